Source: an optimization exercise on an open RTL-to-GDS flow (aim: small area). Production flows keep margins and buffers that such runs may drop. RTL that was checked went through simulation tests only; none was proved equivalent to the original. Runs are listed by start time; runs that overlapped did not see each other's results, and the first one shown may already differ from the original design. Some runs may be left out. An edit can pass the tests and still lose a function that they never use. Function not checked in runs 1, 2, 13, 17, 19 and 20: the RTL went through the layout flow alone. Power and IR drop assume default switching activity.

File: flow/config.mk
export PLATFORM = sky130hd
export DESIGN_NAME = DSP
export DESIGN_NICKNAME = DSP
export VERILOG_FILES = /design/flow/design.v
export SDC_FILE = /design/flow/constraint.sdc
export NUM_CORES = 4
export LEC_CHECK = 0
export CAP_MARGIN = 20
export CORE_MARGIN = 2
export CORE_UTILIZATION = 40
export PLACE_DENSITY = 0.6
export SLEW_MARGIN = 20
File: flow/constraint.sdc
create_clock -name core_clock -period 7.0 [get_ports {clk}]
set_input_delay 1.4000 -clock core_clock [delete_from_list [all_inputs] [get_ports {clk}]]
set_output_delay 1.4000 -clock core_clock [all_outputs]
set_load 0.01 [all_outputs]
File: flow/design.v
module DSP(A, B, C, D, clk, rst_n, P);
input  [17:0] A, B, D;
input  [47:0] C;
input clk, rst_n;
output reg  [47:0] P;
reg  [17:0] A_reg_stg1, A_reg_stg2, B_reg, D_reg;
reg  [18:0] adder_out_stg1, adder_out_stg2;
reg  [47:0] C_reg;
reg  [36:0] mult_out;
always @(posedge clk or negedge rst_n) begin
	if (!rst_n) begin
		 A_reg_stg1 <= 0;
		 A_reg_stg2 <= 0;
		 B_reg <= 0;
                 C_reg <= 0; 
		 D_reg <= 0;
		 adder_out_stg1 <= 0; 
                 adder_out_stg2 <= 0;
		 mult_out <= 0;
		 P <= 0;
	end
	else begin
		A_reg_stg1 <= A;
		A_reg_stg2 <= A_reg_stg1;
		B_reg <= B;
		C_reg <= C;
		D_reg <= D; 
                adder_out_stg1 <= D_reg + B_reg;
		adder_out_stg2 <= adder_out_stg1; 
                mult_out <= A_reg_stg2 * adder_out_stg2;
		P <= mult_out + C_reg;
		end
end
endmodule
File: flow/run.sh
#!/bin/bash
# synth_recipe.tcl (not shown) runs the flow's synth.tcl, then flattens the netlist and writes it again
# the make line also repeats each setting of config.mk as NAME=value (left out here)
make -C /OpenROAD-flow-scripts/flow DESIGN_CONFIG=/design/flow/config.mk WORK_HOME=/design/flow/orfs CLKGATE_MAP_FILE= SYNTH_SCRIPT=/design/flow/synth_recipe.tcl finish
==> qor.csv, run 1 <==
metric,value,unit
outcome,"complete, no violations",
grt_max_degree,125,
finalSetupTns,0,ns
path_clk_slew,0.06,ns
grt_pass1_wl,74.2,mm
worst_setup_path_end_kind,flip-flop,
synthAdderAreaFrac,38.1,%
hp-class,reg2reg,
r2r_end,mult_out[36],
area_delta_synth_final,16.9,%
wirelength,45.5,mm
finClkSkew,0.0113,ns
syn_area_per_cell,10.4,um^2
cts_buffer_depth,3,
pin_count,152,
post_drt_wl_per_cell,16.6,um
slew_violations,0,
htreeDepth,1,
dieArea,51400,um^2
synth-main-ff-cell,dfrtp_1,
place.gp.congestion,0.874,
hold_depth,0,
insertion_delay,0.56,ns
synth-edff-count,0,
drv_cap,0,
num-nets-final,2604,
cts_tree,done,
worstPathArrival,7.14,ns
setup_viol,0,
maxSlewHeadroom,36.3,%
synth-compound-area-share,7.86,%
final_antenna_net_count,0,
r2r_cells,23,
row_count,81,
start_util,40.6,%
cp_cell_sequence,and2_1 > fa_1 > inv_1 > fa_1 > fa_1 > fa_1 > inv_1 > fa_1 > inv_1 > fa_1 > inv_1 > ha_1 > and3_1 > and3_1 > a21o_1 > a2111oi_2 > o21bai_1 > a21oi_2 > o21ai_1 > buf_4 > a221oi_1 > a211oi_1 > xnor2_1,
die_w,227,um
postLayoutCellArea,23200,um^2
port_buffers,151,
hpwl,36.3,mm
fmax,149,MHz
synth_cells,1908,
critPathKind,reg2reg,
grt_usage,18.4,%
cts_sinks,243,
crit_fanout,19,
die_h,227,um
grt_pass1_vias,14100,
ys_seq_area_share,30.6,%
netlist_area,19900,um^2
gr-total-overflow,0,
drive_above_1_share,4.28,%
yosys_register_bits,243,
max_stage_delay,0.56,ns
synthSimpleGateAreaFrac,12.0,%
multi_input_area,12300,um^2
postCtsSetupRepairBufs,0,
period_share,95.7,%
n_antenna_cell,0,
core-area,49000,um^2
period_needed,6.70,ns
synth_cell_types,49,
antenna_found_initial,0,
critPathRequiredTime,7.44,ns
start_kind,flip-flop,
cp_slowest_cell,fa_1,
hold_end,A_reg_stg2[2],
synth.area.mux_share,0,%
worst_pin_slew,0.955,ns
nFillCells,4523,
vias,13200,
register_area,6090,um^2
async_flop_share,100,%
vias_per_cell,4.80,
critPathMostFrequentCell,fa_1,
yosysWarnings,1,
hp-start,A_reg_stg1[2],
drt_iter0_markers,680,
synthesis.nets,2452,
rsz0062_at_grt,false,
drc,0,
hold_viol,0,
cts_root_buffer,clkbuf_16,
mostFrequentLayoutCells,"inv_1, fa_1, nand2_1",
dr.pass1.iters,5,
r2r_start,A_reg_stg2[6],
placed_area,22200,um^2
r2r_slack,0.30,ns
final_common_cell,inv_1,
cts_buffers,29,
synth_xor_area_share,3.84,%
synth_top_family_by_area,adder cells,
area by class of cell:
cell class                 count  share of cell area, %
inverter                     342                   5.53
multi-input combinational   1263                   52.9
clock inverter                13                  0.787
tap                          664                   3.58
sequential                   243                   26.2
timing repair buffer         181                   7.56
clock buffer                  39                   3.42
cells in the mapped netlist, drive strengths merged, types with 4 or more instances:
cell type / number / area, um^2
nor2b: 7 / 43.8
nand3: 15 / 75.1
a31oi: 7 / 43.8
ha: 166 / 2080
nand2: 246 / 923
nand2b: 7 / 43.8
o211ai: 6 / 45.0
a21oi: 71 / 355
xnor2: 66 / 578
and2: 149 / 932
o21a: 9 / 67.6
o31a: 5 / 43.8
o21ai: 40 / 204
nand4: 11 / 68.8
a2111oi: 4 / 47.6
a21o: 49 / 368
fa: 274 / 5490
a211oi: 6 / 45.0
xor2: 21 / 184
o31ai: 4 / 30.0
a21boi: 6 / 48.8
clkbuf: 59 / 221
dfrtp: 243 / 6080
and3: 14 / 87.6
nor2: 39 / 146
a221oi: 4 / 35.0
inv: 342 / 1280
nor3: 4 / 20.0
o21bai: 12 / 90.1
per-stage QoR:
stage	util, %	cells	hold WS (ns)	setup WS, ns
floorplan	-	1908	0.331	0.458
global placement	45.4	2693	0.332	0.223
detailed placement	45.4	2693	0.335	0.140
CTS	47.4	2745	0.348	0.123
global route	47.4	2745	0.354	0.0123
finish	47.4	2745	0.347	0.301
worst max-delay path, delay by kind of cell (launching register included):
family,cells,cell delay (ns)
buffers and inverters,5,0.38
adder cells (fa/ha/maj),7,3.39
AND/OR/NAND/NOR,3,0.65
XOR/XNOR,1,0.13
flip-flops,1,0.51
AO/OA/AOI/OAI,7,1.53
how the worst max path moves through the flow:
stage,startpoint,slack [ns],depth (start not counted),endpoint
final,A_reg_stg2[6],0.30,23,mult_out[36]
after global placement,A_reg_stg2[6],0.22,22,mult_out[32]
after CTS,A_reg_stg2[6],0.12,23,mult_out[36]
after global routing,A_reg_stg2[6],0.01,23,mult_out[36]
after detailed placement,A_reg_stg2[6],0.14,23,mult_out[36]
after floorplan,A_reg_stg2[3],0.46,23,mult_out[32]
what timing repair did:
| action | 4_1_cts | 5_1_grt |
|---|---|---|
| hold buffers | 0 | 0 |
| resized for setup | 0 | 7 |
| hold endpoints to repair | 0 | 0 |
| setup endpoints to repair | 0 | 8 |
cells by family (layout without fill, tap and decap cells):
logic type	after synthesis	after routing
DFF	243	243
adders and majority gates	440	440
xor gates and xnor gates	87	87
buffers and inverters	402	575
AOI/OAI and AO/OA	238	238
and+or+nand+nor	498	498
per-layer routing:
| layer | GRT usage (%) | wire (um) |
|---|---|---|
| met1 | 25.7 | 20800 |
| met2 | 30.2 | 21300 |
| met3 | 2.97 | 2660 |
| met4 | 4.01 | 834 |
| met5 | 0 | 0 |
Power of run 1 is not shown: default switching activity piles up to over one toggle a cycle in this logic, so the estimate is an artifact.
==> run 2, diff against run 1 <==
==> flow/design.v (replaced) <==
module DSP(A, B, C, D, clk, rst_n, P);
input  [17:0] A, B, D;
input  [47:0] C;
input clk, rst_n;
output reg [47:0] P;
reg [18:0] Sr, S1, S2;
reg [17:0] A0, A1;
reg [2:0] v;
reg [47:0] Q;
always @(posedge clk) begin
  Sr <= B + D;
  S1 <= Sr;
  S2 <= S1;
  A0 <= A;
  A1 <= A0;
end
always @(posedge clk or negedge rst_n)
  if (!rst_n) v <= 3'b000;
  else        v <= {v[1:0], 1'b1};
wire [17:0] Am = A1 & {18{v[2]}};
wire [18:0] pp [0:17];
genvar gi;
generate for (gi = 0; gi < 18; gi = gi + 1) begin : g_pp
  assign pp[gi] = S2 & {19{Am[gi]}};
end endgenerate
  wire s1, c2;
  assign s1 = pp[0][12] ^ pp[10][2];
  assign c2 = pp[0][12] & pp[10][2];
  wire s3, c4;
  assign s3 = pp[0][13] ^ pp[10][3] ^ pp[11][2];
  assign c4 = (pp[0][13] & pp[10][3]) | (pp[0][13] & pp[11][2]) | (pp[10][3] & pp[11][2]);
  wire s5, c6;
  assign s5 = pp[12][1] ^ pp[13][0];
  assign c6 = pp[12][1] & pp[13][0];
  wire s7, c8;
  assign s7 = pp[0][14] ^ pp[10][4] ^ pp[11][3];
  assign c8 = (pp[0][14] & pp[10][4]) | (pp[0][14] & pp[11][3]) | (pp[10][4] & pp[11][3]);
  wire s9, c10;
  assign s9 = pp[12][2] ^ pp[13][1] ^ pp[14][0];
  assign c10 = (pp[12][2] & pp[13][1]) | (pp[12][2] & pp[14][0]) | (pp[13][1] & pp[14][0]);
  wire s11, c12;
  assign s11 = pp[1][13] ^ pp[2][12];
  assign c12 = pp[1][13] & pp[2][12];
  wire s13, c14;
  assign s13 = pp[0][15] ^ pp[10][5] ^ pp[11][4];
  assign c14 = (pp[0][15] & pp[10][5]) | (pp[0][15] & pp[11][4]) | (pp[10][5] & pp[11][4]);
  wire s15, c16;
  assign s15 = pp[12][3] ^ pp[13][2] ^ pp[14][1];
  assign c16 = (pp[12][3] & pp[13][2]) | (pp[12][3] & pp[14][1]) | (pp[13][2] & pp[14][1]);
  wire s17, c18;
  assign s17 = pp[15][0] ^ pp[1][14] ^ pp[2][13];
  assign c18 = (pp[15][0] & pp[1][14]) | (pp[15][0] & pp[2][13]) | (pp[1][14] & pp[2][13]);
  wire s19, c20;
  assign s19 = pp[3][12] ^ pp[4][11];
  assign c20 = pp[3][12] & pp[4][11];
  wire s21, c22;
  assign s21 = pp[0][16] ^ pp[10][6] ^ pp[11][5];
  assign c22 = (pp[0][16] & pp[10][6]) | (pp[0][16] & pp[11][5]) | (pp[10][6] & pp[11][5]);
  wire s23, c24;
  assign s23 = pp[12][4] ^ pp[13][3] ^ pp[14][2];
  assign c24 = (pp[12][4] & pp[13][3]) | (pp[12][4] & pp[14][2]) | (pp[13][3] & pp[14][2]);
  wire s25, c26;
  assign s25 = pp[15][1] ^ pp[16][0] ^ pp[1][15];
  assign c26 = (pp[15][1] & pp[16][0]) | (pp[15][1] & pp[1][15]) | (pp[16][0] & pp[1][15]);
  wire s27, c28;
  assign s27 = pp[2][14] ^ pp[3][13] ^ pp[4][12];
  assign c28 = (pp[2][14] & pp[3][13]) | (pp[2][14] & pp[4][12]) | (pp[3][13] & pp[4][12]);
  wire s29, c30;
  assign s29 = pp[5][11] ^ pp[6][10];
  assign c30 = pp[5][11] & pp[6][10];
  wire s31, c32;
  assign s31 = pp[0][17] ^ pp[10][7] ^ pp[11][6];
  assign c32 = (pp[0][17] & pp[10][7]) | (pp[0][17] & pp[11][6]) | (pp[10][7] & pp[11][6]);
  wire s33, c34;
  assign s33 = pp[12][5] ^ pp[13][4] ^ pp[14][3];
  assign c34 = (pp[12][5] & pp[13][4]) | (pp[12][5] & pp[14][3]) | (pp[13][4] & pp[14][3]);
  wire s35, c36;
  assign s35 = pp[15][2] ^ pp[16][1] ^ pp[17][0];
  assign c36 = (pp[15][2] & pp[16][1]) | (pp[15][2] & pp[17][0]) | (pp[16][1] & pp[17][0]);
  wire s37, c38;
  assign s37 = pp[1][16] ^ pp[2][15] ^ pp[3][14];
  assign c38 = (pp[1][16] & pp[2][15]) | (pp[1][16] & pp[3][14]) | (pp[2][15] & pp[3][14]);
  wire s39, c40;
  assign s39 = pp[4][13] ^ pp[5][12] ^ pp[6][11];
  assign c40 = (pp[4][13] & pp[5][12]) | (pp[4][13] & pp[6][11]) | (pp[5][12] & pp[6][11]);
  wire s41, c42;
  assign s41 = pp[7][10] ^ pp[8][9];
  assign c42 = pp[7][10] & pp[8][9];
  wire s43, c44;
  assign s43 = pp[0][18] ^ pp[10][8] ^ pp[11][7];
  assign c44 = (pp[0][18] & pp[10][8]) | (pp[0][18] & pp[11][7]) | (pp[10][8] & pp[11][7]);
  wire s45, c46;
  assign s45 = pp[12][6] ^ pp[13][5] ^ pp[14][4];
  assign c46 = (pp[12][6] & pp[13][5]) | (pp[12][6] & pp[14][4]) | (pp[13][5] & pp[14][4]);
  wire s47, c48;
  assign s47 = pp[15][3] ^ pp[16][2] ^ pp[17][1];
  assign c48 = (pp[15][3] & pp[16][2]) | (pp[15][3] & pp[17][1]) | (pp[16][2] & pp[17][1]);
  wire s49, c50;
  assign s49 = pp[1][17] ^ pp[2][16] ^ pp[3][15];
  assign c50 = (pp[1][17] & pp[2][16]) | (pp[1][17] & pp[3][15]) | (pp[2][16] & pp[3][15]);
  wire s51, c52;
  assign s51 = pp[4][14] ^ pp[5][13] ^ pp[6][12];
  assign c52 = (pp[4][14] & pp[5][13]) | (pp[4][14] & pp[6][12]) | (pp[5][13] & pp[6][12]);
  wire s53, c54;
  assign s53 = pp[7][11] ^ pp[8][10] ^ pp[9][9];
  assign c54 = (pp[7][11] & pp[8][10]) | (pp[7][11] & pp[9][9]) | (pp[8][10] & pp[9][9]);
  wire s55, c56;
  assign s55 = pp[10][9] ^ pp[11][8] ^ pp[12][7];
  assign c56 = (pp[10][9] & pp[11][8]) | (pp[10][9] & pp[12][7]) | (pp[11][8] & pp[12][7]);
  wire s57, c58;
  assign s57 = pp[13][6] ^ pp[14][5] ^ pp[15][4];
  assign c58 = (pp[13][6] & pp[14][5]) | (pp[13][6] & pp[15][4]) | (pp[14][5] & pp[15][4]);
  wire s59, c60;
  assign s59 = pp[16][3] ^ pp[17][2] ^ pp[1][18];
  assign c60 = (pp[16][3] & pp[17][2]) | (pp[16][3] & pp[1][18]) | (pp[17][2] & pp[1][18]);
  wire s61, c62;
  assign s61 = pp[2][17] ^ pp[3][16] ^ pp[4][15];
  assign c62 = (pp[2][17] & pp[3][16]) | (pp[2][17] & pp[4][15]) | (pp[3][16] & pp[4][15]);
  wire s63, c64;
  assign s63 = pp[5][14] ^ pp[6][13] ^ pp[7][12];
  assign c64 = (pp[5][14] & pp[6][13]) | (pp[5][14] & pp[7][12]) | (pp[6][13] & pp[7][12]);
  wire s65, c66;
  assign s65 = pp[8][11] ^ pp[9][10];
  assign c66 = pp[8][11] & pp[9][10];
  wire s67, c68;
  assign s67 = pp[10][10] ^ pp[11][9] ^ pp[12][8];
  assign c68 = (pp[10][10] & pp[11][9]) | (pp[10][10] & pp[12][8]) | (pp[11][9] & pp[12][8]);
  wire s69, c70;
  assign s69 = pp[13][7] ^ pp[14][6] ^ pp[15][5];
  assign c70 = (pp[13][7] & pp[14][6]) | (pp[13][7] & pp[15][5]) | (pp[14][6] & pp[15][5]);
  wire s71, c72;
  assign s71 = pp[16][4] ^ pp[17][3] ^ pp[2][18];
  assign c72 = (pp[16][4] & pp[17][3]) | (pp[16][4] & pp[2][18]) | (pp[17][3] & pp[2][18]);
  wire s73, c74;
  assign s73 = pp[3][17] ^ pp[4][16] ^ pp[5][15];
  assign c74 = (pp[3][17] & pp[4][16]) | (pp[3][17] & pp[5][15]) | (pp[4][16] & pp[5][15]);
  wire s75, c76;
  assign s75 = pp[6][14] ^ pp[7][13] ^ pp[8][12];
  assign c76 = (pp[6][14] & pp[7][13]) | (pp[6][14] & pp[8][12]) | (pp[7][13] & pp[8][12]);
  wire s77, c78;
  assign s77 = pp[10][11] ^ pp[11][10] ^ pp[12][9];
  assign c78 = (pp[10][11] & pp[11][10]) | (pp[10][11] & pp[12][9]) | (pp[11][10] & pp[12][9]);
  wire s79, c80;
  assign s79 = pp[13][8] ^ pp[14][7] ^ pp[15][6];
  assign c80 = (pp[13][8] & pp[14][7]) | (pp[13][8] & pp[15][6]) | (pp[14][7] & pp[15][6]);
  wire s81, c82;
  assign s81 = pp[16][5] ^ pp[17][4] ^ pp[3][18];
  assign c82 = (pp[16][5] & pp[17][4]) | (pp[16][5] & pp[3][18]) | (pp[17][4] & pp[3][18]);
  wire s83, c84;
  assign s83 = pp[4][17] ^ pp[5][16] ^ pp[6][15];
  assign c84 = (pp[4][17] & pp[5][16]) | (pp[4][17] & pp[6][15]) | (pp[5][16] & pp[6][15]);
  wire s85, c86;
  assign s85 = pp[10][12] ^ pp[11][11] ^ pp[12][10];
  assign c86 = (pp[10][12] & pp[11][11]) | (pp[10][12] & pp[12][10]) | (pp[11][11] & pp[12][10]);
  wire s87, c88;
  assign s87 = pp[13][9] ^ pp[14][8] ^ pp[15][7];
  assign c88 = (pp[13][9] & pp[14][8]) | (pp[13][9] & pp[15][7]) | (pp[14][8] & pp[15][7]);
  wire s89, c90;
  assign s89 = pp[16][6] ^ pp[17][5] ^ pp[4][18];
  assign c90 = (pp[16][6] & pp[17][5]) | (pp[16][6] & pp[4][18]) | (pp[17][5] & pp[4][18]);
  wire s91, c92;
  assign s91 = pp[10][13] ^ pp[11][12] ^ pp[12][11];
  assign c92 = (pp[10][13] & pp[11][12]) | (pp[10][13] & pp[12][11]) | (pp[11][12] & pp[12][11]);
  wire s93, c94;
  assign s93 = pp[13][10] ^ pp[14][9] ^ pp[15][8];
  assign c94 = (pp[13][10] & pp[14][9]) | (pp[13][10] & pp[15][8]) | (pp[14][9] & pp[15][8]);
  wire s95, c96;
  assign s95 = pp[10][14] ^ pp[11][13] ^ pp[12][12];
  assign c96 = (pp[10][14] & pp[11][13]) | (pp[10][14] & pp[12][12]) | (pp[11][13] & pp[12][12]);
  wire s97, c98;
  assign s97 = pp[0][8] ^ pp[1][7];
  assign c98 = pp[0][8] & pp[1][7];
  wire s99, c100;
  assign s99 = pp[0][9] ^ pp[1][8] ^ pp[2][7];
  assign c100 = (pp[0][9] & pp[1][8]) | (pp[0][9] & pp[2][7]) | (pp[1][8] & pp[2][7]);
  wire s101, c102;
  assign s101 = pp[3][6] ^ pp[4][5];
  assign c102 = pp[3][6] & pp[4][5];
  wire s103, c104;
  assign s103 = pp[0][10] ^ pp[10][0] ^ pp[1][9];
  assign c104 = (pp[0][10] & pp[10][0]) | (pp[0][10] & pp[1][9]) | (pp[10][0] & pp[1][9]);
  wire s105, c106;
  assign s105 = pp[2][8] ^ pp[3][7] ^ pp[4][6];
  assign c106 = (pp[2][8] & pp[3][7]) | (pp[2][8] & pp[4][6]) | (pp[3][7] & pp[4][6]);
  wire s107, c108;
  assign s107 = pp[5][5] ^ pp[6][4];
  assign c108 = pp[5][5] & pp[6][4];
  wire s109, c110;
  assign s109 = pp[0][11] ^ pp[10][1] ^ pp[11][0];
  assign c110 = (pp[0][11] & pp[10][1]) | (pp[0][11] & pp[11][0]) | (pp[10][1] & pp[11][0]);
  wire s111, c112;
  assign s111 = pp[1][10] ^ pp[2][9] ^ pp[3][8];
  assign c112 = (pp[1][10] & pp[2][9]) | (pp[1][10] & pp[3][8]) | (pp[2][9] & pp[3][8]);
  wire s113, c114;
  assign s113 = pp[4][7] ^ pp[5][6] ^ pp[6][5];
  assign c114 = (pp[4][7] & pp[5][6]) | (pp[4][7] & pp[6][5]) | (pp[5][6] & pp[6][5]);
  wire s115, c116;
  assign s115 = pp[7][4] ^ pp[8][3];
  assign c116 = pp[7][4] & pp[8][3];
  wire s117, c118;
  assign s117 = pp[11][1] ^ pp[12][0] ^ pp[1][11];
  assign c118 = (pp[11][1] & pp[12][0]) | (pp[11][1] & pp[1][11]) | (pp[12][0] & pp[1][11]);
  wire s119, c120;
  assign s119 = pp[2][10] ^ pp[3][9] ^ pp[4][8];
  assign c120 = (pp[2][10] & pp[3][9]) | (pp[2][10] & pp[4][8]) | (pp[3][9] & pp[4][8]);
  wire s121, c122;
  assign s121 = pp[5][7] ^ pp[6][6] ^ pp[7][5];
  assign c122 = (pp[5][7] & pp[6][6]) | (pp[5][7] & pp[7][5]) | (pp[6][6] & pp[7][5]);
  wire s123, c124;
  assign s123 = pp[8][4] ^ pp[9][3] ^ s1;
  assign c124 = (pp[8][4] & pp[9][3]) | (pp[8][4] & s1) | (pp[9][3] & s1);
  wire s125, c126;
  assign s125 = pp[1][12] ^ pp[2][11] ^ pp[3][10];
  assign c126 = (pp[1][12] & pp[2][11]) | (pp[1][12] & pp[3][10]) | (pp[2][11] & pp[3][10]);
  wire s127, c128;
  assign s127 = pp[4][9] ^ pp[5][8] ^ pp[6][7];
  assign c128 = (pp[4][9] & pp[5][8]) | (pp[4][9] & pp[6][7]) | (pp[5][8] & pp[6][7]);
  wire s129, c130;
  assign s129 = pp[7][6] ^ pp[8][5] ^ pp[9][4];
  assign c130 = (pp[7][6] & pp[8][5]) | (pp[7][6] & pp[9][4]) | (pp[8][5] & pp[9][4]);
  wire s131, c132;
  assign s131 = c2 ^ s5 ^ s3;
  assign c132 = (c2 & s5) | (c2 & s3) | (s5 & s3);
  wire s133, c134;
  assign s133 = pp[3][11] ^ pp[4][10] ^ pp[5][9];
  assign c134 = (pp[3][11] & pp[4][10]) | (pp[3][11] & pp[5][9]) | (pp[4][10] & pp[5][9]);
  wire s135, c136;
  assign s135 = pp[6][8] ^ pp[7][7] ^ pp[8][6];
  assign c136 = (pp[6][8] & pp[7][7]) | (pp[6][8] & pp[8][6]) | (pp[7][7] & pp[8][6]);
  wire s137, c138;
  assign s137 = pp[9][5] ^ c6 ^ s11;
  assign c138 = (pp[9][5] & c6) | (pp[9][5] & s11) | (c6 & s11);
  wire s139, c140;
  assign s139 = c4 ^ s7 ^ s9;
  assign c140 = (c4 & s7) | (c4 & s9) | (s7 & s9);
  wire s141, c142;
  assign s141 = pp[5][10] ^ pp[6][9] ^ pp[7][8];
  assign c142 = (pp[5][10] & pp[6][9]) | (pp[5][10] & pp[7][8]) | (pp[6][9] & pp[7][8]);
  wire s143, c144;
  assign s143 = pp[8][7] ^ pp[9][6] ^ c12;
  assign c144 = (pp[8][7] & pp[9][6]) | (pp[8][7] & c12) | (pp[9][6] & c12);
  wire s145, c146;
  assign s145 = s19 ^ c10 ^ c8;
  assign c146 = (s19 & c10) | (s19 & c8) | (c10 & c8);
  wire s147, c148;
  assign s147 = s13 ^ s15 ^ s17;
  assign c148 = (s13 & s15) | (s13 & s17) | (s15 & s17);
  wire s149, c150;
  assign s149 = pp[7][9] ^ pp[8][8] ^ pp[9][7];
  assign c150 = (pp[7][9] & pp[8][8]) | (pp[7][9] & pp[9][7]) | (pp[8][8] & pp[9][7]);
  wire s151, c152;
  assign s151 = c20 ^ s29 ^ c14;
  assign c152 = (c20 & s29) | (c20 & c14) | (s29 & c14);
  wire s153, c154;
  assign s153 = c16 ^ c18 ^ s21;
  assign c154 = (c16 & c18) | (c16 & s21) | (c18 & s21);
  wire s155, c156;
  assign s155 = s23 ^ s25 ^ s27;
  assign c156 = (s23 & s25) | (s23 & s27) | (s25 & s27);
  wire s157, c158;
  assign s157 = pp[9][8] ^ c30 ^ s41;
  assign c158 = (pp[9][8] & c30) | (pp[9][8] & s41) | (c30 & s41);
  wire s159, c160;
  assign s159 = c22 ^ c24 ^ c26;
  assign c160 = (c22 & c24) | (c22 & c26) | (c24 & c26);
  wire s161, c162;
  assign s161 = c28 ^ s31 ^ s33;
  assign c162 = (c28 & s31) | (c28 & s33) | (s31 & s33);
  wire s163, c164;
  assign s163 = s35 ^ s37 ^ s39;
  assign c164 = (s35 & s37) | (s35 & s39) | (s37 & s39);
  wire s165, c166;
  assign s165 = c42 ^ c32 ^ c34;
  assign c166 = (c42 & c32) | (c42 & c34) | (c32 & c34);
  wire s167, c168;
  assign s167 = c36 ^ c38 ^ c40;
  assign c168 = (c36 & c38) | (c36 & c40) | (c38 & c40);
  wire s169, c170;
  assign s169 = s43 ^ s45 ^ s47;
  assign c170 = (s43 & s45) | (s43 & s47) | (s45 & s47);
  wire s171, c172;
  assign s171 = s49 ^ s51 ^ s53;
  assign c172 = (s49 & s51) | (s49 & s53) | (s51 & s53);
  wire s173, c174;
  assign s173 = s65 ^ c44 ^ c46;
  assign c174 = (s65 & c44) | (s65 & c46) | (c44 & c46);
  wire s175, c176;
  assign s175 = c48 ^ c50 ^ c52;
  assign c176 = (c48 & c50) | (c48 & c52) | (c50 & c52);
  wire s177, c178;
  assign s177 = c54 ^ s55 ^ s57;
  assign c178 = (c54 & s55) | (c54 & s57) | (s55 & s57);
  wire s179, c180;
  assign s179 = s59 ^ s61 ^ s63;
  assign c180 = (s59 & s61) | (s59 & s63) | (s61 & s63);
  wire s181, c182;
  assign s181 = pp[9][11] ^ c66 ^ c56;
  assign c182 = (pp[9][11] & c66) | (pp[9][11] & c56) | (c66 & c56);
  wire s183, c184;
  assign s183 = c58 ^ c60 ^ c62;
  assign c184 = (c58 & c60) | (c58 & c62) | (c60 & c62);
  wire s185, c186;
  assign s185 = c64 ^ s67 ^ s69;
  assign c186 = (c64 & s67) | (c64 & s69) | (s67 & s69);
  wire s187, c188;
  assign s187 = s71 ^ s73 ^ s75;
  assign c188 = (s71 & s73) | (s71 & s75) | (s73 & s75);
  wire s189, c190;
  assign s189 = pp[7][14] ^ pp[8][13] ^ pp[9][12];
  assign c190 = (pp[7][14] & pp[8][13]) | (pp[7][14] & pp[9][12]) | (pp[8][13] & pp[9][12]);
  wire s191, c192;
  assign s191 = c68 ^ c70 ^ c72;
  assign c192 = (c68 & c70) | (c68 & c72) | (c70 & c72);
  wire s193, c194;
  assign s193 = c74 ^ c76 ^ s77;
  assign c194 = (c74 & c76) | (c74 & s77) | (c76 & s77);
  wire s195, c196;
  assign s195 = s79 ^ s81 ^ s83;
  assign c196 = (s79 & s81) | (s79 & s83) | (s81 & s83);
  wire s197, c198;
  assign s197 = pp[5][17] ^ pp[6][16] ^ pp[7][15];
  assign c198 = (pp[5][17] & pp[6][16]) | (pp[5][17] & pp[7][15]) | (pp[6][16] & pp[7][15]);
  wire s199, c200;
  assign s199 = pp[8][14] ^ pp[9][13] ^ c78;
  assign c200 = (pp[8][14] & pp[9][13]) | (pp[8][14] & c78) | (pp[9][13] & c78);
  wire s201, c202;
  assign s201 = c80 ^ c82 ^ c84;
  assign c202 = (c80 & c82) | (c80 & c84) | (c82 & c84);
  wire s203, c204;
  assign s203 = s85 ^ s87 ^ s89;
  assign c204 = (s85 & s87) | (s85 & s89) | (s87 & s89);
  wire s205, c206;
  assign s205 = pp[16][7] ^ pp[17][6] ^ pp[5][18];
  assign c206 = (pp[16][7] & pp[17][6]) | (pp[16][7] & pp[5][18]) | (pp[17][6] & pp[5][18]);
  wire s207, c208;
  assign s207 = pp[6][17] ^ pp[7][16] ^ pp[8][15];
  assign c208 = (pp[6][17] & pp[7][16]) | (pp[6][17] & pp[8][15]) | (pp[7][16] & pp[8][15]);
  wire s209, c210;
  assign s209 = pp[9][14] ^ c86 ^ c88;
  assign c210 = (pp[9][14] & c86) | (pp[9][14] & c88) | (c86 & c88);
  wire s211, c212;
  assign s211 = c90 ^ s91 ^ s93;
  assign c212 = (c90 & s91) | (c90 & s93) | (s91 & s93);
  wire s213, c214;
  assign s213 = pp[13][11] ^ pp[14][10] ^ pp[15][9];
  assign c214 = (pp[13][11] & pp[14][10]) | (pp[13][11] & pp[15][9]) | (pp[14][10] & pp[15][9]);
  wire s215, c216;
  assign s215 = pp[16][8] ^ pp[17][7] ^ pp[6][18];
  assign c216 = (pp[16][8] & pp[17][7]) | (pp[16][8] & pp[6][18]) | (pp[17][7] & pp[6][18]);
  wire s217, c218;
  assign s217 = pp[7][17] ^ pp[8][16] ^ pp[9][15];
  assign c218 = (pp[7][17] & pp[8][16]) | (pp[7][17] & pp[9][15]) | (pp[8][16] & pp[9][15]);
  wire s219, c220;
  assign s219 = c92 ^ c94 ^ s95;
  assign c220 = (c92 & c94) | (c92 & s95) | (c94 & s95);
  wire s221, c222;
  assign s221 = pp[10][15] ^ pp[11][14] ^ pp[12][13];
  assign c222 = (pp[10][15] & pp[11][14]) | (pp[10][15] & pp[12][13]) | (pp[11][14] & pp[12][13]);
  wire s223, c224;
  assign s223 = pp[13][12] ^ pp[14][11] ^ pp[15][10];
  assign c224 = (pp[13][12] & pp[14][11]) | (pp[13][12] & pp[15][10]) | (pp[14][11] & pp[15][10]);
  wire s225, c226;
  assign s225 = pp[16][9] ^ pp[17][8] ^ pp[7][18];
  assign c226 = (pp[16][9] & pp[17][8]) | (pp[16][9] & pp[7][18]) | (pp[17][8] & pp[7][18]);
  wire s227, c228;
  assign s227 = pp[8][17] ^ pp[9][16] ^ c96;
  assign c228 = (pp[8][17] & pp[9][16]) | (pp[8][17] & c96) | (pp[9][16] & c96);
  wire s229, c230;
  assign s229 = pp[10][16] ^ pp[11][15] ^ pp[12][14];
  assign c230 = (pp[10][16] & pp[11][15]) | (pp[10][16] & pp[12][14]) | (pp[11][15] & pp[12][14]);
  wire s231, c232;
  assign s231 = pp[13][13] ^ pp[14][12] ^ pp[15][11];
  assign c232 = (pp[13][13] & pp[14][12]) | (pp[13][13] & pp[15][11]) | (pp[14][12] & pp[15][11]);
  wire s233, c234;
  assign s233 = pp[16][10] ^ pp[17][9] ^ pp[8][18];
  assign c234 = (pp[16][10] & pp[17][9]) | (pp[16][10] & pp[8][18]) | (pp[17][9] & pp[8][18]);
  wire s235, c236;
  assign s235 = pp[10][17] ^ pp[11][16] ^ pp[12][15];
  assign c236 = (pp[10][17] & pp[11][16]) | (pp[10][17] & pp[12][15]) | (pp[11][16] & pp[12][15]);
  wire s237, c238;
  assign s237 = pp[13][14] ^ pp[14][13] ^ pp[15][12];
  assign c238 = (pp[13][14] & pp[14][13]) | (pp[13][14] & pp[15][12]) | (pp[14][13] & pp[15][12]);
  wire s239, c240;
  assign s239 = pp[10][18] ^ pp[11][17] ^ pp[12][16];
  assign c240 = (pp[10][18] & pp[11][17]) | (pp[10][18] & pp[12][16]) | (pp[11][17] & pp[12][16]);
  wire s241, c242;
  assign s241 = pp[0][5] ^ pp[1][4];
  assign c242 = pp[0][5] & pp[1][4];
  wire s243, c244;
  assign s243 = pp[0][6] ^ pp[1][5] ^ pp[2][4];
  assign c244 = (pp[0][6] & pp[1][5]) | (pp[0][6] & pp[2][4]) | (pp[1][5] & pp[2][4]);
  wire s245, c246;
  assign s245 = pp[3][3] ^ pp[4][2];
  assign c246 = pp[3][3] & pp[4][2];
  wire s247, c248;
  assign s247 = pp[0][7] ^ pp[1][6] ^ pp[2][5];
  assign c248 = (pp[0][7] & pp[1][6]) | (pp[0][7] & pp[2][5]) | (pp[1][6] & pp[2][5]);
  wire s249, c250;
  assign s249 = pp[3][4] ^ pp[4][3] ^ pp[5][2];
  assign c250 = (pp[3][4] & pp[4][3]) | (pp[3][4] & pp[5][2]) | (pp[4][3] & pp[5][2]);
  wire s251, c252;
  assign s251 = pp[6][1] ^ pp[7][0];
  assign c252 = pp[6][1] & pp[7][0];
  wire s253, c254;
  assign s253 = pp[2][6] ^ pp[3][5] ^ pp[4][4];
  assign c254 = (pp[2][6] & pp[3][5]) | (pp[2][6] & pp[4][4]) | (pp[3][5] & pp[4][4]);
  wire s255, c256;
  assign s255 = pp[5][3] ^ pp[6][2] ^ pp[7][1];
  assign c256 = (pp[5][3] & pp[6][2]) | (pp[5][3] & pp[7][1]) | (pp[6][2] & pp[7][1]);
  wire s257, c258;
  assign s257 = pp[8][0] ^ s97 ^ C[8];
  assign c258 = (pp[8][0] & s97) | (pp[8][0] & C[8]) | (s97 & C[8]);
  wire s259, c260;
  assign s259 = pp[5][4] ^ pp[6][3] ^ pp[7][2];
  assign c260 = (pp[5][4] & pp[6][3]) | (pp[5][4] & pp[7][2]) | (pp[6][3] & pp[7][2]);
  wire s261, c262;
  assign s261 = pp[8][1] ^ pp[9][0] ^ c98;
  assign c262 = (pp[8][1] & pp[9][0]) | (pp[8][1] & c98) | (pp[9][0] & c98);
  wire s263, c264;
  assign s263 = s101 ^ s99 ^ C[9];
  assign c264 = (s101 & s99) | (s101 & C[9]) | (s99 & C[9]);
  wire s265, c266;
  assign s265 = pp[7][3] ^ pp[8][2] ^ pp[9][1];
  assign c266 = (pp[7][3] & pp[8][2]) | (pp[7][3] & pp[9][1]) | (pp[8][2] & pp[9][1]);
  wire s267, c268;
  assign s267 = c102 ^ s107 ^ c100;
  assign c268 = (c102 & s107) | (c102 & c100) | (s107 & c100);
  wire s269, c270;
  assign s269 = s103 ^ s105 ^ C[10];
  assign c270 = (s103 & s105) | (s103 & C[10]) | (s105 & C[10]);
  wire s271, c272;
  assign s271 = pp[9][2] ^ c108 ^ s115;
  assign c272 = (pp[9][2] & c108) | (pp[9][2] & s115) | (c108 & s115);
  wire s273, c274;
  assign s273 = c104 ^ c106 ^ s109;
  assign c274 = (c104 & c106) | (c104 & s109) | (c106 & s109);
  wire s275, c276;
  assign s275 = s111 ^ s113 ^ C[11];
  assign c276 = (s111 & s113) | (s111 & C[11]) | (s113 & C[11]);
  wire s277, c278;
  assign s277 = c116 ^ c110 ^ c112;
  assign c278 = (c116 & c110) | (c116 & c112) | (c110 & c112);
  wire s279, c280;
  assign s279 = c114 ^ s117 ^ s119;
  assign c280 = (c114 & s117) | (c114 & s119) | (s117 & s119);
  wire s281, c282;
  assign s281 = s121 ^ s123 ^ C[12];
  assign c282 = (s121 & s123) | (s121 & C[12]) | (s123 & C[12]);
  wire s283, c284;
  assign s283 = c118 ^ c120 ^ c122;
  assign c284 = (c118 & c120) | (c118 & c122) | (c120 & c122);
  wire s285, c286;
  assign s285 = s125 ^ s127 ^ s129;
  assign c286 = (s125 & s127) | (s125 & s129) | (s127 & s129);
  wire s287, c288;
  assign s287 = c124 ^ s131 ^ C[13];
  assign c288 = (c124 & s131) | (c124 & C[13]) | (s131 & C[13]);
  wire s289, c290;
  assign s289 = c126 ^ c128 ^ c130;
  assign c290 = (c126 & c128) | (c126 & c130) | (c128 & c130);
  wire s291, c292;
  assign s291 = s133 ^ s135 ^ s137;
  assign c292 = (s133 & s135) | (s133 & s137) | (s135 & s137);
  wire s293, c294;
  assign s293 = c132 ^ s139 ^ C[14];
  assign c294 = (c132 & s139) | (c132 & C[14]) | (s139 & C[14]);
  wire s295, c296;
  assign s295 = c134 ^ c136 ^ s141;
  assign c296 = (c134 & c136) | (c134 & s141) | (c136 & s141);
  wire s297, c298;
  assign s297 = c138 ^ s143 ^ c140;
  assign c298 = (c138 & s143) | (c138 & c140) | (s143 & c140);
  wire s299, c300;
  assign s299 = s145 ^ s147 ^ C[15];
  assign c300 = (s145 & s147) | (s145 & C[15]) | (s147 & C[15]);
  wire s301, c302;
  assign s301 = c142 ^ s149 ^ c144;
  assign c302 = (c142 & s149) | (c142 & c144) | (s149 & c144);
  wire s303, c304;
  assign s303 = c146 ^ c148 ^ s151;
  assign c304 = (c146 & c148) | (c146 & s151) | (c148 & s151);
  wire s305, c306;
  assign s305 = s153 ^ s155 ^ C[16];
  assign c306 = (s153 & s155) | (s153 & C[16]) | (s155 & C[16]);
  wire s307, c308;
  assign s307 = c150 ^ s157 ^ c152;
  assign c308 = (c150 & s157) | (c150 & c152) | (s157 & c152);
  wire s309, c310;
  assign s309 = c154 ^ c156 ^ s159;
  assign c310 = (c154 & c156) | (c154 & s159) | (c156 & s159);
  wire s311, c312;
  assign s311 = s161 ^ s163 ^ C[17];
  assign c312 = (s161 & s163) | (s161 & C[17]) | (s163 & C[17]);
  wire s313, c314;
  assign s313 = c158 ^ c160 ^ c162;
  assign c314 = (c158 & c160) | (c158 & c162) | (c160 & c162);
  wire s315, c316;
  assign s315 = c164 ^ s165 ^ s167;
  assign c316 = (c164 & s165) | (c164 & s167) | (s165 & s167);
  wire s317, c318;
  assign s317 = s169 ^ s171 ^ C[18];
  assign c318 = (s169 & s171) | (s169 & C[18]) | (s171 & C[18]);
  wire s319, c320;
  assign s319 = c166 ^ c168 ^ c170;
  assign c320 = (c166 & c168) | (c166 & c170) | (c168 & c170);
  wire s321, c322;
  assign s321 = c172 ^ s173 ^ s175;
  assign c322 = (c172 & s173) | (c172 & s175) | (s173 & s175);
  wire s323, c324;
  assign s323 = s177 ^ s179 ^ C[19];
  assign c324 = (s177 & s179) | (s177 & C[19]) | (s179 & C[19]);
  wire s325, c326;
  assign s325 = c174 ^ c176 ^ c178;
  assign c326 = (c174 & c176) | (c174 & c178) | (c176 & c178);
  wire s327, c328;
  assign s327 = c180 ^ s181 ^ s183;
  assign c328 = (c180 & s181) | (c180 & s183) | (s181 & s183);
  wire s329, c330;
  assign s329 = s185 ^ s187 ^ C[20];
  assign c330 = (s185 & s187) | (s185 & C[20]) | (s187 & C[20]);
  wire s331, c332;
  assign s331 = s189 ^ c182 ^ c184;
  assign c332 = (s189 & c182) | (s189 & c184) | (c182 & c184);
  wire s333, c334;
  assign s333 = c186 ^ c188 ^ s191;
  assign c334 = (c186 & c188) | (c186 & s191) | (c188 & s191);
  wire s335, c336;
  assign s335 = s193 ^ s195 ^ C[21];
  assign c336 = (s193 & s195) | (s193 & C[21]) | (s195 & C[21]);
  wire s337, c338;
  assign s337 = c190 ^ s197 ^ c192;
  assign c338 = (c190 & s197) | (c190 & c192) | (s197 & c192);
  wire s339, c340;
  assign s339 = c194 ^ c196 ^ s199;
  assign c340 = (c194 & c196) | (c194 & s199) | (c196 & s199);
  wire s341, c342;
  assign s341 = s201 ^ s203 ^ C[22];
  assign c342 = (s201 & s203) | (s201 & C[22]) | (s203 & C[22]);
  wire s343, c344;
  assign s343 = c198 ^ s205 ^ s207;
  assign c344 = (c198 & s205) | (c198 & s207) | (s205 & s207);
  wire s345, c346;
  assign s345 = c200 ^ c202 ^ c204;
  assign c346 = (c200 & c202) | (c200 & c204) | (c202 & c204);
  wire s347, c348;
  assign s347 = s209 ^ s211 ^ C[23];
  assign c348 = (s209 & s211) | (s209 & C[23]) | (s211 & C[23]);
  wire s349, c350;
  assign s349 = c206 ^ c208 ^ s213;
  assign c350 = (c206 & c208) | (c206 & s213) | (c208 & s213);
  wire s351, c352;
  assign s351 = s215 ^ s217 ^ c210;
  assign c352 = (s215 & s217) | (s215 & c210) | (s217 & c210);
  wire s353, c354;
  assign s353 = c212 ^ s219 ^ C[24];
  assign c354 = (c212 & s219) | (c212 & C[24]) | (s219 & C[24]);
  wire s355, c356;
  assign s355 = c214 ^ c216 ^ c218;
  assign c356 = (c214 & c216) | (c214 & c218) | (c216 & c218);
  wire s357, c358;
  assign s357 = s221 ^ s223 ^ s225;
  assign c358 = (s221 & s223) | (s221 & s225) | (s223 & s225);
  wire s359, c360;
  assign s359 = c220 ^ s227 ^ C[25];
  assign c360 = (c220 & s227) | (c220 & C[25]) | (s227 & C[25]);
  wire s361, c362;
  assign s361 = pp[9][17] ^ c222 ^ c224;
  assign c362 = (pp[9][17] & c222) | (pp[9][17] & c224) | (c222 & c224);
  wire s363, c364;
  assign s363 = c226 ^ s229 ^ s231;
  assign c364 = (c226 & s229) | (c226 & s231) | (s229 & s231);
  wire s365, c366;
  assign s365 = s233 ^ c228 ^ C[26];
  assign c366 = (s233 & c228) | (s233 & C[26]) | (c228 & C[26]);
  wire s367, c368;
  assign s367 = pp[16][11] ^ pp[17][10] ^ pp[9][18];
  assign c368 = (pp[16][11] & pp[17][10]) | (pp[16][11] & pp[9][18]) | (pp[17][10] & pp[9][18]);
  wire s369, c370;
  assign s369 = c230 ^ c232 ^ c234;
  assign c370 = (c230 & c232) | (c230 & c234) | (c232 & c234);
  wire s371, c372;
  assign s371 = s235 ^ s237 ^ C[27];
  assign c372 = (s235 & s237) | (s235 & C[27]) | (s237 & C[27]);
  wire s373, c374;
  assign s373 = pp[13][15] ^ pp[14][14] ^ pp[15][13];
  assign c374 = (pp[13][15] & pp[14][14]) | (pp[13][15] & pp[15][13]) | (pp[14][14] & pp[15][13]);
  wire s375, c376;
  assign s375 = pp[16][12] ^ pp[17][11] ^ c236;
  assign c376 = (pp[16][12] & pp[17][11]) | (pp[16][12] & c236) | (pp[17][11] & c236);
  wire s377, c378;
  assign s377 = c238 ^ s239 ^ C[28];
  assign c378 = (c238 & s239) | (c238 & C[28]) | (s239 & C[28]);
  wire s379, c380;
  assign s379 = pp[11][18] ^ pp[12][17] ^ pp[13][16];
  assign c380 = (pp[11][18] & pp[12][17]) | (pp[11][18] & pp[13][16]) | (pp[12][17] & pp[13][16]);
  wire s381, c382;
  assign s381 = pp[14][15] ^ pp[15][14] ^ pp[16][13];
  assign c382 = (pp[14][15] & pp[15][14]) | (pp[14][15] & pp[16][13]) | (pp[15][14] & pp[16][13]);
  wire s383, c384;
  assign s383 = pp[17][12] ^ c240 ^ C[29];
  assign c384 = (pp[17][12] & c240) | (pp[17][12] & C[29]) | (c240 & C[29]);
  wire s385, c386;
  assign s385 = pp[12][18] ^ pp[13][17] ^ pp[14][16];
  assign c386 = (pp[12][18] & pp[13][17]) | (pp[12][18] & pp[14][16]) | (pp[13][17] & pp[14][16]);
  wire s387, c388;
  assign s387 = pp[15][15] ^ pp[16][14] ^ pp[17][13];
  assign c388 = (pp[15][15] & pp[16][14]) | (pp[15][15] & pp[17][13]) | (pp[16][14] & pp[17][13]);
  wire s389, c390;
  assign s389 = pp[13][18] ^ pp[14][17] ^ pp[15][16];
  assign c390 = (pp[13][18] & pp[14][17]) | (pp[13][18] & pp[15][16]) | (pp[14][17] & pp[15][16]);
  wire s391, c392;
  assign s391 = pp[0][3] ^ pp[1][2];
  assign c392 = pp[0][3] & pp[1][2];
  wire s393, c394;
  assign s393 = pp[0][4] ^ pp[1][3] ^ pp[2][2];
  assign c394 = (pp[0][4] & pp[1][3]) | (pp[0][4] & pp[2][2]) | (pp[1][3] & pp[2][2]);
  wire s395, c396;
  assign s395 = pp[3][1] ^ pp[4][0];
  assign c396 = pp[3][1] & pp[4][0];
  wire s397, c398;
  assign s397 = pp[2][3] ^ pp[3][2] ^ pp[4][1];
  assign c398 = (pp[2][3] & pp[3][2]) | (pp[2][3] & pp[4][1]) | (pp[3][2] & pp[4][1]);
  wire s399, c400;
  assign s399 = pp[5][0] ^ s241 ^ C[5];
  assign c400 = (pp[5][0] & s241) | (pp[5][0] & C[5]) | (s241 & C[5]);
  wire s401, c402;
  assign s401 = pp[5][1] ^ pp[6][0] ^ c242;
  assign c402 = (pp[5][1] & pp[6][0]) | (pp[5][1] & c242) | (pp[6][0] & c242);
  wire s403, c404;
  assign s403 = s245 ^ s243 ^ C[6];
  assign c404 = (s245 & s243) | (s245 & C[6]) | (s243 & C[6]);
  wire s405, c406;
  assign s405 = c246 ^ s251 ^ c244;
  assign c406 = (c246 & s251) | (c246 & c244) | (s251 & c244);
  wire s407, c408;
  assign s407 = s247 ^ s249 ^ C[7];
  assign c408 = (s247 & s249) | (s247 & C[7]) | (s249 & C[7]);
  wire s409, c410;
  assign s409 = c252 ^ c248 ^ c250;
  assign c410 = (c252 & c248) | (c252 & c250) | (c248 & c250);
  wire s411, c412;
  assign s411 = s253 ^ s255 ^ s257;
  assign c412 = (s253 & s255) | (s253 & s257) | (s255 & s257);
  wire s413, c414;
  assign s413 = c254 ^ c256 ^ s259;
  assign c414 = (c254 & c256) | (c254 & s259) | (c256 & s259);
  wire s415, c416;
  assign s415 = s261 ^ c258 ^ s263;
  assign c416 = (s261 & c258) | (s261 & s263) | (c258 & s263);
  wire s417, c418;
  assign s417 = c260 ^ s265 ^ c262;
  assign c418 = (c260 & s265) | (c260 & c262) | (s265 & c262);
  wire s419, c420;
  assign s419 = s267 ^ c264 ^ s269;
  assign c420 = (s267 & c264) | (s267 & s269) | (c264 & s269);
  wire s421, c422;
  assign s421 = c266 ^ s271 ^ c268;
  assign c422 = (c266 & s271) | (c266 & c268) | (s271 & c268);
  wire s423, c424;
  assign s423 = s273 ^ c270 ^ s275;
  assign c424 = (s273 & c270) | (s273 & s275) | (c270 & s275);
  wire s425, c426;
  assign s425 = c272 ^ c274 ^ s277;
  assign c426 = (c272 & c274) | (c272 & s277) | (c274 & s277);
  wire s427, c428;
  assign s427 = s279 ^ c276 ^ s281;
  assign c428 = (s279 & c276) | (s279 & s281) | (c276 & s281);
  wire s429, c430;
  assign s429 = c278 ^ c280 ^ s283;
  assign c430 = (c278 & c280) | (c278 & s283) | (c280 & s283);
  wire s431, c432;
  assign s431 = s285 ^ c282 ^ s287;
  assign c432 = (s285 & c282) | (s285 & s287) | (c282 & s287);
  wire s433, c434;
  assign s433 = c284 ^ c286 ^ s289;
  assign c434 = (c284 & c286) | (c284 & s289) | (c286 & s289);
  wire s435, c436;
  assign s435 = s291 ^ c288 ^ s293;
  assign c436 = (s291 & c288) | (s291 & s293) | (c288 & s293);
  wire s437, c438;
  assign s437 = c290 ^ s295 ^ c292;
  assign c438 = (c290 & s295) | (c290 & c292) | (s295 & c292);
  wire s439, c440;
  assign s439 = s297 ^ c294 ^ s299;
  assign c440 = (s297 & c294) | (s297 & s299) | (c294 & s299);
  wire s441, c442;
  assign s441 = c296 ^ s301 ^ c298;
  assign c442 = (c296 & s301) | (c296 & c298) | (s301 & c298);
  wire s443, c444;
  assign s443 = s303 ^ c300 ^ s305;
  assign c444 = (s303 & c300) | (s303 & s305) | (c300 & s305);
  wire s445, c446;
  assign s445 = c302 ^ c304 ^ s307;
  assign c446 = (c302 & c304) | (c302 & s307) | (c304 & s307);
  wire s447, c448;
  assign s447 = s309 ^ c306 ^ s311;
  assign c448 = (s309 & c306) | (s309 & s311) | (c306 & s311);
  wire s449, c450;
  assign s449 = c308 ^ c310 ^ s313;
  assign c450 = (c308 & c310) | (c308 & s313) | (c310 & s313);
  wire s451, c452;
  assign s451 = s315 ^ c312 ^ s317;
  assign c452 = (s315 & c312) | (s315 & s317) | (c312 & s317);
  wire s453, c454;
  assign s453 = c314 ^ c316 ^ s319;
  assign c454 = (c314 & c316) | (c314 & s319) | (c316 & s319);
  wire s455, c456;
  assign s455 = s321 ^ c318 ^ s323;
  assign c456 = (s321 & c318) | (s321 & s323) | (c318 & s323);
  wire s457, c458;
  assign s457 = c320 ^ c322 ^ s325;
  assign c458 = (c320 & c322) | (c320 & s325) | (c322 & s325);
  wire s459, c460;
  assign s459 = s327 ^ c324 ^ s329;
  assign c460 = (s327 & c324) | (s327 & s329) | (c324 & s329);
  wire s461, c462;
  assign s461 = c326 ^ c328 ^ s331;
  assign c462 = (c326 & c328) | (c326 & s331) | (c328 & s331);
  wire s463, c464;
  assign s463 = s333 ^ c330 ^ s335;
  assign c464 = (s333 & c330) | (s333 & s335) | (c330 & s335);
  wire s465, c466;
  assign s465 = c332 ^ c334 ^ s337;
  assign c466 = (c332 & c334) | (c332 & s337) | (c334 & s337);
  wire s467, c468;
  assign s467 = s339 ^ c336 ^ s341;
  assign c468 = (s339 & c336) | (s339 & s341) | (c336 & s341);
  wire s469, c470;
  assign s469 = s343 ^ c338 ^ c340;
  assign c470 = (s343 & c338) | (s343 & c340) | (c338 & c340);
  wire s471, c472;
  assign s471 = s345 ^ c342 ^ s347;
  assign c472 = (s345 & c342) | (s345 & s347) | (c342 & s347);
  wire s473, c474;
  assign s473 = c344 ^ s349 ^ c346;
  assign c474 = (c344 & s349) | (c344 & c346) | (s349 & c346);
  wire s475, c476;
  assign s475 = s351 ^ c348 ^ s353;
  assign c476 = (s351 & c348) | (s351 & s353) | (c348 & s353);
  wire s477, c478;
  assign s477 = c350 ^ s355 ^ s357;
  assign c478 = (c350 & s355) | (c350 & s357) | (s355 & s357);
  wire s479, c480;
  assign s479 = c352 ^ c354 ^ s359;
  assign c480 = (c352 & c354) | (c352 & s359) | (c354 & s359);
  wire s481, c482;
  assign s481 = c356 ^ c358 ^ s361;
  assign c482 = (c356 & c358) | (c356 & s361) | (c358 & s361);
  wire s483, c484;
  assign s483 = s363 ^ c360 ^ s365;
  assign c484 = (s363 & c360) | (s363 & s365) | (c360 & s365);
  wire s485, c486;
  assign s485 = s367 ^ c362 ^ c364;
  assign c486 = (s367 & c362) | (s367 & c364) | (c362 & c364);
  wire s487, c488;
  assign s487 = s369 ^ c366 ^ s371;
  assign c488 = (s369 & c366) | (s369 & s371) | (c366 & s371);
  wire s489, c490;
  assign s489 = c368 ^ s373 ^ c370;
  assign c490 = (c368 & s373) | (c368 & c370) | (s373 & c370);
  wire s491, c492;
  assign s491 = s375 ^ c372 ^ s377;
  assign c492 = (s375 & c372) | (s375 & s377) | (c372 & s377);
  wire s493, c494;
  assign s493 = c374 ^ s379 ^ s381;
  assign c494 = (c374 & s379) | (c374 & s381) | (s379 & s381);
  wire s495, c496;
  assign s495 = c376 ^ c378 ^ s383;
  assign c496 = (c376 & c378) | (c376 & s383) | (c378 & s383);
  wire s497, c498;
  assign s497 = c380 ^ c382 ^ s385;
  assign c498 = (c380 & c382) | (c380 & s385) | (c382 & s385);
  wire s499, c500;
  assign s499 = s387 ^ C[30] ^ c384;
  assign c500 = (s387 & C[30]) | (s387 & c384) | (C[30] & c384);
  wire s501, c502;
  assign s501 = pp[16][15] ^ pp[17][14] ^ c386;
  assign c502 = (pp[16][15] & pp[17][14]) | (pp[16][15] & c386) | (pp[17][14] & c386);
  wire s503, c504;
  assign s503 = c388 ^ s389 ^ C[31];
  assign c504 = (c388 & s389) | (c388 & C[31]) | (s389 & C[31]);
  wire s505, c506;
  assign s505 = pp[14][18] ^ pp[15][17] ^ pp[16][16];
  assign c506 = (pp[14][18] & pp[15][17]) | (pp[14][18] & pp[16][16]) | (pp[15][17] & pp[16][16]);
  wire s507, c508;
  assign s507 = pp[17][15] ^ c390 ^ C[32];
  assign c508 = (pp[17][15] & c390) | (pp[17][15] & C[32]) | (c390 & C[32]);
  wire s509, c510;
  assign s509 = pp[15][18] ^ pp[16][17] ^ pp[17][16];
  assign c510 = (pp[15][18] & pp[16][17]) | (pp[15][18] & pp[17][16]) | (pp[16][17] & pp[17][16]);
  wire s511, c512;
  assign s511 = pp[0][2] ^ pp[1][1];
  assign c512 = pp[0][2] & pp[1][1];
  wire s513, c514;
  assign s513 = pp[2][1] ^ pp[3][0] ^ s391;
  assign c514 = (pp[2][1] & pp[3][0]) | (pp[2][1] & s391) | (pp[3][0] & s391);
  wire s515, c516;
  assign s515 = c392 ^ s395 ^ s393;
  assign c516 = (c392 & s395) | (c392 & s393) | (s395 & s393);
  wire s517, c518;
  assign s517 = c396 ^ c394 ^ s397;
  assign c518 = (c396 & c394) | (c396 & s397) | (c394 & s397);
  wire s519, c520;
  assign s519 = c398 ^ s401 ^ c400;
  assign c520 = (c398 & s401) | (c398 & c400) | (s401 & c400);
  wire s521, c522;
  assign s521 = c402 ^ s405 ^ c404;
  assign c522 = (c402 & s405) | (c402 & c404) | (s405 & c404);
  wire s523, c524;
  assign s523 = c406 ^ s409 ^ c408;
  assign c524 = (c406 & s409) | (c406 & c408) | (s409 & c408);
  wire s525, c526;
  assign s525 = c410 ^ s413 ^ c412;
  assign c526 = (c410 & s413) | (c410 & c412) | (s413 & c412);
  wire s527, c528;
  assign s527 = c414 ^ s417 ^ c416;
  assign c528 = (c414 & s417) | (c414 & c416) | (s417 & c416);
  wire s529, c530;
  assign s529 = c418 ^ s421 ^ c420;
  assign c530 = (c418 & s421) | (c418 & c420) | (s421 & c420);
  wire s531, c532;
  assign s531 = c422 ^ s425 ^ c424;
  assign c532 = (c422 & s425) | (c422 & c424) | (s425 & c424);
  wire s533, c534;
  assign s533 = c426 ^ s429 ^ c428;
  assign c534 = (c426 & s429) | (c426 & c428) | (s429 & c428);
  wire s535, c536;
  assign s535 = c430 ^ s433 ^ c432;
  assign c536 = (c430 & s433) | (c430 & c432) | (s433 & c432);
  wire s537, c538;
  assign s537 = c434 ^ s437 ^ c436;
  assign c538 = (c434 & s437) | (c434 & c436) | (s437 & c436);
  wire s539, c540;
  assign s539 = c438 ^ s441 ^ c440;
  assign c540 = (c438 & s441) | (c438 & c440) | (s441 & c440);
  wire s541, c542;
  assign s541 = c442 ^ s445 ^ c444;
  assign c542 = (c442 & s445) | (c442 & c444) | (s445 & c444);
  wire s543, c544;
  assign s543 = c446 ^ s449 ^ c448;
  assign c544 = (c446 & s449) | (c446 & c448) | (s449 & c448);
  wire s545, c546;
  assign s545 = c450 ^ s453 ^ c452;
  assign c546 = (c450 & s453) | (c450 & c452) | (s453 & c452);
  wire s547, c548;
  assign s547 = c454 ^ s457 ^ c456;
  assign c548 = (c454 & s457) | (c454 & c456) | (s457 & c456);
  wire s549, c550;
  assign s549 = s461 ^ c458 ^ c460;
  assign c550 = (s461 & c458) | (s461 & c460) | (c458 & c460);
  wire s551, c552;
  assign s551 = c462 ^ s465 ^ c464;
  assign c552 = (c462 & s465) | (c462 & c464) | (s465 & c464);
  wire s553, c554;
  assign s553 = c466 ^ s469 ^ c468;
  assign c554 = (c466 & s469) | (c466 & c468) | (s469 & c468);
  wire s555, c556;
  assign s555 = c470 ^ s473 ^ c472;
  assign c556 = (c470 & s473) | (c470 & c472) | (s473 & c472);
  wire s557, c558;
  assign s557 = s477 ^ c474 ^ c476;
  assign c558 = (s477 & c474) | (s477 & c476) | (c474 & c476);
  wire s559, c560;
  assign s559 = c478 ^ s481 ^ c480;
  assign c560 = (c478 & s481) | (c478 & c480) | (s481 & c480);
  wire s561, c562;
  assign s561 = c482 ^ s485 ^ c484;
  assign c562 = (c482 & s485) | (c482 & c484) | (s485 & c484);
  wire s563, c564;
  assign s563 = c486 ^ s489 ^ c488;
  assign c564 = (c486 & s489) | (c486 & c488) | (s489 & c488);
  wire s565, c566;
  assign s565 = s493 ^ c490 ^ c492;
  assign c566 = (s493 & c490) | (s493 & c492) | (c490 & c492);
  wire s567, c568;
  assign s567 = c494 ^ s497 ^ s499;
  assign c568 = (c494 & s497) | (c494 & s499) | (s497 & s499);
  wire s569, c570;
  assign s569 = c498 ^ s501 ^ s503;
  assign c570 = (c498 & s501) | (c498 & s503) | (s501 & s503);
  wire s571, c572;
  assign s571 = s505 ^ c502 ^ c504;
  assign c572 = (s505 & c502) | (s505 & c504) | (c502 & c504);
  wire s573, c574;
  assign s573 = c506 ^ s509 ^ C[33];
  assign c574 = (c506 & s509) | (c506 & C[33]) | (s509 & C[33]);
  wire s575, c576;
  assign s575 = pp[16][18] ^ pp[17][17] ^ c510;
  assign c576 = (pp[16][18] & pp[17][17]) | (pp[16][18] & c510) | (pp[17][17] & c510);
  wire s577, c578;
  assign s577 = pp[0][1] ^ pp[1][0];
  assign c578 = pp[0][1] & pp[1][0];
  wire s579, c580;
  assign s579 = pp[2][0] ^ s511 ^ C[2];
  assign c580 = (pp[2][0] & s511) | (pp[2][0] & C[2]) | (s511 & C[2]);
  wire s581, c582;
  assign s581 = c512 ^ s513 ^ C[3];
  assign c582 = (c512 & s513) | (c512 & C[3]) | (s513 & C[3]);
  wire s583, c584;
  assign s583 = c514 ^ s515 ^ C[4];
  assign c584 = (c514 & s515) | (c514 & C[4]) | (s515 & C[4]);
  wire s585, c586;
  assign s585 = c516 ^ s517 ^ s399;
  assign c586 = (c516 & s517) | (c516 & s399) | (s517 & s399);
  wire s587, c588;
  assign s587 = c518 ^ s403 ^ s519;
  assign c588 = (c518 & s403) | (c518 & s519) | (s403 & s519);
  wire s589, c590;
  assign s589 = s407 ^ c520 ^ s521;
  assign c590 = (s407 & c520) | (s407 & s521) | (c520 & s521);
  wire s591, c592;
  assign s591 = c522 ^ s523 ^ s411;
  assign c592 = (c522 & s523) | (c522 & s411) | (s523 & s411);
  wire s593, c594;
  assign s593 = c524 ^ s415 ^ s525;
  assign c594 = (c524 & s415) | (c524 & s525) | (s415 & s525);
  wire s595, c596;
  assign s595 = s419 ^ c526 ^ s527;
  assign c596 = (s419 & c526) | (s419 & s527) | (c526 & s527);
  wire s597, c598;
  assign s597 = s423 ^ c528 ^ s529;
  assign c598 = (s423 & c528) | (s423 & s529) | (c528 & s529);
  wire s599, c600;
  assign s599 = s427 ^ c530 ^ s531;
  assign c600 = (s427 & c530) | (s427 & s531) | (c530 & s531);
  wire s601, c602;
  assign s601 = s431 ^ c532 ^ s533;
  assign c602 = (s431 & c532) | (s431 & s533) | (c532 & s533);
  wire s603, c604;
  assign s603 = s435 ^ c534 ^ s535;
  assign c604 = (s435 & c534) | (s435 & s535) | (c534 & s535);
  wire s605, c606;
  assign s605 = s439 ^ c536 ^ s537;
  assign c606 = (s439 & c536) | (s439 & s537) | (c536 & s537);
  wire s607, c608;
  assign s607 = s443 ^ c538 ^ s539;
  assign c608 = (s443 & c538) | (s443 & s539) | (c538 & s539);
  wire s609, c610;
  assign s609 = s447 ^ c540 ^ s541;
  assign c610 = (s447 & c540) | (s447 & s541) | (c540 & s541);
  wire s611, c612;
  assign s611 = s451 ^ c542 ^ s543;
  assign c612 = (s451 & c542) | (s451 & s543) | (c542 & s543);
  wire s613, c614;
  assign s613 = s455 ^ c544 ^ s545;
  assign c614 = (s455 & c544) | (s455 & s545) | (c544 & s545);
  wire s615, c616;
  assign s615 = s459 ^ c546 ^ s547;
  assign c616 = (s459 & c546) | (s459 & s547) | (c546 & s547);
  wire s617, c618;
  assign s617 = s463 ^ c548 ^ s549;
  assign c618 = (s463 & c548) | (s463 & s549) | (c548 & s549);
  wire s619, c620;
  assign s619 = s467 ^ c550 ^ s551;
  assign c620 = (s467 & c550) | (s467 & s551) | (c550 & s551);
  wire s621, c622;
  assign s621 = s471 ^ c552 ^ s553;
  assign c622 = (s471 & c552) | (s471 & s553) | (c552 & s553);
  wire s623, c624;
  assign s623 = s475 ^ c554 ^ s555;
  assign c624 = (s475 & c554) | (s475 & s555) | (c554 & s555);
  wire s625, c626;
  assign s625 = s479 ^ c556 ^ s557;
  assign c626 = (s479 & c556) | (s479 & s557) | (c556 & s557);
  wire s627, c628;
  assign s627 = s483 ^ c558 ^ s559;
  assign c628 = (s483 & c558) | (s483 & s559) | (c558 & s559);
  wire s629, c630;
  assign s629 = s487 ^ c560 ^ s561;
  assign c630 = (s487 & c560) | (s487 & s561) | (c560 & s561);
  wire s631, c632;
  assign s631 = s491 ^ c562 ^ s563;
  assign c632 = (s491 & c562) | (s491 & s563) | (c562 & s563);
  wire s633, c634;
  assign s633 = s495 ^ c564 ^ s565;
  assign c634 = (s495 & c564) | (s495 & s565) | (c564 & s565);
  wire s635, c636;
  assign s635 = c496 ^ c566 ^ s567;
  assign c636 = (c496 & c566) | (c496 & s567) | (c566 & s567);
  wire s637, c638;
  assign s637 = c500 ^ s569 ^ c568;
  assign c638 = (c500 & s569) | (c500 & c568) | (s569 & c568);
  wire s639, c640;
  assign s639 = s507 ^ s571 ^ c570;
  assign c640 = (s507 & s571) | (s507 & c570) | (s571 & c570);
  wire s641, c642;
  assign s641 = c508 ^ s573 ^ c572;
  assign c642 = (c508 & s573) | (c508 & c572) | (s573 & c572);
  wire s643, c644;
  assign s643 = s575 ^ C[34] ^ c574;
  assign c644 = (s575 & C[34]) | (s575 & c574) | (C[34] & c574);
  wire s645, c646;
  assign s645 = pp[17][18] ^ c576 ^ C[35];
  assign c646 = (pp[17][18] & c576) | (pp[17][18] & C[35]) | (c576 & C[35]);
  wire [47:0] X = {C[47], C[46], C[45], C[44], C[43], C[42], C[41], C[40], C[39], C[38], C[37], C[36], s645, s643, c640, s639, c636, c634, c632, c630, c628, c626, c624, c622, c620, c618, c616, c614, c612, c610, c608, c606, c604, c602, c600, c598, c596, c594, c592, c590, c588, c586, c584, c582, c580, c578, s577, pp[0][0]};
  wire [47:0] Y = {1'b0, 1'b0, 1'b0, 1'b0, 1'b0, 1'b0, 1'b0, 1'b0, 1'b0, 1'b0, 1'b0, c646, c644, c642, s641, c638, s637, s635, s633, s631, s629, s627, s625, s623, s621, s619, s617, s615, s613, s611, s609, s607, s605, s603, s601, s599, s597, s595, s593, s591, s589, s587, s585, s583, s581, s579, C[1], C[0]};
  wire [47:0] SUM = X + Y;
always @(posedge clk or negedge rst_n)
  if (!rst_n) begin
    Q <= 48'd0;
    P <= 48'd0;
  end else begin
    Q <= SUM;
    P <= Q;
  end
endmodule
--- a/flow/config.mk
+++ b/flow/config.mk
@@ -6,4 +6,5 @@
 export NUM_CORES = 4
 export LEC_CHECK = 0
+export ABC_AREA = 1
 export CAP_MARGIN = 20
 export CORE_MARGIN = 2
==> run 2 against run 1 <==
  * Via count increased by 7.7%
  * Critical path depth shrank 1
  * Utilization down 0.46 points
  * Synthesized cell count rose by 17%
  * Synthesized area is 7.9% lower
  * First-iteration DRC count grew 46%
  * Sequential cell count decreased by 51
  * Register-to-register slack gained 0.43 ns
  * Still clean
  * Critical endpoint is now Q[36]
==> qor.csv, run 2 <==
metric,value,unit
outcome,"complete, no violations",
cts_buffer_depth,2,
hold_viol,0,
ys_top_cells_by_area,"fa_1, dfrtp_1, inv_1, nand2_1, dfxtp_1",
critPathRequiredTime,7.36,ns
r2r_slack,0.73,ns
crit_fanout,18,
post_drt_wl_per_cell,17.7,um
num-nets-final,2883,
grt-busiest-layer,met2,
synth-edff-count,0,
grtUsageMet1,29.6,%
drc,0,
setup_viol,0,
synthTopCellsByCount,"inv_1, nand2_1, nor2_1, fa_1, dfrtp_1",
synth-main-ff-cell,dfrtp_1,
cts_root_buffer,clkbuf_16,
vias_per_cell,4.71,
n_antenna_cell,0,
finalSetupTns,0,ns
postCtsSetupRepairBufs,0,
die_w,218,um
period_needed,6.27,ns
area_delta_synth_final,16.2,%
synth_cells,2236,
yosys_register_bits,192,
slew_violations,0,
hpwl,44.3,mm
pin_count,152,
worst_setup_path_end_kind,flip-flop,
drv_cap,0,
met2_usage,40.6,%
grt_usage,23.7,%
start_util,40.4,%
yosysMostFrequentCell,inv_1,
worst_pin_slew,0.917,ns
gr-total-overflow,0,
port_buffers,151,
rsz0062_at_grt,false,
synth_cell_types,37,
path_clk_slew,0.08,ns
htreeDepth,4,
async_flop_share,51.6,%
worstPathArrival,6.63,ns
cts_tree,done,
syn_area_per_cell,8.18,um^2
ys_seq_area_share,23.7,%
nFillCells,4486,
dieArea,47500,um^2
synth_top_cell_area_share,33.3,%
critPathKind,reg2reg,
antenna_found_initial,0,
insertion_delay,0.48,ns
yosysWarnings,1,
maxSlewHeadroom,38.9,%
die_h,218,um
mostFrequentLayoutCells,"inv_1, nand2_1, nor2_1",
row_count,78,
final_antenna_net_count,0,
post_cts_resize_count,0,
synth_top_area_cell,fa_1,
netlist_area,18300,um^2
drt_iter0_markers,995,
vias,14200,
cts_sinks,192,
grt_pass1_wl,83.6,mm
grt_max_degree,76,
grt_pass1_vias,15200,
start_kind,flip-flop,
core-area,45300,um^2
final_common_cell,inv_1,
cts_buffers,17,
synthesis.nets,2720,
period_share,89.6,%
cts_hold_buffers,0,
place.gp.congestion,0.930,
hp-class,reg2reg,
wirelength,53.2,mm
drive_above_1_share,5.85,%
met3_usage,3.86,%
dr.pass1.iters,4,
fmax,160,MHz
finClkSkew,0.0219,ns
## run 2: logic make-up (layout without fill, tap and decap cells)
| family | after synthesis | count (layout) | synth area share, % |
|---|---|---|---|
| other | 1 | 1 | 0.0205 |
| flip-flops | 192 | 192 | 23.7 |
| adder cells (fa/ha/maj) | 380 | 380 | 38.5 |
| AO/OA/AOI/OAI | 67 | 67 | 2.07 |
| XOR/XNOR | 39 | 39 | 1.87 |
| buffers and inverters | 597 | 773 | 12.3 |
| AND/OR/NAND/NOR | 960 | 960 | 21.6 |
## run 2: stage by stage
step / worst slack, ns / utilization, % / instance area (um^2) / hold slack [ns] / instances
floorplan: 1.57 / - / 18300 / 0.310 / 2236
global placement: 0.736 / 45.6 / 20600 / 0.310 / 2980
detailed placement: 0.736 / 45.6 / 20600 / 0.312 / 2980
CTS: 0.719 / 47.0 / 21300 / 0.317 / 3012
global route: 0.431 / 47.0 / 21300 / 0.329 / 3012
finish: 0.731 / 47.0 / 21300 / 0.313 / 3012
## run 2: path summary, 6_finish.rpt
| path | depth (start not counted) | to | from |
|---|---|---|---|
| setup / recovery | 22 | Q[36] | v[2] |
| hold / removal | 0 | S2[13] | S1[13] |
| setup reg to reg | 22 | Q[36] | v[2] |
| hold reg to reg | 0 | S2[13] | S1[13] |
| min in group asynchronous | 1 | Q[7] | rst_n |
| max in group asynchronous | 2 | P[36] | rst_n |
## run 2: cell type report
| type | count | area (um^2) | area share, % |
|---|---|---|---|
| multi-input cells | 1447 | 11700 | 55.1 |
| repair buffers | 183 | 1750 | 8.22 |
| well taps | 600 | 751 | 3.53 |
| clock inverters | 11 | 131 | 0.618 |
| flip-flops and latches | 192 | 4340 | 20.4 |
| inverters | 558 | 2090 | 9.85 |
| clock buffers | 21 | 493 | 2.32 |
## run 2: routing by layer
| metal | vias up | wire, um |
|---|---|---|
| met2 | 494 | 25700 |
| met5 | - | 0 |
| met4 | 0 | 1990 |
| met1 | 6873 | 22200 |
| met3 | 99 | 3330 |
| li1 | 6732 | - |
## run 2: worst max-delay path: stages, from the launching register on
cell and delay (ns):
dfrtp_1 0.72, nand2_1 0.39, inv_1 0.31, nand2_1 0.12
fa_1 0.56, inv_1 0.09, fa_1 0.53, inv_1 0.05
fa_1 0.48, fa_1 0.44, inv_1 0.09, fa_1 0.41
fa_1 0.47, ha_1 0.40, nand2_2 0.11, nor2_2 0.19
inv_2 0.07, nor2_4 0.21, nand3b_1 0.13, nand3_2 0.16
nand2_1 0.09, nand3_1 0.08, nand2_1 0.05
Power of run 2 is not shown: the default activity estimate is doubtful for this run.
==> run 3, diff against run 2 <==
==> flow/design.v (replaced) <==
module DSP(A, B, C, D, clk, rst_n, P);
input  [17:0] A, B, D;
input  [47:0] C;
input clk, rst_n;
output reg [47:0] P;
reg [18:0] Sr, S1, S2;
reg [17:0] A0, A1;
reg [2:0] v;
reg [47:0] Q;
  wire [18:0] Ssum = {u53, u52, u51, u50, u49, u48, u47, u46, u45, s19, s17, s15, s13, s11, s9, s7, s5, s3, s1};
always @(posedge clk) begin
  Sr <= Ssum;
  S1 <= Sr;
  S2 <= S1;
  A0 <= A;
  A1 <= A0;
end
always @(posedge clk or negedge rst_n)
  if (!rst_n) v <= 3'b000;
  else        v <= {v[1:0], 1'b1};
wire [17:0] Am = A1 & {18{v[2]}};
  wire [18:0] pp0 = S2 & {19{Am[0]}};
  wire [18:0] pp1 = S2 & {19{Am[1]}};
  wire [18:0] pp2 = S2 & {19{Am[2]}};
  wire [18:0] pp3 = S2 & {19{Am[3]}};
  wire [18:0] pp4 = S2 & {19{Am[4]}};
  wire [18:0] pp5 = S2 & {19{Am[5]}};
  wire [18:0] pp6 = S2 & {19{Am[6]}};
  wire [18:0] pp7 = S2 & {19{Am[7]}};
  wire [18:0] pp8 = S2 & {19{Am[8]}};
  wire [18:0] pp9 = S2 & {19{Am[9]}};
  wire [18:0] pp10 = S2 & {19{Am[10]}};
  wire [18:0] pp11 = S2 & {19{Am[11]}};
  wire [18:0] pp12 = S2 & {19{Am[12]}};
  wire [18:0] pp13 = S2 & {19{Am[13]}};
  wire [18:0] pp14 = S2 & {19{Am[14]}};
  wire [18:0] pp15 = S2 & {19{Am[15]}};
  wire [18:0] pp16 = S2 & {19{Am[16]}};
  wire [18:0] pp17 = S2 & {19{Am[17]}};
  wire s1, c2;
  ha u_s1 (B[0], D[0], s1, c2);
  wire s3, c4;
  fa u_s3 (B[1], D[1], c2, s3, c4);
  wire s5, c6;
  fa u_s5 (B[2], D[2], c4, s5, c6);
  wire s7, c8;
  fa u_s7 (B[3], D[3], c6, s7, c8);
  wire s9, c10;
  fa u_s9 (B[4], D[4], c8, s9, c10);
  wire s11, c12;
  fa u_s11 (B[5], D[5], c10, s11, c12);
  wire s13, c14;
  fa u_s13 (B[6], D[6], c12, s13, c14);
  wire s15, c16;
  fa u_s15 (B[7], D[7], c14, s15, c16);
  wire s17, c18;
  fa u_s17 (B[8], D[8], c16, s17, c18);
  wire s19, c20;
  fa u_s19 (B[9], D[9], c18, s19, c20);
  wire s21, c22;
  ha u_s21 (B[10], D[10], s21, c22);
  wire s23, c24;
  fa u_s23 (B[11], D[11], c22, s23, c24);
  wire s25, c26;
  fa u_s25 (B[12], D[12], c24, s25, c26);
  wire s27, c28;
  fa u_s27 (B[13], D[13], c26, s27, c28);
  wire s29, c30;
  fa u_s29 (B[14], D[14], c28, s29, c30);
  wire s31, c32;
  fa u_s31 (B[15], D[15], c30, s31, c32);
  wire s33, c34;
  fa u_s33 (B[16], D[16], c32, s33, c34);
  wire s35, c36;
  fa u_s35 (B[17], D[17], c34, s35, c36);
  wire t37 = s21;
  wire t38 = t37 & s23;
  wire t39 = t38 & s25;
  wire t40 = t39 & s27;
  wire t41 = t40 & s29;
  wire t42 = t41 & s31;
  wire t43 = t42 & s33;
  wire t44 = t43 & s35;
  wire u45 = s21 ^ (c20 & 1'b1);
  wire u46 = s23 ^ (c20 & t37);
  wire u47 = s25 ^ (c20 & t38);
  wire u48 = s27 ^ (c20 & t39);
  wire u49 = s29 ^ (c20 & t40);
  wire u50 = s31 ^ (c20 & t41);
  wire u51 = s33 ^ (c20 & t42);
  wire u52 = s35 ^ (c20 & t43);
  wire u53 = c36 | (c20 & t44);
  wire s54, c55;
  ha u_s54 (pp0[12], pp10[2], s54, c55);
  wire s56, c57;
  fa u_s56 (pp0[13], pp10[3], pp11[2], s56, c57);
  wire s58, c59;
  ha u_s58 (pp12[1], pp13[0], s58, c59);
  wire s60, c61;
  fa u_s60 (pp0[14], pp10[4], pp11[3], s60, c61);
  wire s62, c63;
  fa u_s62 (pp12[2], pp13[1], pp14[0], s62, c63);
  wire s64, c65;
  ha u_s64 (pp1[13], pp2[12], s64, c65);
  wire s66, c67;
  fa u_s66 (pp0[15], pp10[5], pp11[4], s66, c67);
  wire s68, c69;
  fa u_s68 (pp12[3], pp13[2], pp14[1], s68, c69);
  wire s70, c71;
  fa u_s70 (pp15[0], pp1[14], pp2[13], s70, c71);
  wire s72, c73;
  ha u_s72 (pp3[12], pp4[11], s72, c73);
  wire s74, c75;
  fa u_s74 (pp0[16], pp10[6], pp11[5], s74, c75);
  wire s76, c77;
  fa u_s76 (pp12[4], pp13[3], pp14[2], s76, c77);
  wire s78, c79;
  fa u_s78 (pp15[1], pp16[0], pp1[15], s78, c79);
  wire s80, c81;
  fa u_s80 (pp2[14], pp3[13], pp4[12], s80, c81);
  wire s82, c83;
  ha u_s82 (pp5[11], pp6[10], s82, c83);
  wire s84, c85;
  fa u_s84 (pp0[17], pp10[7], pp11[6], s84, c85);
  wire s86, c87;
  fa u_s86 (pp12[5], pp13[4], pp14[3], s86, c87);
  wire s88, c89;
  fa u_s88 (pp15[2], pp16[1], pp17[0], s88, c89);
  wire s90, c91;
  fa u_s90 (pp1[16], pp2[15], pp3[14], s90, c91);
  wire s92, c93;
  fa u_s92 (pp4[13], pp5[12], pp6[11], s92, c93);
  wire s94, c95;
  ha u_s94 (pp7[10], pp8[9], s94, c95);
  wire s96, c97;
  fa u_s96 (pp0[18], pp10[8], pp11[7], s96, c97);
  wire s98, c99;
  fa u_s98 (pp12[6], pp13[5], pp14[4], s98, c99);
  wire s100, c101;
  fa u_s100 (pp15[3], pp16[2], pp17[1], s100, c101);
  wire s102, c103;
  fa u_s102 (pp1[17], pp2[16], pp3[15], s102, c103);
  wire s104, c105;
  fa u_s104 (pp4[14], pp5[13], pp6[12], s104, c105);
  wire s106, c107;
  fa u_s106 (pp7[11], pp8[10], pp9[9], s106, c107);
  wire s108, c109;
  fa u_s108 (pp10[9], pp11[8], pp12[7], s108, c109);
  wire s110, c111;
  fa u_s110 (pp13[6], pp14[5], pp15[4], s110, c111);
  wire s112, c113;
  fa u_s112 (pp16[3], pp17[2], pp1[18], s112, c113);
  wire s114, c115;
  fa u_s114 (pp2[17], pp3[16], pp4[15], s114, c115);
  wire s116, c117;
  fa u_s116 (pp5[14], pp6[13], pp7[12], s116, c117);
  wire s118, c119;
  ha u_s118 (pp8[11], pp9[10], s118, c119);
  wire s120, c121;
  fa u_s120 (pp10[10], pp11[9], pp12[8], s120, c121);
  wire s122, c123;
  fa u_s122 (pp13[7], pp14[6], pp15[5], s122, c123);
  wire s124, c125;
  fa u_s124 (pp16[4], pp17[3], pp2[18], s124, c125);
  wire s126, c127;
  fa u_s126 (pp3[17], pp4[16], pp5[15], s126, c127);
  wire s128, c129;
  fa u_s128 (pp6[14], pp7[13], pp8[12], s128, c129);
  wire s130, c131;
  fa u_s130 (pp10[11], pp11[10], pp12[9], s130, c131);
  wire s132, c133;
  fa u_s132 (pp13[8], pp14[7], pp15[6], s132, c133);
  wire s134, c135;
  fa u_s134 (pp16[5], pp17[4], pp3[18], s134, c135);
  wire s136, c137;
  fa u_s136 (pp4[17], pp5[16], pp6[15], s136, c137);
  wire s138, c139;
  fa u_s138 (pp10[12], pp11[11], pp12[10], s138, c139);
  wire s140, c141;
  fa u_s140 (pp13[9], pp14[8], pp15[7], s140, c141);
  wire s142, c143;
  fa u_s142 (pp16[6], pp17[5], pp4[18], s142, c143);
  wire s144, c145;
  fa u_s144 (pp10[13], pp11[12], pp12[11], s144, c145);
  wire s146, c147;
  fa u_s146 (pp13[10], pp14[9], pp15[8], s146, c147);
  wire s148, c149;
  fa u_s148 (pp10[14], pp11[13], pp12[12], s148, c149);
  wire s150, c151;
  ha u_s150 (pp0[8], pp1[7], s150, c151);
  wire s152, c153;
  fa u_s152 (pp0[9], pp1[8], pp2[7], s152, c153);
  wire s154, c155;
  ha u_s154 (pp3[6], pp4[5], s154, c155);
  wire s156, c157;
  fa u_s156 (pp0[10], pp10[0], pp1[9], s156, c157);
  wire s158, c159;
  fa u_s158 (pp2[8], pp3[7], pp4[6], s158, c159);
  wire s160, c161;
  ha u_s160 (pp5[5], pp6[4], s160, c161);
  wire s162, c163;
  fa u_s162 (pp0[11], pp10[1], pp11[0], s162, c163);
  wire s164, c165;
  fa u_s164 (pp1[10], pp2[9], pp3[8], s164, c165);
  wire s166, c167;
  fa u_s166 (pp4[7], pp5[6], pp6[5], s166, c167);
  wire s168, c169;
  ha u_s168 (pp7[4], pp8[3], s168, c169);
  wire s170, c171;
  fa u_s170 (pp11[1], pp12[0], pp1[11], s170, c171);
  wire s172, c173;
  fa u_s172 (pp2[10], pp3[9], pp4[8], s172, c173);
  wire s174, c175;
  fa u_s174 (pp5[7], pp6[6], pp7[5], s174, c175);
  wire s176, c177;
  fa u_s176 (pp8[4], pp9[3], s54, s176, c177);
  wire s178, c179;
  fa u_s178 (pp1[12], pp2[11], pp3[10], s178, c179);
  wire s180, c181;
  fa u_s180 (pp4[9], pp5[8], pp6[7], s180, c181);
  wire s182, c183;
  fa u_s182 (pp7[6], pp8[5], pp9[4], s182, c183);
  wire s184, c185;
  fa u_s184 (c55, s58, s56, s184, c185);
  wire s186, c187;
  fa u_s186 (pp3[11], pp4[10], pp5[9], s186, c187);
  wire s188, c189;
  fa u_s188 (pp6[8], pp7[7], pp8[6], s188, c189);
  wire s190, c191;
  fa u_s190 (pp9[5], c59, s64, s190, c191);
  wire s192, c193;
  fa u_s192 (c57, s60, s62, s192, c193);
  wire s194, c195;
  fa u_s194 (pp5[10], pp6[9], pp7[8], s194, c195);
  wire s196, c197;
  fa u_s196 (pp8[7], pp9[6], c65, s196, c197);
  wire s198, c199;
  fa u_s198 (s72, c61, c63, s198, c199);
  wire s200, c201;
  fa u_s200 (s66, s68, s70, s200, c201);
  wire s202, c203;
  fa u_s202 (pp7[9], pp8[8], pp9[7], s202, c203);
  wire s204, c205;
  fa u_s204 (c73, s82, c67, s204, c205);
  wire s206, c207;
  fa u_s206 (c69, c71, s74, s206, c207);
  wire s208, c209;
  fa u_s208 (s76, s78, s80, s208, c209);
  wire s210, c211;
  fa u_s210 (pp9[8], c83, s94, s210, c211);
  wire s212, c213;
  fa u_s212 (c75, c77, c79, s212, c213);
  wire s214, c215;
  fa u_s214 (c81, s84, s86, s214, c215);
  wire s216, c217;
  fa u_s216 (s88, s90, s92, s216, c217);
  wire s218, c219;
  fa u_s218 (c95, c85, c87, s218, c219);
  wire s220, c221;
  fa u_s220 (c89, c91, c93, s220, c221);
  wire s222, c223;
  fa u_s222 (s100, s102, s104, s222, c223);
  wire s224, c225;
  fa u_s224 (s106, s96, s98, s224, c225);
  wire s226, c227;
  fa u_s226 (s118, c101, c103, s226, c227);
  wire s228, c229;
  fa u_s228 (c105, c107, c97, s228, c229);
  wire s230, c231;
  fa u_s230 (c99, s108, s110, s230, c231);
  wire s232, c233;
  fa u_s232 (s112, s114, s116, s232, c233);
  wire s234, c235;
  fa u_s234 (pp9[11], c119, c109, s234, c235);
  wire s236, c237;
  fa u_s236 (c111, c113, c115, s236, c237);
  wire s238, c239;
  fa u_s238 (c117, s120, s122, s238, c239);
  wire s240, c241;
  fa u_s240 (s124, s126, s128, s240, c241);
  wire s242, c243;
  fa u_s242 (pp7[14], pp8[13], pp9[12], s242, c243);
  wire s244, c245;
  fa u_s244 (c121, c123, c125, s244, c245);
  wire s246, c247;
  fa u_s246 (c127, c129, s130, s246, c247);
  wire s248, c249;
  fa u_s248 (s132, s134, s136, s248, c249);
  wire s250, c251;
  fa u_s250 (pp5[17], pp6[16], pp7[15], s250, c251);
  wire s252, c253;
  fa u_s252 (pp8[14], pp9[13], c131, s252, c253);
  wire s254, c255;
  fa u_s254 (c133, c135, c137, s254, c255);
  wire s256, c257;
  fa u_s256 (s138, s140, s142, s256, c257);
  wire s258, c259;
  fa u_s258 (pp16[7], pp17[6], pp5[18], s258, c259);
  wire s260, c261;
  fa u_s260 (pp6[17], pp7[16], pp8[15], s260, c261);
  wire s262, c263;
  fa u_s262 (pp9[14], c139, c141, s262, c263);
  wire s264, c265;
  fa u_s264 (c143, s144, s146, s264, c265);
  wire s266, c267;
  fa u_s266 (pp13[11], pp14[10], pp15[9], s266, c267);
  wire s268, c269;
  fa u_s268 (pp16[8], pp17[7], pp6[18], s268, c269);
  wire s270, c271;
  fa u_s270 (pp7[17], pp8[16], pp9[15], s270, c271);
  wire s272, c273;
  fa u_s272 (c145, c147, s148, s272, c273);
  wire s274, c275;
  fa u_s274 (pp10[15], pp11[14], pp12[13], s274, c275);
  wire s276, c277;
  fa u_s276 (pp13[12], pp14[11], pp15[10], s276, c277);
  wire s278, c279;
  fa u_s278 (pp16[9], pp17[8], pp7[18], s278, c279);
  wire s280, c281;
  fa u_s280 (pp8[17], pp9[16], c149, s280, c281);
  wire s282, c283;
  fa u_s282 (pp10[16], pp11[15], pp12[14], s282, c283);
  wire s284, c285;
  fa u_s284 (pp13[13], pp14[12], pp15[11], s284, c285);
  wire s286, c287;
  fa u_s286 (pp16[10], pp17[9], pp8[18], s286, c287);
  wire s288, c289;
  fa u_s288 (pp10[17], pp11[16], pp12[15], s288, c289);
  wire s290, c291;
  fa u_s290 (pp13[14], pp14[13], pp15[12], s290, c291);
  wire s292, c293;
  fa u_s292 (pp10[18], pp11[17], pp12[16], s292, c293);
  wire s294, c295;
  ha u_s294 (pp0[5], pp1[4], s294, c295);
  wire s296, c297;
  fa u_s296 (pp0[6], pp1[5], pp2[4], s296, c297);
  wire s298, c299;
  ha u_s298 (pp3[3], pp4[2], s298, c299);
  wire s300, c301;
  fa u_s300 (pp0[7], pp1[6], pp2[5], s300, c301);
  wire s302, c303;
  fa u_s302 (pp3[4], pp4[3], pp5[2], s302, c303);
  wire s304, c305;
  ha u_s304 (pp6[1], pp7[0], s304, c305);
  wire s306, c307;
  fa u_s306 (pp2[6], pp3[5], pp4[4], s306, c307);
  wire s308, c309;
  fa u_s308 (pp5[3], pp6[2], pp7[1], s308, c309);
  wire s310, c311;
  fa u_s310 (pp8[0], s150, C[8], s310, c311);
  wire s312, c313;
  fa u_s312 (pp5[4], pp6[3], pp7[2], s312, c313);
  wire s314, c315;
  fa u_s314 (pp8[1], pp9[0], c151, s314, c315);
  wire s316, c317;
  fa u_s316 (s154, s152, C[9], s316, c317);
  wire s318, c319;
  fa u_s318 (pp7[3], pp8[2], pp9[1], s318, c319);
  wire s320, c321;
  fa u_s320 (c155, s160, c153, s320, c321);
  wire s322, c323;
  fa u_s322 (s156, s158, C[10], s322, c323);
  wire s324, c325;
  fa u_s324 (pp9[2], c161, s168, s324, c325);
  wire s326, c327;
  fa u_s326 (c157, c159, s162, s326, c327);
  wire s328, c329;
  fa u_s328 (s164, s166, C[11], s328, c329);
  wire s330, c331;
  fa u_s330 (c169, c163, c165, s330, c331);
  wire s332, c333;
  fa u_s332 (c167, s170, s172, s332, c333);
  wire s334, c335;
  fa u_s334 (s174, s176, C[12], s334, c335);
  wire s336, c337;
  fa u_s336 (c171, c173, c175, s336, c337);
  wire s338, c339;
  fa u_s338 (s178, s180, s182, s338, c339);
  wire s340, c341;
  fa u_s340 (c177, s184, C[13], s340, c341);
  wire s342, c343;
  fa u_s342 (c179, c181, c183, s342, c343);
  wire s344, c345;
  fa u_s344 (s186, s188, s190, s344, c345);
  wire s346, c347;
  fa u_s346 (c185, s192, C[14], s346, c347);
  wire s348, c349;
  fa u_s348 (c187, c189, s194, s348, c349);
  wire s350, c351;
  fa u_s350 (c191, s196, c193, s350, c351);
  wire s352, c353;
  fa u_s352 (s198, s200, C[15], s352, c353);
  wire s354, c355;
  fa u_s354 (c195, s202, c197, s354, c355);
  wire s356, c357;
  fa u_s356 (c199, c201, s204, s356, c357);
  wire s358, c359;
  fa u_s358 (s206, s208, C[16], s358, c359);
  wire s360, c361;
  fa u_s360 (c203, s210, c205, s360, c361);
  wire s362, c363;
  fa u_s362 (c207, c209, s212, s362, c363);
  wire s364, c365;
  fa u_s364 (s214, s216, C[17], s364, c365);
  wire s366, c367;
  fa u_s366 (c211, c213, c215, s366, c367);
  wire s368, c369;
  fa u_s368 (c217, s218, s220, s368, c369);
  wire s370, c371;
  fa u_s370 (s222, s224, C[18], s370, c371);
  wire s372, c373;
  fa u_s372 (c219, c221, c223, s372, c373);
  wire s374, c375;
  fa u_s374 (c225, s226, s228, s374, c375);
  wire s376, c377;
  fa u_s376 (s230, s232, C[19], s376, c377);
  wire s378, c379;
  fa u_s378 (c227, c229, c231, s378, c379);
  wire s380, c381;
  fa u_s380 (c233, s234, s236, s380, c381);
  wire s382, c383;
  fa u_s382 (s238, s240, C[20], s382, c383);
  wire s384, c385;
  fa u_s384 (s242, c235, c237, s384, c385);
  wire s386, c387;
  fa u_s386 (c239, c241, s244, s386, c387);
  wire s388, c389;
  fa u_s388 (s246, s248, C[21], s388, c389);
  wire s390, c391;
  fa u_s390 (c243, s250, c245, s390, c391);
  wire s392, c393;
  fa u_s392 (c247, c249, s252, s392, c393);
  wire s394, c395;
  fa u_s394 (s254, s256, C[22], s394, c395);
  wire s396, c397;
  fa u_s396 (c251, s258, s260, s396, c397);
  wire s398, c399;
  fa u_s398 (c253, c255, c257, s398, c399);
  wire s400, c401;
  fa u_s400 (s262, s264, C[23], s400, c401);
  wire s402, c403;
  fa u_s402 (c259, c261, s266, s402, c403);
  wire s404, c405;
  fa u_s404 (s268, s270, c263, s404, c405);
  wire s406, c407;
  fa u_s406 (c265, s272, C[24], s406, c407);
  wire s408, c409;
  fa u_s408 (c267, c269, c271, s408, c409);
  wire s410, c411;
  fa u_s410 (s274, s276, s278, s410, c411);
  wire s412, c413;
  fa u_s412 (c273, s280, C[25], s412, c413);
  wire s414, c415;
  fa u_s414 (pp9[17], c275, c277, s414, c415);
  wire s416, c417;
  fa u_s416 (c279, s282, s284, s416, c417);
  wire s418, c419;
  fa u_s418 (s286, c281, C[26], s418, c419);
  wire s420, c421;
  fa u_s420 (pp16[11], pp17[10], pp9[18], s420, c421);
  wire s422, c423;
  fa u_s422 (c283, c285, c287, s422, c423);
  wire s424, c425;
  fa u_s424 (s288, s290, C[27], s424, c425);
  wire s426, c427;
  fa u_s426 (pp13[15], pp14[14], pp15[13], s426, c427);
  wire s428, c429;
  fa u_s428 (pp16[12], pp17[11], c289, s428, c429);
  wire s430, c431;
  fa u_s430 (c291, s292, C[28], s430, c431);
  wire s432, c433;
  fa u_s432 (pp11[18], pp12[17], pp13[16], s432, c433);
  wire s434, c435;
  fa u_s434 (pp14[15], pp15[14], pp16[13], s434, c435);
  wire s436, c437;
  fa u_s436 (pp17[12], c293, C[29], s436, c437);
  wire s438, c439;
  fa u_s438 (pp12[18], pp13[17], pp14[16], s438, c439);
  wire s440, c441;
  fa u_s440 (pp15[15], pp16[14], pp17[13], s440, c441);
  wire s442, c443;
  fa u_s442 (pp13[18], pp14[17], pp15[16], s442, c443);
  wire s444, c445;
  ha u_s444 (pp0[3], pp1[2], s444, c445);
  wire s446, c447;
  fa u_s446 (pp0[4], pp1[3], pp2[2], s446, c447);
  wire s448, c449;
  ha u_s448 (pp3[1], pp4[0], s448, c449);
  wire s450, c451;
  fa u_s450 (pp2[3], pp3[2], pp4[1], s450, c451);
  wire s452, c453;
  fa u_s452 (pp5[0], s294, C[5], s452, c453);
  wire s454, c455;
  fa u_s454 (pp5[1], pp6[0], c295, s454, c455);
  wire s456, c457;
  fa u_s456 (s298, s296, C[6], s456, c457);
  wire s458, c459;
  fa u_s458 (c299, s304, c297, s458, c459);
  wire s460, c461;
  fa u_s460 (s300, s302, C[7], s460, c461);
  wire s462, c463;
  fa u_s462 (c305, c301, c303, s462, c463);
  wire s464, c465;
  fa u_s464 (s306, s308, s310, s464, c465);
  wire s466, c467;
  fa u_s466 (c307, c309, s312, s466, c467);
  wire s468, c469;
  fa u_s468 (s314, c311, s316, s468, c469);
  wire s470, c471;
  fa u_s470 (c313, s318, c315, s470, c471);
  wire s472, c473;
  fa u_s472 (s320, c317, s322, s472, c473);
  wire s474, c475;
  fa u_s474 (c319, s324, c321, s474, c475);
  wire s476, c477;
  fa u_s476 (s326, c323, s328, s476, c477);
  wire s478, c479;
  fa u_s478 (c325, c327, s330, s478, c479);
  wire s480, c481;
  fa u_s480 (s332, c329, s334, s480, c481);
  wire s482, c483;
  fa u_s482 (c331, c333, s336, s482, c483);
  wire s484, c485;
  fa u_s484 (s338, c335, s340, s484, c485);
  wire s486, c487;
  fa u_s486 (c337, c339, s342, s486, c487);
  wire s488, c489;
  fa u_s488 (s344, c341, s346, s488, c489);
  wire s490, c491;
  fa u_s490 (c343, s348, c345, s490, c491);
  wire s492, c493;
  fa u_s492 (s350, c347, s352, s492, c493);
  wire s494, c495;
  fa u_s494 (c349, s354, c351, s494, c495);
  wire s496, c497;
  fa u_s496 (s356, c353, s358, s496, c497);
  wire s498, c499;
  fa u_s498 (c355, c357, s360, s498, c499);
  wire s500, c501;
  fa u_s500 (s362, c359, s364, s500, c501);
  wire s502, c503;
  fa u_s502 (c361, c363, s366, s502, c503);
  wire s504, c505;
  fa u_s504 (s368, c365, s370, s504, c505);
  wire s506, c507;
  fa u_s506 (c367, c369, s372, s506, c507);
  wire s508, c509;
  fa u_s508 (s374, c371, s376, s508, c509);
  wire s510, c511;
  fa u_s510 (c373, c375, s378, s510, c511);
  wire s512, c513;
  fa u_s512 (s380, c377, s382, s512, c513);
  wire s514, c515;
  fa u_s514 (c379, c381, s384, s514, c515);
  wire s516, c517;
  fa u_s516 (s386, c383, s388, s516, c517);
  wire s518, c519;
  fa u_s518 (c385, c387, s390, s518, c519);
  wire s520, c521;
  fa u_s520 (s392, c389, s394, s520, c521);
  wire s522, c523;
  fa u_s522 (s396, c391, c393, s522, c523);
  wire s524, c525;
  fa u_s524 (s398, c395, s400, s524, c525);
  wire s526, c527;
  fa u_s526 (c397, s402, c399, s526, c527);
  wire s528, c529;
  fa u_s528 (s404, c401, s406, s528, c529);
  wire s530, c531;
  fa u_s530 (c403, s408, s410, s530, c531);
  wire s532, c533;
  fa u_s532 (c405, c407, s412, s532, c533);
  wire s534, c535;
  fa u_s534 (c409, c411, s414, s534, c535);
  wire s536, c537;
  fa u_s536 (s416, c413, s418, s536, c537);
  wire s538, c539;
  fa u_s538 (s420, c415, c417, s538, c539);
  wire s540, c541;
  fa u_s540 (s422, c419, s424, s540, c541);
  wire s542, c543;
  fa u_s542 (c421, s426, c423, s542, c543);
  wire s544, c545;
  fa u_s544 (s428, c425, s430, s544, c545);
  wire s546, c547;
  fa u_s546 (c427, s432, s434, s546, c547);
  wire s548, c549;
  fa u_s548 (c429, c431, s436, s548, c549);
  wire s550, c551;
  fa u_s550 (c433, c435, s438, s550, c551);
  wire s552, c553;
  fa u_s552 (s440, C[30], c437, s552, c553);
  wire s554, c555;
  fa u_s554 (pp16[15], pp17[14], c439, s554, c555);
  wire s556, c557;
  fa u_s556 (c441, s442, C[31], s556, c557);
  wire s558, c559;
  fa u_s558 (pp14[18], pp15[17], pp16[16], s558, c559);
  wire s560, c561;
  fa u_s560 (pp17[15], c443, C[32], s560, c561);
  wire s562, c563;
  fa u_s562 (pp15[18], pp16[17], pp17[16], s562, c563);
  wire s564, c565;
  ha u_s564 (pp0[2], pp1[1], s564, c565);
  wire s566, c567;
  fa u_s566 (pp2[1], pp3[0], s444, s566, c567);
  wire s568, c569;
  fa u_s568 (c445, s448, s446, s568, c569);
  wire s570, c571;
  fa u_s570 (c449, c447, s450, s570, c571);
  wire s572, c573;
  fa u_s572 (c451, s454, c453, s572, c573);
  wire s574, c575;
  fa u_s574 (c455, s458, c457, s574, c575);
  wire s576, c577;
  fa u_s576 (c459, s462, c461, s576, c577);
  wire s578, c579;
  fa u_s578 (c463, s466, c465, s578, c579);
  wire s580, c581;
  fa u_s580 (c467, s470, c469, s580, c581);
  wire s582, c583;
  fa u_s582 (c471, s474, c473, s582, c583);
  wire s584, c585;
  fa u_s584 (c475, s478, c477, s584, c585);
  wire s586, c587;
  fa u_s586 (c479, s482, c481, s586, c587);
  wire s588, c589;
  fa u_s588 (c483, s486, c485, s588, c589);
  wire s590, c591;
  fa u_s590 (c487, s490, c489, s590, c591);
  wire s592, c593;
  fa u_s592 (c491, s494, c493, s592, c593);
  wire s594, c595;
  fa u_s594 (c495, s498, c497, s594, c595);
  wire s596, c597;
  fa u_s596 (c499, s502, c501, s596, c597);
  wire s598, c599;
  fa u_s598 (c503, s506, c505, s598, c599);
  wire s600, c601;
  fa u_s600 (c507, s510, c509, s600, c601);
  wire s602, c603;
  fa u_s602 (s514, c511, c513, s602, c603);
  wire s604, c605;
  fa u_s604 (c515, s518, c517, s604, c605);
  wire s606, c607;
  fa u_s606 (c519, s522, c521, s606, c607);
  wire s608, c609;
  fa u_s608 (c523, s526, c525, s608, c609);
  wire s610, c611;
  fa u_s610 (s530, c527, c529, s610, c611);
  wire s612, c613;
  fa u_s612 (c531, s534, c533, s612, c613);
  wire s614, c615;
  fa u_s614 (c535, s538, c537, s614, c615);
  wire s616, c617;
  fa u_s616 (c539, s542, c541, s616, c617);
  wire s618, c619;
  fa u_s618 (s546, c543, c545, s618, c619);
  wire s620, c621;
  fa u_s620 (c547, s550, s552, s620, c621);
  wire s622, c623;
  fa u_s622 (c551, s554, s556, s622, c623);
  wire s624, c625;
  fa u_s624 (s558, c555, c557, s624, c625);
  wire s626, c627;
  fa u_s626 (c559, s562, C[33], s626, c627);
  wire s628, c629;
  fa u_s628 (pp16[18], pp17[17], c563, s628, c629);
  wire s630, c631;
  ha u_s630 (pp0[1], pp1[0], s630, c631);
  wire s632, c633;
  fa u_s632 (pp2[0], s564, C[2], s632, c633);
  wire s634, c635;
  fa u_s634 (c565, s566, C[3], s634, c635);
  wire s636, c637;
  fa u_s636 (c567, s568, C[4], s636, c637);
  wire s638, c639;
  fa u_s638 (c569, s570, s452, s638, c639);
  wire s640, c641;
  fa u_s640 (c571, s456, s572, s640, c641);
  wire s642, c643;
  fa u_s642 (s460, c573, s574, s642, c643);
  wire s644, c645;
  fa u_s644 (c575, s576, s464, s644, c645);
  wire s646, c647;
  fa u_s646 (c577, s468, s578, s646, c647);
  wire s648, c649;
  fa u_s648 (s472, c579, s580, s648, c649);
  wire s650, c651;
  fa u_s650 (s476, c581, s582, s650, c651);
  wire s652, c653;
  fa u_s652 (s480, c583, s584, s652, c653);
  wire s654, c655;
  fa u_s654 (s484, c585, s586, s654, c655);
  wire s656, c657;
  fa u_s656 (s488, c587, s588, s656, c657);
  wire s658, c659;
  fa u_s658 (s492, c589, s590, s658, c659);
  wire s660, c661;
  fa u_s660 (s496, c591, s592, s660, c661);
  wire s662, c663;
  fa u_s662 (s500, c593, s594, s662, c663);
  wire s664, c665;
  fa u_s664 (s504, c595, s596, s664, c665);
  wire s666, c667;
  fa u_s666 (s508, c597, s598, s666, c667);
  wire s668, c669;
  fa u_s668 (s512, c599, s600, s668, c669);
  wire s670, c671;
  fa u_s670 (s516, c601, s602, s670, c671);
  wire s672, c673;
  fa u_s672 (s520, c603, s604, s672, c673);
  wire s674, c675;
  fa u_s674 (s524, c605, s606, s674, c675);
  wire s676, c677;
  fa u_s676 (s528, c607, s608, s676, c677);
  wire s678, c679;
  fa u_s678 (s532, c609, s610, s678, c679);
  wire s680, c681;
  fa u_s680 (s536, c611, s612, s680, c681);
  wire s682, c683;
  fa u_s682 (s540, c613, s614, s682, c683);
  wire s684, c685;
  fa u_s684 (s544, c615, s616, s684, c685);
  wire s686, c687;
  fa u_s686 (s548, c617, s618, s686, c687);
  wire s688, c689;
  fa u_s688 (c549, c619, s620, s688, c689);
  wire s690, c691;
  fa u_s690 (c553, s622, c621, s690, c691);
  wire s692, c693;
  fa u_s692 (s560, s624, c623, s692, c693);
  wire s694, c695;
  fa u_s694 (c561, s626, c625, s694, c695);
  wire s696, c697;
  fa u_s696 (s628, C[34], c627, s696, c697);
  wire s698, c699;
  fa u_s698 (pp17[18], c629, C[35], s698, c699);
  wire s700, c701;
  ha u_s700 (pp0[0], C[0], s700, c701);
  wire s702, c703;
  fa u_s702 (s630, C[1], c701, s702, c703);
  wire s704, c705;
  fa u_s704 (c631, s632, c703, s704, c705);
  wire s706, c707;
  fa u_s706 (c633, s634, c705, s706, c707);
  wire s708, c709;
  fa u_s708 (c635, s636, c707, s708, c709);
  wire s710, c711;
  fa u_s710 (c637, s638, c709, s710, c711);
  wire s712, c713;
  fa u_s712 (c639, s640, c711, s712, c713);
  wire s714, c715;
  fa u_s714 (c641, s642, c713, s714, c715);
  wire s716, c717;
  ha u_s716 (c643, s644, s716, c717);
  wire s718, c719;
  ha u_s718 (c645, s646, s718, c719);
  wire s720, c721;
  ha u_s720 (c647, s648, s720, c721);
  wire s722, c723;
  ha u_s722 (c649, s650, s722, c723);
  wire s724, c725;
  ha u_s724 (c651, s652, s724, c725);
  wire s726, c727;
  ha u_s726 (c653, s654, s726, c727);
  wire s728, c729;
  ha u_s728 (c655, s656, s728, c729);
  wire s730, c731;
  ha u_s730 (c657, s658, s730, c731);
  wire s732, c733;
  ha u_s732 (c659, s660, s732, c733);
  wire s734, c735;
  ha u_s734 (c661, s662, s734, c735);
  wire s736, c737;
  ha u_s736 (c663, s664, s736, c737);
  wire s738, c739;
  ha u_s738 (c665, s666, s738, c739);
  wire s740, c741;
  ha u_s740 (c667, s668, s740, c741);
  wire s742, c743;
  ha u_s742 (c669, s670, s742, c743);
  wire s744, c745;
  ha u_s744 (c671, s672, s744, c745);
  wire s746, c747;
  ha u_s746 (c673, s674, s746, c747);
  wire s748, c749;
  ha u_s748 (c675, s676, s748, c749);
  wire s750, c751;
  ha u_s750 (c677, s678, s750, c751);
  wire s752, c753;
  ha u_s752 (c679, s680, s752, c753);
  wire s754, c755;
  ha u_s754 (c681, s682, s754, c755);
  wire s756, c757;
  ha u_s756 (c683, s684, s756, c757);
  wire s758, c759;
  ha u_s758 (c685, s686, s758, c759);
  wire s760, c761;
  ha u_s760 (c687, s688, s760, c761);
  wire s762, c763;
  ha u_s762 (c689, s690, s762, c763);
  wire s764, c765;
  ha u_s764 (s692, c691, s764, c765);
  wire s766, c767;
  ha u_s766 (c693, s694, s766, c767);
  wire s768, c769;
  ha u_s768 (s696, c695, s768, c769);
  wire s770, c771;
  ha u_s770 (s698, c697, s770, c771);
  wire s772, c773;
  ha u_s772 (C[36], c699, s772, c773);
  wire g774 = c717 | (s716 & c715);
  wire g775 = c719 | (s718 & g774);
  wire p776 = s718 & s716;
  wire g777 = c723 | (s722 & c721);
  wire p778 = s722 & s720;
  wire g779 = c727 | (s726 & c725);
  wire p780 = s726 & s724;
  wire g781 = c731 | (s730 & c729);
  wire p782 = s730 & s728;
  wire g783 = c735 | (s734 & c733);
  wire p784 = s734 & s732;
  wire g785 = c739 | (s738 & c737);
  wire p786 = s738 & s736;
  wire g787 = c743 | (s742 & c741);
  wire p788 = s742 & s740;
  wire g789 = c747 | (s746 & c745);
  wire p790 = s746 & s744;
  wire g791 = c751 | (s750 & c749);
  wire p792 = s750 & s748;
  wire g793 = c755 | (s754 & c753);
  wire p794 = s754 & s752;
  wire g795 = c759 | (s758 & c757);
  wire p796 = s758 & s756;
  wire g797 = c763 | (s762 & c761);
  wire p798 = s762 & s760;
  wire g799 = c767 | (s766 & c765);
  wire p800 = s766 & s764;
  wire g801 = c771 | (s770 & c769);
  wire p802 = s770 & s768;
  wire g803 = g777 | (p778 & g775);
  wire p804 = p778 & p776;
  wire g805 = g781 | (p782 & g779);
  wire p806 = p782 & p780;
  wire g807 = g785 | (p786 & g783);
  wire p808 = p786 & p784;
  wire g809 = g789 | (p790 & g787);
  wire p810 = p790 & p788;
  wire g811 = g793 | (p794 & g791);
  wire p812 = p794 & p792;
  wire g813 = g797 | (p798 & g795);
  wire p814 = p798 & p796;
  wire g815 = g801 | (p802 & g799);
  wire p816 = p802 & p800;
  wire g817 = g805 | (p806 & g803);
  wire p818 = p806 & p804;
  wire g819 = g809 | (p810 & g807);
  wire p820 = p810 & p808;
  wire g821 = g813 | (p814 & g811);
  wire p822 = p814 & p812;
  wire g823 = g819 | (p820 & g817);
  wire p824 = p820 & p818;
  wire g825 = g821 | (p822 & g823);
  wire p826 = p822 & p824;
  wire g827 = g807 | (p808 & g817);
  wire p828 = p808 & p818;
  wire g829 = g811 | (p812 & g823);
  wire p830 = p812 & p824;
  wire g831 = g815 | (p816 & g825);
  wire p832 = p816 & p826;
  wire g833 = g779 | (p780 & g803);
  wire p834 = p780 & p804;
  wire g835 = g783 | (p784 & g817);
  wire p836 = p784 & p818;
  wire g837 = g787 | (p788 & g827);
  wire p838 = p788 & p828;
  wire g839 = g791 | (p792 & g823);
  wire p840 = p792 & p824;
  wire g841 = g795 | (p796 & g829);
  wire p842 = p796 & p830;
  wire g843 = g799 | (p800 & g825);
  wire p844 = p800 & p826;
  wire g845 = c721 | (s720 & g775);
  wire p846 = s720 & p776;
  wire g847 = c725 | (s724 & g803);
  wire p848 = s724 & p804;
  wire g849 = c729 | (s728 & g833);
  wire p850 = s728 & p834;
  wire g851 = c733 | (s732 & g817);
  wire p852 = s732 & p818;
  wire g853 = c737 | (s736 & g835);
  wire p854 = s736 & p836;
  wire g855 = c741 | (s740 & g827);
  wire p856 = s740 & p828;
  wire g857 = c745 | (s744 & g837);
  wire p858 = s744 & p838;
  wire g859 = c749 | (s748 & g823);
  wire p860 = s748 & p824;
  wire g861 = c753 | (s752 & g839);
  wire p862 = s752 & p840;
  wire g863 = c757 | (s756 & g829);
  wire p864 = s756 & p830;
  wire g865 = c761 | (s760 & g841);
  wire p866 = s760 & p842;
  wire g867 = c765 | (s764 & g825);
  wire p868 = s764 & p826;
  wire g869 = c769 | (s768 & g843);
  wire p870 = s768 & p844;
  wire g871 = c773 | (s772 & g831);
  wire p872 = s772 & p832;
  wire r873 = s716 ^ c715;
  wire r874 = s718 ^ g774;
  wire r875 = s720 ^ g775;
  wire r876 = s722 ^ g845;
  wire r877 = s724 ^ g803;
  wire r878 = s726 ^ g847;
  wire r879 = s728 ^ g833;
  wire r880 = s730 ^ g849;
  wire r881 = s732 ^ g817;
  wire r882 = s734 ^ g851;
  wire r883 = s736 ^ g835;
  wire r884 = s738 ^ g853;
  wire r885 = s740 ^ g827;
  wire r886 = s742 ^ g855;
  wire r887 = s744 ^ g837;
  wire r888 = s746 ^ g857;
  wire r889 = s748 ^ g823;
  wire r890 = s750 ^ g859;
  wire r891 = s752 ^ g839;
  wire r892 = s754 ^ g861;
  wire r893 = s756 ^ g829;
  wire r894 = s758 ^ g863;
  wire r895 = s760 ^ g841;
  wire r896 = s762 ^ g865;
  wire r897 = s764 ^ g825;
  wire r898 = s766 ^ g867;
  wire r899 = s768 ^ g843;
  wire r900 = s770 ^ g869;
  wire r901 = s772 ^ g831;
  wire i902 = ~C[37];
  wire s903, c904;
  ha u_s903 (C[38], C[37], s903, c904);
  wire s905, c906;
  ha u_s905 (C[39], c904, s905, c906);
  wire s907, c908;
  ha u_s907 (C[40], c906, s907, c908);
  wire s909, c910;
  ha u_s909 (C[41], c908, s909, c910);
  wire s911, c912;
  ha u_s911 (C[42], c910, s911, c912);
  wire s913, c914;
  ha u_s913 (C[43], c912, s913, c914);
  wire s915, c916;
  ha u_s915 (C[44], c914, s915, c916);
  wire s917, c918;
  ha u_s917 (C[45], c916, s917, c918);
  wire s919, c920;
  ha u_s919 (C[46], c918, s919, c920);
  wire s921, c922;
  ha u_s921 (C[47], c920, s921, c922);
  wire r923 = g871 ? i902 : C[37];
  wire r924 = g871 ? s903 : C[38];
  wire r925 = g871 ? s905 : C[39];
  wire r926 = g871 ? s907 : C[40];
  wire r927 = g871 ? s909 : C[41];
  wire r928 = g871 ? s911 : C[42];
  wire r929 = g871 ? s913 : C[43];
  wire r930 = g871 ? s915 : C[44];
  wire r931 = g871 ? s917 : C[45];
  wire r932 = g871 ? s919 : C[46];
  wire r933 = g871 ? s921 : C[47];
  wire [47:0] SUM = {r933, r932, r931, r930, r929, r928, r927, r926, r925, r924, r923, r901, r900, r899, r898, r897, r896, r895, r894, r893, r892, r891, r890, r889, r888, r887, r886, r885, r884, r883, r882, r881, r880, r879, r878, r877, r876, r875, r874, r873, s714, s712, s710, s708, s706, s704, s702, s700};
always @(posedge clk or negedge rst_n)
  if (!rst_n) begin
    Q <= 48'd0;
    P <= 48'd0;
  end else begin
    Q <= SUM;
    P <= Q;
  end
endmodule
module fa(input a, input b, input c, output s, output co);
  assign s = a ^ b ^ c;
  assign co = (a & b) | (a & c) | (b & c);
endmodule
module ha(input a, input b, output s, output co);
  assign s = a ^ b;
  assign co = a & b;
endmodule
--- a/flow/config.mk
+++ b/flow/config.mk
@@ -12,2 +12,4 @@
 export PLACE_DENSITY = 0.6
 export SLEW_MARGIN = 20
+export SYNTH_HIERARCHICAL = 1
+export SYNTH_MINIMUM_KEEP_SIZE = 0
==> run 3 against run 2 <==
  * Final cell count is 40% lower
  * Die area decreased by 21%
  * Sequential share of layout area up 4.8 points
  * First-iteration DRC count shrank 45%
  * Sequential cell count is the same
  * Utilization is 1.6 points higher
  * Cell area is 19% lower
  * Non-clock buffer count increased by 13
  * Critical path depth increased by 6
  * Worst hold slack better by 0.0070 ns
  * Global-route usage is 4.5 points lower
  * Wire length fell by 37%
==> qor.csv, run 3 <==
metric,value,unit
placed_area,16600,um^2
cts_sinks,192,
grt_usage,19.1,%
worst_setup_path_end_kind,flip-flop,
crit_fanout,5,
cp_slowest_cell,clkdlybuf4s50_1,
final_antenna_net_count,0,
synthTopCellsByCount,"nor2_1, fa_1, dfrtp_1, dfxtp_1, ha_1",
grt_pass1_wl,54.9,mm
postCtsSetupRepairBufs,0,
insertion_delay,0.46,ns
ys_top_cells_by_area,"fa_1, dfrtp_1, dfxtp_1, nor2_1, ha_1",
grt_max_degree,52,
yosysWarnings,7,
crit_buf_inv,3,
core-area,35500,um^2
netlist_area,14300,um^2
slew_violations,0,
synth_top_cell_area_share,45.8,%
worstPathArrival,7.09,ns
post_drt_wl_per_cell,18.5,um
wirelength,33.5,mm
drive_above_1_share,8.73,%
drv_cap,0,
seq_power_share,19.2,%
cts_hold_buffers,0,
hold_slack,0.320,ns
period_needed,6.73,ns
synth_top_area_cell,fa_1,
place.gp.congestion,0.873,
crit_family,adder cells,
port_buffers,151,
setup_viol,0,
gr-total-overflow,0,
hold_viol,0,
critPathRequiredTime,7.36,ns
rsz0062_at_grt,false,
combPwrFrac,68.4,%
critPathMostFrequentCell,fa_1,
power_frac_clock,12.4,%
mostFrequentLayoutCells,"nor2_1, fa_1, clkdlybuf4s50_1",
maxSlewHeadroom,53.3,%
period_share,96.1,%
synth_cell_types,31,
cts_buffer_depth,2,
cts_root_buffer,clkbuf_16,
worst_pin_slew,0.700,ns
p_int,4750,uW
htreeDepth,4,
place_ws,-0.246,ns
path_clk_slew,0.09,ns
hpwl,26.1,mm
vias,8900,
critPathKind,in2reg,
fmax,149,MHz
synthesis.nets,1673,
outcome,"complete, no violations",
dr.pass1.iters,5,
switching_share,43.9,%
postLayoutCellArea,17200,um^2
cts_tree,done,
start_util,40.4,%
max_stage_delay,0.40,ns
synth-main-ff-cell,dfrtp_1,
finClkSkew,0.0118,ns
die_w,193,um
p_leak,0.00821,uW
dieArea,37400,um^2
area_delta_synth_final,20.2,%
pin_count,152,
final_common_cell,nor2_1,
drc,0,
peakVddDrop,0.552,mV
power_density,491,nW/um^2
num-nets-final,1848,
start_kind,input port,
hp-class,reg2reg,
p_switching,3720,uW
ys_seq_area_share,30.2,%
row_count,69,
grt_pass1_vias,10300,
yosysMostFrequentCell,nor2_1,
drt_iter0_markers,547,
antenna_found_initial,1,
synth_cells,1164,
die_h,193,um
synth-edff-count,0,
vias_per_cell,4.91,
async_flop_share,51.6,%
yosys_register_bits,192,
cts_buffers,17,
syn_area_per_cell,12.3,um^2
timing.final.ws_setup,0.271,ns
-- run 3: changes by cell type in the layout (fill, tap and decap cells not counted), sizes merged, moves of 27 or more --
cell	before	now
inv	563	34
nand2	535	61
nand3	66	5
nor2	334	367
xor2	35	6
a21oi	40	13
-- run 3: cell families after synthesis --
logic type      synth area share (%)
other cells                   0.0261
flops                           30.2
fa+ha+maj                       52.5
compound gates                 0.811
simple gates                    12.1
buf+inv                         2.34
xor+xnor                        1.21
mux                            0.785
-- run 3: metrics by stage --
stage	power, uW	cells	setup TNS, ns	util (%)
after CTS	8650	1812	0	48.6
after floorplan	5850	1164	0	-
after detailed placement	7540	1780	-2.46	46.7
after global routing	9530	1813	0	48.6
final	8470	1814	0	48.6
after global placement	7390	1780	-2.63	46.7
-- run 3: per-layer routing --
| layer | up-vias | global-route usage, % | wire [um] |
|---|---|---|---|
| met2 | 310 | 33.1 | 17300 |
| met1 | 4630 | 23.5 | 13300 |
| li1 | 3905 | - | - |
| met5 | - | 0 | 0 |
| met3 | 55 | 4.57 | 2110 |
| met4 | 0 | 6.53 | 827 |
-- run 3: area by class of cell --
type | count | area, um^2
diodes | 1 | 2.50
clock buffers | 17 | 425
clock inverters | 15 | 221
fillers | 3184 | 18200
inverters | 41 | 154
multi-input cells | 891 | 9680
flip-flops and latches | 192 | 4340
well taps | 461 | 577
repair buffers | 196 | 1850
-- run 3: power groups by stage --
| stage | Sequential, uW | Combinational [uW] | Clock [uW] |
|---|---|---|---|
| finish | 1620 | 5800 | 1050 |
| global route | 1660 | 6740 | 1130 |
| CTS | 1630 | 5920 | 1100 |
| detailed placement | 1650 | 5890 | 0 |
| global placement | 1660 | 5740 | 0 |
| floorplan | 1700 | 4160 | 0 |
-- run 3: worst register-to-register path: cells and delay by family (launching register included) --
kind	cells	cell delay, ns
adder cells (fa/ha/maj)	11	3.86
AND/OR/NAND/NOR	15	1.59
flip-flops	1	0.41
multiplexers	1	0.33
buffers and inverters	2	0.20
-- run 3: final timing paths --
path	cells after the start	slack (ns)	start	to
worst min-delay path	0	0.32	Sr[17]	S1[17]
max in group asynchronous	2	4.89	rst_n	P[17]
worst max register to register	29	0.49	v[2]	Q[43]
worst max-delay path	28	0.27	C[0]	Q[43]
worst min register to register	0	0.32	Sr[17]	S1[17]
min in group asynchronous	1	0.94	rst_n	Q[39]
-- run 3: what timing repair did --
item | 4_1_cts | 5_1_grt
endpoints found under the setup margin | 0 | 10
hold endpoints to repair | 0 | 0
resized for setup | 0 | 5
-- run 3: Yosys stat by module, one instance, submodules excluded --
| module | cells inside | flip-flops and latches | cell area, um^2 |
|---|---|---|---|
| fa | 1 | 0 | 20.0 |
| ha | 1 | 0 | 12.5 |
| DSP | 776 | 192 | 7030 |
==> run 4, diff against run 3 <==
==> flow/flow/run.sh (new file) <==
#!/bin/bash
# The standard layout (standard.sh, unchanged synthesis), with each
# port buffered by the smallest buffer cell instead of a delay cell.
set -euo pipefail
export BUFFER_PORTS_ARGS="-buffer_cell sky130_fd_sc_hd__buf_1"
bash standard.sh > standard.log 2>&1
==> flow/standard.sh (new file) <==
#!/bin/bash
# synth_recipe.tcl (not shown) runs the flow's synth.tcl, then flattens the netlist and writes it again
# the make line also repeats each setting of config.mk as NAME=value (left out here)
make -C /OpenROAD-flow-scripts/flow DESIGN_CONFIG=/design/flow/config.mk WORK_HOME=/design/flow/orfs CLKGATE_MAP_FILE= SYNTH_SCRIPT=/design/flow/synth_recipe.tcl "${@:-finish}"
removed: flow/run.sh
==> run 4 against run 3 <==
  * Still clean
  * Global-route usage up 0.22 points
  * Clock power shrank 5%
  * Maximum frequency increased by 2.9%
  * Sequential cell count is the same
  * Worst setup slack improved by 0.19 ns
  * Final cell count shrank 0.33%
  * Sequential share of layout area grew 1.6 points
  * First-iteration DRC count grew 9.5%
  * Synthesized area is the same
  * Sequential power barely moved
  * Clock-buffer cell count grew 1
  * Non-clock buffer count shrank 7
  * Largest power group unchanged
==> qor.csv, run 4 <==
metric,value,unit
maxSlewHeadroom,49.1,%
critPathRequiredTime,7.34,ns
period_needed,6.54,ns
ys_top_cells_by_area,"fa_1, dfrtp_1, dfxtp_1, nor2_1, ha_1",
setup_viol,0,
multi_input_area,9670,um^2
die_h,193,um
hpwl,25.8,mm
p_leak,0.00775,uW
htreeDepth,4,
critPathMostFrequentCell,fa_1,
yosys_register_bits,192,
hold_depth,0,
async_flop_share,51.6,%
cts_buffer_depth,2,
mostFrequentLayoutCells,"nor2_1, fa_1, buf_1",
r2r_cells,29,
row_count,69,
placed_area,15600,um^2
core-area,35500,um^2
worst_pin_slew,0.763,ns
synth-edff-count,0,
worstPathArrival,6.88,ns
synth_cells,1164,
cp_slowest_cell,fa_1,
start_util,40.4,%
finClkSkew,0.0109,ns
drv_cap,0,
period_share,93.4,%
ys_seq_area_share,30.2,%
area_delta_synth_final,13.1,%
postCtsSetupRepairBufs,0,
synth-main-ff-cell,dfrtp_1,
path_clk_slew,0.08,ns
synth_top_area_cell,fa_1,
hold_slack,0.322,ns
yosysWarnings,7,
place.gp.congestion,0.853,
worst_setup_path_end_kind,flip-flop,
slew_violations,0,
rsz0062_at_grt,false,
grt_pass1_wl,55.7,mm
netlist_area,14300,um^2
synthesis.nets,1673,
cts_tree,done,
max_stage_delay,0.53,ns
port_buffers,151,
hp-class,reg2reg,
drive_above_1_share,8.18,%
drc,0,
critPathKind,reg2reg,
post_cts_resize_count,0,
grt_max_degree,58,
postLayoutCellArea,16200,um^2
dieArea,37400,um^2
cts_hold_buffers,0,
vias_per_cell,4.91,
vias,8880,
outcome,"complete, no violations",
cts_sinks,192,
fmax,153,MHz
num-nets-final,1841,
hold_viol,0,
gr-total-overflow,0,
final_antenna_net_count,0,
grt_usage,19.4,%
pin_count,152,
synth_cell_types,31,
final_common_cell,nor2_1,
synth_top_cell_area_share,45.8,%
yosysMostFrequentCell,nor2_1,
syn_area_per_cell,12.3,um^2
nFillCells,3280,
insertion_delay,0.46,ns
power_density,505,nW/um^2
register_area,4340,um^2
peakVddDrop,0.460,mV
wirelength,33.5,mm
dr.pass1.iters,5,
drt_iter0_markers,599,
start_kind,flip-flop,
crit_fanout,16,
antenna_found_initial,2,
synthTopCellsByCount,"nor2_1, fa_1, dfrtp_1, dfxtp_1, ha_1",
grt_pass1_vias,10500,
die_w,193,um
cts_buffers,17,
cts_root_buffer,clkbuf_16,
post_drt_wl_per_cell,18.5,um
-- run 4: changes by cell type in the layout (fill, tap and decap cells not counted), moves of 2 or more --
cell	change
buf_1	+150
clkdlybuf4s50_1	-150
buf_4	-7
inv_12	-4
clkinv_8	+2
inv_16	-2
inv_8	+2
-- run 4: worst max-delay path: cells and delay by family (launching register included) --
kind                     cells  cell delay (ns)
adder cells (fa/ha/maj)     10             3.58
AND/OR/NAND/NOR             15             1.62
multiplexers                 1             0.35
flip-flops                   1             0.37
buffers and inverters        3             0.52
-- run 4: final timing paths --
| path | from | to | slack [ns] |
|---|---|---|---|
| setup / recovery | v[2] | Q[38] | 0.46 |
| hold / removal | S1[1] | S2[1] | 0.32 |
| setup reg to reg | v[2] | Q[38] | 0.46 |
| hold reg to reg | S1[1] | S2[1] | 0.32 |
| max in group asynchronous | rst_n | v[2] | 4.81 |
| min in group asynchronous | rst_n | Q[41] | 0.97 |
-- run 4: layout make-up --
type,instances,area share (%)
Multi-Input combinational cell,891,59.6
Sequential cell,192,26.7
Timing Repair Buffer,189,5.28
Tap cell,461,3.56
Clock buffer,18,2.71
Clock inverter,14,1.11
Inverter,41,0.949
Antenna cell,2,0.0309
-- run 4: layer usage --
layer	up-vias	global-route usage [%]	share of wire, %
met5	-	0	0
met4	0	7.89	3.1
met3	68	4.86	7.2
met2	369	33.0	51
met1	4557	23.6	39
li1	3886	-	-
-- run 4: Yosys stat by module, one instance, submodules excluded --
module | area [um^2] | cells inside
DSP | 7030 | 776
fa | 20.0 | 1
ha | 12.5 | 1
-- run 4: through the flow --
stage	instances	TNS [ns]	power, uW	util [%]	setup slack (ns)
after floorplan	1164	0	5850	-	0.500
after global placement	1774	0	7160	44.0	0.0364
after detailed placement	1774	-0.110	7280	44.0	-0.0139
after CTS	1806	0	8340	45.7	0.410
after global routing	1806	0	9240	45.7	0.103
final	1808	0	8180	45.7	0.461
-- run 4: report_power, final --
part | internal [uW] | switching [uW]
clock network | 499 | 502
registers | 1540 | 75.9
logic | 2430 | 3130
total | 4470 | 3710
-- run 4: logic make-up after synthesis --
family / count (synthesis) / share of synthesized area (%)
flip-flops: 192 / 30.2
other: 1 / 0.0261
buffers and inverters: 81 / 2.34
AND/OR/NAND/NOR: 437 / 12.1
multiplexers: 10 / 0.785
XOR/XNOR: 19 / 1.21
adder cells (fa/ha/maj): 405 / 52.5
AO/OA/AOI/OAI: 19 / 0.811
==> run 5, diff against run 4 <==
==> flow/flow/run.sh (replaced) <==
#!/bin/bash
set -euo pipefail
export BUFFER_PORTS_ARGS="-buffer_cell sky130_fd_sc_hd__buf_1"
export CTS_ARGS="-sink_clustering_enable -repair_clock_nets -dont_use_dummy_load -buf_list sky130_fd_sc_hd__clkbuf_8"
bash standard.sh > standard.log 2>&1
==> run 5 against run 4 <==
  * Still clean on timing, DRC and antenna
  * Synthesized area did not move
  * Wire length shrank 1.1%
  * Register-to-register slack got worse by 0.02 ns
  * Sequential cell count is the same
  * Cell area is 2.4% lower
  * Global-route usage fell by 0.17 points
  * Combinational power is essentially flat
  * Final cell count decreased by 0.83%
  * Via count down 0.24%
==> qor.csv, run 5 <==
metric,value,unit
outcome,"complete, no violations",
hold_depth,0,
fmax,153,MHz
critPathKind,reg2reg,
r2r_cells,29,
cts_hold_buffers,0,
cts_buffers,17,
pin_count,152,
synthTopCellsByCount,"nor2_1, fa_1, dfrtp_1, dfxtp_1, ha_1",
syn_area_per_cell,12.3,um^2
setup_viol,0,
post_cts_resize_count,0,
htreeDepth,4,
num-nets-final,1841,
power_density,488,nW/um^2
drt_iter0_markers,555,
hp-start,S1[12],
cts_tree,done,
mostFrequentLayoutCells,"nor2_1, fa_1, buf_1",
drive_above_1_share,7.14,%
ys_top_cells_by_area,"fa_1, dfrtp_1, dfxtp_1, nor2_1, ha_1",
netlist_area,14300,um^2
max_stage_delay,0.53,ns
async_flop_share,51.6,%
vias_per_cell,4.94,
synth_cell_types,31,
placedCellCount,1774,
cts_sinks,192,
vias,8859,
row_count,69,
start_util,40.4,%
nFillCells,3320,
final_antenna_net_count,0,
antenna_found_initial,2,
rsz0062_at_grt,false,
maxSlewHeadroom,49.3,%
finClkSkew,0.0412,ns
ys_seq_area_share,30.2,%
postCtsSetupRepairBufs,0,
finalNonFillerCells,1793,
dr.pass1.iters,5,
synth_cells,1164,
synth-main-ff-cell,dfrtp_1,
synth-edff-count,0,
postLayoutCellArea,15800,um^2
cts_root_buffer,clkbuf_8,
peakVddDrop,0.459,mV
placed_area,15600,um^2
synth_top_area_cell,fa_1,
hp-class,reg2reg,
yosysWarnings,7,
p_leak,0.00757,uW
post_drt_wl_per_cell,18.5,um
r2r_start,v[2],
worst_pin_slew,0.760,ns
drv_cap,0,
cp_slowest_cell,fa_1,
path_clk_slew,0.11,ns
grt_pass1_vias,10400,
area_delta_synth_final,10.4,%
period_share,93.6,%
slew_violations,0,
yosysMostFrequentCell,nor2_1,
cts_buffer_depth,2,
multi_input_area,9670,um^2
gr-total-overflow,0,
final_common_cell,nor2_1,
hpwl,25.8,mm
register_area,4340,um^2
die_h,193,um
critPathRequiredTime,7.35,ns
r2r_slack,0.45,ns
wirelength,33.1,mm
crit_fanout,16,
core-area,35500,um^2
hold_viol,0,
worstPathArrival,6.90,ns
dieArea,37400,um^2
critPathMostFrequentCell,fa_1,
synth_top_cell_area_share,45.8,%
drc,0,
port_buffers,151,
insertion_delay,0.49,ns
grt_max_degree,58,
r2r_end,Q[38],
place.gp.congestion,0.853,
grt_usage,19.2,%
hold_slack,0.301,ns
die_w,193,um
grt_pass1_wl,55.2,mm
synthesis.nets,1673,
worst_setup_path_end_kind,flip-flop,
start_kind,flip-flop,
period_needed,6.55,ns
yosys_register_bits,192,
hold_end,S2[12],
## run 5: changes by cell type in the layout (fill, tap and decap cells not counted), sizes merged
cell | before | now
inv | 31 | 22
clkinv | 24 | 19
clkbuf | 19 | 18
## run 5: kinds of logic after synthesis
group / after synthesis / share of synthesized area [%]
AOI/OAI and AO/OA: 19 / 0.811
buffers and inverters: 81 / 2.34
adders and majority gates: 405 / 52.5
muxes: 10 / 0.785
DFF: 192 / 30.2
and+or+nand+nor: 437 / 12.1
other: 1 / 0.0261
xor gates and xnor gates: 19 / 1.21
## run 5: cell type report
type	count	share of cell area, %
Inverter	41	0.972
Antenna cell	2	0.0316
Tap cell	461	3.64
Sequential cell	192	27.4
Timing Repair Buffer	189	5.40
Clock buffer	17	1.48
Multi-Input combinational cell	891	61.1
## run 5: worst max path at each step
stage | from | endpoint | slack (ns) | depth (start not counted)
4_1_cts | v[2] | Q[38] | 0.41 | 29
6_report | v[2] | Q[38] | 0.45 | 29
3_3_place_gp | C[0] | Q[39] | 0.04 | 28
3_5_place_dp | C[0] | Q[40] | -0.01 | 28
2_1_floorplan | C[0] | Q[38] | 0.50 | 27
5_1_grt | v[2] | Q[38] | 0.1 | 29
## run 5: stage by stage
stage | utilization [%] | worst slack (ns) | total power [uW] | TNS (ns)
after floorplan | - | 0.500 | 5850 | 0
after detailed placement | 44.0 | -0.0139 | 7280 | -0.110
final | 44.6 | 0.445 | 7720 | 0
after CTS | 44.6 | 0.413 | 7880 | 0
after global routing | 44.6 | 0.0993 | 8770 | 0
after global placement | 44.0 | 0.0364 | 7160 | 0
## run 5: metal layers
metal / up-vias / GRT usage [%] / share of wire [%]
li1: 3867 / - / -
met5: - / 0 / 0
met1: 4561 / 23.5 / 39
met3: 68 / 4.60 / 7.3
met4: 0 / 8.09 / 3.4
met2: 363 / 32.6 / 50
## run 5: Yosys stat by module, one instance, submodules excluded
module / times used / flops+latches
DSP: 1 / 192
fa: 328 / 0
ha: 60 / 0
## run 5: critical path, delay by kind of cell (launching register included)
family / cells / cell delay, ns
adders and majority gates: 10 / 3.59
buffers and inverters: 3 / 0.52
DFF: 1 / 0.37
muxes: 1 / 0.35
and+or+nand+nor: 15 / 1.63
## run 5: power by group
group | leakage, uW | internal (uW) | switching [uW]
Sequential | 0.00194 | 1540 | 75.9
Combinational | 0.00551 | 2430 | 3120
Clock | 0.000122 | 215 | 338
==> run 6, diff against run 5 <==
--- a/flow/config.mk
+++ b/flow/config.mk
@@ -7,9 +7,9 @@
 export LEC_CHECK = 0
 export ABC_AREA = 1
-export CAP_MARGIN = 20
+export CAP_MARGIN = 0
 export CORE_MARGIN = 2
 export CORE_UTILIZATION = 40
 export PLACE_DENSITY = 0.6
-export SLEW_MARGIN = 20
+export SLEW_MARGIN = 0
 export SYNTH_HIERARCHICAL = 1
 export SYNTH_MINIMUM_KEEP_SIZE = 0
==> run 6 against run 5 <==
  * Synthesized cell count is the same
  * Final cell count is the same
  * Register-to-register slack is essentially flat
  * Synthesized area unchanged
  * Largest cell class unchanged
  * Sequential power barely moved
  * Largest power group unchanged
  * Total power did not move
  * Critical path depth unchanged
  * Worst setup slack stayed put
==> qor.csv, run 6 <==
metric,value,unit
final_common_cell,nor2_1,
cts_buffers,17,
synth_top_cell_area_share,45.8,%
drive_above_1_share,7.14,%
htreeDepth,4,
r2r_cells,29,
fmax,153,MHz
area_delta_synth_final,10.4,%
power_density,488,nW/um^2
critPathRequiredTime,7.35,ns
cp_slowest_cell,fa_1,
antenna_found_initial,2,
nFillCells,3320,
hold_viol,0,
register_area,4340,um^2
maxSlewHeadroom,49.3,%
synth-edff-count,0,
worstPathArrival,6.90,ns
rsz0062_at_grt,false,
grt_pass1_vias,10400,
crit_family,adder cells,
post_cts_resize_count,0,
drc,0,
synth_cell_types,31,
fin_util,44.6,%
yosysWarnings,7,
hp-class,reg2reg,
placedCellCount,1774,
start_kind,flip-flop,
hpwl,25.8,mm
p_leak,0.00757,uW
gr-total-overflow,0,
grt_max_degree,58,
die_h,193,um
critPathKind,reg2reg,
place_ws,-0.0139,ns
async_flop_share,51.6,%
cts_hold_buffers,0,
wirelength,33.1,mm
cts_root_buffer,clkbuf_8,
insertion_delay,0.49,ns
period_share,93.6,%
finClkSkew,0.0412,ns
yosysMostFrequentCell,nor2_1,
drt_iter0_markers,555,
netlist_area,14300,um^2
max_stage_delay,0.53,ns
hold_depth,0,
synth-main-ff-cell,dfrtp_1,
outcome,"complete, no violations",
ys_top_cells_by_area,"fa_1, dfrtp_1, dfxtp_1, nor2_1, ha_1",
grt_pass1_wl,55.2,mm
row_count,69,
cts_sinks,192,
synthesis.nets,1673,
num-nets-final,1841,
drv_cap,0,
worst_pin_slew,0.760,ns
port_buffers,151,
ys_seq_area_share,30.2,%
place.gp.congestion,0.853,
dieArea,37400,um^2
yosys_register_bits,192,
peakVddDrop,0.459,mV
cts_buffer_depth,2,
setup_viol,0,
crit_buf_inv,3,
critPathMostFrequentCell,fa_1,
mostFrequentLayoutCells,"nor2_1, fa_1, buf_1",
pin_count,152,
crit_fanout,16,
period_needed,6.55,ns
vias_per_cell,4.94,
dr.pass1.iters,5,
finalNonFillerCells,1793,
cts_tree,done,
final_antenna_net_count,0,
slew_violations,0,
die_w,193,um
synthTopCellsByCount,"nor2_1, fa_1, dfrtp_1, dfxtp_1, ha_1",
vias,8859,
grt_usage,19.2,%
path_clk_slew,0.11,ns
postCtsSetupRepairBufs,0,
worst_setup_path_end_kind,flip-flop,
synth_top_area_cell,fa_1,
start_util,40.4,%
core-area,35500,um^2
syn_area_per_cell,12.3,um^2
path_depth,29,
timing.final.ws_setup,0.445,ns
synth_cells,1164,
post_drt_wl_per_cell,18.5,um
multi_input_area,9670,um^2
run 6: cells by family (layout without fill, tap and decap cells):
family,after synthesis,in the layout,share of synthesized area [%]
mux,10,10,0.785
xor+xnor,19,19,1.21
flops,192,192,30.2
other cells,1,3,0.0261
simple gates,437,437,12.1
buf+inv,81,247,2.34
compound gates,19,19,0.811
fa+ha+maj,405,405,52.5
run 6: metal layers:
metal	vias to the layer above	part of all wire, %	GRT usage [%]
met4	0	3.4	8.09
li1	3867	-	-
met2	363	50	32.6
met3	68	7.3	4.60
met5	-	0	0
met1	4561	39	23.5
run 6: report_power, final:
| part | total [uW] | internal (uW) | switching (uW) |
|---|---|---|---|
| combinational | 5550 | 2430 | 3120 |
| sequential | 1620 | 1540 | 75.9 |
| clock | 553 | 215 | 338 |
run 6: worst register-to-register path, delay by kind of cell, from the launching register on:
kind | cells | cell delay, ns
adders and majority gates | 10 | 3.59
and+or+nand+nor | 15 | 1.64
buffers and inverters | 3 | 0.52
DFF | 1 | 0.37
muxes | 1 | 0.35
run 6: final cells by class:
type                            instances  area share [%]
Antenna cell                            2          0.0316
Clock buffer                           17            1.48
Inverter                               41           0.972
Multi-Input combinational cell        891            61.1
Sequential cell                       192            27.4
Tap cell                              461            3.64
Timing Repair Buffer                  189            5.40
run 6: metrics by stage:
step	hold WS [ns]	total power [uW]	setup TNS, ns	instance area [um^2]
finish	0.301	7720	0	15800
global route	0.304	8770	0	15800
CTS	0.307	7880	0	15800
detailed placement	0.312	7280	-0.110	15600
global placement	0.310	7160	0	15600
floorplan	0.310	5850	0	14300
run 6: path summary, 6_finish.rpt:
check	end	startpoint	slack [ns]
worst max-delay path	Q[38]	v[2]	0.45
worst min register to register	S2[12]	S1[12]	0.30
max in group asynchronous	v[2]	rst_n	4.83
worst max register to register	Q[38]	v[2]	0.45
worst min-delay path	S2[12]	S1[12]	0.30
min in group asynchronous	Q[41]	rst_n	0.94
run 6: Yosys stat by module, one instance, submodules excluded:
module,area (um^2),times used
DSP,7030,1
fa,20.0,328
ha,12.5,60
==> run 7, diff against run 6 <==
--- a/flow/config.mk
+++ b/flow/config.mk
@@ -7,9 +7,10 @@
 export LEC_CHECK = 0
 export ABC_AREA = 1
-export CAP_MARGIN = 0
+export CAP_MARGIN = 20
 export CORE_MARGIN = 2
 export CORE_UTILIZATION = 40
+export GPL_TIMING_DRIVEN = 0
 export PLACE_DENSITY = 0.6
-export SLEW_MARGIN = 0
+export SLEW_MARGIN = 20
 export SYNTH_HIERARCHICAL = 1
 export SYNTH_MINIMUM_KEEP_SIZE = 0
==> run 7 against run 6 <==
  * Synthesized area unchanged
  * Clock skew down 0.0074 ns
  * Utilization down 0.081 points
  * Combinational power down 1%
  * Global-route usage down 0.42 points
  * Synthesized cell count unchanged
  * Worst setup slack worse by 0.12 ns
  * Critical path type unchanged
  * Largest cell class unchanged
  * Largest power group unchanged
==> qor.csv, run 7 <==
metric,value,unit
outcome,"complete, no violations",
grt_max_degree,33,
row_count,69,
critPathKind,reg2reg,
hold_slack,0.313,ns
area_delta_synth_final,10.2,%
r2r_cells,30,
place.gp.congestion,0.888,
max_stage_delay,0.50,ns
finClkSkew,0.0339,ns
synth-main-ff-cell,dfrtp_1,
wirelength,32.8,mm
grt_pass1_vias,10000,
cts_tree,done,
vias,8892,
finalSetupTns,0,ns
port_buffers,151,
final_common_cell,nor2_1,
setup_viol,0,
postCtsSetupRepairBufs,0,
peakVddDrop,0.409,mV
cts_sinks,192,
hold_depth,0,
synthAdderAreaFrac,52.5,%
synth_top_area_cell,fa_1,
synth_cell_types,31,
syn_area_per_cell,12.3,um^2
gr-total-overflow,0,
synth.area.mux_share,0.785,%
p_leak,0.00752,uW
synth_top_cell_area_share,45.8,%
cts_root_buffer,clkbuf_8,
r2r_start,v[2],
r2r_end,Q[42],
critPathMostFrequentCell,fa_1,
synthSimpleGateAreaFrac,12.1,%
grt_pass1_wl,53.8,mm
post_drt_wl_per_cell,18.3,um
drt_iter0_markers,622,
vias_per_cell,4.95,
drive_above_1_share,6.37,%
synth_xor_area_share,1.21,%
worstPathArrival,7.04,ns
htreeDepth,4,
power_density,486,nW/um^2
final_antenna_net_count,0,
worst_setup_path_end_kind,flip-flop,
maxSlewHeadroom,54.6,%
netlist_area,14300,um^2
period_needed,6.68,ns
power_frac_clock,7.4,%
yosysWarnings,7,
start_util,40.4,%
rsz0062_at_grt,false,
nFillCells,3388,
grt_usage,18.8,%
start_kind,flip-flop,
cp_slowest_cell,fa_1,
cts_buffers,17,
core-area,35500,um^2
yosysMostFrequentCell,nor2_1,
insertion_delay,0.50,ns
crit_fanout,10,
async_flop_share,51.6,%
antenna_found_initial,0,
p_int,4150,uW
combPwrFrac,71.5,%
ys_seq_area_share,30.2,%
r2r_slack,0.32,ns
synth_top_family_by_area,adder cells,
pin_count,152,
power,7680,uW
hp-start,S1[4],
fin_util,44.6,%
drc,0,
hold_end,S2[4],
fmax,150,MHz
slew_violations,0,
seq_power_share,21.1,%
synth-edff-count,0,
dr.pass1.iters,5,
hold_viol,0,
num-nets-final,1846,
die_h,193,um
die_w,193,um
drv_cap,0,
hpwl,25.7,mm
n_antenna_cell,0,
synth-compound-area-share,0.811,%
register_area,4340,um^2
switching_share,45.9,%
synth_cells,1164,
synthesis.nets,1673,
path_clk_slew,0.11,ns
cts_buffer_depth,2,
hp-class,reg2reg,
multi_input_area,9690,um^2
yosys_register_bits,192,
startpoint,v[2],
synthTopCellsByCount,"nor2_1, fa_1, dfrtp_1, dfxtp_1, ha_1",
dieArea,37400,um^2
period_share,95.4,%
critPathRequiredTime,7.36,ns
ys_top_cells_by_area,"fa_1, dfrtp_1, dfxtp_1, nor2_1, ha_1",
p_switching,3520,uW
worst_pin_slew,0.681,ns
mostFrequentLayoutCells,"nor2_1, fa_1, buf_1",
## run 7: cell types whose count changed in the layout (fill, tap and decap cells not counted), sizes merged
cell    before  now
diode        2    0
clkbuf      18   37
buf        188  174
## run 7: modules after synthesis (local to each module, per instance)
module  cells  times used  flip-flops and latches
DSP       776           1                     192
fa          1         328                       0
ha          1          60                       0
## run 7: metrics by stage
stage               setup WS, ns  instance area [um^2]  cells
floorplan                  0.500                 14300   1164
global placement          -0.102                 15500   1776
detailed placement        -0.183                 15600   1779
CTS                      0.00244                 15800   1796
global route              0.0247                 15800   1796
finish                     0.325                 15800   1796
## run 7: cell type report
class	count	share of cell area, %
buffer	40	1.16
clock buffer	17	1.48
inverter	41	0.974
multi-input combinational	891	61.3
sequential	192	27.4
tap	461	3.65
timing repair buffer	154	3.97
## run 7: kinds of logic (layout without fill, tap and decap cells)
family          count (synthesis)  in the layout
other cells                     1              1
simple gates                  437            437
buf+inv                        81            252
flops                         192            192
mux                            10             10
fa+ha+maj                     405            405
xor+xnor                       19             19
compound gates                 19             19
## run 7: worst max-delay path by stage
stage               slack (ns)    end  depth (start not counted)
global placement         -0.10  Q[38]                         28
detailed placement       -0.18  Q[42]                         28
finish                    0.32  Q[42]                         30
global route              0.02  Q[39]                         30
CTS                      0.002  Q[42]                         30
floorplan                 0.50  Q[38]                         27
## run 7: per-layer routing
layer / track usage (%) / part of all wire [%] / vias up
li1: - / - / 3876
met1: 24.2 / 41 / 4593
met2: 30.8 / 49 / 361
met3: 4.76 / 7.3 / 62
met4: 6.98 / 3.3 / 0
met5: 0 / 0 / -
## run 7: worst max-delay path, delay by kind of cell, from the launching register on
kind          cells  cell delay [ns]
flops             1             0.37
simple gates     15             1.54
fa+ha+maj        11             3.81
buf+inv           3             0.48
mux               1             0.36
## run 7: power by group through the flow
stage	Sequential (uW)	Combinational (uW)	Clock [uW]
floorplan	1700	4160	0
global placement	1650	5490	0
detailed placement	1650	5560	0
CTS	1630	5610	598
global route	1660	6450	635
finish	1620	5490	565
## run 7: timing repair
item | CTS | global route
hold endpoints to repair | 0 | 0
endpoints found under the setup margin | 0 | 10
gates resized for setup | 0 | 7
hold buffers | 0 | 0
==> run 8, diff against run 7 <==
==> flow/flow/run.sh (replaced) <==
#!/bin/bash
set -euo pipefail
export BUFFER_PORTS_ARGS="-buffer_cell sky130_fd_sc_hd__buf_1"
export CTS_ARGS="-sink_clustering_enable -repair_clock_nets -dont_use_dummy_load -buf_list sky130_fd_sc_hd__clkbuf_8 -sink_clustering_size 30 -sink_clustering_max_diameter 80"
bash standard.sh > standard.log 2>&1
==> run 8 against run 7 <==
  * Sequential share of layout area did not move
  * Clock-buffer cell count did not move
  * First-iteration DRC count did not move
  * Wire length did not move
  * Cell area did not move
  * Sequential power barely moved
  * Clock power barely moved
  * Synthesized area did not move
  * Utilization did not move
  * Via count did not move
  * Maximum frequency did not move
  * Total power did not move
==> qor.csv, run 8 <==
metric,value,unit
nFillCells,3388,
dr.pass1.iters,5,
final_antenna_net_count,0,
insertion_delay,0.50,ns
cts_buffer_depth,2,
port_buffers,151,
power_density,486,nW/um^2
cts_sinks,192,
peakVddDrop,0.409,mV
p_leak,0.00752,uW
gr-total-overflow,0,
period_share,95.4,%
worstPathArrival,7.04,ns
outcome,"complete, no violations",
finalSetupTns,0,ns
r2r_start,v[2],
drt_iter0_markers,622,
yosys_register_bits,192,
grt_usage,18.8,%
finalNonFillerCells,1796,
critPathRequiredTime,7.36,ns
register_area,4340,um^2
finClkSkew,0.0339,ns
yosysMostFrequentCell,nor2_1,
post_drt_wl_per_cell,18.3,um
synth_top_cell_area_share,45.8,%
path_clk_slew,0.11,ns
mostFrequentLayoutCells,"nor2_1, fa_1, buf_1",
wirelength,32.8,mm
r2r_slack,0.32,ns
synth_cell_types,31,
die_w,193,um
hp-start,S1[4],
synthesis.nets,1673,
fmax,150,MHz
hp-class,reg2reg,
row_count,69,
rsz0062_at_grt,false,
hpwl,25.7,mm
pin_count,152,
critPathKind,reg2reg,
max_stage_delay,0.50,ns
hold_viol,0,
dieArea,37400,um^2
num-nets-final,1846,
start_kind,flip-flop,
drv_cap,0,
syn_area_per_cell,12.3,um^2
cts_buffers,17,
synthTopCellsByCount,"nor2_1, fa_1, dfrtp_1, dfxtp_1, ha_1",
final_common_cell,nor2_1,
drive_above_1_share,6.37,%
maxSlewHeadroom,54.6,%
place.gp.congestion,0.888,
drc,0,
period_needed,6.68,ns
core-area,35500,um^2
synth_top_area_cell,fa_1,
n_antenna_cell,0,
multi_input_area,9690,um^2
cts_root_buffer,clkbuf_8,
placedCellCount,1779,
synth-edff-count,0,
crit_fanout,10,
area_delta_synth_final,10.2,%
grt_pass1_wl,53.8,mm
worst_pin_slew,0.681,ns
vias,8892,
ys_top_cells_by_area,"fa_1, dfrtp_1, dfxtp_1, nor2_1, ha_1",
start_util,40.4,%
grt_max_degree,33,
ys_seq_area_share,30.2,%
cp_slowest_cell,fa_1,
grt_pass1_vias,10000,
slew_violations,0,
htreeDepth,4,
async_flop_share,51.6,%
synth-main-ff-cell,dfrtp_1,
die_h,193,um
startpoint,v[2],
cts_tree,done,
setup_viol,0,
critPathMostFrequentCell,fa_1,
worst_setup_path_end_kind,flip-flop,
netlist_area,14300,um^2
antenna_found_initial,0,
yosysWarnings,7,
vias_per_cell,4.95,
synth_cells,1164,
## run 8: cell counts after synthesis
No cell type changed its count.
## run 8: stage by stage
step | setup WS [ns] | power [uW] | util (%) | hold slack, ns | instance area, um^2
after global routing | 0.0247 | 8740 | 44.6 | 0.309 | 15800
final | 0.325 | 7680 | 44.6 | 0.313 | 15800
after detailed placement | -0.183 | 7210 | 43.8 | 0.312 | 15600
after floorplan | 0.500 | 5850 | - | 0.310 | 14300
after global placement | -0.102 | 7140 | 43.7 | 0.312 | 15500
after CTS | 0.00244 | 7840 | 44.5 | 0.310 | 15800
## run 8: path summary, 6_finish.rpt
check / endpoint / cells after the start
setup / recovery: Q[42] / 30
hold / removal: S2[4] / 0
setup reg to reg: Q[42] / 30
hold reg to reg: S2[4] / 0
max in group asynchronous: Q[17] / 3
min in group asynchronous: P[38] / 1
## run 8: cells by family (layout without fill, tap and decap cells)
logic type / count (synthesis) / in the layout / share of synthesized area [%]
AND/OR/NAND/NOR: 437 / 437 / 12.1
adder cells (fa/ha/maj): 405 / 405 / 52.5
flip-flops: 192 / 192 / 30.2
buffers and inverters: 81 / 252 / 2.34
AO/OA/AOI/OAI: 19 / 19 / 0.811
XOR/XNOR: 19 / 19 / 1.21
multiplexers: 10 / 10 / 0.785
other: 1 / 1 / 0.0261
## run 8: repair_timing
| item | 4_1_cts | 5_1_grt |
|---|---|---|
| endpoints found under the hold margin | 0 | 0 |
| hold buffers | 0 | 0 |
| resized for setup | 0 | 7 |
| setup endpoints to repair | 0 | 10 |
| setup buffers | 0 | 0 |
## run 8: layout make-up
type	count	share of cell area, %
Clock buffer	17	1.48
Multi-Input combinational cell	891	61.3
Buffer	40	1.16
Tap cell	461	3.65
Inverter	41	0.974
Sequential cell	192	27.4
Timing Repair Buffer	154	3.97
## run 8: power breakdown
| part | switching, uW | internal [uW] | total, uW |
|---|---|---|---|
| Clock | 350 | 215 | 565 |
| Sequential | 78.1 | 1540 | 1620 |
| Combinational | 3100 | 2400 | 5490 |
## run 8: metal layers
layer / GRT usage [%] / wire [um] / up-vias
met2: 30.8 / 16000 / 361
met5: 0 / 0 / -
met3: 4.76 / 2390 / 62
li1: - / - / 3876
met4: 6.98 / 1080 / 0
met1: 24.2 / 13300 / 4593
## run 8: critical path, delay by kind of cell, from the launching register on
family | cells | cell delay (ns)
fa+ha+maj | 11 | 3.81
buf+inv | 3 | 0.48
flops | 1 | 0.37
mux | 1 | 0.36
simple gates | 15 | 1.54
## run 8: Yosys stat by module (local to each module, per instance)
module	cells	copies in the design	area, um^2	flops+latches
ha	1	60	12.5	0
fa	1	328	20.0	0
DSP	776	1	7030	192
==> run 9, diff against run 8 <==
==> flow/flow/run.sh (replaced) <==
#!/bin/bash
set -euo pipefail
export BUFFER_PORTS_ARGS="-buffer_cell sky130_fd_sc_hd__buf_1"
export CTS_ARGS="-sink_clustering_enable -repair_clock_nets -dont_use_dummy_load -buf_list sky130_fd_sc_hd__clkbuf_8 -sink_buffer_max_cap_derate 0.03"
bash standard.sh > standard.log 2>&1
==> run 9 against run 8 <==
  * Sequential cell count unchanged
  * Sequential share of layout area unchanged
  * Critical path depth unchanged
  * Register-to-register slack about the same
  * Largest cell class unchanged
  * Wire length unchanged
  * Final cell count unchanged
  * Maximum frequency unchanged
  * Non-clock buffer count unchanged
  * Clock skew unchanged
==> qor.csv, run 9 <==
metric,value,unit
die_h,193,um
period_needed,6.68,ns
wirelength,32.8,mm
pin_count,152,
synth_top_area_cell,fa_1,
power_density,486,nW/um^2
critPathKind,reg2reg,
dieArea,37400,um^2
synthesis.nets,1673,
synth-edff-count,0,
fmax,150,MHz
synthTopCellsByCount,"nor2_1, fa_1, dfrtp_1, dfxtp_1, ha_1",
timing.final.ws_setup,0.325,ns
place.gp.congestion,0.888,
n_antenna_cell,0,
place_ws,-0.183,ns
grt_pass1_vias,10000,
hp-class,reg2reg,
post_drt_wl_per_cell,18.3,um
cts_sinks,192,
postCtsSetupRepairBufs,0,
yosysWarnings,7,
start_util,40.4,%
power_frac_clock,7.4,%
worst_setup_path_end_kind,flip-flop,
p_leak,0.00752,uW
rsz0062_at_grt,false,
row_count,69,
area_delta_synth_final,10.2,%
worstPathArrival,7.04,ns
drc,0,
vias,8892,
switching_share,45.9,%
p_switching,3520,uW
path_clk_slew,0.11,ns
critPathRequiredTime,7.36,ns
port_buffers,151,
cts_tree,done,
hpwl,25.7,mm
grt_usage,18.8,%
combPwrFrac,71.5,%
synth_cell_types,31,
hold_viol,0,
finClkSkew,0.0339,ns
grt_max_degree,33,
start_kind,flip-flop,
yosysMostFrequentCell,nor2_1,
drt_iter0_markers,622,
cp_slowest_cell,fa_1,
syn_area_per_cell,12.3,um^2
power,7680,uW
setup_viol,0,
crit_fanout,10,
met2_usage,30.8,%
htreeDepth,4,
cts_hold_buffers,0,
drive_above_1_share,6.37,%
synth-main-ff-cell,dfrtp_1,
grtUsageMet1,24.2,%
worst_pin_slew,0.681,ns
netlist_area,14300,um^2
drv_cap,0,
num-nets-final,1846,
outcome,"complete, no violations",
met3_usage,4.76,%
slew_violations,0,
nFillCells,3388,
synth_top_cell_area_share,45.8,%
peakVddDrop,0.409,mV
post_cts_resize_count,0,
cts_buffer_depth,2,
final_common_cell,nor2_1,
grt_pass1_wl,53.8,mm
seq_power_share,21.1,%
synth_cells,1164,
p_int,4150,uW
die_w,193,um
maxSlewHeadroom,54.6,%
mostFrequentLayoutCells,"nor2_1, fa_1, buf_1",
cts_root_buffer,clkbuf_8,
hold_slack,0.313,ns
gr-total-overflow,0,
vias_per_cell,4.95,
antenna_found_initial,0,
r2r_slack,0.32,ns
fin_util,44.6,%
period_share,95.4,%
final_antenna_net_count,0,
grt-busiest-layer,met2,
finalSetupTns,0,ns
async_flop_share,51.6,%
ys_seq_area_share,30.2,%
insertion_delay,0.50,ns
yosys_register_bits,192,
ys_top_cells_by_area,"fa_1, dfrtp_1, dfxtp_1, nor2_1, ha_1",
critPathMostFrequentCell,fa_1,
cts_buffers,17,
max_stage_delay,0.50,ns
core-area,35500,um^2
dr.pass1.iters,5,
run 9: cell counts in the layout (fill, tap and decap cells not counted):
Identical to the previous run, type by type.
run 9: cells by family (layout without fill, tap and decap cells):
group                      Yosys count  after routing  synth area share [%]
AOI/OAI and AO/OA                   19             19                 0.811
adders and majority gates          405            405                  52.5
xor gates and xnor gates            19             19                  1.21
muxes                               10             10                 0.785
and+or+nand+nor                    437            437                  12.1
buffers and inverters               81            252                  2.34
DFF                                192            192                  30.2
other                                1              1                0.0261
run 9: path summary, 6_finish.rpt:
kind,from,end,depth (start not counted)
setup / recovery,v[2],Q[42],30
hold / removal,S1[4],S2[4],0
setup reg to reg,v[2],Q[42],30
hold reg to reg,S1[4],S2[4],0
max in group asynchronous,rst_n,Q[17],3
min in group asynchronous,rst_n,P[38],1
run 9: worst max-delay path, delay by kind of cell, from the launching register on:
family | cells | cell delay [ns]
simple gates | 15 | 1.54
buf+inv | 3 | 0.48
fa+ha+maj | 11 | 3.81
flops | 1 | 0.37
mux | 1 | 0.36
run 9: metal layers:
metal	share of wire (%)	routed length, um
met5	0	0
met4	3.3	1080
met3	7.3	2390
met2	49	16000
met1	41	13300
run 9: cell type report:
class / instances / area (um^2) / share of cell area, %
well taps: 461 / 577 / 3.65
inverters: 41 / 154 / 0.974
clock buffers: 17 / 234 / 1.48
flip-flops and latches: 192 / 4340 / 27.4
multi-input cells: 891 / 9690 / 61.3
repair buffers: 154 / 628 / 3.97
plain buffers: 40 / 184 / 1.16
run 9: power groups by stage:
stage	Clock, uW	Combinational [uW]	Sequential [uW]
final	565	5490	1620
after detailed placement	0	5560	1650
after CTS	598	5610	1630
after global placement	0	5490	1650
after floorplan	0	4160	1700
after global routing	635	6450	1660
run 9: per-module statistics from Yosys (local to each module, per instance):
module,area [um^2],flops+latches
DSP,7030,192
fa,20.0,0
ha,12.5,0
run 9: per-stage QoR:
| stage | std cells | instance area [um^2] |
|---|---|---|
| after floorplan | 1164 | 14300 |
| after global placement | 1776 | 15500 |
| after detailed placement | 1779 | 15600 |
| after CTS | 1796 | 15800 |
| after global routing | 1796 | 15800 |
| final | 1796 | 15800 |
==> run 10, diff against run 9 <==
==> flow/flow/run.sh (replaced) <==
#!/bin/bash
set -euo pipefail
export BUFFER_PORTS_ARGS="-buffer_cell sky130_fd_sc_hd__buf_1"
export CTS_ARGS="-sink_clustering_enable -repair_clock_nets -dont_use_dummy_load -buf_list sky130_fd_sc_hd__clkbuf_16"
bash standard.sh > standard.log 2>&1
==> run 10 against run 9 <==
  * Utilization increased by 0.54 points
  * Cell area increased by 1.2%
  * Clock skew decreased by 0.011 ns
  * Maximum frequency increased by 0.17%
  * Die area unchanged
  * Total power grew 3.1%
  * Clock power up 42%
  * Register-to-register slack hardly changed
  * Critical endpoint unchanged
  * Largest power group unchanged
  * Highest routed layer unchanged
==> qor.csv, run 10 <==
metric,value,unit
peakVddDrop,0.409,mV
fin_util,45.1,%
cts_buffers,17,
grt_pass1_vias,10100,
finClkSkew,0.0229,ns
critPathRequiredTime,7.32,ns
placed_area,15600,um^2
r2r_cells,30,
mostFrequentLayoutCells,"nor2_1, fa_1, buf_1",
crit_fanout,10,
setup_viol,0,
start_kind,flip-flop,
start_util,40.4,%
cts_sinks,192,
synth_cell_types,31,
final_antenna_net_count,0,
port_buffers,151,
pin_count,152,
p_leak,0.00761,uW
synth-edff-count,0,
rsz0062_at_grt,false,
core-area,35500,um^2
hpwl,25.7,mm
antenna_found_initial,0,
power,7920,uW
power_density,495,nW/um^2
post_cts_resize_count,0,
area_delta_synth_final,11.5,%
synth_top_area_cell,fa_1,
synthTopCellsByCount,"nor2_1, fa_1, dfrtp_1, dfxtp_1, ha_1",
crit_family,adder cells,
grt_pass1_wl,54.2,mm
die_h,193,um
synth_top_cell_area_share,45.8,%
crit_buf_inv,3,
startpoint,v[2],
drive_above_1_share,6.37,%
path_depth,30,
num-nets-final,1846,
syn_area_per_cell,12.3,um^2
yosys_register_bits,192,
async_flop_share,51.6,%
post_drt_wl_per_cell,18.4,um
drt_iter0_markers,548,
place.gp.congestion,0.888,
period_needed,6.66,ns
postLayoutCellArea,16000,um^2
period_share,95.2,%
ys_seq_area_share,30.2,%
maxSlewHeadroom,54.6,%
path_clk_slew,0.07,ns
vias,8932,
htreeDepth,4,
worst_pin_slew,0.681,ns
synth_cells,1164,
die_w,193,um
netlist_area,14300,um^2
final_common_cell,nor2_1,
r2r_start,v[2],
hp-class,reg2reg,
yosysWarnings,7,
drc,0,
critPathMostFrequentCell,fa_1,
drv_cap,0,
outcome,"complete, no violations",
wirelength,33.0,mm
row_count,69,
cts_tree,done,
vias_per_cell,4.97,
dieArea,37400,um^2
synth-main-ff-cell,dfrtp_1,
critPathKind,reg2reg,
worst_setup_path_end_kind,flip-flop,
n_antenna_cell,0,
gr-total-overflow,0,
hold_depth,0,
yosysMostFrequentCell,nor2_1,
cp_slowest_cell,fa_1,
cts_buffer_depth,2,
hold_slack,0.315,ns
cts_root_buffer,clkbuf_16,
ys_top_cells_by_area,"fa_1, dfrtp_1, dfxtp_1, nor2_1, ha_1",
postCtsSetupRepairBufs,0,
worstPathArrival,6.98,ns
max_stage_delay,0.50,ns
fmax,150,MHz
hold_viol,0,
hp-start,A0[14],
synthesis.nets,1673,
insertion_delay,0.45,ns
cts_hold_buffers,0,
grt_max_degree,33,
grt_usage,18.9,%
slew_violations,0,
dr.pass1.iters,5,
## run 10: kinds of logic after synthesis
logic type / count (synthesis) / share of synthesized area, %
buffers and inverters: 81 / 2.34
and+or+nand+nor: 437 / 12.1
other: 1 / 0.0261
AOI/OAI and AO/OA: 19 / 0.811
muxes: 10 / 0.785
DFF: 192 / 30.2
xor gates and xnor gates: 19 / 1.21
adders and majority gates: 405 / 52.5
## run 10: area by class of cell
cell class,count,area (um^2)
fill,3356,19500
multi-input combinational,891,9690
sequential,192,4340
timing repair buffer,154,628
tap,461,577
clock buffer,17,425
buffer,40,184
inverter,41,154
## run 10: final timing paths
check                         end  slack, ns
max                         Q[42]       0.34
min                        A1[14]       0.31
max reg2reg                 Q[42]       0.34
min reg2reg                A1[14]       0.31
max in group asynchronous   Q[17]       5.48
min in group asynchronous   P[38]       0.82
## run 10: metal layers
layer	track usage (%)	part of all wire (%)	wire length (um)	vias up
met5	0	0	0	-
met4	6.73	3.1	1030	0
met3	4.92	7.6	2510	63
met2	31.3	49	16100	360
met1	24.2	40	13300	4630
li1	-	-	-	3879
## run 10: worst reg2reg max path, delay by kind of cell, from the launching register on
family | cells | cell delay [ns]
adders and majority gates | 11 | 3.81
muxes | 1 | 0.36
and+or+nand+nor | 15 | 1.55
buffers and inverters | 3 | 0.48
DFF | 1 | 0.36
## run 10: power breakdown
group | internal, uW | switching [uW] | total (uW) | leakage (uW)
Clock | 422 | 379 | 801 | 0.000209
Combinational | 2400 | 3100 | 5490 | 0.00546
Sequential | 1550 | 78.5 | 1630 | 0.00194
## run 10: through the flow
step                      TNS, ns  worst slack (ns)  std cells
after floorplan                 0             0.500       1164
after global placement     -0.832            -0.102       1776
after detailed placement    -1.55            -0.183       1779
after CTS                       0           0.00432       1796
after global routing            0            0.0371       1796
final                           0             0.336       1796
## run 10: modules after synthesis, one instance, submodules excluded
module	cells inside	area (um^2)	flops+latches
fa	1	20.0	0
DSP	776	7030	192
ha	1	12.5	0
==> run 11, diff against run 10 <==
==> flow/flow/run.sh (replaced) <==
#!/bin/bash
# The standard layout (standard.sh, unchanged synthesis) with:
#  - each port buffered by the smallest buffer cell instead of a delay cell,
#  - clock tree built from clkbuf_8 cells, without dummy loads.
set -euo pipefail
export BUFFER_PORTS_ARGS="-buffer_cell sky130_fd_sc_hd__buf_1"
export CTS_ARGS="-sink_clustering_enable -repair_clock_nets -dont_use_dummy_load -buf_list sky130_fd_sc_hd__clkbuf_8"
bash standard.sh > standard.log 2>&1
==> run 11 against run 10 <==
  * Register-to-register slack barely moved
  * Sequential cell count did not move
  * Sequential power barely moved
  * Largest cell class unchanged
  * Synthesized area did not move
  * First-iteration DRC count rose by 14%
  * Utilization fell by 0.54 points
  * Clock skew rose by 0.011 ns
  * Worst hold slack got worse by 0.0022 ns
  * Synthesized cell count did not move
==> qor.csv, run 11 <==
metric,value,unit
die_w,193,um
critPathMostFrequentCell,fa_1,
placed_area,15600,um^2
vias,8892,
gr-total-overflow,0,
ys_seq_area_share,30.2,%
crit_buf_inv,3,
area_delta_synth_final,10.2,%
synth-main-ff-cell,dfrtp_1,
syn_area_per_cell,12.3,um^2
post_cts_resize_count,0,
hold_slack,0.313,ns
grt_pass1_wl,53.8,mm
final_common_cell,nor2_1,
yosysWarnings,7,
synth-edff-count,0,
worst_setup_path_end_kind,flip-flop,
cts_hold_buffers,0,
start_util,40.4,%
synth_cells,1164,
hpwl,25.7,mm
postCtsSetupRepairBufs,0,
worst_pin_slew,0.681,ns
row_count,69,
ys_top_cells_by_area,"fa_1, dfrtp_1, dfxtp_1, nor2_1, ha_1",
period_needed,6.68,ns
nFillCells,3388,
timing.final.ws_setup,0.325,ns
max_stage_delay,0.50,ns
num-nets-final,1846,
grt_pass1_vias,10000,
place.gp.congestion,0.888,
peakVddDrop,0.409,mV
setup_viol,0,
n_antenna_cell,0,
period_share,95.4,%
cts_sinks,192,
cts_tree,done,
die_h,193,um
outcome,"complete, no violations",
drt_iter0_markers,622,
final_antenna_net_count,0,
crit_family,adder cells,
rsz0062_at_grt,false,
place_ws,-0.183,ns
yosysMostFrequentCell,nor2_1,
critPathKind,reg2reg,
synthTopCellsByCount,"nor2_1, fa_1, dfrtp_1, dfxtp_1, ha_1",
netlist_area,14300,um^2
port_buffers,151,
synth_top_area_cell,fa_1,
hp-class,reg2reg,
maxSlewHeadroom,54.6,%
synth_top_cell_area_share,45.8,%
worstPathArrival,7.04,ns
drc,0,
dieArea,37400,um^2
insertion_delay,0.50,ns
wirelength,32.8,mm
p_leak,0.00752,uW
mostFrequentLayoutCells,"nor2_1, fa_1, buf_1",
cts_root_buffer,clkbuf_8,
post_drt_wl_per_cell,18.3,um
crit_fanout,10,
grt_max_degree,33,
finClkSkew,0.0339,ns
synth_cell_types,31,
core-area,35500,um^2
async_flop_share,51.6,%
cp_slowest_cell,fa_1,
antenna_found_initial,0,
dr.pass1.iters,5,
start_kind,flip-flop,
hold_viol,0,
cts_buffer_depth,2,
grt_usage,18.8,%
yosys_register_bits,192,
critPathRequiredTime,7.36,ns
drive_above_1_share,6.37,%
power_density,486,nW/um^2
htreeDepth,4,
synthesis.nets,1673,
vias_per_cell,4.95,
fin_util,44.6,%
finalSetupTns,0,ns
cts_buffers,17,
postLayoutCellArea,15800,um^2
pin_count,152,
slew_violations,0,
drv_cap,0,
fmax,150,MHz
path_clk_slew,0.11,ns
-- run 11: cell counts after synthesis --
No cell type changed its count.
-- run 11: stage by stage --
step                power (uW)  instances
floorplan                 5850       1164
finish                    7680       1796
detailed placement        7210       1779
CTS                       7840       1796
global route              8740       1796
global placement          7140       1776
-- run 11: cells by family (layout without fill, tap and decap cells) --
group | count (synthesis) | in the layout | synth area share [%]
AOI/OAI and AO/OA | 19 | 19 | 0.811
xor gates and xnor gates | 19 | 19 | 1.21
adders and majority gates | 405 | 405 | 52.5
buffers and inverters | 81 | 252 | 2.34
DFF | 192 | 192 | 30.2
muxes | 10 | 10 | 0.785
other | 1 | 1 | 0.0261
and+or+nand+nor | 437 | 437 | 12.1
-- run 11: path summary, 6_finish.rpt --
path / startpoint / end / slack (ns) / cells past startpoint
worst min register to register: S1[4] / S2[4] / 0.31 / 0
worst max-delay path: v[2] / Q[42] / 0.32 / 30
min in group asynchronous: rst_n / P[38] / 0.78 / 1
worst min-delay path: S1[4] / S2[4] / 0.31 / 0
worst max register to register: v[2] / Q[42] / 0.32 / 30
max in group asynchronous: rst_n / Q[17] / 5.53 / 3
-- run 11: where the power goes --
| part | internal (uW) | switching, uW | total [uW] |
|---|---|---|---|
| registers | 1540 | 78.1 | 1620 |
| logic | 2400 | 3100 | 5490 |
| clock network | 215 | 350 | 565 |
| total | 4150 | 3520 | 7680 |
-- run 11: per-module statistics from Yosys, one instance, submodules excluded --
module	cells inside	flip-flops and latches	copies in the design
fa	1	0	328
ha	1	0	60
DSP	776	192	1
-- run 11: area by class of cell --
class	count	area, um^2	share of cell area, %
clock buffer	17	234	1.48
inverter	41	154	0.974
tap	461	577	3.65
buffer	40	184	1.16
multi-input combinational	891	9690	61.3
timing repair buffer	154	628	3.97
sequential	192	4340	27.4
-- run 11: routing by layer --
metal / vias to the layer above / part of all wire [%] / track usage, %
met5: - / 0 / 0
met4: 0 / 3.3 / 6.98
met3: 62 / 7.3 / 4.76
met2: 361 / 49 / 30.8
met1: 4593 / 41 / 24.2
li1: 3876 / - / -
==> run 12, diff against run 11 <==
==> flow/design.v (replaced) <==
module DSP(A, B, C, D, clk, rst_n, P);
input  [17:0] A, B, D;
input  [47:0] C;
input clk, rst_n;
output reg [47:0] P;
reg [18:0] Sr, S1, S2;
reg [17:0] A0, A1;
reg [2:0] v;     
reg [47:0] Q;
reg [20:0] T2;
  wire [18:0] Ssum = {u52, u50, u48, u46, u44, u42, u40, u38, u37, s19, s17, s15, s13, s11, s9, s7, s5, s3, s1};
  wire [20:0] T3 = {u104, u102, u100, u98, u96, u94, u92, u91, s75, s73, s71, s69, s67, s65, s63, s61, s59, s57, s55, s53, S1[0]};
always @(posedge clk) begin
  Sr <= Ssum;
  S1 <= Sr;
  S2 <= S1;
  T2 <= T3;
  A0 <= A;
  A1 <= A0;
end
always @(posedge clk or negedge rst_n)
  if (!rst_n) v <= 3'b000;
  else        v <= {v[1:0], 1'b1};
  wire [20:0] s1x = {2'b00, S2};
  wire [20:0] s2x = {1'b0, S2, 1'b0};
  wire e1_0 = v[2] & ~A1[1] & A1[0];
  wire e2_0 = v[2] & A1[1] & ~A1[0];
  wire e3_0 = v[2] & A1[1] & A1[0];
  wire [20:0] pp0 = (({21{e1_0}} & s1x) | ({21{e2_0}} & s2x) | ({21{e3_0}} & T2));
  wire e1_1 = v[2] & ~A1[3] & A1[2];
  wire e2_1 = v[2] & A1[3] & ~A1[2];
  wire e3_1 = v[2] & A1[3] & A1[2];
  wire [20:0] pp1 = (({21{e1_1}} & s1x) | ({21{e2_1}} & s2x) | ({21{e3_1}} & T2));
  wire e1_2 = v[2] & ~A1[5] & A1[4];
  wire e2_2 = v[2] & A1[5] & ~A1[4];
  wire e3_2 = v[2] & A1[5] & A1[4];
  wire [20:0] pp2 = (({21{e1_2}} & s1x) | ({21{e2_2}} & s2x) | ({21{e3_2}} & T2));
  wire e1_3 = v[2] & ~A1[7] & A1[6];
  wire e2_3 = v[2] & A1[7] & ~A1[6];
  wire e3_3 = v[2] & A1[7] & A1[6];
  wire [20:0] pp3 = (({21{e1_3}} & s1x) | ({21{e2_3}} & s2x) | ({21{e3_3}} & T2));
  wire e1_4 = v[2] & ~A1[9] & A1[8];
  wire e2_4 = v[2] & A1[9] & ~A1[8];
  wire e3_4 = v[2] & A1[9] & A1[8];
  wire [20:0] pp4 = (({21{e1_4}} & s1x) | ({21{e2_4}} & s2x) | ({21{e3_4}} & T2));
  wire e1_5 = v[2] & ~A1[11] & A1[10];
  wire e2_5 = v[2] & A1[11] & ~A1[10];
  wire e3_5 = v[2] & A1[11] & A1[10];
  wire [20:0] pp5 = (({21{e1_5}} & s1x) | ({21{e2_5}} & s2x) | ({21{e3_5}} & T2));
  wire e1_6 = v[2] & ~A1[13] & A1[12];
  wire e2_6 = v[2] & A1[13] & ~A1[12];
  wire e3_6 = v[2] & A1[13] & A1[12];
  wire [20:0] pp6 = (({21{e1_6}} & s1x) | ({21{e2_6}} & s2x) | ({21{e3_6}} & T2));
  wire e1_7 = v[2] & ~A1[15] & A1[14];
  wire e2_7 = v[2] & A1[15] & ~A1[14];
  wire e3_7 = v[2] & A1[15] & A1[14];
  wire [20:0] pp7 = (({21{e1_7}} & s1x) | ({21{e2_7}} & s2x) | ({21{e3_7}} & T2));
  wire e1_8 = v[2] & ~A1[17] & A1[16];
  wire e2_8 = v[2] & A1[17] & ~A1[16];
  wire e3_8 = v[2] & A1[17] & A1[16];
  wire [20:0] pp8 = (({21{e1_8}} & s1x) | ({21{e2_8}} & s2x) | ({21{e3_8}} & T2));
  wire s1, c2;
  ha u_s1 (B[0], D[0], s1, c2);
  wire s3, c4;
  fa u_s3 (B[1], D[1], c2, s3, c4);
  wire s5, c6;
  fa u_s5 (B[2], D[2], c4, s5, c6);
  wire s7, c8;
  fa u_s7 (B[3], D[3], c6, s7, c8);
  wire s9, c10;
  fa u_s9 (B[4], D[4], c8, s9, c10);
  wire s11, c12;
  fa u_s11 (B[5], D[5], c10, s11, c12);
  wire s13, c14;
  fa u_s13 (B[6], D[6], c12, s13, c14);
  wire s15, c16;
  fa u_s15 (B[7], D[7], c14, s15, c16);
  wire s17, c18;
  fa u_s17 (B[8], D[8], c16, s17, c18);
  wire s19, c20;
  fa u_s19 (B[9], D[9], c18, s19, c20);
  wire s21, c22;
  ha u_s21 (B[10], D[10], s21, c22);
  wire s23, c24;
  fa u_s23 (B[11], D[11], c22, s23, c24);
  wire s25, c26;
  fa u_s25 (B[12], D[12], c24, s25, c26);
  wire s27, c28;
  fa u_s27 (B[13], D[13], c26, s27, c28);
  wire s29, c30;
  fa u_s29 (B[14], D[14], c28, s29, c30);
  wire s31, c32;
  fa u_s31 (B[15], D[15], c30, s31, c32);
  wire s33, c34;
  fa u_s33 (B[16], D[16], c32, s33, c34);
  wire s35, c36;
  fa u_s35 (B[17], D[17], c34, s35, c36);
  wire u37 = s21 ^ c20;
  wire u38 = s23 ^ (c20 & s21);
  wire t39 = s21 & s23;
  wire u40 = s25 ^ (c20 & t39);
  wire t41 = t39 & s25;
  wire u42 = s27 ^ (c20 & t41);
  wire t43 = t41 & s27;
  wire u44 = s29 ^ (c20 & t43);
  wire t45 = t43 & s29;
  wire u46 = s31 ^ (c20 & t45);
  wire t47 = t45 & s31;
  wire u48 = s33 ^ (c20 & t47);
  wire t49 = t47 & s33;
  wire u50 = s35 ^ (c20 & t49);
  wire t51 = t49 & s35;
  wire u52 = c36 | (c20 & t51);
  wire s53, c54;
  ha u_s53 (S1[0], S1[1], s53, c54);
  wire s55, c56;
  fa u_s55 (S1[1], S1[2], c54, s55, c56);
  wire s57, c58;
  fa u_s57 (S1[2], S1[3], c56, s57, c58);
  wire s59, c60;
  fa u_s59 (S1[3], S1[4], c58, s59, c60);
  wire s61, c62;
  fa u_s61 (S1[4], S1[5], c60, s61, c62);
  wire s63, c64;
  fa u_s63 (S1[5], S1[6], c62, s63, c64);
  wire s65, c66;
  fa u_s65 (S1[6], S1[7], c64, s65, c66);
  wire s67, c68;
  fa u_s67 (S1[7], S1[8], c66, s67, c68);
  wire s69, c70;
  fa u_s69 (S1[8], S1[9], c68, s69, c70);
  wire s71, c72;
  fa u_s71 (S1[9], S1[10], c70, s71, c72);
  wire s73, c74;
  fa u_s73 (S1[10], S1[11], c72, s73, c74);
  wire s75, c76;
  fa u_s75 (S1[11], S1[12], c74, s75, c76);
  wire s77, c78;
  ha u_s77 (S1[12], S1[13], s77, c78);
  wire s79, c80;
  fa u_s79 (S1[13], S1[14], c78, s79, c80);
  wire s81, c82;
  fa u_s81 (S1[14], S1[15], c80, s81, c82);
  wire s83, c84;
  fa u_s83 (S1[15], S1[16], c82, s83, c84);
  wire s85, c86;
  fa u_s85 (S1[16], S1[17], c84, s85, c86);
  wire s87, c88;
  fa u_s87 (S1[17], S1[18], c86, s87, c88);
  wire s89, c90;
  ha u_s89 (S1[18], c88, s89, c90);
  wire u91 = s77 ^ c76;
  wire u92 = s79 ^ (c76 & s77);
  wire t93 = s77 & s79;
  wire u94 = s81 ^ (c76 & t93);
  wire t95 = t93 & s81;
  wire u96 = s83 ^ (c76 & t95);
  wire t97 = t95 & s83;
  wire u98 = s85 ^ (c76 & t97);
  wire t99 = t97 & s85;
  wire u100 = s87 ^ (c76 & t99);
  wire t101 = t99 & s87;
  wire u102 = s89 ^ (c76 & t101);
  wire t103 = t101 & s89;
  wire u104 = c90 | (c76 & t103);
  wire s105, c106;
  ha u_s105 (pp0[16], pp1[14], s105, c106);
  wire s107, c108;
  fa u_s107 (pp0[17], pp1[15], pp2[13], s107, c108);
  wire s109, c110;
  fa u_s109 (pp0[18], pp1[16], pp2[14], s109, c110);
  wire s111, c112;
  fa u_s111 (pp0[19], pp1[17], pp2[15], s111, c112);
  wire s113, c114;
  fa u_s113 (pp0[20], pp1[18], pp2[16], s113, c114);
  wire s115, c116;
  ha u_s115 (pp1[19], pp2[17], s115, c116);
  wire s117, c118;
  ha u_s117 (pp1[20], pp2[18], s117, c118);
  wire s119, c120;
  ha u_s119 (pp0[10], pp1[8], s119, c120);
  wire s121, c122;
  fa u_s121 (pp0[11], pp1[9], pp2[7], s121, c122);
  wire s123, c124;
  fa u_s123 (pp0[12], pp1[10], pp2[8], s123, c124);
  wire s125, c126;
  ha u_s125 (pp3[6], pp4[4], s125, c126);
  wire s127, c128;
  fa u_s127 (pp0[13], pp1[11], pp2[9], s127, c128);
  wire s129, c130;
  fa u_s129 (pp3[7], pp4[5], pp5[3], s129, c130);
  wire s131, c132;
  fa u_s131 (pp0[14], pp1[12], pp2[10], s131, c132);
  wire s133, c134;
  fa u_s133 (pp3[8], pp4[6], pp5[4], s133, c134);
  wire s135, c136;
  ha u_s135 (pp6[2], pp7[0], s135, c136);
  wire s137, c138;
  fa u_s137 (pp0[15], pp1[13], pp2[11], s137, c138);
  wire s139, c140;
  fa u_s139 (pp3[9], pp4[7], pp5[5], s139, c140);
  wire s141, c142;
  fa u_s141 (pp6[3], pp7[1], C[15], s141, c142);
  wire s143, c144;
  fa u_s143 (pp2[12], pp3[10], pp4[8], s143, c144);
  wire s145, c146;
  fa u_s145 (pp5[6], pp6[4], pp7[2], s145, c146);
  wire s147, c148;
  fa u_s147 (pp8[0], s105, C[16], s147, c148);
  wire s149, c150;
  fa u_s149 (pp3[11], pp4[9], pp5[7], s149, c150);
  wire s151, c152;
  fa u_s151 (pp6[5], pp7[3], pp8[1], s151, c152);
  wire s153, c154;
  fa u_s153 (c106, s107, C[17], s153, c154);
  wire s155, c156;
  fa u_s155 (pp3[12], pp4[10], pp5[8], s155, c156);
  wire s157, c158;
  fa u_s157 (pp6[6], pp7[4], pp8[2], s157, c158);
  wire s159, c160;
  fa u_s159 (c108, s109, C[18], s159, c160);
  wire s161, c162;
  fa u_s161 (pp3[13], pp4[11], pp5[9], s161, c162);
  wire s163, c164;
  fa u_s163 (pp6[7], pp7[5], pp8[3], s163, c164);
  wire s165, c166;
  fa u_s165 (c110, s111, C[19], s165, c166);
  wire s167, c168;
  fa u_s167 (pp3[14], pp4[12], pp5[10], s167, c168);
  wire s169, c170;
  fa u_s169 (pp6[8], pp7[6], pp8[4], s169, c170);
  wire s171, c172;
  fa u_s171 (c112, s113, C[20], s171, c172);
  wire s173, c174;
  fa u_s173 (pp3[15], pp4[13], pp5[11], s173, c174);
  wire s175, c176;
  fa u_s175 (pp6[9], pp7[7], pp8[5], s175, c176);
  wire s177, c178;
  fa u_s177 (s115, c114, C[21], s177, c178);
  wire s179, c180;
  fa u_s179 (pp3[16], pp4[14], pp5[12], s179, c180);
  wire s181, c182;
  fa u_s181 (pp6[10], pp7[8], pp8[6], s181, c182);
  wire s183, c184;
  fa u_s183 (c116, s117, C[22], s183, c184);
  wire s185, c186;
  fa u_s185 (pp2[19], pp3[17], pp4[15], s185, c186);
  wire s187, c188;
  fa u_s187 (pp5[13], pp6[11], pp7[9], s187, c188);
  wire s189, c190;
  fa u_s189 (pp8[7], c118, C[23], s189, c190);
  wire s191, c192;
  fa u_s191 (pp2[20], pp3[18], pp4[16], s191, c192);
  wire s193, c194;
  fa u_s193 (pp5[14], pp6[12], pp7[10], s193, c194);
  wire s195, c196;
  ha u_s195 (pp8[8], C[24], s195, c196);
  wire s197, c198;
  fa u_s197 (pp3[19], pp4[17], pp5[15], s197, c198);
  wire s199, c200;
  fa u_s199 (pp6[13], pp7[11], pp8[9], s199, c200);
  wire s201, c202;
  fa u_s201 (pp3[20], pp4[18], pp5[16], s201, c202);
  wire s203, c204;
  ha u_s203 (pp6[14], pp7[12], s203, c204);
  wire s205, c206;
  fa u_s205 (pp4[19], pp5[17], pp6[15], s205, c206);
  wire s207, c208;
  ha u_s207 (pp4[20], pp5[18], s207, c208);
  wire s209, c210;
  ha u_s209 (pp0[6], pp1[4], s209, c210);
  wire s211, c212;
  fa u_s211 (pp0[7], pp1[5], pp2[3], s211, c212);
  wire s213, c214;
  fa u_s213 (pp0[8], pp1[6], pp2[4], s213, c214);
  wire s215, c216;
  ha u_s215 (pp3[2], pp4[0], s215, c216);
  wire s217, c218;
  fa u_s217 (pp0[9], pp1[7], pp2[5], s217, c218);
  wire s219, c220;
  fa u_s219 (pp3[3], pp4[1], C[9], s219, c220);
  wire s221, c222;
  fa u_s221 (pp2[6], pp3[4], pp4[2], s221, c222);
  wire s223, c224;
  fa u_s223 (pp5[0], s119, C[10], s223, c224);
  wire s225, c226;
  fa u_s225 (pp3[5], pp4[3], pp5[1], s225, c226);
  wire s227, c228;
  fa u_s227 (c120, s121, C[11], s227, c228);
  wire s229, c230;
  fa u_s229 (pp5[2], pp6[0], s125, s229, c230);
  wire s231, c232;
  fa u_s231 (c122, s123, C[12], s231, c232);
  wire s233, c234;
  fa u_s233 (pp6[1], c126, c124, s233, c234);
  wire s235, c236;
  fa u_s235 (s127, s129, C[13], s235, c236);
  wire s237, c238;
  fa u_s237 (s135, c128, c130, s237, c238);
  wire s239, c240;
  fa u_s239 (s131, s133, C[14], s239, c240);
  wire s241, c242;
  fa u_s241 (c136, c132, c134, s241, c242);
  wire s243, c244;
  fa u_s243 (s137, s139, s141, s243, c244);
  wire s245, c246;
  fa u_s245 (c138, c140, s143, s245, c246);
  wire s247, c248;
  fa u_s247 (s145, c142, s147, s247, c248);
  wire s249, c250;
  fa u_s249 (c144, c146, s149, s249, c250);
  wire s251, c252;
  fa u_s251 (s151, c148, s153, s251, c252);
  wire s253, c254;
  fa u_s253 (c150, c152, s155, s253, c254);
  wire s255, c256;
  fa u_s255 (s157, c154, s159, s255, c256);
  wire s257, c258;
  fa u_s257 (c156, c158, s161, s257, c258);
  wire s259, c260;
  fa u_s259 (s163, c160, s165, s259, c260);
  wire s261, c262;
  fa u_s261 (c162, c164, s167, s261, c262);
  wire s263, c264;
  fa u_s263 (s169, c166, s171, s263, c264);
  wire s265, c266;
  fa u_s265 (c168, c170, s173, s265, c266);
  wire s267, c268;
  fa u_s267 (s175, c172, s177, s267, c268);
  wire s269, c270;
  fa u_s269 (c174, c176, s179, s269, c270);
  wire s271, c272;
  fa u_s271 (s181, c178, s183, s271, c272);
  wire s273, c274;
  fa u_s273 (c180, c182, s185, s273, c274);
  wire s275, c276;
  fa u_s275 (s187, c184, s189, s275, c276);
  wire s277, c278;
  fa u_s277 (c186, c188, s191, s277, c278);
  wire s279, c280;
  fa u_s279 (s193, s195, c190, s279, c280);
  wire s281, c282;
  fa u_s281 (c192, c194, s197, s281, c282);
  wire s283, c284;
  fa u_s283 (s199, C[25], c196, s283, c284);
  wire s285, c286;
  fa u_s285 (pp8[10], s203, c198, s285, c286);
  wire s287, c288;
  fa u_s287 (c200, s201, C[26], s287, c288);
  wire s289, c290;
  fa u_s289 (pp7[13], pp8[11], c204, s289, c290);
  wire s291, c292;
  fa u_s291 (c202, s205, C[27], s291, c292);
  wire s293, c294;
  fa u_s293 (pp6[16], pp7[14], pp8[12], s293, c294);
  wire s295, c296;
  fa u_s295 (s207, c206, C[28], s295, c296);
  wire s297, c298;
  fa u_s297 (pp5[19], pp6[17], pp7[15], s297, c298);
  wire s299, c300;
  fa u_s299 (pp8[13], c208, C[29], s299, c300);
  wire s301, c302;
  fa u_s301 (pp5[20], pp6[18], pp7[16], s301, c302);
  wire s303, c304;
  ha u_s303 (pp8[14], C[30], s303, c304);
  wire s305, c306;
  fa u_s305 (pp6[19], pp7[17], pp8[15], s305, c306);
  wire s307, c308;
  ha u_s307 (pp6[20], pp7[18], s307, c308);
  wire s309, c310;
  ha u_s309 (pp0[4], pp1[2], s309, c310);
  wire s311, c312;
  fa u_s311 (pp0[5], pp1[3], pp2[1], s311, c312);
  wire s313, c314;
  fa u_s313 (pp2[2], pp3[0], s209, s313, c314);
  wire s315, c316;
  fa u_s315 (pp3[1], c210, s211, s315, c316);
  wire s317, c318;
  fa u_s317 (s215, c212, s213, s317, c318);
  wire s319, c320;
  fa u_s319 (c216, c214, s217, s319, c320);
  wire s321, c322;
  fa u_s321 (c218, s221, c220, s321, c322);
  wire s323, c324;
  fa u_s323 (c222, s225, c224, s323, c324);
  wire s325, c326;
  fa u_s325 (c226, s229, c228, s325, c326);
  wire s327, c328;
  fa u_s327 (c230, s233, c232, s327, c328);
  wire s329, c330;
  fa u_s329 (c234, s237, c236, s329, c330);
  wire s331, c332;
  fa u_s331 (c238, s241, c240, s331, c332);
  wire s333, c334;
  fa u_s333 (c242, s245, c244, s333, c334);
  wire s335, c336;
  fa u_s335 (c246, s249, c248, s335, c336);
  wire s337, c338;
  fa u_s337 (c250, s253, c252, s337, c338);
  wire s339, c340;
  fa u_s339 (c254, s257, c256, s339, c340);
  wire s341, c342;
  fa u_s341 (c258, s261, c260, s341, c342);
  wire s343, c344;
  fa u_s343 (c262, s265, c264, s343, c344);
  wire s345, c346;
  fa u_s345 (c266, s269, c268, s345, c346);
  wire s347, c348;
  fa u_s347 (c270, s273, c272, s347, c348);
  wire s349, c350;
  fa u_s349 (c274, s277, s279, s349, c350);
  wire s351, c352;
  fa u_s351 (c278, s281, s283, s351, c352);
  wire s353, c354;
  fa u_s353 (c282, s285, s287, s353, c354);
  wire s355, c356;
  fa u_s355 (s289, c286, c288, s355, c356);
  wire s357, c358;
  fa u_s357 (s293, c290, c292, s357, c358);
  wire s359, c360;
  fa u_s359 (c294, s297, c296, s359, c360);
  wire s361, c362;
  fa u_s361 (c298, s301, s303, s361, c362);
  wire s363, c364;
  fa u_s363 (c302, s305, C[31], s363, c364);
  wire s365, c366;
  fa u_s365 (pp8[16], s307, c306, s365, c366);
  wire s367, c368;
  fa u_s367 (pp7[19], pp8[17], c308, s367, c368);
  wire s369, c370;
  ha u_s369 (pp7[20], pp8[18], s369, c370);
  wire s371, c372;
  ha u_s371 (pp0[2], pp1[0], s371, c372);
  wire s373, c374;
  fa u_s373 (pp0[3], pp1[1], C[3], s373, c374);
  wire s375, c376;
  fa u_s375 (pp2[0], s309, C[4], s375, c376);
  wire s377, c378;
  fa u_s377 (c310, s311, C[5], s377, c378);
  wire s379, c380;
  fa u_s379 (c312, s313, C[6], s379, c380);
  wire s381, c382;
  fa u_s381 (c314, s315, C[7], s381, c382);
  wire s383, c384;
  fa u_s383 (c316, s317, C[8], s383, c384);
  wire s385, c386;
  fa u_s385 (c318, s319, s219, s385, c386);
  wire s387, c388;
  fa u_s387 (c320, s223, s321, s387, c388);
  wire s389, c390;
  fa u_s389 (s227, c322, s323, s389, c390);
  wire s391, c392;
  fa u_s391 (s231, c324, s325, s391, c392);
  wire s393, c394;
  fa u_s393 (s235, c326, s327, s393, c394);
  wire s395, c396;
  fa u_s395 (s239, c328, s329, s395, c396);
  wire s397, c398;
  fa u_s397 (c330, s331, s243, s397, c398);
  wire s399, c400;
  fa u_s399 (c332, s247, s333, s399, c400);
  wire s401, c402;
  fa u_s401 (s251, c334, s335, s401, c402);
  wire s403, c404;
  fa u_s403 (s255, c336, s337, s403, c404);
  wire s405, c406;
  fa u_s405 (s259, c338, s339, s405, c406);
  wire s407, c408;
  fa u_s407 (s263, c340, s341, s407, c408);
  wire s409, c410;
  fa u_s409 (s267, c342, s343, s409, c410);
  wire s411, c412;
  fa u_s411 (s271, c344, s345, s411, c412);
  wire s413, c414;
  fa u_s413 (s275, c346, s347, s413, c414);
  wire s415, c416;
  fa u_s415 (c276, c348, s349, s415, c416);
  wire s417, c418;
  fa u_s417 (c280, s351, c350, s417, c418);
  wire s419, c420;
  fa u_s419 (c284, s353, c352, s419, c420);
  wire s421, c422;
  fa u_s421 (s291, s355, c354, s421, c422);
  wire s423, c424;
  fa u_s423 (s295, c356, s357, s423, c424);
  wire s425, c426;
  fa u_s425 (s299, c358, s359, s425, c426);
  wire s427, c428;
  fa u_s427 (c300, s361, c360, s427, c428);
  wire s429, c430;
  fa u_s429 (c304, s363, c362, s429, c430);
  wire s431, c432;
  fa u_s431 (s365, C[32], c364, s431, c432);
  wire s433, c434;
  fa u_s433 (s367, c366, C[33], s433, c434);
  wire s435, c436;
  fa u_s435 (s369, c368, C[34], s435, c436);
  wire s437, c438;
  fa u_s437 (pp8[19], c370, C[35], s437, c438);
  wire s439, c440;
  ha u_s439 (pp8[20], C[36], s439, c440);
  wire s441, c442;
  ha u_s441 (pp0[0], C[0], s441, c442);
  wire s443, c444;
  fa u_s443 (pp0[1], C[1], c442, s443, c444);
  wire s445, c446;
  fa u_s445 (s371, C[2], c444, s445, c446);
  wire s447, c448;
  fa u_s447 (c372, s373, c446, s447, c448);
  wire s449, c450;
  fa u_s449 (c374, s375, c448, s449, c450);
  wire s451, c452;
  fa u_s451 (c376, s377, c450, s451, c452);
  wire s453, c454;
  fa u_s453 (c378, s379, c452, s453, c454);
  wire s455, c456;
  fa u_s455 (c380, s381, c454, s455, c456);
  wire s457, c458;
  ha u_s457 (c382, s383, s457, c458);
  wire s459, c460;
  ha u_s459 (c384, s385, s459, c460);
  wire s461, c462;
  ha u_s461 (c386, s387, s461, c462);
  wire s463, c464;
  ha u_s463 (c388, s389, s463, c464);
  wire s465, c466;
  ha u_s465 (c390, s391, s465, c466);
  wire s467, c468;
  ha u_s467 (c392, s393, s467, c468);
  wire s469, c470;
  ha u_s469 (c394, s395, s469, c470);
  wire s471, c472;
  ha u_s471 (c396, s397, s471, c472);
  wire s473, c474;
  ha u_s473 (c398, s399, s473, c474);
  wire s475, c476;
  ha u_s475 (c400, s401, s475, c476);
  wire s477, c478;
  ha u_s477 (c402, s403, s477, c478);
  wire s479, c480;
  ha u_s479 (c404, s405, s479, c480);
  wire s481, c482;
  ha u_s481 (c406, s407, s481, c482);
  wire s483, c484;
  ha u_s483 (c408, s409, s483, c484);
  wire s485, c486;
  ha u_s485 (c410, s411, s485, c486);
  wire s487, c488;
  ha u_s487 (c412, s413, s487, c488);
  wire s489, c490;
  ha u_s489 (c414, s415, s489, c490);
  wire s491, c492;
  ha u_s491 (c416, s417, s491, c492);
  wire s493, c494;
  ha u_s493 (s419, c418, s493, c494);
  wire s495, c496;
  ha u_s495 (s421, c420, s495, c496);
  wire s497, c498;
  ha u_s497 (c422, s423, s497, c498);
  wire s499, c500;
  ha u_s499 (c424, s425, s499, c500);
  wire s501, c502;
  ha u_s501 (c426, s427, s501, c502);
  wire s503, c504;
  ha u_s503 (s429, c428, s503, c504);
  wire s505, c506;
  ha u_s505 (s431, c430, s505, c506);
  wire s507, c508;
  ha u_s507 (s433, c432, s507, c508);
  wire s509, c510;
  ha u_s509 (c434, s435, s509, c510);
  wire s511, c512;
  ha u_s511 (c436, s437, s511, c512);
  wire s513, c514;
  ha u_s513 (s439, c438, s513, c514);
  wire g515 = c458 | (s457 & c456);
  wire g516 = c460 | (s459 & g515);
  wire p517 = s459 & s457;
  wire g518 = c464 | (s463 & c462);
  wire p519 = s463 & s461;
  wire g520 = c468 | (s467 & c466);
  wire p521 = s467 & s465;
  wire g522 = c472 | (s471 & c470);
  wire p523 = s471 & s469;
  wire g524 = c476 | (s475 & c474);
  wire p525 = s475 & s473;
  wire g526 = c480 | (s479 & c478);
  wire p527 = s479 & s477;
  wire g528 = c484 | (s483 & c482);
  wire p529 = s483 & s481;
  wire g530 = c488 | (s487 & c486);
  wire p531 = s487 & s485;
  wire g532 = c492 | (s491 & c490);
  wire p533 = s491 & s489;
  wire g534 = c496 | (s495 & c494);
  wire p535 = s495 & s493;
  wire g536 = c500 | (s499 & c498);
  wire p537 = s499 & s497;
  wire g538 = c504 | (s503 & c502);
  wire p539 = s503 & s501;
  wire g540 = c508 | (s507 & c506);
  wire p541 = s507 & s505;
  wire g542 = c512 | (s511 & c510);
  wire p543 = s511 & s509;
  wire g544 = g518 | (p519 & g516);
  wire p545 = p519 & p517;
  wire g546 = g522 | (p523 & g520);
  wire p547 = p523 & p521;
  wire g548 = g526 | (p527 & g524);
  wire p549 = p527 & p525;
  wire g550 = g530 | (p531 & g528);
  wire p551 = p531 & p529;
  wire g552 = g534 | (p535 & g532);
  wire p553 = p535 & p533;
  wire g554 = g538 | (p539 & g536);
  wire p555 = p539 & p537;
  wire g556 = g542 | (p543 & g540);
  wire p557 = p543 & p541;
  wire g558 = g546 | (p547 & g544);
  wire p559 = p547 & p545;
  wire g560 = g550 | (p551 & g548);
  wire p561 = p551 & p549;
  wire g562 = g554 | (p555 & g552);
  wire p563 = p555 & p553;
  wire g564 = g560 | (p561 & g558);
  wire p565 = p561 & p559;
  wire g566 = g562 | (p563 & g564);
  wire p567 = p563 & p565;
  wire g568 = g548 | (p549 & g558);
  wire p569 = p549 & p559;
  wire g570 = g552 | (p553 & g564);
  wire p571 = p553 & p565;
  wire g572 = g556 | (p557 & g566);
  wire p573 = p557 & p567;
  wire g574 = g520 | (p521 & g544);
  wire p575 = p521 & p545;
  wire g576 = g524 | (p525 & g558);
  wire p577 = p525 & p559;
  wire g578 = g528 | (p529 & g568);
  wire p579 = p529 & p569;
  wire g580 = g532 | (p533 & g564);
  wire p581 = p533 & p565;
  wire g582 = g536 | (p537 & g570);
  wire p583 = p537 & p571;
  wire g584 = g540 | (p541 & g566);
  wire p585 = p541 & p567;
  wire g586 = c462 | (s461 & g516);
  wire p587 = s461 & p517;
  wire g588 = c466 | (s465 & g544);
  wire p589 = s465 & p545;
  wire g590 = c470 | (s469 & g574);
  wire p591 = s469 & p575;
  wire g592 = c474 | (s473 & g558);
  wire p593 = s473 & p559;
  wire g594 = c478 | (s477 & g576);
  wire p595 = s477 & p577;
  wire g596 = c482 | (s481 & g568);
  wire p597 = s481 & p569;
  wire g598 = c486 | (s485 & g578);
  wire p599 = s485 & p579;
  wire g600 = c490 | (s489 & g564);
  wire p601 = s489 & p565;
  wire g602 = c494 | (s493 & g580);
  wire p603 = s493 & p581;
  wire g604 = c498 | (s497 & g570);
  wire p605 = s497 & p571;
  wire g606 = c502 | (s501 & g582);
  wire p607 = s501 & p583;
  wire g608 = c506 | (s505 & g566);
  wire p609 = s505 & p567;
  wire g610 = c510 | (s509 & g584);
  wire p611 = s509 & p585;
  wire g612 = c514 | (s513 & g572);
  wire p613 = s513 & p573;
  wire r614 = s457 ^ c456;
  wire r615 = s459 ^ g515;
  wire r616 = s461 ^ g516;
  wire r617 = s463 ^ g586;
  wire r618 = s465 ^ g544;
  wire r619 = s467 ^ g588;
  wire r620 = s469 ^ g574;
  wire r621 = s471 ^ g590;
  wire r622 = s473 ^ g558;
  wire r623 = s475 ^ g592;
  wire r624 = s477 ^ g576;
  wire r625 = s479 ^ g594;
  wire r626 = s481 ^ g568;
  wire r627 = s483 ^ g596;
  wire r628 = s485 ^ g578;
  wire r629 = s487 ^ g598;
  wire r630 = s489 ^ g564;
  wire r631 = s491 ^ g600;
  wire r632 = s493 ^ g580;
  wire r633 = s495 ^ g602;
  wire r634 = s497 ^ g570;
  wire r635 = s499 ^ g604;
  wire r636 = s501 ^ g582;
  wire r637 = s503 ^ g606;
  wire r638 = s505 ^ g566;
  wire r639 = s507 ^ g608;
  wire r640 = s509 ^ g584;
  wire r641 = s511 ^ g610;
  wire r642 = s513 ^ g572;
  wire k643 = g612 ^ c440;
  wire r644 = C[37] ^ k643;
  wire r645 = C[38] ^ (k643 & C[37]);
  wire t646 = C[37] & C[38];
  wire r647 = C[39] ^ (k643 & t646);
  wire t648 = t646 & C[39];
  wire r649 = C[40] ^ (k643 & t648);
  wire t650 = t648 & C[40];
  wire r651 = C[41] ^ (k643 & t650);
  wire t652 = t650 & C[41];
  wire r653 = C[42] ^ (k643 & t652);
  wire t654 = t652 & C[42];
  wire r655 = C[43] ^ (k643 & t654);
  wire t656 = t654 & C[43];
  wire r657 = C[44] ^ (k643 & t656);
  wire t658 = t656 & C[44];
  wire r659 = C[45] ^ (k643 & t658);
  wire t660 = t658 & C[45];
  wire r661 = C[46] ^ (k643 & t660);
  wire t662 = t660 & C[46];
  wire r663 = C[47] ^ (k643 & t662);
  wire t664 = t662 & C[47];
  wire [47:0] SUM = {r663, r661, r659, r657, r655, r653, r651, r649, r647, r645, r644, r642, r641, r640, r639, r638, r637, r636, r635, r634, r633, r632, r631, r630, r629, r628, r627, r626, r625, r624, r623, r622, r621, r620, r619, r618, r617, r616, r615, r614, s455, s453, s451, s449, s447, s445, s443, s441};
always @(posedge clk or negedge rst_n)
  if (!rst_n) begin
    Q <= 48'd0;
    P <= 48'd0;
  end else begin
    Q <= SUM;
    P <= Q;
  end
endmodule
module fa(input a, input b, input c, output s, output co);
  assign s = a ^ b ^ c;
  assign co = (a & b) | (a & c) | (b & c);
endmodule
module ha(input a, input b, output s, output co);
  assign s = a ^ b;
  assign co = a & b;
endmodule
==> run 12 against run 11 <==
  * Sequential share of layout area up 3.9 points
  * Synthesized cell count down 1.1%
  * Critical path depth up 5
  * Sequential cell count up 20
  * Total power down 8.1%
  * Synthesized area down 6.9%
  * Critical endpoint is now Q[38]
==> qor.csv, run 12 <==
metric,value,unit
outcome,"complete, no violations",
critPathMostFrequentCell,nand2_1,
vias_per_cell,5.36,
crit_fanout,10,
path_clk_slew,0.05,ns
worst_pin_slew,0.663,ns
cts_buffer_depth,3,
core-area,32700,um^2
grt_usage,20.8,%
synth-main-ff-cell,dfxtp_1,
setup_viol,0,
cts_sinks,212,
die_w,187,um
r2r_end,Q[38],
yosys_register_bits,212,
yosysWarnings,7,
finClkSkew,0.0525,ns
synth-edff-count,0,
critPathRequiredTime,7.37,ns
synth_cell_types,37,
post_drt_wl_per_cell,19.8,um
row_count,66,
port_buffers,151,
ys_seq_area_share,35.5,%
r2r_start,v[2],
fin_util,46.2,%
pin_count,152,
hold_viol,0,
wirelength,35.3,mm
synthAdderAreaFrac,35.1,%
ys_top_cells_by_area,"fa_1, dfrtp_1, dfxtp_1, o221ai_1, ha_1",
syn_area_per_cell,11.6,um^2
gr-total-overflow,0,
worst_setup_path_end_kind,flip-flop,
finalSetupTns,0,ns
start_util,40.8,%
final_common_cell,nand2_1,
r2r_cells,35,
grt_max_degree,34,
synth_top_family_by_area,adder cells,
die_h,187,um
r2r_slack,0.39,ns
netlist_area,13400,um^2
drt_iter0_markers,687,
rsz0062_at_grt,false,
mostFrequentLayoutCells,"nand2_1, fa_1, o221ai_1",
drc,0,
cts_tree,done,
synth_xor_area_share,1.77,%
cts_root_buffer,clkbuf_8,
synth.area.mux_share,0,%
hpwl,27.8,mm
synth_top_area_cell,fa_1,
fmax,151,MHz
maxSlewHeadroom,55.8,%
cp_slowest_cell,fa_2,
vias,9558,
synthesis.nets,1516,
num-nets-final,1708,
insertion_delay,0.53,ns
cts_buffers,35,
period_share,94.5,%
period_needed,6.61,ns
worstPathArrival,6.98,ns
dr.pass1.iters,5,
dieArea,34900,um^2
final_antenna_net_count,0,
p_leak,0.00649,uW
synthSimpleGateAreaFrac,11.4,%
nFillCells,3094,
critPathKind,reg2reg,
drv_cap,0,
antenna_found_initial,0,
start_kind,flip-flop,
max_stage_delay,0.41,ns
area_delta_synth_final,13.1,%
grt_pass1_wl,56.6,mm
async_flop_share,46.7,%
power_density,467,nW/um^2
grt_pass1_vias,10300,
place.gp.congestion,0.893,
htreeDepth,2,
yosysMostFrequentCell,nand2_1,
synth_top_cell_area_share,28.5,%
startpoint,v[2],
slew_violations,0,
synth_cells,1151,
drive_above_1_share,9.84,%
endpoint,Q[38],
synthTopCellsByCount,"nand2_1, fa_1, o221ai_1, dfxtp_1, dfrtp_1",
synth-compound-area-share,12.0,%
hp-class,reg2reg,
peakVddDrop,0.259,mV
n_antenna_cell,0,
## run 12: area by class of cell
type	count	area, um^2	area share (%)
multi-input combinational	811	8110	53.7
sequential	212	4740	31.4
timing repair buffer	156	648	4.29
tap	442	553	3.66
clock buffer	35	482	3.19
buffer	57	303	2.00
inverter	70	265	1.76
## run 12: per-stage QoR
step                total power [uW]  area (um^2)  hold slack, ns  std cells  worst slack [ns]
floorplan                       5060        13400           0.310       1151             0.348
global placement                6130        14500           0.312       1744            -0.505
detailed placement              6250        14500           0.312       1747            -0.544
CTS                             7140        15000           0.318       1781           0.00336
global route                    7910        15100           0.322       1783            0.0418
finish                          7050        15100           0.316       1783             0.388
## run 12: layer usage
layer	track usage (%)	wire, um	vias up
li1	-	-	4364
met1	26.8	14700	4733
met2	34.0	16600	403
met3	5.91	3070	58
met4	6.38	898	0
met5	0	0	-
## run 12: worst min-delay path by stage
| stage | from | to | slack (ns) | cells past startpoint |
|---|---|---|---|---|
| after floorplan | A0[0] | A1[0] | 0.31 | 0 |
| after global placement | Sr[1] | S1[1] | 0.31 | 0 |
| after detailed placement | A0[6] | A1[6] | 0.31 | 0 |
| after CTS | A0[13] | A1[13] | 0.32 | 0 |
| after global routing | A0[17] | A1[17] | 0.32 | 0 |
| final | A0[13] | A1[13] | 0.32 | 0 |
## run 12: kinds of logic (layout without fill, tap and decap cells)
family,Yosys count,after routing
DFF,212,212
buffers and inverters,128,318
adders and majority gates,261,261
other,1,1
AOI/OAI and AO/OA,192,192
and+or+nand+nor,330,330
xor gates and xnor gates,27,27
## run 12: where the power goes
| part | internal, uW | switching, uW | leakage [uW] |
|---|---|---|---|
| Sequential | 1670 | 114 | 0.00211 |
| Clock | 441 | 410 | 0.000252 |
| Combinational | 1840 | 2570 | 0.00413 |
## run 12: critical path, delay by kind of cell (launching register included)
family                   cells  cell delay [ns]
adder cells (fa/ha/maj)     11             3.37
AND/OR/NAND/NOR             16             1.47
buffers and inverters        5             0.67
XOR/XNOR                     2             0.46
flip-flops                   1             0.35
AO/OA/AOI/OAI                1             0.11
## run 12: what timing repair did
item / in CTS / in global routing
pin swaps: 1 / 2
hold buffers: 0 / 0
endpoints found under the setup margin: 11 / 11
gates resized for setup: 4 / 16
setup buffers: 0 / 2
## run 12: per-module statistics from Yosys (local to each module, per instance)
module	cells inside	area (um^2)	copies in the design
DSP	909	8900	1
fa	1	20.0	190
ha	1	12.5	52
==> run 13, diff against run 12 <==
--- a/flow/design.v
+++ b/flow/design.v
@@ -513,7 +513,7 @@
   fa u_s451 (c376, s377, c450, s451, c452);
   wire s453, c454;
-  fa u_s453 (c378, s379, c452, s453, c454);
+  ha u_s453 (c378, s379, s453, c454);
   wire s455, c456;
-  fa u_s455 (c380, s381, c454, s455, c456);
+  ha u_s455 (c380, s381, s455, c456);
   wire s457, c458;
   ha u_s457 (c382, s383, s457, c458);
@@ -574,155 +574,163 @@
   wire s513, c514;
   ha u_s513 (s439, c438, s513, c514);
-  wire g515 = c458 | (s457 & c456);
-  wire g516 = c460 | (s459 & g515);
-  wire p517 = s459 & s457;
-  wire g518 = c464 | (s463 & c462);
-  wire p519 = s463 & s461;
-  wire g520 = c468 | (s467 & c466);
-  wire p521 = s467 & s465;
-  wire g522 = c472 | (s471 & c470);
-  wire p523 = s471 & s469;
-  wire g524 = c476 | (s475 & c474);
-  wire p525 = s475 & s473;
-  wire g526 = c480 | (s479 & c478);
-  wire p527 = s479 & s477;
-  wire g528 = c484 | (s483 & c482);
-  wire p529 = s483 & s481;
-  wire g530 = c488 | (s487 & c486);
-  wire p531 = s487 & s485;
-  wire g532 = c492 | (s491 & c490);
-  wire p533 = s491 & s489;
-  wire g534 = c496 | (s495 & c494);
-  wire p535 = s495 & s493;
-  wire g536 = c500 | (s499 & c498);
-  wire p537 = s499 & s497;
-  wire g538 = c504 | (s503 & c502);
-  wire p539 = s503 & s501;
-  wire g540 = c508 | (s507 & c506);
-  wire p541 = s507 & s505;
-  wire g542 = c512 | (s511 & c510);
-  wire p543 = s511 & s509;
-  wire g544 = g518 | (p519 & g516);
-  wire p545 = p519 & p517;
-  wire g546 = g522 | (p523 & g520);
-  wire p547 = p523 & p521;
-  wire g548 = g526 | (p527 & g524);
-  wire p549 = p527 & p525;
-  wire g550 = g530 | (p531 & g528);
-  wire p551 = p531 & p529;
-  wire g552 = g534 | (p535 & g532);
-  wire p553 = p535 & p533;
-  wire g554 = g538 | (p539 & g536);
-  wire p555 = p539 & p537;
-  wire g556 = g542 | (p543 & g540);
-  wire p557 = p543 & p541;
-  wire g558 = g546 | (p547 & g544);
-  wire p559 = p547 & p545;
-  wire g560 = g550 | (p551 & g548);
-  wire p561 = p551 & p549;
-  wire g562 = g554 | (p555 & g552);
-  wire p563 = p555 & p553;
-  wire g564 = g560 | (p561 & g558);
-  wire p565 = p561 & p559;
-  wire g566 = g562 | (p563 & g564);
-  wire p567 = p563 & p565;
-  wire g568 = g548 | (p549 & g558);
-  wire p569 = p549 & p559;
-  wire g570 = g552 | (p553 & g564);
-  wire p571 = p553 & p565;
-  wire g572 = g556 | (p557 & g566);
-  wire p573 = p557 & p567;
-  wire g574 = g520 | (p521 & g544);
-  wire p575 = p521 & p545;
-  wire g576 = g524 | (p525 & g558);
-  wire p577 = p525 & p559;
-  wire g578 = g528 | (p529 & g568);
-  wire p579 = p529 & p569;
-  wire g580 = g532 | (p533 & g564);
-  wire p581 = p533 & p565;
-  wire g582 = g536 | (p537 & g570);
-  wire p583 = p537 & p571;
-  wire g584 = g540 | (p541 & g566);
-  wire p585 = p541 & p567;
-  wire g586 = c462 | (s461 & g516);
-  wire p587 = s461 & p517;
-  wire g588 = c466 | (s465 & g544);
-  wire p589 = s465 & p545;
-  wire g590 = c470 | (s469 & g574);
-  wire p591 = s469 & p575;
-  wire g592 = c474 | (s473 & g558);
-  wire p593 = s473 & p559;
-  wire g594 = c478 | (s477 & g576);
-  wire p595 = s477 & p577;
-  wire g596 = c482 | (s481 & g568);
-  wire p597 = s481 & p569;
-  wire g598 = c486 | (s485 & g578);
-  wire p599 = s485 & p579;
-  wire g600 = c490 | (s489 & g564);
-  wire p601 = s489 & p565;
-  wire g602 = c494 | (s493 & g580);
-  wire p603 = s493 & p581;
-  wire g604 = c498 | (s497 & g570);
-  wire p605 = s497 & p571;
-  wire g606 = c502 | (s501 & g582);
-  wire p607 = s501 & p583;
-  wire g608 = c506 | (s505 & g566);
-  wire p609 = s505 & p567;
-  wire g610 = c510 | (s509 & g584);
-  wire p611 = s509 & p585;
-  wire g612 = c514 | (s513 & g572);
-  wire p613 = s513 & p573;
-  wire r614 = s457 ^ c456;
-  wire r615 = s459 ^ g515;
-  wire r616 = s461 ^ g516;
-  wire r617 = s463 ^ g586;
-  wire r618 = s465 ^ g544;
-  wire r619 = s467 ^ g588;
-  wire r620 = s469 ^ g574;
-  wire r621 = s471 ^ g590;
-  wire r622 = s473 ^ g558;
-  wire r623 = s475 ^ g592;
-  wire r624 = s477 ^ g576;
-  wire r625 = s479 ^ g594;
-  wire r626 = s481 ^ g568;
-  wire r627 = s483 ^ g596;
-  wire r628 = s485 ^ g578;
-  wire r629 = s487 ^ g598;
-  wire r630 = s489 ^ g564;
-  wire r631 = s491 ^ g600;
-  wire r632 = s493 ^ g580;
-  wire r633 = s495 ^ g602;
-  wire r634 = s497 ^ g570;
-  wire r635 = s499 ^ g604;
-  wire r636 = s501 ^ g582;
-  wire r637 = s503 ^ g606;
-  wire r638 = s505 ^ g566;
-  wire r639 = s507 ^ g608;
-  wire r640 = s509 ^ g584;
-  wire r641 = s511 ^ g610;
-  wire r642 = s513 ^ g572;
-  wire k643 = g612 ^ c440;
-  wire r644 = C[37] ^ k643;
-  wire r645 = C[38] ^ (k643 & C[37]);
-  wire t646 = C[37] & C[38];
-  wire r647 = C[39] ^ (k643 & t646);
-  wire t648 = t646 & C[39];
-  wire r649 = C[40] ^ (k643 & t648);
-  wire t650 = t648 & C[40];
-  wire r651 = C[41] ^ (k643 & t650);
-  wire t652 = t650 & C[41];
-  wire r653 = C[42] ^ (k643 & t652);
-  wire t654 = t652 & C[42];
-  wire r655 = C[43] ^ (k643 & t654);
-  wire t656 = t654 & C[43];
-  wire r657 = C[44] ^ (k643 & t656);
-  wire t658 = t656 & C[44];
-  wire r659 = C[45] ^ (k643 & t658);
-  wire t660 = t658 & C[45];
-  wire r661 = C[46] ^ (k643 & t660);
-  wire t662 = t660 & C[46];
-  wire r663 = C[47] ^ (k643 & t662);
-  wire t664 = t662 & C[47];
-  wire [47:0] SUM = {r663, r661, r659, r657, r655, r653, r651, r649, r647, r645, r644, r642, r641, r640, r639, r638, r637, r636, r635, r634, r633, r632, r631, r630, r629, r628, r627, r626, r625, r624, r623, r622, r621, r620, r619, r618, r617, r616, r615, r614, s455, s453, s451, s449, s447, s445, s443, s441};
+  wire g515 = c454 | (s453 & c452);
+  wire g516 = c456 | (s455 & g515);
+  wire p517 = s455 & s453;
+  wire g518 = c460 | (s459 & c458);
+  wire p519 = s459 & s457;
+  wire g520 = c464 | (s463 & c462);
+  wire p521 = s463 & s461;
+  wire g522 = c468 | (s467 & c466);
+  wire p523 = s467 & s465;
+  wire g524 = c472 | (s471 & c470);
+  wire p525 = s471 & s469;
+  wire g526 = c476 | (s475 & c474);
+  wire p527 = s475 & s473;
+  wire g528 = c480 | (s479 & c478);
+  wire p529 = s479 & s477;
+  wire g530 = c484 | (s483 & c482);
+  wire p531 = s483 & s481;
+  wire g532 = c488 | (s487 & c486);
+  wire p533 = s487 & s485;
+  wire g534 = c492 | (s491 & c490);
+  wire p535 = s491 & s489;
+  wire g536 = c496 | (s495 & c494);
+  wire p537 = s495 & s493;
+  wire g538 = c500 | (s499 & c498);
+  wire p539 = s499 & s497;
+  wire g540 = c504 | (s503 & c502);
+  wire p541 = s503 & s501;
+  wire g542 = c508 | (s507 & c506);
+  wire p543 = s507 & s505;
+  wire g544 = c512 | (s511 & c510);
+  wire p545 = s511 & s509;
+  wire g546 = g518 | (p519 & g516);
+  wire p547 = p519 & p517;
+  wire g548 = g522 | (p523 & g520);
+  wire p549 = p523 & p521;
+  wire g550 = g526 | (p527 & g524);
+  wire p551 = p527 & p525;
+  wire g552 = g530 | (p531 & g528);
+  wire p553 = p531 & p529;
+  wire g554 = g534 | (p535 & g532);
+  wire p555 = p535 & p533;
+  wire g556 = g538 | (p539 & g536);
+  wire p557 = p539 & p537;
+  wire g558 = g542 | (p543 & g540);
+  wire p559 = p543 & p541;
+  wire g560 = g548 | (p549 & g546);
+  wire p561 = p549 & p547;
+  wire g562 = g552 | (p553 & g550);
+  wire p563 = p553 & p551;
+  wire g564 = g556 | (p557 & g554);
+  wire p565 = p557 & p555;
+  wire g566 = g562 | (p563 & g560);
+  wire p567 = p563 & p561;
+  wire g568 = g564 | (p565 & g566);
+  wire p569 = p565 & p567;
+  wire g570 = g550 | (p551 & g560);
+  wire p571 = p551 & p561;
+  wire g572 = g554 | (p555 & g566);
+  wire p573 = p555 & p567;
+  wire g574 = g558 | (p559 & g568);
+  wire p575 = p559 & p569;
+  wire g576 = g520 | (p521 & g546);
+  wire p577 = p521 & p547;
+  wire g578 = g524 | (p525 & g560);
+  wire p579 = p525 & p561;
+  wire g580 = g528 | (p529 & g570);
+  wire p581 = p529 & p571;
+  wire g582 = g532 | (p533 & g566);
+  wire p583 = p533 & p567;
+  wire g584 = g536 | (p537 & g572);
+  wire p585 = p537 & p573;
+  wire g586 = g540 | (p541 & g568);
+  wire p587 = p541 & p569;
+  wire g588 = g544 | (p545 & g574);
+  wire p589 = p545 & p575;
+  wire g590 = c458 | (s457 & g516);
+  wire p591 = s457 & p517;
+  wire g592 = c462 | (s461 & g546);
+  wire p593 = s461 & p547;
+  wire g594 = c466 | (s465 & g576);
+  wire p595 = s465 & p577;
+  wire g596 = c470 | (s469 & g560);
+  wire p597 = s469 & p561;
+  wire g598 = c474 | (s473 & g578);
+  wire p599 = s473 & p579;
+  wire g600 = c478 | (s477 & g570);
+  wire p601 = s477 & p571;
+  wire g602 = c482 | (s481 & g580);
+  wire p603 = s481 & p581;
+  wire g604 = c486 | (s485 & g566);
+  wire p605 = s485 & p567;
+  wire g606 = c490 | (s489 & g582);
+  wire p607 = s489 & p583;
+  wire g608 = c494 | (s493 & g572);
+  wire p609 = s493 & p573;
+  wire g610 = c498 | (s497 & g584);
+  wire p611 = s497 & p585;
+  wire g612 = c502 | (s501 & g568);
+  wire p613 = s501 & p569;
+  wire g614 = c506 | (s505 & g586);
+  wire p615 = s505 & p587;
+  wire g616 = c510 | (s509 & g574);
+  wire p617 = s509 & p575;
+  wire g618 = c514 | (s513 & g588);
+  wire p619 = s513 & p589;
+  wire r620 = s453 ^ c452;
+  wire r621 = s455 ^ g515;
+  wire r622 = s457 ^ g516;
+  wire r623 = s459 ^ g590;
+  wire r624 = s461 ^ g546;
+  wire r625 = s463 ^ g592;
+  wire r626 = s465 ^ g576;
+  wire r627 = s467 ^ g594;
+  wire r628 = s469 ^ g560;
+  wire r629 = s471 ^ g596;
+  wire r630 = s473 ^ g578;
+  wire r631 = s475 ^ g598;
+  wire r632 = s477 ^ g570;
+  wire r633 = s479 ^ g600;
+  wire r634 = s481 ^ g580;
+  wire r635 = s483 ^ g602;
+  wire r636 = s485 ^ g566;
+  wire r637 = s487 ^ g604;
+  wire r638 = s489 ^ g582;
+  wire r639 = s491 ^ g606;
+  wire r640 = s493 ^ g572;
+  wire r641 = s495 ^ g608;
+  wire r642 = s497 ^ g584;
+  wire r643 = s499 ^ g610;
+  wire r644 = s501 ^ g568;
+  wire r645 = s503 ^ g612;
+  wire r646 = s505 ^ g586;
+  wire r647 = s507 ^ g614;
+  wire r648 = s509 ^ g574;
+  wire r649 = s511 ^ g616;
+  wire r650 = s513 ^ g588;
+  wire k651 = g618 ^ c440;
+  wire r652 = C[37] ^ k651;
+  wire r653 = C[38] ^ (k651 & C[37]);
+  wire t654 = C[37] & C[38];
+  wire r655 = C[39] ^ (k651 & t654);
+  wire t656 = t654 & C[39];
+  wire r657 = C[40] ^ (k651 & t656);
+  wire t658 = t656 & C[40];
+  wire r659 = C[41] ^ (k651 & t658);
+  wire t660 = t658 & C[41];
+  wire r661 = C[42] ^ (k651 & t660);
+  wire t662 = t660 & C[42];
+  wire r663 = C[43] ^ (k651 & t662);
+  wire t664 = t662 & C[43];
+  wire r665 = C[44] ^ (k651 & t664);
+  wire t666 = t664 & C[44];
+  wire r667 = C[45] ^ (k651 & t666);
+  wire t668 = t666 & C[45];
+  wire r669 = C[46] ^ (k651 & t668);
+  wire t670 = t668 & C[46];
+  wire r671 = C[47] ^ (k651 & t670);
+  wire t672 = t670 & C[47];
+  wire [47:0] SUM = {r671, r669, r667, r665, r663, r661, r659, r657, r655, r653, r652, r650, r649, r648, r647, r646, r645, r644, r643, r642, r641, r640, r639, r638, r637, r636, r635, r634, r633, r632, r631, r630, r629, r628, r627, r626, r625, r624, r623, r622, r621, r620, s451, s449, s447, s445, s443, s441};
 always @(posedge clk or negedge rst_n)
   if (!rst_n) begin
==> run 13 against run 12 <==
  * Non-clock buffer count rose by 2
  * Clock power rose by 2.7%
  * Clock skew fell by 0.022 ns
  * Worst setup slack improved by 0.056 ns
  * First-iteration DRC count rose by 18%
  * Synthesized cell count barely moved
  * Combinational power rose by 2%
  * Wire length fell by 0.50%
  * Critical path depth fell by 3
  * Largest cell class unchanged
==> qor.csv, run 13 <==
metric,value,unit
synthTopCellsByCount,"nand2_1, fa_1, o221ai_1, dfxtp_1, dfrtp_1",
drc,0,
finClkSkew,0.0307,ns
hp-start,A0[16],
combPwrFrac,62.5,%
power_density,473,nW/um^2
path_clk_slew,0.05,ns
cp_slowest_cell,fa_1,
r2r_slack,0.44,ns
nFillCells,3100,
synth_top_cell_area_share,28.1,%
final_antenna_net_count,0,
drive_above_1_share,9.98,%
die_h,187,um
critPathRequiredTime,7.42,ns
cts_buffer_depth,3,
slew_violations,0,
critPathKind,reg2reg,
grt_pass1_wl,56.5,mm
hold_depth,0,
fin_util,46.3,%
start_util,40.9,%
synth_cells,1150,
vias,9577,
pin_count,152,
r2r_end,Q[43],
crit_fanout,10,
synth_cell_types,41,
vias_per_cell,5.37,
final_common_cell,nand2_1,
cts_sinks,212,
hold_viol,0,
dieArea,34900,um^2
grt_pass1_vias,10100,
cts_buffers,36,
finalNonFillerCells,1785,
switching_share,43.8,%
power,7170,uW
p_int,4030,uW
netlist_area,13400,um^2
r2r_start,v[2],
cts_root_buffer,clkbuf_8,
hold_end,A1[16],
row_count,66,
maxSlewHeadroom,57.3,%
period_needed,6.56,ns
post_drt_wl_per_cell,19.7,um
async_flop_share,46.7,%
max_stage_delay,0.50,ns
power_frac_clock,12.2,%
cts_tree,done,
p_leak,0.00648,uW
grt_usage,20.7,%
area_delta_synth_final,13.2,%
insertion_delay,0.52,ns
seq_power_share,25.3,%
htreeDepth,2,
antenna_found_initial,0,
outcome,"complete, no violations",
synth-edff-count,0,
p_switching,3140,uW
r2r_cells,32,
hold_slack,0.320,ns
dr.pass1.iters,5,
place.gp.congestion,0.919,
grt_max_degree,34,
drv_cap,0,
peakVddDrop,0.343,mV
yosysWarnings,7,
period_share,93.7,%
hpwl,27.6,mm
yosysMostFrequentCell,nand2_1,
placedCellCount,1746,
start_kind,flip-flop,
ys_seq_area_share,35.4,%
num-nets-final,1711,
synthesis.nets,1516,
wirelength,35.2,mm
syn_area_per_cell,11.6,um^2
core-area,32700,um^2
cts_hold_buffers,0,
ys_top_cells_by_area,"fa_1, dfrtp_1, dfxtp_1, o221ai_1, ha_1",
port_buffers,151,
worstPathArrival,6.97,ns
synth-main-ff-cell,dfxtp_1,
worst_setup_path_end_kind,flip-flop,
finalSetupTns,0,ns
yosys_register_bits,212,
n_antenna_cell,0,
synth_top_area_cell,fa_1,
gr-total-overflow,0,
drt_iter0_markers,813,
hp-class,reg2reg,
die_w,187,um
mostFrequentLayoutCells,"nand2_1, fa_1, o221ai_1",
setup_viol,0,
critPathMostFrequentCell,nand2_1,
worst_pin_slew,0.640,ns
fmax,153,MHz
run 13: power by group through the flow:
stage               Clock, uW  Sequential (uW)  Combinational (uW)
finish                    875             1810                4480
global route              978             1860                5200
CTS                       926             1790                4570
detailed placement          0             1820                4540
global placement            0             1810                4510
floorplan                   0             1850                3390
run 13: layout make-up:
cell class	count	area, um^2	share of cell area, %
Tap cell	442	553	3.65
Sequential cell	212	4740	31.3
Timing Repair Buffer	161	688	4.54
Multi-Input combinational cell	807	8120	53.6
Buffer	54	263	1.73
Clock buffer	36	495	3.27
Inverter	73	289	1.91
run 13: worst max path at each step:
stage / from / end / depth (start not counted)
2_1_floorplan: C[0] / Q[38] / 29
3_3_place_gp: C[0] / Q[38] / 30
3_5_place_dp: C[0] / Q[38] / 30
4_1_cts: v[2] / Q[38] / 30
5_1_grt: S2[13] / Q[43] / 29
6_report: v[2] / Q[43] / 32
run 13: what timing repair did:
action                     CTS  global route
pin swaps                    0             3
setup endpoints to repair    1             8
buffers inserted             0             7
resized for setup            1            11
run 13: per-stage QoR:
stage,worst slack (ns),cell area (um^2)
global route,-0.00480,15200
CTS,0.183,15100
finish,0.444,15200
floorplan,1.04,13400
detailed placement,-0.0156,14600
global placement,0.0712,14500
run 13: metal layers:
metal / wire length [um] / GRT usage, % / vias to the layer above / share of wire (%)
met5: 0 / 0 / - / 0
met4: 794 / 5.59 / 0 / 2.3
met3: 2670 / 4.32 / 62 / 7.6
met2: 16600 / 34.3 / 410 / 47
met1: 15100 / 27.6 / 4737 / 43
li1: - / - / 4368 / -
run 13: kinds of logic (layout without fill, tap and decap cells):
kind of cell             count (synthesis)  after routing  share of synthesized area, %
flip-flops                             212            212                          35.4
adder cells (fa/ha/maj)                262            262                          35.0
AND/OR/NAND/NOR                        319            319                          11.2
other                                    1              1                        0.0280
AO/OA/AOI/OAI                          195            195                          12.2
buffers and inverters                  131            324                          4.11
XOR/XNOR                                30             30                          1.96
run 13: worst max-delay path: cells and delay by family, from the launching register on:
family | cells | cell delay (ns)
compound gates | 2 | 0.51
flops | 1 | 0.32
buf+inv | 6 | 0.98
xor+xnor | 2 | 0.28
simple gates | 15 | 1.54
fa+ha+maj | 7 | 2.80
run 13: modules after synthesis, one instance, submodules excluded:
module,area [um^2],cells inside,times used,flops+latches
ha,12.5,1,54,0
fa,20.0,1,188,0
DSP,8940,908,1,212
==> run 14, diff against run 13 <==
==> flow/design.v: back to that of run 12 <==
--- a/flow/flow/run.sh
+++ b/flow/flow/run.sh
@@ -5,4 +5,4 @@
 set -euo pipefail
 export BUFFER_PORTS_ARGS="-buffer_cell sky130_fd_sc_hd__buf_1"
-export CTS_ARGS="-sink_clustering_enable -repair_clock_nets -dont_use_dummy_load -buf_list sky130_fd_sc_hd__clkbuf_8"
+export CTS_ARGS="-sink_clustering_enable -repair_clock_nets -dont_use_dummy_load -buf_list sky130_fd_sc_hd__clkbuf_16 -sink_clustering_size 30 -sink_clustering_max_diameter 100"
 bash standard.sh > standard.log 2>&1
==> run 14 against run 13 <==
  * Critical path type unchanged
  * Clock-buffer cell count is 25 lower
  * Via count is 1.1% lower
  * Cell area is 1.5% lower
  * Die area is 0.17% lower
  * First-iteration DRC count shrank 9.1%
  * Synthesized cell count barely moved
  * Total power down 4.4%
  * Maximum frequency is 0.67% lower
  * Sequential cell count did not move
  * Largest power group unchanged
  * Combinational power fell by 2%
  * Worst setup slack got worse by 0.044 ns
==> qor.csv, run 14 <==
metric,value,unit
critPathKind,reg2reg,
period_needed,6.60,ns
synth_cell_types,37,
drive_above_1_share,8.28,%
wirelength,35.1,mm
die_h,187,um
hold_slack,0.315,ns
async_flop_share,46.7,%
power,6850,uW
die_w,187,um
worstPathArrival,6.98,ns
synth_top_family_by_area,adder cells,
rsz0062_at_grt,false,
cts_hold_buffers,0,
grt_usage,20.4,%
dr.pass1.iters,6,
yosysMostFrequentCell,nand2_1,
outcome,"complete, no violations",
max_stage_delay,0.41,ns
synth_cells,1151,
start_util,40.8,%
hp-start,Sr[7],
core-area,32700,um^2
pin_count,152,
antenna_found_initial,0,
gr-total-overflow,0,
top_layer,met4,
finClkSkew,0.0255,ns
synth-edff-count,0,
drt_iter0_markers,739,
grt_pass1_vias,10000,
synthAdderAreaFrac,35.1,%
cts_tree,done,
final_antenna_net_count,0,
critPathRequiredTime,7.38,ns
met2_length,16.6,mm
r2r_cells,39,
synth-compound-area-share,12.0,%
row_count,66,
port_buffers,151,
peakVddDrop,0.259,mV
area_delta_synth_final,11.7,%
wl_met1,14.8,mm
synth_xor_area_share,1.77,%
cts_buffer_depth,3,
r2r_start,v[2],
yosys_register_bits,212,
place.gp.congestion,0.893,
vias,9467,
post_drt_wl_per_cell,19.9,um
n_antenna_cell,0,
slew_violations,0,
grt_max_degree,34,
synth-main-ff-cell,dfxtp_1,
nFillCells,3118,
cts_sinks,212,
worst_pin_slew,0.672,ns
critPathMostFrequentCell,nand2_1,
num-nets-final,1684,
synth_top_cell_area_share,28.5,%
power_density,459,nW/um^2
hpwl,27.8,mm
path_clk_slew,0.10,ns
final_common_cell,nand2_1,
cp_slowest_cell,fa_2,
synthTopCellsByCount,"nand2_1, fa_1, o221ai_1, dfxtp_1, dfrtp_1",
syn_area_per_cell,11.6,um^2
grt_pass1_wl,56.1,mm
htreeDepth,1,
startpoint,v[2],
p_leak,0.00638,uW
fmax,152,MHz
vias_per_cell,5.38,
ys_seq_area_share,35.5,%
crit_fanout,10,
netlist_area,13400,um^2
maxSlewHeadroom,55.2,%
setup_viol,0,
mostFrequentLayoutCells,"nand2_1, fa_1, o221ai_1",
drc,0,
yosysWarnings,7,
start_kind,flip-flop,
hold_depth,0,
synth_top_area_cell,fa_1,
cts_buffers,11,
postLayoutCellArea,14900,um^2
insertion_delay,0.48,ns
ys_top_cells_by_area,"fa_1, dfrtp_1, dfxtp_1, o221ai_1, ha_1",
placed_area,14500,um^2
synthSimpleGateAreaFrac,11.4,%
worst_setup_path_end_kind,flip-flop,
dieArea,34900,um^2
period_share,94.3,%
cts_root_buffer,clkbuf_16,
hp-class,reg2reg,
hold_viol,0,
synth.area.mux_share,0,%
drv_cap,0,
wl_met3,2.88,mm
synthesis.nets,1516,
[run 14: cell types whose count changed after synthesis, sizes merged, moves of 3 or more]
cell and change:
xnor2 -3, inv -5, nand2 +14, nor3 -4, clkbuf -10, nor2 +3, buf +10, nand3 -3
ha -3
[run 14: path summary, 6_finish.rpt]
| path | to | slack (ns) |
|---|---|---|
| setup / recovery | Q[47] | 0.40 |
| hold / removal | S1[7] | 0.32 |
| setup reg to reg | Q[47] | 0.40 |
| hold reg to reg | S1[7] | 0.32 |
| max in group asynchronous | P[34] | 5.18 |
| min in group asynchronous | P[3] | 0.86 |
[run 14: cell families after synthesis]
group                      count (synthesis)
adders and majority gates                261
and+or+nand+nor                          330
buffers and inverters                    128
DFF                                      212
xor gates and xnor gates                  27
AOI/OAI and AO/OA                        192
other                                      1
[run 14: timing repair]
action | in CTS | in global routing
resized for setup | 2 | 19
buffers inserted | 1 | 2
pin swaps | 1 | 2
setup endpoints to repair | 11 | 11
[run 14: critical path: cells and delay by family, from the launching register on]
family / cells / cell delay, ns
DFF: 1 / 0.36
adders and majority gates: 10 / 3.22
and+or+nand+nor: 22 / 1.96
buffers and inverters: 5 / 0.73
xor gates and xnor gates: 1 / 0.12
AOI/OAI and AO/OA: 1 / 0.11
[run 14: power by group]
group	switching, uW	leakage [uW]	internal, uW
registers	118	0.00211	1670
clock network	362	0.000136	284
logic	2570	0.00414	1850
[run 14: metrics by stage]
step	std cells	setup TNS (ns)	worst slack (ns)	util [%]
2_1_floorplan	1151	0	0.348	-
3_3_place_gp	1744	-3.76	-0.505	44.3
3_5_place_dp	1747	-4.12	-0.544	44.5
4_1_cts	1759	0	0.0100	45.4
5_1_grt	1759	0	0.0178	45.6
6_report	1759	0	0.399	45.6
[run 14: layout make-up]
class                      instances  area [um^2]  area share [%]
sequential                       212         4740            31.8
multi-input combinational        811         8110            54.4
timing repair buffer             157          668            4.48
clock buffer                      11          275            1.85
inverter                          70          272            1.82
tap                              442          553            3.71
buffer                            56          299            2.00
[run 14: modules after synthesis, one instance, submodules excluded]
module	cells	cell area (um^2)	flops+latches	copies in the design
DSP	909	8900	212	1
fa	1	20.0	0	190
ha	1	12.5	0	52
[run 14: per-layer routing]
metal	global-route usage, %	vias to the layer above
met5	0	-
met4	4.98	0
met3	5.12	50
met2	33.9	376
met1	26.9	4729
li1	-	4312
==> run 15, diff against run 14 <==
==> flow/flow/run.sh (replaced) <==
#!/bin/bash
# The standard layout (standard.sh, unchanged synthesis) with:
#  - each port buffered by the smallest buffer cell instead of a delay cell,
#  - clock tree built from clkbuf_8 cells, without dummy loads.
set -euo pipefail
export BUFFER_PORTS_ARGS="-buffer_cell sky130_fd_sc_hd__buf_1"
export CTS_ARGS="-sink_clustering_enable -repair_clock_nets -dont_use_dummy_load -buf_list sky130_fd_sc_hd__clkbuf_8 -sink_clustering_size 18 -sink_clustering_max_diameter 60"
bash standard.sh > standard.log 2>&1
==> run 15 against run 14 <==
  * Still clean on timing, DRC and antenna
  * Largest cell class unchanged
  * Synthesized area is the same
  * Critical path type unchanged
  * Sequential cell count is the same
  * Worst hold slack gained 0.0045 ns
  * Clock-buffer cell count grew 7
  * Final cell count grew 0.51%
==> qor.csv, run 15 <==
metric,value,unit
core-area,32700,um^2
met2_length,16.7,mm
timing.final.ws_setup,0.379,ns
crit_fanout,10,
grt_usage,20.5,%
cts_buffers,18,
wl_met3,3.16,mm
power_density,456,nW/um^2
fin_util,45.5,%
insertion_delay,0.57,ns
synth-main-ff-cell,dfxtp_1,
worstPathArrival,7.02,ns
die_w,187,um
grt_max_degree,34,
dieArea,34900,um^2
row_count,66,
syn_area_per_cell,11.6,um^2
cts_hold_buffers,0,
fmax,151,MHz
htreeDepth,1,
cp_slowest_cell,fa_2,
startpoint,v[2],
cts_buffer_depth,3,
gr-total-overflow,0,
start_kind,flip-flop,
period_share,94.6,%
final_antenna_net_count,0,
netlist_area,13400,um^2
peakVddDrop,0.258,mV
synthTopCellsByCount,"nand2_1, fa_1, o221ai_1, dfxtp_1, dfrtp_1",
synth-edff-count,0,
grt_pass1_vias,10100,
start_util,40.8,%
hpwl,27.8,mm
wirelength,35.1,mm
critPathRequiredTime,7.40,ns
num-nets-final,1692,
critPathKind,reg2reg,
synth_cell_types,37,
final_common_cell,nand2_1,
setup_viol,0,
hp-start,Sr[7],
place.gp.congestion,0.893,
cts_root_buffer,clkbuf_8,
place_ws,-0.544,ns
synth_top_area_cell,fa_1,
area_delta_synth_final,11.3,%
ys_seq_area_share,35.5,%
synth_top_cell_area_share,28.5,%
top_layer,met4,
synth_cells,1151,
yosys_register_bits,212,
hold_slack,0.320,ns
drive_above_1_share,8.68,%
mostFrequentLayoutCells,"nand2_1, fa_1, o221ai_1",
drc,0,
critPathMostFrequentCell,nand2_1,
worst_setup_path_end_kind,flip-flop,
period_needed,6.62,ns
cts_tree,done,
die_h,187,um
drv_cap,0,
p_leak,0.00637,uW
synthesis.nets,1516,
pin_count,152,
hp-class,reg2reg,
hold_viol,0,
outcome,"complete, no violations",
slew_violations,0,
worst_pin_slew,0.669,ns
antenna_found_initial,1,
post_drt_wl_per_cell,19.9,um
port_buffers,151,
grt_pass1_wl,56.3,mm
r2r_start,v[2],
dr.pass1.iters,6,
path_clk_slew,0.10,ns
cts_sinks,212,
ys_top_cells_by_area,"fa_1, dfrtp_1, dfxtp_1, o221ai_1, ha_1",
drt_iter0_markers,666,
async_flop_share,46.7,%
maxSlewHeadroom,55.4,%
wl_met1,14.7,mm
placedCellCount,1747,
vias_per_cell,5.36,
vias,9481,
finalSetupTns,0,ns
nFillCells,3131,
max_stage_delay,0.41,ns
yosysWarnings,7,
rsz0062_at_grt,false,
finClkSkew,0.0786,ns
finalNonFillerCells,1768,
yosysMostFrequentCell,nand2_1,
-- run 15: final cells by class --
| type | count | area [um^2] | share of cell area, % |
|---|---|---|---|
| sequential | 212 | 4740 | 31.9 |
| tap | 442 | 553 | 3.72 |
| timing repair buffer | 157 | 656 | 4.41 |
| buffer | 57 | 303 | 2.04 |
| inverter | 70 | 265 | 1.78 |
| clock buffer | 18 | 248 | 1.67 |
| antenna | 1 | 2.50 | 0.0168 |
| multi-input combinational | 811 | 8100 | 54.5 |
-- run 15: routing by layer --
metal	up-vias	GRT usage [%]
li1	4326	-
met1	4717	26.9
met2	390	34.2
met3	48	5.55
met4	0	4.12
met5	-	0
-- run 15: worst paths after layout --
kind,endpoint,slack (ns),depth (start not counted)
max,Q[38],0.38,35
min,S1[7],0.32,0
max reg2reg,Q[38],0.38,35
min reg2reg,S1[7],0.32,0
max in group asynchronous,Q[32],5.21,4
min in group asynchronous,Q[1],0.76,1
-- run 15: power by group --
group,switching [uW],internal (uW)
combinational,2560,1840
sequential,114,1670
clock,374,230
total,3050,3740
-- run 15: logic make-up after synthesis --
kind of cell	synth area share (%)
AO/OA/AOI/OAI	12.0
flip-flops	35.5
AND/OR/NAND/NOR	11.4
adder cells (fa/ha/maj)	35.1
buffers and inverters	4.21
other	0.0281
XOR/XNOR	1.77
-- run 15: worst max-delay path, delay by kind of cell, from the launching register on --
kind            cells  cell delay, ns
compound gates      1            0.11
xor+xnor            2            0.43
fa+ha+maj          11            3.35
buf+inv             5            0.70
flops               1            0.36
simple gates       16            1.45
-- run 15: stage by stage --
| stage | power (uW) | cell area, um^2 |
|---|---|---|
| floorplan | 5060 | 13400 |
| detailed placement | 6250 | 14500 |
| global route | 7640 | 14900 |
| finish | 6790 | 14900 |
| CTS | 6880 | 14800 |
| global placement | 6130 | 14500 |
-- run 15: repair_timing --
item	in CTS	in global routing
setup endpoints to repair	11	11
buffers inserted	1	2
pin swaps	1	1
resized for setup	4	13
-- run 15: modules after synthesis (local to each module, per instance) --
module / times used / cells
fa: 190 / 1
ha: 52 / 1
DSP: 1 / 909
==> run 16, diff against run 15 <==
--- a/flow/flow/run.sh
+++ b/flow/flow/run.sh
@@ -2,5 +2,6 @@
 # The standard layout (standard.sh, unchanged synthesis) with:
 #  - each port buffered by the smallest buffer cell instead of a delay cell,
-#  - clock tree built from clkbuf_8 cells, without dummy loads.
+#  - clock tree built from clkbuf_8 cells in clusters of up to 18 sinks,
+#    without dummy loads.
 set -euo pipefail
 export BUFFER_PORTS_ARGS="-buffer_cell sky130_fd_sc_hd__buf_1"
==> run 16 against run 15 <==
  * Cell area unchanged
  * Sequential share of layout area unchanged
  * Final cell count unchanged
  * Synthesized cell count unchanged
  * Still clean on timing, DRC and antenna
  * Largest power group unchanged
  * Non-clock buffer count unchanged
  * Critical path depth unchanged
  * Total power unchanged
  * Synthesized area unchanged
  * Largest cell class unchanged
==> qor.csv, run 16 <==
metric,value,unit
cts_tree,done,
cp_slowest_cell,fa_2,
yosysMostFrequentCell,nand2_1,
setup_viol,0,
max_stage_delay,0.41,ns
worst_setup_path_end_kind,flip-flop,
grt_pass1_wl,56.3,mm
critPathKind,reg2reg,
mostFrequentLayoutCells,"nand2_1, fa_1, o221ai_1",
vias_per_cell,5.36,
maxSlewHeadroom,55.4,%
final_antenna_net_count,0,
vias,9481,
r2r_end,Q[38],
cts_sinks,212,
finClkSkew,0.0786,ns
r2r_start,v[2],
r2r_cells,35,
ys_seq_area_share,35.5,%
drt_iter0_markers,666,
hpwl,27.8,mm
drc,0,
grt_max_degree,34,
netlist_area,13400,um^2
gr-total-overflow,0,
die_w,187,um
p_switching,3050,uW
ys_top_cells_by_area,"fa_1, dfrtp_1, dfxtp_1, o221ai_1, ha_1",
seq_power_share,26.3,%
htreeDepth,1,
area_delta_synth_final,11.3,%
final_common_cell,nand2_1,
outcome,"complete, no violations",
synth_top_area_cell,fa_1,
core-area,32700,um^2
hp-class,reg2reg,
dieArea,34900,um^2
die_h,187,um
yosysWarnings,7,
power_density,456,nW/um^2
row_count,66,
pin_count,152,
r2r_slack,0.38,ns
power_frac_clock,8.9,%
synth_cells,1151,
num-nets-final,1692,
syn_area_per_cell,11.6,um^2
worstPathArrival,7.02,ns
crit_fanout,10,
p_int,3740,uW
post_drt_wl_per_cell,19.9,um
async_flop_share,46.7,%
critPathRequiredTime,7.40,ns
hold_slack,0.320,ns
port_buffers,151,
switching_share,44.9,%
synthesis.nets,1516,
synthTopCellsByCount,"nand2_1, fa_1, o221ai_1, dfxtp_1, dfrtp_1",
start_kind,flip-flop,
period_needed,6.62,ns
synth_cell_types,37,
hold_viol,0,
hold_end,S1[7],
finalSetupTns,0,ns
period_share,94.6,%
worst_pin_slew,0.669,ns
cts_hold_buffers,0,
critPathMostFrequentCell,nand2_1,
hp-start,Sr[7],
synth-main-ff-cell,dfxtp_1,
wirelength,35.1,mm
rsz0062_at_grt,false,
grt_pass1_vias,10100,
hold_depth,0,
grt_usage,20.5,%
dr.pass1.iters,6,
slew_violations,0,
place.gp.congestion,0.893,
drive_above_1_share,8.68,%
cts_root_buffer,clkbuf_8,
yosys_register_bits,212,
fmax,151,MHz
drv_cap,0,
antenna_found_initial,1,
insertion_delay,0.57,ns
synth_top_cell_area_share,28.5,%
combPwrFrac,64.8,%
p_leak,0.00637,uW
cts_buffer_depth,3,
path_clk_slew,0.10,ns
cts_buffers,18,
nFillCells,3131,
synth-edff-count,0,
start_util,40.8,%
peakVddDrop,0.258,mV
-- run 16: cell counts after synthesis --
Identical to the previous run, type by type.
-- run 16: per-module statistics from Yosys, one instance, submodules excluded --
module  flops+latches  area, um^2
ha                  0        12.5
DSP               212        8900
fa                  0        20.0
-- run 16: layer usage --
| metal | global-route usage [%] | wire length, um |
|---|---|---|
| met3 | 5.55 | 3160 |
| met2 | 34.2 | 16700 |
| met5 | 0 | 0 |
| met1 | 26.9 | 14700 |
| met4 | 4.12 | 614 |
-- run 16: worst max-delay path by stage --
stage | start | endpoint | cells past startpoint
floorplan | C[0] | Q[38] | 29
global placement | C[0] | Q[38] | 30
detailed placement | C[0] | Q[38] | 30
CTS | S2[1] | Q[47] | 35
global route | v[2] | Q[47] | 39
finish | v[2] | Q[38] | 35
-- run 16: stage by stage --
stage / std cells / utilization, % / area, um^2 / power, uW / setup slack, ns
after floorplan: 1151 / - / 13400 / 5060 / 0.348
after global placement: 1744 / 44.3 / 14500 / 6130 / -0.505
after detailed placement: 1747 / 44.5 / 14500 / 6250 / -0.544
after CTS: 1766 / 45.3 / 14800 / 6880 / 0.0108
after global routing: 1767 / 45.4 / 14900 / 7640 / 0.000151
final: 1768 / 45.5 / 14900 / 6790 / 0.379
-- run 16: area by class of cell --
type,count,area (um^2),share of cell area [%]
Clock buffer,18,248,1.67
Inverter,70,265,1.78
Tap cell,442,553,3.72
Timing Repair Buffer,157,656,4.41
Multi-Input combinational cell,811,8100,54.5
Antenna cell,1,2.50,0.0168
Buffer,57,303,2.04
Sequential cell,212,4740,31.9
-- run 16: worst max-delay path, delay by kind of cell, from the launching register on --
kind                     cells  cell delay, ns
XOR/XNOR                     2            0.43
flip-flops                   1            0.36
AND/OR/NAND/NOR             16            1.45
adder cells (fa/ha/maj)     11            3.35
AO/OA/AOI/OAI                1            0.11
buffers and inverters        5            0.70
-- run 16: kinds of logic after synthesis --
logic type / after synthesis / synth area share (%)
XOR/XNOR: 27 / 1.77
adder cells (fa/ha/maj): 261 / 35.1
other: 1 / 0.0281
AND/OR/NAND/NOR: 330 / 11.4
flip-flops: 212 / 35.5
buffers and inverters: 128 / 4.21
AO/OA/AOI/OAI: 192 / 12.0
-- run 16: power groups by stage --
stage / Clock (uW) / Combinational [uW] / Sequential, uW
2_1_floorplan: 0 / 3200 / 1860
3_3_place_gp: 0 / 4320 / 1810
3_5_place_dp: 0 / 4430 / 1820
4_1_cts: 637 / 4460 / 1790
5_1_grt: 685 / 5140 / 1820
6_report: 604 / 4400 / 1780
-- run 16: timing repair --
action,4_1_cts,5_1_grt
pin swaps,1,1
cloned,0,0
setup buffers,1,2
endpoints found under the setup margin,11,11
resized for setup,4,13
==> run 17, diff against run 16 <==
==> flow/design.v (replaced) <==
module DSP(A, B, C, D, clk, rst_n, P);
input  [17:0] A, B, D;
input  [47:0] C;
input clk, rst_n;
output reg [47:0] P;
reg [18:0] Sr, S1, S2;
reg [17:0] A0, A1;
reg [2:0] v;     
reg [47:0] Q;
reg [20:0] T2;
  wire [18:0] Ssum = {u48, u46, u44, u42, u40, u38, u37, s23, s21, s19, s17, s15, s13, s11, s9, s7, s5, s3, s1};
  wire [20:0] T3 = {u94, u92, u90, u88, u87, s77, s75, s73, s71, s69, s67, s65, s63, s61, s59, s57, s55, s53, s51, s49, S1[0]};
always @(posedge clk) begin
  Sr <= Ssum;
  S1 <= Sr;
  S2 <= S1;
  T2 <= T3;
  A0 <= A;
  A1 <= A0;
end
always @(posedge clk or negedge rst_n)
  if (!rst_n) v <= 3'b000;
  else        v <= {v[1:0], 1'b1};
  wire [20:0] s1x = {2'b00, S2};
  wire [20:0] s2x = {1'b0, S2, 1'b0};
  wire e1_0 = v[2] & ~A1[1] & A1[0];
  wire e2_0 = v[2] & A1[1] & ~A1[0];
  wire e3_0 = v[2] & A1[1] & A1[0];
  wire [20:0] pp0 = (({21{e1_0}} & s1x) | ({21{e2_0}} & s2x) | ({21{e3_0}} & T2));
  wire e1_1 = v[2] & ~A1[3] & A1[2];
  wire e2_1 = v[2] & A1[3] & ~A1[2];
  wire e3_1 = v[2] & A1[3] & A1[2];
  wire [20:0] pp1 = (({21{e1_1}} & s1x) | ({21{e2_1}} & s2x) | ({21{e3_1}} & T2));
  wire e1_2 = v[2] & ~A1[5] & A1[4];
  wire e2_2 = v[2] & A1[5] & ~A1[4];
  wire e3_2 = v[2] & A1[5] & A1[4];
  wire [20:0] pp2 = (({21{e1_2}} & s1x) | ({21{e2_2}} & s2x) | ({21{e3_2}} & T2));
  wire e1_3 = v[2] & ~A1[7] & A1[6];
  wire e2_3 = v[2] & A1[7] & ~A1[6];
  wire e3_3 = v[2] & A1[7] & A1[6];
  wire [20:0] pp3 = (({21{e1_3}} & s1x) | ({21{e2_3}} & s2x) | ({21{e3_3}} & T2));
  wire e1_4 = v[2] & ~A1[9] & A1[8];
  wire e2_4 = v[2] & A1[9] & ~A1[8];
  wire e3_4 = v[2] & A1[9] & A1[8];
  wire [20:0] pp4 = (({21{e1_4}} & s1x) | ({21{e2_4}} & s2x) | ({21{e3_4}} & T2));
  wire e1_5 = v[2] & ~A1[11] & A1[10];
  wire e2_5 = v[2] & A1[11] & ~A1[10];
  wire e3_5 = v[2] & A1[11] & A1[10];
  wire [20:0] pp5 = (({21{e1_5}} & s1x) | ({21{e2_5}} & s2x) | ({21{e3_5}} & T2));
  wire e1_6 = v[2] & ~A1[13] & A1[12];
  wire e2_6 = v[2] & A1[13] & ~A1[12];
  wire e3_6 = v[2] & A1[13] & A1[12];
  wire [20:0] pp6 = (({21{e1_6}} & s1x) | ({21{e2_6}} & s2x) | ({21{e3_6}} & T2));
  wire e1_7 = v[2] & ~A1[15] & A1[14];
  wire e2_7 = v[2] & A1[15] & ~A1[14];
  wire e3_7 = v[2] & A1[15] & A1[14];
  wire [20:0] pp7 = (({21{e1_7}} & s1x) | ({21{e2_7}} & s2x) | ({21{e3_7}} & T2));
  wire e1_8 = v[2] & ~A1[17] & A1[16];
  wire e2_8 = v[2] & A1[17] & ~A1[16];
  wire e3_8 = v[2] & A1[17] & A1[16];
  wire [20:0] pp8 = (({21{e1_8}} & s1x) | ({21{e2_8}} & s2x) | ({21{e3_8}} & T2));
  wire s1, c2;
  ha u_s1 (B[0], D[0], s1, c2);
  wire s3, c4;
  fa u_s3 (B[1], D[1], c2, s3, c4);
  wire s5, c6;
  fa u_s5 (B[2], D[2], c4, s5, c6);
  wire s7, c8;
  fa u_s7 (B[3], D[3], c6, s7, c8);
  wire s9, c10;
  fa u_s9 (B[4], D[4], c8, s9, c10);
  wire s11, c12;
  fa u_s11 (B[5], D[5], c10, s11, c12);
  wire s13, c14;
  fa u_s13 (B[6], D[6], c12, s13, c14);
  wire s15, c16;
  fa u_s15 (B[7], D[7], c14, s15, c16);
  wire s17, c18;
  fa u_s17 (B[8], D[8], c16, s17, c18);
  wire s19, c20;
  fa u_s19 (B[9], D[9], c18, s19, c20);
  wire s21, c22;
  fa u_s21 (B[10], D[10], c20, s21, c22);
  wire s23, c24;
  fa u_s23 (B[11], D[11], c22, s23, c24);
  wire s25, c26;
  ha u_s25 (B[12], D[12], s25, c26);
  wire s27, c28;
  fa u_s27 (B[13], D[13], c26, s27, c28);
  wire s29, c30;
  fa u_s29 (B[14], D[14], c28, s29, c30);
  wire s31, c32;
  fa u_s31 (B[15], D[15], c30, s31, c32);
  wire s33, c34;
  fa u_s33 (B[16], D[16], c32, s33, c34);
  wire s35, c36;
  fa u_s35 (B[17], D[17], c34, s35, c36);
  wire u37 = s25 ^ c24;
  wire u38 = s27 ^ (c24 & s25);
  wire t39 = s25 & s27;
  wire u40 = s29 ^ (c24 & t39);
  wire t41 = t39 & s29;
  wire u42 = s31 ^ (c24 & t41);
  wire t43 = t41 & s31;
  wire u44 = s33 ^ (c24 & t43);
  wire t45 = t43 & s33;
  wire u46 = s35 ^ (c24 & t45);
  wire t47 = t45 & s35;
  wire u48 = c36 | (c24 & t47);
  wire s49, c50;
  ha u_s49 (S1[0], S1[1], s49, c50);
  wire s51, c52;
  fa u_s51 (S1[1], S1[2], c50, s51, c52);
  wire s53, c54;
  fa u_s53 (S1[2], S1[3], c52, s53, c54);
  wire s55, c56;
  fa u_s55 (S1[3], S1[4], c54, s55, c56);
  wire s57, c58;
  fa u_s57 (S1[4], S1[5], c56, s57, c58);
  wire s59, c60;
  fa u_s59 (S1[5], S1[6], c58, s59, c60);
  wire s61, c62;
  fa u_s61 (S1[6], S1[7], c60, s61, c62);
  wire s63, c64;
  fa u_s63 (S1[7], S1[8], c62, s63, c64);
  wire s65, c66;
  fa u_s65 (S1[8], S1[9], c64, s65, c66);
  wire s67, c68;
  fa u_s67 (S1[9], S1[10], c66, s67, c68);
  wire s69, c70;
  fa u_s69 (S1[10], S1[11], c68, s69, c70);
  wire s71, c72;
  fa u_s71 (S1[11], S1[12], c70, s71, c72);
  wire s73, c74;
  fa u_s73 (S1[12], S1[13], c72, s73, c74);
  wire s75, c76;
  fa u_s75 (S1[13], S1[14], c74, s75, c76);
  wire s77, c78;
  fa u_s77 (S1[14], S1[15], c76, s77, c78);
  wire s79, c80;
  ha u_s79 (S1[15], S1[16], s79, c80);
  wire s81, c82;
  fa u_s81 (S1[16], S1[17], c80, s81, c82);
  wire s83, c84;
  fa u_s83 (S1[17], S1[18], c82, s83, c84);
  wire s85, c86;
  ha u_s85 (S1[18], c84, s85, c86);
  wire u87 = s79 ^ c78;
  wire u88 = s81 ^ (c78 & s79);
  wire t89 = s79 & s81;
  wire u90 = s83 ^ (c78 & t89);
  wire t91 = t89 & s83;
  wire u92 = s85 ^ (c78 & t91);
  wire t93 = t91 & s85;
  wire u94 = c86 | (c78 & t93);
  wire s95, c96;
  fa u_s95 (pp0[2], pp1[0], C[2], s95, c96);
  wire s97, c98;
  fa u_s97 (pp0[3], pp1[1], C[3], s97, c98);
  wire s99, c100;
  fa u_s99 (pp0[4], pp1[2], pp2[0], s99, c100);
  wire s101, c102;
  fa u_s101 (pp0[5], pp1[3], pp2[1], s101, c102);
  wire s103, c104;
  fa u_s103 (pp0[6], pp1[4], pp2[2], s103, c104);
  wire s105, c106;
  fa u_s105 (pp0[7], pp1[5], pp2[3], s105, c106);
  wire s107, c108;
  fa u_s107 (pp0[8], pp1[6], pp2[4], s107, c108);
  wire s109, c110;
  fa u_s109 (pp3[2], pp4[0], C[8], s109, c110);
  wire s111, c112;
  fa u_s111 (pp0[9], pp1[7], pp2[5], s111, c112);
  wire s113, c114;
  fa u_s113 (pp3[3], pp4[1], C[9], s113, c114);
  wire s115, c116;
  fa u_s115 (pp0[10], pp1[8], pp2[6], s115, c116);
  wire s117, c118;
  fa u_s117 (pp3[4], pp4[2], pp5[0], s117, c118);
  wire s119, c120;
  fa u_s119 (pp0[11], pp1[9], pp2[7], s119, c120);
  wire s121, c122;
  fa u_s121 (pp3[5], pp4[3], pp5[1], s121, c122);
  wire s123, c124;
  fa u_s123 (pp0[12], pp1[10], pp2[8], s123, c124);
  wire s125, c126;
  fa u_s125 (pp3[6], pp4[4], pp5[2], s125, c126);
  wire s127, c128;
  fa u_s127 (pp0[13], pp1[11], pp2[9], s127, c128);
  wire s129, c130;
  fa u_s129 (pp3[7], pp4[5], pp5[3], s129, c130);
  wire s131, c132;
  fa u_s131 (pp0[14], pp1[12], pp2[10], s131, c132);
  wire s133, c134;
  fa u_s133 (pp3[8], pp4[6], pp5[4], s133, c134);
  wire s135, c136;
  fa u_s135 (pp6[2], pp7[0], C[14], s135, c136);
  wire s137, c138;
  fa u_s137 (pp0[15], pp1[13], pp2[11], s137, c138);
  wire s139, c140;
  fa u_s139 (pp3[9], pp4[7], pp5[5], s139, c140);
  wire s141, c142;
  fa u_s141 (pp6[3], pp7[1], C[15], s141, c142);
  wire s143, c144;
  fa u_s143 (pp0[16], pp1[14], pp2[12], s143, c144);
  wire s145, c146;
  fa u_s145 (pp3[10], pp4[8], pp5[6], s145, c146);
  wire s147, c148;
  fa u_s147 (pp6[4], pp7[2], pp8[0], s147, c148);
  wire s149, c150;
  fa u_s149 (pp0[17], pp1[15], pp2[13], s149, c150);
  wire s151, c152;
  fa u_s151 (pp3[11], pp4[9], pp5[7], s151, c152);
  wire s153, c154;
  fa u_s153 (pp6[5], pp7[3], pp8[1], s153, c154);
  wire s155, c156;
  fa u_s155 (pp0[18], pp1[16], pp2[14], s155, c156);
  wire s157, c158;
  fa u_s157 (pp3[12], pp4[10], pp5[8], s157, c158);
  wire s159, c160;
  fa u_s159 (pp6[6], pp7[4], pp8[2], s159, c160);
  wire s161, c162;
  fa u_s161 (pp0[19], pp1[17], pp2[15], s161, c162);
  wire s163, c164;
  fa u_s163 (pp3[13], pp4[11], pp5[9], s163, c164);
  wire s165, c166;
  fa u_s165 (pp6[7], pp7[5], pp8[3], s165, c166);
  wire s167, c168;
  fa u_s167 (pp0[20], pp1[18], pp2[16], s167, c168);
  wire s169, c170;
  fa u_s169 (pp3[14], pp4[12], pp5[10], s169, c170);
  wire s171, c172;
  fa u_s171 (pp6[8], pp7[6], pp8[4], s171, c172);
  wire s173, c174;
  fa u_s173 (pp1[19], pp2[17], pp3[15], s173, c174);
  wire s175, c176;
  fa u_s175 (pp4[13], pp5[11], pp6[9], s175, c176);
  wire s177, c178;
  fa u_s177 (pp7[7], pp8[5], C[21], s177, c178);
  wire s179, c180;
  fa u_s179 (pp1[20], pp2[18], pp3[16], s179, c180);
  wire s181, c182;
  fa u_s181 (pp4[14], pp5[12], pp6[10], s181, c182);
  wire s183, c184;
  fa u_s183 (pp7[8], pp8[6], C[22], s183, c184);
  wire s185, c186;
  fa u_s185 (pp2[19], pp3[17], pp4[15], s185, c186);
  wire s187, c188;
  fa u_s187 (pp5[13], pp6[11], pp7[9], s187, c188);
  wire s189, c190;
  fa u_s189 (pp2[20], pp3[18], pp4[16], s189, c190);
  wire s191, c192;
  fa u_s191 (pp5[14], pp6[12], pp7[10], s191, c192);
  wire s193, c194;
  fa u_s193 (pp3[19], pp4[17], pp5[15], s193, c194);
  wire s195, c196;
  fa u_s195 (pp6[13], pp7[11], pp8[9], s195, c196);
  wire s197, c198;
  fa u_s197 (pp3[20], pp4[18], pp5[16], s197, c198);
  wire s199, c200;
  fa u_s199 (pp6[14], pp7[12], pp8[10], s199, c200);
  wire s201, c202;
  fa u_s201 (pp4[19], pp5[17], pp6[15], s201, c202);
  wire s203, c204;
  fa u_s203 (pp7[13], pp8[11], C[27], s203, c204);
  wire s205, c206;
  fa u_s205 (pp4[20], pp5[18], pp6[16], s205, c206);
  wire s207, c208;
  fa u_s207 (pp7[14], pp8[12], C[28], s207, c208);
  wire s209, c210;
  fa u_s209 (pp5[19], pp6[17], pp7[15], s209, c210);
  wire s211, c212;
  fa u_s211 (pp5[20], pp6[18], pp7[16], s211, c212);
  wire s213, c214;
  fa u_s213 (pp6[19], pp7[17], pp8[15], s213, c214);
  wire s215, c216;
  fa u_s215 (pp6[20], pp7[18], pp8[16], s215, c216);
  wire s217, c218;
  fa u_s217 (pp7[19], pp8[17], C[33], s217, c218);
  wire s219, c220;
  fa u_s219 (pp7[20], pp8[18], C[34], s219, c220);
  wire s221, c222;
  fa u_s221 (s99, C[4], c98, s221, c222);
  wire s223, c224;
  fa u_s223 (c100, s101, C[5], s223, c224);
  wire s225, c226;
  fa u_s225 (pp3[0], c102, s103, s225, c226);
  wire s227, c228;
  fa u_s227 (pp3[1], c104, s105, s227, c228);
  wire s229, c230;
  fa u_s229 (c106, s107, s109, s229, c230);
  wire s231, c232;
  fa u_s231 (c108, s111, c110, s231, c232);
  wire s233, c234;
  fa u_s233 (c112, s115, s117, s233, c234);
  wire s235, c236;
  fa u_s235 (c116, c118, s119, s235, c236);
  wire s237, c238;
  fa u_s237 (pp6[0], c120, c122, s237, c238);
  wire s239, c240;
  fa u_s239 (s123, s125, C[12], s239, c240);
  wire s241, c242;
  fa u_s241 (pp6[1], c124, c126, s241, c242);
  wire s243, c244;
  fa u_s243 (s127, s129, C[13], s243, c244);
  wire s245, c246;
  fa u_s245 (c128, c130, s131, s245, c246);
  wire s247, c248;
  fa u_s247 (c132, c134, s137, s247, c248);
  wire s249, c250;
  fa u_s249 (s139, c136, s141, s249, c250);
  wire s251, c252;
  fa u_s251 (c138, c140, s143, s251, c252);
  wire s253, c254;
  fa u_s253 (s145, s147, C[16], s253, c254);
  wire s255, c256;
  fa u_s255 (c144, c146, c148, s255, c256);
  wire s257, c258;
  fa u_s257 (s149, s151, s153, s257, c258);
  wire s259, c260;
  fa u_s259 (c150, c152, c154, s259, c260);
  wire s261, c262;
  fa u_s261 (s155, s157, s159, s261, c262);
  wire s263, c264;
  fa u_s263 (c156, c158, c160, s263, c264);
  wire s265, c266;
  fa u_s265 (s161, s163, s165, s265, c266);
  wire s267, c268;
  fa u_s267 (c162, c164, c166, s267, c268);
  wire s269, c270;
  fa u_s269 (s167, s169, s171, s269, c270);
  wire s271, c272;
  fa u_s271 (c168, c170, c172, s271, c272);
  wire s273, c274;
  fa u_s273 (s173, s175, s177, s273, c274);
  wire s275, c276;
  fa u_s275 (c174, c176, s179, s275, c276);
  wire s277, c278;
  fa u_s277 (s181, c178, s183, s277, c278);
  wire s279, c280;
  fa u_s279 (pp8[7], c180, c182, s279, c280);
  wire s281, c282;
  fa u_s281 (s185, s187, C[23], s281, c282);
  wire s283, c284;
  fa u_s283 (pp8[8], c186, c188, s283, c284);
  wire s285, c286;
  fa u_s285 (s189, s191, C[24], s285, c286);
  wire s287, c288;
  fa u_s287 (c190, c192, s193, s287, c288);
  wire s289, c290;
  fa u_s289 (c194, c196, s197, s289, c290);
  wire s291, c292;
  fa u_s291 (c198, c200, s201, s291, c292);
  wire s293, c294;
  fa u_s293 (c202, s205, c204, s293, c294);
  wire s295, c296;
  fa u_s295 (pp8[13], c206, s209, s295, c296);
  wire s297, c298;
  fa u_s297 (pp8[14], c210, s211, s297, c298);
  wire s299, c300;
  fa u_s299 (c212, s213, C[31], s299, c300);
  wire s301, c302;
  fa u_s301 (c214, s215, C[32], s301, c302);
  wire s303, c304;
  fa u_s303 (pp8[19], C[35], c220, s303, c304);
  wire s305, c306;
  fa u_s305 (s225, C[6], c224, s305, c306);
  wire s307, c308;
  fa u_s307 (c226, s227, C[7], s307, c308);
  wire s309, c310;
  fa u_s309 (s113, s231, c230, s309, c310);
  wire s311, c312;
  fa u_s311 (s233, C[10], c114, s311, c312);
  wire s313, c314;
  fa u_s313 (s121, c234, s235, s313, c314);
  wire s315, c316;
  fa u_s315 (c236, s237, s239, s315, c316);
  wire s317, c318;
  fa u_s317 (c238, s241, c240, s317, c318);
  wire s319, c320;
  fa u_s319 (s133, c242, s245, s319, c320);
  wire s321, c322;
  fa u_s321 (c246, s247, s249, s321, c322);
  wire s323, c324;
  fa u_s323 (c248, s251, c142, s323, c324);
  wire s325, c326;
  fa u_s325 (c252, s255, s257, s325, c326);
  wire s327, c328;
  fa u_s327 (c256, c258, s259, s327, c328);
  wire s329, c330;
  fa u_s329 (c260, c262, s263, s329, c330);
  wire s331, c332;
  fa u_s331 (c264, c266, s267, s331, c332);
  wire s333, c334;
  fa u_s333 (c268, c270, s271, s333, c334);
  wire s335, c336;
  fa u_s335 (c272, s275, c274, s335, c336);
  wire s337, c338;
  fa u_s337 (c276, s279, c184, s337, c338);
  wire s339, c340;
  fa u_s339 (c280, s283, c282, s339, c340);
  wire s341, c342;
  fa u_s341 (s195, c284, s287, s341, c342);
  wire s343, c344;
  fa u_s343 (s199, c288, s289, s343, c344);
  wire s345, c346;
  fa u_s345 (c290, s291, s203, s345, c346);
  wire s347, c348;
  fa u_s347 (c292, s207, s293, s347, c348);
  wire s349, c350;
  fa u_s349 (s295, C[29], c208, s349, c350);
  wire s351, c352;
  fa u_s351 (c296, s297, C[30], s351, c352);
  wire s353, c354;
  fa u_s353 (c216, c302, s217, s353, c354);
  wire s355, c356;
  fa u_s355 (pp8[20], C[36], c304, s355, c356);
  wire s357, c358;
  fa u_s357 (c228, c308, s229, s357, c358);
  wire s359, c360;
  fa u_s359 (c232, s311, c310, s359, c360);
  wire s361, c362;
  fa u_s361 (C[11], s313, c312, s361, c362);
  wire s363, c364;
  fa u_s363 (s243, s317, c316, s363, c364);
  wire s365, c366;
  fa u_s365 (s319, c244, s135, s365, c366);
  wire s367, c368;
  fa u_s367 (s253, s323, c250, s367, c368);
  wire s369, c370;
  fa u_s369 (C[17], s325, c254, s369, c370);
  wire s371, c372;
  fa u_s371 (s261, C[18], c326, s371, c372);
  wire s373, c374;
  fa u_s373 (s265, C[19], c328, s373, c374);
  wire s375, c376;
  fa u_s375 (s269, C[20], c330, s375, c376);
  wire s377, c378;
  fa u_s377 (c332, s333, s273, s377, c378);
  wire s379, c380;
  fa u_s379 (c334, s277, s335, s379, c380);
  wire s381, c382;
  fa u_s381 (s281, s337, c278, s381, c382);
  wire s383, c384;
  fa u_s383 (s285, c338, s339, s383, c384);
  wire s385, c386;
  fa u_s385 (C[25], s341, c286, s385, c386);
  wire s387, c388;
  fa u_s387 (C[26], c342, s343, s387, c388);
  wire s389, c390;
  fa u_s389 (c294, s349, c348, s389, c390);
  wire s391, c392;
  fa u_s391 (c298, c352, s299, s391, c392);
  wire s393, c394;
  fa u_s393 (c218, s219, c354, s393, c394);
  wire s395, c396;
  fa u_s395 (c314, s315, c362, s395, c396);
  wire s397, c398;
  fa u_s397 (c318, s365, c364, s397, c398);
  wire s399, c400;
  fa u_s399 (c320, c366, s321, s399, c400);
  wire s401, c402;
  fa u_s401 (c324, s369, c368, s401, c402);
  wire s403, c404;
  fa u_s403 (s327, s371, c370, s403, c404);
  wire s405, c406;
  fa u_s405 (s329, s373, c372, s405, c406);
  wire s407, c408;
  fa u_s407 (s331, c374, s375, s407, c408);
  wire s409, c410;
  fa u_s409 (c336, s381, c380, s409, c410);
  wire s411, c412;
  fa u_s411 (c340, s385, c384, s411, c412);
  wire s413, c414;
  fa u_s413 (c344, c388, s345, s413, c414);
  wire s415, c416;
  fa u_s415 (s351, c350, c390, s415, c416);
  wire s417, c418;
  fa u_s417 (c300, s301, c392, s417, c418);
  wire s419, c420;
  fa u_s419 (c322, s367, c400, s419, c420);
  wire s421, c422;
  fa u_s421 (c376, c408, s377, s421, c422);
  wire s423, c424;
  fa u_s423 (c382, s383, c410, s423, c424);
  wire s425, c426;
  fa u_s425 (c386, s387, c412, s425, c426);
  wire s427, c428;
  fa u_s427 (c346, c414, s347, s427, c428);
  wire s429, c430;
  fa u_s429 (c378, c422, s379, s429, c430);
  wire s431, c432;
  ha u_s431 (pp0[0], C[0], s431, c432);
  wire s433, c434;
  fa u_s433 (pp0[1], C[1], c432, s433, c434);
  wire s435, c436;
  ha u_s435 (s95, c434, s435, c436);
  wire s437, c438;
  fa u_s437 (c96, s97, c436, s437, c438);
  wire s439, c440;
  ha u_s439 (s221, c438, s439, c440);
  wire s441, c442;
  fa u_s441 (s223, c222, c440, s441, c442);
  wire s443, c444;
  ha u_s443 (s305, c442, s443, c444);
  wire s445, c446;
  fa u_s445 (s307, c306, c444, s445, c446);
  wire s447, c448;
  ha u_s447 (s357, c446, s447, c448);
  wire s449, c450;
  fa u_s449 (c358, s309, c448, s449, c450);
  wire s451, c452;
  ha u_s451 (s359, c450, s451, c452);
  wire s453, c454;
  fa u_s453 (s361, c360, c452, s453, c454);
  wire s455, c456;
  ha u_s455 (s363, c396, s455, c456);
  wire s457, c458;
  ha u_s457 (c398, s399, s457, c458);
  wire s459, c460;
  ha u_s459 (s401, c420, s459, c460);
  wire s461, c462;
  ha u_s461 (s403, c402, s461, c462);
  wire s463, c464;
  ha u_s463 (s405, c404, s463, c464);
  wire s465, c466;
  ha u_s465 (c406, s407, s465, c466);
  wire s467, c468;
  ha u_s467 (c430, s409, s467, c468);
  wire s469, c470;
  ha u_s469 (s411, c424, s469, c470);
  wire s471, c472;
  ha u_s471 (s413, c426, s471, c472);
  wire s473, c474;
  ha u_s473 (c428, s389, s473, c474);
  wire s475, c476;
  ha u_s475 (s391, c416, s475, c476);
  wire s477, c478;
  ha u_s477 (s353, c418, s477, c478);
  wire s479, c480;
  ha u_s479 (s303, c394, s479, c480);
  wire g481 = 1'b0 | (s395 & c454);
  wire g482 = c456 | (s455 & g481);
  wire p483 = s455 & s395;
  wire g484 = c458 | (s457 & 1'b0);
  wire p485 = s457 & s397;
  wire g486 = c460 | (s459 & 1'b0);
  wire p487 = s459 & s419;
  wire g488 = c464 | (s463 & c462);
  wire p489 = s463 & s461;
  wire g490 = 1'b0 | (s421 & c466);
  wire p491 = s421 & s465;
  wire g492 = c468 | (s467 & 1'b0);
  wire p493 = s467 & s429;
  wire g494 = c470 | (s469 & 1'b0);
  wire p495 = s469 & s423;
  wire g496 = c472 | (s471 & 1'b0);
  wire p497 = s471 & s425;
  wire g498 = c474 | (s473 & 1'b0);
  wire p499 = s473 & s427;
  wire g500 = c476 | (s475 & 1'b0);
  wire p501 = s475 & s415;
  wire g502 = c478 | (s477 & 1'b0);
  wire p503 = s477 & s417;
  wire g504 = c480 | (s479 & 1'b0);
  wire p505 = s479 & s393;
  wire g506 = g484 | (p485 & g482);
  wire p507 = p485 & p483;
  wire g508 = g488 | (p489 & g486);
  wire p509 = p489 & p487;
  wire g510 = g492 | (p493 & g490);
  wire p511 = p493 & p491;
  wire g512 = g496 | (p497 & g494);
  wire p513 = p497 & p495;
  wire g514 = g500 | (p501 & g498);
  wire p515 = p501 & p499;
  wire g516 = g504 | (p505 & g502);
  wire p517 = p505 & p503;
  wire g518 = g508 | (p509 & g506);
  wire p519 = p509 & p507;
  wire g520 = g512 | (p513 & g510);
  wire p521 = p513 & p511;
  wire g522 = g516 | (p517 & g514);
  wire p523 = p517 & p515;
  wire g524 = g520 | (p521 & g518);
  wire p525 = p521 & p519;
  wire g526 = g522 | (p523 & g524);
  wire p527 = p523 & p525;
  wire g528 = g510 | (p511 & g518);
  wire p529 = p511 & p519;
  wire g530 = g514 | (p515 & g524);
  wire p531 = p515 & p525;
  wire g532 = g486 | (p487 & g506);
  wire p533 = p487 & p507;
  wire g534 = g490 | (p491 & g518);
  wire p535 = p491 & p519;
  wire g536 = g494 | (p495 & g528);
  wire p537 = p495 & p529;
  wire g538 = g498 | (p499 & g524);
  wire p539 = p499 & p525;
  wire g540 = g502 | (p503 & g530);
  wire p541 = p503 & p531;
  wire g542 = 1'b0 | (s397 & g482);
  wire p543 = s397 & p483;
  wire g544 = 1'b0 | (s419 & g506);
  wire p545 = s419 & p507;
  wire g546 = c462 | (s461 & g532);
  wire p547 = s461 & p533;
  wire g548 = c466 | (s465 & g518);
  wire p549 = s465 & p519;
  wire g550 = 1'b0 | (s429 & g534);
  wire p551 = s429 & p535;
  wire g552 = 1'b0 | (s423 & g528);
  wire p553 = s423 & p529;
  wire g554 = 1'b0 | (s425 & g536);
  wire p555 = s425 & p537;
  wire g556 = 1'b0 | (s427 & g524);
  wire p557 = s427 & p525;
  wire g558 = 1'b0 | (s415 & g538);
  wire p559 = s415 & p539;
  wire g560 = 1'b0 | (s417 & g530);
  wire p561 = s417 & p531;
  wire g562 = 1'b0 | (s393 & g540);
  wire p563 = s393 & p541;
  wire g564 = 1'b0 | (s355 & g526);
  wire p565 = s355 & p527;
  wire r566 = s395 ^ c454;
  wire r567 = s455 ^ g481;
  wire r568 = s397 ^ g482;
  wire r569 = s457 ^ g542;
  wire r570 = s419 ^ g506;
  wire r571 = s459 ^ g544;
  wire r572 = s461 ^ g532;
  wire r573 = s463 ^ g546;
  wire r574 = s465 ^ g518;
  wire r575 = s421 ^ g548;
  wire r576 = s429 ^ g534;
  wire r577 = s467 ^ g550;
  wire r578 = s423 ^ g528;
  wire r579 = s469 ^ g552;
  wire r580 = s425 ^ g536;
  wire r581 = s471 ^ g554;
  wire r582 = s427 ^ g524;
  wire r583 = s473 ^ g556;
  wire r584 = s415 ^ g538;
  wire r585 = s475 ^ g558;
  wire r586 = s417 ^ g530;
  wire r587 = s477 ^ g560;
  wire r588 = s393 ^ g540;
  wire r589 = s479 ^ g562;
  wire r590 = s355 ^ g526;
  wire k591 = g564 ^ c356;
  wire r592 = C[37] ^ k591;
  wire r593 = C[38] ^ (k591 & C[37]);
  wire t594 = C[37] & C[38];
  wire r595 = C[39] ^ (k591 & t594);
  wire t596 = t594 & C[39];
  wire r597 = C[40] ^ (k591 & t596);
  wire t598 = t596 & C[40];
  wire r599 = C[41] ^ (k591 & t598);
  wire t600 = t598 & C[41];
  wire r601 = C[42] ^ (k591 & t600);
  wire t602 = t600 & C[42];
  wire r603 = C[43] ^ (k591 & t602);
  wire t604 = t602 & C[43];
  wire r605 = C[44] ^ (k591 & t604);
  wire t606 = t604 & C[44];
  wire r607 = C[45] ^ (k591 & t606);
  wire t608 = t606 & C[45];
  wire r609 = C[46] ^ (k591 & t608);
  wire t610 = t608 & C[46];
  wire r611 = C[47] ^ (k591 & t610);
  wire t612 = t610 & C[47];
  wire [47:0] SUM = {r611, r609, r607, r605, r603, r601, r599, r597, r595, r593, r592, r590, r589, r588, r587, r586, r585, r584, r583, r582, r581, r580, r579, r578, r577, r576, r575, r574, r573, r572, r571, r570, r569, r568, r567, r566, s453, s451, s449, s447, s445, s443, s441, s439, s437, s435, s433, s431};
always @(posedge clk or negedge rst_n)
  if (!rst_n) begin
    Q <= 48'd0;
    P <= 48'd0;
  end else begin
    Q <= SUM;
    P <= Q;
  end
endmodule
module fa(input a, input b, input c, output s, output co);
  assign s = a ^ b ^ c;
  assign co = (a & b) | (a & c) | (b & c);
endmodule
module ha(input a, input b, output s, output co);
  assign s = a ^ b;
  assign co = a & b;
endmodule
==> run 17 against run 16 <==
  * First-iteration DRC count up 21%
  * Highest routed layer unchanged
  * Total power up 0.93%
  * Worst setup slack worse by 0.030 ns
  * Critical path type unchanged
  * Sequential share of layout area down 0.17 points
  * Non-clock buffer count up 9
  * Worst hold slack better by 0.0082 ns
  * Sequential power up 2%
  * Critical path depth down 18
  * Synthesized area down 1.9%
  * Largest cell class unchanged
  * Final cell count down 4.3%
==> qor.csv, run 17 <==
metric,value,unit
grt_pass1_wl,54.6,mm
insertion_delay,0.56,ns
worst_setup_path_end_kind,flip-flop,
cts_buffer_depth,3,
synth-main-ff-cell,dfxtp_1,
path_clk_slew,0.10,ns
place.gp.congestion,0.932,
hold_slack,0.328,ns
grt_max_degree,33,
cts_hold_buffers,0,
antenna_found_initial,0,
period_share,95.0,%
cp_cell_sequence,ha_1 > fa_1 > fa_1 > fa_1 > fa_1 > fa_1 > fa_1 > fa_1 > fa_1 > fa_1 > fa_1 > fa_1 > fa_1 > fa_1 > fa_1 > ha_1 > xor2_1,
maxSlewHeadroom,62.4,%
setup_viol,0,
nFillCells,3054,
hold_viol,0,
dieArea,34200,um^2
core-area,32400,um^2
die_h,185,um
start_kind,flip-flop,
die_w,185,um
n_antenna_cell,0,
htreeDepth,1,
yosysWarnings,7,
multi_input_area,7990,um^2
grt_pass1_vias,9627,
grt_usage,20.9,%
max_stage_delay,0.43,ns
drc,0,
synthesis.nets,1418,
slew_violations,0,
cts_root_buffer,clkbuf_8,
cts_sinks,212,
start_util,40.5,%
yosys_register_bits,212,
ys_seq_area_share,36.2,%
synth_cell_types,35,
netlist_area,13100,um^2
cts_buffers,18,
vias_per_cell,5.33,
num-nets-final,1603,
worst_pin_slew,0.564,ns
hp-class,reg2reg,
final_antenna_net_count,0,
p_leak,0.00622,uW
gr-total-overflow,0,
cts_tree,done,
vias,9016,
peakVddDrop,0.275,mV
yosysMostFrequentCell,fa_1,
synth_top_cell_area_share,31.5,%
critPathMostFrequentCell,fa_1,
dr.pass1.iters,5,
crit_fanout,3,
hpwl,27.0,mm
synth_cells,1067,
power_density,458,nW/um^2
ys_top_cells_by_area,"fa_1, dfrtp_1, dfxtp_1, o221ai_1, nand2_1",
synthTopCellsByCount,"fa_1, nand2_1, o221ai_1, dfxtp_1, dfrtp_1",
fmax,150,MHz
wirelength,34.7,mm
mostFrequentLayoutCells,"fa_1, nand2_1, o221ai_1",
worstPathArrival,7.04,ns
register_area,4740,um^2
syn_area_per_cell,12.3,um^2
pin_count,152,
area_delta_synth_final,14.2,%
finalSetupTns,0,ns
synth-edff-count,0,
drv_cap,0,
row_count,66,
drive_above_1_share,13.3,%
outcome,"complete, no violations",
synth_top_area_cell,fa_1,
critPathKind,reg2reg,
async_flop_share,46.7,%
drt_iter0_markers,807,
final_common_cell,fa_1,
critPathRequiredTime,7.39,ns
port_buffers,151,
period_needed,6.65,ns
cp_slowest_cell,fa_1,
post_drt_wl_per_cell,20.5,um
finClkSkew,0.0638,ns
[run 17: Yosys stat by module (local to each module, per instance)]
module	times used	cell area, um^2	flip-flops and latches	cells inside
DSP	1	8680	212	837
ha	24	12.5	0	1
fa	206	20.0	0	1
[run 17: timing repair]
| action | CTS | global route |
|---|---|---|
| cloned | 0 | 2 |
| setup endpoints to repair | 11 | 11 |
| pin swaps | 4 | 20 |
| buffers inserted | 7 | 10 |
| resized for setup | 13 | 61 |
[run 17: per-layer routing]
layer	global-route usage, %	share of wire, %
met1	28.8	43
met2	33.5	46
met3	4.72	9.2
met4	5.56	2.3
met5	0.593	0
[run 17: power breakdown]
group          total [uW]  switching, uW  internal [uW]
Sequential           1820            147           1680
Clock                 597            366            230
Combinational        4430           2550           1880
Total                6850           3060           3790
[run 17: cell type report]
class | instances | area share [%]
multi-input cells | 739 | 53.4
flip-flops and latches | 212 | 31.7
repair buffers | 173 | 5.25
well taps | 442 | 3.70
plain buffers | 50 | 2.66
clock buffers | 18 | 1.66
inverters | 58 | 1.58
[run 17: final timing paths]
path	startpoint	end	slack, ns	cells past startpoint
worst max-delay path	S1[1]	T2[17]	0.35	17
worst min-delay path	Sr[17]	S1[17]	0.33	0
worst max register to register	S1[1]	T2[17]	0.35	17
worst min register to register	Sr[17]	S1[17]	0.33	0
max in group asynchronous	rst_n	P[33]	5.28	4
min in group asynchronous	rst_n	P[4]	0.71	1
[run 17: worst max-delay path, delay by kind of cell (launching register included)]
kind / cells / cell delay [ns]
adders and majority gates: 16 / 6.01
DFF: 1 / 0.35
xor gates and xnor gates: 1 / 0.14
[run 17: through the flow]
stage               cells  cell area [um^2]  setup slack (ns)  power (uW)  util [%]
floorplan            1067             13100             0.305        5010         -
global placement     1660             14200            -0.475        6050      43.9
detailed placement   1663             14300            -0.528        6150      44.1
CTS                  1683             14600           0.00347        6790      45.1
global route         1692             15000           -0.0163        7680      46.2
finish               1692             15000             0.348        6850      46.2
[run 17: cells by family after synthesis]
group,share of synthesized area (%)
buffers and inverters,4.71
and+or+nand+nor,9.98
DFF,36.2
AOI/OAI and AO/OA,11.8
xor gates and xnor gates,1.93
other,0.0286
adders and majority gates,35.4
==> run 18, diff against run 17 <==
==> flow/design.v: back to that of run 12 <==
--- a/flow/config.mk
+++ b/flow/config.mk
@@ -9,7 +9,7 @@
 export CAP_MARGIN = 20
 export CORE_MARGIN = 2
-export CORE_UTILIZATION = 40
+export CORE_UTILIZATION = 55
 export GPL_TIMING_DRIVEN = 0
-export PLACE_DENSITY = 0.6
+export PLACE_DENSITY = 0.75
 export SLEW_MARGIN = 20
 export SYNTH_HIERARCHICAL = 1
==> run 18 against run 17 <==
  * Still clean on timing, DRC and antenna
  * Critical path depth up 16
  * Total power is 2.2% lower
  * Worst setup slack better by 0.039 ns
  * Critical endpoint is now Q[38]
  * Largest power group unchanged
==> qor.csv, run 18 <==
metric,value,unit
outcome,"complete, no violations",
cts_buffers,17,
hp-start,Sr[9],
drive_above_1_share,8.55,%
dieArea,25500,um^2
cts_hold_buffers,0,
core-area,24100,um^2
pin_count,152,
synthTopCellsByCount,"nand2_1, fa_1, o221ai_1, dfxtp_1, dfrtp_1",
period_needed,6.61,ns
place.gp.congestion,0.971,
worstPathArrival,7.03,ns
r2r_cells,33,
finClkSkew,0.0445,ns
synth_top_area_cell,fa_1,
vias,9596,
netlist_area,13400,um^2
rsz0062_at_grt,false,
cts_sinks,212,
hold_viol,0,
synthesis.nets,1516,
yosysMostFrequentCell,nand2_1,
grt_pass1_wl,54.6,mm
power_frac_clock,8.6,%
antenna_found_initial,0,
p_int,3710,uW
vias_per_cell,5.83,
yosys_register_bits,212,
fmax,151,MHz
r2r_start,v[2],
dr.pass1.iters,6,
hold_depth,0,
drt_iter0_markers,848,
async_flop_share,46.7,%
htreeDepth,1,
critPathKind,reg2reg,
wirelength,33.0,mm
synth_top_cell_area_share,28.5,%
drv_cap,0,
hold_end,S1[9],
die_w,160,um
switching_share,44.7,%
mostFrequentLayoutCells,"nand2_1, fa_1, o221ai_1",
cts_buffer_depth,3,
final_common_cell,nand2_1,
drc,0,
synth_cells,1151,
synth-main-ff-cell,dfxtp_1,
grt_pass1_vias,10200,
gr-total-overflow,0,
power_density,455,nW/um^2
insertion_delay,0.52,ns
nFillCells,2030,
r2r_end,Q[38],
p_switching,2990,uW
setup_viol,0,
synth_cell_types,37,
crit_buf_inv,5,
post_drt_wl_per_cell,20.1,um
peakVddDrop,0.387,mV
ys_seq_area_share,35.5,%
cts_tree,done,
fin_util,61.0,%
combPwrFrac,64.6,%
p_leak,0.00637,uW
r2r_slack,0.39,ns
maxSlewHeadroom,59.4,%
ys_top_cells_by_area,"fa_1, dfrtp_1, dfxtp_1, o221ai_1, ha_1",
die_h,160,um
num-nets-final,1689,
start_kind,flip-flop,
row_count,57,
synth-edff-count,0,
max_stage_delay,0.42,ns
cp_slowest_cell,fa_2,
worst_pin_slew,0.609,ns
syn_area_per_cell,11.6,um^2
yosysWarnings,7,
crit_family,adder cells,
grt_usage,27.0,%
critPathMostFrequentCell,nand2_1,
area_delta_synth_final,10.1,%
hold_slack,0.279,ns
worst_setup_path_end_kind,flip-flop,
port_buffers,151,
hp-class,reg2reg,
crit_fanout,10,
finalSetupTns,0,ns
hpwl,26.2,mm
grt_max_degree,35,
n_antenna_cell,0,
final_antenna_net_count,0,
period_share,94.5,%
critPathRequiredTime,7.42,ns
cts_root_buffer,clkbuf_8,
slew_violations,0,
start_util,55.4,%
seq_power_share,26.9,%
path_clk_slew,0.10,ns
==> run 18: changes by cell type after synthesis, moves of 13 or more <==
cell     before  now
buf_4        17    1
nand2_1     198  218
fa_1        206  190
buf_2        19   35
nor2_1       34   55
a21oi_1       2   15
ha_1         41   71
==> run 18: routing by layer <==
layer	share of wire [%]	track usage, %
met5	0	0
met4	2.9	7.86
met3	8.1	4.55
met2	47	44.4
met1	42	37.4
==> run 18: power groups by stage <==
stage               combinational [uW]  clock, uW  sequential (uW)
floorplan                         3200          0             1860
global placement                  4190          0             1810
detailed placement                4330          0             1820
CTS                               4370        601             1800
global route                      5060        643             1840
finish                            4330        573             1800
==> run 18: metrics by stage <==
| step | cell area, um^2 | cells | setup slack (ns) | total power [uW] |
|---|---|---|---|---|
| 6_report | 14700 | 1646 | 0.387 | 6700 |
| 4_1_cts | 14600 | 1646 | 0.0255 | 6760 |
| 2_1_floorplan | 13400 | 1151 | 0.348 | 5060 |
| 3_3_place_gp | 14300 | 1626 | -0.514 | 6000 |
| 5_1_grt | 14700 | 1646 | 0.0257 | 7540 |
| 3_5_place_dp | 14400 | 1629 | -0.645 | 6160 |
==> run 18: Yosys stat by module (local to each module, per instance) <==
module,copies in the design,area (um^2),cells,flops+latches
fa,190,20.0,1,0
DSP,1,8900,909,212
ha,52,12.5,1,0
==> run 18: logic make-up after synthesis <==
group | Yosys count | share of synthesized area, %
fa+ha+maj | 261 | 35.1
buf+inv | 128 | 4.21
simple gates | 330 | 11.4
flops | 212 | 35.5
other cells | 1 | 0.0281
compound gates | 192 | 12.0
xor+xnor | 27 | 1.77
==> run 18: area by class of cell <==
cell class                 instances  area (um^2)  share of cell area, %
buffer                            55          300                   2.04
clock buffer                      17          234                   1.59
inverter                          70          269                   1.83
multi-input combinational        811         8110                   55.1
sequential                       212         4740                   32.2
tap                              324          405                   2.76
timing repair buffer             157          658                   4.47
==> run 18: how the worst max path moves through the flow <==
stage          slack (ns)  cells after the start     to  from
3_3_place_gp        -0.51                     30  Q[38]  C[0]
3_5_place_dp        -0.64                     30  Q[38]  C[0]
4_1_cts              0.03                     33  Q[38]  v[2]
2_1_floorplan        0.35                     29  Q[38]  C[0]
6_report             0.39                     33  Q[38]  v[2]
5_1_grt              0.03                     33  Q[38]  v[2]
==> run 18: what timing repair did <==
item	4_1_cts	5_1_grt
buffers inserted	0	3
pin swaps	1	2
gates resized for setup	6	12
setup endpoints to repair	11	11
==> run 18: worst reg2reg max path, delay by kind of cell, from the launching register on <==
family / cells / cell delay (ns)
AOI/OAI and AO/OA: 1 / 0.16
xor gates and xnor gates: 2 / 0.46
adders and majority gates: 11 / 3.44
buffers and inverters: 5 / 0.63
DFF: 1 / 0.37
and+or+nand+nor: 14 / 1.43
==> run 19, diff against run 18 <==
==> flow/design.v (replaced) <==
module DSP(A, B, C, D, clk, rst_n, P);
input  [17:0] A, B, D;
input  [47:0] C;
input clk, rst_n;
output reg [47:0] P;
reg [18:0] Sr, S1, S2;
reg [17:0] A0, A1;
reg [2:0] v;     
reg [47:0] Q;
reg [20:0] T2;
  wire [18:0] Ssum = {u48, u46, u44, u42, u40, u38, u37, s23, s21, s19, s17, s15, s13, s11, s9, s7, s5, s3, s1};
  wire [20:0] T3 = {u94, u92, u90, u88, u87, s77, s75, s73, s71, s69, s67, s65, s63, s61, s59, s57, s55, s53, s51, s49, S1[0]};
always @(posedge clk) begin
  Sr <= Ssum;
  S1 <= Sr;
  S2 <= S1;
  T2 <= T3;
  A0 <= A;
  A1 <= A0;
end
always @(posedge clk or negedge rst_n)
  if (!rst_n) v <= 3'b000;
  else        v <= {v[1:0], 1'b1};
  wire [20:0] s1x = {2'b00, S2};
  wire [20:0] s2x = {1'b0, S2, 1'b0};
  wire e1_0 = v[2] & ~A1[1] & A1[0];
  wire e2_0 = v[2] & A1[1] & ~A1[0];
  wire e3_0 = v[2] & A1[1] & A1[0];
  wire [20:0] pp0 = (({21{e1_0}} & s1x) | ({21{e2_0}} & s2x) | ({21{e3_0}} & T2));
  wire e1_1 = v[2] & ~A1[3] & A1[2];
  wire e2_1 = v[2] & A1[3] & ~A1[2];
  wire e3_1 = v[2] & A1[3] & A1[2];
  wire [20:0] pp1 = (({21{e1_1}} & s1x) | ({21{e2_1}} & s2x) | ({21{e3_1}} & T2));
  wire e1_2 = v[2] & ~A1[5] & A1[4];
  wire e2_2 = v[2] & A1[5] & ~A1[4];
  wire e3_2 = v[2] & A1[5] & A1[4];
  wire [20:0] pp2 = (({21{e1_2}} & s1x) | ({21{e2_2}} & s2x) | ({21{e3_2}} & T2));
  wire e1_3 = v[2] & ~A1[7] & A1[6];
  wire e2_3 = v[2] & A1[7] & ~A1[6];
  wire e3_3 = v[2] & A1[7] & A1[6];
  wire [20:0] pp3 = (({21{e1_3}} & s1x) | ({21{e2_3}} & s2x) | ({21{e3_3}} & T2));
  wire e1_4 = v[2] & ~A1[9] & A1[8];
  wire e2_4 = v[2] & A1[9] & ~A1[8];
  wire e3_4 = v[2] & A1[9] & A1[8];
  wire [20:0] pp4 = (({21{e1_4}} & s1x) | ({21{e2_4}} & s2x) | ({21{e3_4}} & T2));
  wire e1_5 = v[2] & ~A1[11] & A1[10];
  wire e2_5 = v[2] & A1[11] & ~A1[10];
  wire e3_5 = v[2] & A1[11] & A1[10];
  wire [20:0] pp5 = (({21{e1_5}} & s1x) | ({21{e2_5}} & s2x) | ({21{e3_5}} & T2));
  wire e1_6 = v[2] & ~A1[13] & A1[12];
  wire e2_6 = v[2] & A1[13] & ~A1[12];
  wire e3_6 = v[2] & A1[13] & A1[12];
  wire [20:0] pp6 = (({21{e1_6}} & s1x) | ({21{e2_6}} & s2x) | ({21{e3_6}} & T2));
  wire e1_7 = v[2] & ~A1[15] & A1[14];
  wire e2_7 = v[2] & A1[15] & ~A1[14];
  wire e3_7 = v[2] & A1[15] & A1[14];
  wire [20:0] pp7 = (({21{e1_7}} & s1x) | ({21{e2_7}} & s2x) | ({21{e3_7}} & T2));
  wire e1_8 = v[2] & ~A1[17] & A1[16];
  wire e2_8 = v[2] & A1[17] & ~A1[16];
  wire e3_8 = v[2] & A1[17] & A1[16];
  wire [20:0] pp8 = (({21{e1_8}} & s1x) | ({21{e2_8}} & s2x) | ({21{e3_8}} & T2));
  wire s1, c2;
  ha u_s1 (B[0], D[0], s1, c2);
  wire s3, c4;
  fa u_s3 (B[1], D[1], c2, s3, c4);
  wire s5, c6;
  fa u_s5 (B[2], D[2], c4, s5, c6);
  wire s7, c8;
  fa u_s7 (B[3], D[3], c6, s7, c8);
  wire s9, c10;
  fa u_s9 (B[4], D[4], c8, s9, c10);
  wire s11, c12;
  fa u_s11 (B[5], D[5], c10, s11, c12);
  wire s13, c14;
  fa u_s13 (B[6], D[6], c12, s13, c14);
  wire s15, c16;
  fa u_s15 (B[7], D[7], c14, s15, c16);
  wire s17, c18;
  fa u_s17 (B[8], D[8], c16, s17, c18);
  wire s19, c20;
  fa u_s19 (B[9], D[9], c18, s19, c20);
  wire s21, c22;
  fa u_s21 (B[10], D[10], c20, s21, c22);
  wire s23, c24;
  fa u_s23 (B[11], D[11], c22, s23, c24);
  wire s25, c26;
  ha u_s25 (B[12], D[12], s25, c26);
  wire s27, c28;
  fa u_s27 (B[13], D[13], c26, s27, c28);
  wire s29, c30;
  fa u_s29 (B[14], D[14], c28, s29, c30);
  wire s31, c32;
  fa u_s31 (B[15], D[15], c30, s31, c32);
  wire s33, c34;
  fa u_s33 (B[16], D[16], c32, s33, c34);
  wire s35, c36;
  fa u_s35 (B[17], D[17], c34, s35, c36);
  wire u37 = s25 ^ c24;
  wire u38 = s27 ^ (c24 & s25);
  wire t39 = s25 & s27;
  wire u40 = s29 ^ (c24 & t39);
  wire t41 = t39 & s29;
  wire u42 = s31 ^ (c24 & t41);
  wire t43 = t41 & s31;
  wire u44 = s33 ^ (c24 & t43);
  wire t45 = t43 & s33;
  wire u46 = s35 ^ (c24 & t45);
  wire t47 = t45 & s35;
  wire u48 = c36 | (c24 & t47);
  wire s49, c50;
  ha u_s49 (S1[0], S1[1], s49, c50);
  wire s51, c52;
  fa u_s51 (S1[1], S1[2], c50, s51, c52);
  wire s53, c54;
  fa u_s53 (S1[2], S1[3], c52, s53, c54);
  wire s55, c56;
  fa u_s55 (S1[3], S1[4], c54, s55, c56);
  wire s57, c58;
  fa u_s57 (S1[4], S1[5], c56, s57, c58);
  wire s59, c60;
  fa u_s59 (S1[5], S1[6], c58, s59, c60);
  wire s61, c62;
  fa u_s61 (S1[6], S1[7], c60, s61, c62);
  wire s63, c64;
  fa u_s63 (S1[7], S1[8], c62, s63, c64);
  wire s65, c66;
  fa u_s65 (S1[8], S1[9], c64, s65, c66);
  wire s67, c68;
  fa u_s67 (S1[9], S1[10], c66, s67, c68);
  wire s69, c70;
  fa u_s69 (S1[10], S1[11], c68, s69, c70);
  wire s71, c72;
  fa u_s71 (S1[11], S1[12], c70, s71, c72);
  wire s73, c74;
  fa u_s73 (S1[12], S1[13], c72, s73, c74);
  wire s75, c76;
  fa u_s75 (S1[13], S1[14], c74, s75, c76);
  wire s77, c78;
  fa u_s77 (S1[14], S1[15], c76, s77, c78);
  wire s79, c80;
  ha u_s79 (S1[15], S1[16], s79, c80);
  wire s81, c82;
  fa u_s81 (S1[16], S1[17], c80, s81, c82);
  wire s83, c84;
  fa u_s83 (S1[17], S1[18], c82, s83, c84);
  wire s85, c86;
  ha u_s85 (S1[18], c84, s85, c86);
  wire u87 = s79 ^ c78;
  wire u88 = s81 ^ (c78 & s79);
  wire t89 = s79 & s81;
  wire u90 = s83 ^ (c78 & t89);
  wire t91 = t89 & s83;
  wire u92 = s85 ^ (c78 & t91);
  wire t93 = t91 & s85;
  wire u94 = c86 | (c78 & t93);
  wire s95, c96;
  ha u_s95 (pp0[16], pp1[14], s95, c96);
  wire s97, c98;
  fa u_s97 (pp0[17], pp1[15], pp2[13], s97, c98);
  wire s99, c100;
  fa u_s99 (pp0[18], pp1[16], pp2[14], s99, c100);
  wire s101, c102;
  fa u_s101 (pp0[19], pp1[17], pp2[15], s101, c102);
  wire s103, c104;
  fa u_s103 (pp0[20], pp1[18], pp2[16], s103, c104);
  wire s105, c106;
  ha u_s105 (pp1[19], pp2[17], s105, c106);
  wire s107, c108;
  ha u_s107 (pp1[20], pp2[18], s107, c108);
  wire s109, c110;
  ha u_s109 (pp0[10], pp1[8], s109, c110);
  wire s111, c112;
  fa u_s111 (pp0[11], pp1[9], pp2[7], s111, c112);
  wire s113, c114;
  fa u_s113 (pp0[12], pp1[10], pp2[8], s113, c114);
  wire s115, c116;
  ha u_s115 (pp3[6], pp4[4], s115, c116);
  wire s117, c118;
  fa u_s117 (pp0[13], pp1[11], pp2[9], s117, c118);
  wire s119, c120;
  fa u_s119 (pp3[7], pp4[5], pp5[3], s119, c120);
  wire s121, c122;
  fa u_s121 (pp0[14], pp1[12], pp2[10], s121, c122);
  wire s123, c124;
  fa u_s123 (pp3[8], pp4[6], pp5[4], s123, c124);
  wire s125, c126;
  ha u_s125 (pp6[2], pp7[0], s125, c126);
  wire s127, c128;
  fa u_s127 (pp0[15], pp1[13], pp2[11], s127, c128);
  wire s129, c130;
  fa u_s129 (pp3[9], pp4[7], pp5[5], s129, c130);
  wire s131, c132;
  fa u_s131 (pp6[3], pp7[1], C[15], s131, c132);
  wire s133, c134;
  fa u_s133 (pp2[12], pp3[10], pp4[8], s133, c134);
  wire s135, c136;
  fa u_s135 (pp5[6], pp6[4], pp7[2], s135, c136);
  wire s137, c138;
  fa u_s137 (pp8[0], s95, C[16], s137, c138);
  wire s139, c140;
  fa u_s139 (pp3[11], pp4[9], pp5[7], s139, c140);
  wire s141, c142;
  fa u_s141 (pp6[5], pp7[3], pp8[1], s141, c142);
  wire s143, c144;
  fa u_s143 (c96, s97, C[17], s143, c144);
  wire s145, c146;
  fa u_s145 (pp3[12], pp4[10], pp5[8], s145, c146);
  wire s147, c148;
  fa u_s147 (pp6[6], pp7[4], pp8[2], s147, c148);
  wire s149, c150;
  fa u_s149 (c98, s99, C[18], s149, c150);
  wire s151, c152;
  fa u_s151 (pp3[13], pp4[11], pp5[9], s151, c152);
  wire s153, c154;
  fa u_s153 (pp6[7], pp7[5], pp8[3], s153, c154);
  wire s155, c156;
  fa u_s155 (c100, s101, C[19], s155, c156);
  wire s157, c158;
  fa u_s157 (pp3[14], pp4[12], pp5[10], s157, c158);
  wire s159, c160;
  fa u_s159 (pp6[8], pp7[6], pp8[4], s159, c160);
  wire s161, c162;
  fa u_s161 (c102, s103, C[20], s161, c162);
  wire s163, c164;
  fa u_s163 (pp3[15], pp4[13], pp5[11], s163, c164);
  wire s165, c166;
  fa u_s165 (pp6[9], pp7[7], pp8[5], s165, c166);
  wire s167, c168;
  fa u_s167 (s105, c104, C[21], s167, c168);
  wire s169, c170;
  fa u_s169 (pp3[16], pp4[14], pp5[12], s169, c170);
  wire s171, c172;
  fa u_s171 (pp6[10], pp7[8], pp8[6], s171, c172);
  wire s173, c174;
  fa u_s173 (c106, s107, C[22], s173, c174);
  wire s175, c176;
  fa u_s175 (pp2[19], pp3[17], pp4[15], s175, c176);
  wire s177, c178;
  fa u_s177 (pp5[13], pp6[11], pp7[9], s177, c178);
  wire s179, c180;
  fa u_s179 (pp8[7], c108, C[23], s179, c180);
  wire s181, c182;
  fa u_s181 (pp2[20], pp3[18], pp4[16], s181, c182);
  wire s183, c184;
  fa u_s183 (pp5[14], pp6[12], pp7[10], s183, c184);
  wire s185, c186;
  ha u_s185 (pp8[8], C[24], s185, c186);
  wire s187, c188;
  fa u_s187 (pp3[19], pp4[17], pp5[15], s187, c188);
  wire s189, c190;
  fa u_s189 (pp6[13], pp7[11], pp8[9], s189, c190);
  wire s191, c192;
  fa u_s191 (pp3[20], pp4[18], pp5[16], s191, c192);
  wire s193, c194;
  ha u_s193 (pp6[14], pp7[12], s193, c194);
  wire s195, c196;
  fa u_s195 (pp4[19], pp5[17], pp6[15], s195, c196);
  wire s197, c198;
  ha u_s197 (pp4[20], pp5[18], s197, c198);
  wire s199, c200;
  ha u_s199 (pp0[6], pp1[4], s199, c200);
  wire s201, c202;
  fa u_s201 (pp0[7], pp1[5], pp2[3], s201, c202);
  wire s203, c204;
  fa u_s203 (pp0[8], pp1[6], pp2[4], s203, c204);
  wire s205, c206;
  ha u_s205 (pp3[2], pp4[0], s205, c206);
  wire s207, c208;
  fa u_s207 (pp0[9], pp1[7], pp2[5], s207, c208);
  wire s209, c210;
  fa u_s209 (pp3[3], pp4[1], C[9], s209, c210);
  wire s211, c212;
  fa u_s211 (pp2[6], pp3[4], pp4[2], s211, c212);
  wire s213, c214;
  fa u_s213 (pp5[0], s109, C[10], s213, c214);
  wire s215, c216;
  fa u_s215 (pp3[5], pp4[3], pp5[1], s215, c216);
  wire s217, c218;
  fa u_s217 (c110, s111, C[11], s217, c218);
  wire s219, c220;
  fa u_s219 (pp5[2], pp6[0], s115, s219, c220);
  wire s221, c222;
  fa u_s221 (c112, s113, C[12], s221, c222);
  wire s223, c224;
  fa u_s223 (pp6[1], c116, c114, s223, c224);
  wire s225, c226;
  fa u_s225 (s117, s119, C[13], s225, c226);
  wire s227, c228;
  fa u_s227 (s125, c118, c120, s227, c228);
  wire s229, c230;
  fa u_s229 (s121, s123, C[14], s229, c230);
  wire s231, c232;
  fa u_s231 (c126, c122, c124, s231, c232);
  wire s233, c234;
  fa u_s233 (s127, s129, s131, s233, c234);
  wire s235, c236;
  fa u_s235 (c128, c130, s133, s235, c236);
  wire s237, c238;
  fa u_s237 (s135, c132, s137, s237, c238);
  wire s239, c240;
  fa u_s239 (c134, c136, s139, s239, c240);
  wire s241, c242;
  fa u_s241 (s141, c138, s143, s241, c242);
  wire s243, c244;
  fa u_s243 (c140, c142, s145, s243, c244);
  wire s245, c246;
  fa u_s245 (s147, c144, s149, s245, c246);
  wire s247, c248;
  fa u_s247 (c146, c148, s151, s247, c248);
  wire s249, c250;
  fa u_s249 (s153, c150, s155, s249, c250);
  wire s251, c252;
  fa u_s251 (c152, c154, s157, s251, c252);
  wire s253, c254;
  fa u_s253 (s159, c156, s161, s253, c254);
  wire s255, c256;
  fa u_s255 (c158, c160, s163, s255, c256);
  wire s257, c258;
  fa u_s257 (s165, c162, s167, s257, c258);
  wire s259, c260;
  fa u_s259 (c164, c166, s169, s259, c260);
  wire s261, c262;
  fa u_s261 (s171, c168, s173, s261, c262);
  wire s263, c264;
  fa u_s263 (c170, c172, s175, s263, c264);
  wire s265, c266;
  fa u_s265 (s177, c174, s179, s265, c266);
  wire s267, c268;
  fa u_s267 (c176, c178, s181, s267, c268);
  wire s269, c270;
  fa u_s269 (s183, s185, c180, s269, c270);
  wire s271, c272;
  fa u_s271 (c182, c184, s187, s271, c272);
  wire s273, c274;
  fa u_s273 (s189, C[25], c186, s273, c274);
  wire s275, c276;
  fa u_s275 (pp8[10], s193, c188, s275, c276);
  wire s277, c278;
  fa u_s277 (c190, s191, C[26], s277, c278);
  wire s279, c280;
  fa u_s279 (pp7[13], pp8[11], c194, s279, c280);
  wire s281, c282;
  fa u_s281 (c192, s195, C[27], s281, c282);
  wire s283, c284;
  fa u_s283 (pp6[16], pp7[14], pp8[12], s283, c284);
  wire s285, c286;
  fa u_s285 (s197, c196, C[28], s285, c286);
  wire s287, c288;
  fa u_s287 (pp5[19], pp6[17], pp7[15], s287, c288);
  wire s289, c290;
  fa u_s289 (pp8[13], c198, C[29], s289, c290);
  wire s291, c292;
  fa u_s291 (pp5[20], pp6[18], pp7[16], s291, c292);
  wire s293, c294;
  ha u_s293 (pp8[14], C[30], s293, c294);
  wire s295, c296;
  fa u_s295 (pp6[19], pp7[17], pp8[15], s295, c296);
  wire s297, c298;
  ha u_s297 (pp6[20], pp7[18], s297, c298);
  wire s299, c300;
  ha u_s299 (pp0[4], pp1[2], s299, c300);
  wire s301, c302;
  fa u_s301 (pp0[5], pp1[3], pp2[1], s301, c302);
  wire s303, c304;
  fa u_s303 (pp2[2], pp3[0], s199, s303, c304);
  wire s305, c306;
  fa u_s305 (pp3[1], c200, s201, s305, c306);
  wire s307, c308;
  fa u_s307 (s205, c202, s203, s307, c308);
  wire s309, c310;
  fa u_s309 (c206, c204, s207, s309, c310);
  wire s311, c312;
  fa u_s311 (c208, s211, c210, s311, c312);
  wire s313, c314;
  fa u_s313 (c212, s215, c214, s313, c314);
  wire s315, c316;
  fa u_s315 (c216, s219, c218, s315, c316);
  wire s317, c318;
  fa u_s317 (c220, s223, c222, s317, c318);
  wire s319, c320;
  fa u_s319 (c224, s227, c226, s319, c320);
  wire s321, c322;
  fa u_s321 (c228, s231, c230, s321, c322);
  wire s323, c324;
  fa u_s323 (c232, s235, c234, s323, c324);
  wire s325, c326;
  fa u_s325 (c236, s239, c238, s325, c326);
  wire s327, c328;
  fa u_s327 (c240, s243, c242, s327, c328);
  wire s329, c330;
  fa u_s329 (c244, s247, c246, s329, c330);
  wire s331, c332;
  fa u_s331 (c248, s251, c250, s331, c332);
  wire s333, c334;
  fa u_s333 (c252, s255, c254, s333, c334);
  wire s335, c336;
  fa u_s335 (c256, s259, c258, s335, c336);
  wire s337, c338;
  fa u_s337 (c260, s263, c262, s337, c338);
  wire s339, c340;
  fa u_s339 (c264, s267, s269, s339, c340);
  wire s341, c342;
  fa u_s341 (c268, s271, s273, s341, c342);
  wire s343, c344;
  fa u_s343 (c272, s275, s277, s343, c344);
  wire s345, c346;
  fa u_s345 (s279, c276, c278, s345, c346);
  wire s347, c348;
  fa u_s347 (s283, c280, c282, s347, c348);
  wire s349, c350;
  fa u_s349 (c284, s287, c286, s349, c350);
  wire s351, c352;
  fa u_s351 (c288, s291, s293, s351, c352);
  wire s353, c354;
  fa u_s353 (c292, s295, C[31], s353, c354);
  wire s355, c356;
  fa u_s355 (pp8[16], s297, c296, s355, c356);
  wire s357, c358;
  fa u_s357 (pp7[19], pp8[17], c298, s357, c358);
  wire s359, c360;
  ha u_s359 (pp7[20], pp8[18], s359, c360);
  wire s361, c362;
  ha u_s361 (pp0[2], pp1[0], s361, c362);
  wire s363, c364;
  fa u_s363 (pp0[3], pp1[1], C[3], s363, c364);
  wire s365, c366;
  fa u_s365 (pp2[0], s299, C[4], s365, c366);
  wire s367, c368;
  fa u_s367 (c300, s301, C[5], s367, c368);
  wire s369, c370;
  fa u_s369 (c302, s303, C[6], s369, c370);
  wire s371, c372;
  fa u_s371 (c304, s305, C[7], s371, c372);
  wire s373, c374;
  fa u_s373 (c306, s307, C[8], s373, c374);
  wire s375, c376;
  fa u_s375 (c308, s309, s209, s375, c376);
  wire s377, c378;
  fa u_s377 (c310, s213, s311, s377, c378);
  wire s379, c380;
  fa u_s379 (s217, c312, s313, s379, c380);
  wire s381, c382;
  fa u_s381 (s221, c314, s315, s381, c382);
  wire s383, c384;
  fa u_s383 (s225, c316, s317, s383, c384);
  wire s385, c386;
  fa u_s385 (s229, c318, s319, s385, c386);
  wire s387, c388;
  fa u_s387 (c320, s321, s233, s387, c388);
  wire s389, c390;
  fa u_s389 (c322, s237, s323, s389, c390);
  wire s391, c392;
  fa u_s391 (s241, c324, s325, s391, c392);
  wire s393, c394;
  fa u_s393 (s245, c326, s327, s393, c394);
  wire s395, c396;
  fa u_s395 (s249, c328, s329, s395, c396);
  wire s397, c398;
  fa u_s397 (s253, c330, s331, s397, c398);
  wire s399, c400;
  fa u_s399 (s257, c332, s333, s399, c400);
  wire s401, c402;
  fa u_s401 (s261, c334, s335, s401, c402);
  wire s403, c404;
  fa u_s403 (s265, c336, s337, s403, c404);
  wire s405, c406;
  fa u_s405 (c266, c338, s339, s405, c406);
  wire s407, c408;
  fa u_s407 (c270, s341, c340, s407, c408);
  wire s409, c410;
  fa u_s409 (c274, s343, c342, s409, c410);
  wire s411, c412;
  fa u_s411 (s281, s345, c344, s411, c412);
  wire s413, c414;
  fa u_s413 (s285, c346, s347, s413, c414);
  wire s415, c416;
  fa u_s415 (s289, c348, s349, s415, c416);
  wire s417, c418;
  fa u_s417 (c290, s351, c350, s417, c418);
  wire s419, c420;
  fa u_s419 (c294, s353, c352, s419, c420);
  wire s421, c422;
  fa u_s421 (s355, C[32], c354, s421, c422);
  wire s423, c424;
  fa u_s423 (s357, c356, C[33], s423, c424);
  wire s425, c426;
  fa u_s425 (s359, c358, C[34], s425, c426);
  wire s427, c428;
  fa u_s427 (pp8[19], c360, C[35], s427, c428);
  wire s429, c430;
  ha u_s429 (pp8[20], C[36], s429, c430);
  wire s431, c432;
  ha u_s431 (pp0[0], C[0], s431, c432);
  wire s433, c434;
  fa u_s433 (pp0[1], C[1], c432, s433, c434);
  wire s435, c436;
  fa u_s435 (s361, C[2], c434, s435, c436);
  wire s437, c438;
  fa u_s437 (c362, s363, c436, s437, c438);
  wire s439, c440;
  fa u_s439 (c364, s365, c438, s439, c440);
  wire s441, c442;
  fa u_s441 (c366, s367, c440, s441, c442);
  wire s443, c444;
  fa u_s443 (c368, s369, c442, s443, c444);
  wire s445, c446;
  fa u_s445 (c370, s371, c444, s445, c446);
  wire s447, c448;
  fa u_s447 (c372, s373, c446, s447, c448);
  wire s449, c450;
  ha u_s449 (c374, s375, s449, c450);
  wire s451, c452;
  ha u_s451 (c376, s377, s451, c452);
  wire s453, c454;
  ha u_s453 (c378, s379, s453, c454);
  wire s455, c456;
  ha u_s455 (c380, s381, s455, c456);
  wire s457, c458;
  ha u_s457 (c382, s383, s457, c458);
  wire s459, c460;
  ha u_s459 (c384, s385, s459, c460);
  wire s461, c462;
  ha u_s461 (c386, s387, s461, c462);
  wire s463, c464;
  ha u_s463 (c388, s389, s463, c464);
  wire s465, c466;
  ha u_s465 (c390, s391, s465, c466);
  wire s467, c468;
  ha u_s467 (c392, s393, s467, c468);
  wire s469, c470;
  ha u_s469 (c394, s395, s469, c470);
  wire s471, c472;
  ha u_s471 (c396, s397, s471, c472);
  wire s473, c474;
  ha u_s473 (c398, s399, s473, c474);
  wire s475, c476;
  ha u_s475 (c400, s401, s475, c476);
  wire s477, c478;
  ha u_s477 (c402, s403, s477, c478);
  wire s479, c480;
  ha u_s479 (c404, s405, s479, c480);
  wire s481, c482;
  ha u_s481 (c406, s407, s481, c482);
  wire s483, c484;
  ha u_s483 (s409, c408, s483, c484);
  wire s485, c486;
  ha u_s485 (s411, c410, s485, c486);
  wire s487, c488;
  ha u_s487 (c412, s413, s487, c488);
  wire s489, c490;
  ha u_s489 (c414, s415, s489, c490);
  wire s491, c492;
  ha u_s491 (c416, s417, s491, c492);
  wire s493, c494;
  ha u_s493 (s419, c418, s493, c494);
  wire s495, c496;
  ha u_s495 (s421, c420, s495, c496);
  wire s497, c498;
  ha u_s497 (s423, c422, s497, c498);
  wire s499, c500;
  ha u_s499 (c424, s425, s499, c500);
  wire s501, c502;
  ha u_s501 (c426, s427, s501, c502);
  wire s503, c504;
  ha u_s503 (s429, c428, s503, c504);
  wire g505 = c450 | (s449 & c448);
  wire g506 = c452 | (s451 & g505);
  wire p507 = s451 & s449;
  wire g508 = c456 | (s455 & c454);
  wire p509 = s455 & s453;
  wire g510 = c460 | (s459 & c458);
  wire p511 = s459 & s457;
  wire g512 = c464 | (s463 & c462);
  wire p513 = s463 & s461;
  wire g514 = c468 | (s467 & c466);
  wire p515 = s467 & s465;
  wire g516 = c472 | (s471 & c470);
  wire p517 = s471 & s469;
  wire g518 = c476 | (s475 & c474);
  wire p519 = s475 & s473;
  wire g520 = c480 | (s479 & c478);
  wire p521 = s479 & s477;
  wire g522 = c484 | (s483 & c482);
  wire p523 = s483 & s481;
  wire g524 = c488 | (s487 & c486);
  wire p525 = s487 & s485;
  wire g526 = c492 | (s491 & c490);
  wire p527 = s491 & s489;
  wire g528 = c496 | (s495 & c494);
  wire p529 = s495 & s493;
  wire g530 = c500 | (s499 & c498);
  wire p531 = s499 & s497;
  wire g532 = c504 | (s503 & c502);
  wire p533 = s503 & s501;
  wire g534 = g508 | (p509 & g506);
  wire p535 = p509 & p507;
  wire g536 = g512 | (p513 & g510);
  wire p537 = p513 & p511;
  wire g538 = g516 | (p517 & g514);
  wire p539 = p517 & p515;
  wire g540 = g520 | (p521 & g518);
  wire p541 = p521 & p519;
  wire g542 = g524 | (p525 & g522);
  wire p543 = p525 & p523;
  wire g544 = g528 | (p529 & g526);
  wire p545 = p529 & p527;
  wire g546 = g532 | (p533 & g530);
  wire p547 = p533 & p531;
  wire g548 = g536 | (p537 & g534);
  wire p549 = p537 & p535;
  wire g550 = g540 | (p541 & g538);
  wire p551 = p541 & p539;
  wire g552 = g544 | (p545 & g542);
  wire p553 = p545 & p543;
  wire g554 = g550 | (p551 & g548);
  wire p555 = p551 & p549;
  wire g556 = g552 | (p553 & g554);
  wire p557 = p553 & p555;
  wire g558 = g538 | (p539 & g548);
  wire p559 = p539 & p549;
  wire g560 = g542 | (p543 & g554);
  wire p561 = p543 & p555;
  wire g562 = g546 | (p547 & g556);
  wire p563 = p547 & p557;
  wire g564 = g510 | (p511 & g534);
  wire p565 = p511 & p535;
  wire g566 = g514 | (p515 & g548);
  wire p567 = p515 & p549;
  wire g568 = g518 | (p519 & g558);
  wire p569 = p519 & p559;
  wire g570 = g522 | (p523 & g554);
  wire p571 = p523 & p555;
  wire g572 = g526 | (p527 & g560);
  wire p573 = p527 & p561;
  wire g574 = g530 | (p531 & g556);
  wire p575 = p531 & p557;
  wire g576 = c454 | (s453 & g506);
  wire p577 = s453 & p507;
  wire g578 = c458 | (s457 & g534);
  wire p579 = s457 & p535;
  wire g580 = c462 | (s461 & g564);
  wire p581 = s461 & p565;
  wire g582 = c466 | (s465 & g548);
  wire p583 = s465 & p549;
  wire g584 = c470 | (s469 & g566);
  wire p585 = s469 & p567;
  wire g586 = c474 | (s473 & g558);
  wire p587 = s473 & p559;
  wire g588 = c478 | (s477 & g568);
  wire p589 = s477 & p569;
  wire g590 = c482 | (s481 & g554);
  wire p591 = s481 & p555;
  wire g592 = c486 | (s485 & g570);
  wire p593 = s485 & p571;
  wire g594 = c490 | (s489 & g560);
  wire p595 = s489 & p561;
  wire g596 = c494 | (s493 & g572);
  wire p597 = s493 & p573;
  wire g598 = c498 | (s497 & g556);
  wire p599 = s497 & p557;
  wire g600 = c502 | (s501 & g574);
  wire p601 = s501 & p575;
  wire r602 = s449 ^ c448;
  wire r603 = s451 ^ g505;
  wire r604 = s453 ^ g506;
  wire r605 = s455 ^ g576;
  wire r606 = s457 ^ g534;
  wire r607 = s459 ^ g578;
  wire r608 = s461 ^ g564;
  wire r609 = s463 ^ g580;
  wire r610 = s465 ^ g548;
  wire r611 = s467 ^ g582;
  wire r612 = s469 ^ g566;
  wire r613 = s471 ^ g584;
  wire r614 = s473 ^ g558;
  wire r615 = s475 ^ g586;
  wire r616 = s477 ^ g568;
  wire r617 = s479 ^ g588;
  wire r618 = s481 ^ g554;
  wire r619 = s483 ^ g590;
  wire r620 = s485 ^ g570;
  wire r621 = s487 ^ g592;
  wire r622 = s489 ^ g560;
  wire r623 = s491 ^ g594;
  wire r624 = s493 ^ g572;
  wire r625 = s495 ^ g596;
  wire r626 = s497 ^ g556;
  wire r627 = s499 ^ g598;
  wire r628 = s501 ^ g574;
  wire r629 = s503 ^ g600;
  wire k630 = g562 ^ c430;
  wire r631 = C[37] ^ k630;
  wire r632 = C[38] ^ (k630 & C[37]);
  wire t633 = C[37] & C[38];
  wire r634 = C[39] ^ (k630 & t633);
  wire t635 = t633 & C[39];
  wire r636 = C[40] ^ (k630 & t635);
  wire t637 = t635 & C[40];
  wire r638 = C[41] ^ (k630 & t637);
  wire t639 = t637 & C[41];
  wire r640 = C[42] ^ (k630 & t639);
  wire t641 = t639 & C[42];
  wire r642 = C[43] ^ (k630 & t641);
  wire t643 = t641 & C[43];
  wire r644 = C[44] ^ (k630 & t643);
  wire t645 = t643 & C[44];
  wire r646 = C[45] ^ (k630 & t645);
  wire t647 = t645 & C[45];
  wire r648 = C[46] ^ (k630 & t647);
  wire t649 = t647 & C[46];
  wire r650 = C[47] ^ (k630 & t649);
  wire t651 = t649 & C[47];
  wire [47:0] SUM = {r650, r648, r646, r644, r642, r640, r638, r636, r634, r632, r631, r629, r628, r627, r626, r625, r624, r623, r622, r621, r620, r619, r618, r617, r616, r615, r614, r613, r612, r611, r610, r609, r608, r607, r606, r605, r604, r603, r602, s447, s445, s443, s441, s439, s437, s435, s433, s431};
always @(posedge clk or negedge rst_n)
  if (!rst_n) begin
    Q <= 48'd0;
    P <= 48'd0;
  end else begin
    Q <= SUM;
    P <= Q;
  end
endmodule
module fa(input a, input b, input c, output s, output co);
  assign s = a ^ b ^ c;
  assign co = (a & b) | (a & c) | (b & c);
endmodule
module ha(input a, input b, output s, output co);
  assign s = a ^ b;
  assign co = a & b;
endmodule
--- a/flow/config.mk
+++ b/flow/config.mk
@@ -9,7 +9,7 @@
 export CAP_MARGIN = 20
 export CORE_MARGIN = 2
-export CORE_UTILIZATION = 55
+export CORE_UTILIZATION = 40
 export GPL_TIMING_DRIVEN = 0
-export PLACE_DENSITY = 0.75
+export PLACE_DENSITY = 0.6
 export SLEW_MARGIN = 20
 export SYNTH_HIERARCHICAL = 1
==> run 19 against run 18 <==
  * Clock power increased by 6.8%
  * Non-clock buffer count increased by 9
  * Sequential cell count unchanged
  * Combinational power increased by 5.8%
  * Synthesized area decreased by 0.72%
  * Worst hold slack improved by 0.037 ns
  * Total power increased by 4.2%
  * Via count increased by 1.2%
==> qor.csv, run 19 <==
metric,value,unit
num-nets-final,1695,
postLayoutCellArea,14800,um^2
dr.pass1.iters,6,
synthSimpleGateAreaFrac,11.2,%
die_h,186,um
yosys_register_bits,212,
cts_sinks,212,
critPathRequiredTime,7.45,ns
max_stage_delay,0.48,ns
yosysMostFrequentCell,nand2_1,
pin_count,152,
grt_pass1_wl,55.9,mm
placed_area,14500,um^2
worst_pin_slew,0.876,ns
maxSlewHeadroom,41.4,%
cp_slowest_cell,clkinv_1,
finClkSkew,0.0553,ns
p_leak,0.00627,uW
synth_top_cell_area_share,28.8,%
drt_iter0_markers,852,
grt_max_degree,34,
gr-total-overflow,0,
core-area,32600,um^2
cts_buffer_depth,3,
peakVddDrop,0.327,mV
synth.area.mux_share,0,%
cts_tree,done,
ys_top_cells_by_area,"fa_1, dfrtp_1, dfxtp_1, o221ai_1, ha_1",
fmax,150,MHz
worstPathArrival,7.12,ns
synthesis.nets,1513,
yosysWarnings,7,
drv_cap,0,
fin_util,45.5,%
cts_hold_buffers,0,
die_w,186,um
async_flop_share,46.7,%
cts_root_buffer,clkbuf_8,
synth-edff-count,0,
synth_top_area_cell,fa_1,
grt_pass1_vias,10100,
vias_per_cell,5.48,
hpwl,27.7,mm
grt_usage,21.2,%
synth_cells,1149,
ys_seq_area_share,35.7,%
synthAdderAreaFrac,35.3,%
multi_input_area,8050,um^2
post_drt_wl_per_cell,19.9,um
synth_xor_area_share,1.45,%
syn_area_per_cell,11.5,um^2
slew_violations,0,
placedCellCount,1745,
timing.final.ws_setup,0.329,ns
place_ws,-0.289,ns
final_antenna_net_count,0,
path_clk_slew,0.11,ns
period_share,95.3,%
register_area,4740,um^2
synth_cell_types,38,
mostFrequentLayoutCells,"nand2_1, fa_1, o221ai_1",
drive_above_1_share,6.47,%
place.gp.congestion,0.951,
critPathKind,reg2reg,
final_common_cell,nand2_1,
worst_setup_path_end_kind,flip-flop,
vias,9713,
outcome,"complete, no violations",
nFillCells,3080,
critPathMostFrequentCell,nand2_4,
period_needed,6.67,ns
dieArea,34600,um^2
htreeDepth,1,
setup_viol,0,
port_buffers,151,
start_kind,flip-flop,
power_density,471,nW/um^2
n_antenna_cell,0,
wirelength,35.3,mm
synth-main-ff-cell,dfxtp_1,
synthTopCellsByCount,"nand2_1, fa_1, o221ai_1, dfxtp_1, dfrtp_1",
insertion_delay,0.55,ns
synth-compound-area-share,12.4,%
row_count,66,
crit_fanout,10,
finalNonFillerCells,1771,
hp-class,reg2reg,
synth_top_family_by_area,adder cells,
start_util,40.7,%
netlist_area,13300,um^2
cts_buffers,19,
antenna_found_initial,0,
hold_viol,0,
drc,0,
area_delta_synth_final,11.9,%
==> run 19: per-stage QoR <==
stage	total power, uW	setup TNS [ns]	hold WS [ns]
5_1_grt	7830	-0.00367	0.324
2_1_floorplan	5320	0	0.310
3_5_place_dp	6430	-0.539	0.312
4_1_cts	7090	0	0.324
6_report	6980	0	0.316
3_3_place_gp	6370	-0.448	0.311
==> run 19: where the power goes <==
group | switching [uW] | internal [uW] | total, uW
clock | 370 | 242 | 612
sequential | 120 | 1670 | 1790
combinational | 2660 | 1920 | 4580
total | 3150 | 3830 | 6980
==> run 19: routing by layer <==
layer,GRT usage [%],vias to the layer above,part of all wire [%]
li1,-,4353,-
met5,0,-,0
met3,4.99,70,8.6
met1,28.1,4850,42
met4,6.93,0,3.1
met2,34.4,440,46
==> run 19: kinds of logic (layout without fill, tap and decap cells) <==
kind of cell,count (synthesis),after routing
compound gates,193,193
xor+xnor,22,22
fa+ha+maj,260,260
buf+inv,131,311
flops,212,212
other cells,1,1
simple gates,330,330
==> run 19: Yosys stat by module, one instance, submodules excluded <==
module  area (um^2)  flops+latches  cells
DSP            8800            212    907
fa             20.0              0      1
ha             12.5              0      1
==> run 19: worst max-delay path, delay by kind of cell, from the launching register on <==
family	cells	cell delay, ns
fa+ha+maj	10	3.32
simple gates	13	1.31
buf+inv	4	1.15
compound gates	1	0.35
flops	1	0.30
xor+xnor	1	0.16
==> run 19: cell type report <==
class	count	area share (%)
tap	442	3.73
sequential	212	31.9
clock buffer	19	1.76
multi-input combinational	806	54.2
timing repair buffer	164	4.79
inverter	71	1.83
buffer	57	1.70
==> run 19: final timing paths <==
check                      depth (start not counted)     to  slack, ns  start
setup / recovery                                  29  Q[38]       0.33  S2[3]
hold / removal                                     0  P[40]       0.32  Q[40]
setup reg to reg                                  29  Q[38]       0.33  S2[3]
hold reg to reg                                    0  P[40]       0.32  Q[40]
max in group asynchronous                          4  Q[43]       5.22  rst_n
min in group asynchronous                          1   P[2]       0.78  rst_n
==> run 19: what timing repair did <==
item / CTS / global route
pin swaps: 1 / 2
gates resized for setup: 5 / 17
setup endpoints to repair: 2 / 7
buffers inserted: 2 / 8
==> run 20, diff against run 19 <==
--- a/flow/design.v
+++ b/flow/design.v
@@ -509,5 +509,5 @@
   fa u_s447 (c372, s373, c446, s447, c448);
   wire s449, c450;
-  ha u_s449 (c374, s375, s449, c450);
+  fa u_s449 (c374, s375, c448, s449, c450);
   wire s451, c452;
   ha u_s451 (c376, s377, s451, c452);
@@ -564,152 +564,145 @@
   wire s503, c504;
   ha u_s503 (s429, c428, s503, c504);
-  wire g505 = c450 | (s449 & c448);
-  wire g506 = c452 | (s451 & g505);
-  wire p507 = s451 & s449;
-  wire g508 = c456 | (s455 & c454);
-  wire p509 = s455 & s453;
-  wire g510 = c460 | (s459 & c458);
-  wire p511 = s459 & s457;
-  wire g512 = c464 | (s463 & c462);
-  wire p513 = s463 & s461;
-  wire g514 = c468 | (s467 & c466);
-  wire p515 = s467 & s465;
-  wire g516 = c472 | (s471 & c470);
-  wire p517 = s471 & s469;
-  wire g518 = c476 | (s475 & c474);
-  wire p519 = s475 & s473;
-  wire g520 = c480 | (s479 & c478);
-  wire p521 = s479 & s477;
-  wire g522 = c484 | (s483 & c482);
-  wire p523 = s483 & s481;
-  wire g524 = c488 | (s487 & c486);
-  wire p525 = s487 & s485;
-  wire g526 = c492 | (s491 & c490);
-  wire p527 = s491 & s489;
-  wire g528 = c496 | (s495 & c494);
-  wire p529 = s495 & s493;
-  wire g530 = c500 | (s499 & c498);
-  wire p531 = s499 & s497;
-  wire g532 = c504 | (s503 & c502);
-  wire p533 = s503 & s501;
-  wire g534 = g508 | (p509 & g506);
-  wire p535 = p509 & p507;
-  wire g536 = g512 | (p513 & g510);
-  wire p537 = p513 & p511;
-  wire g538 = g516 | (p517 & g514);
-  wire p539 = p517 & p515;
-  wire g540 = g520 | (p521 & g518);
-  wire p541 = p521 & p519;
-  wire g542 = g524 | (p525 & g522);
-  wire p543 = p525 & p523;
-  wire g544 = g528 | (p529 & g526);
-  wire p545 = p529 & p527;
-  wire g546 = g532 | (p533 & g530);
-  wire p547 = p533 & p531;
-  wire g548 = g536 | (p537 & g534);
-  wire p549 = p537 & p535;
-  wire g550 = g540 | (p541 & g538);
-  wire p551 = p541 & p539;
-  wire g552 = g544 | (p545 & g542);
-  wire p553 = p545 & p543;
-  wire g554 = g550 | (p551 & g548);
-  wire p555 = p551 & p549;
-  wire g556 = g552 | (p553 & g554);
-  wire p557 = p553 & p555;
-  wire g558 = g538 | (p539 & g548);
-  wire p559 = p539 & p549;
-  wire g560 = g542 | (p543 & g554);
-  wire p561 = p543 & p555;
-  wire g562 = g546 | (p547 & g556);
-  wire p563 = p547 & p557;
-  wire g564 = g510 | (p511 & g534);
-  wire p565 = p511 & p535;
-  wire g566 = g514 | (p515 & g548);
-  wire p567 = p515 & p549;
-  wire g568 = g518 | (p519 & g558);
-  wire p569 = p519 & p559;
-  wire g570 = g522 | (p523 & g554);
-  wire p571 = p523 & p555;
-  wire g572 = g526 | (p527 & g560);
-  wire p573 = p527 & p561;
-  wire g574 = g530 | (p531 & g556);
-  wire p575 = p531 & p557;
-  wire g576 = c454 | (s453 & g506);
-  wire p577 = s453 & p507;
-  wire g578 = c458 | (s457 & g534);
-  wire p579 = s457 & p535;
-  wire g580 = c462 | (s461 & g564);
-  wire p581 = s461 & p565;
-  wire g582 = c466 | (s465 & g548);
-  wire p583 = s465 & p549;
-  wire g584 = c470 | (s469 & g566);
-  wire p585 = s469 & p567;
-  wire g586 = c474 | (s473 & g558);
-  wire p587 = s473 & p559;
-  wire g588 = c478 | (s477 & g568);
-  wire p589 = s477 & p569;
-  wire g590 = c482 | (s481 & g554);
-  wire p591 = s481 & p555;
-  wire g592 = c486 | (s485 & g570);
-  wire p593 = s485 & p571;
-  wire g594 = c490 | (s489 & g560);
-  wire p595 = s489 & p561;
-  wire g596 = c494 | (s493 & g572);
-  wire p597 = s493 & p573;
-  wire g598 = c498 | (s497 & g556);
-  wire p599 = s497 & p557;
-  wire g600 = c502 | (s501 & g574);
-  wire p601 = s501 & p575;
-  wire r602 = s449 ^ c448;
-  wire r603 = s451 ^ g505;
-  wire r604 = s453 ^ g506;
-  wire r605 = s455 ^ g576;
-  wire r606 = s457 ^ g534;
-  wire r607 = s459 ^ g578;
-  wire r608 = s461 ^ g564;
-  wire r609 = s463 ^ g580;
-  wire r610 = s465 ^ g548;
-  wire r611 = s467 ^ g582;
-  wire r612 = s469 ^ g566;
-  wire r613 = s471 ^ g584;
-  wire r614 = s473 ^ g558;
-  wire r615 = s475 ^ g586;
-  wire r616 = s477 ^ g568;
-  wire r617 = s479 ^ g588;
-  wire r618 = s481 ^ g554;
-  wire r619 = s483 ^ g590;
-  wire r620 = s485 ^ g570;
-  wire r621 = s487 ^ g592;
-  wire r622 = s489 ^ g560;
-  wire r623 = s491 ^ g594;
-  wire r624 = s493 ^ g572;
-  wire r625 = s495 ^ g596;
-  wire r626 = s497 ^ g556;
-  wire r627 = s499 ^ g598;
-  wire r628 = s501 ^ g574;
-  wire r629 = s503 ^ g600;
-  wire k630 = g562 ^ c430;
-  wire r631 = C[37] ^ k630;
-  wire r632 = C[38] ^ (k630 & C[37]);
-  wire t633 = C[37] & C[38];
-  wire r634 = C[39] ^ (k630 & t633);
-  wire t635 = t633 & C[39];
-  wire r636 = C[40] ^ (k630 & t635);
-  wire t637 = t635 & C[40];
-  wire r638 = C[41] ^ (k630 & t637);
-  wire t639 = t637 & C[41];
-  wire r640 = C[42] ^ (k630 & t639);
-  wire t641 = t639 & C[42];
-  wire r642 = C[43] ^ (k630 & t641);
-  wire t643 = t641 & C[43];
-  wire r644 = C[44] ^ (k630 & t643);
-  wire t645 = t643 & C[44];
-  wire r646 = C[45] ^ (k630 & t645);
-  wire t647 = t645 & C[45];
-  wire r648 = C[46] ^ (k630 & t647);
-  wire t649 = t647 & C[46];
-  wire r650 = C[47] ^ (k630 & t649);
-  wire t651 = t649 & C[47];
-  wire [47:0] SUM = {r650, r648, r646, r644, r642, r640, r638, r636, r634, r632, r631, r629, r628, r627, r626, r625, r624, r623, r622, r621, r620, r619, r618, r617, r616, r615, r614, r613, r612, r611, r610, r609, r608, r607, r606, r605, r604, r603, r602, s447, s445, s443, s441, s439, s437, s435, s433, s431};
+  wire g505 = c452 | (s451 & c450);
+  wire g506 = c454 | (s453 & g505);
+  wire p507 = s453 & s451;
+  wire g508 = c458 | (s457 & c456);
+  wire p509 = s457 & s455;
+  wire g510 = c462 | (s461 & c460);
+  wire p511 = s461 & s459;
+  wire g512 = c466 | (s465 & c464);
+  wire p513 = s465 & s463;
+  wire g514 = c470 | (s469 & c468);
+  wire p515 = s469 & s467;
+  wire g516 = c474 | (s473 & c472);
+  wire p517 = s473 & s471;
+  wire g518 = c478 | (s477 & c476);
+  wire p519 = s477 & s475;
+  wire g520 = c482 | (s481 & c480);
+  wire p521 = s481 & s479;
+  wire g522 = c486 | (s485 & c484);
+  wire p523 = s485 & s483;
+  wire g524 = c490 | (s489 & c488);
+  wire p525 = s489 & s487;
+  wire g526 = c494 | (s493 & c492);
+  wire p527 = s493 & s491;
+  wire g528 = c498 | (s497 & c496);
+  wire p529 = s497 & s495;
+  wire g530 = c502 | (s501 & c500);
+  wire p531 = s501 & s499;
+  wire g532 = g508 | (p509 & g506);
+  wire p533 = p509 & p507;
+  wire g534 = g512 | (p513 & g510);
+  wire p535 = p513 & p511;
+  wire g536 = g516 | (p517 & g514);
+  wire p537 = p517 & p515;
+  wire g538 = g520 | (p521 & g518);
+  wire p539 = p521 & p519;
+  wire g540 = g524 | (p525 & g522);
+  wire p541 = p525 & p523;
+  wire g542 = g528 | (p529 & g526);
+  wire p543 = p529 & p527;
+  wire g544 = g534 | (p535 & g532);
+  wire p545 = p535 & p533;
+  wire g546 = g538 | (p539 & g536);
+  wire p547 = p539 & p537;
+  wire g548 = g542 | (p543 & g540);
+  wire p549 = p543 & p541;
+  wire g550 = g546 | (p547 & g544);
+  wire p551 = p547 & p545;
+  wire g552 = g548 | (p549 & g550);
+  wire p553 = p549 & p551;
+  wire g554 = g536 | (p537 & g544);
+  wire p555 = p537 & p545;
+  wire g556 = g540 | (p541 & g550);
+  wire p557 = p541 & p551;
+  wire g558 = g510 | (p511 & g532);
+  wire p559 = p511 & p533;
+  wire g560 = g514 | (p515 & g544);
+  wire p561 = p515 & p545;
+  wire g562 = g518 | (p519 & g554);
+  wire p563 = p519 & p555;
+  wire g564 = g522 | (p523 & g550);
+  wire p565 = p523 & p551;
+  wire g566 = g526 | (p527 & g556);
+  wire p567 = p527 & p557;
+  wire g568 = g530 | (p531 & g552);
+  wire p569 = p531 & p553;
+  wire g570 = c456 | (s455 & g506);
+  wire p571 = s455 & p507;
+  wire g572 = c460 | (s459 & g532);
+  wire p573 = s459 & p533;
+  wire g574 = c464 | (s463 & g558);
+  wire p575 = s463 & p559;
+  wire g576 = c468 | (s467 & g544);
+  wire p577 = s467 & p545;
+  wire g578 = c472 | (s471 & g560);
+  wire p579 = s471 & p561;
+  wire g580 = c476 | (s475 & g554);
+  wire p581 = s475 & p555;
+  wire g582 = c480 | (s479 & g562);
+  wire p583 = s479 & p563;
+  wire g584 = c484 | (s483 & g550);
+  wire p585 = s483 & p551;
+  wire g586 = c488 | (s487 & g564);
+  wire p587 = s487 & p565;
+  wire g588 = c492 | (s491 & g556);
+  wire p589 = s491 & p557;
+  wire g590 = c496 | (s495 & g566);
+  wire p591 = s495 & p567;
+  wire g592 = c500 | (s499 & g552);
+  wire p593 = s499 & p553;
+  wire g594 = c504 | (s503 & g568);
+  wire p595 = s503 & p569;
+  wire r596 = s451 ^ c450;
+  wire r597 = s453 ^ g505;
+  wire r598 = s455 ^ g506;
+  wire r599 = s457 ^ g570;
+  wire r600 = s459 ^ g532;
+  wire r601 = s461 ^ g572;
+  wire r602 = s463 ^ g558;
+  wire r603 = s465 ^ g574;
+  wire r604 = s467 ^ g544;
+  wire r605 = s469 ^ g576;
+  wire r606 = s471 ^ g560;
+  wire r607 = s473 ^ g578;
+  wire r608 = s475 ^ g554;
+  wire r609 = s477 ^ g580;
+  wire r610 = s479 ^ g562;
+  wire r611 = s481 ^ g582;
+  wire r612 = s483 ^ g550;
+  wire r613 = s485 ^ g584;
+  wire r614 = s487 ^ g564;
+  wire r615 = s489 ^ g586;
+  wire r616 = s491 ^ g556;
+  wire r617 = s493 ^ g588;
+  wire r618 = s495 ^ g566;
+  wire r619 = s497 ^ g590;
+  wire r620 = s499 ^ g552;
+  wire r621 = s501 ^ g592;
+  wire r622 = s503 ^ g568;
+  wire k623 = g594 ^ c430;
+  wire r624 = C[37] ^ k623;
+  wire r625 = C[38] ^ (k623 & C[37]);
+  wire t626 = C[37] & C[38];
+  wire r627 = C[39] ^ (k623 & t626);
+  wire t628 = t626 & C[39];
+  wire r629 = C[40] ^ (k623 & t628);
+  wire t630 = t628 & C[40];
+  wire r631 = C[41] ^ (k623 & t630);
+  wire t632 = t630 & C[41];
+  wire r633 = C[42] ^ (k623 & t632);
+  wire t634 = t632 & C[42];
+  wire r635 = C[43] ^ (k623 & t634);
+  wire t636 = t634 & C[43];
+  wire r637 = C[44] ^ (k623 & t636);
+  wire t638 = t636 & C[44];
+  wire r639 = C[45] ^ (k623 & t638);
+  wire t640 = t638 & C[45];
+  wire r641 = C[46] ^ (k623 & t640);
+  wire t642 = t640 & C[46];
+  wire r643 = C[47] ^ (k623 & t642);
+  wire t644 = t642 & C[47];
+  wire [47:0] SUM = {r643, r641, r639, r637, r635, r633, r631, r629, r627, r625, r624, r622, r621, r620, r619, r618, r617, r616, r615, r614, r613, r612, r611, r610, r609, r608, r607, r606, r605, r604, r603, r602, r601, r600, r599, r598, r597, r596, s449, s447, s445, s443, s441, s439, s437, s435, s433, s431};
 always @(posedge clk or negedge rst_n)
   if (!rst_n) begin
==> run 20 against run 19 <==
  * Sequential share of layout area decreased by 0.27 points
  * Synthesized cell count fell by 2.2%
  * Maximum frequency shrank 0.94%
  * Clock-buffer cell count unchanged
  * Clock power rose by 1%
  * Sequential power is essentially flat
  * Clock skew rose by 0.017 ns
  * Still clean on timing, DRC and antenna
  * Combinational power is 3% lower
  * Total power down 2.1%
  * Synthesized area increased by 0.88%
==> qor.csv, run 20 <==
metric,value,unit
drive_above_1_share,11.2,%
nFillCells,3099,
cts_hold_buffers,0,
port_buffers,151,
peakVddDrop,0.275,mV
hpwl,27.3,mm
dr.pass1.iters,5,
wl_met3,2.60,mm
vias,9355,
period_needed,6.73,ns
grt_pass1_wl,55.7,mm
drc,0,
hp-class,reg2reg,
synth-compound-area-share,11.8,%
netlist_area,13400,um^2
synth_top_area_cell,fa_1,
critPathMostFrequentCell,fa_2,
fmax,148,MHz
insertion_delay,0.58,ns
max_stage_delay,0.39,ns
dieArea,34900,um^2
synth_xor_area_share,1.82,%
core-area,32700,um^2
top_layer,met4,
grt_pass1_vias,9896,
cts_tree,done,
start_kind,input port,
worstPathArrival,7.20,ns
row_count,66,
crit_family,adder cells,
start_util,40.9,%
place.gp.congestion,0.887,
critPathRequiredTime,7.46,ns
power,6840,uW
synthSimpleGateAreaFrac,11.2,%
p_leak,0.00639,uW
synth_cell_types,34,
area_delta_synth_final,11.9,%
htreeDepth,1,
crit_fanout,8,
slew_violations,0,
die_h,187,um
post_drt_wl_per_cell,19.8,um
final_antenna_net_count,0,
antenna_found_initial,0,
cts_sinks,212,
outcome,"complete, no violations",
grt_usage,20.2,%
worst_setup_path_end_kind,flip-flop,
maxSlewHeadroom,59.3,%
n_antenna_cell,0,
async_flop_share,46.7,%
path_clk_slew,0.10,ns
rsz0062_at_grt,false,
cp_slowest_cell,fa_2,
synth_top_family_by_area,adder cells,
grt_max_degree,34,
wirelength,34.6,mm
drt_iter0_markers,843,
finClkSkew,0.0728,ns
power_density,457,nW/um^2
drv_cap,0,
num-nets-final,1667,
pin_count,152,
synthAdderAreaFrac,35.1,%
yosysWarnings,7,
multi_input_area,8100,um^2
met2_length,16.4,mm
hold_viol,0,
synthTopCellsByCount,"nand2_1, fa_1, o221ai_1, dfxtp_1, dfrtp_1",
critPathKind,in2reg,
synth_top_cell_area_share,28.7,%
cts_buffer_depth,3,
period_share,96.2,%
gr-total-overflow,0,
synth-edff-count,0,
vias_per_cell,5.37,
synth_cells,1124,
syn_area_per_cell,11.9,um^2
ys_top_cells_by_area,"fa_1, dfrtp_1, dfxtp_1, o221ai_1, ha_1",
synth.area.mux_share,0,%
fin_util,45.8,%
postLayoutCellArea,15000,um^2
setup_viol,0,
final_common_cell,nand2_1,
wl_met1,15.0,mm
cts_root_buffer,clkbuf_8,
crit_buf_inv,2,
synth-main-ff-cell,dfxtp_1,
worst_pin_slew,0.610,ns
cts_buffers,19,
yosysMostFrequentCell,nand2_1,
register_area,4740,um^2
mostFrequentLayoutCells,"nand2_1, fa_1, o221ai_1",
hold_slack,0.263,ns
yosys_register_bits,212,
placed_area,14600,um^2
die_w,187,um
ys_seq_area_share,35.4,%
synthesis.nets,1488,
## run 20: metal layers
metal  track usage, %  up-vias
met5                0        -
met4             4.76        0
met3             3.40       42
met2             33.4      383
met1             28.0     4680
li1                 -     4250
## run 20: stage by stage
| step | std cells | setup TNS [ns] | setup WS, ns |
|---|---|---|---|
| finish | 1743 | 0 | 0.266 |
| global route | 1743 | 0 | 0.000862 |
| detailed placement | 1720 | -4.88 | -0.523 |
| floorplan | 1124 | 0 | 0.0216 |
| global placement | 1717 | -4.47 | -0.488 |
| CTS | 1738 | 0 | 0.00992 |
## run 20: modules after synthesis, one instance, submodules excluded
module	area (um^2)	copies in the design	flip-flops and latches
DSP	8910	1	212
fa	20.0	192	0
ha	12.5	50	0
## run 20: worst paths after layout
path,cells after the start,from,slack (ns),to
setup / recovery,33,C[0],0.27,Q[42]
hold / removal,0,Sr[17],0.26,S1[17]
setup reg to reg,33,S2[3],0.30,Q[42]
hold reg to reg,0,Sr[17],0.26,S1[17]
max in group asynchronous,4,rst_n,5.33,P[33]
min in group asynchronous,1,rst_n,0.66,P[1]
## run 20: repair_timing
item                                    CTS  global route
buffers inserted                          0             6
pin swaps                                 0             8
resized for setup                         9            23
endpoints found under the setup margin   11            11
## run 20: cell type report
cell class | count | share of cell area, %
Multi-Input combinational cell | 786 | 54.1
Timing Repair Buffer | 160 | 4.50
Sequential cell | 212 | 31.7
Clock buffer | 19 | 1.75
Tap cell | 442 | 3.69
Inverter | 68 | 1.75
Buffer | 56 | 2.54
## run 20: power breakdown
part | switching (uW) | internal (uW) | total [uW]
sequential | 122 | 1670 | 1790
clock | 376 | 242 | 618
combinational | 2550 | 1870 | 4430
total | 3050 | 3790 | 6840
## run 20: cells by family (layout without fill, tap and decap cells)
group	after synthesis	in the layout
AO/OA/AOI/OAI	187	187
buffers and inverters	126	303
other	1	1
XOR/XNOR	27	27
AND/OR/NAND/NOR	311	311
flip-flops	212	212
adder cells (fa/ha/maj)	260	260
==> run 21, diff against run 20 <==
--- a/flow/design.v
+++ b/flow/design.v
@@ -507,7 +507,7 @@
   fa u_s445 (c370, s371, c444, s445, c446);
   wire s447, c448;
-  fa u_s447 (c372, s373, c446, s447, c448);
+  ha u_s447 (c372, s373, s447, c448);
   wire s449, c450;
-  fa u_s449 (c374, s375, c448, s449, c450);
+  ha u_s449 (c374, s375, s449, c450);
   wire s451, c452;
   ha u_s451 (c376, s377, s451, c452);
@@ -564,145 +564,155 @@
   wire s503, c504;
   ha u_s503 (s429, c428, s503, c504);
-  wire g505 = c452 | (s451 & c450);
-  wire g506 = c454 | (s453 & g505);
-  wire p507 = s453 & s451;
-  wire g508 = c458 | (s457 & c456);
-  wire p509 = s457 & s455;
-  wire g510 = c462 | (s461 & c460);
-  wire p511 = s461 & s459;
-  wire g512 = c466 | (s465 & c464);
-  wire p513 = s465 & s463;
-  wire g514 = c470 | (s469 & c468);
-  wire p515 = s469 & s467;
-  wire g516 = c474 | (s473 & c472);
-  wire p517 = s473 & s471;
-  wire g518 = c478 | (s477 & c476);
-  wire p519 = s477 & s475;
-  wire g520 = c482 | (s481 & c480);
-  wire p521 = s481 & s479;
-  wire g522 = c486 | (s485 & c484);
-  wire p523 = s485 & s483;
-  wire g524 = c490 | (s489 & c488);
-  wire p525 = s489 & s487;
-  wire g526 = c494 | (s493 & c492);
-  wire p527 = s493 & s491;
-  wire g528 = c498 | (s497 & c496);
-  wire p529 = s497 & s495;
-  wire g530 = c502 | (s501 & c500);
-  wire p531 = s501 & s499;
-  wire g532 = g508 | (p509 & g506);
-  wire p533 = p509 & p507;
-  wire g534 = g512 | (p513 & g510);
-  wire p535 = p513 & p511;
-  wire g536 = g516 | (p517 & g514);
-  wire p537 = p517 & p515;
-  wire g538 = g520 | (p521 & g518);
-  wire p539 = p521 & p519;
-  wire g540 = g524 | (p525 & g522);
-  wire p541 = p525 & p523;
-  wire g542 = g528 | (p529 & g526);
-  wire p543 = p529 & p527;
-  wire g544 = g534 | (p535 & g532);
-  wire p545 = p535 & p533;
-  wire g546 = g538 | (p539 & g536);
-  wire p547 = p539 & p537;
-  wire g548 = g542 | (p543 & g540);
-  wire p549 = p543 & p541;
-  wire g550 = g546 | (p547 & g544);
-  wire p551 = p547 & p545;
-  wire g552 = g548 | (p549 & g550);
-  wire p553 = p549 & p551;
-  wire g554 = g536 | (p537 & g544);
-  wire p555 = p537 & p545;
-  wire g556 = g540 | (p541 & g550);
-  wire p557 = p541 & p551;
-  wire g558 = g510 | (p511 & g532);
-  wire p559 = p511 & p533;
-  wire g560 = g514 | (p515 & g544);
-  wire p561 = p515 & p545;
-  wire g562 = g518 | (p519 & g554);
-  wire p563 = p519 & p555;
-  wire g564 = g522 | (p523 & g550);
-  wire p565 = p523 & p551;
-  wire g566 = g526 | (p527 & g556);
-  wire p567 = p527 & p557;
-  wire g568 = g530 | (p531 & g552);
-  wire p569 = p531 & p553;
-  wire g570 = c456 | (s455 & g506);
-  wire p571 = s455 & p507;
-  wire g572 = c460 | (s459 & g532);
-  wire p573 = s459 & p533;
-  wire g574 = c464 | (s463 & g558);
-  wire p575 = s463 & p559;
-  wire g576 = c468 | (s467 & g544);
-  wire p577 = s467 & p545;
-  wire g578 = c472 | (s471 & g560);
-  wire p579 = s471 & p561;
-  wire g580 = c476 | (s475 & g554);
-  wire p581 = s475 & p555;
-  wire g582 = c480 | (s479 & g562);
-  wire p583 = s479 & p563;
-  wire g584 = c484 | (s483 & g550);
-  wire p585 = s483 & p551;
-  wire g586 = c488 | (s487 & g564);
-  wire p587 = s487 & p565;
-  wire g588 = c492 | (s491 & g556);
-  wire p589 = s491 & p557;
-  wire g590 = c496 | (s495 & g566);
-  wire p591 = s495 & p567;
-  wire g592 = c500 | (s499 & g552);
-  wire p593 = s499 & p553;
-  wire g594 = c504 | (s503 & g568);
-  wire p595 = s503 & p569;
-  wire r596 = s451 ^ c450;
-  wire r597 = s453 ^ g505;
-  wire r598 = s455 ^ g506;
-  wire r599 = s457 ^ g570;
-  wire r600 = s459 ^ g532;
-  wire r601 = s461 ^ g572;
-  wire r602 = s463 ^ g558;
-  wire r603 = s465 ^ g574;
-  wire r604 = s467 ^ g544;
-  wire r605 = s469 ^ g576;
-  wire r606 = s471 ^ g560;
-  wire r607 = s473 ^ g578;
-  wire r608 = s475 ^ g554;
-  wire r609 = s477 ^ g580;
-  wire r610 = s479 ^ g562;
-  wire r611 = s481 ^ g582;
-  wire r612 = s483 ^ g550;
-  wire r613 = s485 ^ g584;
-  wire r614 = s487 ^ g564;
-  wire r615 = s489 ^ g586;
-  wire r616 = s491 ^ g556;
-  wire r617 = s493 ^ g588;
-  wire r618 = s495 ^ g566;
-  wire r619 = s497 ^ g590;
-  wire r620 = s499 ^ g552;
-  wire r621 = s501 ^ g592;
-  wire r622 = s503 ^ g568;
-  wire k623 = g594 ^ c430;
-  wire r624 = C[37] ^ k623;
-  wire r625 = C[38] ^ (k623 & C[37]);
-  wire t626 = C[37] & C[38];
-  wire r627 = C[39] ^ (k623 & t626);
-  wire t628 = t626 & C[39];
-  wire r629 = C[40] ^ (k623 & t628);
-  wire t630 = t628 & C[40];
-  wire r631 = C[41] ^ (k623 & t630);
-  wire t632 = t630 & C[41];
-  wire r633 = C[42] ^ (k623 & t632);
-  wire t634 = t632 & C[42];
-  wire r635 = C[43] ^ (k623 & t634);
-  wire t636 = t634 & C[43];
-  wire r637 = C[44] ^ (k623 & t636);
-  wire t638 = t636 & C[44];
-  wire r639 = C[45] ^ (k623 & t638);
-  wire t640 = t638 & C[45];
-  wire r641 = C[46] ^ (k623 & t640);
-  wire t642 = t640 & C[46];
-  wire r643 = C[47] ^ (k623 & t642);
-  wire t644 = t642 & C[47];
-  wire [47:0] SUM = {r643, r641, r639, r637, r635, r633, r631, r629, r627, r625, r624, r622, r621, r620, r619, r618, r617, r616, r615, r614, r613, r612, r611, r610, r609, r608, r607, r606, r605, r604, r603, r602, r601, r600, r599, r598, r597, r596, s449, s447, s445, s443, s441, s439, s437, s435, s433, s431};
+  wire g505 = c448 | (s447 & c446);
+  wire g506 = c450 | (s449 & g505);
+  wire p507 = s449 & s447;
+  wire g508 = c454 | (s453 & c452);
+  wire p509 = s453 & s451;
+  wire g510 = c458 | (s457 & c456);
+  wire p511 = s457 & s455;
+  wire g512 = c462 | (s461 & c460);
+  wire p513 = s461 & s459;
+  wire g514 = c466 | (s465 & c464);
+  wire p515 = s465 & s463;
+  wire g516 = c470 | (s469 & c468);
+  wire p517 = s469 & s467;
+  wire g518 = c474 | (s473 & c472);
+  wire p519 = s473 & s471;
+  wire g520 = c478 | (s477 & c476);
+  wire p521 = s477 & s475;
+  wire g522 = c482 | (s481 & c480);
+  wire p523 = s481 & s479;
+  wire g524 = c486 | (s485 & c484);
+  wire p525 = s485 & s483;
+  wire g526 = c490 | (s489 & c488);
+  wire p527 = s489 & s487;
+  wire g528 = c494 | (s493 & c492);
+  wire p529 = s493 & s491;
+  wire g530 = c498 | (s497 & c496);
+  wire p531 = s497 & s495;
+  wire g532 = c502 | (s501 & c500);
+  wire p533 = s501 & s499;
+  wire g534 = g508 | (p509 & g506);
+  wire p535 = p509 & p507;
+  wire g536 = g512 | (p513 & g510);
+  wire p537 = p513 & p511;
+  wire g538 = g516 | (p517 & g514);
+  wire p539 = p517 & p515;
+  wire g540 = g520 | (p521 & g518);
+  wire p541 = p521 & p519;
+  wire g542 = g524 | (p525 & g522);
+  wire p543 = p525 & p523;
+  wire g544 = g528 | (p529 & g526);
+  wire p545 = p529 & p527;
+  wire g546 = g532 | (p533 & g530);
+  wire p547 = p533 & p531;
+  wire g548 = g536 | (p537 & g534);
+  wire p549 = p537 & p535;
+  wire g550 = g540 | (p541 & g538);
+  wire p551 = p541 & p539;
+  wire g552 = g544 | (p545 & g542);
+  wire p553 = p545 & p543;
+  wire g554 = g550 | (p551 & g548);
+  wire p555 = p551 & p549;
+  wire g556 = g552 | (p553 & g554);
+  wire p557 = p553 & p555;
+  wire g558 = g538 | (p539 & g548);
+  wire p559 = p539 & p549;
+  wire g560 = g542 | (p543 & g554);
+  wire p561 = p543 & p555;
+  wire g562 = g546 | (p547 & g556);
+  wire p563 = p547 & p557;
+  wire g564 = g510 | (p511 & g534);
+  wire p565 = p511 & p535;
+  wire g566 = g514 | (p515 & g548);
+  wire p567 = p515 & p549;
+  wire g568 = g518 | (p519 & g558);
+  wire p569 = p519 & p559;
+  wire g570 = g522 | (p523 & g554);
+  wire p571 = p523 & p555;
+  wire g572 = g526 | (p527 & g560);
+  wire p573 = p527 & p561;
+  wire g574 = g530 | (p531 & g556);
+  wire p575 = p531 & p557;
+  wire g576 = c452 | (s451 & g506);
+  wire p577 = s451 & p507;
+  wire g578 = c456 | (s455 & g534);
+  wire p579 = s455 & p535;
+  wire g580 = c460 | (s459 & g564);
+  wire p581 = s459 & p565;
+  wire g582 = c464 | (s463 & g548);
+  wire p583 = s463 & p549;
+  wire g584 = c468 | (s467 & g566);
+  wire p585 = s467 & p567;
+  wire g586 = c472 | (s471 & g558);
+  wire p587 = s471 & p559;
+  wire g588 = c476 | (s475 & g568);
+  wire p589 = s475 & p569;
+  wire g590 = c480 | (s479 & g554);
+  wire p591 = s479 & p555;
+  wire g592 = c484 | (s483 & g570);
+  wire p593 = s483 & p571;
+  wire g594 = c488 | (s487 & g560);
+  wire p595 = s487 & p561;
+  wire g596 = c492 | (s491 & g572);
+  wire p597 = s491 & p573;
+  wire g598 = c496 | (s495 & g556);
+  wire p599 = s495 & p557;
+  wire g600 = c500 | (s499 & g574);
+  wire p601 = s499 & p575;
+  wire g602 = c504 | (s503 & g562);
+  wire p603 = s503 & p563;
+  wire r604 = s447 ^ c446;
+  wire r605 = s449 ^ g505;
+  wire r606 = s451 ^ g506;
+  wire r607 = s453 ^ g576;
+  wire r608 = s455 ^ g534;
+  wire r609 = s457 ^ g578;
+  wire r610 = s459 ^ g564;
+  wire r611 = s461 ^ g580;
+  wire r612 = s463 ^ g548;
+  wire r613 = s465 ^ g582;
+  wire r614 = s467 ^ g566;
+  wire r615 = s469 ^ g584;
+  wire r616 = s471 ^ g558;
+  wire r617 = s473 ^ g586;
+  wire r618 = s475 ^ g568;
+  wire r619 = s477 ^ g588;
+  wire r620 = s479 ^ g554;
+  wire r621 = s481 ^ g590;
+  wire r622 = s483 ^ g570;
+  wire r623 = s485 ^ g592;
+  wire r624 = s487 ^ g560;
+  wire r625 = s489 ^ g594;
+  wire r626 = s491 ^ g572;
+  wire r627 = s493 ^ g596;
+  wire r628 = s495 ^ g556;
+  wire r629 = s497 ^ g598;
+  wire r630 = s499 ^ g574;
+  wire r631 = s501 ^ g600;
+  wire r632 = s503 ^ g562;
+  wire k633 = g602 ^ c430;
+  wire r634 = C[37] ^ k633;
+  wire r635 = C[38] ^ (k633 & C[37]);
+  wire t636 = C[37] & C[38];
+  wire r637 = C[39] ^ (k633 & t636);
+  wire t638 = t636 & C[39];
+  wire r639 = C[40] ^ (k633 & t638);
+  wire t640 = t638 & C[40];
+  wire r641 = C[41] ^ (k633 & t640);
+  wire t642 = t640 & C[41];
+  wire r643 = C[42] ^ (k633 & t642);
+  wire t644 = t642 & C[42];
+  wire r645 = C[43] ^ (k633 & t644);
+  wire t646 = t644 & C[43];
+  wire r647 = C[44] ^ (k633 & t646);
+  wire t648 = t646 & C[44];
+  wire r649 = C[45] ^ (k633 & t648);
+  wire t650 = t648 & C[45];
+  wire r651 = C[46] ^ (k633 & t650);
+  wire t652 = t650 & C[46];
+  wire r653 = C[47] ^ (k633 & t652);
+  wire t654 = t652 & C[47];
+  wire [47:0] SUM = {r653, r651, r649, r647, r645, r643, r641, r639, r637, r635, r634, r632, r631, r630, r629, r628, r627, r626, r625, r624, r623, r622, r621, r620, r619, r618, r617, r616, r615, r614, r613, r612, r611, r610, r609, r608, r607, r606, r605, r604, s445, s443, s441, s439, s437, s435, s433, s431};
 always @(posedge clk or negedge rst_n)
   if (!rst_n) begin
==> run 21 against run 20 <==
  * Worst setup slack gained 0.15 ns
  * Combinational power is 2% lower
  * Sequential share of layout area increased by 0.37 points
  * Wire length rose by 1.9%
  * Synthesized area down 0.75%
  * First-iteration DRC count fell by 12%
  * Global-route usage increased by 0.83 points
  * Utilization decreased by 0.44 points
  * Via count increased by 0.83%
  * Sequential power barely moved
  * Clock skew shrank 0.028 ns
==> qor.csv, run 21 <==
metric,value,unit
r2r_end,Q[38],
r2r_start,v[2],
grt_max_degree,33,
finalNonFillerCells,1751,
p_switching,3040,uW
num-nets-final,1676,
hold_end,S1[7],
synthesis.nets,1500,
cts_buffer_depth,3,
max_stage_delay,0.43,ns
grt_pass1_wl,55.7,mm
pin_count,152,
grt_usage,21.1,%
drive_above_1_share,7.72,%
hp-class,reg2reg,
combPwrFrac,64.2,%
port_buffers,151,
ys_top_cells_by_area,"fa_1, dfrtp_1, dfxtp_1, o221ai_1, ha_1",
peakVddDrop,0.257,mV
power_frac_clock,9.3,%
vias,9433,
hpwl,27.6,mm
cts_tree,done,
startpoint,v[2],
nFillCells,3115,
die_w,186,um
cts_sinks,212,
grt_pass1_vias,9930,
worstPathArrival,7.04,ns
r2r_slack,0.42,ns
yosysMostFrequentCell,nand2_1,
row_count,66,
place.gp.congestion,0.904,
gr-total-overflow,0,
vias_per_cell,5.39,
worst_setup_path_end_kind,flip-flop,
setup_viol,0,
cts_root_buffer,clkbuf_8,
drt_iter0_markers,745,
final_antenna_net_count,0,
ys_seq_area_share,35.7,%
period_share,94.0,%
drc,0,
seq_power_share,26.5,%
synth_top_cell_area_share,28.6,%
synthTopCellsByCount,"nand2_1, fa_1, o221ai_1, dfxtp_1, dfrtp_1",
critPathRequiredTime,7.46,ns
r2r_cells,33,
worst_pin_slew,0.718,ns
async_flop_share,46.7,%
hold_viol,0,
cts_hold_buffers,0,
register_area,4740,um^2
htreeDepth,1,
hold_depth,0,
netlist_area,13300,um^2
power_density,458,nW/um^2
period_needed,6.58,ns
maxSlewHeadroom,52.1,%
start_util,40.7,%
finClkSkew,0.0450,ns
switching_share,44.8,%
rsz0062_at_grt,false,
yosys_register_bits,212,
yosysWarnings,7,
outcome,"complete, no violations",
dr.pass1.iters,5,
synth-edff-count,0,
synth_cells,1135,
cp_slowest_cell,fa_2,
area_delta_synth_final,11.4,%
core-area,32600,um^2
placedCellCount,1731,
p_leak,0.00628,uW
post_drt_wl_per_cell,20.1,um
fin_util,45.3,%
slew_violations,0,
final_common_cell,nand2_1,
wirelength,35.2,mm
dieArea,34700,um^2
synth_cell_types,36,
synth_top_area_cell,fa_1,
mostFrequentLayoutCells,"nand2_1, fa_1, o221ai_1",
syn_area_per_cell,11.7,um^2
crit_fanout,10,
start_kind,flip-flop,
path_clk_slew,0.10,ns
fmax,152,MHz
die_h,186,um
synth-main-ff-cell,dfxtp_1,
insertion_delay,0.57,ns
hp-start,Sr[7],
critPathKind,reg2reg,
p_int,3740,uW
drv_cap,0,
n_antenna_cell,0,
cts_buffers,19,
multi_input_area,8010,um^2
antenna_found_initial,0,
## run 21: power by group through the flow
stage | logic (uW) | clock network (uW) | registers (uW)
2_1_floorplan | 3180 | 0 | 1860
3_3_place_gp | 4290 | 0 | 1810
3_5_place_dp | 4380 | 0 | 1820
4_1_cts | 4410 | 664 | 1790
5_1_grt | 5140 | 710 | 1840
6_report | 4350 | 628 | 1800
## run 21: kinds of logic (layout without fill, tap and decap cells)
logic type / count (synthesis) / after routing / share of synthesized area, %
simple gates: 320 / 320 / 11.0
xor+xnor: 26 / 26 / 1.77
other cells: 1 / 1 / 0.0282
fa+ha+maj: 261 / 261 / 35.3
flops: 212 / 212 / 35.7
compound gates: 190 / 190 / 12.0
buf+inv: 125 / 299 / 4.23
## run 21: modules after synthesis, one instance, submodules excluded
module	copies in the design	flops+latches	area, um^2	cells
fa	190	0	20.0	1
ha	52	0	12.5	1
DSP	1	212	8820	893
## run 21: metrics by stage
step,area [um^2],setup slack [ns],hold WS (ns),TNS (ns),total power [uW]
floorplan,13300,0.385,0.310,0,5040
global placement,14400,-0.329,0.312,-2.01,6100
detailed placement,14500,-0.365,0.312,-2.37,6210
CTS,14700,0.0450,0.303,0,6870
global route,14800,0.0354,0.293,0,7690
finish,14800,0.419,0.293,0,6780
## run 21: repair_timing
action | CTS | global route
buffers inserted | 0 | 4
resized for setup | 1 | 15
pin swaps | 0 | 3
endpoints found under the setup margin | 1 | 11
## run 21: layer usage
layer  up-vias  track usage, %  part of all wire, %
met5         -               0                    0
met4         0            5.51                  2.3
met3        53            3.52                  7.0
met2       362            35.0                   47
met1      4739            28.7                   43
li1       4279               -                    -
## run 21: worst max path at each step
| stage | end | cells after the start | slack (ns) |
|---|---|---|---|
| final | Q[38] | 33 | 0.42 |
| after global routing | Q[38] | 33 | 0.04 |
| after CTS | Q[38] | 33 | 0.05 |
| after detailed placement | Q[38] | 30 | -0.36 |
| after global placement | Q[38] | 30 | -0.33 |
| after floorplan | Q[38] | 29 | 0.39 |
## run 21: final cells by class
| class | count | area share (%) |
|---|---|---|
| multi-input combinational | 798 | 54.2 |
| tap | 442 | 3.74 |
| buffer | 55 | 2.07 |
| timing repair buffer | 158 | 4.45 |
| inverter | 67 | 1.76 |
| sequential | 212 | 32.0 |
| clock buffer | 19 | 1.77 |
## run 21: critical path, delay by kind of cell, from the launching register on
kind            cells  cell delay [ns]
simple gates       14             1.36
buf+inv             5             0.65
fa+ha+maj          11             3.58
flops               1             0.36
xor+xnor            2             0.43
compound gates      1             0.17
==> run 22, diff against run 21 <==
==> flow/flow/run.sh (replaced) <==
#!/bin/bash
# The standard layout (standard.sh, unchanged synthesis) with:
#  - each port buffered by the smallest buffer cell instead of a delay cell,
#  - clock tree built from clkbuf_8 cells in clusters of up to 22 sinks,
#    without dummy loads.
set -euo pipefail
export BUFFER_PORTS_ARGS="-buffer_cell sky130_fd_sc_hd__buf_1"
export CTS_ARGS="-sink_clustering_enable -repair_clock_nets -dont_use_dummy_load -buf_list sky130_fd_sc_hd__clkbuf_8 -sink_clustering_size 22 -sink_clustering_max_diameter 60"
bash standard.sh > standard.log 2>&1
==> run 22 against run 21 <==
  * Still clean on timing, DRC and antenna
  * Clock power is 4.1% lower
  * Critical path depth unchanged
  * Worst setup slack got worse by 0.0057 ns
  * Combinational power barely moved
  * Synthesized cell count unchanged
  * Critical endpoint unchanged
==> qor.csv, run 22 <==
metric,value,unit
synthSimpleGateAreaFrac,11.0,%
final_antenna_net_count,0,
nFillCells,3119,
synth-main-ff-cell,dfxtp_1,
maxSlewHeadroom,50.2,%
row_count,66,
post_drt_wl_per_cell,20.1,um
cts_root_buffer,clkbuf_8,
path_clk_slew,0.12,ns
synth-compound-area-share,12.0,%
synth.area.mux_share,0,%
yosys_register_bits,212,
hp-class,reg2reg,
drc,0,
slew_violations,0,
start_util,40.7,%
htreeDepth,1,
grt_pass1_vias,9905,
power_density,457,nW/um^2
cp_slowest_cell,fa_2,
grt_usage,21.0,%
finalSetupTns,0,ns
wirelength,35.1,mm
synth_xor_area_share,1.77,%
synthAdderAreaFrac,35.3,%
num-nets-final,1675,
drv_cap,0,
cts_sinks,212,
outcome,"complete, no violations",
drt_iter0_markers,672,
finClkSkew,0.0685,ns
critPathRequiredTime,7.43,ns
die_h,186,um
antenna_found_initial,0,
insertion_delay,0.56,ns
r2r_slack,0.41,ns
start_kind,flip-flop,
n_antenna_cell,0,
vias,9434,
syn_area_per_cell,11.7,um^2
hpwl,27.6,mm
port_buffers,151,
core-area,32600,um^2
rsz0062_at_grt,false,
synth_top_family_by_area,adder cells,
dr.pass1.iters,5,
peakVddDrop,0.256,mV
drive_above_1_share,7.72,%
cts_hold_buffers,0,
crit_family,adder cells,
fmax,152,MHz
ys_top_cells_by_area,"fa_1, dfrtp_1, dfxtp_1, o221ai_1, ha_1",
async_flop_share,46.7,%
netlist_area,13300,um^2
wl_met1,15.3,mm
synth-edff-count,0,
cts_buffers,18,
cts_tree,done,
period_share,94.1,%
yosysMostFrequentCell,nand2_1,
mostFrequentLayoutCells,"nand2_1, fa_1, o221ai_1",
hold_viol,0,
ys_seq_area_share,35.7,%
worstPathArrival,7.02,ns
setup_viol,0,
cts_buffer_depth,3,
place.gp.congestion,0.904,
synthTopCellsByCount,"nand2_1, fa_1, o221ai_1, dfxtp_1, dfrtp_1",
die_w,186,um
final_common_cell,nand2_1,
synth_cell_types,36,
fin_util,45.3,%
critPathMostFrequentCell,nand2_1,
grt_pass1_wl,55.6,mm
worst_setup_path_end_kind,flip-flop,
yosysWarnings,7,
synth_top_cell_area_share,28.6,%
synth_top_area_cell,fa_1,
vias_per_cell,5.39,
period_needed,6.59,ns
area_delta_synth_final,11.3,%
gr-total-overflow,0,
power,6750,uW
wl_met3,2.38,mm
p_leak,0.00628,uW
max_stage_delay,0.43,ns
grt_max_degree,33,
worst_pin_slew,0.747,ns
met2_length,16.7,mm
pin_count,152,
synth_cells,1135,
top_layer,met4,
crit_buf_inv,5,
dieArea,34700,um^2
critPathKind,reg2reg,
synthesis.nets,1500,
crit_fanout,10,
run 22: area by class of cell:
| type | instances | area, um^2 | area share (%) |
|---|---|---|---|
| inverter | 67 | 260 | 1.76 |
| multi-input combinational | 798 | 8010 | 54.2 |
| sequential | 212 | 4740 | 32.1 |
| clock buffer | 18 | 248 | 1.68 |
| timing repair buffer | 158 | 658 | 4.45 |
| tap | 442 | 553 | 3.74 |
| buffer | 55 | 307 | 2.07 |
run 22: worst reg2reg max path: cells and delay by family (launching register included):
kind            cells  cell delay [ns]
buf+inv             5             0.64
flops               1             0.36
compound gates      1             0.17
simple gates       14             1.38
fa+ha+maj          11             3.52
xor+xnor            2             0.43
run 22: power breakdown:
part	internal (uW)	switching, uW	leakage (uW)
combinational	1830	2530	0.00404
clock	230	372	0.000129
sequential	1670	126	0.00211
total	3730	3030	0.00628
run 22: final timing paths:
path	from	endpoint	depth (start not counted)
hold / removal	A0[8]	A1[8]	0
min in group asynchronous	rst_n	P[4]	1
max in group asynchronous	rst_n	P[34]	4
hold reg to reg	A0[8]	A1[8]	0
setup reg to reg	v[2]	Q[38]	33
setup / recovery	v[2]	Q[38]	33
run 22: through the flow:
step	hold WS (ns)	setup WS [ns]	area [um^2]	cells
CTS	0.300	0.00695	14700	1749
floorplan	0.310	0.385	13300	1135
detailed placement	0.312	-0.365	14500	1731
global placement	0.312	-0.329	14400	1728
finish	0.294	0.413	14800	1750
global route	0.296	0.0369	14800	1750
run 22: repair_timing:
item / CTS / global route
setup buffers: 0 / 4
endpoints found under the setup margin: 3 / 11
resized for setup: 2 / 14
endpoints found under the hold margin: 0 / 0
pin swaps: 1 / 2
run 22: per-layer routing:
layer / GRT usage, % / vias up
met1: 28.7 / 4734
met3: 3.43 / 52
met5: 0 / -
met2: 34.9 / 368
li1: - / 4280
met4: 5.23 / 0
run 22: Yosys stat by module, one instance, submodules excluded:
module  copies in the design  cells inside  flip-flops and latches  cell area [um^2]
fa                       190             1                       0              20.0
ha                        52             1                       0              12.5
DSP                        1           893                     212              8820
run 22: cell families (layout without fill, tap and decap cells):
kind of cell,after synthesis,after routing
buf+inv,125,298
fa+ha+maj,261,261
flops,212,212
other cells,1,1
xor+xnor,26,26
simple gates,320,320
compound gates,190,190

-- separate check: timing with driven ports --
The results above use ideal ports. As a check the final layouts listed here were re-extracted and re-timed, cells and wires unchanged.
Step 1: set_driving_cell puts a clkbuf_16 on clk and a buf_2 on each other input, an assumption about the parent block.
Step 2 moves the port delays by t, midway between the first and last clock arrival at a register: inputs arrive t later, outputs are due t later. That takes back most of the time a late clock gives input paths.
a / b / c = ideal ports / drivers / drivers and shift; a / b = the first two.
run	t (ns)	setup slack, ns	worst setup path after step 2	worst slew at a driven data input, ns
run 1	0.605	0.301 / 0.301 / 0.301	register to register	0.06
run 2	0.521	0.731 / 0.731 / 0.731	register to register	0.05
run 3	0.507	0.271 / 0.296 / -0.211	input to register	0.07
run 4	0.502	0.461 / 0.461 / 0.019	input to register	0.07
run 5	0.520	0.445 / 0.445 / 0.005	input to register	0.07
run 6	0.520	0.445 / 0.445 / 0.005	input to register	0.07
run 7	0.529	0.325 / 0.325 / -0.122	input to register	0.05
run 8	0.529	0.325 / 0.325 / -0.122	input to register	0.05
run 9	0.529	0.325 / 0.325 / -0.122	input to register	0.05
run 10	0.489	0.336 / 0.336 / -0.117	input to register	0.05
run 11	0.529	0.325 / 0.325 / -0.122	input to register	0.05
run 12	0.554	0.388 / 0.388 / 0.019	input to register	0.04
run 13	0.560	0.444 / 0.444 / 0.340	input to register	0.04
run 14	0.519	0.399 / 0.399 / 0.013	input to register	0.04
run 15	0.581	0.379 / 0.379 / 0.029	input to register	0.04
run 16	0.581	0.379 / 0.379 / 0.029	input to register	0.04
run 17	0.572	0.348 / 0.348 / -0.029	input to register	0.04
run 18	0.544	0.387 / 0.387 / -0.090	input to register	0.04
run 19	0.570	0.329 / 0.329 / -0.160	input to register	0.04
run 20	0.596	0.266 / 0.294 / -0.301	input to register	0.04
run 21	0.593	0.419 / 0.419 / -0.063	input to register	0.04
run 22	0.577	0.413 / 0.413 / -0.051	input to register	0.04
With both steps, setup timing fails in 12 of these runs, where it was met with ideal ports. For run 20, which loses most, drivers alone change the setup slack by +0.028 ns; drivers and shift together by -0.567 ns.
